Context: an optimization exercise on an open-source flow, tuned for small area, a short achievable clock period and few clock cycles per item. The choices shown serve that exercise and are no tape-out recipe. Where RTL was checked, it was by simulation tests only, not by an equivalence proof against the original. Order is by start time. A run may have started before the one above it ended, and the first run may already hold edits. The series may have gaps, and a smaller design here may also do less where the tests do not look. For runs 2, 5, 6, 9 to 11, 16, 18 and 20, only the layout was checked, not whether the RTL still works. No activity file was given, so power comes from the tool's default toggle rates.

$ cat flow/design.v
module mult(
      input  reset,
      input  clk,
      input  [31:0] a_in,
      input  [31:0] b_in,
      input  start,
      output logic [63:0] product,
      output logic done);
      reg [7:0] count; 
      reg cycleAlternator;
      reg startRegister;
      reg carry; 
      always_ff @(posedge clk, posedge reset) begin
            if (reset) begin 
                  count <= '0;
                  product <= '0;
                  cycleAlternator <= 1'b1;
                  done <= 0;
                  startRegister <= 1'b0;
                  carry <= 1'b0;
            end
            else if (start || startRegister) begin
                  startRegister <= 1;
                  if (!count) begin 
                        product <= b_in; 
                        count <= count + 7'b1;
                        carry <= 1'b0;
                        done <= 0;
                  end
                  else begin
                        if (count == 7'b1000001) begin 
                              done <= 1;
                              count <= '0;
                              startRegister <= 1'b0;
                        end
                        else begin
                              if (cycleAlternator) begin
                                    if (product[0]) begin 
                                          {carry, product[63:32]} <= product [63:32] + a_in; 
                                          cycleAlternator <= !cycleAlternator;
                                    end
                                    else begin
                                          cycleAlternator <= !cycleAlternator; 
                                    end
                              end
                              else begin
                                    cycleAlternator <= !cycleAlternator;
                                    product <= {carry, product[63:1]};
                                    carry <= 1'b0;
                              end
                              count <= count + 7'b1; 
                        end
                  end
            end
            else
                  count <= 0; 
      end
endmodule
$ cat flow/run.sh
#!/bin/bash
# synth_recipe.tcl (not shown) runs the flow's synth.tcl, then flattens the netlist and writes it again
# the make line also repeats each setting of config.mk as NAME=value (left out here)
make -C /OpenROAD-flow-scripts/flow DESIGN_CONFIG=/design/flow/config.mk WORK_HOME=/design/flow/orfs CLKGATE_MAP_FILE= SYNTH_SCRIPT=/design/flow/synth_recipe.tcl finish
$ cat flow/config.mk
export PLATFORM = sky130hd
export DESIGN_NAME = mult
export DESIGN_NICKNAME = mult
export VERILOG_FILES = /design/flow/design.v
export SDC_FILE = /design/flow/constraint.sdc
export NUM_CORES = 4
export LEC_CHECK = 0
export CAP_MARGIN = 20
export CORE_MARGIN = 2
export CORE_UTILIZATION = 40
export PLACE_DENSITY = 0.6
export SLEW_MARGIN = 20
$ cat flow/constraint.sdc
create_clock -name core_clock -period 4.0 [get_ports {clk}]
set_input_delay 0.8000 -clock core_clock [delete_from_list [all_inputs] [get_ports {clk}]]
set_output_delay 0.8000 -clock core_clock [all_outputs]
set_load 0.01 [all_outputs]
==> flow_metrics.tcl, run 1 <==
set metrics [dict create \
    multiInputGateArea_um2 3120 \
    tightest_slew_ns 0.846 \
    syn-cell-area_um2 5190 \
    fin_total_pwr_w 0.00571 \
    synth_commonest_cells "75 x dfrtp_1, 65 x nand2_1, 64 x o21ai_0" \
    rr_endpoint "product[54]" \
    hold_viol 0 \
    num_antenna_cells 0 \
    path_cells "clkdlybuf4s50_1 -> ha_1 -> fa_1 -> a211oi_1 -> o21bai_2 -> a21oi_2 -> o21ba_2 -> a22oi_1 -> a221oi_1 -> xor2_1 -> o21ai_0" \
    yosysTopAreaCellShare 0.362 \
    critPathMaxFanout 4 \
    synth_top_area_cell "dfrtp_1" \
    grt_pass1_vias 4675 \
    ant_nets 0 \
    die_area_um2 13900 \
    track_usage 0.208 \
    wirelength_um 14200 \
    drive_above_1_share 0.0538 \
    cp.required_ns 4.19 \
    grt_overflow 0 \
    dr.pass1.iters 7 \
    ys_seq_area_frac 0.367 \
    post-route-min-period_ns 3.39 \
    setup_viol 0 \
    synth_edf_count 0 \
    crit_path_end "product[54]" \
    clk_pin_slew_worst_paths_ns 0.06 \
    io_pins 132 \
    htreeDepth 3 \
    grt_pass1_wl_um 23700 \
    clock_latency_ns 0.34 \
    crit_cells 11 \
    postCtsSetupBuffers 0 \
    cts-root-buf "clkbuf_16" \
    crit_path_end_kind "flop" \
    crit_type "in -> reg" \
    ys_seq_elements 76 \
    cts_tree "done" \
    power_density_nw_per_um2 820 \
    grt_setup_unrepaired "no" \
    r2r-start "product[32]" \
    postCtsHoldBufs 0 \
    cap_violations 0 \
    arrival_ns 3.57 \
    vias 4714 \
    synth_flop_cell "dfrtp_1" \
    post-route-period-util 0.847 \
    outcome "complete, no violations" \
    worst-path-buf-inv 1 \
    grt_max_degree 77 \
    port_buffers 131 \
    skew_ns 0.00713 \
    cpPeakStageDelay_ns 0.43 \
    synth-async-reset-ratio 1.00 \
    drc_errors 0 \
    cts_max_path_buffers 2 \
    hold_path_class "reg -> reg" \
    vdd_drop_max_mv 0.434 \
    core_um2 12700 \
    yosys-top-cells-area "dfrtp_1 36%, ha_1 8.4%, mux2i_1 8.1%" \
    critPathSlowestCell "fa_1" \
    cts.repair.resized 0 \
    start_kind "primary input" \
    relSlewSlack 0.436 \
    synthMostInstantiatedCell "dfrtp_1" \
    dieWidth_um 118 \
    slew_viol_final 0 \
    start_util 0.410 \
    clock-sinks 76 \
    wl_per_cell_um 16.5 \
    startpoint "a_in[0]" \
    power.leakage_nw 2.95 \
    rrSetupSlack_ns 1.07 \
    regArea_um2 1900 \
    die_height_um 118 \
    synth_area_per_cell_um2 9.16 \
    fmax_mhz 295 \
    grt_antenna_before_repair 0 \
    drt_iter0_drc 265 \
    nets 787 \
    num_rows 41 \
    syn2layout_area_growth_pct 34.1 \
    cts_made_buffers 9 \
    synth_nets 670 \
    via_per_inst 5.48 \
    fillerInstances 1194 \
    hpwl_um 10300 \
    syn-instance-count 567 \
    yosysUniqueCellTypes 61 \
    fin_tns_setup_ns 0 \
    rr_worst_depth 10 \
    yosys_warnings 1 \
    gp_congestion 0.841 \
    cp_top_family "compound AO/OA/AOI/OAI gates" \
]
## cell type report
type | count | area share
repair buffers | 138 | 0.198
clock inverters | 6 | 0.0129
multi-input cells | 451 | 0.448
clock buffers | 9 | 0.0324
flip-flops and latches | 76 | 0.273
well taps | 172 | 0.0309
inverters | 8 | 0.00431
## state kept, by name, indices dropped and copies added (netlist names)
name and flops:
carry 1, cycleAlternator 1, count 8, startRegister 1, product 64, done 1
## metrics by stage
step / area (um2) / hold slack [ns] / utilization / setup slack (ns) / std cells
2_1_floorplan: 5190 / 0.479 / - / 0.944 / 567
3_3_place_gp: 6650 / 0.487 / 0.524 / 0.315 / 845
3_5_place_dp: 6650 / 0.495 / 0.524 / 0.244 / 845
4_1_cts: 6960 / 0.510 / 0.549 / 0.605 / 860
5_1_grt: 6960 / 0.541 / 0.549 / 0.382 / 860
6_report: 6960 / 0.504 / 0.549 / 0.613 / 860
## how the worst min path moves through the flow
stage	from	end	slack, ns	cells after the start
6_report	product[12]	product[12]	0.50	2
5_1_grt	carry	carry	0.54	2
4_1_cts	product[12]	product[12]	0.51	2
3_5_place_dp	product[12]	product[12]	0.50	2
3_3_place_gp	product[12]	product[12]	0.49	2
2_1_floorplan	carry	carry	0.48	2
## worst reg2reg max path: stages, from the launching register on
cell	delay, ns
dfrtp_1	0.42
ha_1	0.23
fa_1	0.43
a211oi_1	0.37
o21bai_2	0.12
a21oi_2	0.23
o21ba_2	0.26
a22oi_1	0.14
a221oi_1	0.33
xor2_1	0.17
o21ai_0	0.08
## kinds of logic (layout without fill, tap and decap cells)
logic type               count (synthesis)  after routing  share of synthesized area
AO/OA/AOI/OAI                          195            195                      0.248
AND/OR/NAND/NOR                        148            148                      0.132
flip-flops                              76             76                      0.367
multiplexers                            43             43                     0.0832
buffers and inverters                   40            161                     0.0337
adder cells (fa/ha/maj)                 36             36                     0.0882
XOR/XNOR                                29             29                     0.0489
## where the power goes
part / internal [W] / switching [W] / leakage, nW
Clock: 0.000544 / 0.000330 / 0.151
Combinational: 0.00155 / 0.00178 / 1.83
Sequential: 0.00113 / 0.000383 / 0.968
## layout by cell type (no fill, tap or decap), drive strengths merged, types with 17 or more instances in the layout
master	Yosys	final
a21o	25	25
a21oi	35	35
clkdlybuf4s50	0	131
dfrtp	75	75
ha	35	35
mux2i	42	42
nand2	65	65
nor2	32	32
o21ai	72	72
xor2	17	17
## per-layer routing
layer,part of all wire,track usage
met2,0.48,0.340
met5,0,0
met4,0.012,0.0617
met1,0.47,0.277
met3,0.040,0.0441
Testbench counts, summed over its fixed seeds: cycles 79,200, items 1,200.
==> run 2: changes to the inputs <==
==> flow/design.v (replaced) <==
module mult(
      input  reset,
      input  clk,
      input  [31:0] a_in,
      input  [31:0] b_in,
      input  start,
      output logic [63:0] product,
      output logic done);
  logic busy;
  logic [2:0] cnt;
  logic [31:0] sw, cw;       
  logic [6:0] ls, lc;       
  logic [27:0] l;          
  logic cy;                  
  wire [6:0] bsel = busy ? l[6:0] : b_in[6:0];
  wire [31:0] ws = busy ? sw : 32'd0;
  wire [31:0] wc = busy ? cw : 32'd0;
  wire [31:0] pp0 = a_in & {32{bsel[0]}};
  wire [31:0] pp1 = a_in & {32{bsel[1]}};
  wire [31:0] pp2 = a_in & {32{bsel[2]}};
  wire [31:0] pp3 = a_in & {32{bsel[3]}};
  wire [31:0] pp4 = a_in & {32{bsel[4]}};
  wire [31:0] pp5 = a_in & {32{bsel[5]}};
  wire [31:0] pp6 = a_in & {32{bsel[6]}};
  wire s1 = wc[4] ^ ws[4];
  wire c2 = wc[4] & ws[4];
  wire s3 = wc[5] ^ ws[5] ^ pp0[5];
  wire c4 = (wc[5] & ws[5]) | (wc[5] & pp0[5]) | (ws[5] & pp0[5]);
  wire s5 = pp1[4] ^ pp2[3];
  wire c6 = pp1[4] & pp2[3];
  wire s7 = wc[6] ^ ws[6] ^ pp0[6];
  wire c8 = (wc[6] & ws[6]) | (wc[6] & pp0[6]) | (ws[6] & pp0[6]);
  wire s9 = pp1[5] ^ pp2[4] ^ pp3[3];
  wire c10 = (pp1[5] & pp2[4]) | (pp1[5] & pp3[3]) | (pp2[4] & pp3[3]);
  wire s11 = pp4[2] ^ pp5[1];
  wire c12 = pp4[2] & pp5[1];
  wire s13 = wc[7] ^ ws[7] ^ pp0[7];
  wire c14 = (wc[7] & ws[7]) | (wc[7] & pp0[7]) | (ws[7] & pp0[7]);
  wire s15 = pp1[6] ^ pp2[5] ^ pp3[4];
  wire c16 = (pp1[6] & pp2[5]) | (pp1[6] & pp3[4]) | (pp2[5] & pp3[4]);
  wire s17 = pp4[3] ^ pp5[2] ^ pp6[1];
  wire c18 = (pp4[3] & pp5[2]) | (pp4[3] & pp6[1]) | (pp5[2] & pp6[1]);
  wire s19 = wc[8] ^ ws[8] ^ pp0[8];
  wire c20 = (wc[8] & ws[8]) | (wc[8] & pp0[8]) | (ws[8] & pp0[8]);
  wire s21 = pp1[7] ^ pp2[6] ^ pp3[5];
  wire c22 = (pp1[7] & pp2[6]) | (pp1[7] & pp3[5]) | (pp2[6] & pp3[5]);
  wire s23 = pp4[4] ^ pp5[3] ^ pp6[2];
  wire c24 = (pp4[4] & pp5[3]) | (pp4[4] & pp6[2]) | (pp5[3] & pp6[2]);
  wire s25 = wc[9] ^ ws[9] ^ pp0[9];
  wire c26 = (wc[9] & ws[9]) | (wc[9] & pp0[9]) | (ws[9] & pp0[9]);
  wire s27 = pp1[8] ^ pp2[7] ^ pp3[6];
  wire c28 = (pp1[8] & pp2[7]) | (pp1[8] & pp3[6]) | (pp2[7] & pp3[6]);
  wire s29 = pp4[5] ^ pp5[4] ^ pp6[3];
  wire c30 = (pp4[5] & pp5[4]) | (pp4[5] & pp6[3]) | (pp5[4] & pp6[3]);
  wire s31 = wc[10] ^ ws[10] ^ pp0[10];
  wire c32 = (wc[10] & ws[10]) | (wc[10] & pp0[10]) | (ws[10] & pp0[10]);
  wire s33 = pp1[9] ^ pp2[8] ^ pp3[7];
  wire c34 = (pp1[9] & pp2[8]) | (pp1[9] & pp3[7]) | (pp2[8] & pp3[7]);
  wire s35 = pp4[6] ^ pp5[5] ^ pp6[4];
  wire c36 = (pp4[6] & pp5[5]) | (pp4[6] & pp6[4]) | (pp5[5] & pp6[4]);
  wire s37 = wc[11] ^ ws[11] ^ pp0[11];
  wire c38 = (wc[11] & ws[11]) | (wc[11] & pp0[11]) | (ws[11] & pp0[11]);
  wire s39 = pp1[10] ^ pp2[9] ^ pp3[8];
  wire c40 = (pp1[10] & pp2[9]) | (pp1[10] & pp3[8]) | (pp2[9] & pp3[8]);
  wire s41 = pp4[7] ^ pp5[6] ^ pp6[5];
  wire c42 = (pp4[7] & pp5[6]) | (pp4[7] & pp6[5]) | (pp5[6] & pp6[5]);
  wire s43 = wc[12] ^ ws[12] ^ pp0[12];
  wire c44 = (wc[12] & ws[12]) | (wc[12] & pp0[12]) | (ws[12] & pp0[12]);
  wire s45 = pp1[11] ^ pp2[10] ^ pp3[9];
  wire c46 = (pp1[11] & pp2[10]) | (pp1[11] & pp3[9]) | (pp2[10] & pp3[9]);
  wire s47 = pp4[8] ^ pp5[7] ^ pp6[6];
  wire c48 = (pp4[8] & pp5[7]) | (pp4[8] & pp6[6]) | (pp5[7] & pp6[6]);
  wire s49 = wc[13] ^ ws[13] ^ pp0[13];
  wire c50 = (wc[13] & ws[13]) | (wc[13] & pp0[13]) | (ws[13] & pp0[13]);
  wire s51 = pp1[12] ^ pp2[11] ^ pp3[10];
  wire c52 = (pp1[12] & pp2[11]) | (pp1[12] & pp3[10]) | (pp2[11] & pp3[10]);
  wire s53 = pp4[9] ^ pp5[8] ^ pp6[7];
  wire c54 = (pp4[9] & pp5[8]) | (pp4[9] & pp6[7]) | (pp5[8] & pp6[7]);
  wire s55 = wc[14] ^ ws[14] ^ pp0[14];
  wire c56 = (wc[14] & ws[14]) | (wc[14] & pp0[14]) | (ws[14] & pp0[14]);
  wire s57 = pp1[13] ^ pp2[12] ^ pp3[11];
  wire c58 = (pp1[13] & pp2[12]) | (pp1[13] & pp3[11]) | (pp2[12] & pp3[11]);
  wire s59 = pp4[10] ^ pp5[9] ^ pp6[8];
  wire c60 = (pp4[10] & pp5[9]) | (pp4[10] & pp6[8]) | (pp5[9] & pp6[8]);
  wire s61 = wc[15] ^ ws[15] ^ pp0[15];
  wire c62 = (wc[15] & ws[15]) | (wc[15] & pp0[15]) | (ws[15] & pp0[15]);
  wire s63 = pp1[14] ^ pp2[13] ^ pp3[12];
  wire c64 = (pp1[14] & pp2[13]) | (pp1[14] & pp3[12]) | (pp2[13] & pp3[12]);
  wire s65 = pp4[11] ^ pp5[10] ^ pp6[9];
  wire c66 = (pp4[11] & pp5[10]) | (pp4[11] & pp6[9]) | (pp5[10] & pp6[9]);
  wire s67 = wc[16] ^ ws[16] ^ pp0[16];
  wire c68 = (wc[16] & ws[16]) | (wc[16] & pp0[16]) | (ws[16] & pp0[16]);
  wire s69 = pp1[15] ^ pp2[14] ^ pp3[13];
  wire c70 = (pp1[15] & pp2[14]) | (pp1[15] & pp3[13]) | (pp2[14] & pp3[13]);
  wire s71 = pp4[12] ^ pp5[11] ^ pp6[10];
  wire c72 = (pp4[12] & pp5[11]) | (pp4[12] & pp6[10]) | (pp5[11] & pp6[10]);
  wire s73 = wc[17] ^ ws[17] ^ pp0[17];
  wire c74 = (wc[17] & ws[17]) | (wc[17] & pp0[17]) | (ws[17] & pp0[17]);
  wire s75 = pp1[16] ^ pp2[15] ^ pp3[14];
  wire c76 = (pp1[16] & pp2[15]) | (pp1[16] & pp3[14]) | (pp2[15] & pp3[14]);
  wire s77 = pp4[13] ^ pp5[12] ^ pp6[11];
  wire c78 = (pp4[13] & pp5[12]) | (pp4[13] & pp6[11]) | (pp5[12] & pp6[11]);
  wire s79 = wc[18] ^ ws[18] ^ pp0[18];
  wire c80 = (wc[18] & ws[18]) | (wc[18] & pp0[18]) | (ws[18] & pp0[18]);
  wire s81 = pp1[17] ^ pp2[16] ^ pp3[15];
  wire c82 = (pp1[17] & pp2[16]) | (pp1[17] & pp3[15]) | (pp2[16] & pp3[15]);
  wire s83 = pp4[14] ^ pp5[13] ^ pp6[12];
  wire c84 = (pp4[14] & pp5[13]) | (pp4[14] & pp6[12]) | (pp5[13] & pp6[12]);
  wire s85 = wc[19] ^ ws[19] ^ pp0[19];
  wire c86 = (wc[19] & ws[19]) | (wc[19] & pp0[19]) | (ws[19] & pp0[19]);
  wire s87 = pp1[18] ^ pp2[17] ^ pp3[16];
  wire c88 = (pp1[18] & pp2[17]) | (pp1[18] & pp3[16]) | (pp2[17] & pp3[16]);
  wire s89 = pp4[15] ^ pp5[14] ^ pp6[13];
  wire c90 = (pp4[15] & pp5[14]) | (pp4[15] & pp6[13]) | (pp5[14] & pp6[13]);
  wire s91 = wc[20] ^ ws[20] ^ pp0[20];
  wire c92 = (wc[20] & ws[20]) | (wc[20] & pp0[20]) | (ws[20] & pp0[20]);
  wire s93 = pp1[19] ^ pp2[18] ^ pp3[17];
  wire c94 = (pp1[19] & pp2[18]) | (pp1[19] & pp3[17]) | (pp2[18] & pp3[17]);
  wire s95 = pp4[16] ^ pp5[15] ^ pp6[14];
  wire c96 = (pp4[16] & pp5[15]) | (pp4[16] & pp6[14]) | (pp5[15] & pp6[14]);
  wire s97 = wc[21] ^ ws[21] ^ pp0[21];
  wire c98 = (wc[21] & ws[21]) | (wc[21] & pp0[21]) | (ws[21] & pp0[21]);
  wire s99 = pp1[20] ^ pp2[19] ^ pp3[18];
  wire c100 = (pp1[20] & pp2[19]) | (pp1[20] & pp3[18]) | (pp2[19] & pp3[18]);
  wire s101 = pp4[17] ^ pp5[16] ^ pp6[15];
  wire c102 = (pp4[17] & pp5[16]) | (pp4[17] & pp6[15]) | (pp5[16] & pp6[15]);
  wire s103 = wc[22] ^ ws[22] ^ pp0[22];
  wire c104 = (wc[22] & ws[22]) | (wc[22] & pp0[22]) | (ws[22] & pp0[22]);
  wire s105 = pp1[21] ^ pp2[20] ^ pp3[19];
  wire c106 = (pp1[21] & pp2[20]) | (pp1[21] & pp3[19]) | (pp2[20] & pp3[19]);
  wire s107 = pp4[18] ^ pp5[17] ^ pp6[16];
  wire c108 = (pp4[18] & pp5[17]) | (pp4[18] & pp6[16]) | (pp5[17] & pp6[16]);
  wire s109 = wc[23] ^ ws[23] ^ pp0[23];
  wire c110 = (wc[23] & ws[23]) | (wc[23] & pp0[23]) | (ws[23] & pp0[23]);
  wire s111 = pp1[22] ^ pp2[21] ^ pp3[20];
  wire c112 = (pp1[22] & pp2[21]) | (pp1[22] & pp3[20]) | (pp2[21] & pp3[20]);
  wire s113 = pp4[19] ^ pp5[18] ^ pp6[17];
  wire c114 = (pp4[19] & pp5[18]) | (pp4[19] & pp6[17]) | (pp5[18] & pp6[17]);
  wire s115 = wc[24] ^ ws[24] ^ pp0[24];
  wire c116 = (wc[24] & ws[24]) | (wc[24] & pp0[24]) | (ws[24] & pp0[24]);
  wire s117 = pp1[23] ^ pp2[22] ^ pp3[21];
  wire c118 = (pp1[23] & pp2[22]) | (pp1[23] & pp3[21]) | (pp2[22] & pp3[21]);
  wire s119 = pp4[20] ^ pp5[19] ^ pp6[18];
  wire c120 = (pp4[20] & pp5[19]) | (pp4[20] & pp6[18]) | (pp5[19] & pp6[18]);
  wire s121 = wc[25] ^ ws[25] ^ pp0[25];
  wire c122 = (wc[25] & ws[25]) | (wc[25] & pp0[25]) | (ws[25] & pp0[25]);
  wire s123 = pp1[24] ^ pp2[23] ^ pp3[22];
  wire c124 = (pp1[24] & pp2[23]) | (pp1[24] & pp3[22]) | (pp2[23] & pp3[22]);
  wire s125 = pp4[21] ^ pp5[20] ^ pp6[19];
  wire c126 = (pp4[21] & pp5[20]) | (pp4[21] & pp6[19]) | (pp5[20] & pp6[19]);
  wire s127 = wc[26] ^ ws[26] ^ pp0[26];
  wire c128 = (wc[26] & ws[26]) | (wc[26] & pp0[26]) | (ws[26] & pp0[26]);
  wire s129 = pp1[25] ^ pp2[24] ^ pp3[23];
  wire c130 = (pp1[25] & pp2[24]) | (pp1[25] & pp3[23]) | (pp2[24] & pp3[23]);
  wire s131 = pp4[22] ^ pp5[21] ^ pp6[20];
  wire c132 = (pp4[22] & pp5[21]) | (pp4[22] & pp6[20]) | (pp5[21] & pp6[20]);
  wire s133 = wc[27] ^ ws[27] ^ pp0[27];
  wire c134 = (wc[27] & ws[27]) | (wc[27] & pp0[27]) | (ws[27] & pp0[27]);
  wire s135 = pp1[26] ^ pp2[25] ^ pp3[24];
  wire c136 = (pp1[26] & pp2[25]) | (pp1[26] & pp3[24]) | (pp2[25] & pp3[24]);
  wire s137 = pp4[23] ^ pp5[22] ^ pp6[21];
  wire c138 = (pp4[23] & pp5[22]) | (pp4[23] & pp6[21]) | (pp5[22] & pp6[21]);
  wire s139 = wc[28] ^ ws[28] ^ pp0[28];
  wire c140 = (wc[28] & ws[28]) | (wc[28] & pp0[28]) | (ws[28] & pp0[28]);
  wire s141 = pp1[27] ^ pp2[26] ^ pp3[25];
  wire c142 = (pp1[27] & pp2[26]) | (pp1[27] & pp3[25]) | (pp2[26] & pp3[25]);
  wire s143 = pp4[24] ^ pp5[23] ^ pp6[22];
  wire c144 = (pp4[24] & pp5[23]) | (pp4[24] & pp6[22]) | (pp5[23] & pp6[22]);
  wire s145 = wc[29] ^ ws[29] ^ pp0[29];
  wire c146 = (wc[29] & ws[29]) | (wc[29] & pp0[29]) | (ws[29] & pp0[29]);
  wire s147 = pp1[28] ^ pp2[27] ^ pp3[26];
  wire c148 = (pp1[28] & pp2[27]) | (pp1[28] & pp3[26]) | (pp2[27] & pp3[26]);
  wire s149 = pp4[25] ^ pp5[24] ^ pp6[23];
  wire c150 = (pp4[25] & pp5[24]) | (pp4[25] & pp6[23]) | (pp5[24] & pp6[23]);
  wire s151 = wc[30] ^ ws[30] ^ pp0[30];
  wire c152 = (wc[30] & ws[30]) | (wc[30] & pp0[30]) | (ws[30] & pp0[30]);
  wire s153 = pp1[29] ^ pp2[28] ^ pp3[27];
  wire c154 = (pp1[29] & pp2[28]) | (pp1[29] & pp3[27]) | (pp2[28] & pp3[27]);
  wire s155 = pp4[26] ^ pp5[25] ^ pp6[24];
  wire c156 = (pp4[26] & pp5[25]) | (pp4[26] & pp6[24]) | (pp5[25] & pp6[24]);
  wire s157 = wc[31] ^ ws[31] ^ pp0[31];
  wire c158 = (wc[31] & ws[31]) | (wc[31] & pp0[31]) | (ws[31] & pp0[31]);
  wire s159 = pp1[30] ^ pp2[29] ^ pp3[28];
  wire c160 = (pp1[30] & pp2[29]) | (pp1[30] & pp3[28]) | (pp2[29] & pp3[28]);
  wire s161 = pp4[27] ^ pp5[26] ^ pp6[25];
  wire c162 = (pp4[27] & pp5[26]) | (pp4[27] & pp6[25]) | (pp5[26] & pp6[25]);
  wire s163 = pp1[31] ^ pp2[30] ^ pp3[29];
  wire c164 = (pp1[31] & pp2[30]) | (pp1[31] & pp3[29]) | (pp2[30] & pp3[29]);
  wire s165 = pp4[28] ^ pp5[27];
  wire c166 = pp4[28] & pp5[27];
  wire s167 = pp2[31] ^ pp3[30];
  wire c168 = pp2[31] & pp3[30];
  wire s169 = wc[2] ^ ws[2];
  wire c170 = wc[2] & ws[2];
  wire s171 = wc[3] ^ ws[3] ^ pp0[3];
  wire c172 = (wc[3] & ws[3]) | (wc[3] & pp0[3]) | (ws[3] & pp0[3]);
  wire s173 = pp1[2] ^ pp2[1];
  wire c174 = pp1[2] & pp2[1];
  wire s175 = s1 ^ pp0[4] ^ pp1[3];
  wire c176 = (s1 & pp0[4]) | (s1 & pp1[3]) | (pp0[4] & pp1[3]);
  wire s177 = pp2[2] ^ pp3[1] ^ pp4[0];
  wire c178 = (pp2[2] & pp3[1]) | (pp2[2] & pp4[0]) | (pp3[1] & pp4[0]);
  wire s179 = c2 ^ pp3[2] ^ pp4[1];
  wire c180 = (c2 & pp3[2]) | (c2 & pp4[1]) | (pp3[2] & pp4[1]);
  wire s181 = pp5[0] ^ s5 ^ s3;
  wire c182 = (pp5[0] & s5) | (pp5[0] & s3) | (s5 & s3);
  wire s183 = pp6[0] ^ c6 ^ s11;
  wire c184 = (pp6[0] & c6) | (pp6[0] & s11) | (c6 & s11);
  wire s185 = c4 ^ s7 ^ s9;
  wire c186 = (c4 & s7) | (c4 & s9) | (s7 & s9);
  wire s187 = c12 ^ c10 ^ c8;
  wire c188 = (c12 & c10) | (c12 & c8) | (c10 & c8);
  wire s189 = s13 ^ s15 ^ s17;
  wire c190 = (s13 & s15) | (s13 & s17) | (s15 & s17);
  wire s191 = c14 ^ c16 ^ c18;
  wire c192 = (c14 & c16) | (c14 & c18) | (c16 & c18);
  wire s193 = s19 ^ s21 ^ s23;
  wire c194 = (s19 & s21) | (s19 & s23) | (s21 & s23);
  wire s195 = c20 ^ c22 ^ c24;
  wire c196 = (c20 & c22) | (c20 & c24) | (c22 & c24);
  wire s197 = s25 ^ s27 ^ s29;
  wire c198 = (s25 & s27) | (s25 & s29) | (s27 & s29);
  wire s199 = c26 ^ c28 ^ c30;
  wire c200 = (c26 & c28) | (c26 & c30) | (c28 & c30);
  wire s201 = s31 ^ s33 ^ s35;
  wire c202 = (s31 & s33) | (s31 & s35) | (s33 & s35);
  wire s203 = c32 ^ c34 ^ c36;
  wire c204 = (c32 & c34) | (c32 & c36) | (c34 & c36);
  wire s205 = s37 ^ s39 ^ s41;
  wire c206 = (s37 & s39) | (s37 & s41) | (s39 & s41);
  wire s207 = c38 ^ c40 ^ c42;
  wire c208 = (c38 & c40) | (c38 & c42) | (c40 & c42);
  wire s209 = s43 ^ s45 ^ s47;
  wire c210 = (s43 & s45) | (s43 & s47) | (s45 & s47);
  wire s211 = c44 ^ c46 ^ c48;
  wire c212 = (c44 & c46) | (c44 & c48) | (c46 & c48);
  wire s213 = s49 ^ s51 ^ s53;
  wire c214 = (s49 & s51) | (s49 & s53) | (s51 & s53);
  wire s215 = c50 ^ c52 ^ c54;
  wire c216 = (c50 & c52) | (c50 & c54) | (c52 & c54);
  wire s217 = s55 ^ s57 ^ s59;
  wire c218 = (s55 & s57) | (s55 & s59) | (s57 & s59);
  wire s219 = c56 ^ c58 ^ c60;
  wire c220 = (c56 & c58) | (c56 & c60) | (c58 & c60);
  wire s221 = s61 ^ s63 ^ s65;
  wire c222 = (s61 & s63) | (s61 & s65) | (s63 & s65);
  wire s223 = c62 ^ c64 ^ c66;
  wire c224 = (c62 & c64) | (c62 & c66) | (c64 & c66);
  wire s225 = s67 ^ s69 ^ s71;
  wire c226 = (s67 & s69) | (s67 & s71) | (s69 & s71);
  wire s227 = c68 ^ c70 ^ c72;
  wire c228 = (c68 & c70) | (c68 & c72) | (c70 & c72);
  wire s229 = s73 ^ s75 ^ s77;
  wire c230 = (s73 & s75) | (s73 & s77) | (s75 & s77);
  wire s231 = c74 ^ c76 ^ c78;
  wire c232 = (c74 & c76) | (c74 & c78) | (c76 & c78);
  wire s233 = s79 ^ s81 ^ s83;
  wire c234 = (s79 & s81) | (s79 & s83) | (s81 & s83);
  wire s235 = c80 ^ c82 ^ c84;
  wire c236 = (c80 & c82) | (c80 & c84) | (c82 & c84);
  wire s237 = s85 ^ s87 ^ s89;
  wire c238 = (s85 & s87) | (s85 & s89) | (s87 & s89);
  wire s239 = c86 ^ c88 ^ c90;
  wire c240 = (c86 & c88) | (c86 & c90) | (c88 & c90);
  wire s241 = s91 ^ s93 ^ s95;
  wire c242 = (s91 & s93) | (s91 & s95) | (s93 & s95);
  wire s243 = c92 ^ c94 ^ c96;
  wire c244 = (c92 & c94) | (c92 & c96) | (c94 & c96);
  wire s245 = s101 ^ s97 ^ s99;
  wire c246 = (s101 & s97) | (s101 & s99) | (s97 & s99);
  wire s247 = c100 ^ c102 ^ c98;
  wire c248 = (c100 & c102) | (c100 & c98) | (c102 & c98);
  wire s249 = s103 ^ s105 ^ s107;
  wire c250 = (s103 & s105) | (s103 & s107) | (s105 & s107);
  wire s251 = c104 ^ c106 ^ c108;
  wire c252 = (c104 & c106) | (c104 & c108) | (c106 & c108);
  wire s253 = s109 ^ s111 ^ s113;
  wire c254 = (s109 & s111) | (s109 & s113) | (s111 & s113);
  wire s255 = c110 ^ c112 ^ c114;
  wire c256 = (c110 & c112) | (c110 & c114) | (c112 & c114);
  wire s257 = s115 ^ s117 ^ s119;
  wire c258 = (s115 & s117) | (s115 & s119) | (s117 & s119);
  wire s259 = c116 ^ c118 ^ c120;
  wire c260 = (c116 & c118) | (c116 & c120) | (c118 & c120);
  wire s261 = s121 ^ s123 ^ s125;
  wire c262 = (s121 & s123) | (s121 & s125) | (s123 & s125);
  wire s263 = c122 ^ c124 ^ c126;
  wire c264 = (c122 & c124) | (c122 & c126) | (c124 & c126);
  wire s265 = s127 ^ s129 ^ s131;
  wire c266 = (s127 & s129) | (s127 & s131) | (s129 & s131);
  wire s267 = c128 ^ c130 ^ c132;
  wire c268 = (c128 & c130) | (c128 & c132) | (c130 & c132);
  wire s269 = s133 ^ s135 ^ s137;
  wire c270 = (s133 & s135) | (s133 & s137) | (s135 & s137);
  wire s271 = c134 ^ c136 ^ c138;
  wire c272 = (c134 & c136) | (c134 & c138) | (c136 & c138);
  wire s273 = s139 ^ s141 ^ s143;
  wire c274 = (s139 & s141) | (s139 & s143) | (s141 & s143);
  wire s275 = c140 ^ c142 ^ c144;
  wire c276 = (c140 & c142) | (c140 & c144) | (c142 & c144);
  wire s277 = s145 ^ s147 ^ s149;
  wire c278 = (s145 & s147) | (s145 & s149) | (s147 & s149);
  wire s279 = c146 ^ c148 ^ c150;
  wire c280 = (c146 & c148) | (c146 & c150) | (c148 & c150);
  wire s281 = s151 ^ s153 ^ s155;
  wire c282 = (s151 & s153) | (s151 & s155) | (s153 & s155);
  wire s283 = c152 ^ c154 ^ c156;
  wire c284 = (c152 & c154) | (c152 & c156) | (c154 & c156);
  wire s285 = s157 ^ s159 ^ s161;
  wire c286 = (s157 & s159) | (s157 & s161) | (s159 & s161);
  wire s287 = pp6[26] ^ s165 ^ c158;
  wire c288 = (pp6[26] & s165) | (pp6[26] & c158) | (s165 & c158);
  wire s289 = c160 ^ c162 ^ s163;
  wire c290 = (c160 & c162) | (c160 & s163) | (c162 & s163);
  wire s291 = pp4[29] ^ pp5[28] ^ pp6[27];
  wire c292 = (pp4[29] & pp5[28]) | (pp4[29] & pp6[27]) | (pp5[28] & pp6[27]);
  wire s293 = c166 ^ s167 ^ c164;
  wire c294 = (c166 & s167) | (c166 & c164) | (s167 & c164);
  wire s295 = pp3[31] ^ pp4[30] ^ pp5[29];
  wire c296 = (pp3[31] & pp4[30]) | (pp3[31] & pp5[29]) | (pp4[30] & pp5[29]);
  wire s297 = pp6[28] ^ c168;
  wire c298 = pp6[28] & c168;
  wire s299 = pp4[31] ^ pp5[30];
  wire c300 = pp4[31] & pp5[30];
  wire s301 = wc[1] ^ ws[1];
  wire c302 = wc[1] & ws[1];
  wire s303 = s169 ^ pp0[2] ^ pp1[1];
  wire c304 = (s169 & pp0[2]) | (s169 & pp1[1]) | (pp0[2] & pp1[1]);
  wire s305 = c170 ^ pp3[0] ^ s173;
  wire c306 = (c170 & pp3[0]) | (c170 & s173) | (pp3[0] & s173);
  wire s307 = c174 ^ c172 ^ s175;
  wire c308 = (c174 & c172) | (c174 & s175) | (c172 & s175);
  wire s309 = c176 ^ c178 ^ s179;
  wire c310 = (c176 & c178) | (c176 & s179) | (c178 & s179);
  wire s311 = c180 ^ s183 ^ c182;
  wire c312 = (c180 & s183) | (c180 & c182) | (s183 & c182);
  wire s313 = c184 ^ c186 ^ s187;
  wire c314 = (c184 & c186) | (c184 & s187) | (c186 & s187);
  wire s315 = c188 ^ c190 ^ s191;
  wire c316 = (c188 & c190) | (c188 & s191) | (c190 & s191);
  wire s317 = c192 ^ c194 ^ s195;
  wire c318 = (c192 & c194) | (c192 & s195) | (c194 & s195);
  wire s319 = c196 ^ c198 ^ s199;
  wire c320 = (c196 & c198) | (c196 & s199) | (c198 & s199);
  wire s321 = c200 ^ c202 ^ s203;
  wire c322 = (c200 & c202) | (c200 & s203) | (c202 & s203);
  wire s323 = c204 ^ c206 ^ s207;
  wire c324 = (c204 & c206) | (c204 & s207) | (c206 & s207);
  wire s325 = c208 ^ c210 ^ s211;
  wire c326 = (c208 & c210) | (c208 & s211) | (c210 & s211);
  wire s327 = c212 ^ c214 ^ s215;
  wire c328 = (c212 & c214) | (c212 & s215) | (c214 & s215);
  wire s329 = c216 ^ c218 ^ s219;
  wire c330 = (c216 & c218) | (c216 & s219) | (c218 & s219);
  wire s331 = c220 ^ c222 ^ s223;
  wire c332 = (c220 & c222) | (c220 & s223) | (c222 & s223);
  wire s333 = c224 ^ c226 ^ s227;
  wire c334 = (c224 & c226) | (c224 & s227) | (c226 & s227);
  wire s335 = c228 ^ c230 ^ s231;
  wire c336 = (c228 & c230) | (c228 & s231) | (c230 & s231);
  wire s337 = c232 ^ c234 ^ s235;
  wire c338 = (c232 & c234) | (c232 & s235) | (c234 & s235);
  wire s339 = c236 ^ c238 ^ s239;
  wire c340 = (c236 & c238) | (c236 & s239) | (c238 & s239);
  wire s341 = c240 ^ c242 ^ s243;
  wire c342 = (c240 & c242) | (c240 & s243) | (c242 & s243);
  wire s343 = c244 ^ c246 ^ s247;
  wire c344 = (c244 & c246) | (c244 & s247) | (c246 & s247);
  wire s345 = c248 ^ c250 ^ s251;
  wire c346 = (c248 & c250) | (c248 & s251) | (c250 & s251);
  wire s347 = c252 ^ c254 ^ s255;
  wire c348 = (c252 & c254) | (c252 & s255) | (c254 & s255);
  wire s349 = c256 ^ c258 ^ s259;
  wire c350 = (c256 & c258) | (c256 & s259) | (c258 & s259);
  wire s351 = c260 ^ c262 ^ s263;
  wire c352 = (c260 & c262) | (c260 & s263) | (c262 & s263);
  wire s353 = c264 ^ c266 ^ s267;
  wire c354 = (c264 & c266) | (c264 & s267) | (c266 & s267);
  wire s355 = c268 ^ c270 ^ s271;
  wire c356 = (c268 & c270) | (c268 & s271) | (c270 & s271);
  wire s357 = c272 ^ c274 ^ s275;
  wire c358 = (c272 & c274) | (c272 & s275) | (c274 & s275);
  wire s359 = c276 ^ c278 ^ s279;
  wire c360 = (c276 & c278) | (c276 & s279) | (c278 & s279);
  wire s361 = c280 ^ c282 ^ s283;
  wire c362 = (c280 & c282) | (c280 & s283) | (c282 & s283);
  wire s363 = c284 ^ c286 ^ s287;
  wire c364 = (c284 & c286) | (c284 & s287) | (c286 & s287);
  wire s365 = s291 ^ c288 ^ c290;
  wire c366 = (s291 & c288) | (s291 & c290) | (c288 & c290);
  wire s367 = c292 ^ s295 ^ s297;
  wire c368 = (c292 & s295) | (c292 & s297) | (s295 & s297);
  wire s369 = pp6[29] ^ s299 ^ c296;
  wire c370 = (pp6[29] & s299) | (pp6[29] & c296) | (s299 & c296);
  wire s371 = pp5[31] ^ pp6[30];
  wire c372 = pp5[31] & pp6[30];
  wire s373 = wc[0] ^ ws[0];
  wire c374 = wc[0] & ws[0];
  wire s375 = s301 ^ pp0[1] ^ pp1[0];
  wire c376 = (s301 & pp0[1]) | (s301 & pp1[0]) | (pp0[1] & pp1[0]);
  wire s377 = c302 ^ pp2[0] ^ s303;
  wire c378 = (c302 & pp2[0]) | (c302 & s303) | (pp2[0] & s303);
  wire s379 = c304 ^ s171 ^ s305;
  wire c380 = (c304 & s171) | (c304 & s305) | (s171 & s305);
  wire s381 = s177 ^ c306 ^ s307;
  wire c382 = (s177 & c306) | (s177 & s307) | (c306 & s307);
  wire s383 = c308 ^ s181 ^ s309;
  wire c384 = (c308 & s181) | (c308 & s309) | (s181 & s309);
  wire s385 = c310 ^ s185 ^ s311;
  wire c386 = (c310 & s185) | (c310 & s311) | (s185 & s311);
  wire s387 = s189 ^ c312 ^ s313;
  wire c388 = (s189 & c312) | (s189 & s313) | (c312 & s313);
  wire s389 = s193 ^ c314 ^ s315;
  wire c390 = (s193 & c314) | (s193 & s315) | (c314 & s315);
  wire s391 = s197 ^ c316 ^ s317;
  wire c392 = (s197 & c316) | (s197 & s317) | (c316 & s317);
  wire s393 = s201 ^ c318 ^ s319;
  wire c394 = (s201 & c318) | (s201 & s319) | (c318 & s319);
  wire s395 = s205 ^ c320 ^ s321;
  wire c396 = (s205 & c320) | (s205 & s321) | (c320 & s321);
  wire s397 = s209 ^ c322 ^ s323;
  wire c398 = (s209 & c322) | (s209 & s323) | (c322 & s323);
  wire s399 = s213 ^ c324 ^ s325;
  wire c400 = (s213 & c324) | (s213 & s325) | (c324 & s325);
  wire s401 = s217 ^ c326 ^ s327;
  wire c402 = (s217 & c326) | (s217 & s327) | (c326 & s327);
  wire s403 = s221 ^ c328 ^ s329;
  wire c404 = (s221 & c328) | (s221 & s329) | (c328 & s329);
  wire s405 = s225 ^ c330 ^ s331;
  wire c406 = (s225 & c330) | (s225 & s331) | (c330 & s331);
  wire s407 = s229 ^ c332 ^ s333;
  wire c408 = (s229 & c332) | (s229 & s333) | (c332 & s333);
  wire s409 = s233 ^ c334 ^ s335;
  wire c410 = (s233 & c334) | (s233 & s335) | (c334 & s335);
  wire s411 = s237 ^ c336 ^ s337;
  wire c412 = (s237 & c336) | (s237 & s337) | (c336 & s337);
  wire s413 = s241 ^ c338 ^ s339;
  wire c414 = (s241 & c338) | (s241 & s339) | (c338 & s339);
  wire s415 = s245 ^ c340 ^ s341;
  wire c416 = (s245 & c340) | (s245 & s341) | (c340 & s341);
  wire s417 = s249 ^ c342 ^ s343;
  wire c418 = (s249 & c342) | (s249 & s343) | (c342 & s343);
  wire s419 = s253 ^ c344 ^ s345;
  wire c420 = (s253 & c344) | (s253 & s345) | (c344 & s345);
  wire s421 = s257 ^ c346 ^ s347;
  wire c422 = (s257 & c346) | (s257 & s347) | (c346 & s347);
  wire s423 = s261 ^ c348 ^ s349;
  wire c424 = (s261 & c348) | (s261 & s349) | (c348 & s349);
  wire s425 = s265 ^ c350 ^ s351;
  wire c426 = (s265 & c350) | (s265 & s351) | (c350 & s351);
  wire s427 = s269 ^ c352 ^ s353;
  wire c428 = (s269 & c352) | (s269 & s353) | (c352 & s353);
  wire s429 = s273 ^ c354 ^ s355;
  wire c430 = (s273 & c354) | (s273 & s355) | (c354 & s355);
  wire s431 = s277 ^ c356 ^ s357;
  wire c432 = (s277 & c356) | (s277 & s357) | (c356 & s357);
  wire s433 = s281 ^ c358 ^ s359;
  wire c434 = (s281 & c358) | (s281 & s359) | (c358 & s359);
  wire s435 = s285 ^ c360 ^ s361;
  wire c436 = (s285 & c360) | (s285 & s361) | (c360 & s361);
  wire s437 = s289 ^ c362 ^ s363;
  wire c438 = (s289 & c362) | (s289 & s363) | (c362 & s363);
  wire s439 = s293 ^ c364 ^ s365;
  wire c440 = (s293 & c364) | (s293 & s365) | (c364 & s365);
  wire s441 = c294 ^ s367 ^ c366;
  wire c442 = (c294 & s367) | (c294 & c366) | (s367 & c366);
  wire s443 = c298 ^ s369 ^ c368;
  wire c444 = (c298 & s369) | (c298 & c368) | (s369 & c368);
  wire s445 = c300 ^ s371 ^ c370;
  wire c446 = (c300 & s371) | (c300 & c370) | (s371 & c370);
  wire s447 = pp6[31] ^ c372;
  wire c448 = pp6[31] & c372;
  wire [38:0] r0 = {c448, s447, s445, s443, c440, c438, c436, c434, c432, c430, c428, c426, c424, c422, c420, c418, c416, c414, c412, c410, c408, c406, c404, c402, c400, c398, c396, c394, c392, c390, c388, c386, c384, c382, c380, c378, c376, c374, s373};
  wire [38:0] r1 = {1'b0, c446, c444, c442, s441, s439, s437, s435, s433, s431, s429, s427, s425, s423, s421, s419, s417, s415, s413, s411, s409, s407, s405, s403, s401, s399, s397, s395, s393, s391, s389, s387, s385, s383, s381, s379, s377, s375, pp0[0]};
  wire [7:0] lres = ls + lc + cy;
  always_ff @(posedge clk, posedge reset) begin
    if (reset) begin
      busy <= 1'b0;
      done <= 1'b0;
      cnt <= '0;
    end else if (start || busy) begin
      if (cnt == 3'd4) begin
        busy <= 1'b0;
        done <= 1'b1;
        cnt <= '0;
      end else begin
        busy <= 1'b1;
        done <= 1'b0;
        cnt <= cnt + 1'b1;
      end
    end
  end
  always_ff @(posedge clk) begin
    if (start || busy) begin
      sw <= r0[38:7];
      cw <= r1[38:7];
      ls <= r0[6:0];
      lc <= r1[6:0];
      cy <= busy & lres[7];
      l <= busy ? {lres[6:0], l[27:7]} : {3'd0, b_in[31:7]};
    end
  end
  assign product[27:0] = l;
  assign product[63:28] = {sw[28:0], ls} + {cw[28:0], lc} + cy;
endmodule
==> flow_metrics.tcl, run 2 <==
set metrics [dict create \
    ys_seq_elements 111 \
    slew_viol_final 0 \
    port_buffers 131 \
    clk_pin_slew_worst_paths_ns 0.10 \
    route.met3.wl_um 1310 \
    critPathMostFrequentCell "buf_4" \
    yosys-top-cells-area "fa_1 35%, edfxtp_1 26%, nand2_1 8.0%" \
    outcome "finished with violations" \
    synth_area_per_cell_um2 10.3 \
    die_area_um2 32000 \
    via_per_inst 5.00 \
    relSlewSlack 0.547 \
    synth_top_area_cell "fa_1" \
    crit_type "reg -> out" \
    synthMostInstantiatedCell "nand2_1" \
    highest_layer "met4" \
    wirelength_um 32000 \
    cpPeakStageDelay_ns 0.38 \
    grt_pass1_wl_um 51600 \
    drive_above_1_share 0.125 \
    grt_overflow 0 \
    met2WireLength_um 16000 \
    syn-instance-count 1183 \
    grt_antenna_before_repair 0 \
    largest_reg_flops 32 \
    gp_congestion 0.868 \
    setup_slack_ns -0.0798 \
    htreeDepth 3 \
    cap_violations 0 \
    hold_path_class "reg -> reg" \
    cts_tree "done" \
    holdWs_ns 0.500 \
    cts-root-buf "clkbuf_16" \
    post-route-period-util 1.02 \
    cts_made_buffers 9 \
    yosys_warnings 1 \
    placed_area_um2 14500 \
    synth_commonest_cells "262 x nand2_1, 212 x fa_1, 197 x inv_1" \
    arrival_ns 3.28 \
    nets 1682 \
    cts_max_path_buffers 2 \
    io_pins 132 \
    hold_viol 0 \
    ys_seq_area_frac 0.271 \
    track_usage 0.212 \
    dr.pass1.iters 5 \
    clock-sinks 111 \
    post-route-min-period_ns 4.08 \
    die_height_um 179 \
    grt_max_degree 54 \
    fin_area_um2 15000 \
    yosysUniqueCellTypes 49 \
    synth_edf_count 106 \
    wl_met1_um 14100 \
    grt_pass1_vias 9546 \
    hpwl_um 26400 \
    skew_ns 0.0193 \
    grt_setup_unrepaired "yes" \
    fmax_mhz 245 \
    vias 8767 \
    final_cell_mix "262 x nand2_1, 210 x fa_1, 195 x inv_1" \
    syn-cell-area_um2 12200 \
    ant_nets 0 \
    fin_util 0.496 \
    postCtsHoldBufs 0 \
    start_util 0.403 \
    core_um2 30300 \
    synth-async-reset-ratio 0.0450 \
    dieWidth_um 179 \
    tightest_slew_ns 0.680 \
    yosysTopAreaCellShare 0.347 \
    reg_top3 "sw x32, cw x31, l x28" \
    num_rows 64 \
    num_antenna_cells 0 \
    layout_commonest_cell "nand2_1" \
    drc_errors 0 \
    syn2layout_area_growth_pct 23.0 \
    critPathMaxFanout 4 \
    crit_path_end_kind "output pin" \
    synth_nets 1512 \
    fillerInstances 2787 \
    wl_per_cell_um 18.2 \
    setup_viol 4 \
    clock_latency_ns 0.38 \
    path_cells "fa_2 -> inv_2 -> fa_2 -> nand2b_4 -> a21o_1 -> a31o_4 -> o211a_4 -> o41ai_4 -> buf_4 -> buf_4 -> a31oi_2 -> xnor2_1 -> buf_4 -> buf_6" \
    critPathSlowestCell "edfxtp_1" \
    top_register "sw" \
    violations "negative setup slack" \
    start_kind "flop" \
    synth_flop_cell "edfxtp_1" \
    cp.required_ns 3.20 \
    drt_iter0_drc 509 \
]
[run 2: routing by layer]
metal  vias up  GRT usage
li1       4053          -
met1      4484      0.288
met2       195      0.364
met3        35     0.0201
met4         0     0.0545
met5         -          0
[run 2: cell type report]
cell class | instances | area [um2] | share of cell area
sequential | 111 | 3310 | 0.220
clock inverter | 7 | 101 | 0.00674
tap | 396 | 495 | 0.0329
clock buffer | 9 | 225 | 0.0150
timing repair buffer | 199 | 1950 | 0.130
inverter | 197 | 742 | 0.0493
multi-input combinational | 835 | 8220 | 0.546
[run 2: worst max-delay path: cells and delay by family (launching register included)]
| family | cells | cell delay, ns |
|---|---|---|
| compound gates | 5 | 1.03 |
| buf+inv | 5 | 0.59 |
| fa+ha+maj | 2 | 0.57 |
| flops | 1 | 0.38 |
| xor+xnor | 1 | 0.17 |
| simple gates | 1 | 0.15 |
[run 2: cells by family (layout without fill, tap and decap cells)]
| group | count (synthesis) | after routing | synth area share |
|---|---|---|---|
| simple gates | 380 | 380 | 0.137 |
| buf+inv | 237 | 412 | 0.0728 |
| mux | 32 | 32 | 0.0295 |
| compound gates | 129 | 129 | 0.0693 |
| fa+ha+maj | 262 | 262 | 0.398 |
| flops | 111 | 111 | 0.271 |
| xor+xnor | 32 | 32 | 0.0229 |
[run 2: worst paths after layout]
kind                       slack (ns)   start          end  depth (start not counted)
setup / recovery                -0.08   ls[0]  product[60]                         14
hold / removal                   0.50  cnt[2]       cnt[2]                          1
setup reg to reg                 0.40    busy       cw[16]                         10
hold reg to reg                  0.50  cnt[2]       cnt[2]                          1
max in group asynchronous        3.19   reset         busy                          2
min in group asynchronous        0.62   reset       cnt[0]                          2
[run 2: per-stage QoR]
stage / std cells / TNS (ns) / setup WS [ns]
5_1_grt: 1754 / -0.778 / -0.202
2_1_floorplan: 1183 / 0 / 0.161
4_1_cts: 1750 / -0.469 / -0.157
3_5_place_dp: 1729 / -5.10 / -0.176
3_3_place_gp: 1729 / -3.23 / -0.139
6_report: 1754 / -0.144 / -0.0798
[run 2: repair_timing]
| action | in CTS | in global routing |
|---|---|---|
| gates cloned | 0 | 0 |
| endpoints found under the setup margin | 23 | 18 |
| resized for setup | 64 | 45 |
| setup buffers | 5 | 4 |
| pin swaps | 9 | 15 |
Power of run 2 is left out: the tool's default activity adds up to more than one toggle a clock period on the data nets, which glitch-free logic cannot reach.
==> run 3: changes to the inputs <==
--- a/flow/design.v
+++ b/flow/design.v
@@ -11,10 +11,10 @@
   logic [31:0] sw, cw;       
   logic [6:0] ls, lc;       
   logic [27:0] l;          
-  logic cy;                  
   wire [6:0] bsel = busy ? l[6:0] : b_in[6:0];
   wire [31:0] ws = busy ? sw : 32'd0;
   wire [31:0] wc = busy ? cw : 32'd0;
+  wire cyi = busy & lres[7];   
   wire [31:0] pp0 = a_in & {32{bsel[0]}};
   wire [31:0] pp1 = a_in & {32{bsel[1]}};
   wire [31:0] pp2 = a_in & {32{bsel[2]}};
@@ -322,157 +322,159 @@
   wire c298 = pp6[28] & c168;
   wire s299 = pp4[31] ^ pp5[30];
   wire c300 = pp4[31] & pp5[30];
-  wire s301 = wc[1] ^ ws[1];
-  wire c302 = wc[1] & ws[1];
-  wire s303 = s169 ^ pp0[2] ^ pp1[1];
-  wire c304 = (s169 & pp0[2]) | (s169 & pp1[1]) | (pp0[2] & pp1[1]);
-  wire s305 = c170 ^ pp3[0] ^ s173;
-  wire c306 = (c170 & pp3[0]) | (c170 & s173) | (pp3[0] & s173);
-  wire s307 = c174 ^ c172 ^ s175;
-  wire c308 = (c174 & c172) | (c174 & s175) | (c172 & s175);
-  wire s309 = c176 ^ c178 ^ s179;
-  wire c310 = (c176 & c178) | (c176 & s179) | (c178 & s179);
-  wire s311 = c180 ^ s183 ^ c182;
-  wire c312 = (c180 & s183) | (c180 & c182) | (s183 & c182);
-  wire s313 = c184 ^ c186 ^ s187;
-  wire c314 = (c184 & c186) | (c184 & s187) | (c186 & s187);
-  wire s315 = c188 ^ c190 ^ s191;
-  wire c316 = (c188 & c190) | (c188 & s191) | (c190 & s191);
-  wire s317 = c192 ^ c194 ^ s195;
-  wire c318 = (c192 & c194) | (c192 & s195) | (c194 & s195);
-  wire s319 = c196 ^ c198 ^ s199;
-  wire c320 = (c196 & c198) | (c196 & s199) | (c198 & s199);
-  wire s321 = c200 ^ c202 ^ s203;
-  wire c322 = (c200 & c202) | (c200 & s203) | (c202 & s203);
-  wire s323 = c204 ^ c206 ^ s207;
-  wire c324 = (c204 & c206) | (c204 & s207) | (c206 & s207);
-  wire s325 = c208 ^ c210 ^ s211;
-  wire c326 = (c208 & c210) | (c208 & s211) | (c210 & s211);
-  wire s327 = c212 ^ c214 ^ s215;
-  wire c328 = (c212 & c214) | (c212 & s215) | (c214 & s215);
-  wire s329 = c216 ^ c218 ^ s219;
-  wire c330 = (c216 & c218) | (c216 & s219) | (c218 & s219);
-  wire s331 = c220 ^ c222 ^ s223;
-  wire c332 = (c220 & c222) | (c220 & s223) | (c222 & s223);
-  wire s333 = c224 ^ c226 ^ s227;
-  wire c334 = (c224 & c226) | (c224 & s227) | (c226 & s227);
-  wire s335 = c228 ^ c230 ^ s231;
-  wire c336 = (c228 & c230) | (c228 & s231) | (c230 & s231);
-  wire s337 = c232 ^ c234 ^ s235;
-  wire c338 = (c232 & c234) | (c232 & s235) | (c234 & s235);
-  wire s339 = c236 ^ c238 ^ s239;
-  wire c340 = (c236 & c238) | (c236 & s239) | (c238 & s239);
-  wire s341 = c240 ^ c242 ^ s243;
-  wire c342 = (c240 & c242) | (c240 & s243) | (c242 & s243);
-  wire s343 = c244 ^ c246 ^ s247;
-  wire c344 = (c244 & c246) | (c244 & s247) | (c246 & s247);
-  wire s345 = c248 ^ c250 ^ s251;
-  wire c346 = (c248 & c250) | (c248 & s251) | (c250 & s251);
-  wire s347 = c252 ^ c254 ^ s255;
-  wire c348 = (c252 & c254) | (c252 & s255) | (c254 & s255);
-  wire s349 = c256 ^ c258 ^ s259;
-  wire c350 = (c256 & c258) | (c256 & s259) | (c258 & s259);
-  wire s351 = c260 ^ c262 ^ s263;
-  wire c352 = (c260 & c262) | (c260 & s263) | (c262 & s263);
-  wire s353 = c264 ^ c266 ^ s267;
-  wire c354 = (c264 & c266) | (c264 & s267) | (c266 & s267);
-  wire s355 = c268 ^ c270 ^ s271;
-  wire c356 = (c268 & c270) | (c268 & s271) | (c270 & s271);
-  wire s357 = c272 ^ c274 ^ s275;
-  wire c358 = (c272 & c274) | (c272 & s275) | (c274 & s275);
-  wire s359 = c276 ^ c278 ^ s279;
-  wire c360 = (c276 & c278) | (c276 & s279) | (c278 & s279);
-  wire s361 = c280 ^ c282 ^ s283;
-  wire c362 = (c280 & c282) | (c280 & s283) | (c282 & s283);
-  wire s363 = c284 ^ c286 ^ s287;
-  wire c364 = (c284 & c286) | (c284 & s287) | (c286 & s287);
-  wire s365 = s291 ^ c288 ^ c290;
-  wire c366 = (s291 & c288) | (s291 & c290) | (c288 & c290);
-  wire s367 = c292 ^ s295 ^ s297;
-  wire c368 = (c292 & s295) | (c292 & s297) | (s295 & s297);
-  wire s369 = pp6[29] ^ s299 ^ c296;
-  wire c370 = (pp6[29] & s299) | (pp6[29] & c296) | (s299 & c296);
-  wire s371 = pp5[31] ^ pp6[30];
-  wire c372 = pp5[31] & pp6[30];
-  wire s373 = wc[0] ^ ws[0];
-  wire c374 = wc[0] & ws[0];
-  wire s375 = s301 ^ pp0[1] ^ pp1[0];
-  wire c376 = (s301 & pp0[1]) | (s301 & pp1[0]) | (pp0[1] & pp1[0]);
-  wire s377 = c302 ^ pp2[0] ^ s303;
-  wire c378 = (c302 & pp2[0]) | (c302 & s303) | (pp2[0] & s303);
-  wire s379 = c304 ^ s171 ^ s305;
-  wire c380 = (c304 & s171) | (c304 & s305) | (s171 & s305);
-  wire s381 = s177 ^ c306 ^ s307;
-  wire c382 = (s177 & c306) | (s177 & s307) | (c306 & s307);
-  wire s383 = c308 ^ s181 ^ s309;
-  wire c384 = (c308 & s181) | (c308 & s309) | (s181 & s309);
-  wire s385 = c310 ^ s185 ^ s311;
-  wire c386 = (c310 & s185) | (c310 & s311) | (s185 & s311);
-  wire s387 = s189 ^ c312 ^ s313;
-  wire c388 = (s189 & c312) | (s189 & s313) | (c312 & s313);
-  wire s389 = s193 ^ c314 ^ s315;
-  wire c390 = (s193 & c314) | (s193 & s315) | (c314 & s315);
-  wire s391 = s197 ^ c316 ^ s317;
-  wire c392 = (s197 & c316) | (s197 & s317) | (c316 & s317);
-  wire s393 = s201 ^ c318 ^ s319;
-  wire c394 = (s201 & c318) | (s201 & s319) | (c318 & s319);
-  wire s395 = s205 ^ c320 ^ s321;
-  wire c396 = (s205 & c320) | (s205 & s321) | (c320 & s321);
-  wire s397 = s209 ^ c322 ^ s323;
-  wire c398 = (s209 & c322) | (s209 & s323) | (c322 & s323);
-  wire s399 = s213 ^ c324 ^ s325;
-  wire c400 = (s213 & c324) | (s213 & s325) | (c324 & s325);
-  wire s401 = s217 ^ c326 ^ s327;
-  wire c402 = (s217 & c326) | (s217 & s327) | (c326 & s327);
-  wire s403 = s221 ^ c328 ^ s329;
-  wire c404 = (s221 & c328) | (s221 & s329) | (c328 & s329);
-  wire s405 = s225 ^ c330 ^ s331;
-  wire c406 = (s225 & c330) | (s225 & s331) | (c330 & s331);
-  wire s407 = s229 ^ c332 ^ s333;
-  wire c408 = (s229 & c332) | (s229 & s333) | (c332 & s333);
-  wire s409 = s233 ^ c334 ^ s335;
-  wire c410 = (s233 & c334) | (s233 & s335) | (c334 & s335);
-  wire s411 = s237 ^ c336 ^ s337;
-  wire c412 = (s237 & c336) | (s237 & s337) | (c336 & s337);
-  wire s413 = s241 ^ c338 ^ s339;
-  wire c414 = (s241 & c338) | (s241 & s339) | (c338 & s339);
-  wire s415 = s245 ^ c340 ^ s341;
-  wire c416 = (s245 & c340) | (s245 & s341) | (c340 & s341);
-  wire s417 = s249 ^ c342 ^ s343;
-  wire c418 = (s249 & c342) | (s249 & s343) | (c342 & s343);
-  wire s419 = s253 ^ c344 ^ s345;
-  wire c420 = (s253 & c344) | (s253 & s345) | (c344 & s345);
-  wire s421 = s257 ^ c346 ^ s347;
-  wire c422 = (s257 & c346) | (s257 & s347) | (c346 & s347);
-  wire s423 = s261 ^ c348 ^ s349;
-  wire c424 = (s261 & c348) | (s261 & s349) | (c348 & s349);
-  wire s425 = s265 ^ c350 ^ s351;
-  wire c426 = (s265 & c350) | (s265 & s351) | (c350 & s351);
-  wire s427 = s269 ^ c352 ^ s353;
-  wire c428 = (s269 & c352) | (s269 & s353) | (c352 & s353);
-  wire s429 = s273 ^ c354 ^ s355;
-  wire c430 = (s273 & c354) | (s273 & s355) | (c354 & s355);
-  wire s431 = s277 ^ c356 ^ s357;
-  wire c432 = (s277 & c356) | (s277 & s357) | (c356 & s357);
-  wire s433 = s281 ^ c358 ^ s359;
-  wire c434 = (s281 & c358) | (s281 & s359) | (c358 & s359);
-  wire s435 = s285 ^ c360 ^ s361;
-  wire c436 = (s285 & c360) | (s285 & s361) | (c360 & s361);
-  wire s437 = s289 ^ c362 ^ s363;
-  wire c438 = (s289 & c362) | (s289 & s363) | (c362 & s363);
-  wire s439 = s293 ^ c364 ^ s365;
-  wire c440 = (s293 & c364) | (s293 & s365) | (c364 & s365);
-  wire s441 = c294 ^ s367 ^ c366;
-  wire c442 = (c294 & s367) | (c294 & c366) | (s367 & c366);
-  wire s443 = c298 ^ s369 ^ c368;
-  wire c444 = (c298 & s369) | (c298 & c368) | (s369 & c368);
-  wire s445 = c300 ^ s371 ^ c370;
-  wire c446 = (c300 & s371) | (c300 & c370) | (s371 & c370);
-  wire s447 = pp6[31] ^ c372;
-  wire c448 = pp6[31] & c372;
-  wire [38:0] r0 = {c448, s447, s445, s443, c440, c438, c436, c434, c432, c430, c428, c426, c424, c422, c420, c418, c416, c414, c412, c410, c408, c406, c404, c402, c400, c398, c396, c394, c392, c390, c388, c386, c384, c382, c380, c378, c376, c374, s373};
-  wire [38:0] r1 = {1'b0, c446, c444, c442, s441, s439, s437, s435, s433, s431, s429, s427, s425, s423, s421, s419, s417, s415, s413, s411, s409, s407, s405, s403, s401, s399, s397, s395, s393, s391, s389, s387, s385, s383, s381, s379, s377, s375, pp0[0]};
-  wire [7:0] lres = ls + lc + cy;
+  wire s301 = wc[0] ^ ws[0];
+  wire c302 = wc[0] & ws[0];
+  wire s303 = wc[1] ^ ws[1] ^ pp0[1];
+  wire c304 = (wc[1] & ws[1]) | (wc[1] & pp0[1]) | (ws[1] & pp0[1]);
+  wire s305 = s169 ^ pp0[2] ^ pp1[1];
+  wire c306 = (s169 & pp0[2]) | (s169 & pp1[1]) | (pp0[2] & pp1[1]);
+  wire s307 = c170 ^ pp3[0] ^ s173;
+  wire c308 = (c170 & pp3[0]) | (c170 & s173) | (pp3[0] & s173);
+  wire s309 = c174 ^ c172 ^ s175;
+  wire c310 = (c174 & c172) | (c174 & s175) | (c172 & s175);
+  wire s311 = c176 ^ c178 ^ s179;
+  wire c312 = (c176 & c178) | (c176 & s179) | (c178 & s179);
+  wire s313 = c180 ^ s183 ^ c182;
+  wire c314 = (c180 & s183) | (c180 & c182) | (s183 & c182);
+  wire s315 = c184 ^ c186 ^ s187;
+  wire c316 = (c184 & c186) | (c184 & s187) | (c186 & s187);
+  wire s317 = c188 ^ c190 ^ s191;
+  wire c318 = (c188 & c190) | (c188 & s191) | (c190 & s191);
+  wire s319 = c192 ^ c194 ^ s195;
+  wire c320 = (c192 & c194) | (c192 & s195) | (c194 & s195);
+  wire s321 = c196 ^ c198 ^ s199;
+  wire c322 = (c196 & c198) | (c196 & s199) | (c198 & s199);
+  wire s323 = c200 ^ c202 ^ s203;
+  wire c324 = (c200 & c202) | (c200 & s203) | (c202 & s203);
+  wire s325 = c204 ^ c206 ^ s207;
+  wire c326 = (c204 & c206) | (c204 & s207) | (c206 & s207);
+  wire s327 = c208 ^ c210 ^ s211;
+  wire c328 = (c208 & c210) | (c208 & s211) | (c210 & s211);
+  wire s329 = c212 ^ c214 ^ s215;
+  wire c330 = (c212 & c214) | (c212 & s215) | (c214 & s215);
+  wire s331 = c216 ^ c218 ^ s219;
+  wire c332 = (c216 & c218) | (c216 & s219) | (c218 & s219);
+  wire s333 = c220 ^ c222 ^ s223;
+  wire c334 = (c220 & c222) | (c220 & s223) | (c222 & s223);
+  wire s335 = c224 ^ c226 ^ s227;
+  wire c336 = (c224 & c226) | (c224 & s227) | (c226 & s227);
+  wire s337 = c228 ^ c230 ^ s231;
+  wire c338 = (c228 & c230) | (c228 & s231) | (c230 & s231);
+  wire s339 = c232 ^ c234 ^ s235;
+  wire c340 = (c232 & c234) | (c232 & s235) | (c234 & s235);
+  wire s341 = c236 ^ c238 ^ s239;
+  wire c342 = (c236 & c238) | (c236 & s239) | (c238 & s239);
+  wire s343 = c240 ^ c242 ^ s243;
+  wire c344 = (c240 & c242) | (c240 & s243) | (c242 & s243);
+  wire s345 = c244 ^ c246 ^ s247;
+  wire c346 = (c244 & c246) | (c244 & s247) | (c246 & s247);
+  wire s347 = c248 ^ c250 ^ s251;
+  wire c348 = (c248 & c250) | (c248 & s251) | (c250 & s251);
+  wire s349 = c252 ^ c254 ^ s255;
+  wire c350 = (c252 & c254) | (c252 & s255) | (c254 & s255);
+  wire s351 = c256 ^ c258 ^ s259;
+  wire c352 = (c256 & c258) | (c256 & s259) | (c258 & s259);
+  wire s353 = c260 ^ c262 ^ s263;
+  wire c354 = (c260 & c262) | (c260 & s263) | (c262 & s263);
+  wire s355 = c264 ^ c266 ^ s267;
+  wire c356 = (c264 & c266) | (c264 & s267) | (c266 & s267);
+  wire s357 = c268 ^ c270 ^ s271;
+  wire c358 = (c268 & c270) | (c268 & s271) | (c270 & s271);
+  wire s359 = c272 ^ c274 ^ s275;
+  wire c360 = (c272 & c274) | (c272 & s275) | (c274 & s275);
+  wire s361 = c276 ^ c278 ^ s279;
+  wire c362 = (c276 & c278) | (c276 & s279) | (c278 & s279);
+  wire s363 = c280 ^ c282 ^ s283;
+  wire c364 = (c280 & c282) | (c280 & s283) | (c282 & s283);
+  wire s365 = c284 ^ c286 ^ s287;
+  wire c366 = (c284 & c286) | (c284 & s287) | (c286 & s287);
+  wire s367 = s291 ^ c288 ^ c290;
+  wire c368 = (s291 & c288) | (s291 & c290) | (c288 & c290);
+  wire s369 = c292 ^ s295 ^ s297;
+  wire c370 = (c292 & s295) | (c292 & s297) | (s295 & s297);
+  wire s371 = pp6[29] ^ s299 ^ c296;
+  wire c372 = (pp6[29] & s299) | (pp6[29] & c296) | (s299 & c296);
+  wire s373 = pp5[31] ^ pp6[30];
+  wire c374 = pp5[31] & pp6[30];
+  wire s375 = s301 ^ cyi;
+  wire c376 = s301 & cyi;
+  wire s377 = c302 ^ pp1[0] ^ s303;
+  wire c378 = (c302 & pp1[0]) | (c302 & s303) | (pp1[0] & s303);
+  wire s379 = pp2[0] ^ c304 ^ s305;
+  wire c380 = (pp2[0] & c304) | (pp2[0] & s305) | (c304 & s305);
+  wire s381 = c306 ^ s171 ^ s307;
+  wire c382 = (c306 & s171) | (c306 & s307) | (s171 & s307);
+  wire s383 = s177 ^ c308 ^ s309;
+  wire c384 = (s177 & c308) | (s177 & s309) | (c308 & s309);
+  wire s385 = c310 ^ s181 ^ s311;
+  wire c386 = (c310 & s181) | (c310 & s311) | (s181 & s311);
+  wire s387 = c312 ^ s185 ^ s313;
+  wire c388 = (c312 & s185) | (c312 & s313) | (s185 & s313);
+  wire s389 = s189 ^ c314 ^ s315;
+  wire c390 = (s189 & c314) | (s189 & s315) | (c314 & s315);
+  wire s391 = s193 ^ c316 ^ s317;
+  wire c392 = (s193 & c316) | (s193 & s317) | (c316 & s317);
+  wire s393 = s197 ^ c318 ^ s319;
+  wire c394 = (s197 & c318) | (s197 & s319) | (c318 & s319);
+  wire s395 = s201 ^ c320 ^ s321;
+  wire c396 = (s201 & c320) | (s201 & s321) | (c320 & s321);
+  wire s397 = s205 ^ c322 ^ s323;
+  wire c398 = (s205 & c322) | (s205 & s323) | (c322 & s323);
+  wire s399 = s209 ^ c324 ^ s325;
+  wire c400 = (s209 & c324) | (s209 & s325) | (c324 & s325);
+  wire s401 = s213 ^ c326 ^ s327;
+  wire c402 = (s213 & c326) | (s213 & s327) | (c326 & s327);
+  wire s403 = s217 ^ c328 ^ s329;
+  wire c404 = (s217 & c328) | (s217 & s329) | (c328 & s329);
+  wire s405 = s221 ^ c330 ^ s331;
+  wire c406 = (s221 & c330) | (s221 & s331) | (c330 & s331);
+  wire s407 = s225 ^ c332 ^ s333;
+  wire c408 = (s225 & c332) | (s225 & s333) | (c332 & s333);
+  wire s409 = s229 ^ c334 ^ s335;
+  wire c410 = (s229 & c334) | (s229 & s335) | (c334 & s335);
+  wire s411 = s233 ^ c336 ^ s337;
+  wire c412 = (s233 & c336) | (s233 & s337) | (c336 & s337);
+  wire s413 = s237 ^ c338 ^ s339;
+  wire c414 = (s237 & c338) | (s237 & s339) | (c338 & s339);
+  wire s415 = s241 ^ c340 ^ s341;
+  wire c416 = (s241 & c340) | (s241 & s341) | (c340 & s341);
+  wire s417 = s245 ^ c342 ^ s343;
+  wire c418 = (s245 & c342) | (s245 & s343) | (c342 & s343);
+  wire s419 = s249 ^ c344 ^ s345;
+  wire c420 = (s249 & c344) | (s249 & s345) | (c344 & s345);
+  wire s421 = s253 ^ c346 ^ s347;
+  wire c422 = (s253 & c346) | (s253 & s347) | (c346 & s347);
+  wire s423 = s257 ^ c348 ^ s349;
+  wire c424 = (s257 & c348) | (s257 & s349) | (c348 & s349);
+  wire s425 = s261 ^ c350 ^ s351;
+  wire c426 = (s261 & c350) | (s261 & s351) | (c350 & s351);
+  wire s427 = s265 ^ c352 ^ s353;
+  wire c428 = (s265 & c352) | (s265 & s353) | (c352 & s353);
+  wire s429 = s269 ^ c354 ^ s355;
+  wire c430 = (s269 & c354) | (s269 & s355) | (c354 & s355);
+  wire s431 = s273 ^ c356 ^ s357;
+  wire c432 = (s273 & c356) | (s273 & s357) | (c356 & s357);
+  wire s433 = s277 ^ c358 ^ s359;
+  wire c434 = (s277 & c358) | (s277 & s359) | (c358 & s359);
+  wire s435 = s281 ^ c360 ^ s361;
+  wire c436 = (s281 & c360) | (s281 & s361) | (c360 & s361);
+  wire s437 = s285 ^ c362 ^ s363;
+  wire c438 = (s285 & c362) | (s285 & s363) | (c362 & s363);
+  wire s439 = s289 ^ c364 ^ s365;
+  wire c440 = (s289 & c364) | (s289 & s365) | (c364 & s365);
+  wire s441 = s293 ^ c366 ^ s367;
+  wire c442 = (s293 & c366) | (s293 & s367) | (c366 & s367);
+  wire s443 = c294 ^ s369 ^ c368;
+  wire c444 = (c294 & s369) | (c294 & c368) | (s369 & c368);
+  wire s445 = c298 ^ s371 ^ c370;
+  wire c446 = (c298 & s371) | (c298 & c370) | (s371 & c370);
+  wire s447 = c300 ^ s373 ^ c372;
+  wire c448 = (c300 & s373) | (c300 & c372) | (s373 & c372);
+  wire s449 = pp6[31] ^ c374;
+  wire c450 = pp6[31] & c374;
+  wire [38:0] r0 = {c450, s449, s447, s445, c442, c440, c438, c436, c434, c432, c430, c428, c426, c424, c422, c420, c418, c416, c414, c412, c410, c408, c406, c404, c402, c400, c398, c396, c394, c392, c390, c388, c386, c384, c382, c380, c378, c376, pp0[0]};
+  wire [38:0] r1 = {1'b0, c448, c446, c444, s443, s441, s439, s437, s435, s433, s431, s429, s427, s425, s423, s421, s419, s417, s415, s413, s411, s409, s407, s405, s403, s401, s399, s397, s395, s393, s391, s389, s387, s385, s383, s381, s379, s377, s375};
+  wire [7:0] lres = ls + lc;
   always_ff @(posedge clk, posedge reset) begin
     if (reset) begin
       busy <= 1'b0;
@@ -496,10 +498,9 @@
       cw <= r1[38:7];
       ls <= r0[6:0];
       lc <= r1[6:0];
-      cy <= busy & lres[7];
       l <= busy ? {lres[6:0], l[27:7]} : {3'd0, b_in[31:7]};
     end
   end
   assign product[27:0] = l;
-  assign product[63:28] = {sw[28:0], ls} + {cw[28:0], lc} + cy;
+  assign product[63:28] = {sw[28:0], ls} + {cw[28:0], lc};
 endmodule
==> flow_metrics.tcl, run 3 <==
set metrics [dict create \
    synth_edf_count 105 \
    dieWidth_um 179 \
    final_cell_mix "265 x nand2_1, 211 x fa_1, 200 x inv_1" \
    vias 9043 \
    crit_path_end_kind "output pin" \
    synth_flop_cell "edfxtp_1" \
    setup_viol 0 \
    ys_seq_area_frac 0.266 \
    grt_max_degree 65 \
    via_per_inst 5.09 \
    cp.required_ns 3.20 \
    stdcell_count 1775 \
    dr.pass1.iters 5 \
    hold_path_class "reg -> reg" \
    tightest_slew_ns 0.826 \
    htreeDepth 3 \
    grt_antenna_before_repair 0 \
    arrival_ns 3.13 \
    num_antenna_cells 0 \
    start_util 0.405 \
    synth-async-reset-ratio 0.0455 \
    die_area_um2 32200 \
    clock-sinks 110 \
    hold_depth 1 \
    skew_ns 0.0140 \
    cts-root-buf "clkbuf_16" \
    hold_viol 0 \
    relSlewSlack 0.443 \
    fmax_mhz 254 \
    grt_setup_unrepaired "yes" \
    syn2layout_area_growth_pct 23.2 \
    clk_pin_slew_worst_paths_ns 0.09 \
    grt_pass1_vias 9618 \
    largest_reg_flops 32 \
    post-route-min-period_ns 3.93 \
    ant_nets 0 \
    wl_per_cell_um 18.4 \
    yosys_warnings 1 \
    track_usage 0.209 \
    placed_area_um2 14600 \
    outcome "complete, no violations" \
    port_buffers 131 \
    fin_area_um2 15200 \
    syn-cell-area_um2 12300 \
    yosys-top-cells-area "fa_1 34%, edfxtp_1 26%, nand2_1 8.1%" \
    crit_type "reg -> out" \
    synth_area_per_cell_um2 10.2 \
    cts_max_path_buffers 2 \
    layout_commonest_cell "nand2_1" \
    nets 1704 \
    reg_top3 "sw x32, cw x31, l x28" \
    synth_top_area_cell "fa_1" \
    hpwl_um 26300 \
    synthMostInstantiatedCell "nand2_1" \
    start_kind "flop" \
    synth_nets 1535 \
    yosysTopAreaCellShare 0.345 \
    core_um2 30400 \
    critPathMaxFanout 3 \
    gp_congestion 0.822 \
    postCtsHoldBufs 0 \
    synth_commonest_cells "265 x nand2_1, 212 x fa_1, 201 x inv_1" \
    regArea_um2 3280 \
    io_pins 132 \
    fillerInstances 2828 \
    cts_tree "done" \
    grt_overflow 0 \
    num_rows 64 \
    die_height_um 179 \
    grt_pass1_wl_um 52600 \
    rr_worst_depth 9 \
    drt_iter0_drc 537 \
    clock_latency_ns 0.37 \
    dp_cells 1749 \
    ys_seq_elements 110 \
    drive_above_1_share 0.125 \
    multiInputGateArea_um2 8360 \
    cap_violations 0 \
    yosysUniqueCellTypes 50 \
    cts_made_buffers 9 \
    slew_viol_final 0 \
    drc_errors 0 \
    syn-instance-count 1205 \
    wirelength_um 32700 \
    top_register "sw" \
    post-route-period-util 0.983 \
]
[run 3: cell count changes in the layout (fill, tap and decap cells not counted), sizes merged, moves of 5 or more]
| cell | change |
|---|---|
| nor2 | +6 |
| nor2b | -6 |
| a21o | -5 |
| o21a | -5 |
| o31ai | +5 |
[run 3: layer usage]
metal | up-vias | track usage | share of wire
li1 | 4146 | - | -
met1 | 4636 | 0.274 | 0.42
met2 | 234 | 0.361 | 0.51
met3 | 27 | 0.0391 | 0.052
met4 | 0 | 0.0442 | 0.014
met5 | - | 0 | 0
[run 3: per-stage QoR]
stage | util | hold WS [ns] | setup slack (ns) | setup TNS, ns
2_1_floorplan | - | 0.451 | 0.241 | 0
3_3_place_gp | 0.480 | 0.468 | -0.161 | -3.33
3_5_place_dp | 0.480 | 0.482 | -0.152 | -4.43
4_1_cts | 0.494 | 0.499 | -0.228 | -0.285
5_1_grt | 0.499 | 0.515 | -0.0880 | -0.120
6_report | 0.499 | 0.501 | 0.0678 | 0
[run 3: final timing paths]
path / start / end / slack [ns]
max: lc[6] / product[63] / 0.07
min: cnt[2] / cnt[2] / 0.50
max reg2reg: busy / cw[15] / 0.40
min reg2reg: cnt[2] / cnt[2] / 0.50
max in group asynchronous: reset / busy / 3.17
min in group asynchronous: reset / done / 0.63
[run 3: cell type report]
class                   count  share of cell area
clock inverters             7             0.00478
well taps                 396              0.0326
inverters                 201              0.0499
repair buffers            204               0.131
clock buffers               9              0.0148
flip-flops and latches    110               0.216
multi-input cells         848               0.551
[run 3: worst max-delay path, cell delays in order, from the launching register on]
cell	delay [ns]
edfxtp_1	0.43
ha_4	0.28
a211oi_4	0.27
o221ai_4	0.17
a211oi_4	0.37
o211ai_1	0.26
a21oi_2	0.29
buf_4	0.16
o21ai_4	0.06
a2111oi_4	0.28
buf_2	0.19
[run 3: cells by family after synthesis]
kind of cell,Yosys count,share of synthesized area
mux,36,0.0327
compound gates,125,0.0680
simple gates,394,0.140
flops,110,0.266
buf+inv,247,0.0753
fa+ha+maj,263,0.396
xor+xnor,30,0.0213
[run 3: timing repair]
item | CTS | global route
endpoints found under the setup margin | 25 | 18
cloned | 0 | 0
pin swaps | 5 | 21
gates resized for setup | 42 | 46
buffers inserted | 5 | 6
Testbench counts for the RTL of run 3, summed over its fixed seeds: cycles 6,000, items 1,200.
Power of run 3 is left out for the same reason.
==> run 4: changes to the inputs <==
==> flow/flow/run.sh (new file) <==
#!/bin/bash
export SYNTH_ARGS="-noabc"
bash standard.sh > standard.log 2>&1
==> flow/standard.sh (new file) <==
#!/bin/bash
# synth_recipe.tcl (not shown) runs the flow's synth.tcl, then flattens the netlist and writes it again
# the make line also repeats each setting of config.mk as NAME=value (left out here)
make -C /OpenROAD-flow-scripts/flow DESIGN_CONFIG=/design/flow/config.mk WORK_HOME=/design/flow/orfs CLKGATE_MAP_FILE= SYNTH_SCRIPT=/design/flow/synth_recipe.tcl "${@:-finish}"
removed: flow/run.sh
==> flow_metrics.tcl, run 4 <==
set metrics [dict create \
    start_kind "flop" \
    ys_seq_elements 110 \
    die_area_um2 31300 \
    core_um2 29600 \
    fmax_mhz 252 \
    nets 1462 \
    rr_worst_depth 7 \
    yosysUniqueCellTypes 54 \
    layout_commonest_cell "nor2b_1" \
    tightest_slew_ns 1.01 \
    post-route-period-util 0.990 \
    synth_flop_cell "edfxtp_1" \
    path_cells "ha_4 -> o21ai_0 -> o211ai_1 -> a31oi_2 -> nand3b_1 -> buf_4 -> a2111o_1 -> buf_4 -> a21bo_2 -> o311ai_1 -> buf_2" \
    yosysTopAreaCellShare 0.355 \
    fin_tns_setup_ns 0 \
    track_usage 0.210 \
    start_util 0.404 \
    min_to "cnt[2]" \
    highest_layer "met4" \
    dp_cells 1502 \
    stdcell_count 1528 \
    holdWs_ns 0.491 \
    ant_nets 0 \
    hold_path_class "reg -> reg" \
    cts-root-buf "clkbuf_16" \
    grt_max_degree 71 \
    r2r-start "busy" \
    critPathSlowestCell "edfxtp_1" \
    cap_violations 0 \
    die_height_um 177 \
    synth_commonest_cells "229 x nor2b_1, 212 x fa_1, 105 x edfxtp_1" \
    dr.pass1.iters 7 \
    grt_antenna_before_repair 2 \
    port_buffers 131 \
    outcome "complete, no violations" \
    yosys-top-cells-area "fa_1 36%, edfxtp_1 26%, nor2b_1 12%" \
    worstHoldStart "cnt[2]" \
    top_register "sw" \
    synth_top_area_cell "fa_1" \
    clk_pin_slew_worst_paths_ns 0.07 \
    grt_setup_unrepaired "yes" \
    met2WireLength_um 16300 \
    wl_met1_um 13300 \
    setup_viol 0 \
    clock-sinks 110 \
    largest_reg_flops 32 \
    arrival_ns 3.16 \
    via_per_inst 5.10 \
    relSlewSlack 0.327 \
    grt_overflow 0 \
    rrSetupSlack_ns 0.46 \
    grt_pass1_wl_um 49300 \
    post-route-min-period_ns 3.96 \
    htreeDepth 3 \
    synth_edf_count 105 \
    slew_viol_final 0 \
    critPathMostFrequentCell "buf_4" \
    synthMostInstantiatedCell "nor2b_1" \
    cpPeakStageDelay_ns 0.46 \
    syn-cell-area_um2 11900 \
    hold_viol 0 \
    io_pins 132 \
    cts_max_path_buffers 2 \
    ys_seq_area_frac 0.274 \
    cp_top_family "compound AO/OA/AOI/OAI gates" \
    reg_top3 "sw x32, cw x31, l x28" \
    synth-async-reset-ratio 0.0455 \
    synth_nets 1301 \
    dieWidth_um 177 \
    hold_depth 1 \
    syn2layout_area_growth_pct 23.5 \
    wirelength_um 31400 \
    gp_congestion 0.838 \
    skew_ns 0.00884 \
    cts_made_buffers 9 \
    clock_latency_ns 0.36 \
    yosys_warnings 1 \
    drive_above_1_share 0.148 \
    critPathMaxFanout 4 \
    worst-path-buf-inv 3 \
    wl_per_cell_um 20.6 \
    fin_util 0.499 \
    rr_endpoint "cw[25]" \
    vias 7796 \
    hpwl_um 24400 \
    synth_area_per_cell_um2 12.3 \
    crit_path_end_kind "output pin" \
    drt_iter0_drc 425 \
    route.met3.wl_um 1170 \
    drc_errors 0 \
    final_cell_mix "228 x nor2b_1, 211 x fa_1, 111 x clkdlybuf4s50_1" \
    cts_tree "done" \
    grt_pass1_vias 8667 \
    syn-instance-count 971 \
    num_rows 63 \
    cp.required_ns 3.20 \
    crit_type "reg -> out" \
]
[run 4: cells by family after synthesis]
group                      count (synthesis)  synth area share
and+or+nand+nor                          380             0.187
xor gates and xnor gates                  31            0.0227
muxes                                     33            0.0304
DFF                                      110             0.274
AOI/OAI and AO/OA                         98            0.0557
adders and majority gates                263             0.409
buffers and inverters                     56            0.0207
[run 4: worst max-delay path by stage]
stage	cells after the start	end	slack, ns	start
CTS	12	product[61]	-0.005	ls[1]
global placement	11	product[60]	-0.22	ls[0]
floorplan	8	cw[10]	0.44	busy
detailed placement	11	product[60]	-0.24	ls[0]
finish	11	product[61]	0.04	cw[10]
global route	13	product[60]	-0.12	ls[1]
[run 4: cell type report]
type,count,area (um2)
Antenna cell,1,2.50
Clock buffer,9,225
Clock inverter,7,95.1
Fill cell,2684,14800
Inverter,8,32.5
Multi-Input combinational cell,805,8750
Sequential cell,110,3280
Tap cell,390,488
Timing Repair Buffer,198,1880
[run 4: worst register-to-register path: stages, from the launching register on]
cell and delay [ns]:
dfrtp_4 0.65, mux2i_4 0.33, buf_12 0.22, nor2b_1 0.13, fa_1 0.51, fa_1 0.43
fa_1 0.53, fa_1 0.47
[run 4: per-stage QoR]
step	cell area, um2	setup slack [ns]
after global routing	14800	-0.117
after global placement	14200	-0.223
after CTS	14600	-0.00484
final	14800	0.0389
after floorplan	11900	0.441
after detailed placement	14200	-0.243
[run 4: what timing repair did]
action / in CTS / in global routing
resized for setup: 52 / 31
buffers inserted: 7 / 4
endpoints found under the setup margin: 21 / 17
hold buffers: 0 / 0
pin swaps: 16 / 14
[run 4: routing by layer]
| metal | vias up | global-route usage |
|---|---|---|
| met1 | 4021 | 0.273 |
| met5 | - | 0 |
| li1 | 3569 | - |
| met4 | 0 | 0.0561 |
| met2 | 171 | 0.368 |
| met3 | 35 | 0.0314 |
Power of run 4 is left out for the same reason.
--- run 5: outline of the changes from run 4 ---
flow/design.v: 506 -> 766 lines; modules unchanged: 0
  mult: edited, 506 -> 766 lines, shown in part
==> module mult, changes in run 5, first 45 of 1220 lines <==
@@ -7,14 +7,14 @@
       output logic [63:0] product,
       output logic done);
   logic busy;
-  logic [2:0] cnt;
+  logic [1:0] cnt;
   logic [31:0] sw, cw;       
-  logic [6:0] ls, lc;       
-  logic [27:0] l;          
-  wire [6:0] bsel = busy ? l[6:0] : b_in[6:0];
+  logic [10:0] ls, lc;       
+  logic [21:0] l;          
+  wire [10:0] bsel = busy ? l[10:0] : b_in[10:0];
   wire [31:0] ws = busy ? sw : 32'd0;
   wire [31:0] wc = busy ? cw : 32'd0;
-  wire cyi = busy & lres[7];   
+  wire cyi = busy & lres[11];   
   wire [31:0] pp0 = a_in & {32{bsel[0]}};
   wire [31:0] pp1 = a_in & {32{bsel[1]}};
   wire [31:0] pp2 = a_in & {32{bsel[2]}};
@@ -22,466 +22,726 @@
   wire [31:0] pp4 = a_in & {32{bsel[4]}};
   wire [31:0] pp5 = a_in & {32{bsel[5]}};
   wire [31:0] pp6 = a_in & {32{bsel[6]}};
-  wire s1 = wc[4] ^ ws[4];
-  wire c2 = wc[4] & ws[4];
-  wire s3 = wc[5] ^ ws[5] ^ pp0[5];
-  wire c4 = (wc[5] & ws[5]) | (wc[5] & pp0[5]) | (ws[5] & pp0[5]);
-  wire s5 = pp1[4] ^ pp2[3];
-  wire c6 = pp1[4] & pp2[3];
-  wire s7 = wc[6] ^ ws[6] ^ pp0[6];
-  wire c8 = (wc[6] & ws[6]) | (wc[6] & pp0[6]) | (ws[6] & pp0[6]);
-  wire s9 = pp1[5] ^ pp2[4] ^ pp3[3];
-  wire c10 = (pp1[5] & pp2[4]) | (pp1[5] & pp3[3]) | (pp2[4] & pp3[3]);
-  wire s11 = pp4[2] ^ pp5[1];
-  wire c12 = pp4[2] & pp5[1];
-  wire s13 = wc[7] ^ ws[7] ^ pp0[7];
-  wire c14 = (wc[7] & ws[7]) | (wc[7] & pp0[7]) | (ws[7] & pp0[7]);
-  wire s15 = pp1[6] ^ pp2[5] ^ pp3[4];
-  wire c16 = (pp1[6] & pp2[5]) | (pp1[6] & pp3[4]) | (pp2[5] & pp3[4]);
-  wire s17 = pp4[3] ^ pp5[2] ^ pp6[1];
-  wire c18 = (pp4[3] & pp5[2]) | (pp4[3] & pp6[1]) | (pp5[2] & pp6[1]);
-  wire s19 = wc[8] ^ ws[8] ^ pp0[8];
-  wire c20 = (wc[8] & ws[8]) | (wc[8] & pp0[8]) | (ws[8] & pp0[8]);
-  wire s21 = pp1[7] ^ pp2[6] ^ pp3[5];
==> flow/flow/run.sh (replaced) <==
#!/bin/bash
export SYNTH_ARGS="-noabc"
export BUFFER_PORTS_ARGS="-buffer_cell sky130_fd_sc_hd__buf_1"
bash standard.sh > standard.log 2>&1
==> flow_metrics.tcl, run 5 <==
set metrics [dict create \
    dp_cells 1985 \
    crit_type "reg -> out" \
    start_kind "flop" \
    multiInputGateArea_um2 12800 \
    syn2layout_area_growth_pct 22.1 \
    yosys_warnings 1 \
    path_cells "ha_4 -> nand3_2 -> o211ai_1 -> o41ai_2 -> buf_4 -> a2111o_1 -> o31a_1 -> buf_6 -> o21a_4 -> a21oi_2 -> xor2_1 -> buf_2" \
    slew_viol_final 0 \
    r2r-start "busy" \
    rr_worst_depth 10 \
    ant_nets 0 \
    setup_slack_ns -0.115 \
    stdcell_count 2040 \
    yosysUniqueCellTypes 52 \
    rr_endpoint "cw[7]" \
    rrSetupSlack_ns -0.02 \
    drive_above_1_share 0.250 \
    clock_latency_ns 0.37 \
    gp_congestion 0.863 \
    hold_path_class "in -> async" \
    grt_setup_unrepaired "yes" \
    post-route-period-util 1.03 \
    arrival_ns 3.31 \
    layout_commonest_cell "nor2b_1" \
    clk_pin_slew_worst_paths_ns 0.08 \
    top_register "sw" \
    reg_top3 "sw x32, cw x31, l x22" \
    crit_path_end_kind "output pin" \
    hpwl_um 36200 \
    vias 11000 \
    syn-instance-count 1340 \
    wl_per_cell_um 23.9 \
    largest_reg_flops 32 \
    grt_pass1_vias 12000 \
    wirelength_um 48700 \
    worst-path-buf-inv 3 \
    cts_tree "done" \
    drc_errors 0 \
    num_rows 72 \
    ys_seq_area_frac 0.209 \
    cp.required_ns 3.20 \
    cts_made_buffers 9 \
    synth_edf_count 107 \
    fmax_mhz 243 \
    relSlewSlack 0.590 \
    grt_overflow 0 \
    clock-sinks 111 \
    dr.pass1.iters 5 \
    critPathMaxFanout 3 \
    fillerInstances 3480 \
    setup_viol 9 \
    cap_violations 0 \
    core_um2 38900 \
    regArea_um2 3320 \
    synth_top_area_cell "fa_1" \
    critPathSlowestCell "edfxtp_1" \
    synth_commonest_cells "356 x nor2b_1, 332 x fa_1, 107 x edfxtp_1" \
    port_buffers 131 \
    postCtsHoldBufs 0 \
    start_util 0.407 \
    synth_area_per_cell_um2 11.8 \
    cpPeakStageDelay_ns 0.44 \
    num_antenna_cells 0 \
    yosys-top-cells-area "fa_1 42%, edfxtp_1 20%, nor2b_1 14%" \
    yosysTopAreaCellShare 0.419 \
    cts_max_path_buffers 2 \
    final_cell_mix "314 x nor2b_1, 236 x fa_1, 121 x buf_1" \
    synth-async-reset-ratio 0.0360 \
    syn-cell-area_um2 15900 \
    tightest_slew_ns 0.611 \
    violations "negative setup slack" \
    skew_ns 0.0110 \
    grt_max_degree 50 \
    synth_nets 1804 \
    synthMostInstantiatedCell "nor2b_1" \
    grt_pass1_wl_um 73100 \
    post-route-min-period_ns 4.11 \
    hold_viol 0 \
    drt_iter0_drc 861 \
    track_usage 0.236 \
    synth_flop_cell "edfxtp_1" \
    die_area_um2 41200 \
    io_pins 132 \
    htreeDepth 3 \
    cts-root-buf "clkbuf_16" \
    nets 1981 \
    via_per_inst 5.41 \
    fin_util 0.497 \
    ys_seq_elements 111 \
    dieWidth_um 203 \
    outcome "finished with violations" \
    cp_top_family "compound AO/OA/AOI/OAI gates" \
    die_height_um 203 \
    grt_antenna_before_repair 0 \
]
run 5: area by class of cell:
class,instances,share of cell area
Clock buffer,9,0.0116
Clock inverter,7,0.00472
Inverter,18,0.00362
Multi-Input combinational cell,1111,0.663
Sequential cell,111,0.171
Tap cell,518,0.0335
Timing Repair Buffer,266,0.112
run 5: worst max path at each step:
| stage | startpoint | end | slack, ns | cells after the start |
|---|---|---|---|---|
| after global routing | ls[0] | product[62] | -0.30 | 12 |
| after CTS | lc[5] | product[58] | -0.13 | 12 |
| after global placement | b_in[1] | cw[1] | -0.12 | 9 |
| after detailed placement | b_in[3] | cw[22] | -0.17 | 9 |
| final | lc[5] | product[58] | -0.11 | 12 |
| after floorplan | busy | cw[22] | 0.003 | 10 |
run 5: worst reg2reg max path, delay by kind of cell, from the launching register on:
family	cells	cell delay, ns
adder cells (fa/ha/maj)	5	2.38
buffers and inverters	3	0.48
flip-flops	1	0.54
multiplexers	1	0.33
AND/OR/NAND/NOR	1	0.05
run 5: what timing repair did:
action	in CTS	in global routing
endpoints found under the setup margin	18	66
gates resized for setup	50	181
gates cloned	2	6
buffers inserted	4	29
pin swaps	23	86
endpoints found under the hold margin	0	0
run 5: metrics by stage:
step / hold slack [ns] / worst slack [ns] / setup TNS [ns] / area [um2]
floorplan: 0.537 / 0.00291 / 0 / 15900
global placement: 0.497 / -0.117 / -1.35 / 17900
detailed placement: 0.505 / -0.167 / -2.57 / 17900
CTS: 0.275 / -0.126 / -0.999 / 18500
global route: 0.292 / -0.301 / -2.99 / 19400
finish: 0.277 / -0.115 / -0.376 / 19400
run 5: kinds of logic after synthesis:
family | count (synthesis) | share of synthesized area
buffers and inverters | 118 | 0.0305
xor gates and xnor gates | 38 | 0.0210
DFF | 111 | 0.209
adders and majority gates | 397 | 0.471
muxes | 34 | 0.0233
and+or+nand+nor | 509 | 0.191
AOI/OAI and AO/OA | 133 | 0.0545
run 5: per-layer routing:
layer	vias to the layer above	GRT usage	part of all wire
li1	4712	-	-
met1	5824	0.331	0.43
met2	429	0.386	0.47
met3	72	0.0319	0.065
met4	0	0.0678	0.027
met5	-	0	0
Power of run 5 is left out for the same reason.
==> run 6: changes to the inputs <==
--- a/flow/design.v
+++ b/flow/design.v
@@ -762,5 +762,219 @@
     end
   end
   assign product[21:0] = l;
-  assign product[63:22] = {sw[30:0], ls} + {cw[30:0], lc};
+  wire [41:0] ox = {sw[30:0], ls};
+  wire [41:0] oy = {cw[30:0], lc};
+  wire [41:0] og0 = ox & oy;
+  wire [41:0] op0 = ox ^ oy;
+  wire og1_1 = og0[1] | (op0[1] & og0[0]);
+  wire og1_3 = og0[3] | (op0[3] & og0[2]);
+  wire op1_3 = op0[3] & op0[2];
+  wire og1_5 = og0[5] | (op0[5] & og0[4]);
+  wire op1_5 = op0[5] & op0[4];
+  wire og1_7 = og0[7] | (op0[7] & og0[6]);
+  wire op1_7 = op0[7] & op0[6];
+  wire og1_9 = og0[9] | (op0[9] & og0[8]);
+  wire op1_9 = op0[9] & op0[8];
+  wire og1_11 = og0[11] | (op0[11] & og0[10]);
+  wire op1_11 = op0[11] & op0[10];
+  wire og1_13 = og0[13] | (op0[13] & og0[12]);
+  wire op1_13 = op0[13] & op0[12];
+  wire og1_15 = og0[15] | (op0[15] & og0[14]);
+  wire op1_15 = op0[15] & op0[14];
+  wire og1_17 = og0[17] | (op0[17] & og0[16]);
+  wire op1_17 = op0[17] & op0[16];
+  wire og1_19 = og0[19] | (op0[19] & og0[18]);
+  wire op1_19 = op0[19] & op0[18];
+  wire og1_21 = og0[21] | (op0[21] & og0[20]);
+  wire op1_21 = op0[21] & op0[20];
+  wire og1_23 = og0[23] | (op0[23] & og0[22]);
+  wire op1_23 = op0[23] & op0[22];
+  wire og1_25 = og0[25] | (op0[25] & og0[24]);
+  wire op1_25 = op0[25] & op0[24];
+  wire og1_27 = og0[27] | (op0[27] & og0[26]);
+  wire op1_27 = op0[27] & op0[26];
+  wire og1_29 = og0[29] | (op0[29] & og0[28]);
+  wire op1_29 = op0[29] & op0[28];
+  wire og1_31 = og0[31] | (op0[31] & og0[30]);
+  wire op1_31 = op0[31] & op0[30];
+  wire og1_33 = og0[33] | (op0[33] & og0[32]);
+  wire op1_33 = op0[33] & op0[32];
+  wire og1_35 = og0[35] | (op0[35] & og0[34]);
+  wire op1_35 = op0[35] & op0[34];
+  wire og1_37 = og0[37] | (op0[37] & og0[36]);
+  wire op1_37 = op0[37] & op0[36];
+  wire og1_39 = og0[39] | (op0[39] & og0[38]);
+  wire op1_39 = op0[39] & op0[38];
+  wire og1_41 = og0[41] | (op0[41] & og0[40]);
+  wire op1_41 = op0[41] & op0[40];
+  wire og2_2 = og0[2] | (op0[2] & og1_1);
+  wire og2_3 = og1_3 | (op1_3 & og1_1);
+  wire og2_6 = og0[6] | (op0[6] & og1_5);
+  wire op2_6 = op0[6] & op1_5;
+  wire og2_7 = og1_7 | (op1_7 & og1_5);
+  wire op2_7 = op1_7 & op1_5;
+  wire og2_10 = og0[10] | (op0[10] & og1_9);
+  wire op2_10 = op0[10] & op1_9;
+  wire og2_11 = og1_11 | (op1_11 & og1_9);
+  wire op2_11 = op1_11 & op1_9;
+  wire og2_14 = og0[14] | (op0[14] & og1_13);
+  wire op2_14 = op0[14] & op1_13;
+  wire og2_15 = og1_15 | (op1_15 & og1_13);
+  wire op2_15 = op1_15 & op1_13;
+  wire og2_18 = og0[18] | (op0[18] & og1_17);
+  wire op2_18 = op0[18] & op1_17;
+  wire og2_19 = og1_19 | (op1_19 & og1_17);
+  wire op2_19 = op1_19 & op1_17;
+  wire og2_22 = og0[22] | (op0[22] & og1_21);
+  wire op2_22 = op0[22] & op1_21;
+  wire og2_23 = og1_23 | (op1_23 & og1_21);
+  wire op2_23 = op1_23 & op1_21;
+  wire og2_26 = og0[26] | (op0[26] & og1_25);
+  wire op2_26 = op0[26] & op1_25;
+  wire og2_27 = og1_27 | (op1_27 & og1_25);
+  wire op2_27 = op1_27 & op1_25;
+  wire og2_30 = og0[30] | (op0[30] & og1_29);
+  wire op2_30 = op0[30] & op1_29;
+  wire og2_31 = og1_31 | (op1_31 & og1_29);
+  wire op2_31 = op1_31 & op1_29;
+  wire og2_34 = og0[34] | (op0[34] & og1_33);
+  wire op2_34 = op0[34] & op1_33;
+  wire og2_35 = og1_35 | (op1_35 & og1_33);
+  wire op2_35 = op1_35 & op1_33;
+  wire og2_38 = og0[38] | (op0[38] & og1_37);
+  wire op2_38 = op0[38] & op1_37;
+  wire og2_39 = og1_39 | (op1_39 & og1_37);
+  wire op2_39 = op1_39 & op1_37;
+  wire og3_4 = og0[4] | (op0[4] & og2_3);
+  wire og3_5 = og1_5 | (op1_5 & og2_3);
+  wire og3_6 = og2_6 | (op2_6 & og2_3);
+  wire og3_7 = og2_7 | (op2_7 & og2_3);
+  wire og3_12 = og0[12] | (op0[12] & og2_11);
+  wire op3_12 = op0[12] & op2_11;
+  wire og3_13 = og1_13 | (op1_13 & og2_11);
+  wire op3_13 = op1_13 & op2_11;
+  wire og3_14 = og2_14 | (op2_14 & og2_11);
+  wire op3_14 = op2_14 & op2_11;
+  wire og3_15 = og2_15 | (op2_15 & og2_11);
+  wire op3_15 = op2_15 & op2_11;
+  wire og3_20 = og0[20] | (op0[20] & og2_19);
+  wire op3_20 = op0[20] & op2_19;
+  wire og3_21 = og1_21 | (op1_21 & og2_19);
+  wire op3_21 = op1_21 & op2_19;
+  wire og3_22 = og2_22 | (op2_22 & og2_19);
+  wire op3_22 = op2_22 & op2_19;
+  wire og3_23 = og2_23 | (op2_23 & og2_19);
+  wire op3_23 = op2_23 & op2_19;
+  wire og3_28 = og0[28] | (op0[28] & og2_27);
+  wire op3_28 = op0[28] & op2_27;
+  wire og3_29 = og1_29 | (op1_29 & og2_27);
+  wire op3_29 = op1_29 & op2_27;
+  wire og3_30 = og2_30 | (op2_30 & og2_27);
+  wire op3_30 = op2_30 & op2_27;
+  wire og3_31 = og2_31 | (op2_31 & og2_27);
+  wire op3_31 = op2_31 & op2_27;
+  wire og3_36 = og0[36] | (op0[36] & og2_35);
+  wire op3_36 = op0[36] & op2_35;
+  wire og3_37 = og1_37 | (op1_37 & og2_35);
+  wire op3_37 = op1_37 & op2_35;
+  wire og3_38 = og2_38 | (op2_38 & og2_35);
+  wire op3_38 = op2_38 & op2_35;
+  wire og3_39 = og2_39 | (op2_39 & og2_35);
+  wire op3_39 = op2_39 & op2_35;
+  wire og4_8 = og0[8] | (op0[8] & og3_7);
+  wire og4_9 = og1_9 | (op1_9 & og3_7);
+  wire og4_10 = og2_10 | (op2_10 & og3_7);
+  wire og4_11 = og2_11 | (op2_11 & og3_7);
+  wire og4_12 = og3_12 | (op3_12 & og3_7);
+  wire og4_13 = og3_13 | (op3_13 & og3_7);
+  wire og4_14 = og3_14 | (op3_14 & og3_7);
+  wire og4_15 = og3_15 | (op3_15 & og3_7);
+  wire og4_24 = og0[24] | (op0[24] & og3_23);
+  wire op4_24 = op0[24] & op3_23;
+  wire og4_25 = og1_25 | (op1_25 & og3_23);
+  wire op4_25 = op1_25 & op3_23;
+  wire og4_26 = og2_26 | (op2_26 & og3_23);
+  wire op4_26 = op2_26 & op3_23;
+  wire og4_27 = og2_27 | (op2_27 & og3_23);
+  wire op4_27 = op2_27 & op3_23;
+  wire og4_28 = og3_28 | (op3_28 & og3_23);
+  wire op4_28 = op3_28 & op3_23;
+  wire og4_29 = og3_29 | (op3_29 & og3_23);
+  wire op4_29 = op3_29 & op3_23;
+  wire og4_30 = og3_30 | (op3_30 & og3_23);
+  wire op4_30 = op3_30 & op3_23;
+  wire og4_31 = og3_31 | (op3_31 & og3_23);
+  wire op4_31 = op3_31 & op3_23;
+  wire og4_40 = og0[40] | (op0[40] & og3_39);
+  wire op4_40 = op0[40] & op3_39;
+  wire og4_41 = og1_41 | (op1_41 & og3_39);
+  wire op4_41 = op1_41 & op3_39;
+  wire og5_16 = og0[16] | (op0[16] & og4_15);
+  wire og5_17 = og1_17 | (op1_17 & og4_15);
+  wire og5_18 = og2_18 | (op2_18 & og4_15);
+  wire og5_19 = og2_19 | (op2_19 & og4_15);
+  wire og5_20 = og3_20 | (op3_20 & og4_15);
+  wire og5_21 = og3_21 | (op3_21 & og4_15);
+  wire og5_22 = og3_22 | (op3_22 & og4_15);
+  wire og5_23 = og3_23 | (op3_23 & og4_15);
+  wire og5_24 = og4_24 | (op4_24 & og4_15);
+  wire og5_25 = og4_25 | (op4_25 & og4_15);
+  wire og5_26 = og4_26 | (op4_26 & og4_15);
+  wire og5_27 = og4_27 | (op4_27 & og4_15);
+  wire og5_28 = og4_28 | (op4_28 & og4_15);
+  wire og5_29 = og4_29 | (op4_29 & og4_15);
+  wire og5_30 = og4_30 | (op4_30 & og4_15);
+  wire og5_31 = og4_31 | (op4_31 & og4_15);
+  wire og6_32 = og0[32] | (op0[32] & og5_31);
+  wire og6_33 = og1_33 | (op1_33 & og5_31);
+  wire og6_34 = og2_34 | (op2_34 & og5_31);
+  wire og6_35 = og2_35 | (op2_35 & og5_31);
+  wire og6_36 = og3_36 | (op3_36 & og5_31);
+  wire og6_37 = og3_37 | (op3_37 & og5_31);
+  wire og6_38 = og3_38 | (op3_38 & og5_31);
+  wire og6_39 = og3_39 | (op3_39 & og5_31);
+  wire og6_40 = og4_40 | (op4_40 & og5_31);
+  wire og6_41 = og4_41 | (op4_41 & og5_31);
+  assign product[22] = op0[0];
+  assign product[23] = op0[1] ^ og0[0];
+  assign product[24] = op0[2] ^ og1_1;
+  assign product[25] = op0[3] ^ og2_2;
+  assign product[26] = op0[4] ^ og2_3;
+  assign product[27] = op0[5] ^ og3_4;
+  assign product[28] = op0[6] ^ og3_5;
+  assign product[29] = op0[7] ^ og3_6;
+  assign product[30] = op0[8] ^ og3_7;
+  assign product[31] = op0[9] ^ og4_8;
+  assign product[32] = op0[10] ^ og4_9;
+  assign product[33] = op0[11] ^ og4_10;
+  assign product[34] = op0[12] ^ og4_11;
+  assign product[35] = op0[13] ^ og4_12;
+  assign product[36] = op0[14] ^ og4_13;
+  assign product[37] = op0[15] ^ og4_14;
+  assign product[38] = op0[16] ^ og4_15;
+  assign product[39] = op0[17] ^ og5_16;
+  assign product[40] = op0[18] ^ og5_17;
+  assign product[41] = op0[19] ^ og5_18;
+  assign product[42] = op0[20] ^ og5_19;
+  assign product[43] = op0[21] ^ og5_20;
+  assign product[44] = op0[22] ^ og5_21;
+  assign product[45] = op0[23] ^ og5_22;
+  assign product[46] = op0[24] ^ og5_23;
+  assign product[47] = op0[25] ^ og5_24;
+  assign product[48] = op0[26] ^ og5_25;
+  assign product[49] = op0[27] ^ og5_26;
+  assign product[50] = op0[28] ^ og5_27;
+  assign product[51] = op0[29] ^ og5_28;
+  assign product[52] = op0[30] ^ og5_29;
+  assign product[53] = op0[31] ^ og5_30;
+  assign product[54] = op0[32] ^ og5_31;
+  assign product[55] = op0[33] ^ og6_32;
+  assign product[56] = op0[34] ^ og6_33;
+  assign product[57] = op0[35] ^ og6_34;
+  assign product[58] = op0[36] ^ og6_35;
+  assign product[59] = op0[37] ^ og6_36;
+  assign product[60] = op0[38] ^ og6_37;
+  assign product[61] = op0[39] ^ og6_38;
+  assign product[62] = op0[40] ^ og6_39;
+  assign product[63] = op0[41] ^ og6_40;
 endmodule
==> flow_metrics.tcl, run 6 <==
set metrics [dict create \
    outcome "finished with violations" \
    violations "negative setup slack" \
    wirelength_um 46100 \
    cpPeakStageDelay_ns 0.39 \
    critPathMaxFanout 2 \
    die_height_um 200 \
    synth_area_per_cell_um2 12.6 \
    hold_path_class "in -> async" \
    start_kind "flop" \
    reg_top3 "sw x32, cw x31, l x22" \
    rr_endpoint "cw[0]" \
    synth_flop_cell "edfxtp_1" \
    ys_seq_elements 111 \
    r2r-start "busy" \
    via_per_inst 5.20 \
    yosys-top-cells-area "fa_1 44%, edfxtp_1 21%, nor2b_1 14%" \
    io_pins 132 \
    path_cells "ha_2 -> fa_2 -> a211oi_4 -> nor4_4 -> o2111ai_2 -> a21oi_4 -> a32oi_2 -> buf_6 -> o311ai_4 -> or3_4 -> a31oi_4 -> xnor2_2 -> buf_2" \
    hpwl_um 32500 \
    num_antenna_cells 0 \
    gp_congestion 0.841 \
    syn2layout_area_growth_pct 26.6 \
    htreeDepth 3 \
    syn-cell-area_um2 15400 \
    relSlewSlack 0.402 \
    drt_iter0_drc 625 \
    nets 1888 \
    slew_viol_final 0 \
    synthMostInstantiatedCell "nor2b_1" \
    post-route-min-period_ns 4.26 \
    drc_errors 0 \
    synth_nets 1689 \
    synth_commonest_cells "353 x nor2b_1, 337 x fa_1, 107 x edfxtp_1" \
    grt_max_degree 67 \
    cp.required_ns 3.20 \
    setup_slack_ns -0.257 \
    cts_max_path_buffers 2 \
    cp_top_family "compound AO/OA/AOI/OAI gates" \
    clock_latency_ns 0.39 \
    fin_area_um2 19500 \
    largest_reg_flops 32 \
    clock-sinks 111 \
    cts-root-buf "clkbuf_16" \
    rrSetupSlack_ns -0.04 \
    grt_pass1_wl_um 65800 \
    core_um2 37800 \
    rr_worst_depth 11 \
    tightest_slew_ns 0.896 \
    cts_tree "done" \
    grt_antenna_before_repair 2 \
    layout_commonest_cell "nor2b_1" \
    clk_pin_slew_worst_paths_ns 0.09 \
    die_area_um2 40000 \
    fillerInstances 3249 \
    grt_setup_unrepaired "yes" \
    startpoint "lc[0]" \
    multiInputGateArea_um2 12700 \
    top_register "sw" \
    grt_overflow 0 \
    synth-async-reset-ratio 0.0360 \
    num_rows 71 \
    cap_violations 0 \
    regArea_um2 3320 \
    yosysTopAreaCellShare 0.439 \
    crit_type "reg -> out" \
    dieWidth_um 200 \
    yosysUniqueCellTypes 54 \
    start_util 0.407 \
    post-route-period-util 1.06 \
    synth_edf_count 107 \
    crit_path_end_kind "output pin" \
    setup_viol 19 \
    skew_ns 0.0109 \
    final_cell_mix "276 x nor2b_1, 241 x fa_1, 108 x buf_1" \
    wl_per_cell_um 23.8 \
    grt_pass1_vias 11100 \
    worst-path-buf-inv 2 \
    hold_viol 0 \
    yosys_warnings 1 \
    critPathSlowestCell "edfxtp_1" \
    arrival_ns 3.46 \
    crit_path_end "product[63]" \
    vias 10100 \
    syn-instance-count 1220 \
    dr.pass1.iters 5 \
    synth_top_area_cell "fa_1" \
    ys_seq_area_frac 0.215 \
    fmax_mhz 235 \
    port_buffers 131 \
    ant_nets 0 \
    placed_area_um2 17400 \
    drive_above_1_share 0.310 \
    track_usage 0.225 \
    crit_cells 13 \
    cts_made_buffers 9 \
    postCtsHoldBufs 0 \
]
run 6: what timing repair did:
action | 4_1_cts | 5_1_grt
endpoints found under the setup margin | 38 | 48
resized for setup | 48 | 244
cloned | 1 | 17
pin swaps | 14 | 102
setup buffers | 11 | 31
run 6: layout make-up:
type                    instances  share of cell area
clock buffers                   9              0.0116
clock inverters                 7             0.00495
inverters                      13             0.00264
multi-input cells            1012               0.651
flip-flops and latches        111               0.170
well taps                     511              0.0328
repair buffers                272               0.127
run 6: worst reg2reg max path, delay by kind of cell (launching register included):
kind	cells	cell delay, ns
adders and majority gates	5	2.31
and+or+nand+nor	1	0.14
buffers and inverters	4	0.61
muxes	1	0.18
DFF	1	0.53
run 6: how the worst min path moves through the flow:
stage,startpoint,end,cells after the start
5_1_grt,reset,busy,2
6_report,reset,busy,2
3_5_place_dp,done,done,1
3_3_place_gp,done,done,1
2_1_floorplan,cnt[1],cnt[1],2
4_1_cts,reset,busy,2
run 6: metrics by stage:
| stage | setup slack [ns] | setup TNS (ns) | hold WS, ns | utilization | cells |
|---|---|---|---|---|---|
| final | -0.257 | -2.17 | 0.253 | 0.516 | 1935 |
| after global routing | -0.418 | -6.61 | 0.251 | 0.516 | 1935 |
| after CTS | -0.359 | -2.86 | 0.241 | 0.476 | 1887 |
| after detailed placement | -0.162 | -2.89 | 0.501 | 0.460 | 1860 |
| after global placement | -0.164 | -2.10 | 0.496 | 0.460 | 1860 |
| after floorplan | -0.0136 | -0.291 | 0.537 | - | 1220 |
run 6: cell families after synthesis:
kind of cell,Yosys count,share of synthesized area
buffers and inverters,97,0.0259
multiplexers,34,0.0240
XOR/XNOR,35,0.0199
AND/OR/NAND/NOR,466,0.187
flip-flops,111,0.215
AO/OA/AOI/OAI,75,0.0368
adder cells (fa/ha/maj),402,0.491
run 6: metal layers:
metal | track usage | vias up | wire (um)
li1 | - | 4320 | -
met1 | 0.294 | 5340 | 18400
met2 | 0.395 | 303 | 24100
met3 | 0.0349 | 92 | 2320
met4 | 0.0502 | 2 | 1230
met5 | 0 | - | 8
Power of run 6 is left out for the same reason.
==> run 7: changes to the inputs <==
==> flow/design.v (replaced) <==
module mult(
      input  reset,
      input  clk,
      input  [31:0] a_in,
      input  [31:0] b_in,
      input  start,
      output logic [63:0] product,
      output logic done);
  logic busy;
  logic [2:0] cnt;
  logic [31:0] sw, cw;       
  logic [6:0] ls, lc;       
  logic [27:0] l;          
  wire [6:0] bsel = busy ? l[6:0] : b_in[6:0];
  wire [31:0] ws = busy ? sw : 32'd0;
  wire [31:0] wc = busy ? cw : 32'd0;
  wire cyi = busy & lres[7];   
  wire [31:0] pp0 = a_in & {32{bsel[0]}};
  wire [31:0] pp1 = a_in & {32{bsel[1]}};
  wire [31:0] pp2 = a_in & {32{bsel[2]}};
  wire [31:0] pp3 = a_in & {32{bsel[3]}};
  wire [31:0] pp4 = a_in & {32{bsel[4]}};
  wire [31:0] pp5 = a_in & {32{bsel[5]}};
  wire [31:0] pp6 = a_in & {32{bsel[6]}};
  wire s1 = wc[4] ^ ws[4];
  wire c2 = wc[4] & ws[4];
  wire s3 = wc[5] ^ ws[5] ^ pp0[5];
  wire c4 = (wc[5] & ws[5]) | (wc[5] & pp0[5]) | (ws[5] & pp0[5]);
  wire s5 = pp1[4] ^ pp2[3];
  wire c6 = pp1[4] & pp2[3];
  wire s7 = wc[6] ^ ws[6] ^ pp0[6];
  wire c8 = (wc[6] & ws[6]) | (wc[6] & pp0[6]) | (ws[6] & pp0[6]);
  wire s9 = pp1[5] ^ pp2[4] ^ pp3[3];
  wire c10 = (pp1[5] & pp2[4]) | (pp1[5] & pp3[3]) | (pp2[4] & pp3[3]);
  wire s11 = pp4[2] ^ pp5[1];
  wire c12 = pp4[2] & pp5[1];
  wire s13 = wc[7] ^ ws[7] ^ pp0[7];
  wire c14 = (wc[7] & ws[7]) | (wc[7] & pp0[7]) | (ws[7] & pp0[7]);
  wire s15 = pp1[6] ^ pp2[5] ^ pp3[4];
  wire c16 = (pp1[6] & pp2[5]) | (pp1[6] & pp3[4]) | (pp2[5] & pp3[4]);
  wire s17 = pp4[3] ^ pp5[2] ^ pp6[1];
  wire c18 = (pp4[3] & pp5[2]) | (pp4[3] & pp6[1]) | (pp5[2] & pp6[1]);
  wire s19 = wc[8] ^ ws[8] ^ pp0[8];
  wire c20 = (wc[8] & ws[8]) | (wc[8] & pp0[8]) | (ws[8] & pp0[8]);
  wire s21 = pp1[7] ^ pp2[6] ^ pp3[5];
  wire c22 = (pp1[7] & pp2[6]) | (pp1[7] & pp3[5]) | (pp2[6] & pp3[5]);
  wire s23 = pp4[4] ^ pp5[3] ^ pp6[2];
  wire c24 = (pp4[4] & pp5[3]) | (pp4[4] & pp6[2]) | (pp5[3] & pp6[2]);
  wire s25 = wc[9] ^ ws[9] ^ pp0[9];
  wire c26 = (wc[9] & ws[9]) | (wc[9] & pp0[9]) | (ws[9] & pp0[9]);
  wire s27 = pp1[8] ^ pp2[7] ^ pp3[6];
  wire c28 = (pp1[8] & pp2[7]) | (pp1[8] & pp3[6]) | (pp2[7] & pp3[6]);
  wire s29 = pp4[5] ^ pp5[4] ^ pp6[3];
  wire c30 = (pp4[5] & pp5[4]) | (pp4[5] & pp6[3]) | (pp5[4] & pp6[3]);
  wire s31 = wc[10] ^ ws[10] ^ pp0[10];
  wire c32 = (wc[10] & ws[10]) | (wc[10] & pp0[10]) | (ws[10] & pp0[10]);
  wire s33 = pp1[9] ^ pp2[8] ^ pp3[7];
  wire c34 = (pp1[9] & pp2[8]) | (pp1[9] & pp3[7]) | (pp2[8] & pp3[7]);
  wire s35 = pp4[6] ^ pp5[5] ^ pp6[4];
  wire c36 = (pp4[6] & pp5[5]) | (pp4[6] & pp6[4]) | (pp5[5] & pp6[4]);
  wire s37 = wc[11] ^ ws[11] ^ pp0[11];
  wire c38 = (wc[11] & ws[11]) | (wc[11] & pp0[11]) | (ws[11] & pp0[11]);
  wire s39 = pp1[10] ^ pp2[9] ^ pp3[8];
  wire c40 = (pp1[10] & pp2[9]) | (pp1[10] & pp3[8]) | (pp2[9] & pp3[8]);
  wire s41 = pp4[7] ^ pp5[6] ^ pp6[5];
  wire c42 = (pp4[7] & pp5[6]) | (pp4[7] & pp6[5]) | (pp5[6] & pp6[5]);
  wire s43 = wc[12] ^ ws[12] ^ pp0[12];
  wire c44 = (wc[12] & ws[12]) | (wc[12] & pp0[12]) | (ws[12] & pp0[12]);
  wire s45 = pp1[11] ^ pp2[10] ^ pp3[9];
  wire c46 = (pp1[11] & pp2[10]) | (pp1[11] & pp3[9]) | (pp2[10] & pp3[9]);
  wire s47 = pp4[8] ^ pp5[7] ^ pp6[6];
  wire c48 = (pp4[8] & pp5[7]) | (pp4[8] & pp6[6]) | (pp5[7] & pp6[6]);
  wire s49 = wc[13] ^ ws[13] ^ pp0[13];
  wire c50 = (wc[13] & ws[13]) | (wc[13] & pp0[13]) | (ws[13] & pp0[13]);
  wire s51 = pp1[12] ^ pp2[11] ^ pp3[10];
  wire c52 = (pp1[12] & pp2[11]) | (pp1[12] & pp3[10]) | (pp2[11] & pp3[10]);
  wire s53 = pp4[9] ^ pp5[8] ^ pp6[7];
  wire c54 = (pp4[9] & pp5[8]) | (pp4[9] & pp6[7]) | (pp5[8] & pp6[7]);
  wire s55 = wc[14] ^ ws[14] ^ pp0[14];
  wire c56 = (wc[14] & ws[14]) | (wc[14] & pp0[14]) | (ws[14] & pp0[14]);
  wire s57 = pp1[13] ^ pp2[12] ^ pp3[11];
  wire c58 = (pp1[13] & pp2[12]) | (pp1[13] & pp3[11]) | (pp2[12] & pp3[11]);
  wire s59 = pp4[10] ^ pp5[9] ^ pp6[8];
  wire c60 = (pp4[10] & pp5[9]) | (pp4[10] & pp6[8]) | (pp5[9] & pp6[8]);
  wire s61 = wc[15] ^ ws[15] ^ pp0[15];
  wire c62 = (wc[15] & ws[15]) | (wc[15] & pp0[15]) | (ws[15] & pp0[15]);
  wire s63 = pp1[14] ^ pp2[13] ^ pp3[12];
  wire c64 = (pp1[14] & pp2[13]) | (pp1[14] & pp3[12]) | (pp2[13] & pp3[12]);
  wire s65 = pp4[11] ^ pp5[10] ^ pp6[9];
  wire c66 = (pp4[11] & pp5[10]) | (pp4[11] & pp6[9]) | (pp5[10] & pp6[9]);
  wire s67 = wc[16] ^ ws[16] ^ pp0[16];
  wire c68 = (wc[16] & ws[16]) | (wc[16] & pp0[16]) | (ws[16] & pp0[16]);
  wire s69 = pp1[15] ^ pp2[14] ^ pp3[13];
  wire c70 = (pp1[15] & pp2[14]) | (pp1[15] & pp3[13]) | (pp2[14] & pp3[13]);
  wire s71 = pp4[12] ^ pp5[11] ^ pp6[10];
  wire c72 = (pp4[12] & pp5[11]) | (pp4[12] & pp6[10]) | (pp5[11] & pp6[10]);
  wire s73 = wc[17] ^ ws[17] ^ pp0[17];
  wire c74 = (wc[17] & ws[17]) | (wc[17] & pp0[17]) | (ws[17] & pp0[17]);
  wire s75 = pp1[16] ^ pp2[15] ^ pp3[14];
  wire c76 = (pp1[16] & pp2[15]) | (pp1[16] & pp3[14]) | (pp2[15] & pp3[14]);
  wire s77 = pp4[13] ^ pp5[12] ^ pp6[11];
  wire c78 = (pp4[13] & pp5[12]) | (pp4[13] & pp6[11]) | (pp5[12] & pp6[11]);
  wire s79 = wc[18] ^ ws[18] ^ pp0[18];
  wire c80 = (wc[18] & ws[18]) | (wc[18] & pp0[18]) | (ws[18] & pp0[18]);
  wire s81 = pp1[17] ^ pp2[16] ^ pp3[15];
  wire c82 = (pp1[17] & pp2[16]) | (pp1[17] & pp3[15]) | (pp2[16] & pp3[15]);
  wire s83 = pp4[14] ^ pp5[13] ^ pp6[12];
  wire c84 = (pp4[14] & pp5[13]) | (pp4[14] & pp6[12]) | (pp5[13] & pp6[12]);
  wire s85 = wc[19] ^ ws[19] ^ pp0[19];
  wire c86 = (wc[19] & ws[19]) | (wc[19] & pp0[19]) | (ws[19] & pp0[19]);
  wire s87 = pp1[18] ^ pp2[17] ^ pp3[16];
  wire c88 = (pp1[18] & pp2[17]) | (pp1[18] & pp3[16]) | (pp2[17] & pp3[16]);
  wire s89 = pp4[15] ^ pp5[14] ^ pp6[13];
  wire c90 = (pp4[15] & pp5[14]) | (pp4[15] & pp6[13]) | (pp5[14] & pp6[13]);
  wire s91 = wc[20] ^ ws[20] ^ pp0[20];
  wire c92 = (wc[20] & ws[20]) | (wc[20] & pp0[20]) | (ws[20] & pp0[20]);
  wire s93 = pp1[19] ^ pp2[18] ^ pp3[17];
  wire c94 = (pp1[19] & pp2[18]) | (pp1[19] & pp3[17]) | (pp2[18] & pp3[17]);
  wire s95 = pp4[16] ^ pp5[15] ^ pp6[14];
  wire c96 = (pp4[16] & pp5[15]) | (pp4[16] & pp6[14]) | (pp5[15] & pp6[14]);
  wire s97 = wc[21] ^ ws[21] ^ pp0[21];
  wire c98 = (wc[21] & ws[21]) | (wc[21] & pp0[21]) | (ws[21] & pp0[21]);
  wire s99 = pp1[20] ^ pp2[19] ^ pp3[18];
  wire c100 = (pp1[20] & pp2[19]) | (pp1[20] & pp3[18]) | (pp2[19] & pp3[18]);
  wire s101 = pp4[17] ^ pp5[16] ^ pp6[15];
  wire c102 = (pp4[17] & pp5[16]) | (pp4[17] & pp6[15]) | (pp5[16] & pp6[15]);
  wire s103 = wc[22] ^ ws[22] ^ pp0[22];
  wire c104 = (wc[22] & ws[22]) | (wc[22] & pp0[22]) | (ws[22] & pp0[22]);
  wire s105 = pp1[21] ^ pp2[20] ^ pp3[19];
  wire c106 = (pp1[21] & pp2[20]) | (pp1[21] & pp3[19]) | (pp2[20] & pp3[19]);
  wire s107 = pp4[18] ^ pp5[17] ^ pp6[16];
  wire c108 = (pp4[18] & pp5[17]) | (pp4[18] & pp6[16]) | (pp5[17] & pp6[16]);
  wire s109 = wc[23] ^ ws[23] ^ pp0[23];
  wire c110 = (wc[23] & ws[23]) | (wc[23] & pp0[23]) | (ws[23] & pp0[23]);
  wire s111 = pp1[22] ^ pp2[21] ^ pp3[20];
  wire c112 = (pp1[22] & pp2[21]) | (pp1[22] & pp3[20]) | (pp2[21] & pp3[20]);
  wire s113 = pp4[19] ^ pp5[18] ^ pp6[17];
  wire c114 = (pp4[19] & pp5[18]) | (pp4[19] & pp6[17]) | (pp5[18] & pp6[17]);
  wire s115 = wc[24] ^ ws[24] ^ pp0[24];
  wire c116 = (wc[24] & ws[24]) | (wc[24] & pp0[24]) | (ws[24] & pp0[24]);
  wire s117 = pp1[23] ^ pp2[22] ^ pp3[21];
  wire c118 = (pp1[23] & pp2[22]) | (pp1[23] & pp3[21]) | (pp2[22] & pp3[21]);
  wire s119 = pp4[20] ^ pp5[19] ^ pp6[18];
  wire c120 = (pp4[20] & pp5[19]) | (pp4[20] & pp6[18]) | (pp5[19] & pp6[18]);
  wire s121 = wc[25] ^ ws[25] ^ pp0[25];
  wire c122 = (wc[25] & ws[25]) | (wc[25] & pp0[25]) | (ws[25] & pp0[25]);
  wire s123 = pp1[24] ^ pp2[23] ^ pp3[22];
  wire c124 = (pp1[24] & pp2[23]) | (pp1[24] & pp3[22]) | (pp2[23] & pp3[22]);
  wire s125 = pp4[21] ^ pp5[20] ^ pp6[19];
  wire c126 = (pp4[21] & pp5[20]) | (pp4[21] & pp6[19]) | (pp5[20] & pp6[19]);
  wire s127 = wc[26] ^ ws[26] ^ pp0[26];
  wire c128 = (wc[26] & ws[26]) | (wc[26] & pp0[26]) | (ws[26] & pp0[26]);
  wire s129 = pp1[25] ^ pp2[24] ^ pp3[23];
  wire c130 = (pp1[25] & pp2[24]) | (pp1[25] & pp3[23]) | (pp2[24] & pp3[23]);
  wire s131 = pp4[22] ^ pp5[21] ^ pp6[20];
  wire c132 = (pp4[22] & pp5[21]) | (pp4[22] & pp6[20]) | (pp5[21] & pp6[20]);
  wire s133 = wc[27] ^ ws[27] ^ pp0[27];
  wire c134 = (wc[27] & ws[27]) | (wc[27] & pp0[27]) | (ws[27] & pp0[27]);
  wire s135 = pp1[26] ^ pp2[25] ^ pp3[24];
  wire c136 = (pp1[26] & pp2[25]) | (pp1[26] & pp3[24]) | (pp2[25] & pp3[24]);
  wire s137 = pp4[23] ^ pp5[22] ^ pp6[21];
  wire c138 = (pp4[23] & pp5[22]) | (pp4[23] & pp6[21]) | (pp5[22] & pp6[21]);
  wire s139 = wc[28] ^ ws[28] ^ pp0[28];
  wire c140 = (wc[28] & ws[28]) | (wc[28] & pp0[28]) | (ws[28] & pp0[28]);
  wire s141 = pp1[27] ^ pp2[26] ^ pp3[25];
  wire c142 = (pp1[27] & pp2[26]) | (pp1[27] & pp3[25]) | (pp2[26] & pp3[25]);
  wire s143 = pp4[24] ^ pp5[23] ^ pp6[22];
  wire c144 = (pp4[24] & pp5[23]) | (pp4[24] & pp6[22]) | (pp5[23] & pp6[22]);
  wire s145 = wc[29] ^ ws[29] ^ pp0[29];
  wire c146 = (wc[29] & ws[29]) | (wc[29] & pp0[29]) | (ws[29] & pp0[29]);
  wire s147 = pp1[28] ^ pp2[27] ^ pp3[26];
  wire c148 = (pp1[28] & pp2[27]) | (pp1[28] & pp3[26]) | (pp2[27] & pp3[26]);
  wire s149 = pp4[25] ^ pp5[24] ^ pp6[23];
  wire c150 = (pp4[25] & pp5[24]) | (pp4[25] & pp6[23]) | (pp5[24] & pp6[23]);
  wire s151 = wc[30] ^ ws[30] ^ pp0[30];
  wire c152 = (wc[30] & ws[30]) | (wc[30] & pp0[30]) | (ws[30] & pp0[30]);
  wire s153 = pp1[29] ^ pp2[28] ^ pp3[27];
  wire c154 = (pp1[29] & pp2[28]) | (pp1[29] & pp3[27]) | (pp2[28] & pp3[27]);
  wire s155 = pp4[26] ^ pp5[25] ^ pp6[24];
  wire c156 = (pp4[26] & pp5[25]) | (pp4[26] & pp6[24]) | (pp5[25] & pp6[24]);
  wire s157 = wc[31] ^ ws[31] ^ pp0[31];
  wire c158 = (wc[31] & ws[31]) | (wc[31] & pp0[31]) | (ws[31] & pp0[31]);
  wire s159 = pp1[30] ^ pp2[29] ^ pp3[28];
  wire c160 = (pp1[30] & pp2[29]) | (pp1[30] & pp3[28]) | (pp2[29] & pp3[28]);
  wire s161 = pp4[27] ^ pp5[26] ^ pp6[25];
  wire c162 = (pp4[27] & pp5[26]) | (pp4[27] & pp6[25]) | (pp5[26] & pp6[25]);
  wire s163 = pp1[31] ^ pp2[30] ^ pp3[29];
  wire c164 = (pp1[31] & pp2[30]) | (pp1[31] & pp3[29]) | (pp2[30] & pp3[29]);
  wire s165 = pp4[28] ^ pp5[27];
  wire c166 = pp4[28] & pp5[27];
  wire s167 = pp2[31] ^ pp3[30];
  wire c168 = pp2[31] & pp3[30];
  wire s169 = wc[2] ^ ws[2];
  wire c170 = wc[2] & ws[2];
  wire s171 = wc[3] ^ ws[3] ^ pp0[3];
  wire c172 = (wc[3] & ws[3]) | (wc[3] & pp0[3]) | (ws[3] & pp0[3]);
  wire s173 = pp1[2] ^ pp2[1];
  wire c174 = pp1[2] & pp2[1];
  wire s175 = s1 ^ pp0[4] ^ pp1[3];
  wire c176 = (s1 & pp0[4]) | (s1 & pp1[3]) | (pp0[4] & pp1[3]);
  wire s177 = pp2[2] ^ pp3[1] ^ pp4[0];
  wire c178 = (pp2[2] & pp3[1]) | (pp2[2] & pp4[0]) | (pp3[1] & pp4[0]);
  wire s179 = c2 ^ pp3[2] ^ pp4[1];
  wire c180 = (c2 & pp3[2]) | (c2 & pp4[1]) | (pp3[2] & pp4[1]);
  wire s181 = pp5[0] ^ s5 ^ s3;
  wire c182 = (pp5[0] & s5) | (pp5[0] & s3) | (s5 & s3);
  wire s183 = pp6[0] ^ c6 ^ s11;
  wire c184 = (pp6[0] & c6) | (pp6[0] & s11) | (c6 & s11);
  wire s185 = c4 ^ s7 ^ s9;
  wire c186 = (c4 & s7) | (c4 & s9) | (s7 & s9);
  wire s187 = c12 ^ c10 ^ c8;
  wire c188 = (c12 & c10) | (c12 & c8) | (c10 & c8);
  wire s189 = s13 ^ s15 ^ s17;
  wire c190 = (s13 & s15) | (s13 & s17) | (s15 & s17);
  wire s191 = c14 ^ c16 ^ c18;
  wire c192 = (c14 & c16) | (c14 & c18) | (c16 & c18);
  wire s193 = s19 ^ s21 ^ s23;
  wire c194 = (s19 & s21) | (s19 & s23) | (s21 & s23);
  wire s195 = c20 ^ c22 ^ c24;
  wire c196 = (c20 & c22) | (c20 & c24) | (c22 & c24);
  wire s197 = s25 ^ s27 ^ s29;
  wire c198 = (s25 & s27) | (s25 & s29) | (s27 & s29);
  wire s199 = c26 ^ c28 ^ c30;
  wire c200 = (c26 & c28) | (c26 & c30) | (c28 & c30);
  wire s201 = s31 ^ s33 ^ s35;
  wire c202 = (s31 & s33) | (s31 & s35) | (s33 & s35);
  wire s203 = c32 ^ c34 ^ c36;
  wire c204 = (c32 & c34) | (c32 & c36) | (c34 & c36);
  wire s205 = s37 ^ s39 ^ s41;
  wire c206 = (s37 & s39) | (s37 & s41) | (s39 & s41);
  wire s207 = c38 ^ c40 ^ c42;
  wire c208 = (c38 & c40) | (c38 & c42) | (c40 & c42);
  wire s209 = s43 ^ s45 ^ s47;
  wire c210 = (s43 & s45) | (s43 & s47) | (s45 & s47);
  wire s211 = c44 ^ c46 ^ c48;
  wire c212 = (c44 & c46) | (c44 & c48) | (c46 & c48);
  wire s213 = s49 ^ s51 ^ s53;
  wire c214 = (s49 & s51) | (s49 & s53) | (s51 & s53);
  wire s215 = c50 ^ c52 ^ c54;
  wire c216 = (c50 & c52) | (c50 & c54) | (c52 & c54);
  wire s217 = s55 ^ s57 ^ s59;
  wire c218 = (s55 & s57) | (s55 & s59) | (s57 & s59);
  wire s219 = c56 ^ c58 ^ c60;
  wire c220 = (c56 & c58) | (c56 & c60) | (c58 & c60);
  wire s221 = s61 ^ s63 ^ s65;
  wire c222 = (s61 & s63) | (s61 & s65) | (s63 & s65);
  wire s223 = c62 ^ c64 ^ c66;
  wire c224 = (c62 & c64) | (c62 & c66) | (c64 & c66);
  wire s225 = s67 ^ s69 ^ s71;
  wire c226 = (s67 & s69) | (s67 & s71) | (s69 & s71);
  wire s227 = c68 ^ c70 ^ c72;
  wire c228 = (c68 & c70) | (c68 & c72) | (c70 & c72);
  wire s229 = s73 ^ s75 ^ s77;
  wire c230 = (s73 & s75) | (s73 & s77) | (s75 & s77);
  wire s231 = c74 ^ c76 ^ c78;
  wire c232 = (c74 & c76) | (c74 & c78) | (c76 & c78);
  wire s233 = s79 ^ s81 ^ s83;
  wire c234 = (s79 & s81) | (s79 & s83) | (s81 & s83);
  wire s235 = c80 ^ c82 ^ c84;
  wire c236 = (c80 & c82) | (c80 & c84) | (c82 & c84);
  wire s237 = s85 ^ s87 ^ s89;
  wire c238 = (s85 & s87) | (s85 & s89) | (s87 & s89);
  wire s239 = c86 ^ c88 ^ c90;
  wire c240 = (c86 & c88) | (c86 & c90) | (c88 & c90);
  wire s241 = s91 ^ s93 ^ s95;
  wire c242 = (s91 & s93) | (s91 & s95) | (s93 & s95);
  wire s243 = c92 ^ c94 ^ c96;
  wire c244 = (c92 & c94) | (c92 & c96) | (c94 & c96);
  wire s245 = s101 ^ s97 ^ s99;
  wire c246 = (s101 & s97) | (s101 & s99) | (s97 & s99);
  wire s247 = c100 ^ c102 ^ c98;
  wire c248 = (c100 & c102) | (c100 & c98) | (c102 & c98);
  wire s249 = s103 ^ s105 ^ s107;
  wire c250 = (s103 & s105) | (s103 & s107) | (s105 & s107);
  wire s251 = c104 ^ c106 ^ c108;
  wire c252 = (c104 & c106) | (c104 & c108) | (c106 & c108);
  wire s253 = s109 ^ s111 ^ s113;
  wire c254 = (s109 & s111) | (s109 & s113) | (s111 & s113);
  wire s255 = c110 ^ c112 ^ c114;
  wire c256 = (c110 & c112) | (c110 & c114) | (c112 & c114);
  wire s257 = s115 ^ s117 ^ s119;
  wire c258 = (s115 & s117) | (s115 & s119) | (s117 & s119);
  wire s259 = c116 ^ c118 ^ c120;
  wire c260 = (c116 & c118) | (c116 & c120) | (c118 & c120);
  wire s261 = s121 ^ s123 ^ s125;
  wire c262 = (s121 & s123) | (s121 & s125) | (s123 & s125);
  wire s263 = c122 ^ c124 ^ c126;
  wire c264 = (c122 & c124) | (c122 & c126) | (c124 & c126);
  wire s265 = s127 ^ s129 ^ s131;
  wire c266 = (s127 & s129) | (s127 & s131) | (s129 & s131);
  wire s267 = c128 ^ c130 ^ c132;
  wire c268 = (c128 & c130) | (c128 & c132) | (c130 & c132);
  wire s269 = s133 ^ s135 ^ s137;
  wire c270 = (s133 & s135) | (s133 & s137) | (s135 & s137);
  wire s271 = c134 ^ c136 ^ c138;
  wire c272 = (c134 & c136) | (c134 & c138) | (c136 & c138);
  wire s273 = s139 ^ s141 ^ s143;
  wire c274 = (s139 & s141) | (s139 & s143) | (s141 & s143);
  wire s275 = c140 ^ c142 ^ c144;
  wire c276 = (c140 & c142) | (c140 & c144) | (c142 & c144);
  wire s277 = s145 ^ s147 ^ s149;
  wire c278 = (s145 & s147) | (s145 & s149) | (s147 & s149);
  wire s279 = c146 ^ c148 ^ c150;
  wire c280 = (c146 & c148) | (c146 & c150) | (c148 & c150);
  wire s281 = s151 ^ s153 ^ s155;
  wire c282 = (s151 & s153) | (s151 & s155) | (s153 & s155);
  wire s283 = c152 ^ c154 ^ c156;
  wire c284 = (c152 & c154) | (c152 & c156) | (c154 & c156);
  wire s285 = s157 ^ s159 ^ s161;
  wire c286 = (s157 & s159) | (s157 & s161) | (s159 & s161);
  wire s287 = pp6[26] ^ s165 ^ c158;
  wire c288 = (pp6[26] & s165) | (pp6[26] & c158) | (s165 & c158);
  wire s289 = c160 ^ c162 ^ s163;
  wire c290 = (c160 & c162) | (c160 & s163) | (c162 & s163);
  wire s291 = pp4[29] ^ pp5[28] ^ pp6[27];
  wire c292 = (pp4[29] & pp5[28]) | (pp4[29] & pp6[27]) | (pp5[28] & pp6[27]);
  wire s293 = c166 ^ s167 ^ c164;
  wire c294 = (c166 & s167) | (c166 & c164) | (s167 & c164);
  wire s295 = pp3[31] ^ pp4[30] ^ pp5[29];
  wire c296 = (pp3[31] & pp4[30]) | (pp3[31] & pp5[29]) | (pp4[30] & pp5[29]);
  wire s297 = pp6[28] ^ c168;
  wire c298 = pp6[28] & c168;
  wire s299 = pp4[31] ^ pp5[30];
  wire c300 = pp4[31] & pp5[30];
  wire s301 = wc[0] ^ ws[0];
  wire c302 = wc[0] & ws[0];
  wire s303 = wc[1] ^ ws[1] ^ pp0[1];
  wire c304 = (wc[1] & ws[1]) | (wc[1] & pp0[1]) | (ws[1] & pp0[1]);
  wire s305 = s169 ^ pp0[2] ^ pp1[1];
  wire c306 = (s169 & pp0[2]) | (s169 & pp1[1]) | (pp0[2] & pp1[1]);
  wire s307 = c170 ^ pp3[0] ^ s173;
  wire c308 = (c170 & pp3[0]) | (c170 & s173) | (pp3[0] & s173);
  wire s309 = c174 ^ c172 ^ s175;
  wire c310 = (c174 & c172) | (c174 & s175) | (c172 & s175);
  wire s311 = c176 ^ c178 ^ s179;
  wire c312 = (c176 & c178) | (c176 & s179) | (c178 & s179);
  wire s313 = c180 ^ s183 ^ c182;
  wire c314 = (c180 & s183) | (c180 & c182) | (s183 & c182);
  wire s315 = c184 ^ c186 ^ s187;
  wire c316 = (c184 & c186) | (c184 & s187) | (c186 & s187);
  wire s317 = c188 ^ c190 ^ s191;
  wire c318 = (c188 & c190) | (c188 & s191) | (c190 & s191);
  wire s319 = c192 ^ c194 ^ s195;
  wire c320 = (c192 & c194) | (c192 & s195) | (c194 & s195);
  wire s321 = c196 ^ c198 ^ s199;
  wire c322 = (c196 & c198) | (c196 & s199) | (c198 & s199);
  wire s323 = c200 ^ c202 ^ s203;
  wire c324 = (c200 & c202) | (c200 & s203) | (c202 & s203);
  wire s325 = c204 ^ c206 ^ s207;
  wire c326 = (c204 & c206) | (c204 & s207) | (c206 & s207);
  wire s327 = c208 ^ c210 ^ s211;
  wire c328 = (c208 & c210) | (c208 & s211) | (c210 & s211);
  wire s329 = c212 ^ c214 ^ s215;
  wire c330 = (c212 & c214) | (c212 & s215) | (c214 & s215);
  wire s331 = c216 ^ c218 ^ s219;
  wire c332 = (c216 & c218) | (c216 & s219) | (c218 & s219);
  wire s333 = c220 ^ c222 ^ s223;
  wire c334 = (c220 & c222) | (c220 & s223) | (c222 & s223);
  wire s335 = c224 ^ c226 ^ s227;
  wire c336 = (c224 & c226) | (c224 & s227) | (c226 & s227);
  wire s337 = c228 ^ c230 ^ s231;
  wire c338 = (c228 & c230) | (c228 & s231) | (c230 & s231);
  wire s339 = c232 ^ c234 ^ s235;
  wire c340 = (c232 & c234) | (c232 & s235) | (c234 & s235);
  wire s341 = c236 ^ c238 ^ s239;
  wire c342 = (c236 & c238) | (c236 & s239) | (c238 & s239);
  wire s343 = c240 ^ c242 ^ s243;
  wire c344 = (c240 & c242) | (c240 & s243) | (c242 & s243);
  wire s345 = c244 ^ c246 ^ s247;
  wire c346 = (c244 & c246) | (c244 & s247) | (c246 & s247);
  wire s347 = c248 ^ c250 ^ s251;
  wire c348 = (c248 & c250) | (c248 & s251) | (c250 & s251);
  wire s349 = c252 ^ c254 ^ s255;
  wire c350 = (c252 & c254) | (c252 & s255) | (c254 & s255);
  wire s351 = c256 ^ c258 ^ s259;
  wire c352 = (c256 & c258) | (c256 & s259) | (c258 & s259);
  wire s353 = c260 ^ c262 ^ s263;
  wire c354 = (c260 & c262) | (c260 & s263) | (c262 & s263);
  wire s355 = c264 ^ c266 ^ s267;
  wire c356 = (c264 & c266) | (c264 & s267) | (c266 & s267);
  wire s357 = c268 ^ c270 ^ s271;
  wire c358 = (c268 & c270) | (c268 & s271) | (c270 & s271);
  wire s359 = c272 ^ c274 ^ s275;
  wire c360 = (c272 & c274) | (c272 & s275) | (c274 & s275);
  wire s361 = c276 ^ c278 ^ s279;
  wire c362 = (c276 & c278) | (c276 & s279) | (c278 & s279);
  wire s363 = c280 ^ c282 ^ s283;
  wire c364 = (c280 & c282) | (c280 & s283) | (c282 & s283);
  wire s365 = c284 ^ c286 ^ s287;
  wire c366 = (c284 & c286) | (c284 & s287) | (c286 & s287);
  wire s367 = s291 ^ c288 ^ c290;
  wire c368 = (s291 & c288) | (s291 & c290) | (c288 & c290);
  wire s369 = c292 ^ s295 ^ s297;
  wire c370 = (c292 & s295) | (c292 & s297) | (s295 & s297);
  wire s371 = pp6[29] ^ s299 ^ c296;
  wire c372 = (pp6[29] & s299) | (pp6[29] & c296) | (s299 & c296);
  wire s373 = pp5[31] ^ pp6[30];
  wire c374 = pp5[31] & pp6[30];
  wire s375 = s301 ^ cyi;
  wire c376 = s301 & cyi;
  wire s377 = c302 ^ pp1[0] ^ s303;
  wire c378 = (c302 & pp1[0]) | (c302 & s303) | (pp1[0] & s303);
  wire s379 = pp2[0] ^ c304 ^ s305;
  wire c380 = (pp2[0] & c304) | (pp2[0] & s305) | (c304 & s305);
  wire s381 = c306 ^ s171 ^ s307;
  wire c382 = (c306 & s171) | (c306 & s307) | (s171 & s307);
  wire s383 = s177 ^ c308 ^ s309;
  wire c384 = (s177 & c308) | (s177 & s309) | (c308 & s309);
  wire s385 = c310 ^ s181 ^ s311;
  wire c386 = (c310 & s181) | (c310 & s311) | (s181 & s311);
  wire s387 = c312 ^ s185 ^ s313;
  wire c388 = (c312 & s185) | (c312 & s313) | (s185 & s313);
  wire s389 = s189 ^ c314 ^ s315;
  wire c390 = (s189 & c314) | (s189 & s315) | (c314 & s315);
  wire s391 = s193 ^ c316 ^ s317;
  wire c392 = (s193 & c316) | (s193 & s317) | (c316 & s317);
  wire s393 = s197 ^ c318 ^ s319;
  wire c394 = (s197 & c318) | (s197 & s319) | (c318 & s319);
  wire s395 = s201 ^ c320 ^ s321;
  wire c396 = (s201 & c320) | (s201 & s321) | (c320 & s321);
  wire s397 = s205 ^ c322 ^ s323;
  wire c398 = (s205 & c322) | (s205 & s323) | (c322 & s323);
  wire s399 = s209 ^ c324 ^ s325;
  wire c400 = (s209 & c324) | (s209 & s325) | (c324 & s325);
  wire s401 = s213 ^ c326 ^ s327;
  wire c402 = (s213 & c326) | (s213 & s327) | (c326 & s327);
  wire s403 = s217 ^ c328 ^ s329;
  wire c404 = (s217 & c328) | (s217 & s329) | (c328 & s329);
  wire s405 = s221 ^ c330 ^ s331;
  wire c406 = (s221 & c330) | (s221 & s331) | (c330 & s331);
  wire s407 = s225 ^ c332 ^ s333;
  wire c408 = (s225 & c332) | (s225 & s333) | (c332 & s333);
  wire s409 = s229 ^ c334 ^ s335;
  wire c410 = (s229 & c334) | (s229 & s335) | (c334 & s335);
  wire s411 = s233 ^ c336 ^ s337;
  wire c412 = (s233 & c336) | (s233 & s337) | (c336 & s337);
  wire s413 = s237 ^ c338 ^ s339;
  wire c414 = (s237 & c338) | (s237 & s339) | (c338 & s339);
  wire s415 = s241 ^ c340 ^ s341;
  wire c416 = (s241 & c340) | (s241 & s341) | (c340 & s341);
  wire s417 = s245 ^ c342 ^ s343;
  wire c418 = (s245 & c342) | (s245 & s343) | (c342 & s343);
  wire s419 = s249 ^ c344 ^ s345;
  wire c420 = (s249 & c344) | (s249 & s345) | (c344 & s345);
  wire s421 = s253 ^ c346 ^ s347;
  wire c422 = (s253 & c346) | (s253 & s347) | (c346 & s347);
  wire s423 = s257 ^ c348 ^ s349;
  wire c424 = (s257 & c348) | (s257 & s349) | (c348 & s349);
  wire s425 = s261 ^ c350 ^ s351;
  wire c426 = (s261 & c350) | (s261 & s351) | (c350 & s351);
  wire s427 = s265 ^ c352 ^ s353;
  wire c428 = (s265 & c352) | (s265 & s353) | (c352 & s353);
  wire s429 = s269 ^ c354 ^ s355;
  wire c430 = (s269 & c354) | (s269 & s355) | (c354 & s355);
  wire s431 = s273 ^ c356 ^ s357;
  wire c432 = (s273 & c356) | (s273 & s357) | (c356 & s357);
  wire s433 = s277 ^ c358 ^ s359;
  wire c434 = (s277 & c358) | (s277 & s359) | (c358 & s359);
  wire s435 = s281 ^ c360 ^ s361;
  wire c436 = (s281 & c360) | (s281 & s361) | (c360 & s361);
  wire s437 = s285 ^ c362 ^ s363;
  wire c438 = (s285 & c362) | (s285 & s363) | (c362 & s363);
  wire s439 = s289 ^ c364 ^ s365;
  wire c440 = (s289 & c364) | (s289 & s365) | (c364 & s365);
  wire s441 = s293 ^ c366 ^ s367;
  wire c442 = (s293 & c366) | (s293 & s367) | (c366 & s367);
  wire s443 = c294 ^ s369 ^ c368;
  wire c444 = (c294 & s369) | (c294 & c368) | (s369 & c368);
  wire s445 = c298 ^ s371 ^ c370;
  wire c446 = (c298 & s371) | (c298 & c370) | (s371 & c370);
  wire s447 = c300 ^ s373 ^ c372;
  wire c448 = (c300 & s373) | (c300 & c372) | (s373 & c372);
  wire s449 = pp6[31] ^ c374;
  wire c450 = pp6[31] & c374;
  wire [38:0] r0 = {c450, s449, s447, s445, c442, c440, c438, c436, c434, c432, c430, c428, c426, c424, c422, c420, c418, c416, c414, c412, c410, c408, c406, c404, c402, c400, c398, c396, c394, c392, c390, c388, c386, c384, c382, c380, c378, c376, pp0[0]};
  wire [38:0] r1 = {1'b0, c448, c446, c444, s443, s441, s439, s437, s435, s433, s431, s429, s427, s425, s423, s421, s419, s417, s415, s413, s411, s409, s407, s405, s403, s401, s399, s397, s395, s393, s391, s389, s387, s385, s383, s381, s379, s377, s375};
  wire [7:0] lres = ls + lc;
  always_ff @(posedge clk, posedge reset) begin
    if (reset) begin
      busy <= 1'b0;
      done <= 1'b0;
      cnt <= '0;
    end else if (start || busy) begin
      if (cnt == 3'd4) begin
        busy <= 1'b0;
        done <= 1'b1;
        cnt <= '0;
      end else begin
        busy <= 1'b1;
        done <= 1'b0;
        cnt <= cnt + 1'b1;
      end
    end
  end
  always_ff @(posedge clk) begin
    if (start || busy) begin
      sw <= r0[38:7];
      cw <= r1[38:7];
      ls <= r0[6:0];
      lc <= r1[6:0];
      l <= busy ? {lres[6:0], l[27:7]} : {3'd0, b_in[31:7]};
    end
  end
  assign product[27:0] = l;
  wire [35:0] ox = {sw[28:0], ls};
  wire [35:0] oy = {cw[28:0], lc};
  wire [35:0] og0 = ox & oy;
  wire [35:0] op0 = ox ^ oy;
  wire og1_1 = og0[1] | (op0[1] & og0[0]);
  wire og1_3 = og0[3] | (op0[3] & og0[2]);
  wire op1_3 = op0[3] & op0[2];
  wire og1_5 = og0[5] | (op0[5] & og0[4]);
  wire op1_5 = op0[5] & op0[4];
  wire og1_7 = og0[7] | (op0[7] & og0[6]);
  wire op1_7 = op0[7] & op0[6];
  wire og1_9 = og0[9] | (op0[9] & og0[8]);
  wire op1_9 = op0[9] & op0[8];
  wire og1_11 = og0[11] | (op0[11] & og0[10]);
  wire op1_11 = op0[11] & op0[10];
  wire og1_13 = og0[13] | (op0[13] & og0[12]);
  wire op1_13 = op0[13] & op0[12];
  wire og1_15 = og0[15] | (op0[15] & og0[14]);
  wire op1_15 = op0[15] & op0[14];
  wire og1_17 = og0[17] | (op0[17] & og0[16]);
  wire op1_17 = op0[17] & op0[16];
  wire og1_19 = og0[19] | (op0[19] & og0[18]);
  wire op1_19 = op0[19] & op0[18];
  wire og1_21 = og0[21] | (op0[21] & og0[20]);
  wire op1_21 = op0[21] & op0[20];
  wire og1_23 = og0[23] | (op0[23] & og0[22]);
  wire op1_23 = op0[23] & op0[22];
  wire og1_25 = og0[25] | (op0[25] & og0[24]);
  wire op1_25 = op0[25] & op0[24];
  wire og1_27 = og0[27] | (op0[27] & og0[26]);
  wire op1_27 = op0[27] & op0[26];
  wire og1_29 = og0[29] | (op0[29] & og0[28]);
  wire op1_29 = op0[29] & op0[28];
  wire og1_31 = og0[31] | (op0[31] & og0[30]);
  wire op1_31 = op0[31] & op0[30];
  wire og1_33 = og0[33] | (op0[33] & og0[32]);
  wire op1_33 = op0[33] & op0[32];
  wire og1_35 = og0[35] | (op0[35] & og0[34]);
  wire op1_35 = op0[35] & op0[34];
  wire og2_2 = og0[2] | (op0[2] & og1_1);
  wire og2_3 = og1_3 | (op1_3 & og1_1);
  wire og2_6 = og0[6] | (op0[6] & og1_5);
  wire op2_6 = op0[6] & op1_5;
  wire og2_7 = og1_7 | (op1_7 & og1_5);
  wire op2_7 = op1_7 & op1_5;
  wire og2_10 = og0[10] | (op0[10] & og1_9);
  wire op2_10 = op0[10] & op1_9;
  wire og2_11 = og1_11 | (op1_11 & og1_9);
  wire op2_11 = op1_11 & op1_9;
  wire og2_14 = og0[14] | (op0[14] & og1_13);
  wire op2_14 = op0[14] & op1_13;
  wire og2_15 = og1_15 | (op1_15 & og1_13);
  wire op2_15 = op1_15 & op1_13;
  wire og2_18 = og0[18] | (op0[18] & og1_17);
  wire op2_18 = op0[18] & op1_17;
  wire og2_19 = og1_19 | (op1_19 & og1_17);
  wire op2_19 = op1_19 & op1_17;
  wire og2_22 = og0[22] | (op0[22] & og1_21);
  wire op2_22 = op0[22] & op1_21;
  wire og2_23 = og1_23 | (op1_23 & og1_21);
  wire op2_23 = op1_23 & op1_21;
  wire og2_26 = og0[26] | (op0[26] & og1_25);
  wire op2_26 = op0[26] & op1_25;
  wire og2_27 = og1_27 | (op1_27 & og1_25);
  wire op2_27 = op1_27 & op1_25;
  wire og2_30 = og0[30] | (op0[30] & og1_29);
  wire op2_30 = op0[30] & op1_29;
  wire og2_31 = og1_31 | (op1_31 & og1_29);
  wire op2_31 = op1_31 & op1_29;
  wire og2_34 = og0[34] | (op0[34] & og1_33);
  wire op2_34 = op0[34] & op1_33;
  wire og2_35 = og1_35 | (op1_35 & og1_33);
  wire op2_35 = op1_35 & op1_33;
  wire og3_4 = og0[4] | (op0[4] & og2_3);
  wire og3_5 = og1_5 | (op1_5 & og2_3);
  wire og3_6 = og2_6 | (op2_6 & og2_3);
  wire og3_7 = og2_7 | (op2_7 & og2_3);
  wire og3_12 = og0[12] | (op0[12] & og2_11);
  wire op3_12 = op0[12] & op2_11;
  wire og3_13 = og1_13 | (op1_13 & og2_11);
  wire op3_13 = op1_13 & op2_11;
  wire og3_14 = og2_14 | (op2_14 & og2_11);
  wire op3_14 = op2_14 & op2_11;
  wire og3_15 = og2_15 | (op2_15 & og2_11);
  wire op3_15 = op2_15 & op2_11;
  wire og3_20 = og0[20] | (op0[20] & og2_19);
  wire op3_20 = op0[20] & op2_19;
  wire og3_21 = og1_21 | (op1_21 & og2_19);
  wire op3_21 = op1_21 & op2_19;
  wire og3_22 = og2_22 | (op2_22 & og2_19);
  wire op3_22 = op2_22 & op2_19;
  wire og3_23 = og2_23 | (op2_23 & og2_19);
  wire op3_23 = op2_23 & op2_19;
  wire og3_28 = og0[28] | (op0[28] & og2_27);
  wire op3_28 = op0[28] & op2_27;
  wire og3_29 = og1_29 | (op1_29 & og2_27);
  wire op3_29 = op1_29 & op2_27;
  wire og3_30 = og2_30 | (op2_30 & og2_27);
  wire op3_30 = op2_30 & op2_27;
  wire og3_31 = og2_31 | (op2_31 & og2_27);
  wire op3_31 = op2_31 & op2_27;
  wire og4_8 = og0[8] | (op0[8] & og3_7);
  wire og4_9 = og1_9 | (op1_9 & og3_7);
  wire og4_10 = og2_10 | (op2_10 & og3_7);
  wire og4_11 = og2_11 | (op2_11 & og3_7);
  wire og4_12 = og3_12 | (op3_12 & og3_7);
  wire og4_13 = og3_13 | (op3_13 & og3_7);
  wire og4_14 = og3_14 | (op3_14 & og3_7);
  wire og4_15 = og3_15 | (op3_15 & og3_7);
  wire og4_24 = og0[24] | (op0[24] & og3_23);
  wire op4_24 = op0[24] & op3_23;
  wire og4_25 = og1_25 | (op1_25 & og3_23);
  wire op4_25 = op1_25 & op3_23;
  wire og4_26 = og2_26 | (op2_26 & og3_23);
  wire op4_26 = op2_26 & op3_23;
  wire og4_27 = og2_27 | (op2_27 & og3_23);
  wire op4_27 = op2_27 & op3_23;
  wire og4_28 = og3_28 | (op3_28 & og3_23);
  wire op4_28 = op3_28 & op3_23;
  wire og4_29 = og3_29 | (op3_29 & og3_23);
  wire op4_29 = op3_29 & op3_23;
  wire og4_30 = og3_30 | (op3_30 & og3_23);
  wire op4_30 = op3_30 & op3_23;
  wire og4_31 = og3_31 | (op3_31 & og3_23);
  wire op4_31 = op3_31 & op3_23;
  wire og5_16 = og0[16] | (op0[16] & og4_15);
  wire og5_17 = og1_17 | (op1_17 & og4_15);
  wire og5_18 = og2_18 | (op2_18 & og4_15);
  wire og5_19 = og2_19 | (op2_19 & og4_15);
  wire og5_20 = og3_20 | (op3_20 & og4_15);
  wire og5_21 = og3_21 | (op3_21 & og4_15);
  wire og5_22 = og3_22 | (op3_22 & og4_15);
  wire og5_23 = og3_23 | (op3_23 & og4_15);
  wire og5_24 = og4_24 | (op4_24 & og4_15);
  wire og5_25 = og4_25 | (op4_25 & og4_15);
  wire og5_26 = og4_26 | (op4_26 & og4_15);
  wire og5_27 = og4_27 | (op4_27 & og4_15);
  wire og5_28 = og4_28 | (op4_28 & og4_15);
  wire og5_29 = og4_29 | (op4_29 & og4_15);
  wire og5_30 = og4_30 | (op4_30 & og4_15);
  wire og5_31 = og4_31 | (op4_31 & og4_15);
  wire og6_32 = og0[32] | (op0[32] & og5_31);
  wire og6_33 = og1_33 | (op1_33 & og5_31);
  wire og6_34 = og2_34 | (op2_34 & og5_31);
  wire og6_35 = og2_35 | (op2_35 & og5_31);
  assign product[28] = op0[0];
  assign product[29] = op0[1] ^ og0[0];
  assign product[30] = op0[2] ^ og1_1;
  assign product[31] = op0[3] ^ og2_2;
  assign product[32] = op0[4] ^ og2_3;
  assign product[33] = op0[5] ^ og3_4;
  assign product[34] = op0[6] ^ og3_5;
  assign product[35] = op0[7] ^ og3_6;
  assign product[36] = op0[8] ^ og3_7;
  assign product[37] = op0[9] ^ og4_8;
  assign product[38] = op0[10] ^ og4_9;
  assign product[39] = op0[11] ^ og4_10;
  assign product[40] = op0[12] ^ og4_11;
  assign product[41] = op0[13] ^ og4_12;
  assign product[42] = op0[14] ^ og4_13;
  assign product[43] = op0[15] ^ og4_14;
  assign product[44] = op0[16] ^ og4_15;
  assign product[45] = op0[17] ^ og5_16;
  assign product[46] = op0[18] ^ og5_17;
  assign product[47] = op0[19] ^ og5_18;
  assign product[48] = op0[20] ^ og5_19;
  assign product[49] = op0[21] ^ og5_20;
  assign product[50] = op0[22] ^ og5_21;
  assign product[51] = op0[23] ^ og5_22;
  assign product[52] = op0[24] ^ og5_23;
  assign product[53] = op0[25] ^ og5_24;
  assign product[54] = op0[26] ^ og5_25;
  assign product[55] = op0[27] ^ og5_26;
  assign product[56] = op0[28] ^ og5_27;
  assign product[57] = op0[29] ^ og5_28;
  assign product[58] = op0[30] ^ og5_29;
  assign product[59] = op0[31] ^ og5_30;
  assign product[60] = op0[32] ^ og5_31;
  assign product[61] = op0[33] ^ og6_32;
  assign product[62] = op0[34] ^ og6_33;
  assign product[63] = op0[35] ^ og6_34;
endmodule
==> flow_metrics.tcl, run 7 <==
set metrics [dict create \
    dr.pass1.iters 7 \
    synth_area_per_cell_um2 12.8 \
    cp_top_family "adder cells" \
    regArea_um2 3280 \
    layout_commonest_cell "nor2b_1" \
    grt_setup_unrepaired "yes" \
    crit_type "reg -> out" \
    tightest_slew_ns 0.525 \
    wirelength_um 28900 \
    synth_top_area_cell "fa_1" \
    met2WireLength_um 14800 \
    rr_worst_depth 7 \
    reg_top3 "sw x32, cw x31, l x28" \
    core_um2 28900 \
    wl_met1_um 12500 \
    setup_slack_ns 0.0807 \
    hold_path_class "in -> async" \
    gp_congestion 0.798 \
    syn-cell-area_um2 11800 \
    fmax_mhz 255 \
    drc_errors 0 \
    cap_violations 0 \
    io_pins 132 \
    fillerInstances 2691 \
    fin_area_um2 13300 \
    relSlewSlack 0.650 \
    yosys-top-cells-area "fa_1 37%, edfxtp_1 27%, nor2b_1 12%" \
    cp.required_ns 3.20 \
    yosysTopAreaCellShare 0.369 \
    highest_layer "met4" \
    hpwl_um 22000 \
    path_cells "ha_2 -> fa_2 -> a211oi_4 -> nor3_4 -> o21ai_2 -> a21oi_4 -> a211oi_4 -> o21bai_1 -> fa_2 -> buf_6" \
    yosys_warnings 1 \
    r2r-start "busy" \
    syn-instance-count 923 \
    rrSetupSlack_ns 0.39 \
    crit_path_end_kind "output pin" \
    ant_nets 0 \
    die_height_um 176 \
    setup_viol 0 \
    clock_latency_ns 0.37 \
    grt_overflow 0 \
    grt_pass1_vias 8127 \
    syn2layout_area_growth_pct 12.9 \
    clock-sinks 110 \
    via_per_inst 5.13 \
    stdcell_count 1435 \
    num_rows 62 \
    outcome "complete, no violations" \
    synth_flop_cell "edfxtp_1" \
    dp_cells 1417 \
    skew_ns 0.0147 \
    die_area_um2 30800 \
    fin_tns_setup_ns 0 \
    grt_pass1_wl_um 45900 \
    ys_seq_area_frac 0.279 \
    rr_endpoint "cw[12]" \
    multiInputGateArea_um2 8450 \
    synthMostInstantiatedCell "nor2b_1" \
    critPathSlowestCell "fa_2" \
    hold_viol 0 \
    post-route-period-util 0.980 \
    synth-async-reset-ratio 0.0455 \
    yosysUniqueCellTypes 47 \
    slew_viol_final 0 \
    htreeDepth 3 \
    clk_pin_slew_worst_paths_ns 0.09 \
    cts_made_buffers 9 \
    cts-root-buf "clkbuf_16" \
    placed_area_um2 12900 \
    track_usage 0.195 \
    drt_iter0_drc 423 \
    port_buffers 131 \
    synth_commonest_cells "227 x nor2b_1, 217 x fa_1, 105 x edfxtp_1" \
    post-route-min-period_ns 3.92 \
    synth_edf_count 105 \
    start_kind "flop" \
    cpPeakStageDelay_ns 0.54 \
    worst-path-buf-inv 1 \
    cts_tree "done" \
    num_antenna_cells 0 \
    grt_max_degree 90 \
    wl_per_cell_um 20.1 \
    top_register "sw" \
    postCtsHoldBufs 0 \
    start_util 0.408 \
    grt_antenna_before_repair 0 \
    dieWidth_um 176 \
    synth_nets 1258 \
    critPathMaxFanout 2 \
    arrival_ns 3.12 \
    final_cell_mix "227 x nor2b_1, 215 x fa_1, 127 x buf_1" \
    largest_reg_flops 32 \
    drive_above_1_share 0.0885 \
    preCtsSetupSlack_ns 0.198 \
    nets 1381 \
    cts_max_path_buffers 2 \
    ys_seq_elements 110 \
    vias 7364 \
    route.met3.wl_um 1120 \
]
[run 7: changes by cell type after synthesis, sizes merged, moves of 5 or more]
cell | before | now
xnor2 | 21 | 13
fa | 337 | 217
nor2b | 353 | 227
o21ai | 9 | 14
nand2 | 13 | 18
ha | 65 | 51
clkbuf | 75 | 30
nand2b | 1 | 6
[run 7: cell type report]
cell class | instances | area share
tap | 384 | 0.0362
timing repair buffer | 148 | 0.0550
clock buffer | 10 | 0.0172
inverter | 14 | 0.00414
sequential | 110 | 0.247
clock inverter | 6 | 0.00471
multi-input combinational | 763 | 0.636
[run 7: through the flow]
step	hold slack (ns)	util
2_1_floorplan	0.451	-
3_3_place_gp	0.468	0.447
3_5_place_dp	0.499	0.447
4_1_cts	0.278	0.458
5_1_grt	0.298	0.460
6_report	0.282	0.460
[run 7: repair_timing]
item                                    CTS  global route
endpoints found under the setup margin    6             7
buffers inserted                          1             1
pin swaps                                 7             9
gates resized for setup                   8            17
hold endpoints to repair                  0             0
[run 7: worst max-delay path by stage]
| stage | end | cells after the start | startpoint | slack, ns |
|---|---|---|---|---|
| 6_report | product[60] | 10 | lc[0] | 0.08 |
| 5_1_grt | product[43] | 9 | lc[0] | -0.0004 |
| 4_1_cts | product[61] | 11 | ls[0] | -0.006 |
| 3_5_place_dp | product[61] | 11 | ls[0] | 0.20 |
| 3_3_place_gp | product[61] | 11 | ls[0] | 0.24 |
| 2_1_floorplan | cw[10] | 7 | b_in[1] | 0.45 |
[run 7: per-layer routing]
metal,vias to the layer above,GRT usage
met5,-,0
li1,3311,-
met3,24,0.0225
met1,3874,0.265
met2,155,0.336
met4,0,0.0513
[run 7: cells by family after synthesis]
group / after synthesis / share of synthesized area
and+or+nand+nor: 360 / 0.184
adders and majority gates: 268 / 0.423
DFF: 110 / 0.279
AOI/OAI and AO/OA: 73 / 0.0444
buffers and inverters: 50 / 0.0173
muxes: 34 / 0.0317
xor gates and xnor gates: 28 / 0.0208
Testbench counts for the RTL of run 7, summed over its fixed seeds: cycles 6,000, items 1,200.
Power of run 7 is left out for the same reason.
==> run 8: changes to the inputs <==
==> flow/flow/run.sh (replaced) <==
#!/bin/bash
export SYNTH_ARGS="-noabc"
export ADDER_MAP_FILE=
export BUFFER_PORTS_ARGS="-buffer_cell sky130_fd_sc_hd__buf_1"
bash standard.sh > standard.log 2>&1
==> flow_metrics.tcl, run 8 <==
set metrics [dict create \
    outcome "finished with violations" \
    violations "negative setup slack" \
    path_cells "a21o_1 -> a2111oi_4 -> nor4_4 -> a221oi_2 -> a21oi_2 -> o211ai_1 -> nand4_1 -> maj3_2 -> maj3_2 -> xor2_1 -> buf_2" \
    via_per_inst 5.30 \
    r2r-start "busy" \
    critPathSlowestCell "edfxtp_1" \
    worst-path-buf-inv 1 \
    synth_nets 1581 \
    layout_commonest_cell "nand2_1" \
    dr.pass1.iters 5 \
    yosys-top-cells-area "edfxtp_1 24%, xnor2_1 18%, xor2_1 13%" \
    grt_overflow 0 \
    tightest_slew_ns 0.991 \
    hold_viol 0 \
    clock_latency_ns 0.37 \
    wirelength_um 35400 \
    synth_area_per_cell_um2 8.53 \
    start_util 0.408 \
    final_cell_mix "335 x nand2_1, 267 x xnor2_1, 185 x xor2_1" \
    ys_seq_elements 110 \
    critPathMaxFanout 3 \
    dieWidth_um 184 \
    setup_viol 6 \
    synth-async-reset-ratio 0.0455 \
    fmax_mhz 233 \
    relSlewSlack 0.339 \
    syn-instance-count 1514 \
    cp_top_family "compound AO/OA/AOI/OAI gates" \
    start_kind "flop" \
    yosysTopAreaCellShare 0.244 \
    preCtsSetupSlack_ns -0.0249 \
    cts_max_path_buffers 2 \
    core_um2 31600 \
    track_usage 0.210 \
    rr_endpoint "cw[20]" \
    io_pins 132 \
    htreeDepth 3 \
    ant_nets 0 \
    largest_reg_flops 32 \
    yosys_warnings 1 \
    cp.required_ns 3.20 \
    drc_errors 0 \
    synth_top_area_cell "edfxtp_1" \
    synth_flop_cell "edfxtp_1" \
    post-route-min-period_ns 4.30 \
    cts_made_buffers 9 \
    num_rows 65 \
    cpPeakStageDelay_ns 0.43 \
    grt_antenna_before_repair 1 \
    clk_pin_slew_worst_paths_ns 0.09 \
    hold_path_class "in -> async" \
    cap_violations 0 \
    post-route-period-util 1.07 \
    rrSetupSlack_ns 0.50 \
    ys_seq_area_frac 0.254 \
    fillerInstances 3067 \
    die_height_um 184 \
    grt_max_degree 63 \
    top_register "sw" \
    crit_path_end_kind "output pin" \
    setup_slack_ns -0.299 \
    reg_top3 "sw x32, cw x31, l x28" \
    gp_congestion 0.847 \
    port_buffers 131 \
    syn2layout_area_growth_pct 12.2 \
    clock-sinks 110 \
    synth_commonest_cells "336 x nand2_1, 267 x xnor2_1, 187 x xor2_1" \
    drive_above_1_share 0.108 \
    yosysUniqueCellTypes 58 \
    wl_per_cell_um 17.3 \
    cts-root-buf "clkbuf_16" \
    vias 10900 \
    synth_edf_count 105 \
    cts_tree "done" \
    die_area_um2 33700 \
    skew_ns 0.0186 \
    slew_viol_final 0 \
    arrival_ns 3.50 \
    grt_pass1_vias 10500 \
    synthMostInstantiatedCell "nand2_1" \
    grt_setup_unrepaired "yes" \
    rr_worst_depth 9 \
    syn-cell-area_um2 12900 \
    hpwl_um 26100 \
    grt_pass1_wl_um 55500 \
    crit_type "reg -> out" \
    drt_iter0_drc 704 \
    critPathMostFrequentCell "maj3_2" \
    nets 1708 \
]
## run 8: routing by layer
| layer | GRT usage | share of wire |
|---|---|---|
| met5 | 0 | 0 |
| met2 | 0.369 | 0.47 |
| met1 | 0.272 | 0.45 |
| met4 | 0.0554 | 0.019 |
| met3 | 0.0273 | 0.058 |
## run 8: worst max path at each step
stage	from	endpoint	slack [ns]	cells past startpoint
3_3_place_gp	ls[1]	product[63]	-0.001	11
6_report	sw[1]	product[63]	-0.30	11
2_1_floorplan	busy	done	0.23	8
3_5_place_dp	ls[1]	product[63]	-0.02	11
4_1_cts	sw[1]	product[63]	-0.22	11
5_1_grt	sw[1]	product[63]	-0.38	11
## run 8: metrics by stage
stage	cells	area (um2)	setup TNS, ns	hold WS [ns]	utilization
floorplan	1514	12900	0	0.472	-
finish	2050	14500	-0.984	0.315	0.458
CTS	2042	14400	-0.817	0.313	0.455
global placement	2009	13900	-0.00139	0.496	0.438
detailed placement	2009	13900	-0.0249	0.501	0.438
global route	2048	14500	-2.03	0.322	0.458
## run 8: worst reg2reg max path, stage by stage, from the launching register on
cell     delay, ns
dfrtp_4       0.52
mux2_2        0.90
nand2_1       0.25
maj3_1        0.44
xor2_1        0.17
xnor2_1       0.29
nor2_1        0.10
o21ai_2       0.21
xor2_1        0.22
xnor2_1       0.13
## run 8: kinds of logic (layout without fill, tap and decap cells)
group	after synthesis	count (layout)	share of synthesized area
xor+xnor	457	457	0.313
buf+inv	90	222	0.0309
other cells	0	2	0
mux	36	36	0.0316
fa+ha+maj	170	170	0.134
simple gates	497	497	0.159
compound gates	154	154	0.0768
flops	110	110	0.254
## run 8: what timing repair did
action	4_1_cts	5_1_grt
gates resized for setup	26	19
pin swaps	25	7
endpoints found under the setup margin	13	13
buffers inserted	17	6
hold buffers	0	0
## run 8: layout make-up
class / instances / area (um2) / area share
Clock buffer: 10 / 229 / 0.0158
Sequential cell: 110 / 3280 / 0.227
Antenna cell: 2 / 5.00 / 0.000346
Inverter: 16 / 63.8 / 0.00441
Tap cell: 402 / 503 / 0.0347
Timing Repair Buffer: 190 / 968 / 0.0669
Multi-Input combinational cell: 1314 / 9370 / 0.647
Clock inverter: 6 / 62.6 / 0.00432
Power of run 8 is left out for the same reason.
==> run 9: changes to the inputs <==
==> flow/design.v: back to that of run 6 <==
==> flow_metrics.tcl, run 9 <==
set metrics [dict create \
    largest_reg_flops 32 \
    cts-root-buf "clkbuf_16" \
    synth_area_per_cell_um2 8.45 \
    synth_commonest_cells "486 x nand2_1, 407 x xnor2_1, 242 x xor2_1" \
    relSlewSlack 0.315 \
    syn-cell-area_um2 17900 \
    post-route-period-util 1.08 \
    htreeDepth 3 \
    dr.pass1.iters 5 \
    multiInputGateArea_um2 14200 \
    gp_congestion 0.902 \
    fin_util 0.470 \
    path_cells "xor2_1 -> nand4_1 -> or4_4 -> o2bb2ai_4 -> a21oi_4 -> buf_6 -> o21ai_4 -> a21oi_2 -> buf_4 -> maj3_2 -> a221o_1 -> nor4b_4 -> buf_6" \
    cp_top_family "simple AND/OR/NAND/NOR gates" \
    crit_path_end_kind "output pin" \
    critPathSlowestCell "or4_4" \
    clock_latency_ns 0.40 \
    yosys-top-cells-area "xnor2_1 20%, edfxtp_1 18%, xor2_1 12%" \
    synth_top_area_cell "xnor2_1" \
    arrival_ns 3.51 \
    synth_flop_cell "edfxtp_1" \
    drt_iter0_drc 1080 \
    clock-sinks 111 \
    die_height_um 215 \
    rrSetupSlack_ns 0.27 \
    nets 2419 \
    clk_pin_slew_worst_paths_ns 0.08 \
    stdcell_count 2949 \
    ys_seq_area_frac 0.185 \
    setup_slack_ns -0.313 \
    rr_endpoint "cw[16]" \
    grt_pass1_wl_um 84300 \
    cts_tree "done" \
    num_antenna_cells 0 \
    syn-instance-count 2115 \
    grt_util_met3 0.0376 \
    layout_commonest_cell "nand2_1" \
    placed_area_um2 19900 \
    start_kind "flop" \
    reg_top3 "sw x32, cw x31, l x22" \
    top_register "sw" \
    wirelength_um 54300 \
    crit_type "reg -> out" \
    cpPeakStageDelay_ns 0.59 \
    yosys_warnings 1 \
    post-route-min-period_ns 4.31 \
    r2r-start "busy" \
    die_area_um2 46400 \
    slew_viol_final 0 \
    track_usage 0.232 \
    cap_violations 0 \
    drive_above_1_share 0.199 \
    io_pins 132 \
    hold_viol 0 \
    fillerInstances 4305 \
    grtUsageMet1 0.292 \
    critPathMostFrequentCell "buf_6" \
    worst-path-buf-inv 3 \
    skew_ns 0.0122 \
    hold_path_class "in -> async" \
    via_per_inst 5.30 \
    port_buffers 131 \
    grt_setup_unrepaired "yes" \
    core_um2 44100 \
    fmax_mhz 232 \
    hpwl_um 40600 \
    cts_made_buffers 9 \
    tightest_slew_ns 1.03 \
    start_util 0.405 \
    wl_per_cell_um 18.4 \
    ant_nets 0 \
    num_rows 77 \
    syn2layout_area_growth_pct 16.0 \
    postCtsHoldBufs 0 \
    synth-async-reset-ratio 0.0360 \
    grt_max_degree 71 \
    fin_area_um2 20700 \
    synth_nets 2182 \
    setup_viol 12 \
    grt_pass1_vias 15600 \
    grt_antenna_before_repair 0 \
    regArea_um2 3320 \
    outcome "finished with violations" \
    vias 15600 \
    final_cell_mix "486 x nand2_1, 400 x xnor2_1, 241 x xor2_1" \
    synth_edf_count 107 \
    dieWidth_um 215 \
    cts_max_path_buffers 2 \
    dp_cells 2906 \
    busiest_layer "met2" \
    critPathMaxFanout 2 \
    drc_errors 0 \
    violations "negative setup slack" \
    grt_overflow 0 \
    yosysTopAreaCellShare 0.199 \
    met2_usage 0.396 \
    synthMostInstantiatedCell "nand2_1" \
    rr_worst_depth 10 \
    yosysUniqueCellTypes 72 \
    cp.required_ns 3.20 \
    ys_seq_elements 111 \
]
[run 9: cell count changes in the layout (fill, tap and decap cells not counted), sizes merged, moves of 9 or more]
| cell | change |
|---|---|
| xnor2 | +164 |
| nand2 | +156 |
| buf | +131 |
| maj3 | +109 |
| xor2 | +61 |
| nor2 | +16 |
| xnor3 | +16 |
| inv | +14 |
| a21oi | +11 |
| o21ai | +9 |
[run 9: worst reg2reg max path, stage by stage (launching register included)]
cell      delay, ns
dfrtp_4        0.65
mux2_4         0.64
nand2_1        0.24
maj3_1         0.44
maj3_1         0.39
nor2_1         0.14
nand2b_1       0.13
xor2_1         0.22
xnor3_1        0.31
xor2_1         0.18
xnor2_1        0.15
[run 9: logic make-up after synthesis]
logic type	synth area share
AOI/OAI and AO/OA	0.0664
and+or+nand+nor	0.157
muxes	0.0216
buffers and inverters	0.0367
adders and majority gates	0.163
xor gates and xnor gates	0.370
DFF	0.185
[run 9: routing by layer]
layer	vias to the layer above	wire, um
met3	136	3700
met5	-	0
met2	574	25800
met1	7401	22800
met4	0	2090
li1	7507	-
[run 9: worst max-delay path by stage]
stage,startpoint,to,slack [ns],cells after the start
after floorplan,busy,cw[0],0.13,8
after CTS,cw[4],product[57],-0.31,13
after global routing,sw[4],product[57],-0.44,13
final,sw[4],product[57],-0.31,13
after global placement,lc[5],product[49],-0.03,11
after detailed placement,sw[0],product[39],-0.07,12
[run 9: final cells by class]
class                           count  share of cell area
Clock inverter                      7             0.00404
Sequential cell                   111               0.160
Clock buffer                        9              0.0109
Multi-Input combinational cell   1876               0.685
Inverter                           31             0.00579
Timing Repair Buffer              323              0.0988
Tap cell                          592              0.0357
[run 9: metrics by stage]
stage | hold WS [ns] | TNS (ns) | worst slack [ns]
finish | 0.250 | -1.75 | -0.313
global route | 0.273 | -4.18 | -0.445
CTS | 0.234 | -1.57 | -0.313
detailed placement | 0.500 | -0.135 | -0.0747
global placement | 0.468 | -0.0312 | -0.0257
floorplan | 0.481 | 0 | 0.126
[run 9: what timing repair did]
action | 4_1_cts | 5_1_grt
pin swaps | 35 | 34
buffers inserted | 18 | 12
endpoints found under the setup margin | 22 | 21
endpoints found under the hold margin | 0 | 0
gates resized for setup | 63 | 23
Power of run 9 is left out for the same reason.
==> run 10: changes to the inputs <==
==> flow/design.v (replaced) <==
module mult(
      input  reset,
      input  clk,
      input  [31:0] a_in,
      input  [31:0] b_in,
      input  start,
      output logic [63:0] product,
      output logic done);
  logic busy;                
  logic idle;                
  logic [2:0] cnt;
  logic [31:0] swn, cwn;     
  logic [6:0] lsn, lcn;     
  logic [27:0] l;          
  wire [6:0] bsel = idle ? b_in[6:0] : l[6:0];
  wire [31:0] wsn = swn | {32{~busy}};
  wire [31:0] wcn = cwn | {32{~busy}};
  wire [7:0] lres = ~lsn + ~lcn;
  wire cyin = ~(busy & lres[7]);   
  wire [31:0] pp0n = ~(a_in & {32{bsel[0]}});
  wire [31:0] pp1n = ~(a_in & {32{bsel[1]}});
  wire [31:0] pp2n = ~(a_in & {32{bsel[2]}});
  wire [31:0] pp3n = ~(a_in & {32{bsel[3]}});
  wire [31:0] pp4n = ~(a_in & {32{bsel[4]}});
  wire [31:0] pp5n = ~(a_in & {32{bsel[5]}});
  wire [31:0] pp6n = ~(a_in & {32{bsel[6]}});
  wire s1 = ~(wcn[4] ^ wsn[4]);
  wire c2 = wcn[4] | wsn[4];
  wire s3 = wcn[5] ^ wsn[5] ^ pp0n[5];
  wire c4 = (wcn[5] & wsn[5]) | (wcn[5] & pp0n[5]) | (wsn[5] & pp0n[5]);
  wire s5 = ~(pp1n[4] ^ pp2n[3]);
  wire c6 = pp1n[4] | pp2n[3];
  wire s7 = wcn[6] ^ wsn[6] ^ pp0n[6];
  wire c8 = (wcn[6] & wsn[6]) | (wcn[6] & pp0n[6]) | (wsn[6] & pp0n[6]);
  wire s9 = pp1n[5] ^ pp2n[4] ^ pp3n[3];
  wire c10 = (pp1n[5] & pp2n[4]) | (pp1n[5] & pp3n[3]) | (pp2n[4] & pp3n[3]);
  wire s11 = ~(pp4n[2] ^ pp5n[1]);
  wire c12 = pp4n[2] | pp5n[1];
  wire s13 = wcn[7] ^ wsn[7] ^ pp0n[7];
  wire c14 = (wcn[7] & wsn[7]) | (wcn[7] & pp0n[7]) | (wsn[7] & pp0n[7]);
  wire s15 = pp1n[6] ^ pp2n[5] ^ pp3n[4];
  wire c16 = (pp1n[6] & pp2n[5]) | (pp1n[6] & pp3n[4]) | (pp2n[5] & pp3n[4]);
  wire s17 = pp4n[3] ^ pp5n[2] ^ pp6n[1];
  wire c18 = (pp4n[3] & pp5n[2]) | (pp4n[3] & pp6n[1]) | (pp5n[2] & pp6n[1]);
  wire s19 = wcn[8] ^ wsn[8] ^ pp0n[8];
  wire c20 = (wcn[8] & wsn[8]) | (wcn[8] & pp0n[8]) | (wsn[8] & pp0n[8]);
  wire s21 = pp1n[7] ^ pp2n[6] ^ pp3n[5];
  wire c22 = (pp1n[7] & pp2n[6]) | (pp1n[7] & pp3n[5]) | (pp2n[6] & pp3n[5]);
  wire s23 = pp4n[4] ^ pp5n[3] ^ pp6n[2];
  wire c24 = (pp4n[4] & pp5n[3]) | (pp4n[4] & pp6n[2]) | (pp5n[3] & pp6n[2]);
  wire s25 = wcn[9] ^ wsn[9] ^ pp0n[9];
  wire c26 = (wcn[9] & wsn[9]) | (wcn[9] & pp0n[9]) | (wsn[9] & pp0n[9]);
  wire s27 = pp1n[8] ^ pp2n[7] ^ pp3n[6];
  wire c28 = (pp1n[8] & pp2n[7]) | (pp1n[8] & pp3n[6]) | (pp2n[7] & pp3n[6]);
  wire s29 = pp4n[5] ^ pp5n[4] ^ pp6n[3];
  wire c30 = (pp4n[5] & pp5n[4]) | (pp4n[5] & pp6n[3]) | (pp5n[4] & pp6n[3]);
  wire s31 = wcn[10] ^ wsn[10] ^ pp0n[10];
  wire c32 = (wcn[10] & wsn[10]) | (wcn[10] & pp0n[10]) | (wsn[10] & pp0n[10]);
  wire s33 = pp1n[9] ^ pp2n[8] ^ pp3n[7];
  wire c34 = (pp1n[9] & pp2n[8]) | (pp1n[9] & pp3n[7]) | (pp2n[8] & pp3n[7]);
  wire s35 = pp4n[6] ^ pp5n[5] ^ pp6n[4];
  wire c36 = (pp4n[6] & pp5n[5]) | (pp4n[6] & pp6n[4]) | (pp5n[5] & pp6n[4]);
  wire s37 = wcn[11] ^ wsn[11] ^ pp0n[11];
  wire c38 = (wcn[11] & wsn[11]) | (wcn[11] & pp0n[11]) | (wsn[11] & pp0n[11]);
  wire s39 = pp1n[10] ^ pp2n[9] ^ pp3n[8];
  wire c40 = (pp1n[10] & pp2n[9]) | (pp1n[10] & pp3n[8]) | (pp2n[9] & pp3n[8]);
  wire s41 = pp4n[7] ^ pp5n[6] ^ pp6n[5];
  wire c42 = (pp4n[7] & pp5n[6]) | (pp4n[7] & pp6n[5]) | (pp5n[6] & pp6n[5]);
  wire s43 = wcn[12] ^ wsn[12] ^ pp0n[12];
  wire c44 = (wcn[12] & wsn[12]) | (wcn[12] & pp0n[12]) | (wsn[12] & pp0n[12]);
  wire s45 = pp1n[11] ^ pp2n[10] ^ pp3n[9];
  wire c46 = (pp1n[11] & pp2n[10]) | (pp1n[11] & pp3n[9]) | (pp2n[10] & pp3n[9]);
  wire s47 = pp4n[8] ^ pp5n[7] ^ pp6n[6];
  wire c48 = (pp4n[8] & pp5n[7]) | (pp4n[8] & pp6n[6]) | (pp5n[7] & pp6n[6]);
  wire s49 = wcn[13] ^ wsn[13] ^ pp0n[13];
  wire c50 = (wcn[13] & wsn[13]) | (wcn[13] & pp0n[13]) | (wsn[13] & pp0n[13]);
  wire s51 = pp1n[12] ^ pp2n[11] ^ pp3n[10];
  wire c52 = (pp1n[12] & pp2n[11]) | (pp1n[12] & pp3n[10]) | (pp2n[11] & pp3n[10]);
  wire s53 = pp4n[9] ^ pp5n[8] ^ pp6n[7];
  wire c54 = (pp4n[9] & pp5n[8]) | (pp4n[9] & pp6n[7]) | (pp5n[8] & pp6n[7]);
  wire s55 = wcn[14] ^ wsn[14] ^ pp0n[14];
  wire c56 = (wcn[14] & wsn[14]) | (wcn[14] & pp0n[14]) | (wsn[14] & pp0n[14]);
  wire s57 = pp1n[13] ^ pp2n[12] ^ pp3n[11];
  wire c58 = (pp1n[13] & pp2n[12]) | (pp1n[13] & pp3n[11]) | (pp2n[12] & pp3n[11]);
  wire s59 = pp4n[10] ^ pp5n[9] ^ pp6n[8];
  wire c60 = (pp4n[10] & pp5n[9]) | (pp4n[10] & pp6n[8]) | (pp5n[9] & pp6n[8]);
  wire s61 = wcn[15] ^ wsn[15] ^ pp0n[15];
  wire c62 = (wcn[15] & wsn[15]) | (wcn[15] & pp0n[15]) | (wsn[15] & pp0n[15]);
  wire s63 = pp1n[14] ^ pp2n[13] ^ pp3n[12];
  wire c64 = (pp1n[14] & pp2n[13]) | (pp1n[14] & pp3n[12]) | (pp2n[13] & pp3n[12]);
  wire s65 = pp4n[11] ^ pp5n[10] ^ pp6n[9];
  wire c66 = (pp4n[11] & pp5n[10]) | (pp4n[11] & pp6n[9]) | (pp5n[10] & pp6n[9]);
  wire s67 = wcn[16] ^ wsn[16] ^ pp0n[16];
  wire c68 = (wcn[16] & wsn[16]) | (wcn[16] & pp0n[16]) | (wsn[16] & pp0n[16]);
  wire s69 = pp1n[15] ^ pp2n[14] ^ pp3n[13];
  wire c70 = (pp1n[15] & pp2n[14]) | (pp1n[15] & pp3n[13]) | (pp2n[14] & pp3n[13]);
  wire s71 = pp4n[12] ^ pp5n[11] ^ pp6n[10];
  wire c72 = (pp4n[12] & pp5n[11]) | (pp4n[12] & pp6n[10]) | (pp5n[11] & pp6n[10]);
  wire s73 = wcn[17] ^ wsn[17] ^ pp0n[17];
  wire c74 = (wcn[17] & wsn[17]) | (wcn[17] & pp0n[17]) | (wsn[17] & pp0n[17]);
  wire s75 = pp1n[16] ^ pp2n[15] ^ pp3n[14];
  wire c76 = (pp1n[16] & pp2n[15]) | (pp1n[16] & pp3n[14]) | (pp2n[15] & pp3n[14]);
  wire s77 = pp4n[13] ^ pp5n[12] ^ pp6n[11];
  wire c78 = (pp4n[13] & pp5n[12]) | (pp4n[13] & pp6n[11]) | (pp5n[12] & pp6n[11]);
  wire s79 = wcn[18] ^ wsn[18] ^ pp0n[18];
  wire c80 = (wcn[18] & wsn[18]) | (wcn[18] & pp0n[18]) | (wsn[18] & pp0n[18]);
  wire s81 = pp1n[17] ^ pp2n[16] ^ pp3n[15];
  wire c82 = (pp1n[17] & pp2n[16]) | (pp1n[17] & pp3n[15]) | (pp2n[16] & pp3n[15]);
  wire s83 = pp4n[14] ^ pp5n[13] ^ pp6n[12];
  wire c84 = (pp4n[14] & pp5n[13]) | (pp4n[14] & pp6n[12]) | (pp5n[13] & pp6n[12]);
  wire s85 = wcn[19] ^ wsn[19] ^ pp0n[19];
  wire c86 = (wcn[19] & wsn[19]) | (wcn[19] & pp0n[19]) | (wsn[19] & pp0n[19]);
  wire s87 = pp1n[18] ^ pp2n[17] ^ pp3n[16];
  wire c88 = (pp1n[18] & pp2n[17]) | (pp1n[18] & pp3n[16]) | (pp2n[17] & pp3n[16]);
  wire s89 = pp4n[15] ^ pp5n[14] ^ pp6n[13];
  wire c90 = (pp4n[15] & pp5n[14]) | (pp4n[15] & pp6n[13]) | (pp5n[14] & pp6n[13]);
  wire s91 = wcn[20] ^ wsn[20] ^ pp0n[20];
  wire c92 = (wcn[20] & wsn[20]) | (wcn[20] & pp0n[20]) | (wsn[20] & pp0n[20]);
  wire s93 = pp1n[19] ^ pp2n[18] ^ pp3n[17];
  wire c94 = (pp1n[19] & pp2n[18]) | (pp1n[19] & pp3n[17]) | (pp2n[18] & pp3n[17]);
  wire s95 = pp4n[16] ^ pp5n[15] ^ pp6n[14];
  wire c96 = (pp4n[16] & pp5n[15]) | (pp4n[16] & pp6n[14]) | (pp5n[15] & pp6n[14]);
  wire s97 = wcn[21] ^ wsn[21] ^ pp0n[21];
  wire c98 = (wcn[21] & wsn[21]) | (wcn[21] & pp0n[21]) | (wsn[21] & pp0n[21]);
  wire s99 = pp1n[20] ^ pp2n[19] ^ pp3n[18];
  wire c100 = (pp1n[20] & pp2n[19]) | (pp1n[20] & pp3n[18]) | (pp2n[19] & pp3n[18]);
  wire s101 = pp4n[17] ^ pp5n[16] ^ pp6n[15];
  wire c102 = (pp4n[17] & pp5n[16]) | (pp4n[17] & pp6n[15]) | (pp5n[16] & pp6n[15]);
  wire s103 = wcn[22] ^ wsn[22] ^ pp0n[22];
  wire c104 = (wcn[22] & wsn[22]) | (wcn[22] & pp0n[22]) | (wsn[22] & pp0n[22]);
  wire s105 = pp1n[21] ^ pp2n[20] ^ pp3n[19];
  wire c106 = (pp1n[21] & pp2n[20]) | (pp1n[21] & pp3n[19]) | (pp2n[20] & pp3n[19]);
  wire s107 = pp4n[18] ^ pp5n[17] ^ pp6n[16];
  wire c108 = (pp4n[18] & pp5n[17]) | (pp4n[18] & pp6n[16]) | (pp5n[17] & pp6n[16]);
  wire s109 = wcn[23] ^ wsn[23] ^ pp0n[23];
  wire c110 = (wcn[23] & wsn[23]) | (wcn[23] & pp0n[23]) | (wsn[23] & pp0n[23]);
  wire s111 = pp1n[22] ^ pp2n[21] ^ pp3n[20];
  wire c112 = (pp1n[22] & pp2n[21]) | (pp1n[22] & pp3n[20]) | (pp2n[21] & pp3n[20]);
  wire s113 = pp4n[19] ^ pp5n[18] ^ pp6n[17];
  wire c114 = (pp4n[19] & pp5n[18]) | (pp4n[19] & pp6n[17]) | (pp5n[18] & pp6n[17]);
  wire s115 = wcn[24] ^ wsn[24] ^ pp0n[24];
  wire c116 = (wcn[24] & wsn[24]) | (wcn[24] & pp0n[24]) | (wsn[24] & pp0n[24]);
  wire s117 = pp1n[23] ^ pp2n[22] ^ pp3n[21];
  wire c118 = (pp1n[23] & pp2n[22]) | (pp1n[23] & pp3n[21]) | (pp2n[22] & pp3n[21]);
  wire s119 = pp4n[20] ^ pp5n[19] ^ pp6n[18];
  wire c120 = (pp4n[20] & pp5n[19]) | (pp4n[20] & pp6n[18]) | (pp5n[19] & pp6n[18]);
  wire s121 = wcn[25] ^ wsn[25] ^ pp0n[25];
  wire c122 = (wcn[25] & wsn[25]) | (wcn[25] & pp0n[25]) | (wsn[25] & pp0n[25]);
  wire s123 = pp1n[24] ^ pp2n[23] ^ pp3n[22];
  wire c124 = (pp1n[24] & pp2n[23]) | (pp1n[24] & pp3n[22]) | (pp2n[23] & pp3n[22]);
  wire s125 = pp4n[21] ^ pp5n[20] ^ pp6n[19];
  wire c126 = (pp4n[21] & pp5n[20]) | (pp4n[21] & pp6n[19]) | (pp5n[20] & pp6n[19]);
  wire s127 = wcn[26] ^ wsn[26] ^ pp0n[26];
  wire c128 = (wcn[26] & wsn[26]) | (wcn[26] & pp0n[26]) | (wsn[26] & pp0n[26]);
  wire s129 = pp1n[25] ^ pp2n[24] ^ pp3n[23];
  wire c130 = (pp1n[25] & pp2n[24]) | (pp1n[25] & pp3n[23]) | (pp2n[24] & pp3n[23]);
  wire s131 = pp4n[22] ^ pp5n[21] ^ pp6n[20];
  wire c132 = (pp4n[22] & pp5n[21]) | (pp4n[22] & pp6n[20]) | (pp5n[21] & pp6n[20]);
  wire s133 = wcn[27] ^ wsn[27] ^ pp0n[27];
  wire c134 = (wcn[27] & wsn[27]) | (wcn[27] & pp0n[27]) | (wsn[27] & pp0n[27]);
  wire s135 = pp1n[26] ^ pp2n[25] ^ pp3n[24];
  wire c136 = (pp1n[26] & pp2n[25]) | (pp1n[26] & pp3n[24]) | (pp2n[25] & pp3n[24]);
  wire s137 = pp4n[23] ^ pp5n[22] ^ pp6n[21];
  wire c138 = (pp4n[23] & pp5n[22]) | (pp4n[23] & pp6n[21]) | (pp5n[22] & pp6n[21]);
  wire s139 = wcn[28] ^ wsn[28] ^ pp0n[28];
  wire c140 = (wcn[28] & wsn[28]) | (wcn[28] & pp0n[28]) | (wsn[28] & pp0n[28]);
  wire s141 = pp1n[27] ^ pp2n[26] ^ pp3n[25];
  wire c142 = (pp1n[27] & pp2n[26]) | (pp1n[27] & pp3n[25]) | (pp2n[26] & pp3n[25]);
  wire s143 = pp4n[24] ^ pp5n[23] ^ pp6n[22];
  wire c144 = (pp4n[24] & pp5n[23]) | (pp4n[24] & pp6n[22]) | (pp5n[23] & pp6n[22]);
  wire s145 = wcn[29] ^ wsn[29] ^ pp0n[29];
  wire c146 = (wcn[29] & wsn[29]) | (wcn[29] & pp0n[29]) | (wsn[29] & pp0n[29]);
  wire s147 = pp1n[28] ^ pp2n[27] ^ pp3n[26];
  wire c148 = (pp1n[28] & pp2n[27]) | (pp1n[28] & pp3n[26]) | (pp2n[27] & pp3n[26]);
  wire s149 = pp4n[25] ^ pp5n[24] ^ pp6n[23];
  wire c150 = (pp4n[25] & pp5n[24]) | (pp4n[25] & pp6n[23]) | (pp5n[24] & pp6n[23]);
  wire s151 = wcn[30] ^ wsn[30] ^ pp0n[30];
  wire c152 = (wcn[30] & wsn[30]) | (wcn[30] & pp0n[30]) | (wsn[30] & pp0n[30]);
  wire s153 = pp1n[29] ^ pp2n[28] ^ pp3n[27];
  wire c154 = (pp1n[29] & pp2n[28]) | (pp1n[29] & pp3n[27]) | (pp2n[28] & pp3n[27]);
  wire s155 = pp4n[26] ^ pp5n[25] ^ pp6n[24];
  wire c156 = (pp4n[26] & pp5n[25]) | (pp4n[26] & pp6n[24]) | (pp5n[25] & pp6n[24]);
  wire s157 = wcn[31] ^ wsn[31] ^ pp0n[31];
  wire c158 = (wcn[31] & wsn[31]) | (wcn[31] & pp0n[31]) | (wsn[31] & pp0n[31]);
  wire s159 = pp1n[30] ^ pp2n[29] ^ pp3n[28];
  wire c160 = (pp1n[30] & pp2n[29]) | (pp1n[30] & pp3n[28]) | (pp2n[29] & pp3n[28]);
  wire s161 = pp4n[27] ^ pp5n[26] ^ pp6n[25];
  wire c162 = (pp4n[27] & pp5n[26]) | (pp4n[27] & pp6n[25]) | (pp5n[26] & pp6n[25]);
  wire s163 = pp1n[31] ^ pp2n[30] ^ pp3n[29];
  wire c164 = (pp1n[31] & pp2n[30]) | (pp1n[31] & pp3n[29]) | (pp2n[30] & pp3n[29]);
  wire s165 = ~(pp4n[28] ^ pp5n[27]);
  wire c166 = pp4n[28] | pp5n[27];
  wire s167 = ~(pp2n[31] ^ pp3n[30]);
  wire c168 = pp2n[31] | pp3n[30];
  wire s169 = ~(wcn[2] ^ wsn[2]);
  wire c170 = wcn[2] | wsn[2];
  wire s171 = wcn[3] ^ wsn[3] ^ pp0n[3];
  wire c172 = (wcn[3] & wsn[3]) | (wcn[3] & pp0n[3]) | (wsn[3] & pp0n[3]);
  wire s173 = ~(pp1n[2] ^ pp2n[1]);
  wire c174 = pp1n[2] | pp2n[1];
  wire s175 = s1 ^ pp0n[4] ^ pp1n[3];
  wire c176 = (s1 & pp0n[4]) | (s1 & pp1n[3]) | (pp0n[4] & pp1n[3]);
  wire s177 = pp2n[2] ^ pp3n[1] ^ pp4n[0];
  wire c178 = (pp2n[2] & pp3n[1]) | (pp2n[2] & pp4n[0]) | (pp3n[1] & pp4n[0]);
  wire s179 = c2 ^ pp3n[2] ^ pp4n[1];
  wire c180 = (c2 & pp3n[2]) | (c2 & pp4n[1]) | (pp3n[2] & pp4n[1]);
  wire s181 = pp5n[0] ^ s5 ^ s3;
  wire c182 = (pp5n[0] & s5) | (pp5n[0] & s3) | (s5 & s3);
  wire s183 = pp6n[0] ^ c6 ^ s11;
  wire c184 = (pp6n[0] & c6) | (pp6n[0] & s11) | (c6 & s11);
  wire s185 = c4 ^ s7 ^ s9;
  wire c186 = (c4 & s7) | (c4 & s9) | (s7 & s9);
  wire s187 = c12 ^ c10 ^ c8;
  wire c188 = (c12 & c10) | (c12 & c8) | (c10 & c8);
  wire s189 = s13 ^ s15 ^ s17;
  wire c190 = (s13 & s15) | (s13 & s17) | (s15 & s17);
  wire s191 = c14 ^ c16 ^ c18;
  wire c192 = (c14 & c16) | (c14 & c18) | (c16 & c18);
  wire s193 = s19 ^ s21 ^ s23;
  wire c194 = (s19 & s21) | (s19 & s23) | (s21 & s23);
  wire s195 = c20 ^ c22 ^ c24;
  wire c196 = (c20 & c22) | (c20 & c24) | (c22 & c24);
  wire s197 = s25 ^ s27 ^ s29;
  wire c198 = (s25 & s27) | (s25 & s29) | (s27 & s29);
  wire s199 = c26 ^ c28 ^ c30;
  wire c200 = (c26 & c28) | (c26 & c30) | (c28 & c30);
  wire s201 = s31 ^ s33 ^ s35;
  wire c202 = (s31 & s33) | (s31 & s35) | (s33 & s35);
  wire s203 = c32 ^ c34 ^ c36;
  wire c204 = (c32 & c34) | (c32 & c36) | (c34 & c36);
  wire s205 = s37 ^ s39 ^ s41;
  wire c206 = (s37 & s39) | (s37 & s41) | (s39 & s41);
  wire s207 = c38 ^ c40 ^ c42;
  wire c208 = (c38 & c40) | (c38 & c42) | (c40 & c42);
  wire s209 = s43 ^ s45 ^ s47;
  wire c210 = (s43 & s45) | (s43 & s47) | (s45 & s47);
  wire s211 = c44 ^ c46 ^ c48;
  wire c212 = (c44 & c46) | (c44 & c48) | (c46 & c48);
  wire s213 = s49 ^ s51 ^ s53;
  wire c214 = (s49 & s51) | (s49 & s53) | (s51 & s53);
  wire s215 = c50 ^ c52 ^ c54;
  wire c216 = (c50 & c52) | (c50 & c54) | (c52 & c54);
  wire s217 = s55 ^ s57 ^ s59;
  wire c218 = (s55 & s57) | (s55 & s59) | (s57 & s59);
  wire s219 = c56 ^ c58 ^ c60;
  wire c220 = (c56 & c58) | (c56 & c60) | (c58 & c60);
  wire s221 = s61 ^ s63 ^ s65;
  wire c222 = (s61 & s63) | (s61 & s65) | (s63 & s65);
  wire s223 = c62 ^ c64 ^ c66;
  wire c224 = (c62 & c64) | (c62 & c66) | (c64 & c66);
  wire s225 = s67 ^ s69 ^ s71;
  wire c226 = (s67 & s69) | (s67 & s71) | (s69 & s71);
  wire s227 = c68 ^ c70 ^ c72;
  wire c228 = (c68 & c70) | (c68 & c72) | (c70 & c72);
  wire s229 = s73 ^ s75 ^ s77;
  wire c230 = (s73 & s75) | (s73 & s77) | (s75 & s77);
  wire s231 = c74 ^ c76 ^ c78;
  wire c232 = (c74 & c76) | (c74 & c78) | (c76 & c78);
  wire s233 = s79 ^ s81 ^ s83;
  wire c234 = (s79 & s81) | (s79 & s83) | (s81 & s83);
  wire s235 = c80 ^ c82 ^ c84;
  wire c236 = (c80 & c82) | (c80 & c84) | (c82 & c84);
  wire s237 = s85 ^ s87 ^ s89;
  wire c238 = (s85 & s87) | (s85 & s89) | (s87 & s89);
  wire s239 = c86 ^ c88 ^ c90;
  wire c240 = (c86 & c88) | (c86 & c90) | (c88 & c90);
  wire s241 = s91 ^ s93 ^ s95;
  wire c242 = (s91 & s93) | (s91 & s95) | (s93 & s95);
  wire s243 = c92 ^ c94 ^ c96;
  wire c244 = (c92 & c94) | (c92 & c96) | (c94 & c96);
  wire s245 = s101 ^ s97 ^ s99;
  wire c246 = (s101 & s97) | (s101 & s99) | (s97 & s99);
  wire s247 = c100 ^ c102 ^ c98;
  wire c248 = (c100 & c102) | (c100 & c98) | (c102 & c98);
  wire s249 = s103 ^ s105 ^ s107;
  wire c250 = (s103 & s105) | (s103 & s107) | (s105 & s107);
  wire s251 = c104 ^ c106 ^ c108;
  wire c252 = (c104 & c106) | (c104 & c108) | (c106 & c108);
  wire s253 = s109 ^ s111 ^ s113;
  wire c254 = (s109 & s111) | (s109 & s113) | (s111 & s113);
  wire s255 = c110 ^ c112 ^ c114;
  wire c256 = (c110 & c112) | (c110 & c114) | (c112 & c114);
  wire s257 = s115 ^ s117 ^ s119;
  wire c258 = (s115 & s117) | (s115 & s119) | (s117 & s119);
  wire s259 = c116 ^ c118 ^ c120;
  wire c260 = (c116 & c118) | (c116 & c120) | (c118 & c120);
  wire s261 = s121 ^ s123 ^ s125;
  wire c262 = (s121 & s123) | (s121 & s125) | (s123 & s125);
  wire s263 = c122 ^ c124 ^ c126;
  wire c264 = (c122 & c124) | (c122 & c126) | (c124 & c126);
  wire s265 = s127 ^ s129 ^ s131;
  wire c266 = (s127 & s129) | (s127 & s131) | (s129 & s131);
  wire s267 = c128 ^ c130 ^ c132;
  wire c268 = (c128 & c130) | (c128 & c132) | (c130 & c132);
  wire s269 = s133 ^ s135 ^ s137;
  wire c270 = (s133 & s135) | (s133 & s137) | (s135 & s137);
  wire s271 = c134 ^ c136 ^ c138;
  wire c272 = (c134 & c136) | (c134 & c138) | (c136 & c138);
  wire s273 = s139 ^ s141 ^ s143;
  wire c274 = (s139 & s141) | (s139 & s143) | (s141 & s143);
  wire s275 = c140 ^ c142 ^ c144;
  wire c276 = (c140 & c142) | (c140 & c144) | (c142 & c144);
  wire s277 = s145 ^ s147 ^ s149;
  wire c278 = (s145 & s147) | (s145 & s149) | (s147 & s149);
  wire s279 = c146 ^ c148 ^ c150;
  wire c280 = (c146 & c148) | (c146 & c150) | (c148 & c150);
  wire s281 = s151 ^ s153 ^ s155;
  wire c282 = (s151 & s153) | (s151 & s155) | (s153 & s155);
  wire s283 = c152 ^ c154 ^ c156;
  wire c284 = (c152 & c154) | (c152 & c156) | (c154 & c156);
  wire s285 = s157 ^ s159 ^ s161;
  wire c286 = (s157 & s159) | (s157 & s161) | (s159 & s161);
  wire s287 = pp6n[26] ^ s165 ^ c158;
  wire c288 = (pp6n[26] & s165) | (pp6n[26] & c158) | (s165 & c158);
  wire s289 = c160 ^ c162 ^ s163;
  wire c290 = (c160 & c162) | (c160 & s163) | (c162 & s163);
  wire s291 = pp4n[29] ^ pp5n[28] ^ pp6n[27];
  wire c292 = (pp4n[29] & pp5n[28]) | (pp4n[29] & pp6n[27]) | (pp5n[28] & pp6n[27]);
  wire s293 = c166 ^ s167 ^ c164;
  wire c294 = (c166 & s167) | (c166 & c164) | (s167 & c164);
  wire s295 = pp3n[31] ^ pp4n[30] ^ pp5n[29];
  wire c296 = (pp3n[31] & pp4n[30]) | (pp3n[31] & pp5n[29]) | (pp4n[30] & pp5n[29]);
  wire s297 = ~(pp6n[28] ^ c168);
  wire c298 = pp6n[28] | c168;
  wire s299 = ~(pp4n[31] ^ pp5n[30]);
  wire c300 = pp4n[31] | pp5n[30];
  wire s301 = ~(wcn[0] ^ wsn[0]);
  wire c302 = wcn[0] | wsn[0];
  wire s303 = wcn[1] ^ wsn[1] ^ pp0n[1];
  wire c304 = (wcn[1] & wsn[1]) | (wcn[1] & pp0n[1]) | (wsn[1] & pp0n[1]);
  wire s305 = s169 ^ pp0n[2] ^ pp1n[1];
  wire c306 = (s169 & pp0n[2]) | (s169 & pp1n[1]) | (pp0n[2] & pp1n[1]);
  wire s307 = c170 ^ pp3n[0] ^ s173;
  wire c308 = (c170 & pp3n[0]) | (c170 & s173) | (pp3n[0] & s173);
  wire s309 = c174 ^ c172 ^ s175;
  wire c310 = (c174 & c172) | (c174 & s175) | (c172 & s175);
  wire s311 = c176 ^ c178 ^ s179;
  wire c312 = (c176 & c178) | (c176 & s179) | (c178 & s179);
  wire s313 = c180 ^ s183 ^ c182;
  wire c314 = (c180 & s183) | (c180 & c182) | (s183 & c182);
  wire s315 = c184 ^ c186 ^ s187;
  wire c316 = (c184 & c186) | (c184 & s187) | (c186 & s187);
  wire s317 = c188 ^ c190 ^ s191;
  wire c318 = (c188 & c190) | (c188 & s191) | (c190 & s191);
  wire s319 = c192 ^ c194 ^ s195;
  wire c320 = (c192 & c194) | (c192 & s195) | (c194 & s195);
  wire s321 = c196 ^ c198 ^ s199;
  wire c322 = (c196 & c198) | (c196 & s199) | (c198 & s199);
  wire s323 = c200 ^ c202 ^ s203;
  wire c324 = (c200 & c202) | (c200 & s203) | (c202 & s203);
  wire s325 = c204 ^ c206 ^ s207;
  wire c326 = (c204 & c206) | (c204 & s207) | (c206 & s207);
  wire s327 = c208 ^ c210 ^ s211;
  wire c328 = (c208 & c210) | (c208 & s211) | (c210 & s211);
  wire s329 = c212 ^ c214 ^ s215;
  wire c330 = (c212 & c214) | (c212 & s215) | (c214 & s215);
  wire s331 = c216 ^ c218 ^ s219;
  wire c332 = (c216 & c218) | (c216 & s219) | (c218 & s219);
  wire s333 = c220 ^ c222 ^ s223;
  wire c334 = (c220 & c222) | (c220 & s223) | (c222 & s223);
  wire s335 = c224 ^ c226 ^ s227;
  wire c336 = (c224 & c226) | (c224 & s227) | (c226 & s227);
  wire s337 = c228 ^ c230 ^ s231;
  wire c338 = (c228 & c230) | (c228 & s231) | (c230 & s231);
  wire s339 = c232 ^ c234 ^ s235;
  wire c340 = (c232 & c234) | (c232 & s235) | (c234 & s235);
  wire s341 = c236 ^ c238 ^ s239;
  wire c342 = (c236 & c238) | (c236 & s239) | (c238 & s239);
  wire s343 = c240 ^ c242 ^ s243;
  wire c344 = (c240 & c242) | (c240 & s243) | (c242 & s243);
  wire s345 = c244 ^ c246 ^ s247;
  wire c346 = (c244 & c246) | (c244 & s247) | (c246 & s247);
  wire s347 = c248 ^ c250 ^ s251;
  wire c348 = (c248 & c250) | (c248 & s251) | (c250 & s251);
  wire s349 = c252 ^ c254 ^ s255;
  wire c350 = (c252 & c254) | (c252 & s255) | (c254 & s255);
  wire s351 = c256 ^ c258 ^ s259;
  wire c352 = (c256 & c258) | (c256 & s259) | (c258 & s259);
  wire s353 = c260 ^ c262 ^ s263;
  wire c354 = (c260 & c262) | (c260 & s263) | (c262 & s263);
  wire s355 = c264 ^ c266 ^ s267;
  wire c356 = (c264 & c266) | (c264 & s267) | (c266 & s267);
  wire s357 = c268 ^ c270 ^ s271;
  wire c358 = (c268 & c270) | (c268 & s271) | (c270 & s271);
  wire s359 = c272 ^ c274 ^ s275;
  wire c360 = (c272 & c274) | (c272 & s275) | (c274 & s275);
  wire s361 = c276 ^ c278 ^ s279;
  wire c362 = (c276 & c278) | (c276 & s279) | (c278 & s279);
  wire s363 = c280 ^ c282 ^ s283;
  wire c364 = (c280 & c282) | (c280 & s283) | (c282 & s283);
  wire s365 = c284 ^ c286 ^ s287;
  wire c366 = (c284 & c286) | (c284 & s287) | (c286 & s287);
  wire s367 = s291 ^ c288 ^ c290;
  wire c368 = (s291 & c288) | (s291 & c290) | (c288 & c290);
  wire s369 = c292 ^ s295 ^ s297;
  wire c370 = (c292 & s295) | (c292 & s297) | (s295 & s297);
  wire s371 = pp6n[29] ^ s299 ^ c296;
  wire c372 = (pp6n[29] & s299) | (pp6n[29] & c296) | (s299 & c296);
  wire s373 = ~(pp5n[31] ^ pp6n[30]);
  wire c374 = pp5n[31] | pp6n[30];
  wire s375 = ~(s301 ^ cyin);
  wire c376 = s301 | cyin;
  wire s377 = c302 ^ pp1n[0] ^ s303;
  wire c378 = (c302 & pp1n[0]) | (c302 & s303) | (pp1n[0] & s303);
  wire s379 = pp2n[0] ^ c304 ^ s305;
  wire c380 = (pp2n[0] & c304) | (pp2n[0] & s305) | (c304 & s305);
  wire s381 = c306 ^ s171 ^ s307;
  wire c382 = (c306 & s171) | (c306 & s307) | (s171 & s307);
  wire s383 = s177 ^ c308 ^ s309;
  wire c384 = (s177 & c308) | (s177 & s309) | (c308 & s309);
  wire s385 = c310 ^ s181 ^ s311;
  wire c386 = (c310 & s181) | (c310 & s311) | (s181 & s311);
  wire s387 = c312 ^ s185 ^ s313;
  wire c388 = (c312 & s185) | (c312 & s313) | (s185 & s313);
  wire s389 = s189 ^ c314 ^ s315;
  wire c390 = (s189 & c314) | (s189 & s315) | (c314 & s315);
  wire s391 = s193 ^ c316 ^ s317;
  wire c392 = (s193 & c316) | (s193 & s317) | (c316 & s317);
  wire s393 = s197 ^ c318 ^ s319;
  wire c394 = (s197 & c318) | (s197 & s319) | (c318 & s319);
  wire s395 = s201 ^ c320 ^ s321;
  wire c396 = (s201 & c320) | (s201 & s321) | (c320 & s321);
  wire s397 = s205 ^ c322 ^ s323;
  wire c398 = (s205 & c322) | (s205 & s323) | (c322 & s323);
  wire s399 = s209 ^ c324 ^ s325;
  wire c400 = (s209 & c324) | (s209 & s325) | (c324 & s325);
  wire s401 = s213 ^ c326 ^ s327;
  wire c402 = (s213 & c326) | (s213 & s327) | (c326 & s327);
  wire s403 = s217 ^ c328 ^ s329;
  wire c404 = (s217 & c328) | (s217 & s329) | (c328 & s329);
  wire s405 = s221 ^ c330 ^ s331;
  wire c406 = (s221 & c330) | (s221 & s331) | (c330 & s331);
  wire s407 = s225 ^ c332 ^ s333;
  wire c408 = (s225 & c332) | (s225 & s333) | (c332 & s333);
  wire s409 = s229 ^ c334 ^ s335;
  wire c410 = (s229 & c334) | (s229 & s335) | (c334 & s335);
  wire s411 = s233 ^ c336 ^ s337;
  wire c412 = (s233 & c336) | (s233 & s337) | (c336 & s337);
  wire s413 = s237 ^ c338 ^ s339;
  wire c414 = (s237 & c338) | (s237 & s339) | (c338 & s339);
  wire s415 = s241 ^ c340 ^ s341;
  wire c416 = (s241 & c340) | (s241 & s341) | (c340 & s341);
  wire s417 = s245 ^ c342 ^ s343;
  wire c418 = (s245 & c342) | (s245 & s343) | (c342 & s343);
  wire s419 = s249 ^ c344 ^ s345;
  wire c420 = (s249 & c344) | (s249 & s345) | (c344 & s345);
  wire s421 = s253 ^ c346 ^ s347;
  wire c422 = (s253 & c346) | (s253 & s347) | (c346 & s347);
  wire s423 = s257 ^ c348 ^ s349;
  wire c424 = (s257 & c348) | (s257 & s349) | (c348 & s349);
  wire s425 = s261 ^ c350 ^ s351;
  wire c426 = (s261 & c350) | (s261 & s351) | (c350 & s351);
  wire s427 = s265 ^ c352 ^ s353;
  wire c428 = (s265 & c352) | (s265 & s353) | (c352 & s353);
  wire s429 = s269 ^ c354 ^ s355;
  wire c430 = (s269 & c354) | (s269 & s355) | (c354 & s355);
  wire s431 = s273 ^ c356 ^ s357;
  wire c432 = (s273 & c356) | (s273 & s357) | (c356 & s357);
  wire s433 = s277 ^ c358 ^ s359;
  wire c434 = (s277 & c358) | (s277 & s359) | (c358 & s359);
  wire s435 = s281 ^ c360 ^ s361;
  wire c436 = (s281 & c360) | (s281 & s361) | (c360 & s361);
  wire s437 = s285 ^ c362 ^ s363;
  wire c438 = (s285 & c362) | (s285 & s363) | (c362 & s363);
  wire s439 = s289 ^ c364 ^ s365;
  wire c440 = (s289 & c364) | (s289 & s365) | (c364 & s365);
  wire s441 = s293 ^ c366 ^ s367;
  wire c442 = (s293 & c366) | (s293 & s367) | (c366 & s367);
  wire s443 = c294 ^ s369 ^ c368;
  wire c444 = (c294 & s369) | (c294 & c368) | (s369 & c368);
  wire s445 = c298 ^ s371 ^ c370;
  wire c446 = (c298 & s371) | (c298 & c370) | (s371 & c370);
  wire s447 = c300 ^ s373 ^ c372;
  wire c448 = (c300 & s373) | (c300 & c372) | (s373 & c372);
  wire s449 = ~(pp6n[31] ^ c374);
  wire c450 = pp6n[31] | c374;
  wire [38:0] r0n = {c450, s449, s447, s445, c442, c440, c438, c436, c434, c432, c430, c428, c426, c424, c422, c420, c418, c416, c414, c412, c410, c408, c406, c404, c402, c400, c398, c396, c394, c392, c390, c388, c386, c384, c382, c380, c378, c376, pp0n[0]};
  wire [38:0] r1n = {1'b1, c448, c446, c444, s443, s441, s439, s437, s435, s433, s431, s429, s427, s425, s423, s421, s419, s417, s415, s413, s411, s409, s407, s405, s403, s401, s399, s397, s395, s393, s391, s389, s387, s385, s383, s381, s379, s377, s375};
  always_ff @(posedge clk, posedge reset) begin
    if (reset) begin
      busy <= 1'b0;
      idle <= 1'b1;
      done <= 1'b0;
      cnt <= '0;
    end else if (start || busy) begin
      if (cnt == 3'd4) begin
        busy <= 1'b0;
        idle <= 1'b1;
        done <= 1'b1;
        cnt <= '0;
      end else begin
        busy <= 1'b1;
        idle <= 1'b0;
        done <= 1'b0;
        cnt <= cnt + 1'b1;
      end
    end
  end
  always_ff @(posedge clk) begin
    if (start || busy) begin
      swn <= r0n[38:7];
      cwn <= r1n[38:7];
      lsn <= r0n[6:0];
      lcn <= r1n[6:0];
      l <= busy ? {lres[6:0], l[27:7]} : {3'd0, b_in[31:7]};
    end
  end
  assign product[27:0] = l;
  wire [35:0] ox = ~{swn[28:0], lsn};
  wire [35:0] oy = ~{cwn[28:0], lcn};
  wire [35:0] og0 = ox & oy;
  wire [35:0] op0 = ox ^ oy;
  wire og1_1 = og0[1] | (op0[1] & og0[0]);
  wire og1_3 = og0[3] | (op0[3] & og0[2]);
  wire op1_3 = op0[3] & op0[2];
  wire og1_5 = og0[5] | (op0[5] & og0[4]);
  wire op1_5 = op0[5] & op0[4];
  wire og1_7 = og0[7] | (op0[7] & og0[6]);
  wire op1_7 = op0[7] & op0[6];
  wire og1_9 = og0[9] | (op0[9] & og0[8]);
  wire op1_9 = op0[9] & op0[8];
  wire og1_11 = og0[11] | (op0[11] & og0[10]);
  wire op1_11 = op0[11] & op0[10];
  wire og1_13 = og0[13] | (op0[13] & og0[12]);
  wire op1_13 = op0[13] & op0[12];
  wire og1_15 = og0[15] | (op0[15] & og0[14]);
  wire op1_15 = op0[15] & op0[14];
  wire og1_17 = og0[17] | (op0[17] & og0[16]);
  wire op1_17 = op0[17] & op0[16];
  wire og1_19 = og0[19] | (op0[19] & og0[18]);
  wire op1_19 = op0[19] & op0[18];
  wire og1_21 = og0[21] | (op0[21] & og0[20]);
  wire op1_21 = op0[21] & op0[20];
  wire og1_23 = og0[23] | (op0[23] & og0[22]);
  wire op1_23 = op0[23] & op0[22];
  wire og1_25 = og0[25] | (op0[25] & og0[24]);
  wire op1_25 = op0[25] & op0[24];
  wire og1_27 = og0[27] | (op0[27] & og0[26]);
  wire op1_27 = op0[27] & op0[26];
  wire og1_29 = og0[29] | (op0[29] & og0[28]);
  wire op1_29 = op0[29] & op0[28];
  wire og1_31 = og0[31] | (op0[31] & og0[30]);
  wire op1_31 = op0[31] & op0[30];
  wire og1_33 = og0[33] | (op0[33] & og0[32]);
  wire op1_33 = op0[33] & op0[32];
  wire og1_35 = og0[35] | (op0[35] & og0[34]);
  wire op1_35 = op0[35] & op0[34];
  wire og2_2 = og0[2] | (op0[2] & og1_1);
  wire og2_3 = og1_3 | (op1_3 & og1_1);
  wire og2_6 = og0[6] | (op0[6] & og1_5);
  wire op2_6 = op0[6] & op1_5;
  wire og2_7 = og1_7 | (op1_7 & og1_5);
  wire op2_7 = op1_7 & op1_5;
  wire og2_10 = og0[10] | (op0[10] & og1_9);
  wire op2_10 = op0[10] & op1_9;
  wire og2_11 = og1_11 | (op1_11 & og1_9);
  wire op2_11 = op1_11 & op1_9;
  wire og2_14 = og0[14] | (op0[14] & og1_13);
  wire op2_14 = op0[14] & op1_13;
  wire og2_15 = og1_15 | (op1_15 & og1_13);
  wire op2_15 = op1_15 & op1_13;
  wire og2_18 = og0[18] | (op0[18] & og1_17);
  wire op2_18 = op0[18] & op1_17;
  wire og2_19 = og1_19 | (op1_19 & og1_17);
  wire op2_19 = op1_19 & op1_17;
  wire og2_22 = og0[22] | (op0[22] & og1_21);
  wire op2_22 = op0[22] & op1_21;
  wire og2_23 = og1_23 | (op1_23 & og1_21);
  wire op2_23 = op1_23 & op1_21;
  wire og2_26 = og0[26] | (op0[26] & og1_25);
  wire op2_26 = op0[26] & op1_25;
  wire og2_27 = og1_27 | (op1_27 & og1_25);
  wire op2_27 = op1_27 & op1_25;
  wire og2_30 = og0[30] | (op0[30] & og1_29);
  wire op2_30 = op0[30] & op1_29;
  wire og2_31 = og1_31 | (op1_31 & og1_29);
  wire op2_31 = op1_31 & op1_29;
  wire og2_34 = og0[34] | (op0[34] & og1_33);
  wire op2_34 = op0[34] & op1_33;
  wire og2_35 = og1_35 | (op1_35 & og1_33);
  wire op2_35 = op1_35 & op1_33;
  wire og3_4 = og0[4] | (op0[4] & og2_3);
  wire og3_5 = og1_5 | (op1_5 & og2_3);
  wire og3_6 = og2_6 | (op2_6 & og2_3);
  wire og3_7 = og2_7 | (op2_7 & og2_3);
  wire og3_12 = og0[12] | (op0[12] & og2_11);
  wire op3_12 = op0[12] & op2_11;
  wire og3_13 = og1_13 | (op1_13 & og2_11);
  wire op3_13 = op1_13 & op2_11;
  wire og3_14 = og2_14 | (op2_14 & og2_11);
  wire op3_14 = op2_14 & op2_11;
  wire og3_15 = og2_15 | (op2_15 & og2_11);
  wire op3_15 = op2_15 & op2_11;
  wire og3_20 = og0[20] | (op0[20] & og2_19);
  wire op3_20 = op0[20] & op2_19;
  wire og3_21 = og1_21 | (op1_21 & og2_19);
  wire op3_21 = op1_21 & op2_19;
  wire og3_22 = og2_22 | (op2_22 & og2_19);
  wire op3_22 = op2_22 & op2_19;
  wire og3_23 = og2_23 | (op2_23 & og2_19);
  wire op3_23 = op2_23 & op2_19;
  wire og3_28 = og0[28] | (op0[28] & og2_27);
  wire op3_28 = op0[28] & op2_27;
  wire og3_29 = og1_29 | (op1_29 & og2_27);
  wire op3_29 = op1_29 & op2_27;
  wire og3_30 = og2_30 | (op2_30 & og2_27);
  wire op3_30 = op2_30 & op2_27;
  wire og3_31 = og2_31 | (op2_31 & og2_27);
  wire op3_31 = op2_31 & op2_27;
  wire og4_8 = og0[8] | (op0[8] & og3_7);
  wire og4_9 = og1_9 | (op1_9 & og3_7);
  wire og4_10 = og2_10 | (op2_10 & og3_7);
  wire og4_11 = og2_11 | (op2_11 & og3_7);
  wire og4_12 = og3_12 | (op3_12 & og3_7);
  wire og4_13 = og3_13 | (op3_13 & og3_7);
  wire og4_14 = og3_14 | (op3_14 & og3_7);
  wire og4_15 = og3_15 | (op3_15 & og3_7);
  wire og4_24 = og0[24] | (op0[24] & og3_23);
  wire op4_24 = op0[24] & op3_23;
  wire og4_25 = og1_25 | (op1_25 & og3_23);
  wire op4_25 = op1_25 & op3_23;
  wire og4_26 = og2_26 | (op2_26 & og3_23);
  wire op4_26 = op2_26 & op3_23;
  wire og4_27 = og2_27 | (op2_27 & og3_23);
  wire op4_27 = op2_27 & op3_23;
  wire og4_28 = og3_28 | (op3_28 & og3_23);
  wire op4_28 = op3_28 & op3_23;
  wire og4_29 = og3_29 | (op3_29 & og3_23);
  wire op4_29 = op3_29 & op3_23;
  wire og4_30 = og3_30 | (op3_30 & og3_23);
  wire op4_30 = op3_30 & op3_23;
  wire og4_31 = og3_31 | (op3_31 & og3_23);
  wire op4_31 = op3_31 & op3_23;
  wire og5_16 = og0[16] | (op0[16] & og4_15);
  wire og5_17 = og1_17 | (op1_17 & og4_15);
  wire og5_18 = og2_18 | (op2_18 & og4_15);
  wire og5_19 = og2_19 | (op2_19 & og4_15);
  wire og5_20 = og3_20 | (op3_20 & og4_15);
  wire og5_21 = og3_21 | (op3_21 & og4_15);
  wire og5_22 = og3_22 | (op3_22 & og4_15);
  wire og5_23 = og3_23 | (op3_23 & og4_15);
  wire og5_24 = og4_24 | (op4_24 & og4_15);
  wire og5_25 = og4_25 | (op4_25 & og4_15);
  wire og5_26 = og4_26 | (op4_26 & og4_15);
  wire og5_27 = og4_27 | (op4_27 & og4_15);
  wire og5_28 = og4_28 | (op4_28 & og4_15);
  wire og5_29 = og4_29 | (op4_29 & og4_15);
  wire og5_30 = og4_30 | (op4_30 & og4_15);
  wire og5_31 = og4_31 | (op4_31 & og4_15);
  wire og6_32 = og0[32] | (op0[32] & og5_31);
  wire og6_33 = og1_33 | (op1_33 & og5_31);
  wire og6_34 = og2_34 | (op2_34 & og5_31);
  wire og6_35 = og2_35 | (op2_35 & og5_31);
  assign product[28] = op0[0];
  assign product[29] = op0[1] ^ og0[0];
  assign product[30] = op0[2] ^ og1_1;
  assign product[31] = op0[3] ^ og2_2;
  assign product[32] = op0[4] ^ og2_3;
  assign product[33] = op0[5] ^ og3_4;
  assign product[34] = op0[6] ^ og3_5;
  assign product[35] = op0[7] ^ og3_6;
  assign product[36] = op0[8] ^ og3_7;
  assign product[37] = op0[9] ^ og4_8;
  assign product[38] = op0[10] ^ og4_9;
  assign product[39] = op0[11] ^ og4_10;
  assign product[40] = op0[12] ^ og4_11;
  assign product[41] = op0[13] ^ og4_12;
  assign product[42] = op0[14] ^ og4_13;
  assign product[43] = op0[15] ^ og4_14;
  assign product[44] = op0[16] ^ og4_15;
  assign product[45] = op0[17] ^ og5_16;
  assign product[46] = op0[18] ^ og5_17;
  assign product[47] = op0[19] ^ og5_18;
  assign product[48] = op0[20] ^ og5_19;
  assign product[49] = op0[21] ^ og5_20;
  assign product[50] = op0[22] ^ og5_21;
  assign product[51] = op0[23] ^ og5_22;
  assign product[52] = op0[24] ^ og5_23;
  assign product[53] = op0[25] ^ og5_24;
  assign product[54] = op0[26] ^ og5_25;
  assign product[55] = op0[27] ^ og5_26;
  assign product[56] = op0[28] ^ og5_27;
  assign product[57] = op0[29] ^ og5_28;
  assign product[58] = op0[30] ^ og5_29;
  assign product[59] = op0[31] ^ og5_30;
  assign product[60] = op0[32] ^ og5_31;
  assign product[61] = op0[33] ^ og6_32;
  assign product[62] = op0[34] ^ og6_33;
  assign product[63] = op0[35] ^ og6_34;
endmodule
==> flow/flow/run.sh (replaced) <==
#!/bin/bash
export SYNTH_ARGS="-noabc"
export BUFFER_PORTS_ARGS="-buffer_cell sky130_fd_sc_hd__buf_1"
bash standard.sh > standard.log 2>&1
==> flow_metrics.tcl, run 10 <==
set metrics [dict create \
    r2r-start "idle" \
    grt_max_degree 70 \
    fmax_mhz 245 \
    route.met3.wl_um 1060 \
    cts_max_path_buffers 2 \
    tightest_slew_ns 0.591 \
    cts_made_buffers 9 \
    ys_seq_area_frac 0.269 \
    final_cell_mix "222 x inv_1, 215 x fa_1, 205 x nor2b_1" \
    violations "negative setup slack" \
    grt_setup_unrepaired "yes" \
    drt_iter0_drc 394 \
    crit_path_end_kind "output pin" \
    setup_slack_ns -0.0835 \
    synth_commonest_cells "229 x inv_1, 217 x fa_1, 205 x nor2b_1" \
    cp.required_ns 3.20 \
    grt_antenna_before_repair 0 \
    clk_pin_slew_worst_paths_ns 0.09 \
    ant_nets 0 \
    syn-cell-area_um2 12300 \
    cts-root-buf "clkbuf_16" \
    synth-async-reset-ratio 0.0541 \
    grt_pass1_wl_um 47200 \
    drc_errors 0 \
    via_per_inst 4.81 \
    skew_ns 0.0137 \
    hold_viol 0 \
    grt_overflow 0 \
    die_area_um2 32200 \
    syn-instance-count 1128 \
    track_usage 0.194 \
    synth_flop_cell "edfxtp_1" \
    outcome "finished with violations" \
    clock_latency_ns 0.38 \
    dr.pass1.iters 5 \
    fillerInstances 2879 \
    synth_nets 1463 \
    hold_path_class "in -> async" \
    highest_layer "met4" \
    drive_above_1_share 0.107 \
    num_rows 64 \
    critPathMostFrequentCell "buf_4" \
    die_height_um 179 \
    setup_viol 5 \
    startpoint "swn[7]" \
    cap_violations 0 \
    critPathSlowestCell "a2111oi_4" \
    synth_edf_count 105 \
    gp_congestion 0.826 \
    htreeDepth 3 \
    wirelength_um 29200 \
    crit_type "reg -> out" \
    wl_met1_um 12800 \
    rrSetupSlack_ns 0.25 \
    path_cells "inv_2 -> ha_4 -> nand4_1 -> buf_4 -> a2111oi_4 -> o21ai_4 -> o41ai_4 -> buf_4 -> a311o_2 -> nor2_1 -> fa_2 -> xnor2_1 -> buf_4 -> buf_6" \
    met2WireLength_um 14800 \
    yosysTopAreaCellShare 0.353 \
    top_register "swn" \
    start_util 0.404 \
    slew_viol_final 0 \
    relSlewSlack 0.605 \
    cts_tree "done" \
    layout_commonest_cell "inv_1" \
    arrival_ns 3.28 \
    yosys-top-cells-area "fa_1 35%, edfxtp_1 26%, nor2b_1 10%" \
    holdWs_ns 0.303 \
    post-route-min-period_ns 4.08 \
    largest_reg_flops 32 \
    critPathMaxFanout 3 \
    reg_top3 "swn x32, cwn x31, l x28" \
    wl_per_cell_um 17.5 \
    cp_top_family "compound AO/OA/AOI/OAI gates" \
    worst-path-buf-inv 5 \
    rr_endpoint "cwn[19]" \
    syn2layout_area_growth_pct 15.0 \
    clock-sinks 111 \
    dieWidth_um 179 \
    post-route-period-util 1.02 \
    grt_pass1_vias 8657 \
    cpPeakStageDelay_ns 0.36 \
    io_pins 132 \
    port_buffers 131 \
    hpwl_um 22600 \
    synth_area_per_cell_um2 10.9 \
    yosys_warnings 1 \
    synthMostInstantiatedCell "inv_1" \
    core_um2 30400 \
    synth_top_area_cell "fa_1" \
    nets 1607 \
    vias 8040 \
    crit_path_end "product[61]" \
    yosysUniqueCellTypes 46 \
    num_antenna_cells 0 \
    crit_cells 14 \
    rr_worst_depth 9 \
    ys_seq_elements 111 \
    start_kind "flop" \
]
[run 10: timing repair]
| action | CTS | global route |
|---|---|---|
| setup buffers | 9 | 10 |
| pin swaps | 7 | 19 |
| setup endpoints to repair | 10 | 14 |
| hold buffers | 0 | 0 |
| gates resized for setup | 19 | 32 |
[run 10: logic make-up after synthesis]
group	Yosys count	share of synthesized area
xor+xnor	28	0.0199
flops	111	0.269
buf+inv	265	0.0821
simple gates	357	0.157
mux	33	0.0295
fa+ha+maj	268	0.405
compound gates	66	0.0374
[run 10: how the worst min path moves through the flow]
stage | to | slack [ns] | cells past startpoint
6_report | done | 0.30 | 2
3_3_place_gp | cnt[2] | 0.47 | 1
3_5_place_dp | cnt[2] | 0.50 | 1
5_1_grt | cnt[1] | 0.33 | 2
2_1_floorplan | cnt[2] | 0.45 | 1
4_1_cts | done | 0.29 | 2
[run 10: worst reg2reg max path, cell delays in order, from the launching register on]
cell	delay (ns)
dfstp_2	0.70
buf_4	0.19
mux2i_4	0.25
buf_12	0.23
nor2b_1	0.11
fa_1	0.56
inv_1	0.05
fa_1	0.38
fa_1	0.54
fa_1	0.46
[run 10: routing by layer]
metal  global-route usage  up-vias
li1                     -     3722
met1                0.259     4141
met2                0.332      146
met3               0.0253       31
met4               0.0538        0
met5                    0        -
[run 10: layout make-up]
cell class | count | area (um2) | area share
timing repair buffer | 169 | 920 | 0.0650
tap | 396 | 495 | 0.0350
inverter | 229 | 862 | 0.0609
clock buffer | 9 | 225 | 0.0159
multi-input combinational | 752 | 8260 | 0.584
clock inverter | 7 | 82.6 | 0.00584
sequential | 111 | 3310 | 0.234
[run 10: metrics by stage]
stage / std cells / setup TNS [ns] / util / area (um2) / setup WS, ns
after floorplan: 1128 / 0 / - / 12300 / 0.240
final: 1673 / -0.269 / 0.465 / 14100 / -0.0835
after global placement: 1640 / 0 / 0.444 / 13500 / 0.0484
after detailed placement: 1640 / 0 / 0.444 / 13500 / 0.0494
after CTS: 1665 / -0.433 / 0.459 / 14000 / -0.117
after global routing: 1673 / -2.41 / 0.465 / 14100 / -0.291
Power of run 10 is left out for the same reason.
==> run 11: changes to the inputs <==
--- a/flow/design.v
+++ b/flow/design.v
@@ -9,205 +9,205 @@
   logic busy;                
   logic idle;                
   logic [2:0] cnt;
-  logic [31:0] swn, cwn;     
-  logic [6:0] lsn, lcn;     
+  logic [31:0] sw, cw;     
+  logic [6:0] ls, lc;     
   logic [27:0] l;          
   wire [6:0] bsel = idle ? b_in[6:0] : l[6:0];
-  wire [31:0] wsn = swn | {32{~busy}};
-  wire [31:0] wcn = cwn | {32{~busy}};
-  wire [7:0] lres = ~lsn + ~lcn;
-  wire cyin = ~(busy & lres[7]);   
-  wire [31:0] pp0n = ~(a_in & {32{bsel[0]}});
-  wire [31:0] pp1n = ~(a_in & {32{bsel[1]}});
-  wire [31:0] pp2n = ~(a_in & {32{bsel[2]}});
-  wire [31:0] pp3n = ~(a_in & {32{bsel[3]}});
-  wire [31:0] pp4n = ~(a_in & {32{bsel[4]}});
-  wire [31:0] pp5n = ~(a_in & {32{bsel[5]}});
-  wire [31:0] pp6n = ~(a_in & {32{bsel[6]}});
-  wire s1 = ~(wcn[4] ^ wsn[4]);
-  wire c2 = wcn[4] | wsn[4];
-  wire s3 = wcn[5] ^ wsn[5] ^ pp0n[5];
-  wire c4 = (wcn[5] & wsn[5]) | (wcn[5] & pp0n[5]) | (wsn[5] & pp0n[5]);
-  wire s5 = ~(pp1n[4] ^ pp2n[3]);
-  wire c6 = pp1n[4] | pp2n[3];
-  wire s7 = wcn[6] ^ wsn[6] ^ pp0n[6];
-  wire c8 = (wcn[6] & wsn[6]) | (wcn[6] & pp0n[6]) | (wsn[6] & pp0n[6]);
-  wire s9 = pp1n[5] ^ pp2n[4] ^ pp3n[3];
-  wire c10 = (pp1n[5] & pp2n[4]) | (pp1n[5] & pp3n[3]) | (pp2n[4] & pp3n[3]);
-  wire s11 = ~(pp4n[2] ^ pp5n[1]);
-  wire c12 = pp4n[2] | pp5n[1];
-  wire s13 = wcn[7] ^ wsn[7] ^ pp0n[7];
-  wire c14 = (wcn[7] & wsn[7]) | (wcn[7] & pp0n[7]) | (wsn[7] & pp0n[7]);
-  wire s15 = pp1n[6] ^ pp2n[5] ^ pp3n[4];
-  wire c16 = (pp1n[6] & pp2n[5]) | (pp1n[6] & pp3n[4]) | (pp2n[5] & pp3n[4]);
-  wire s17 = pp4n[3] ^ pp5n[2] ^ pp6n[1];
-  wire c18 = (pp4n[3] & pp5n[2]) | (pp4n[3] & pp6n[1]) | (pp5n[2] & pp6n[1]);
-  wire s19 = wcn[8] ^ wsn[8] ^ pp0n[8];
-  wire c20 = (wcn[8] & wsn[8]) | (wcn[8] & pp0n[8]) | (wsn[8] & pp0n[8]);
-  wire s21 = pp1n[7] ^ pp2n[6] ^ pp3n[5];
-  wire c22 = (pp1n[7] & pp2n[6]) | (pp1n[7] & pp3n[5]) | (pp2n[6] & pp3n[5]);
-  wire s23 = pp4n[4] ^ pp5n[3] ^ pp6n[2];
-  wire c24 = (pp4n[4] & pp5n[3]) | (pp4n[4] & pp6n[2]) | (pp5n[3] & pp6n[2]);
-  wire s25 = wcn[9] ^ wsn[9] ^ pp0n[9];
-  wire c26 = (wcn[9] & wsn[9]) | (wcn[9] & pp0n[9]) | (wsn[9] & pp0n[9]);
-  wire s27 = pp1n[8] ^ pp2n[7] ^ pp3n[6];
-  wire c28 = (pp1n[8] & pp2n[7]) | (pp1n[8] & pp3n[6]) | (pp2n[7] & pp3n[6]);
-  wire s29 = pp4n[5] ^ pp5n[4] ^ pp6n[3];
-  wire c30 = (pp4n[5] & pp5n[4]) | (pp4n[5] & pp6n[3]) | (pp5n[4] & pp6n[3]);
-  wire s31 = wcn[10] ^ wsn[10] ^ pp0n[10];
-  wire c32 = (wcn[10] & wsn[10]) | (wcn[10] & pp0n[10]) | (wsn[10] & pp0n[10]);
-  wire s33 = pp1n[9] ^ pp2n[8] ^ pp3n[7];
-  wire c34 = (pp1n[9] & pp2n[8]) | (pp1n[9] & pp3n[7]) | (pp2n[8] & pp3n[7]);
-  wire s35 = pp4n[6] ^ pp5n[5] ^ pp6n[4];
-  wire c36 = (pp4n[6] & pp5n[5]) | (pp4n[6] & pp6n[4]) | (pp5n[5] & pp6n[4]);
-  wire s37 = wcn[11] ^ wsn[11] ^ pp0n[11];
-  wire c38 = (wcn[11] & wsn[11]) | (wcn[11] & pp0n[11]) | (wsn[11] & pp0n[11]);
-  wire s39 = pp1n[10] ^ pp2n[9] ^ pp3n[8];
-  wire c40 = (pp1n[10] & pp2n[9]) | (pp1n[10] & pp3n[8]) | (pp2n[9] & pp3n[8]);
-  wire s41 = pp4n[7] ^ pp5n[6] ^ pp6n[5];
-  wire c42 = (pp4n[7] & pp5n[6]) | (pp4n[7] & pp6n[5]) | (pp5n[6] & pp6n[5]);
-  wire s43 = wcn[12] ^ wsn[12] ^ pp0n[12];
-  wire c44 = (wcn[12] & wsn[12]) | (wcn[12] & pp0n[12]) | (wsn[12] & pp0n[12]);
-  wire s45 = pp1n[11] ^ pp2n[10] ^ pp3n[9];
-  wire c46 = (pp1n[11] & pp2n[10]) | (pp1n[11] & pp3n[9]) | (pp2n[10] & pp3n[9]);
-  wire s47 = pp4n[8] ^ pp5n[7] ^ pp6n[6];
-  wire c48 = (pp4n[8] & pp5n[7]) | (pp4n[8] & pp6n[6]) | (pp5n[7] & pp6n[6]);
-  wire s49 = wcn[13] ^ wsn[13] ^ pp0n[13];
-  wire c50 = (wcn[13] & wsn[13]) | (wcn[13] & pp0n[13]) | (wsn[13] & pp0n[13]);
-  wire s51 = pp1n[12] ^ pp2n[11] ^ pp3n[10];
-  wire c52 = (pp1n[12] & pp2n[11]) | (pp1n[12] & pp3n[10]) | (pp2n[11] & pp3n[10]);
-  wire s53 = pp4n[9] ^ pp5n[8] ^ pp6n[7];
-  wire c54 = (pp4n[9] & pp5n[8]) | (pp4n[9] & pp6n[7]) | (pp5n[8] & pp6n[7]);
-  wire s55 = wcn[14] ^ wsn[14] ^ pp0n[14];
-  wire c56 = (wcn[14] & wsn[14]) | (wcn[14] & pp0n[14]) | (wsn[14] & pp0n[14]);
-  wire s57 = pp1n[13] ^ pp2n[12] ^ pp3n[11];
-  wire c58 = (pp1n[13] & pp2n[12]) | (pp1n[13] & pp3n[11]) | (pp2n[12] & pp3n[11]);
-  wire s59 = pp4n[10] ^ pp5n[9] ^ pp6n[8];
-  wire c60 = (pp4n[10] & pp5n[9]) | (pp4n[10] & pp6n[8]) | (pp5n[9] & pp6n[8]);
-  wire s61 = wcn[15] ^ wsn[15] ^ pp0n[15];
-  wire c62 = (wcn[15] & wsn[15]) | (wcn[15] & pp0n[15]) | (wsn[15] & pp0n[15]);
-  wire s63 = pp1n[14] ^ pp2n[13] ^ pp3n[12];
-  wire c64 = (pp1n[14] & pp2n[13]) | (pp1n[14] & pp3n[12]) | (pp2n[13] & pp3n[12]);
-  wire s65 = pp4n[11] ^ pp5n[10] ^ pp6n[9];
-  wire c66 = (pp4n[11] & pp5n[10]) | (pp4n[11] & pp6n[9]) | (pp5n[10] & pp6n[9]);
-  wire s67 = wcn[16] ^ wsn[16] ^ pp0n[16];
-  wire c68 = (wcn[16] & wsn[16]) | (wcn[16] & pp0n[16]) | (wsn[16] & pp0n[16]);
-  wire s69 = pp1n[15] ^ pp2n[14] ^ pp3n[13];
-  wire c70 = (pp1n[15] & pp2n[14]) | (pp1n[15] & pp3n[13]) | (pp2n[14] & pp3n[13]);
-  wire s71 = pp4n[12] ^ pp5n[11] ^ pp6n[10];
-  wire c72 = (pp4n[12] & pp5n[11]) | (pp4n[12] & pp6n[10]) | (pp5n[11] & pp6n[10]);
-  wire s73 = wcn[17] ^ wsn[17] ^ pp0n[17];
-  wire c74 = (wcn[17] & wsn[17]) | (wcn[17] & pp0n[17]) | (wsn[17] & pp0n[17]);
-  wire s75 = pp1n[16] ^ pp2n[15] ^ pp3n[14];
-  wire c76 = (pp1n[16] & pp2n[15]) | (pp1n[16] & pp3n[14]) | (pp2n[15] & pp3n[14]);
-  wire s77 = pp4n[13] ^ pp5n[12] ^ pp6n[11];
-  wire c78 = (pp4n[13] & pp5n[12]) | (pp4n[13] & pp6n[11]) | (pp5n[12] & pp6n[11]);
-  wire s79 = wcn[18] ^ wsn[18] ^ pp0n[18];
-  wire c80 = (wcn[18] & wsn[18]) | (wcn[18] & pp0n[18]) | (wsn[18] & pp0n[18]);
-  wire s81 = pp1n[17] ^ pp2n[16] ^ pp3n[15];
-  wire c82 = (pp1n[17] & pp2n[16]) | (pp1n[17] & pp3n[15]) | (pp2n[16] & pp3n[15]);
-  wire s83 = pp4n[14] ^ pp5n[13] ^ pp6n[12];
-  wire c84 = (pp4n[14] & pp5n[13]) | (pp4n[14] & pp6n[12]) | (pp5n[13] & pp6n[12]);
-  wire s85 = wcn[19] ^ wsn[19] ^ pp0n[19];
-  wire c86 = (wcn[19] & wsn[19]) | (wcn[19] & pp0n[19]) | (wsn[19] & pp0n[19]);
-  wire s87 = pp1n[18] ^ pp2n[17] ^ pp3n[16];
-  wire c88 = (pp1n[18] & pp2n[17]) | (pp1n[18] & pp3n[16]) | (pp2n[17] & pp3n[16]);
-  wire s89 = pp4n[15] ^ pp5n[14] ^ pp6n[13];
-  wire c90 = (pp4n[15] & pp5n[14]) | (pp4n[15] & pp6n[13]) | (pp5n[14] & pp6n[13]);
-  wire s91 = wcn[20] ^ wsn[20] ^ pp0n[20];
-  wire c92 = (wcn[20] & wsn[20]) | (wcn[20] & pp0n[20]) | (wsn[20] & pp0n[20]);
-  wire s93 = pp1n[19] ^ pp2n[18] ^ pp3n[17];
-  wire c94 = (pp1n[19] & pp2n[18]) | (pp1n[19] & pp3n[17]) | (pp2n[18] & pp3n[17]);
-  wire s95 = pp4n[16] ^ pp5n[15] ^ pp6n[14];
-  wire c96 = (pp4n[16] & pp5n[15]) | (pp4n[16] & pp6n[14]) | (pp5n[15] & pp6n[14]);
-  wire s97 = wcn[21] ^ wsn[21] ^ pp0n[21];
-  wire c98 = (wcn[21] & wsn[21]) | (wcn[21] & pp0n[21]) | (wsn[21] & pp0n[21]);
-  wire s99 = pp1n[20] ^ pp2n[19] ^ pp3n[18];
-  wire c100 = (pp1n[20] & pp2n[19]) | (pp1n[20] & pp3n[18]) | (pp2n[19] & pp3n[18]);
-  wire s101 = pp4n[17] ^ pp5n[16] ^ pp6n[15];
-  wire c102 = (pp4n[17] & pp5n[16]) | (pp4n[17] & pp6n[15]) | (pp5n[16] & pp6n[15]);
-  wire s103 = wcn[22] ^ wsn[22] ^ pp0n[22];
-  wire c104 = (wcn[22] & wsn[22]) | (wcn[22] & pp0n[22]) | (wsn[22] & pp0n[22]);
-  wire s105 = pp1n[21] ^ pp2n[20] ^ pp3n[19];
-  wire c106 = (pp1n[21] & pp2n[20]) | (pp1n[21] & pp3n[19]) | (pp2n[20] & pp3n[19]);
-  wire s107 = pp4n[18] ^ pp5n[17] ^ pp6n[16];
-  wire c108 = (pp4n[18] & pp5n[17]) | (pp4n[18] & pp6n[16]) | (pp5n[17] & pp6n[16]);
-  wire s109 = wcn[23] ^ wsn[23] ^ pp0n[23];
-  wire c110 = (wcn[23] & wsn[23]) | (wcn[23] & pp0n[23]) | (wsn[23] & pp0n[23]);
-  wire s111 = pp1n[22] ^ pp2n[21] ^ pp3n[20];
-  wire c112 = (pp1n[22] & pp2n[21]) | (pp1n[22] & pp3n[20]) | (pp2n[21] & pp3n[20]);
-  wire s113 = pp4n[19] ^ pp5n[18] ^ pp6n[17];
-  wire c114 = (pp4n[19] & pp5n[18]) | (pp4n[19] & pp6n[17]) | (pp5n[18] & pp6n[17]);
-  wire s115 = wcn[24] ^ wsn[24] ^ pp0n[24];
-  wire c116 = (wcn[24] & wsn[24]) | (wcn[24] & pp0n[24]) | (wsn[24] & pp0n[24]);
-  wire s117 = pp1n[23] ^ pp2n[22] ^ pp3n[21];
-  wire c118 = (pp1n[23] & pp2n[22]) | (pp1n[23] & pp3n[21]) | (pp2n[22] & pp3n[21]);
-  wire s119 = pp4n[20] ^ pp5n[19] ^ pp6n[18];
-  wire c120 = (pp4n[20] & pp5n[19]) | (pp4n[20] & pp6n[18]) | (pp5n[19] & pp6n[18]);
-  wire s121 = wcn[25] ^ wsn[25] ^ pp0n[25];
-  wire c122 = (wcn[25] & wsn[25]) | (wcn[25] & pp0n[25]) | (wsn[25] & pp0n[25]);
-  wire s123 = pp1n[24] ^ pp2n[23] ^ pp3n[22];
-  wire c124 = (pp1n[24] & pp2n[23]) | (pp1n[24] & pp3n[22]) | (pp2n[23] & pp3n[22]);
-  wire s125 = pp4n[21] ^ pp5n[20] ^ pp6n[19];
-  wire c126 = (pp4n[21] & pp5n[20]) | (pp4n[21] & pp6n[19]) | (pp5n[20] & pp6n[19]);
-  wire s127 = wcn[26] ^ wsn[26] ^ pp0n[26];
-  wire c128 = (wcn[26] & wsn[26]) | (wcn[26] & pp0n[26]) | (wsn[26] & pp0n[26]);
-  wire s129 = pp1n[25] ^ pp2n[24] ^ pp3n[23];
-  wire c130 = (pp1n[25] & pp2n[24]) | (pp1n[25] & pp3n[23]) | (pp2n[24] & pp3n[23]);
-  wire s131 = pp4n[22] ^ pp5n[21] ^ pp6n[20];
-  wire c132 = (pp4n[22] & pp5n[21]) | (pp4n[22] & pp6n[20]) | (pp5n[21] & pp6n[20]);
-  wire s133 = wcn[27] ^ wsn[27] ^ pp0n[27];
-  wire c134 = (wcn[27] & wsn[27]) | (wcn[27] & pp0n[27]) | (wsn[27] & pp0n[27]);
-  wire s135 = pp1n[26] ^ pp2n[25] ^ pp3n[24];
-  wire c136 = (pp1n[26] & pp2n[25]) | (pp1n[26] & pp3n[24]) | (pp2n[25] & pp3n[24]);
-  wire s137 = pp4n[23] ^ pp5n[22] ^ pp6n[21];
-  wire c138 = (pp4n[23] & pp5n[22]) | (pp4n[23] & pp6n[21]) | (pp5n[22] & pp6n[21]);
-  wire s139 = wcn[28] ^ wsn[28] ^ pp0n[28];
-  wire c140 = (wcn[28] & wsn[28]) | (wcn[28] & pp0n[28]) | (wsn[28] & pp0n[28]);
-  wire s141 = pp1n[27] ^ pp2n[26] ^ pp3n[25];
-  wire c142 = (pp1n[27] & pp2n[26]) | (pp1n[27] & pp3n[25]) | (pp2n[26] & pp3n[25]);
-  wire s143 = pp4n[24] ^ pp5n[23] ^ pp6n[22];
-  wire c144 = (pp4n[24] & pp5n[23]) | (pp4n[24] & pp6n[22]) | (pp5n[23] & pp6n[22]);
-  wire s145 = wcn[29] ^ wsn[29] ^ pp0n[29];
-  wire c146 = (wcn[29] & wsn[29]) | (wcn[29] & pp0n[29]) | (wsn[29] & pp0n[29]);
-  wire s147 = pp1n[28] ^ pp2n[27] ^ pp3n[26];
-  wire c148 = (pp1n[28] & pp2n[27]) | (pp1n[28] & pp3n[26]) | (pp2n[27] & pp3n[26]);
-  wire s149 = pp4n[25] ^ pp5n[24] ^ pp6n[23];
-  wire c150 = (pp4n[25] & pp5n[24]) | (pp4n[25] & pp6n[23]) | (pp5n[24] & pp6n[23]);
-  wire s151 = wcn[30] ^ wsn[30] ^ pp0n[30];
-  wire c152 = (wcn[30] & wsn[30]) | (wcn[30] & pp0n[30]) | (wsn[30] & pp0n[30]);
-  wire s153 = pp1n[29] ^ pp2n[28] ^ pp3n[27];
-  wire c154 = (pp1n[29] & pp2n[28]) | (pp1n[29] & pp3n[27]) | (pp2n[28] & pp3n[27]);
-  wire s155 = pp4n[26] ^ pp5n[25] ^ pp6n[24];
-  wire c156 = (pp4n[26] & pp5n[25]) | (pp4n[26] & pp6n[24]) | (pp5n[25] & pp6n[24]);
-  wire s157 = wcn[31] ^ wsn[31] ^ pp0n[31];
-  wire c158 = (wcn[31] & wsn[31]) | (wcn[31] & pp0n[31]) | (wsn[31] & pp0n[31]);
-  wire s159 = pp1n[30] ^ pp2n[29] ^ pp3n[28];
-  wire c160 = (pp1n[30] & pp2n[29]) | (pp1n[30] & pp3n[28]) | (pp2n[29] & pp3n[28]);
-  wire s161 = pp4n[27] ^ pp5n[26] ^ pp6n[25];
-  wire c162 = (pp4n[27] & pp5n[26]) | (pp4n[27] & pp6n[25]) | (pp5n[26] & pp6n[25]);
-  wire s163 = pp1n[31] ^ pp2n[30] ^ pp3n[29];
-  wire c164 = (pp1n[31] & pp2n[30]) | (pp1n[31] & pp3n[29]) | (pp2n[30] & pp3n[29]);
-  wire s165 = ~(pp4n[28] ^ pp5n[27]);
-  wire c166 = pp4n[28] | pp5n[27];
-  wire s167 = ~(pp2n[31] ^ pp3n[30]);
-  wire c168 = pp2n[31] | pp3n[30];
-  wire s169 = ~(wcn[2] ^ wsn[2]);
-  wire c170 = wcn[2] | wsn[2];
-  wire s171 = wcn[3] ^ wsn[3] ^ pp0n[3];
-  wire c172 = (wcn[3] & wsn[3]) | (wcn[3] & pp0n[3]) | (wsn[3] & pp0n[3]);
-  wire s173 = ~(pp1n[2] ^ pp2n[1]);
-  wire c174 = pp1n[2] | pp2n[1];
-  wire s175 = s1 ^ pp0n[4] ^ pp1n[3];
-  wire c176 = (s1 & pp0n[4]) | (s1 & pp1n[3]) | (pp0n[4] & pp1n[3]);
-  wire s177 = pp2n[2] ^ pp3n[1] ^ pp4n[0];
-  wire c178 = (pp2n[2] & pp3n[1]) | (pp2n[2] & pp4n[0]) | (pp3n[1] & pp4n[0]);
-  wire s179 = c2 ^ pp3n[2] ^ pp4n[1];
-  wire c180 = (c2 & pp3n[2]) | (c2 & pp4n[1]) | (pp3n[2] & pp4n[1]);
-  wire s181 = pp5n[0] ^ s5 ^ s3;
-  wire c182 = (pp5n[0] & s5) | (pp5n[0] & s3) | (s5 & s3);
-  wire s183 = pp6n[0] ^ c6 ^ s11;
-  wire c184 = (pp6n[0] & c6) | (pp6n[0] & s11) | (c6 & s11);
+  wire [31:0] ws = sw & {32{busy}};
+  wire [31:0] wc = cw & {32{busy}};
+  wire [7:0] lres = ls + lc;
+  wire cyi = busy & lres[7];   
+  wire [31:0] pp0 = a_in & {32{bsel[0]}};
+  wire [31:0] pp1 = a_in & {32{bsel[1]}};
+  wire [31:0] pp2 = a_in & {32{bsel[2]}};
+  wire [31:0] pp3 = a_in & {32{bsel[3]}};
+  wire [31:0] pp4 = a_in & {32{bsel[4]}};
+  wire [31:0] pp5 = a_in & {32{bsel[5]}};
+  wire [31:0] pp6 = a_in & {32{bsel[6]}};
+  wire s1 = wc[4] ^ ws[4];
+  wire c2 = wc[4] & ws[4];
+  wire s3 = wc[5] ^ ws[5] ^ pp0[5];
+  wire c4 = (wc[5] & ws[5]) | (wc[5] & pp0[5]) | (ws[5] & pp0[5]);
+  wire s5 = pp1[4] ^ pp2[3];
+  wire c6 = pp1[4] & pp2[3];
+  wire s7 = wc[6] ^ ws[6] ^ pp0[6];
+  wire c8 = (wc[6] & ws[6]) | (wc[6] & pp0[6]) | (ws[6] & pp0[6]);
+  wire s9 = pp1[5] ^ pp2[4] ^ pp3[3];
+  wire c10 = (pp1[5] & pp2[4]) | (pp1[5] & pp3[3]) | (pp2[4] & pp3[3]);
+  wire s11 = pp4[2] ^ pp5[1];
+  wire c12 = pp4[2] & pp5[1];
+  wire s13 = wc[7] ^ ws[7] ^ pp0[7];
+  wire c14 = (wc[7] & ws[7]) | (wc[7] & pp0[7]) | (ws[7] & pp0[7]);
+  wire s15 = pp1[6] ^ pp2[5] ^ pp3[4];
+  wire c16 = (pp1[6] & pp2[5]) | (pp1[6] & pp3[4]) | (pp2[5] & pp3[4]);
+  wire s17 = pp4[3] ^ pp5[2] ^ pp6[1];
+  wire c18 = (pp4[3] & pp5[2]) | (pp4[3] & pp6[1]) | (pp5[2] & pp6[1]);
+  wire s19 = wc[8] ^ ws[8] ^ pp0[8];
+  wire c20 = (wc[8] & ws[8]) | (wc[8] & pp0[8]) | (ws[8] & pp0[8]);
+  wire s21 = pp1[7] ^ pp2[6] ^ pp3[5];
+  wire c22 = (pp1[7] & pp2[6]) | (pp1[7] & pp3[5]) | (pp2[6] & pp3[5]);
+  wire s23 = pp4[4] ^ pp5[3] ^ pp6[2];
+  wire c24 = (pp4[4] & pp5[3]) | (pp4[4] & pp6[2]) | (pp5[3] & pp6[2]);
+  wire s25 = wc[9] ^ ws[9] ^ pp0[9];
+  wire c26 = (wc[9] & ws[9]) | (wc[9] & pp0[9]) | (ws[9] & pp0[9]);
+  wire s27 = pp1[8] ^ pp2[7] ^ pp3[6];
+  wire c28 = (pp1[8] & pp2[7]) | (pp1[8] & pp3[6]) | (pp2[7] & pp3[6]);
+  wire s29 = pp4[5] ^ pp5[4] ^ pp6[3];
+  wire c30 = (pp4[5] & pp5[4]) | (pp4[5] & pp6[3]) | (pp5[4] & pp6[3]);
+  wire s31 = wc[10] ^ ws[10] ^ pp0[10];
+  wire c32 = (wc[10] & ws[10]) | (wc[10] & pp0[10]) | (ws[10] & pp0[10]);
+  wire s33 = pp1[9] ^ pp2[8] ^ pp3[7];
+  wire c34 = (pp1[9] & pp2[8]) | (pp1[9] & pp3[7]) | (pp2[8] & pp3[7]);
+  wire s35 = pp4[6] ^ pp5[5] ^ pp6[4];
+  wire c36 = (pp4[6] & pp5[5]) | (pp4[6] & pp6[4]) | (pp5[5] & pp6[4]);
+  wire s37 = wc[11] ^ ws[11] ^ pp0[11];
+  wire c38 = (wc[11] & ws[11]) | (wc[11] & pp0[11]) | (ws[11] & pp0[11]);
+  wire s39 = pp1[10] ^ pp2[9] ^ pp3[8];
+  wire c40 = (pp1[10] & pp2[9]) | (pp1[10] & pp3[8]) | (pp2[9] & pp3[8]);
+  wire s41 = pp4[7] ^ pp5[6] ^ pp6[5];
+  wire c42 = (pp4[7] & pp5[6]) | (pp4[7] & pp6[5]) | (pp5[6] & pp6[5]);
+  wire s43 = wc[12] ^ ws[12] ^ pp0[12];
+  wire c44 = (wc[12] & ws[12]) | (wc[12] & pp0[12]) | (ws[12] & pp0[12]);
+  wire s45 = pp1[11] ^ pp2[10] ^ pp3[9];
+  wire c46 = (pp1[11] & pp2[10]) | (pp1[11] & pp3[9]) | (pp2[10] & pp3[9]);
+  wire s47 = pp4[8] ^ pp5[7] ^ pp6[6];
+  wire c48 = (pp4[8] & pp5[7]) | (pp4[8] & pp6[6]) | (pp5[7] & pp6[6]);
+  wire s49 = wc[13] ^ ws[13] ^ pp0[13];
+  wire c50 = (wc[13] & ws[13]) | (wc[13] & pp0[13]) | (ws[13] & pp0[13]);
+  wire s51 = pp1[12] ^ pp2[11] ^ pp3[10];
+  wire c52 = (pp1[12] & pp2[11]) | (pp1[12] & pp3[10]) | (pp2[11] & pp3[10]);
+  wire s53 = pp4[9] ^ pp5[8] ^ pp6[7];
+  wire c54 = (pp4[9] & pp5[8]) | (pp4[9] & pp6[7]) | (pp5[8] & pp6[7]);
+  wire s55 = wc[14] ^ ws[14] ^ pp0[14];
+  wire c56 = (wc[14] & ws[14]) | (wc[14] & pp0[14]) | (ws[14] & pp0[14]);
+  wire s57 = pp1[13] ^ pp2[12] ^ pp3[11];
+  wire c58 = (pp1[13] & pp2[12]) | (pp1[13] & pp3[11]) | (pp2[12] & pp3[11]);
+  wire s59 = pp4[10] ^ pp5[9] ^ pp6[8];
+  wire c60 = (pp4[10] & pp5[9]) | (pp4[10] & pp6[8]) | (pp5[9] & pp6[8]);
+  wire s61 = wc[15] ^ ws[15] ^ pp0[15];
+  wire c62 = (wc[15] & ws[15]) | (wc[15] & pp0[15]) | (ws[15] & pp0[15]);
+  wire s63 = pp1[14] ^ pp2[13] ^ pp3[12];
+  wire c64 = (pp1[14] & pp2[13]) | (pp1[14] & pp3[12]) | (pp2[13] & pp3[12]);
+  wire s65 = pp4[11] ^ pp5[10] ^ pp6[9];
+  wire c66 = (pp4[11] & pp5[10]) | (pp4[11] & pp6[9]) | (pp5[10] & pp6[9]);
+  wire s67 = wc[16] ^ ws[16] ^ pp0[16];
+  wire c68 = (wc[16] & ws[16]) | (wc[16] & pp0[16]) | (ws[16] & pp0[16]);
+  wire s69 = pp1[15] ^ pp2[14] ^ pp3[13];
+  wire c70 = (pp1[15] & pp2[14]) | (pp1[15] & pp3[13]) | (pp2[14] & pp3[13]);
+  wire s71 = pp4[12] ^ pp5[11] ^ pp6[10];
+  wire c72 = (pp4[12] & pp5[11]) | (pp4[12] & pp6[10]) | (pp5[11] & pp6[10]);
+  wire s73 = wc[17] ^ ws[17] ^ pp0[17];
+  wire c74 = (wc[17] & ws[17]) | (wc[17] & pp0[17]) | (ws[17] & pp0[17]);
+  wire s75 = pp1[16] ^ pp2[15] ^ pp3[14];
+  wire c76 = (pp1[16] & pp2[15]) | (pp1[16] & pp3[14]) | (pp2[15] & pp3[14]);
+  wire s77 = pp4[13] ^ pp5[12] ^ pp6[11];
+  wire c78 = (pp4[13] & pp5[12]) | (pp4[13] & pp6[11]) | (pp5[12] & pp6[11]);
+  wire s79 = wc[18] ^ ws[18] ^ pp0[18];
+  wire c80 = (wc[18] & ws[18]) | (wc[18] & pp0[18]) | (ws[18] & pp0[18]);
+  wire s81 = pp1[17] ^ pp2[16] ^ pp3[15];
+  wire c82 = (pp1[17] & pp2[16]) | (pp1[17] & pp3[15]) | (pp2[16] & pp3[15]);
+  wire s83 = pp4[14] ^ pp5[13] ^ pp6[12];
+  wire c84 = (pp4[14] & pp5[13]) | (pp4[14] & pp6[12]) | (pp5[13] & pp6[12]);
+  wire s85 = wc[19] ^ ws[19] ^ pp0[19];
+  wire c86 = (wc[19] & ws[19]) | (wc[19] & pp0[19]) | (ws[19] & pp0[19]);
+  wire s87 = pp1[18] ^ pp2[17] ^ pp3[16];
+  wire c88 = (pp1[18] & pp2[17]) | (pp1[18] & pp3[16]) | (pp2[17] & pp3[16]);
+  wire s89 = pp4[15] ^ pp5[14] ^ pp6[13];
+  wire c90 = (pp4[15] & pp5[14]) | (pp4[15] & pp6[13]) | (pp5[14] & pp6[13]);
+  wire s91 = wc[20] ^ ws[20] ^ pp0[20];
+  wire c92 = (wc[20] & ws[20]) | (wc[20] & pp0[20]) | (ws[20] & pp0[20]);
+  wire s93 = pp1[19] ^ pp2[18] ^ pp3[17];
+  wire c94 = (pp1[19] & pp2[18]) | (pp1[19] & pp3[17]) | (pp2[18] & pp3[17]);
+  wire s95 = pp4[16] ^ pp5[15] ^ pp6[14];
+  wire c96 = (pp4[16] & pp5[15]) | (pp4[16] & pp6[14]) | (pp5[15] & pp6[14]);
+  wire s97 = wc[21] ^ ws[21] ^ pp0[21];
+  wire c98 = (wc[21] & ws[21]) | (wc[21] & pp0[21]) | (ws[21] & pp0[21]);
+  wire s99 = pp1[20] ^ pp2[19] ^ pp3[18];
+  wire c100 = (pp1[20] & pp2[19]) | (pp1[20] & pp3[18]) | (pp2[19] & pp3[18]);
+  wire s101 = pp4[17] ^ pp5[16] ^ pp6[15];
+  wire c102 = (pp4[17] & pp5[16]) | (pp4[17] & pp6[15]) | (pp5[16] & pp6[15]);
+  wire s103 = wc[22] ^ ws[22] ^ pp0[22];
+  wire c104 = (wc[22] & ws[22]) | (wc[22] & pp0[22]) | (ws[22] & pp0[22]);
+  wire s105 = pp1[21] ^ pp2[20] ^ pp3[19];
+  wire c106 = (pp1[21] & pp2[20]) | (pp1[21] & pp3[19]) | (pp2[20] & pp3[19]);
+  wire s107 = pp4[18] ^ pp5[17] ^ pp6[16];
+  wire c108 = (pp4[18] & pp5[17]) | (pp4[18] & pp6[16]) | (pp5[17] & pp6[16]);
+  wire s109 = wc[23] ^ ws[23] ^ pp0[23];
+  wire c110 = (wc[23] & ws[23]) | (wc[23] & pp0[23]) | (ws[23] & pp0[23]);
+  wire s111 = pp1[22] ^ pp2[21] ^ pp3[20];
+  wire c112 = (pp1[22] & pp2[21]) | (pp1[22] & pp3[20]) | (pp2[21] & pp3[20]);
+  wire s113 = pp4[19] ^ pp5[18] ^ pp6[17];
+  wire c114 = (pp4[19] & pp5[18]) | (pp4[19] & pp6[17]) | (pp5[18] & pp6[17]);
+  wire s115 = wc[24] ^ ws[24] ^ pp0[24];
+  wire c116 = (wc[24] & ws[24]) | (wc[24] & pp0[24]) | (ws[24] & pp0[24]);
+  wire s117 = pp1[23] ^ pp2[22] ^ pp3[21];
+  wire c118 = (pp1[23] & pp2[22]) | (pp1[23] & pp3[21]) | (pp2[22] & pp3[21]);
+  wire s119 = pp4[20] ^ pp5[19] ^ pp6[18];
+  wire c120 = (pp4[20] & pp5[19]) | (pp4[20] & pp6[18]) | (pp5[19] & pp6[18]);
+  wire s121 = wc[25] ^ ws[25] ^ pp0[25];
+  wire c122 = (wc[25] & ws[25]) | (wc[25] & pp0[25]) | (ws[25] & pp0[25]);
+  wire s123 = pp1[24] ^ pp2[23] ^ pp3[22];
+  wire c124 = (pp1[24] & pp2[23]) | (pp1[24] & pp3[22]) | (pp2[23] & pp3[22]);
+  wire s125 = pp4[21] ^ pp5[20] ^ pp6[19];
+  wire c126 = (pp4[21] & pp5[20]) | (pp4[21] & pp6[19]) | (pp5[20] & pp6[19]);
+  wire s127 = wc[26] ^ ws[26] ^ pp0[26];
+  wire c128 = (wc[26] & ws[26]) | (wc[26] & pp0[26]) | (ws[26] & pp0[26]);
+  wire s129 = pp1[25] ^ pp2[24] ^ pp3[23];
+  wire c130 = (pp1[25] & pp2[24]) | (pp1[25] & pp3[23]) | (pp2[24] & pp3[23]);
+  wire s131 = pp4[22] ^ pp5[21] ^ pp6[20];
+  wire c132 = (pp4[22] & pp5[21]) | (pp4[22] & pp6[20]) | (pp5[21] & pp6[20]);
+  wire s133 = wc[27] ^ ws[27] ^ pp0[27];
+  wire c134 = (wc[27] & ws[27]) | (wc[27] & pp0[27]) | (ws[27] & pp0[27]);
+  wire s135 = pp1[26] ^ pp2[25] ^ pp3[24];
+  wire c136 = (pp1[26] & pp2[25]) | (pp1[26] & pp3[24]) | (pp2[25] & pp3[24]);
+  wire s137 = pp4[23] ^ pp5[22] ^ pp6[21];
+  wire c138 = (pp4[23] & pp5[22]) | (pp4[23] & pp6[21]) | (pp5[22] & pp6[21]);
+  wire s139 = wc[28] ^ ws[28] ^ pp0[28];
+  wire c140 = (wc[28] & ws[28]) | (wc[28] & pp0[28]) | (ws[28] & pp0[28]);
+  wire s141 = pp1[27] ^ pp2[26] ^ pp3[25];
+  wire c142 = (pp1[27] & pp2[26]) | (pp1[27] & pp3[25]) | (pp2[26] & pp3[25]);
+  wire s143 = pp4[24] ^ pp5[23] ^ pp6[22];
+  wire c144 = (pp4[24] & pp5[23]) | (pp4[24] & pp6[22]) | (pp5[23] & pp6[22]);
+  wire s145 = wc[29] ^ ws[29] ^ pp0[29];
+  wire c146 = (wc[29] & ws[29]) | (wc[29] & pp0[29]) | (ws[29] & pp0[29]);
+  wire s147 = pp1[28] ^ pp2[27] ^ pp3[26];
+  wire c148 = (pp1[28] & pp2[27]) | (pp1[28] & pp3[26]) | (pp2[27] & pp3[26]);
+  wire s149 = pp4[25] ^ pp5[24] ^ pp6[23];
+  wire c150 = (pp4[25] & pp5[24]) | (pp4[25] & pp6[23]) | (pp5[24] & pp6[23]);
+  wire s151 = wc[30] ^ ws[30] ^ pp0[30];
+  wire c152 = (wc[30] & ws[30]) | (wc[30] & pp0[30]) | (ws[30] & pp0[30]);
+  wire s153 = pp1[29] ^ pp2[28] ^ pp3[27];
+  wire c154 = (pp1[29] & pp2[28]) | (pp1[29] & pp3[27]) | (pp2[28] & pp3[27]);
+  wire s155 = pp4[26] ^ pp5[25] ^ pp6[24];
+  wire c156 = (pp4[26] & pp5[25]) | (pp4[26] & pp6[24]) | (pp5[25] & pp6[24]);
+  wire s157 = wc[31] ^ ws[31] ^ pp0[31];
+  wire c158 = (wc[31] & ws[31]) | (wc[31] & pp0[31]) | (ws[31] & pp0[31]);
+  wire s159 = pp1[30] ^ pp2[29] ^ pp3[28];
+  wire c160 = (pp1[30] & pp2[29]) | (pp1[30] & pp3[28]) | (pp2[29] & pp3[28]);
+  wire s161 = pp4[27] ^ pp5[26] ^ pp6[25];
+  wire c162 = (pp4[27] & pp5[26]) | (pp4[27] & pp6[25]) | (pp5[26] & pp6[25]);
+  wire s163 = pp1[31] ^ pp2[30] ^ pp3[29];
+  wire c164 = (pp1[31] & pp2[30]) | (pp1[31] & pp3[29]) | (pp2[30] & pp3[29]);
+  wire s165 = pp4[28] ^ pp5[27];
+  wire c166 = pp4[28] & pp5[27];
+  wire s167 = pp2[31] ^ pp3[30];
+  wire c168 = pp2[31] & pp3[30];
+  wire s169 = wc[2] ^ ws[2];
+  wire c170 = wc[2] & ws[2];
+  wire s171 = wc[3] ^ ws[3] ^ pp0[3];
+  wire c172 = (wc[3] & ws[3]) | (wc[3] & pp0[3]) | (ws[3] & pp0[3]);
+  wire s173 = pp1[2] ^ pp2[1];
+  wire c174 = pp1[2] & pp2[1];
+  wire s175 = s1 ^ pp0[4] ^ pp1[3];
+  wire c176 = (s1 & pp0[4]) | (s1 & pp1[3]) | (pp0[4] & pp1[3]);
+  wire s177 = pp2[2] ^ pp3[1] ^ pp4[0];
+  wire c178 = (pp2[2] & pp3[1]) | (pp2[2] & pp4[0]) | (pp3[1] & pp4[0]);
+  wire s179 = c2 ^ pp3[2] ^ pp4[1];
+  wire c180 = (c2 & pp3[2]) | (c2 & pp4[1]) | (pp3[2] & pp4[1]);
+  wire s181 = pp5[0] ^ s5 ^ s3;
+  wire c182 = (pp5[0] & s5) | (pp5[0] & s3) | (s5 & s3);
+  wire s183 = pp6[0] ^ c6 ^ s11;
+  wire c184 = (pp6[0] & c6) | (pp6[0] & s11) | (c6 & s11);
   wire s185 = c4 ^ s7 ^ s9;
   wire c186 = (c4 & s7) | (c4 & s9) | (s7 & s9);
   wire s187 = c12 ^ c10 ^ c8;
@@ -310,28 +310,28 @@
   wire c284 = (c152 & c154) | (c152 & c156) | (c154 & c156);
   wire s285 = s157 ^ s159 ^ s161;
   wire c286 = (s157 & s159) | (s157 & s161) | (s159 & s161);
-  wire s287 = pp6n[26] ^ s165 ^ c158;
-  wire c288 = (pp6n[26] & s165) | (pp6n[26] & c158) | (s165 & c158);
+  wire s287 = pp6[26] ^ s165 ^ c158;
+  wire c288 = (pp6[26] & s165) | (pp6[26] & c158) | (s165 & c158);
   wire s289 = c160 ^ c162 ^ s163;
   wire c290 = (c160 & c162) | (c160 & s163) | (c162 & s163);
-  wire s291 = pp4n[29] ^ pp5n[28] ^ pp6n[27];
-  wire c292 = (pp4n[29] & pp5n[28]) | (pp4n[29] & pp6n[27]) | (pp5n[28] & pp6n[27]);
+  wire s291 = pp4[29] ^ pp5[28] ^ pp6[27];
+  wire c292 = (pp4[29] & pp5[28]) | (pp4[29] & pp6[27]) | (pp5[28] & pp6[27]);
   wire s293 = c166 ^ s167 ^ c164;
   wire c294 = (c166 & s167) | (c166 & c164) | (s167 & c164);
-  wire s295 = pp3n[31] ^ pp4n[30] ^ pp5n[29];
-  wire c296 = (pp3n[31] & pp4n[30]) | (pp3n[31] & pp5n[29]) | (pp4n[30] & pp5n[29]);
-  wire s297 = ~(pp6n[28] ^ c168);
-  wire c298 = pp6n[28] | c168;
-  wire s299 = ~(pp4n[31] ^ pp5n[30]);
-  wire c300 = pp4n[31] | pp5n[30];
-  wire s301 = ~(wcn[0] ^ wsn[0]);
-  wire c302 = wcn[0] | wsn[0];
-  wire s303 = wcn[1] ^ wsn[1] ^ pp0n[1];
-  wire c304 = (wcn[1] & wsn[1]) | (wcn[1] & pp0n[1]) | (wsn[1] & pp0n[1]);
-  wire s305 = s169 ^ pp0n[2] ^ pp1n[1];
-  wire c306 = (s169 & pp0n[2]) | (s169 & pp1n[1]) | (pp0n[2] & pp1n[1]);
-  wire s307 = c170 ^ pp3n[0] ^ s173;
-  wire c308 = (c170 & pp3n[0]) | (c170 & s173) | (pp3n[0] & s173);
+  wire s295 = pp3[31] ^ pp4[30] ^ pp5[29];
+  wire c296 = (pp3[31] & pp4[30]) | (pp3[31] & pp5[29]) | (pp4[30] & pp5[29]);
+  wire s297 = pp6[28] ^ c168;
+  wire c298 = pp6[28] & c168;
+  wire s299 = pp4[31] ^ pp5[30];
+  wire c300 = pp4[31] & pp5[30];
+  wire s301 = wc[0] ^ ws[0];
+  wire c302 = wc[0] & ws[0];
+  wire s303 = wc[1] ^ ws[1] ^ pp0[1];
+  wire c304 = (wc[1] & ws[1]) | (wc[1] & pp0[1]) | (ws[1] & pp0[1]);
+  wire s305 = s169 ^ pp0[2] ^ pp1[1];
+  wire c306 = (s169 & pp0[2]) | (s169 & pp1[1]) | (pp0[2] & pp1[1]);
+  wire s307 = c170 ^ pp3[0] ^ s173;
+  wire c308 = (c170 & pp3[0]) | (c170 & s173) | (pp3[0] & s173);
   wire s309 = c174 ^ c172 ^ s175;
   wire c310 = (c174 & c172) | (c174 & s175) | (c172 & s175);
   wire s311 = c176 ^ c178 ^ s179;
@@ -394,16 +394,16 @@
   wire c368 = (s291 & c288) | (s291 & c290) | (c288 & c290);
   wire s369 = c292 ^ s295 ^ s297;
   wire c370 = (c292 & s295) | (c292 & s297) | (s295 & s297);
-  wire s371 = pp6n[29] ^ s299 ^ c296;
-  wire c372 = (pp6n[29] & s299) | (pp6n[29] & c296) | (s299 & c296);
-  wire s373 = ~(pp5n[31] ^ pp6n[30]);
-  wire c374 = pp5n[31] | pp6n[30];
-  wire s375 = ~(s301 ^ cyin);
-  wire c376 = s301 | cyin;
-  wire s377 = c302 ^ pp1n[0] ^ s303;
-  wire c378 = (c302 & pp1n[0]) | (c302 & s303) | (pp1n[0] & s303);
-  wire s379 = pp2n[0] ^ c304 ^ s305;
-  wire c380 = (pp2n[0] & c304) | (pp2n[0] & s305) | (c304 & s305);
+  wire s371 = pp6[29] ^ s299 ^ c296;
+  wire c372 = (pp6[29] & s299) | (pp6[29] & c296) | (s299 & c296);
+  wire s373 = pp5[31] ^ pp6[30];
+  wire c374 = pp5[31] & pp6[30];
+  wire s375 = s301 ^ cyi;
+  wire c376 = s301 & cyi;
+  wire s377 = c302 ^ pp1[0] ^ s303;
+  wire c378 = (c302 & pp1[0]) | (c302 & s303) | (pp1[0] & s303);
+  wire s379 = pp2[0] ^ c304 ^ s305;
+  wire c380 = (pp2[0] & c304) | (pp2[0] & s305) | (c304 & s305);
   wire s381 = c306 ^ s171 ^ s307;
   wire c382 = (c306 & s171) | (c306 & s307) | (s171 & s307);
   wire s383 = s177 ^ c308 ^ s309;
@@ -472,10 +472,10 @@
   wire c446 = (c298 & s371) | (c298 & c370) | (s371 & c370);
   wire s447 = c300 ^ s373 ^ c372;
   wire c448 = (c300 & s373) | (c300 & c372) | (s373 & c372);
-  wire s449 = ~(pp6n[31] ^ c374);
-  wire c450 = pp6n[31] | c374;
-  wire [38:0] r0n = {c450, s449, s447, s445, c442, c440, c438, c436, c434, c432, c430, c428, c426, c424, c422, c420, c418, c416, c414, c412, c410, c408, c406, c404, c402, c400, c398, c396, c394, c392, c390, c388, c386, c384, c382, c380, c378, c376, pp0n[0]};
-  wire [38:0] r1n = {1'b1, c448, c446, c444, s443, s441, s439, s437, s435, s433, s431, s429, s427, s425, s423, s421, s419, s417, s415, s413, s411, s409, s407, s405, s403, s401, s399, s397, s395, s393, s391, s389, s387, s385, s383, s381, s379, s377, s375};
+  wire s449 = pp6[31] ^ c374;
+  wire c450 = pp6[31] & c374;
+  wire [38:0] r0 = {c450, s449, s447, s445, c442, c440, c438, c436, c434, c432, c430, c428, c426, c424, c422, c420, c418, c416, c414, c412, c410, c408, c406, c404, c402, c400, c398, c396, c394, c392, c390, c388, c386, c384, c382, c380, c378, c376, pp0[0]};
+  wire [38:0] r1 = {1'b0, c448, c446, c444, s443, s441, s439, s437, s435, s433, s431, s429, s427, s425, s423, s421, s419, s417, s415, s413, s411, s409, s407, s405, s403, s401, s399, s397, s395, s393, s391, s389, s387, s385, s383, s381, s379, s377, s375};
   always_ff @(posedge clk, posedge reset) begin
     if (reset) begin
       busy <= 1'b0;
@@ -498,16 +498,16 @@
   end
   always_ff @(posedge clk) begin
     if (start || busy) begin
-      swn <= r0n[38:7];
-      cwn <= r1n[38:7];
-      lsn <= r0n[6:0];
-      lcn <= r1n[6:0];
+      sw <= r0[38:7];
+      cw <= r1[38:7];
+      ls <= r0[6:0];
+      lc <= r1[6:0];
       l <= busy ? {lres[6:0], l[27:7]} : {3'd0, b_in[31:7]};
     end
   end
   assign product[27:0] = l;
-  wire [35:0] ox = ~{swn[28:0], lsn};
-  wire [35:0] oy = ~{cwn[28:0], lcn};
+  wire [35:0] ox = {sw[28:0], ls};
+  wire [35:0] oy = {cw[28:0], lc};
   wire [35:0] og0 = ox & oy;
   wire [35:0] op0 = ox ^ oy;
   wire og1_1 = og0[1] | (op0[1] & og0[0]);
==> flow_metrics.tcl, run 11 <==
set metrics [dict create \
    outcome "finished with violations" \
    violations "negative setup slack" \
    cp_top_family "adder cells" \
    port_buffers 131 \
    yosysTopAreaCellShare 0.368 \
    dr.pass1.iters 4 \
    cts-root-buf "clkbuf_16" \
    largest_reg_flops 32 \
    critPathMaxFanout 6 \
    syn-instance-count 924 \
    layout_commonest_cell "nor2b_1" \
    hpwl_um 21900 \
    rr_endpoint "cw[15]" \
    wirelength_um 28700 \
    cts_tree "done" \
    synth_flop_cell "edfxtp_1" \
    die_area_um2 30900 \
    syn2layout_area_growth_pct 14.2 \
    ys_seq_area_frac 0.280 \
    crit_path_end_kind "output pin" \
    grt_max_degree 59 \
    rr_worst_depth 7 \
    yosysUniqueCellTypes 54 \
    num_rows 62 \
    via_per_inst 5.15 \
    yosys-top-cells-area "fa_1 37%, edfxtp_1 27%, nor2b_1 12%" \
    fin_area_um2 13500 \
    dieWidth_um 176 \
    cts_max_path_buffers 2 \
    clk_pin_slew_worst_paths_ns 0.10 \
    setup_slack_ns -0.0407 \
    synth_edf_count 105 \
    setup_viol 1 \
    drt_iter0_drc 416 \
    placed_area_um2 12900 \
    post-route-period-util 1.01 \
    vias 7412 \
    synth_area_per_cell_um2 12.8 \
    worst-path-buf-inv 2 \
    cap_violations 0 \
    drive_above_1_share 0.110 \
    cp.required_ns 3.20 \
    crit_type "reg -> out" \
    synth_commonest_cells "226 x nor2b_1, 217 x fa_1, 105 x edfxtp_1" \
    relSlewSlack 0.452 \
    io_pins 132 \
    start_util 0.409 \
    grt_pass1_vias 8088 \
    rrSetupSlack_ns 0.30 \
    clock-sinks 111 \
    gp_congestion 0.813 \
    r2r-start "idle" \
    wl_per_cell_um 19.9 \
    grt_pass1_wl_um 45600 \
    core_um2 28900 \
    cpPeakStageDelay_ns 0.46 \
    fmax_mhz 247 \
    synthMostInstantiatedCell "nor2b_1" \
    synth-async-reset-ratio 0.0541 \
    cts_made_buffers 9 \
    grt_overflow 0 \
    ys_seq_elements 111 \
    arrival_ns 3.24 \
    hold_viol 0 \
    post-route-min-period_ns 4.04 \
    nets 1384 \
    preCtsSetupSlack_ns 0.244 \
    final_cell_mix "226 x nor2b_1, 214 x fa_1, 121 x buf_1" \
    hold_path_class "in -> async" \
    drc_errors 0 \
    tightest_slew_ns 0.821 \
    skew_ns 0.0201 \
    synth_nets 1259 \
    slew_viol_final 0 \
    yosys_warnings 1 \
    syn-cell-area_um2 11800 \
    reg_top3 "sw x32, cw x31, l x28" \
    ant_nets 0 \
    start_kind "flop" \
    path_cells "ha_4 -> nand4_1 -> buf_4 -> nor3_4 -> o21ai_4 -> a2111oi_4 -> nor3_4 -> o21bai_1 -> fa_2 -> buf_6" \
    die_height_um 176 \
    top_register "sw" \
    grt_setup_unrepaired "yes" \
    synth_top_area_cell "fa_1" \
    critPathSlowestCell "fa_2" \
    grt_antenna_before_repair 0 \
    num_antenna_cells 0 \
    htreeDepth 3 \
    clock_latency_ns 0.37 \
    critPathMostFrequentCell "nor3_4" \
    track_usage 0.193 \
]
## run 11: worst max path at each step
stage,startpoint,to,slack [ns],cells after the start
4_1_cts,lc[0],product[60],-0.08,10
3_3_place_gp,cw[7],product[60],0.24,9
3_5_place_dp,cw[6],product[60],0.24,9
2_1_floorplan,idle,cw[11],0.29,8
6_report,sw[7],product[60],-0.04,10
5_1_grt,sw[7],product[60],-0.18,10
## run 11: stage by stage
step | utilization | setup TNS, ns | instances | hold slack [ns]
5_1_grt | 0.468 | -0.726 | 1438 | 0.342
2_1_floorplan | - | 0 | 924 | 0.451
3_3_place_gp | 0.447 | 0 | 1414 | 0.471
4_1_cts | 0.464 | -0.160 | 1436 | 0.322
6_report | 0.468 | -0.0407 | 1438 | 0.322
3_5_place_dp | 0.447 | 0 | 1414 | 0.485
## run 11: cells by family after synthesis
kind of cell / after synthesis / share of synthesized area
XOR/XNOR: 28 / 0.0208
adder cells (fa/ha/maj): 268 / 0.422
flip-flops: 111 / 0.280
AO/OA/AOI/OAI: 73 / 0.0451
AND/OR/NAND/NOR: 359 / 0.184
multiplexers: 34 / 0.0316
buffers and inverters: 51 / 0.0175
## run 11: layout make-up
cell class / count / area (um2)
clock inverters: 7 / 91.3
well taps: 384 / 480
fillers: 2638 / 15400
inverters: 15 / 58.8
clock buffers: 9 / 225
flip-flops and latches: 111 / 3310
repair buffers: 150 / 753
multi-input cells: 762 / 8580
## run 11: repair_timing
| item | 4_1_cts | 5_1_grt |
|---|---|---|
| setup endpoints to repair | 9 | 14 |
| pin swaps | 15 | 10 |
| buffers inserted | 7 | 2 |
| cloned | 0 | 0 |
| hold buffers | 0 | 0 |
| gates resized for setup | 23 | 25 |
## run 11: routing by layer
metal	part of all wire	up-vias	global-route usage
li1	-	3321	-
met1	0.45	3869	0.268
met3	0.053	22	0.0346
met5	0	-	0
met4	0.010	0	0.0355
met2	0.49	200	0.323
Power of run 11 is left out for the same reason.
==> run 12: changes to the inputs <==
--- a/flow/design.v
+++ b/flow/design.v
@@ -7,12 +7,12 @@
       output logic [63:0] product,
       output logic done);
   logic busy;                
-  logic idle;                
+  logic selb;                
   logic [2:0] cnt;
   logic [31:0] sw, cw;     
   logic [6:0] ls, lc;     
   logic [27:0] l;          
-  wire [6:0] bsel = idle ? b_in[6:0] : l[6:0];
+  wire [6:0] bsel = selb ? l[6:0] : b_in[6:0];
   wire [31:0] ws = sw & {32{busy}};
   wire [31:0] wc = cw & {32{busy}};
   wire [7:0] lres = ls + lc;
@@ -479,23 +479,24 @@
   always_ff @(posedge clk, posedge reset) begin
     if (reset) begin
       busy <= 1'b0;
-      idle <= 1'b1;
       done <= 1'b0;
       cnt <= '0;
     end else if (start || busy) begin
       if (cnt == 3'd4) begin
         busy <= 1'b0;
-        idle <= 1'b1;
         done <= 1'b1;
         cnt <= '0;
       end else begin
         busy <= 1'b1;
-        idle <= 1'b0;
         done <= 1'b0;
         cnt <= cnt + 1'b1;
       end
     end
   end
+  always_ff @(posedge clk, posedge reset) begin
+    if (reset) selb <= 1'b0;
+    else selb <= (start || busy) && cnt != 3'd4;
+  end
   always_ff @(posedge clk) begin
     if (start || busy) begin
       sw <= r0[38:7];
==> flow_metrics.tcl, run 12 <==
set metrics [dict create \
    synth_flop_cell "edfxtp_1" \
    dr.pass1.iters 4 \
    top_register "sw" \
    hpwl_um 22400 \
    hold_path_class "in -> async" \
    vias 7441 \
    clock-sinks 111 \
    cp.required_ns 3.20 \
    die_area_um2 30900 \
    drt_iter0_drc 393 \
    num_antenna_cells 0 \
    start_kind "flop" \
    largest_reg_flops 32 \
    path_cells "ha_2 -> fa_2 -> a211oi_4 -> nor3_4 -> o21ai_2 -> buf_12 -> a21oi_2 -> nor3_2 -> buf_4 -> o21bai_4 -> fa_2 -> buf_6" \
    num_rows 62 \
    post-route-period-util 0.986 \
    nets 1388 \
    synth_area_per_cell_um2 12.8 \
    yosys-top-cells-area "fa_1 37%, edfxtp_1 27%, nor2b_1 12%" \
    cts_tree "done" \
    grt_pass1_wl_um 45400 \
    start_util 0.409 \
    preCtsSetupSlack_ns 0.271 \
    dieWidth_um 176 \
    setup_viol 0 \
    crit_path_end_kind "output pin" \
    yosysUniqueCellTypes 56 \
    drc_errors 0 \
    layout_commonest_cell "nor2b_1" \
    grt_max_degree 61 \
    htreeDepth 3 \
    dp_cells 1421 \
    crit_type "reg -> out" \
    syn-cell-area_um2 11800 \
    cpPeakStageDelay_ns 0.54 \
    relSlewSlack 0.370 \
    yosys_warnings 1 \
    ant_nets 0 \
    setup_slack_ns 0.0560 \
    syn2layout_area_growth_pct 13.7 \
    synthMostInstantiatedCell "nor2b_1" \
    fillerInstances 2663 \
    synth-async-reset-ratio 0.0541 \
    yosysTopAreaCellShare 0.368 \
    via_per_inst 5.16 \
    stdcell_count 1442 \
    synth_edf_count 105 \
    cts_made_buffers 9 \
    wirelength_um 28900 \
    critPathMaxFanout 3 \
    synth_top_area_cell "fa_1" \
    grt_pass1_vias 8129 \
    fmax_mhz 254 \
    post-route-min-period_ns 3.94 \
    critPathMostFrequentCell "fa_2" \
    grt_antenna_before_repair 0 \
    critPathSlowestCell "fa_2" \
    cts_max_path_buffers 2 \
    cts-root-buf "clkbuf_16" \
    final_cell_mix "227 x nor2b_1, 215 x fa_1, 125 x buf_1" \
    ys_seq_elements 111 \
    rrSetupSlack_ns 0.47 \
    reg_top3 "sw x32, cw x31, l x28" \
    outcome "complete, no violations" \
    tightest_slew_ns 0.945 \
    core_um2 28900 \
    track_usage 0.195 \
    drive_above_1_share 0.102 \
    skew_ns 0.0129 \
    die_height_um 176 \
    slew_viol_final 0 \
    clk_pin_slew_worst_paths_ns 0.08 \
    grt_setup_unrepaired "yes" \
    syn-instance-count 924 \
    wl_per_cell_um 20.0 \
    synth_commonest_cells "227 x nor2b_1, 217 x fa_1, 105 x edfxtp_1" \
    port_buffers 131 \
    gp_congestion 0.817 \
    ys_seq_area_frac 0.280 \
    synth_nets 1259 \
    hold_viol 0 \
    arrival_ns 3.14 \
    clock_latency_ns 0.37 \
    io_pins 132 \
    grt_overflow 0 \
    cap_violations 0 \
]
[run 12: changes by cell type after synthesis, sizes merged, moves of 3 or more]
cell | before | now
xor2 | 13 | 16
o21ai | 13 | 16
nor2 | 18 | 12
xnor2 | 15 | 12
a2111oi | 5 | 2
[run 12: metrics by stage]
| stage | setup TNS [ns] | util | instance area (um2) | hold WS [ns] |
|---|---|---|---|---|
| 4_1_cts | -0.195 | 0.464 | 13400 | 0.305 |
| 3_5_place_dp | 0 | 0.450 | 13000 | 0.478 |
| 5_1_grt | -0.210 | 0.465 | 13400 | 0.323 |
| 6_report | 0 | 0.465 | 13400 | 0.304 |
| 3_3_place_gp | 0 | 0.450 | 13000 | 0.480 |
| 2_1_floorplan | 0 | - | 11800 | 0.453 |
[run 12: cell families after synthesis]
group | share of synthesized area
AOI/OAI and AO/OA | 0.0463
xor gates and xnor gates | 0.0208
adders and majority gates | 0.422
buffers and inverters | 0.0168
DFF | 0.280
muxes | 0.0307
and+or+nand+nor | 0.184
[run 12: worst max-delay path, delay by kind of cell (launching register included)]
family | cells | cell delay [ns]
fa+ha+maj | 3 | 1.13
compound gates | 4 | 0.60
buf+inv | 3 | 0.42
flops | 1 | 0.38
simple gates | 2 | 0.26
[run 12: final cells by class]
class                      count  area (um2)  area share
inverter                      13        51.3     0.00382
multi-input combinational    764        8500       0.633
tap                          384         480      0.0358
clock buffer                  10         229      0.0171
clock inverter                 6        57.6     0.00429
timing repair buffer         154         807      0.0601
sequential                   111        3300       0.246
[run 12: metal layers]
layer  vias to the layer above  global-route usage  wire length [um]
li1                       3341                   -                 -
met5                         -                   0                 0
met4                         0              0.0523               555
met3                        30              0.0240               898
met2                       139               0.326             14400
met1                      3931               0.270             13000
[run 12: worst paths after layout]
| path | from | end | cells past startpoint |
|---|---|---|---|
| worst max-delay path | lc[0] | product[60] | 12 |
| worst min-delay path | reset | done | 2 |
| worst max register to register | selb | cw[25] | 8 |
| worst min register to register | cnt[2] | selb | 1 |
| max in group asynchronous | reset | busy | 2 |
| min in group core_clock | cnt[2] | selb | 1 |
[run 12: repair_timing]
action | 4_1_cts | 5_1_grt
hold buffers | 0 | 0
endpoints found under the setup margin | 5 | 18
buffers inserted | 4 | 1
pin swaps | 12 | 5
gates resized for setup | 20 | 9
cloned | 0 | 0
endpoints found under the hold margin | 0 | 0
Testbench counts for the RTL of run 12, summed over its fixed seeds: cycles 6,000, items 1,200.
Power of run 12 is left out for the same reason.
==> run 13: changes to the inputs <==
==> flow/flow/run.sh (replaced) <==
#!/bin/bash
# The standard layout (standard.sh) with these changes to its synthesis:
#  - Yosys's early "abc -fast" is skipped (SYNTH_ARGS=-noabc), so extract_fa
#    sees the carry-save tree as the RTL writes it;
#  - port buffers use the smallest buffer (the resizer upsizes where needed).
# Registers, their names and the flatten/rename steps are those of synth_recipe.tcl.
set -euo pipefail
HERE=$(pwd)
export SYNTH_ARGS="-noabc"
export BUFFER_PORTS_ARGS="-buffer_cell sky130_fd_sc_hd__buf_1"
sed 's|^\( *\)extract_fa {\*}\[dont_use_extract_fa_args\]$|\1extract_fa {*}[dont_use_extract_fa_args] * w:og* w:op* %u o:product %u %ci1 %d|' \
  "$FLOW_HOME/scripts/synth.tcl" > synth_x.tcl
grep -q 'o:product %u %ci1 %d' synth_x.tcl
sed "s|source \$::env(SCRIPTS_DIR)/synth.tcl|source $HERE/synth_x.tcl|" synth_recipe.tcl > synth_recipe_x.tcl
grep -q "source $HERE/synth_x.tcl" synth_recipe_x.tcl
sed "s|SYNTH_SCRIPT=[^ ]*|SYNTH_SCRIPT=$HERE/synth_recipe_x.tcl|" standard.sh > standard_x.sh
bash standard_x.sh synth > synth.log 2>&1
bash standard.sh > standard.log 2>&1
==> flow_metrics.tcl, run 13 <==
set metrics [dict create \
    cts-root-buf "clkbuf_16" \
    synth_commonest_cells "224 x nor2b_1, 211 x fa_1, 105 x edfxtp_1" \
    yosysUniqueCellTypes 47 \
    start_kind "flop" \
    tightest_slew_ns 0.833 \
    relSlewSlack 0.445 \
    synthMostInstantiatedCell "nor2b_1" \
    synth_top_area_cell "fa_1" \
    gp_congestion 0.785 \
    grt_max_degree 55 \
    track_usage 0.195 \
    hpwl_um 21000 \
    dr.pass1.iters 5 \
    top_register "sw" \
    crit_type "reg -> out" \
    port_buffers 131 \
    crit_path_end_kind "output pin" \
    htreeDepth 3 \
    outcome "finished with violations" \
    vias 7288 \
    io_pins 132 \
    r2r-start "selb" \
    rrSetupSlack_ns 0.53 \
    rr_worst_depth 8 \
    critPathMaxFanout 2 \
    hold_path_class "in -> async" \
    cts_made_buffers 9 \
    cts_max_path_buffers 2 \
    grt_util_met3 0.0343 \
    setup_slack_ns -0.0191 \
    skew_ns 0.0138 \
    syn2layout_area_growth_pct 15.6 \
    setup_viol 2 \
    fmax_mhz 249 \
    cp.required_ns 3.20 \
    final_cell_mix "224 x nor2b_1, 211 x fa_1, 121 x buf_1" \
    clk_pin_slew_worst_paths_ns 0.08 \
    grtUsageMet1 0.245 \
    yosys_warnings 1 \
    num_antenna_cells 0 \
    cts_tree "done" \
    die_height_um 174 \
    clock-sinks 111 \
    startpoint "sw[0]" \
    core_um2 28600 \
    grt_antenna_before_repair 1 \
    start_util 0.404 \
    syn-cell-area_um2 11600 \
    arrival_ns 3.22 \
    post-route-min-period_ns 4.02 \
    grt_pass1_vias 8253 \
    violations "negative setup slack" \
    yosysTopAreaCellShare 0.365 \
    cap_violations 0 \
    met2_usage 0.347 \
    slew_viol_final 0 \
    synth-async-reset-ratio 0.0541 \
    num_rows 62 \
    wl_per_cell_um 19.5 \
    drive_above_1_share 0.127 \
    synth_nets 1204 \
    via_per_inst 5.04 \
    ant_nets 0 \
    grt_pass1_wl_um 45300 \
    dieWidth_um 174 \
    ys_seq_elements 111 \
    busiest_layer "met2" \
    drt_iter0_drc 361 \
    layout_commonest_cell "nor2b_1" \
    reg_top3 "sw x32, cw x31, l x28" \
    hold_viol 0 \
    crit_path_end "product[63]" \
    synth_area_per_cell_um2 12.7 \
    yosys-top-cells-area "fa_1 37%, edfxtp_1 27%, nor2b_1 12%" \
    grt_overflow 0 \
    grt_setup_unrepaired "yes" \
    synth_flop_cell "edfxtp_1" \
    wirelength_um 28200 \
    syn-instance-count 910 \
    ys_seq_area_frac 0.285 \
    synth_edf_count 105 \
    rr_endpoint "cw[7]" \
    nets 1352 \
    drc_errors 0 \
    die_area_um2 30300 \
    holdWs_ns 0.312 \
    largest_reg_flops 32 \
    post-route-period-util 1.00 \
    clock_latency_ns 0.37 \
]
run 13: changes by cell type in the layout (fill, tap and decap cells not counted), moves of 7 or more:
cell,delta
a21oi_1,-11
buf_4,+21
maj3_2,+7
ha_1,-32
nor3_1,-7
xnor2_1,+37
o21ai_0,-7
maj3_1,+14
run 13: worst max-delay path: stages (launching register included):
cell	delay [ns]
edfxtp_1	0.45
xnor2_2	0.17
or4_4	0.56
a2111oi_4	0.32
o311ai_4	0.17
a21oi_4	0.22
o31ai_4	0.09
a222oi_1	0.34
a211oi_2	0.09
o21ai_1	0.16
xnor2_1	0.14
buf_2	0.15
run 13: area by class of cell:
class | count | area (um2)
clock inverter | 7 | 76.3
clock buffer | 9 | 225
inverter | 15 | 58.8
tap | 384 | 480
sequential | 111 | 3300
multi-input combinational | 748 | 8300
fill | 2660 | 15200
timing repair buffer | 173 | 932
run 13: through the flow:
step | std cells | utilization | cell area, um2 | setup slack (ns) | setup TNS (ns)
floorplan | 910 | - | 11600 | 0.449 | 0
global placement | 1417 | 0.447 | 12800 | 0.0287 | 0
detailed placement | 1417 | 0.447 | 12800 | 0.0105 | 0
CTS | 1444 | 0.465 | 13300 | -0.0451 | -0.128
global route | 1447 | 0.467 | 13400 | -0.198 | -1.14
finish | 1447 | 0.467 | 13400 | -0.0191 | -0.0248
run 13: cells by family (layout without fill, tap and decap cells):
group	count (synthesis)	count (layout)	synth area share
flip-flops	111	111	0.285
AND/OR/NAND/NOR	338	338	0.176
adder cells (fa/ha/maj)	248	248	0.401
buffers and inverters	51	204	0.0178
multiplexers	33	33	0.0314
XOR/XNOR	71	71	0.0537
AO/OA/AOI/OAI	58	58	0.0349
run 13: worst min path at each step:
stage                end  slack (ns)  cells after the start
global placement    selb        0.48                      1
global route        selb        0.32                      2
finish              selb        0.31                      2
detailed placement  selb        0.48                      1
CTS                 selb        0.30                      2
floorplan           selb        0.45                      1
run 13: metal layers:
| layer | part of all wire | wire length, um | up-vias |
|---|---|---|---|
| met2 | 0.52 | 14800 | 207 |
| li1 | - | - | 3282 |
| met5 | 0.00046 | 13 | - |
| met4 | 0.019 | 529 | 2 |
| met1 | 0.41 | 11400 | 3764 |
| met3 | 0.051 | 1450 | 33 |
run 13: timing repair:
action                     in CTS  in global routing
pin swaps                      20                 10
setup endpoints to repair      11                 12
setup buffers                  12                  3
hold buffers                    0                  0
gates resized for setup        33                 14
Power of run 13 is left out for the same reason.
==> run 14: changes to the inputs <==
--- a/flow/flow/run.sh
+++ b/flow/flow/run.sh
@@ -11,6 +11,8 @@
 sed 's|^\( *\)extract_fa {\*}\[dont_use_extract_fa_args\]$|\1extract_fa {*}[dont_use_extract_fa_args] * w:og* w:op* %u o:product %u %ci1 %d|' \
   "$FLOW_HOME/scripts/synth.tcl" > synth_x.tcl
 grep -q 'o:product %u %ci1 %d' synth_x.tcl
+sed -i 's|^\( *\)log_cmd abc {\*}\$abc_args$|\1log_cmd abc {*}$lib_args {*}$lib_dont_use_args -D 900 o:product %ci*:-sky130_fd_sc_hd__edfxtp_1\n\1log_cmd abc {*}$abc_args|' synth_x.tcl
+grep -q -- '-D 900 o:product' synth_x.tcl
 sed "s|source \$::env(SCRIPTS_DIR)/synth.tcl|source $HERE/synth_x.tcl|" synth_recipe.tcl > synth_recipe_x.tcl
 grep -q "source $HERE/synth_x.tcl" synth_recipe_x.tcl
 sed "s|SYNTH_SCRIPT=[^ ]*|SYNTH_SCRIPT=$HERE/synth_recipe_x.tcl|" standard.sh > standard_x.sh
==> flow_metrics.tcl, run 14 <==
set metrics [dict create \
    layout_commonest_cell "fa_1" \
    synth_commonest_cells "211 x fa_1, 161 x and2b_1, 105 x edfxtp_1" \
    reg_top3 "sw x32, cw x31, l x28" \
    critPathMaxFanout 2 \
    num_rows 62 \
    dieWidth_um 174 \
    synth_nets 1210 \
    final_cell_mix "211 x fa_1, 161 x and2b_1, 108 x buf_1" \
    synth_edf_count 105 \
    critPathMostFrequentCell "maj3_2" \
    nets 1407 \
    core_um2 28600 \
    relSlewSlack 0.431 \
    hold_viol 0 \
    route.met3.wl_um 774 \
    setup_slack_ns -2.10 \
    wl_met1_um 12600 \
    dr.pass1.iters 4 \
    wl_per_cell_um 18.4 \
    clock_latency_ns 0.37 \
    cts_tree "done" \
    cp.required_ns 3.20 \
    yosys_warnings 1 \
    grt_antenna_before_repair 0 \
    cts-root-buf "clkbuf_16" \
    yosysTopAreaCellShare 0.363 \
    fillerInstances 2607 \
    drive_above_1_share 0.178 \
    startpoint "ls[2]" \
    htreeDepth 3 \
    cts_made_buffers 9 \
    cap_violations 0 \
    vias 7347 \
    synth_flop_cell "edfxtp_1" \
    slew_viol_final 0 \
    drt_iter0_drc 348 \
    io_pins 132 \
    grt_pass1_wl_um 45100 \
    synth-async-reset-ratio 0.0541 \
    yosys-top-cells-area "fa_1 36%, edfxtp_1 27%, and2b_1 10%" \
    crit_path_end_kind "output pin" \
    grt_setup_unrepaired "yes" \
    post-route-period-util 1.52 \
    violations "negative setup slack" \
    path_cells "and2_4 -> maj3_2 -> a21oi_2 -> o21bai_1 -> a21o_1 -> maj3_2 -> a221oi_4 -> o311ai_4 -> a311oi_2 -> o311ai_2 -> a41oi_2 -> o41ai_4 -> a31o_1 -> a221oi_2 -> o211ai_1 -> nand3_2 -> a211oi_2 -> o221a_1 -> o221a_4 -> o21ai_2 -> a31oi_1 -> xnor2_1 -> buf_2" \
    gp_congestion 0.804 \
    ys_seq_area_frac 0.284 \
    setup_viol 22 \
    track_usage 0.194 \
    cts_max_path_buffers 2 \
    yosysUniqueCellTypes 46 \
    crit_type "reg -> out" \
    start_kind "flop" \
    grt_pass1_vias 8115 \
    start_util 0.406 \
    port_buffers 131 \
    syn-cell-area_um2 11600 \
    grt_max_degree 58 \
    die_height_um 174 \
    clk_pin_slew_worst_paths_ns 0.08 \
    highest_layer "met4" \
    rrSetupSlack_ns 0.46 \
    syn-instance-count 916 \
    top_register "sw" \
    largest_reg_flops 32 \
    cpPeakStageDelay_ns 0.40 \
    synthMostInstantiatedCell "fa_1" \
    tightest_slew_ns 0.853 \
    postCtsHoldBufs 0 \
    synth_area_per_cell_um2 12.7 \
    grt_overflow 0 \
    syn2layout_area_growth_pct 19.3 \
    synth_top_area_cell "fa_1" \
    hold_path_class "in -> async" \
    fin_util 0.485 \
    post-route-min-period_ns 6.10 \
    critPathSlowestCell "edfxtp_1" \
    drc_errors 0 \
    r2r-start "selb" \
    arrival_ns 5.30 \
    clock-sinks 111 \
    die_area_um2 30400 \
    met2WireLength_um 13800 \
    fmax_mhz 164 \
    hpwl_um 21600 \
    skew_ns 0.0138 \
    ys_seq_elements 111 \
    via_per_inst 4.88 \
    wirelength_um 27700 \
    outcome "finished with violations" \
    ant_nets 0 \
]
-- run 14: changes by cell type after synthesis, moves of 8 or more --
| cell | change |
|---|---|
| and2_0 | +12 |
| and2b_1 | +161 |
| inv_1 | -10 |
| maj3_1 | -17 |
| nand2_1 | +12 |
| nor2_1 | +14 |
| nor2b_1 | -160 |
| o21ai_0 | +11 |
| or2_0 | +8 |
| xnor2_1 | -14 |
-- run 14: through the flow --
step | hold WS [ns] | cells | setup TNS [ns] | instance area, um2 | worst slack (ns)
after global routing | 0.347 | 1502 | -30.74 | 13900 | -2.40
after CTS | 0.339 | 1499 | -26.65 | 13800 | -2.24
after detailed placement | 0.489 | 1478 | -19.02 | 13300 | -1.99
after floorplan | 0.478 | 916 | -12.91 | 11700 | -1.54
after global placement | 0.471 | 1478 | -17.85 | 13300 | -1.90
final | 0.332 | 1504 | -25.32 | 13900 | -2.10
-- run 14: cell type report --
class | count | area, um2 | share of cell area
diodes | 2 | 5.00 | 0.000361
clock buffers | 9 | 225 | 0.0162
clock inverters | 7 | 76.3 | 0.00550
inverters | 11 | 43.8 | 0.00316
multi-input cells | 758 | 8420 | 0.607
flip-flops and latches | 111 | 3300 | 0.238
well taps | 384 | 480 | 0.0346
repair buffers | 222 | 1320 | 0.0951
-- run 14: logic make-up after synthesis --
family,synth area share
AOI/OAI and AO/OA,0.0371
xor gates and xnor gates,0.0414
adders and majority gates,0.383
buffers and inverters,0.0171
DFF,0.284
muxes,0.0302
and+or+nand+nor,0.207
-- run 14: final timing paths --
path                                    end  depth (start not counted)
worst max-delay path            product[63]                         23
worst min-delay path                   selb                          2
worst max register to register       cw[22]                          8
worst min register to register         done                          2
max in group asynchronous              busy                          2
min in group core_clock                done                          2
-- run 14: layer usage --
layer / GRT usage / vias up
met5: 0 / -
met4: 0.0462 / 0
met3: 0.0236 / 24
met2: 0.325 / 95
met1: 0.269 / 3844
li1: - / 3384
-- run 14: worst max-delay path, delay by kind of cell (launching register included) --
family          cells  cell delay (ns)
flops               1             0.40
simple gates        2             0.30
fa+ha+maj           2             0.64
buf+inv             1             0.14
xor+xnor            1             0.13
compound gates     17             3.29
-- run 14: timing repair --
item | CTS | global route
setup buffers | 7 | 6
resized for setup | 42 | 16
endpoints found under the setup margin | 23 | 23
pin swaps | 29 | 19
Power of run 14 is left out for the same reason.
==> run 15: changes to the inputs <==
--- a/flow/flow/run.sh
+++ b/flow/flow/run.sh
@@ -11,8 +11,8 @@
 sed 's|^\( *\)extract_fa {\*}\[dont_use_extract_fa_args\]$|\1extract_fa {*}[dont_use_extract_fa_args] * w:og* w:op* %u o:product %u %ci1 %d|' \
   "$FLOW_HOME/scripts/synth.tcl" > synth_x.tcl
 grep -q 'o:product %u %ci1 %d' synth_x.tcl
-sed -i 's|^\( *\)log_cmd abc {\*}\$abc_args$|\1log_cmd abc {*}$lib_args {*}$lib_dont_use_args -D 900 o:product %ci*:-sky130_fd_sc_hd__edfxtp_1\n\1log_cmd abc {*}$abc_args|' synth_x.tcl
-grep -q -- '-D 900 o:product' synth_x.tcl
+sed -i 's|^\( *\)log_cmd abc {\*}\$abc_args$|\1log_cmd abc {*}$lib_args {*}$lib_dont_use_args -script {+strash;map,-D,1200;buffer;upsize,-D,1200;dnsize,-D,1200} o:product %ci*:-sky130_fd_sc_hd__edfxtp_1\n\1log_cmd abc {*}$abc_args|' synth_x.tcl
+grep -q -- '-script {+strash;map,-D,1200;buffer;upsize,-D,1200;dnsize,-D,1200} o:product' synth_x.tcl
 sed "s|source \$::env(SCRIPTS_DIR)/synth.tcl|source $HERE/synth_x.tcl|" synth_recipe.tcl > synth_recipe_x.tcl
 grep -q "source $HERE/synth_x.tcl" synth_recipe_x.tcl
 sed "s|SYNTH_SCRIPT=[^ ]*|SYNTH_SCRIPT=$HERE/synth_recipe_x.tcl|" standard.sh > standard_x.sh
==> flow_metrics.tcl, run 15 <==
set metrics [dict create \
    layout_commonest_cell "fa_1" \
    ant_nets 0 \
    htreeDepth 3 \
    io_pins 132 \
    crit_type "reg -> out" \
    hold_path_class "in -> async" \
    reg_top3 "sw x32, cw x31, l x28" \
    dr.pass1.iters 5 \
    postCtsHoldBufs 0 \
    clock_latency_ns 0.37 \
    synth_edf_count 105 \
    grt_overflow 0 \
    synth_commonest_cells "211 x fa_1, 161 x and2b_1, 105 x edfxtp_1" \
    drt_iter0_drc 413 \
    drc_errors 0 \
    synth-async-reset-ratio 0.0541 \
    die_height_um 179 \
    cts.repair.resized 0 \
    syn-instance-count 1022 \
    port_buffers 131 \
    synthMostInstantiatedCell "fa_1" \
    syn-cell-area_um2 12300 \
    yosysTopAreaCellShare 0.343 \
    cap_violations 0 \
    gp_congestion 0.788 \
    synth_flop_cell "edfxtp_1" \
    slew_viol_final 0 \
    postCtsSetupBuffers 0 \
    yosys-top-cells-area "fa_1 34%, edfxtp_1 26%, and2b_1 9.8%" \
    worst-path-buf-inv 1 \
    post-route-period-util 0.941 \
    crit_path_end_kind "output pin" \
    hpwl_um 22400 \
    grt_max_degree 63 \
    tightest_slew_ns 0.988 \
    num_antenna_cells 0 \
    clock-sinks 111 \
    cts_tree "done" \
    setup_viol 0 \
    largest_reg_flops 32 \
    grt_pass1_vias 8332 \
    path_cells "xor2_2 -> nand2_1 -> o21ai_1 -> nand2_1 -> nand2_2 -> a21boi_4 -> o21ai_4 -> nand2_2 -> nand2_2 -> nand2_1 -> nand3b_1 -> nand2_1 -> buf_1" \
    arrival_ns 2.96 \
    cp.required_ns 3.20 \
    wirelength_um 29100 \
    skew_ns 0.0131 \
    critPathSlowestCell "o21ai_4" \
    wl_per_cell_um 18.9 \
    critPathMaxFanout 15 \
    fin_area_um2 13700 \
    final_cell_mix "211 x fa_1, 161 x and2b_1, 131 x buf_1" \
    grt_setup_unrepaired "no" \
    synth_area_per_cell_um2 12.0 \
    cts_max_path_buffers 2 \
    hold_viol 0 \
    dieWidth_um 179 \
    die_area_um2 32200 \
    yosys_warnings 1 \
    top_register "sw" \
    fin_tns_setup_ns 0 \
    start_util 0.404 \
    vias 7732 \
    post-route-min-period_ns 3.76 \
    setup_slack_ns 0.238 \
    syn2layout_area_growth_pct 11.1 \
    nets 1433 \
    start_kind "flop" \
    preCtsSetupSlack_ns 0.216 \
    grt_antenna_before_repair 2 \
    dp_cells 1524 \
    critPathMostFrequentCell "nand2_1" \
    fmax_mhz 266 \
    cts-root-buf "clkbuf_16" \
    placed_area_um2 13400 \
    cpPeakStageDelay_ns 0.54 \
    grt_pass1_wl_um 46100 \
    relSlewSlack 0.342 \
    via_per_inst 5.02 \
    synth_top_area_cell "fa_1" \
    track_usage 0.189 \
    yosysUniqueCellTypes 58 \
    stdcell_count 1540 \
    drive_above_1_share 0.0848 \
    clk_pin_slew_worst_paths_ns 0.09 \
    ys_seq_elements 111 \
    core_um2 30400 \
    outcome "complete, no violations" \
    ys_seq_area_frac 0.269 \
    synth_nets 1316 \
    cp_top_family "simple AND/OR/NAND/NOR gates" \
    cts_made_buffers 9 \
    num_rows 64 \
]
## run 15: cell types whose count changed in the layout (fill, tap and decap cells not counted), sizes merged, moves of 9 or more
cell and delta:
xor2 +28, xnor2 -17, a31oi +9, clkinv -9
a21oi +17, nand2 +21, buf -78, o21ai +15
inv +44
## run 15: per-stage QoR
step | hold slack (ns) | utilization
final | 0.308 | 0.449
after global routing | 0.327 | 0.449
after detailed placement | 0.489 | 0.439
after CTS | 0.307 | 0.449
after global placement | 0.466 | 0.439
after floorplan | 0.478 | -
## run 15: routing by layer
layer / global-route usage / vias to the layer above / wire length [um]
met5: 0 / - / 27
met4: 0.0460 / 4 / 599
met3: 0.0300 / 35 / 1330
met2: 0.308 / 189 / 13700
met1: 0.267 / 3968 / 13500
li1: - / 3536 / -
## run 15: final cells by class
type                    count  area, um2
fillers                  2796      16800
well taps                 396        495
inverters                  46        175
clock buffers               9        225
flip-flops and latches    111       3300
clock inverters             7       93.8
multi-input cells         828       8680
repair buffers            143        694
## run 15: final timing paths
path / startpoint / end / slack [ns] / cells after the start
worst max register to register: selb / cw[23] / 0.33 / 7
worst max-delay path: ls[1] / product[62] / 0.24 / 13
worst min register to register: done / done / 0.50 / 2
min in group core_clock: done / done / 0.50 / 2
worst min-delay path: reset / selb / 0.31 / 2
max in group asynchronous: reset / busy / 3.49 / 2
## run 15: cell families after synthesis
kind of cell,after synthesis,synth area share
AO/OA/AOI/OAI,95,0.0503
XOR/XNOR,66,0.0543
adder cells (fa/ha/maj),231,0.363
buffers and inverters,83,0.0278
flip-flops,111,0.269
multiplexers,32,0.0286
AND/OR/NAND/NOR,404,0.207
Power of run 15 is left out for the same reason.
## Run 16: large edit since run 15, in outline
flow/design.v: 691 -> 985 lines; modules unchanged: 0
  mult: edited, 691 -> 985 lines, shown in part
==> module mult, changes in run 16, first 45 of 1372 lines <==
@@ -8,15 +8,15 @@
       output logic done);
   logic busy;                
   logic selb;                
-  logic [2:0] cnt;
+  logic [1:0] cnt;
   logic [31:0] sw, cw;     
-  logic [6:0] ls, lc;     
-  logic [27:0] l;          
-  wire [6:0] bsel = selb ? l[6:0] : b_in[6:0];
+  logic [10:0] ls, lc;     
+  logic [21:0] l;          
+  wire [10:0] bsel = selb ? l[10:0] : b_in[10:0];
   wire [31:0] ws = sw & {32{busy}};
   wire [31:0] wc = cw & {32{busy}};
-  wire [7:0] lres = ls + lc;
-  wire cyi = busy & lres[7];   
+  wire [11:0] lres = ls + lc;
+  wire cyi = busy & lres[11];   
   wire [31:0] pp0 = a_in & {32{bsel[0]}};
   wire [31:0] pp1 = a_in & {32{bsel[1]}};
   wire [31:0] pp2 = a_in & {32{bsel[2]}};
@@ -24,465 +24,725 @@
   wire [31:0] pp4 = a_in & {32{bsel[4]}};
   wire [31:0] pp5 = a_in & {32{bsel[5]}};
   wire [31:0] pp6 = a_in & {32{bsel[6]}};
-  wire s1 = wc[4] ^ ws[4];
-  wire c2 = wc[4] & ws[4];
-  wire s3 = wc[5] ^ ws[5] ^ pp0[5];
-  wire c4 = (wc[5] & ws[5]) | (wc[5] & pp0[5]) | (ws[5] & pp0[5]);
-  wire s5 = pp1[4] ^ pp2[3];
-  wire c6 = pp1[4] & pp2[3];
-  wire s7 = wc[6] ^ ws[6] ^ pp0[6];
-  wire c8 = (wc[6] & ws[6]) | (wc[6] & pp0[6]) | (ws[6] & pp0[6]);
-  wire s9 = pp1[5] ^ pp2[4] ^ pp3[3];
-  wire c10 = (pp1[5] & pp2[4]) | (pp1[5] & pp3[3]) | (pp2[4] & pp3[3]);
-  wire s11 = pp4[2] ^ pp5[1];
-  wire c12 = pp4[2] & pp5[1];
-  wire s13 = wc[7] ^ ws[7] ^ pp0[7];
-  wire c14 = (wc[7] & ws[7]) | (wc[7] & pp0[7]) | (ws[7] & pp0[7]);
-  wire s15 = pp1[6] ^ pp2[5] ^ pp3[4];
-  wire c16 = (pp1[6] & pp2[5]) | (pp1[6] & pp3[4]) | (pp2[5] & pp3[4]);
-  wire s17 = pp4[3] ^ pp5[2] ^ pp6[1];
-  wire c18 = (pp4[3] & pp5[2]) | (pp4[3] & pp6[1]) | (pp5[2] & pp6[1]);
-  wire s19 = wc[8] ^ ws[8] ^ pp0[8];
==> flow_metrics.tcl, run 16 <==
set metrics [dict create \
    outcome "finished with violations" \
    violations "negative setup slack" \
    ys_seq_area_frac 0.204 \
    wirelength_um 45400 \
    holdWs_ns 0.274 \
    syn-instance-count 1419 \
    critPathMostFrequentCell "fa_1" \
    largest_reg_flops 32 \
    synth_commonest_cells "331 x fa_1, 218 x and2b_1, 134 x nor2b_1" \
    grt_pass1_wl_um 69500 \
    path_cells "buf_12 -> mux2i_4 -> buf_12 -> clkbuf_16 -> and2b_1 -> fa_1 -> fa_1 -> fa_1 -> fa_1 -> fa_1" \
    dieWidth_um 206 \
    final_cell_mix "275 x fa_1, 218 x and2b_1, 133 x nor2b_1" \
    reg_top3 "sw x32, cw x31, l x22" \
    start_kind "flop" \
    syn2layout_area_growth_pct 15.2 \
    yosysUniqueCellTypes 63 \
    nets 1989 \
    cp.required_ns 4.12 \
    fmax_mhz 248 \
    grt_overflow 0 \
    fin_area_um2 18900 \
    cap_violations 0 \
    top_register "sw" \
    track_usage 0.222 \
    io_pins 132 \
    cts_tree "done" \
    critPathMaxFanout 13 \
    yosys-top-cells-area "fa_1 41%, edfxtp_1 20%, and2b_1 10%" \
    die_area_um2 42500 \
    cts_max_path_buffers 2 \
    start_util 0.403 \
    tightest_slew_ns 0.598 \
    ant_nets 0 \
    cts-root-buf "clkbuf_16" \
    port_buffers 131 \
    hpwl_um 35300 \
    yosys_warnings 1 \
    setup_slack_ns -0.0265 \
    yosysTopAreaCellShare 0.405 \
    grt_setup_unrepaired "yes" \
    ys_seq_elements 112 \
    skew_ns 0.0144 \
    drc_errors 0 \
    core_um2 40600 \
    clk_pin_slew_worst_paths_ns 0.09 \
    via_per_inst 5.11 \
    clock_latency_ns 0.39 \
    dr.pass1.iters 5 \
    hold_viol 0 \
    critPathSlowestCell "fa_1" \
    wl_per_cell_um 21.6 \
    syn-cell-area_um2 16400 \
    arrival_ns 4.15 \
    slew_viol_final 0 \
    grt_max_degree 56 \
    setup_viol 8 \
    synth_top_area_cell "fa_1" \
    num_rows 74 \
    grt_antenna_before_repair 1 \
    hold_path_class "in -> async" \
    post-route-period-util 1.01 \
    synth_area_per_cell_um2 11.5 \
    grt_pass1_vias 12000 \
    crit_path_end_kind "flop" \
    drive_above_1_share 0.149 \
    relSlewSlack 0.598 \
    synth-async-reset-ratio 0.0446 \
    vias 10800 \
    htreeDepth 3 \
    die_height_um 206 \
    placed_area_um2 18200 \
    layout_commonest_cell "fa_1" \
    post-route-min-period_ns 4.03 \
    drt_iter0_drc 521 \
    synthMostInstantiatedCell "fa_1" \
    cts_made_buffers 9 \
    clock-sinks 112 \
    synth_edf_count 107 \
    synth_nets 1841 \
    cpPeakStageDelay_ns 0.57 \
    gp_congestion 0.844 \
    synth_flop_cell "edfxtp_1" \
    crit_type "reg -> reg" \
]
==> run 16: cell type report <==
cell class	instances	area, um2
Fill cell	3761	21700
Inverter	66	250
Tap cell	532	666
Multi-Input combinational cell	1159	12700
Clock inverter	6	72.6
Clock buffer	10	229
Timing Repair Buffer	219	1610
Antenna cell	1	2.50
Sequential cell	112	3340
==> run 16: worst max-delay path: cells and delay by family, from the launching register on <==
family	cells	cell delay, ns
buf+inv	3	0.53
mux	1	0.27
simple gates	1	0.21
flops	1	0.41
fa+ha+maj	5	2.32
==> run 16: metrics by stage <==
stage               TNS (ns)  cells  utilization  setup WS (ns)
finish                -0.109   2105        0.465        -0.0265
global route           -2.01   2105        0.465         -0.138
CTS                   -0.567   2097        0.456        -0.0841
detailed placement     -9.17   2081        0.449         -0.276
global placement       -8.02   2081        0.449         -0.252
floorplan             -0.281   1419            -        -0.0136
==> run 16: path summary, 6_finish.rpt <==
check	from	end	slack, ns	cells after the start
worst max-delay path	selb	cw[5]	-0.03	10
worst min-delay path	reset	busy	0.27	2
worst max register to register	selb	cw[5]	-0.03	10
worst min register to register	done	done	0.52	1
max in group asynchronous	reset	busy	3.54	2
min in group core_clock	done	done	0.52	1
==> run 16: cells by family (layout without fill, tap and decap cells) <==
logic type / Yosys count / in the layout / synth area share
XOR/XNOR: 73 / 73 / 0.0469
AO/OA/AOI/OAI: 118 / 118 / 0.0451
AND/OR/NAND/NOR: 578 / 578 / 0.221
adder cells (fa/ha/maj): 358 / 358 / 0.425
other: 0 / 1 / 0
flip-flops: 112 / 112 / 0.204
buffers and inverters: 148 / 301 / 0.0363
multiplexers: 32 / 32 / 0.0212
==> run 16: metal layers <==
metal  wire [um]  part of all wire  vias to the layer above  GRT usage
li1            -                 -                     4783          -
met1       18800              0.41                     5628      0.280
met2       23400              0.52                      276      0.393
met3        1670             0.037                       69     0.0281
met4        1480             0.033                        0     0.0806
met5           0                 0                        -          0
==> run 16: timing repair <==
item                                   CTS  global route
pin swaps                                0             0
resized for setup                        2            63
hold buffers                             0             0
setup buffers                            0             3
cloned                                   0             4
endpoints found under the hold margin    0             0
setup endpoints to repair               22            52
Power of run 16 is left out for the same reason.
==> run 17: changes to the inputs <==
==> flow/design.v: back to that of run 12 <==
--- a/flow/flow/run.sh
+++ b/flow/flow/run.sh
@@ -11,8 +11,8 @@
 sed 's|^\( *\)extract_fa {\*}\[dont_use_extract_fa_args\]$|\1extract_fa {*}[dont_use_extract_fa_args] * w:og* w:op* %u o:product %u %ci1 %d|' \
   "$FLOW_HOME/scripts/synth.tcl" > synth_x.tcl
 grep -q 'o:product %u %ci1 %d' synth_x.tcl
-sed -i 's|^\( *\)log_cmd abc {\*}\$abc_args$|\1log_cmd abc {*}$lib_args {*}$lib_dont_use_args -script {+strash;map,-D,1200;buffer;upsize,-D,1200;dnsize,-D,1200} o:product %ci*:-sky130_fd_sc_hd__edfxtp_1\n\1log_cmd abc {*}$abc_args|' synth_x.tcl
-grep -q -- '-script {+strash;map,-D,1200;buffer;upsize,-D,1200;dnsize,-D,1200} o:product' synth_x.tcl
+sed -i 's|^\( *\)log_cmd abc {\*}\$abc_args$|\1log_cmd abc {*}$lib_args {*}$lib_dont_use_args -script {+strash;dch;map,-D,600;buffer;upsize,-D,600;dnsize,-D,600} o:product %ci*:-sky130_fd_sc_hd__edfxtp_1\n\1log_cmd abc {*}$abc_args|' synth_x.tcl
+grep -q -- '-script {+strash;dch;map,-D,600;buffer;upsize,-D,600;dnsize,-D,600} o:product' synth_x.tcl
 sed "s|source \$::env(SCRIPTS_DIR)/synth.tcl|source $HERE/synth_x.tcl|" synth_recipe.tcl > synth_recipe_x.tcl
 grep -q "source $HERE/synth_x.tcl" synth_recipe_x.tcl
 sed "s|SYNTH_SCRIPT=[^ ]*|SYNTH_SCRIPT=$HERE/synth_recipe_x.tcl|" standard.sh > standard_x.sh
==> flow_metrics.tcl, run 17 <==
set metrics [dict create \
    syn-cell-area_um2 12800 \
    dieWidth_um 183 \
    grt_pass1_wl_um 51500 \
    synth_fa_ha_area_frac 0.346 \
    yosysUniqueCellTypes 67 \
    ant_nets 0 \
    synth_xor_area_frac 0.0163 \
    via_per_inst 5.05 \
    arrival_ns 3.60 \
    clock_latency_ns 0.37 \
    skew_ns 0.0157 \
    ys_seq_elements 111 \
    tightest_slew_ns 0.872 \
    synth.area.mux_share 0.0275 \
    relSlewSlack 0.419 \
    synth_edf_count 105 \
    synth_compound_area_frac 0.0663 \
    fin_tns_setup_ns 0 \
    io_pins 132 \
    synthMostInstantiatedCell "fa_1" \
    yosys-top-cells-area "fa_1 33%, edfxtp_1 25%, and2b_1 9.4%" \
    die_area_um2 33500 \
    vias 8417 \
    post-route-min-period_ns 3.49 \
    largest_reg_flops 32 \
    setup_viol 0 \
    crit_type "reg -> reg" \
    wirelength_um 31300 \
    synth_top_area_cell "fa_1" \
    cts_tree "done" \
    reg_top3 "sw x32, cw x31, l x28" \
    port_buffers 131 \
    postCtsSetupBuffers 0 \
    dr.pass1.iters 5 \
    slew_viol_final 0 \
    grt_setup_unrepaired "no" \
    layout_commonest_cell "fa_1" \
    yosys_warnings 1 \
    synth_nets 1439 \
    start_kind "flop" \
    hold_viol 0 \
    synth-async-reset-ratio 0.0541 \
    drt_iter0_drc 454 \
    top_register "sw" \
    cts.repair.resized 0 \
    syn2layout_area_growth_pct 10.8 \
    grt_pass1_vias 9364 \
    crit_path_end_kind "flop" \
    num_antenna_cells 0 \
    cap_violations 0 \
    syn-instance-count 1145 \
    clk_pin_slew_worst_paths_ns 0.09 \
    drc_errors 0 \
    synth_flop_cell "edfxtp_1" \
    fmax_mhz 287 \
    start_util 0.406 \
    grt_overflow 0 \
    ys_seq_area_frac 0.258 \
    synth_simple_gate_area_frac 0.253 \
    hpwl_um 24400 \
    yosysTopAreaCellShare 0.330 \
    die_height_um 183 \
    synth_commonest_cells "211 x fa_1, 161 x and2b_1, 110 x nand2_1" \
    grt_max_degree 61 \
    critPathMaxFanout 32 \
    gp_congestion 0.845 \
    drive_above_1_share 0.111 \
    cts_max_path_buffers 2 \
    hold_path_class "in -> async" \
    grt_antenna_before_repair 0 \
    track_usage 0.200 \
    outcome "complete, no violations" \
    htreeDepth 3 \
    synth_area_per_cell_um2 11.2 \
    cp.required_ns 4.11 \
    wl_per_cell_um 18.8 \
    post-route-period-util 0.872 \
    num_rows 65 \
    cts-root-buf "clkbuf_16" \
    core_um2 31600 \
    final_cell_mix "211 x fa_1, 161 x and2b_1, 131 x buf_1" \
    postCtsHoldBufs 0 \
    nets 1555 \
    clock-sinks 111 \
    cts_made_buffers 9 \
    synth_top_family_by_area "adder cells" \
]
==> run 17: cell types whose count changed in the layout (fill, tap and decap cells not counted), moves of 19 or more <==
| cell | delta |
|---|---|
| buf_4 | -50 |
| and2b_1 | -57 |
| buf_12 | -23 |
| nor2b_1 | -70 |
| xnor2_1 | -24 |
| fa_1 | -64 |
| a21oi_1 | -19 |
| nand2_1 | +40 |
| fa_2 | -56 |
==> run 17: layer usage <==
| metal | vias up | share of wire | wire length (um) | GRT usage |
|---|---|---|---|---|
| met4 | 0 | 0.020 | 633 | 0.0547 |
| met1 | 4291 | 0.45 | 14000 | 0.269 |
| li1 | 3960 | - | - | - |
| met5 | - | 0 | 0 | 0 |
| met3 | 29 | 0.035 | 1100 | 0.0274 |
| met2 | 137 | 0.50 | 15500 | 0.343 |
==> run 17: area by class of cell <==
type,count,area [um2]
Clock buffer,9,225
Clock inverter,7,95.1
Fill cell,2998,17400
Inverter,66,263
Multi-Input combinational cell,931,9130
Sequential cell,111,3300
Tap cell,402,503
Timing Repair Buffer,142,674
==> run 17: kinds of logic (layout without fill, tap and decap cells) <==
logic type / count (synthesis) / in the layout
AOI/OAI and AO/OA: 115 / 115
muxes: 32 / 32
DFF: 111 / 111
and+or+nand+nor: 534 / 534
adders and majority gates: 227 / 227
buffers and inverters: 103 / 224
xor gates and xnor gates: 23 / 23
==> run 17: path summary, 6_finish.rpt <==
check,from,to,slack (ns),cells past startpoint
max,selb,cw[7],0.51,8
min,reset,cnt[1],0.31,2
max reg2reg,selb,cw[7],0.51,8
min reg2reg,done,done,0.49,2
max in group asynchronous,reset,busy,3.47,2
min in group core_clock,done,done,0.49,2
==> run 17: through the flow <==
stage / cells / hold WS [ns] / setup WS, ns / area (um2) / util
after floorplan: 1145 / 0.478 / 0.418 / 12800 / -
after global placement: 1652 / 0.464 / 0.248 / 13900 / 0.440
after detailed placement: 1652 / 0.477 / 0.260 / 13900 / 0.440
after CTS: 1668 / 0.299 / 0.482 / 14200 / 0.450
after global routing: 1668 / 0.314 / 0.350 / 14200 / 0.450
final: 1668 / 0.306 / 0.511 / 14200 / 0.450
==> run 17: worst max-delay path, stage by stage, from the launching register on <==
cell and delay (ns):
dfrtp_1 0.33, buf_4 0.22, mux2i_2 0.29, buf_12 0.23
and2b_1 0.23, fa_1 0.48, fa_1 0.43, fa_1 0.57
fa_1 0.42
Testbench counts for the RTL of run 17, summed over its fixed seeds: cycles 6,000, items 1,200.
Power of run 17 is left out for the same reason.
==> run 18: changes to the inputs <==
==> flow/design.v: back to that of run 16 <==
--- a/flow/flow/run.sh
+++ b/flow/flow/run.sh
@@ -11,8 +11,8 @@
 sed 's|^\( *\)extract_fa {\*}\[dont_use_extract_fa_args\]$|\1extract_fa {*}[dont_use_extract_fa_args] * w:og* w:op* %u o:product %u %ci1 %d|' \
   "$FLOW_HOME/scripts/synth.tcl" > synth_x.tcl
 grep -q 'o:product %u %ci1 %d' synth_x.tcl
-sed -i 's|^\( *\)log_cmd abc {\*}\$abc_args$|\1log_cmd abc {*}$lib_args {*}$lib_dont_use_args -script {+strash;dch;map,-D,600;buffer;upsize,-D,600;dnsize,-D,600} o:product %ci*:-sky130_fd_sc_hd__edfxtp_1\n\1log_cmd abc {*}$abc_args|' synth_x.tcl
-grep -q -- '-script {+strash;dch;map,-D,600;buffer;upsize,-D,600;dnsize,-D,600} o:product' synth_x.tcl
+sed -i 's|^\( *\)log_cmd abc {\*}\$abc_args$|\1log_cmd abc {*}$lib_args {*}$lib_dont_use_args -script {+strash;map,-D,1200;buffer;upsize,-D,1200;dnsize,-D,1200} o:product %ci*:-sky130_fd_sc_hd__edfxtp_1\n\1log_cmd abc {*}$abc_args|' synth_x.tcl
+grep -q -- '-script {+strash;map,-D,1200;buffer;upsize,-D,1200;dnsize,-D,1200} o:product' synth_x.tcl
 sed "s|source \$::env(SCRIPTS_DIR)/synth.tcl|source $HERE/synth_x.tcl|" synth_recipe.tcl > synth_recipe_x.tcl
 grep -q "source $HERE/synth_x.tcl" synth_recipe_x.tcl
 sed "s|SYNTH_SCRIPT=[^ ]*|SYNTH_SCRIPT=$HERE/synth_recipe_x.tcl|" standard.sh > standard_x.sh
--- a/flow/config.mk
+++ b/flow/config.mk
@@ -9,4 +9,5 @@
 export CORE_MARGIN = 2
 export CORE_UTILIZATION = 40
 export PLACE_DENSITY = 0.6
+export SETUP_SLACK_MARGIN = 0.15
 export SLEW_MARGIN = 20
==> flow_metrics.tcl, run 18 <==
set metrics [dict create \
    final_cell_mix "218 x and2b_1, 180 x fa_1, 151 x fa_2" \
    relSlewSlack 0.529 \
    synth_edf_count 107 \
    yosysTopAreaCellShare 0.405 \
    post-route-period-util 1.00 \
    num_rows 74 \
    synth_nets 1841 \
    grt_pass1_vias 12100 \
    skew_ns 0.0180 \
    cp.required_ns 4.12 \
    crit_path_end_kind "flop" \
    grt_overflow 0 \
    cts_tree "done" \
    cts_made_buffers 9 \
    rr_endpoint "cw[6]" \
    ys_seq_elements 112 \
    fin_area_um2 19600 \
    outcome "finished with violations" \
    synth-async-reset-ratio 0.0446 \
    grtUsageMet1 0.303 \
    start_util 0.403 \
    preCtsSetupSlack_ns -0.220 \
    post-route-min-period_ns 4.01 \
    synth_area_per_cell_um2 11.5 \
    cpPeakStageDelay_ns 0.55 \
    fmax_mhz 249 \
    tightest_slew_ns 0.700 \
    fillerInstances 3718 \
    reg_top3 "sw x32, cw x31, l x22" \
    met2_usage 0.386 \
    postCtsHoldBufs 0 \
    drc_errors 0 \
    synthMostInstantiatedCell "fa_1" \
    placed_area_um2 18500 \
    grt_antenna_before_repair 0 \
    via_per_inst 5.12 \
    arrival_ns 4.14 \
    hold_viol 0 \
    yosysUniqueCellTypes 63 \
    syn2layout_area_growth_pct 19.8 \
    syn-instance-count 1419 \
    wl_per_cell_um 22.6 \
    critPathMostFrequentCell "fa_2" \
    gp_congestion 0.872 \
    holdWs_ns 0.279 \
    r2r-start "selb" \
    rrSetupSlack_ns -0.01 \
    path_cells "buf_12 -> mux2i_4 -> buf_4 -> clkbuf_16 -> and2b_1 -> fa_1 -> fa_2 -> fa_2 -> fa_1 -> fa_2" \
    violations "negative setup slack" \
    setup_slack_ns -0.0148 \
    htreeDepth 3 \
    start_kind "flop" \
    yosys_warnings 1 \
    grt_max_degree 53 \
    slew_viol_final 0 \
    layout_commonest_cell "and2b_1" \
    crit_type "reg -> reg" \
    synth_top_area_cell "fa_1" \
    die_area_um2 42500 \
    largest_reg_flops 32 \
    grt_setup_unrepaired "yes" \
    worst-path-buf-inv 3 \
    cts-root-buf "clkbuf_16" \
    hold_path_class "in -> async" \
    die_height_um 206 \
    nets 2016 \
    vias 10900 \
    dieWidth_um 206 \
    drt_iter0_drc 717 \
    clock_latency_ns 0.39 \
    syn-cell-area_um2 16400 \
    synth_commonest_cells "331 x fa_1, 218 x and2b_1, 134 x nor2b_1" \
    grt_pass1_wl_um 71300 \
    rr_worst_depth 10 \
    yosys-top-cells-area "fa_1 41%, edfxtp_1 20%, and2b_1 10%" \
    busiest_layer "met2" \
    wirelength_um 48200 \
    drive_above_1_share 0.232 \
    clk_pin_slew_worst_paths_ns 0.10 \
    clock-sinks 112 \
    cts_max_path_buffers 2 \
    ys_seq_area_frac 0.204 \
    synth_flop_cell "edfxtp_1" \
    core_um2 40600 \
    grt_util_met3 0.0289 \
    ant_nets 0 \
    hpwl_um 36400 \
    track_usage 0.228 \
    cp_top_family "adder cells" \
    critPathSlowestCell "fa_1" \
    cap_violations 0 \
    top_register "sw" \
    port_buffers 131 \
    num_antenna_cells 0 \
    critPathMaxFanout 7 \
    dr.pass1.iters 5 \
    setup_viol 2 \
    io_pins 132 \
]
==> run 18: changes by cell type after synthesis, sizes merged, moves of 14 or more <==
| cell | change |
|---|---|
| or2 | -14 |
| a21oi | +15 |
| fa | +120 |
| nor2b | +71 |
| clkbuf | +43 |
| and2b | +57 |
| xor2 | +21 |
| xnor2 | +29 |
| nand2 | -62 |
==> run 18: kinds of logic after synthesis <==
logic type      share of synthesized area
buf+inv                            0.0363
compound gates                     0.0451
fa+ha+maj                           0.425
flops                               0.204
simple gates                        0.221
mux                                0.0212
xor+xnor                           0.0469
==> run 18: worst max-delay path by stage <==
stage	from	end	slack, ns	depth (start not counted)
floorplan	b_in[10]	cw[18]	0.11	8
global placement	b_in[2]	cw[17]	-0.17	9
detailed placement	b_in[2]	cw[2]	-0.22	9
CTS	selb	cw[10]	0.009	9
global route	selb	cw[3]	-0.08	10
finish	selb	cw[6]	-0.01	10
==> run 18: routing by layer <==
layer  routed length (um)  vias to the layer above  part of all wire
met5                    0                        -                 0
met1                20100                     5686              0.42
li1                     -                     4832                 -
met3                 2180                       81             0.045
met4                 1900                        0             0.039
met2                24000                      322              0.50
==> run 18: final cells by class <==
class	count	area, um2	share of cell area
Tap cell	532	666	0.0340
Sequential cell	112	3340	0.170
Clock buffer	9	225	0.0115
Clock inverter	7	83.8	0.00428
Inverter	66	250	0.0128
Timing Repair Buffer	246	1980	0.101
Multi-Input combinational cell	1159	13100	0.666
==> run 18: timing repair <==
| action | in CTS | in global routing |
|---|---|---|
| resized for setup | 57 | 66 |
| setup endpoints to repair | 63 | 72 |
| pin swaps | 9 | 61 |
| hold endpoints to repair | 0 | 0 |
| gates cloned | 0 | 10 |
| setup buffers | 3 | 17 |
==> run 18: worst reg2reg max path, delay by kind of cell, from the launching register on <==
family | cells | cell delay [ns]
adders and majority gates | 5 | 2.37
buffers and inverters | 3 | 0.50
DFF | 1 | 0.43
muxes | 1 | 0.26
and+or+nand+nor | 1 | 0.20
==> run 18: through the flow <==
step	setup TNS [ns]	utilization	instances
floorplan	0	-	1419
global placement	-5.32	0.455	2085
detailed placement	-7.16	0.455	2085
CTS	0	0.468	2104
global route	-0.950	0.483	2131
finish	-0.0226	0.483	2131
Power of run 18 is left out for the same reason.
==> run 19: changes to the inputs <==
--- a/flow/design.v
+++ b/flow/design.v
@@ -13,21 +13,23 @@
   logic [10:0] ls, lc;     
   logic [21:0] l;          
   wire [10:0] bsel = selb ? l[10:0] : b_in[10:0];
+  logic selc;                
+  wire [10:0] bselc = selc ? l[10:0] : b_in[10:0];
   wire [31:0] ws = sw & {32{busy}};
   wire [31:0] wc = cw & {32{busy}};
   wire [11:0] lres = ls + lc;
   wire cyi = busy & lres[11];   
-  wire [31:0] pp0 = a_in & {32{bsel[0]}};
-  wire [31:0] pp1 = a_in & {32{bsel[1]}};
-  wire [31:0] pp2 = a_in & {32{bsel[2]}};
-  wire [31:0] pp3 = a_in & {32{bsel[3]}};
-  wire [31:0] pp4 = a_in & {32{bsel[4]}};
-  wire [31:0] pp5 = a_in & {32{bsel[5]}};
-  wire [31:0] pp6 = a_in & {32{bsel[6]}};
-  wire [31:0] pp7 = a_in & {32{bsel[7]}};
-  wire [31:0] pp8 = a_in & {32{bsel[8]}};
-  wire [31:0] pp9 = a_in & {32{bsel[9]}};
-  wire [31:0] pp10 = a_in & {32{bsel[10]}};
+  wire [31:0] pp0 = a_in & {{16{bselc[0]}}, {16{bsel[0]}}};
+  wire [31:0] pp1 = a_in & {{16{bselc[1]}}, {16{bsel[1]}}};
+  wire [31:0] pp2 = a_in & {{16{bselc[2]}}, {16{bsel[2]}}};
+  wire [31:0] pp3 = a_in & {{16{bselc[3]}}, {16{bsel[3]}}};
+  wire [31:0] pp4 = a_in & {{16{bselc[4]}}, {16{bsel[4]}}};
+  wire [31:0] pp5 = a_in & {{16{bselc[5]}}, {16{bsel[5]}}};
+  wire [31:0] pp6 = a_in & {{16{bselc[6]}}, {16{bsel[6]}}};
+  wire [31:0] pp7 = a_in & {{16{bselc[7]}}, {16{bsel[7]}}};
+  wire [31:0] pp8 = a_in & {{16{bselc[8]}}, {16{bsel[8]}}};
+  wire [31:0] pp9 = a_in & {{16{bselc[9]}}, {16{bsel[9]}}};
+  wire [31:0] pp10 = a_in & {{16{bselc[10]}}, {16{bsel[10]}}};
   wire s1 = wc[7] ^ ws[7];
   wire c2 = wc[7] & ws[7];
   wire s3 = wc[8] ^ ws[8] ^ pp0[8];
@@ -757,6 +759,10 @@
     if (reset) selb <= 1'b0;
     else selb <= (start || busy) && cnt != 2'd2;
   end
+  always_ff @(posedge clk, posedge reset) begin
+    if (reset) selc <= 1'b0;
+    else selc <= busy ? cnt != 2'd2 : start;
+  end
   always_ff @(posedge clk) begin
     if (start || busy) begin
       sw <= r0[42:11];
--- a/flow/config.mk
+++ b/flow/config.mk
@@ -9,5 +9,5 @@
 export CORE_MARGIN = 2
 export CORE_UTILIZATION = 40
 export PLACE_DENSITY = 0.6
-export SETUP_SLACK_MARGIN = 0.15
+export SETUP_SLACK_MARGIN = 0.3
 export SLEW_MARGIN = 20
==> flow_metrics.tcl, run 19 <==
set metrics [dict create \
    postCtsHoldBufs 0 \
    dp_cells 2121 \
    grt_max_degree 60 \
    grt_overflow 0 \
    syn2layout_area_growth_pct 23.8 \
    synth_simple_gate_area_frac 0.224 \
    slew_viol_final 0 \
    core_um2 40900 \
    via_per_inst 5.12 \
    regArea_um2 3360 \
    drt_iter0_drc 670 \
    arrival_ns 4.10 \
    die_height_um 208 \
    setup_viol 0 \
    outcome "complete, no violations" \
    dieWidth_um 208 \
    stdcell_count 2204 \
    cts_max_path_buffers 2 \
    synth_nets 1859 \
    yosys-top-cells-area "fa_1 40%, edfxtp_1 19%, and2b_1 12%" \
    cts_made_buffers 17 \
    vias 11300 \
    ys_seq_area_frac 0.203 \
    grt_pass1_wl_um 73400 \
    fillerInstances 3679 \
    holdWs_ns 0.244 \
    die_area_um2 43100 \
    wl_per_cell_um 21.5 \
    rrSetupSlack_ns 0.07 \
    fin_area_um2 20500 \
    fmax_mhz 254 \
    final_cell_mix "260 x and2b_1, 183 x fa_1, 148 x fa_2" \
    start_kind "flop" \
    drive_above_1_share 0.262 \
    fin_util 0.502 \
    top_register "sw" \
    dr.pass1.iters 5 \
    yosysTopAreaCellShare 0.399 \
    rr_worst_depth 10 \
    largest_reg_flops 32 \
    yosys_warnings 1 \
    io_pins 132 \
    placed_area_um2 19100 \
    post-route-period-util 0.983 \
    cts_tree "done" \
    drc_errors 0 \
    ant_nets 0 \
    clock_latency_ns 0.44 \
    post-route-min-period_ns 3.93 \
    syn-cell-area_um2 16600 \
    layout_commonest_cell "and2b_1" \
    hpwl_um 37000 \
    multiInputGateArea_um2 13500 \
    rr_endpoint "cw[22]" \
    skew_ns 0.0107 \
    ys_seq_elements 113 \
    cts-root-buf "clkbuf_16" \
    synth_area_per_cell_um2 11.6 \
    crit_type "reg -> reg" \
    synth_compound_area_frac 0.0477 \
    hold_viol 0 \
    synth_edf_count 107 \
    grt_antenna_before_repair 1 \
    track_usage 0.225 \
    port_buffers 131 \
    num_rows 74 \
    htreeDepth 4 \
    critPathMaxFanout 16 \
    yosysUniqueCellTypes 67 \
    synth_top_family_by_area "adder cells" \
    wirelength_um 47500 \
    synth_xor_area_frac 0.0436 \
    synth_flop_cell "edfxtp_1" \
    r2r-start "selc" \
    grt_setup_unrepaired "yes" \
    crit_path_end_kind "flop" \
    tightest_slew_ns 0.658 \
    nets 2079 \
    reg_top3 "sw x32, cw x31, l x22" \
    synth_commonest_cells "331 x fa_1, 260 x and2b_1, 107 x edfxtp_1" \
    synthMostInstantiatedCell "fa_1" \
    syn-instance-count 1437 \
    synth_top_area_cell "fa_1" \
    relSlewSlack 0.562 \
    cp.required_ns 4.17 \
    synth_fa_ha_area_frac 0.419 \
    grt_pass1_vias 12700 \
    synth-async-reset-ratio 0.0531 \
    clock-sinks 113 \
    start_util 0.406 \
    clk_pin_slew_worst_paths_ns 0.06 \
    gp_congestion 0.858 \
    hold_path_class "in -> async" \
    cap_violations 0 \
    synth.area.mux_share 0.0280 \
]
run 19: cell types whose count changed after synthesis, sizes merged, moves of 3 or more:
cell / delta
nand3: +7
and2b: +42
clkbuf: -9
nor2b: -37
a21o: +3
mux2i: +13
run 19: per-stage QoR:
stage,setup TNS (ns),worst slack (ns)
floorplan,0,0.119
global placement,-10.31,-0.340
detailed placement,-11.81,-0.377
CTS,0,0.0817
global route,-0.0102,-0.00759
finish,0,0.0699
run 19: worst max path at each step:
stage          startpoint  endpoint  slack (ns)  cells past startpoint
5_1_grt              selb     cw[2]      -0.008                     10
2_1_floorplan     b_in[3]    cw[10]        0.12                      8
4_1_cts              selc    cw[18]        0.08                     10
3_5_place_dp      b_in[2]    cw[17]       -0.38                      8
3_3_place_gp      b_in[2]    cw[12]       -0.34                      8
6_report             selc    cw[22]        0.07                     10
run 19: logic make-up after synthesis:
| family | after synthesis |
|---|---|
| multiplexers | 44 |
| AND/OR/NAND/NOR | 586 |
| AO/OA/AOI/OAI | 124 |
| XOR/XNOR | 72 |
| adder cells (fa/ha/maj) | 358 |
| buffers and inverters | 140 |
| flip-flops | 113 |
run 19: per-layer routing:
metal,global-route usage,vias to the layer above,wire length [um]
met1,0.277,5906,19400
met4,0.0699,0,1210
met2,0.408,281,25300
met3,0.0301,69,1510
met5,0,-,0
li1,-,5033,-
run 19: layout make-up:
cell class | count | area share
tap | 532 | 0.0324
antenna | 2 | 0.000244
clock inverter | 15 | 0.00767
inverter | 67 | 0.0124
clock buffer | 17 | 0.0207
multi-input combinational | 1185 | 0.657
timing repair buffer | 273 | 0.106
sequential | 113 | 0.164
run 19: worst max-delay path: stages (launching register included):
cell and delay (ns):
dfrtp_1 0.37, buf_12 0.14, buf_12 0.11, mux2i_4 0.25, buf_12 0.18, and2b_1 0.21, fa_1 0.59, fa_2 0.47
fa_2 0.36, fa_2 0.55, fa_2 0.43
run 19: what timing repair did:
item                                    4_1_cts  5_1_grt
gates cloned                                  1        1
endpoints found under the setup margin       77       81
endpoints found under the hold margin         0        0
buffers inserted                             24       23
gates resized for setup                      29       96
pin swaps                                    18       30
Testbench counts for the RTL of run 19, summed over its fixed seeds: cycles 3,600, items 1,200.
Power of run 19 is left out for the same reason.
==> run 20: changes to the inputs <==
==> flow/design.v (replaced) <==
module mult(
      input  reset,
      input  clk,
      input  [31:0] a_in,
      input  [31:0] b_in,
      input  start,
      output logic [63:0] product,
      output logic done);
  logic busy;                
  logic selb;                
  logic [2:0] cnt;
  logic [31:0] sw, cw;     
  logic [6:0] ls, lc;     
  logic [27:0] l;          
  wire [6:0] bsel = selb ? l[6:0] : b_in[6:0];
  logic selc;                
  wire [6:0] bselc = selc ? l[6:0] : b_in[6:0];
  wire [31:0] ws = sw & {32{busy}};
  wire [31:0] wc = cw & {32{busy}};
  wire [7:0] lres = ls + lc;
  wire cyi = busy & lres[7];   
  wire [31:0] pp0 = a_in & {{16{bselc[0]}}, {16{bsel[0]}}};
  wire [31:0] pp1 = a_in & {{16{bselc[1]}}, {16{bsel[1]}}};
  wire [31:0] pp2 = a_in & {{16{bselc[2]}}, {16{bsel[2]}}};
  wire [31:0] pp3 = a_in & {{16{bselc[3]}}, {16{bsel[3]}}};
  wire [31:0] pp4 = a_in & {{16{bselc[4]}}, {16{bsel[4]}}};
  wire [31:0] pp5 = a_in & {{16{bselc[5]}}, {16{bsel[5]}}};
  wire [31:0] pp6 = a_in & {{16{bselc[6]}}, {16{bsel[6]}}};
  wire s1 = wc[4] ^ ws[4];
  wire c2 = wc[4] & ws[4];
  wire s3 = wc[5] ^ ws[5] ^ pp0[5];
  wire c4 = (wc[5] & ws[5]) | (wc[5] & pp0[5]) | (ws[5] & pp0[5]);
  wire s5 = pp1[4] ^ pp2[3];
  wire c6 = pp1[4] & pp2[3];
  wire s7 = wc[6] ^ ws[6] ^ pp0[6];
  wire c8 = (wc[6] & ws[6]) | (wc[6] & pp0[6]) | (ws[6] & pp0[6]);
  wire s9 = pp1[5] ^ pp2[4] ^ pp3[3];
  wire c10 = (pp1[5] & pp2[4]) | (pp1[5] & pp3[3]) | (pp2[4] & pp3[3]);
  wire s11 = pp4[2] ^ pp5[1];
  wire c12 = pp4[2] & pp5[1];
  wire s13 = wc[7] ^ ws[7] ^ pp0[7];
  wire c14 = (wc[7] & ws[7]) | (wc[7] & pp0[7]) | (ws[7] & pp0[7]);
  wire s15 = pp1[6] ^ pp2[5] ^ pp3[4];
  wire c16 = (pp1[6] & pp2[5]) | (pp1[6] & pp3[4]) | (pp2[5] & pp3[4]);
  wire s17 = pp4[3] ^ pp5[2] ^ pp6[1];
  wire c18 = (pp4[3] & pp5[2]) | (pp4[3] & pp6[1]) | (pp5[2] & pp6[1]);
  wire s19 = wc[8] ^ ws[8] ^ pp0[8];
  wire c20 = (wc[8] & ws[8]) | (wc[8] & pp0[8]) | (ws[8] & pp0[8]);
  wire s21 = pp1[7] ^ pp2[6] ^ pp3[5];
  wire c22 = (pp1[7] & pp2[6]) | (pp1[7] & pp3[5]) | (pp2[6] & pp3[5]);
  wire s23 = pp4[4] ^ pp5[3] ^ pp6[2];
  wire c24 = (pp4[4] & pp5[3]) | (pp4[4] & pp6[2]) | (pp5[3] & pp6[2]);
  wire s25 = wc[9] ^ ws[9] ^ pp0[9];
  wire c26 = (wc[9] & ws[9]) | (wc[9] & pp0[9]) | (ws[9] & pp0[9]);
  wire s27 = pp1[8] ^ pp2[7] ^ pp3[6];
  wire c28 = (pp1[8] & pp2[7]) | (pp1[8] & pp3[6]) | (pp2[7] & pp3[6]);
  wire s29 = pp4[5] ^ pp5[4] ^ pp6[3];
  wire c30 = (pp4[5] & pp5[4]) | (pp4[5] & pp6[3]) | (pp5[4] & pp6[3]);
  wire s31 = wc[10] ^ ws[10] ^ pp0[10];
  wire c32 = (wc[10] & ws[10]) | (wc[10] & pp0[10]) | (ws[10] & pp0[10]);
  wire s33 = pp1[9] ^ pp2[8] ^ pp3[7];
  wire c34 = (pp1[9] & pp2[8]) | (pp1[9] & pp3[7]) | (pp2[8] & pp3[7]);
  wire s35 = pp4[6] ^ pp5[5] ^ pp6[4];
  wire c36 = (pp4[6] & pp5[5]) | (pp4[6] & pp6[4]) | (pp5[5] & pp6[4]);
  wire s37 = wc[11] ^ ws[11] ^ pp0[11];
  wire c38 = (wc[11] & ws[11]) | (wc[11] & pp0[11]) | (ws[11] & pp0[11]);
  wire s39 = pp1[10] ^ pp2[9] ^ pp3[8];
  wire c40 = (pp1[10] & pp2[9]) | (pp1[10] & pp3[8]) | (pp2[9] & pp3[8]);
  wire s41 = pp4[7] ^ pp5[6] ^ pp6[5];
  wire c42 = (pp4[7] & pp5[6]) | (pp4[7] & pp6[5]) | (pp5[6] & pp6[5]);
  wire s43 = wc[12] ^ ws[12] ^ pp0[12];
  wire c44 = (wc[12] & ws[12]) | (wc[12] & pp0[12]) | (ws[12] & pp0[12]);
  wire s45 = pp1[11] ^ pp2[10] ^ pp3[9];
  wire c46 = (pp1[11] & pp2[10]) | (pp1[11] & pp3[9]) | (pp2[10] & pp3[9]);
  wire s47 = pp4[8] ^ pp5[7] ^ pp6[6];
  wire c48 = (pp4[8] & pp5[7]) | (pp4[8] & pp6[6]) | (pp5[7] & pp6[6]);
  wire s49 = wc[13] ^ ws[13] ^ pp0[13];
  wire c50 = (wc[13] & ws[13]) | (wc[13] & pp0[13]) | (ws[13] & pp0[13]);
  wire s51 = pp1[12] ^ pp2[11] ^ pp3[10];
  wire c52 = (pp1[12] & pp2[11]) | (pp1[12] & pp3[10]) | (pp2[11] & pp3[10]);
  wire s53 = pp4[9] ^ pp5[8] ^ pp6[7];
  wire c54 = (pp4[9] & pp5[8]) | (pp4[9] & pp6[7]) | (pp5[8] & pp6[7]);
  wire s55 = wc[14] ^ ws[14] ^ pp0[14];
  wire c56 = (wc[14] & ws[14]) | (wc[14] & pp0[14]) | (ws[14] & pp0[14]);
  wire s57 = pp1[13] ^ pp2[12] ^ pp3[11];
  wire c58 = (pp1[13] & pp2[12]) | (pp1[13] & pp3[11]) | (pp2[12] & pp3[11]);
  wire s59 = pp4[10] ^ pp5[9] ^ pp6[8];
  wire c60 = (pp4[10] & pp5[9]) | (pp4[10] & pp6[8]) | (pp5[9] & pp6[8]);
  wire s61 = wc[15] ^ ws[15] ^ pp0[15];
  wire c62 = (wc[15] & ws[15]) | (wc[15] & pp0[15]) | (ws[15] & pp0[15]);
  wire s63 = pp1[14] ^ pp2[13] ^ pp3[12];
  wire c64 = (pp1[14] & pp2[13]) | (pp1[14] & pp3[12]) | (pp2[13] & pp3[12]);
  wire s65 = pp4[11] ^ pp5[10] ^ pp6[9];
  wire c66 = (pp4[11] & pp5[10]) | (pp4[11] & pp6[9]) | (pp5[10] & pp6[9]);
  wire s67 = wc[16] ^ ws[16] ^ pp0[16];
  wire c68 = (wc[16] & ws[16]) | (wc[16] & pp0[16]) | (ws[16] & pp0[16]);
  wire s69 = pp1[15] ^ pp2[14] ^ pp3[13];
  wire c70 = (pp1[15] & pp2[14]) | (pp1[15] & pp3[13]) | (pp2[14] & pp3[13]);
  wire s71 = pp4[12] ^ pp5[11] ^ pp6[10];
  wire c72 = (pp4[12] & pp5[11]) | (pp4[12] & pp6[10]) | (pp5[11] & pp6[10]);
  wire s73 = wc[17] ^ ws[17] ^ pp0[17];
  wire c74 = (wc[17] & ws[17]) | (wc[17] & pp0[17]) | (ws[17] & pp0[17]);
  wire s75 = pp1[16] ^ pp2[15] ^ pp3[14];
  wire c76 = (pp1[16] & pp2[15]) | (pp1[16] & pp3[14]) | (pp2[15] & pp3[14]);
  wire s77 = pp4[13] ^ pp5[12] ^ pp6[11];
  wire c78 = (pp4[13] & pp5[12]) | (pp4[13] & pp6[11]) | (pp5[12] & pp6[11]);
  wire s79 = wc[18] ^ ws[18] ^ pp0[18];
  wire c80 = (wc[18] & ws[18]) | (wc[18] & pp0[18]) | (ws[18] & pp0[18]);
  wire s81 = pp1[17] ^ pp2[16] ^ pp3[15];
  wire c82 = (pp1[17] & pp2[16]) | (pp1[17] & pp3[15]) | (pp2[16] & pp3[15]);
  wire s83 = pp4[14] ^ pp5[13] ^ pp6[12];
  wire c84 = (pp4[14] & pp5[13]) | (pp4[14] & pp6[12]) | (pp5[13] & pp6[12]);
  wire s85 = wc[19] ^ ws[19] ^ pp0[19];
  wire c86 = (wc[19] & ws[19]) | (wc[19] & pp0[19]) | (ws[19] & pp0[19]);
  wire s87 = pp1[18] ^ pp2[17] ^ pp3[16];
  wire c88 = (pp1[18] & pp2[17]) | (pp1[18] & pp3[16]) | (pp2[17] & pp3[16]);
  wire s89 = pp4[15] ^ pp5[14] ^ pp6[13];
  wire c90 = (pp4[15] & pp5[14]) | (pp4[15] & pp6[13]) | (pp5[14] & pp6[13]);
  wire s91 = wc[20] ^ ws[20] ^ pp0[20];
  wire c92 = (wc[20] & ws[20]) | (wc[20] & pp0[20]) | (ws[20] & pp0[20]);
  wire s93 = pp1[19] ^ pp2[18] ^ pp3[17];
  wire c94 = (pp1[19] & pp2[18]) | (pp1[19] & pp3[17]) | (pp2[18] & pp3[17]);
  wire s95 = pp4[16] ^ pp5[15] ^ pp6[14];
  wire c96 = (pp4[16] & pp5[15]) | (pp4[16] & pp6[14]) | (pp5[15] & pp6[14]);
  wire s97 = wc[21] ^ ws[21] ^ pp0[21];
  wire c98 = (wc[21] & ws[21]) | (wc[21] & pp0[21]) | (ws[21] & pp0[21]);
  wire s99 = pp1[20] ^ pp2[19] ^ pp3[18];
  wire c100 = (pp1[20] & pp2[19]) | (pp1[20] & pp3[18]) | (pp2[19] & pp3[18]);
  wire s101 = pp4[17] ^ pp5[16] ^ pp6[15];
  wire c102 = (pp4[17] & pp5[16]) | (pp4[17] & pp6[15]) | (pp5[16] & pp6[15]);
  wire s103 = wc[22] ^ ws[22] ^ pp0[22];
  wire c104 = (wc[22] & ws[22]) | (wc[22] & pp0[22]) | (ws[22] & pp0[22]);
  wire s105 = pp1[21] ^ pp2[20] ^ pp3[19];
  wire c106 = (pp1[21] & pp2[20]) | (pp1[21] & pp3[19]) | (pp2[20] & pp3[19]);
  wire s107 = pp4[18] ^ pp5[17] ^ pp6[16];
  wire c108 = (pp4[18] & pp5[17]) | (pp4[18] & pp6[16]) | (pp5[17] & pp6[16]);
  wire s109 = wc[23] ^ ws[23] ^ pp0[23];
  wire c110 = (wc[23] & ws[23]) | (wc[23] & pp0[23]) | (ws[23] & pp0[23]);
  wire s111 = pp1[22] ^ pp2[21] ^ pp3[20];
  wire c112 = (pp1[22] & pp2[21]) | (pp1[22] & pp3[20]) | (pp2[21] & pp3[20]);
  wire s113 = pp4[19] ^ pp5[18] ^ pp6[17];
  wire c114 = (pp4[19] & pp5[18]) | (pp4[19] & pp6[17]) | (pp5[18] & pp6[17]);
  wire s115 = wc[24] ^ ws[24] ^ pp0[24];
  wire c116 = (wc[24] & ws[24]) | (wc[24] & pp0[24]) | (ws[24] & pp0[24]);
  wire s117 = pp1[23] ^ pp2[22] ^ pp3[21];
  wire c118 = (pp1[23] & pp2[22]) | (pp1[23] & pp3[21]) | (pp2[22] & pp3[21]);
  wire s119 = pp4[20] ^ pp5[19] ^ pp6[18];
  wire c120 = (pp4[20] & pp5[19]) | (pp4[20] & pp6[18]) | (pp5[19] & pp6[18]);
  wire s121 = wc[25] ^ ws[25] ^ pp0[25];
  wire c122 = (wc[25] & ws[25]) | (wc[25] & pp0[25]) | (ws[25] & pp0[25]);
  wire s123 = pp1[24] ^ pp2[23] ^ pp3[22];
  wire c124 = (pp1[24] & pp2[23]) | (pp1[24] & pp3[22]) | (pp2[23] & pp3[22]);
  wire s125 = pp4[21] ^ pp5[20] ^ pp6[19];
  wire c126 = (pp4[21] & pp5[20]) | (pp4[21] & pp6[19]) | (pp5[20] & pp6[19]);
  wire s127 = wc[26] ^ ws[26] ^ pp0[26];
  wire c128 = (wc[26] & ws[26]) | (wc[26] & pp0[26]) | (ws[26] & pp0[26]);
  wire s129 = pp1[25] ^ pp2[24] ^ pp3[23];
  wire c130 = (pp1[25] & pp2[24]) | (pp1[25] & pp3[23]) | (pp2[24] & pp3[23]);
  wire s131 = pp4[22] ^ pp5[21] ^ pp6[20];
  wire c132 = (pp4[22] & pp5[21]) | (pp4[22] & pp6[20]) | (pp5[21] & pp6[20]);
  wire s133 = wc[27] ^ ws[27] ^ pp0[27];
  wire c134 = (wc[27] & ws[27]) | (wc[27] & pp0[27]) | (ws[27] & pp0[27]);
  wire s135 = pp1[26] ^ pp2[25] ^ pp3[24];
  wire c136 = (pp1[26] & pp2[25]) | (pp1[26] & pp3[24]) | (pp2[25] & pp3[24]);
  wire s137 = pp4[23] ^ pp5[22] ^ pp6[21];
  wire c138 = (pp4[23] & pp5[22]) | (pp4[23] & pp6[21]) | (pp5[22] & pp6[21]);
  wire s139 = wc[28] ^ ws[28] ^ pp0[28];
  wire c140 = (wc[28] & ws[28]) | (wc[28] & pp0[28]) | (ws[28] & pp0[28]);
  wire s141 = pp1[27] ^ pp2[26] ^ pp3[25];
  wire c142 = (pp1[27] & pp2[26]) | (pp1[27] & pp3[25]) | (pp2[26] & pp3[25]);
  wire s143 = pp4[24] ^ pp5[23] ^ pp6[22];
  wire c144 = (pp4[24] & pp5[23]) | (pp4[24] & pp6[22]) | (pp5[23] & pp6[22]);
  wire s145 = wc[29] ^ ws[29] ^ pp0[29];
  wire c146 = (wc[29] & ws[29]) | (wc[29] & pp0[29]) | (ws[29] & pp0[29]);
  wire s147 = pp1[28] ^ pp2[27] ^ pp3[26];
  wire c148 = (pp1[28] & pp2[27]) | (pp1[28] & pp3[26]) | (pp2[27] & pp3[26]);
  wire s149 = pp4[25] ^ pp5[24] ^ pp6[23];
  wire c150 = (pp4[25] & pp5[24]) | (pp4[25] & pp6[23]) | (pp5[24] & pp6[23]);
  wire s151 = wc[30] ^ ws[30] ^ pp0[30];
  wire c152 = (wc[30] & ws[30]) | (wc[30] & pp0[30]) | (ws[30] & pp0[30]);
  wire s153 = pp1[29] ^ pp2[28] ^ pp3[27];
  wire c154 = (pp1[29] & pp2[28]) | (pp1[29] & pp3[27]) | (pp2[28] & pp3[27]);
  wire s155 = pp4[26] ^ pp5[25] ^ pp6[24];
  wire c156 = (pp4[26] & pp5[25]) | (pp4[26] & pp6[24]) | (pp5[25] & pp6[24]);
  wire s157 = wc[31] ^ ws[31] ^ pp0[31];
  wire c158 = (wc[31] & ws[31]) | (wc[31] & pp0[31]) | (ws[31] & pp0[31]);
  wire s159 = pp1[30] ^ pp2[29] ^ pp3[28];
  wire c160 = (pp1[30] & pp2[29]) | (pp1[30] & pp3[28]) | (pp2[29] & pp3[28]);
  wire s161 = pp4[27] ^ pp5[26] ^ pp6[25];
  wire c162 = (pp4[27] & pp5[26]) | (pp4[27] & pp6[25]) | (pp5[26] & pp6[25]);
  wire s163 = pp1[31] ^ pp2[30] ^ pp3[29];
  wire c164 = (pp1[31] & pp2[30]) | (pp1[31] & pp3[29]) | (pp2[30] & pp3[29]);
  wire s165 = pp4[28] ^ pp5[27];
  wire c166 = pp4[28] & pp5[27];
  wire s167 = pp2[31] ^ pp3[30];
  wire c168 = pp2[31] & pp3[30];
  wire s169 = wc[2] ^ ws[2];
  wire c170 = wc[2] & ws[2];
  wire s171 = wc[3] ^ ws[3] ^ pp0[3];
  wire c172 = (wc[3] & ws[3]) | (wc[3] & pp0[3]) | (ws[3] & pp0[3]);
  wire s173 = pp1[2] ^ pp2[1];
  wire c174 = pp1[2] & pp2[1];
  wire s175 = s1 ^ pp0[4] ^ pp1[3];
  wire c176 = (s1 & pp0[4]) | (s1 & pp1[3]) | (pp0[4] & pp1[3]);
  wire s177 = pp2[2] ^ pp3[1] ^ pp4[0];
  wire c178 = (pp2[2] & pp3[1]) | (pp2[2] & pp4[0]) | (pp3[1] & pp4[0]);
  wire s179 = c2 ^ pp3[2] ^ pp4[1];
  wire c180 = (c2 & pp3[2]) | (c2 & pp4[1]) | (pp3[2] & pp4[1]);
  wire s181 = pp5[0] ^ s5 ^ s3;
  wire c182 = (pp5[0] & s5) | (pp5[0] & s3) | (s5 & s3);
  wire s183 = pp6[0] ^ c6 ^ s11;
  wire c184 = (pp6[0] & c6) | (pp6[0] & s11) | (c6 & s11);
  wire s185 = c4 ^ s7 ^ s9;
  wire c186 = (c4 & s7) | (c4 & s9) | (s7 & s9);
  wire s187 = c12 ^ c10 ^ c8;
  wire c188 = (c12 & c10) | (c12 & c8) | (c10 & c8);
  wire s189 = s13 ^ s15 ^ s17;
  wire c190 = (s13 & s15) | (s13 & s17) | (s15 & s17);
  wire s191 = c14 ^ c16 ^ c18;
  wire c192 = (c14 & c16) | (c14 & c18) | (c16 & c18);
  wire s193 = s19 ^ s21 ^ s23;
  wire c194 = (s19 & s21) | (s19 & s23) | (s21 & s23);
  wire s195 = c20 ^ c22 ^ c24;
  wire c196 = (c20 & c22) | (c20 & c24) | (c22 & c24);
  wire s197 = s25 ^ s27 ^ s29;
  wire c198 = (s25 & s27) | (s25 & s29) | (s27 & s29);
  wire s199 = c26 ^ c28 ^ c30;
  wire c200 = (c26 & c28) | (c26 & c30) | (c28 & c30);
  wire s201 = s31 ^ s33 ^ s35;
  wire c202 = (s31 & s33) | (s31 & s35) | (s33 & s35);
  wire s203 = c32 ^ c34 ^ c36;
  wire c204 = (c32 & c34) | (c32 & c36) | (c34 & c36);
  wire s205 = s37 ^ s39 ^ s41;
  wire c206 = (s37 & s39) | (s37 & s41) | (s39 & s41);
  wire s207 = c38 ^ c40 ^ c42;
  wire c208 = (c38 & c40) | (c38 & c42) | (c40 & c42);
  wire s209 = s43 ^ s45 ^ s47;
  wire c210 = (s43 & s45) | (s43 & s47) | (s45 & s47);
  wire s211 = c44 ^ c46 ^ c48;
  wire c212 = (c44 & c46) | (c44 & c48) | (c46 & c48);
  wire s213 = s49 ^ s51 ^ s53;
  wire c214 = (s49 & s51) | (s49 & s53) | (s51 & s53);
  wire s215 = c50 ^ c52 ^ c54;
  wire c216 = (c50 & c52) | (c50 & c54) | (c52 & c54);
  wire s217 = s55 ^ s57 ^ s59;
  wire c218 = (s55 & s57) | (s55 & s59) | (s57 & s59);
  wire s219 = c56 ^ c58 ^ c60;
  wire c220 = (c56 & c58) | (c56 & c60) | (c58 & c60);
  wire s221 = s61 ^ s63 ^ s65;
  wire c222 = (s61 & s63) | (s61 & s65) | (s63 & s65);
  wire s223 = c62 ^ c64 ^ c66;
  wire c224 = (c62 & c64) | (c62 & c66) | (c64 & c66);
  wire s225 = s67 ^ s69 ^ s71;
  wire c226 = (s67 & s69) | (s67 & s71) | (s69 & s71);
  wire s227 = c68 ^ c70 ^ c72;
  wire c228 = (c68 & c70) | (c68 & c72) | (c70 & c72);
  wire s229 = s73 ^ s75 ^ s77;
  wire c230 = (s73 & s75) | (s73 & s77) | (s75 & s77);
  wire s231 = c74 ^ c76 ^ c78;
  wire c232 = (c74 & c76) | (c74 & c78) | (c76 & c78);
  wire s233 = s79 ^ s81 ^ s83;
  wire c234 = (s79 & s81) | (s79 & s83) | (s81 & s83);
  wire s235 = c80 ^ c82 ^ c84;
  wire c236 = (c80 & c82) | (c80 & c84) | (c82 & c84);
  wire s237 = s85 ^ s87 ^ s89;
  wire c238 = (s85 & s87) | (s85 & s89) | (s87 & s89);
  wire s239 = c86 ^ c88 ^ c90;
  wire c240 = (c86 & c88) | (c86 & c90) | (c88 & c90);
  wire s241 = s91 ^ s93 ^ s95;
  wire c242 = (s91 & s93) | (s91 & s95) | (s93 & s95);
  wire s243 = c92 ^ c94 ^ c96;
  wire c244 = (c92 & c94) | (c92 & c96) | (c94 & c96);
  wire s245 = s101 ^ s97 ^ s99;
  wire c246 = (s101 & s97) | (s101 & s99) | (s97 & s99);
  wire s247 = c100 ^ c102 ^ c98;
  wire c248 = (c100 & c102) | (c100 & c98) | (c102 & c98);
  wire s249 = s103 ^ s105 ^ s107;
  wire c250 = (s103 & s105) | (s103 & s107) | (s105 & s107);
  wire s251 = c104 ^ c106 ^ c108;
  wire c252 = (c104 & c106) | (c104 & c108) | (c106 & c108);
  wire s253 = s109 ^ s111 ^ s113;
  wire c254 = (s109 & s111) | (s109 & s113) | (s111 & s113);
  wire s255 = c110 ^ c112 ^ c114;
  wire c256 = (c110 & c112) | (c110 & c114) | (c112 & c114);
  wire s257 = s115 ^ s117 ^ s119;
  wire c258 = (s115 & s117) | (s115 & s119) | (s117 & s119);
  wire s259 = c116 ^ c118 ^ c120;
  wire c260 = (c116 & c118) | (c116 & c120) | (c118 & c120);
  wire s261 = s121 ^ s123 ^ s125;
  wire c262 = (s121 & s123) | (s121 & s125) | (s123 & s125);
  wire s263 = c122 ^ c124 ^ c126;
  wire c264 = (c122 & c124) | (c122 & c126) | (c124 & c126);
  wire s265 = s127 ^ s129 ^ s131;
  wire c266 = (s127 & s129) | (s127 & s131) | (s129 & s131);
  wire s267 = c128 ^ c130 ^ c132;
  wire c268 = (c128 & c130) | (c128 & c132) | (c130 & c132);
  wire s269 = s133 ^ s135 ^ s137;
  wire c270 = (s133 & s135) | (s133 & s137) | (s135 & s137);
  wire s271 = c134 ^ c136 ^ c138;
  wire c272 = (c134 & c136) | (c134 & c138) | (c136 & c138);
  wire s273 = s139 ^ s141 ^ s143;
  wire c274 = (s139 & s141) | (s139 & s143) | (s141 & s143);
  wire s275 = c140 ^ c142 ^ c144;
  wire c276 = (c140 & c142) | (c140 & c144) | (c142 & c144);
  wire s277 = s145 ^ s147 ^ s149;
  wire c278 = (s145 & s147) | (s145 & s149) | (s147 & s149);
  wire s279 = c146 ^ c148 ^ c150;
  wire c280 = (c146 & c148) | (c146 & c150) | (c148 & c150);
  wire s281 = s151 ^ s153 ^ s155;
  wire c282 = (s151 & s153) | (s151 & s155) | (s153 & s155);
  wire s283 = c152 ^ c154 ^ c156;
  wire c284 = (c152 & c154) | (c152 & c156) | (c154 & c156);
  wire s285 = s157 ^ s159 ^ s161;
  wire c286 = (s157 & s159) | (s157 & s161) | (s159 & s161);
  wire s287 = pp6[26] ^ s165 ^ c158;
  wire c288 = (pp6[26] & s165) | (pp6[26] & c158) | (s165 & c158);
  wire s289 = c160 ^ c162 ^ s163;
  wire c290 = (c160 & c162) | (c160 & s163) | (c162 & s163);
  wire s291 = pp4[29] ^ pp5[28] ^ pp6[27];
  wire c292 = (pp4[29] & pp5[28]) | (pp4[29] & pp6[27]) | (pp5[28] & pp6[27]);
  wire s293 = c166 ^ s167 ^ c164;
  wire c294 = (c166 & s167) | (c166 & c164) | (s167 & c164);
  wire s295 = pp3[31] ^ pp4[30] ^ pp5[29];
  wire c296 = (pp3[31] & pp4[30]) | (pp3[31] & pp5[29]) | (pp4[30] & pp5[29]);
  wire s297 = pp6[28] ^ c168;
  wire c298 = pp6[28] & c168;
  wire s299 = pp4[31] ^ pp5[30];
  wire c300 = pp4[31] & pp5[30];
  wire s301 = wc[0] ^ ws[0];
  wire c302 = wc[0] & ws[0];
  wire s303 = wc[1] ^ ws[1] ^ pp0[1];
  wire c304 = (wc[1] & ws[1]) | (wc[1] & pp0[1]) | (ws[1] & pp0[1]);
  wire s305 = s169 ^ pp0[2] ^ pp1[1];
  wire c306 = (s169 & pp0[2]) | (s169 & pp1[1]) | (pp0[2] & pp1[1]);
  wire s307 = c170 ^ pp3[0] ^ s173;
  wire c308 = (c170 & pp3[0]) | (c170 & s173) | (pp3[0] & s173);
  wire s309 = c174 ^ c172 ^ s175;
  wire c310 = (c174 & c172) | (c174 & s175) | (c172 & s175);
  wire s311 = c176 ^ c178 ^ s179;
  wire c312 = (c176 & c178) | (c176 & s179) | (c178 & s179);
  wire s313 = c180 ^ s183 ^ c182;
  wire c314 = (c180 & s183) | (c180 & c182) | (s183 & c182);
  wire s315 = c184 ^ c186 ^ s187;
  wire c316 = (c184 & c186) | (c184 & s187) | (c186 & s187);
  wire s317 = c188 ^ c190 ^ s191;
  wire c318 = (c188 & c190) | (c188 & s191) | (c190 & s191);
  wire s319 = c192 ^ c194 ^ s195;
  wire c320 = (c192 & c194) | (c192 & s195) | (c194 & s195);
  wire s321 = c196 ^ c198 ^ s199;
  wire c322 = (c196 & c198) | (c196 & s199) | (c198 & s199);
  wire s323 = c200 ^ c202 ^ s203;
  wire c324 = (c200 & c202) | (c200 & s203) | (c202 & s203);
  wire s325 = c204 ^ c206 ^ s207;
  wire c326 = (c204 & c206) | (c204 & s207) | (c206 & s207);
  wire s327 = c208 ^ c210 ^ s211;
  wire c328 = (c208 & c210) | (c208 & s211) | (c210 & s211);
  wire s329 = c212 ^ c214 ^ s215;
  wire c330 = (c212 & c214) | (c212 & s215) | (c214 & s215);
  wire s331 = c216 ^ c218 ^ s219;
  wire c332 = (c216 & c218) | (c216 & s219) | (c218 & s219);
  wire s333 = c220 ^ c222 ^ s223;
  wire c334 = (c220 & c222) | (c220 & s223) | (c222 & s223);
  wire s335 = c224 ^ c226 ^ s227;
  wire c336 = (c224 & c226) | (c224 & s227) | (c226 & s227);
  wire s337 = c228 ^ c230 ^ s231;
  wire c338 = (c228 & c230) | (c228 & s231) | (c230 & s231);
  wire s339 = c232 ^ c234 ^ s235;
  wire c340 = (c232 & c234) | (c232 & s235) | (c234 & s235);
  wire s341 = c236 ^ c238 ^ s239;
  wire c342 = (c236 & c238) | (c236 & s239) | (c238 & s239);
  wire s343 = c240 ^ c242 ^ s243;
  wire c344 = (c240 & c242) | (c240 & s243) | (c242 & s243);
  wire s345 = c244 ^ c246 ^ s247;
  wire c346 = (c244 & c246) | (c244 & s247) | (c246 & s247);
  wire s347 = c248 ^ c250 ^ s251;
  wire c348 = (c248 & c250) | (c248 & s251) | (c250 & s251);
  wire s349 = c252 ^ c254 ^ s255;
  wire c350 = (c252 & c254) | (c252 & s255) | (c254 & s255);
  wire s351 = c256 ^ c258 ^ s259;
  wire c352 = (c256 & c258) | (c256 & s259) | (c258 & s259);
  wire s353 = c260 ^ c262 ^ s263;
  wire c354 = (c260 & c262) | (c260 & s263) | (c262 & s263);
  wire s355 = c264 ^ c266 ^ s267;
  wire c356 = (c264 & c266) | (c264 & s267) | (c266 & s267);
  wire s357 = c268 ^ c270 ^ s271;
  wire c358 = (c268 & c270) | (c268 & s271) | (c270 & s271);
  wire s359 = c272 ^ c274 ^ s275;
  wire c360 = (c272 & c274) | (c272 & s275) | (c274 & s275);
  wire s361 = c276 ^ c278 ^ s279;
  wire c362 = (c276 & c278) | (c276 & s279) | (c278 & s279);
  wire s363 = c280 ^ c282 ^ s283;
  wire c364 = (c280 & c282) | (c280 & s283) | (c282 & s283);
  wire s365 = c284 ^ c286 ^ s287;
  wire c366 = (c284 & c286) | (c284 & s287) | (c286 & s287);
  wire s367 = s291 ^ c288 ^ c290;
  wire c368 = (s291 & c288) | (s291 & c290) | (c288 & c290);
  wire s369 = c292 ^ s295 ^ s297;
  wire c370 = (c292 & s295) | (c292 & s297) | (s295 & s297);
  wire s371 = pp6[29] ^ s299 ^ c296;
  wire c372 = (pp6[29] & s299) | (pp6[29] & c296) | (s299 & c296);
  wire s373 = pp5[31] ^ pp6[30];
  wire c374 = pp5[31] & pp6[30];
  wire s375 = s301 ^ cyi;
  wire c376 = s301 & cyi;
  wire s377 = c302 ^ pp1[0] ^ s303;
  wire c378 = (c302 & pp1[0]) | (c302 & s303) | (pp1[0] & s303);
  wire s379 = pp2[0] ^ c304 ^ s305;
  wire c380 = (pp2[0] & c304) | (pp2[0] & s305) | (c304 & s305);
  wire s381 = c306 ^ s171 ^ s307;
  wire c382 = (c306 & s171) | (c306 & s307) | (s171 & s307);
  wire s383 = s177 ^ c308 ^ s309;
  wire c384 = (s177 & c308) | (s177 & s309) | (c308 & s309);
  wire s385 = c310 ^ s181 ^ s311;
  wire c386 = (c310 & s181) | (c310 & s311) | (s181 & s311);
  wire s387 = c312 ^ s185 ^ s313;
  wire c388 = (c312 & s185) | (c312 & s313) | (s185 & s313);
  wire s389 = s189 ^ c314 ^ s315;
  wire c390 = (s189 & c314) | (s189 & s315) | (c314 & s315);
  wire s391 = s193 ^ c316 ^ s317;
  wire c392 = (s193 & c316) | (s193 & s317) | (c316 & s317);
  wire s393 = s197 ^ c318 ^ s319;
  wire c394 = (s197 & c318) | (s197 & s319) | (c318 & s319);
  wire s395 = s201 ^ c320 ^ s321;
  wire c396 = (s201 & c320) | (s201 & s321) | (c320 & s321);
  wire s397 = s205 ^ c322 ^ s323;
  wire c398 = (s205 & c322) | (s205 & s323) | (c322 & s323);
  wire s399 = s209 ^ c324 ^ s325;
  wire c400 = (s209 & c324) | (s209 & s325) | (c324 & s325);
  wire s401 = s213 ^ c326 ^ s327;
  wire c402 = (s213 & c326) | (s213 & s327) | (c326 & s327);
  wire s403 = s217 ^ c328 ^ s329;
  wire c404 = (s217 & c328) | (s217 & s329) | (c328 & s329);
  wire s405 = s221 ^ c330 ^ s331;
  wire c406 = (s221 & c330) | (s221 & s331) | (c330 & s331);
  wire s407 = s225 ^ c332 ^ s333;
  wire c408 = (s225 & c332) | (s225 & s333) | (c332 & s333);
  wire s409 = s229 ^ c334 ^ s335;
  wire c410 = (s229 & c334) | (s229 & s335) | (c334 & s335);
  wire s411 = s233 ^ c336 ^ s337;
  wire c412 = (s233 & c336) | (s233 & s337) | (c336 & s337);
  wire s413 = s237 ^ c338 ^ s339;
  wire c414 = (s237 & c338) | (s237 & s339) | (c338 & s339);
  wire s415 = s241 ^ c340 ^ s341;
  wire c416 = (s241 & c340) | (s241 & s341) | (c340 & s341);
  wire s417 = s245 ^ c342 ^ s343;
  wire c418 = (s245 & c342) | (s245 & s343) | (c342 & s343);
  wire s419 = s249 ^ c344 ^ s345;
  wire c420 = (s249 & c344) | (s249 & s345) | (c344 & s345);
  wire s421 = s253 ^ c346 ^ s347;
  wire c422 = (s253 & c346) | (s253 & s347) | (c346 & s347);
  wire s423 = s257 ^ c348 ^ s349;
  wire c424 = (s257 & c348) | (s257 & s349) | (c348 & s349);
  wire s425 = s261 ^ c350 ^ s351;
  wire c426 = (s261 & c350) | (s261 & s351) | (c350 & s351);
  wire s427 = s265 ^ c352 ^ s353;
  wire c428 = (s265 & c352) | (s265 & s353) | (c352 & s353);
  wire s429 = s269 ^ c354 ^ s355;
  wire c430 = (s269 & c354) | (s269 & s355) | (c354 & s355);
  wire s431 = s273 ^ c356 ^ s357;
  wire c432 = (s273 & c356) | (s273 & s357) | (c356 & s357);
  wire s433 = s277 ^ c358 ^ s359;
  wire c434 = (s277 & c358) | (s277 & s359) | (c358 & s359);
  wire s435 = s281 ^ c360 ^ s361;
  wire c436 = (s281 & c360) | (s281 & s361) | (c360 & s361);
  wire s437 = s285 ^ c362 ^ s363;
  wire c438 = (s285 & c362) | (s285 & s363) | (c362 & s363);
  wire s439 = s289 ^ c364 ^ s365;
  wire c440 = (s289 & c364) | (s289 & s365) | (c364 & s365);
  wire s441 = s293 ^ c366 ^ s367;
  wire c442 = (s293 & c366) | (s293 & s367) | (c366 & s367);
  wire s443 = c294 ^ s369 ^ c368;
  wire c444 = (c294 & s369) | (c294 & c368) | (s369 & c368);
  wire s445 = c298 ^ s371 ^ c370;
  wire c446 = (c298 & s371) | (c298 & c370) | (s371 & c370);
  wire s447 = c300 ^ s373 ^ c372;
  wire c448 = (c300 & s373) | (c300 & c372) | (s373 & c372);
  wire s449 = pp6[31] ^ c374;
  wire c450 = pp6[31] & c374;
  wire [38:0] r0 = {c450, s449, s447, s445, c442, c440, c438, c436, c434, c432, c430, c428, c426, c424, c422, c420, c418, c416, c414, c412, c410, c408, c406, c404, c402, c400, c398, c396, c394, c392, c390, c388, c386, c384, c382, c380, c378, c376, pp0[0]};
  wire [38:0] r1 = {1'b0, c448, c446, c444, s443, s441, s439, s437, s435, s433, s431, s429, s427, s425, s423, s421, s419, s417, s415, s413, s411, s409, s407, s405, s403, s401, s399, s397, s395, s393, s391, s389, s387, s385, s383, s381, s379, s377, s375};
  always_ff @(posedge clk, posedge reset) begin
    if (reset) begin
      busy <= 1'b0;
      done <= 1'b0;
      cnt <= '0;
    end else if (start || busy) begin
      if (cnt == 3'd4) begin
        busy <= 1'b0;
        done <= 1'b1;
        cnt <= '0;
      end else begin
        busy <= 1'b1;
        done <= 1'b0;
        cnt <= cnt + 1'b1;
      end
    end
  end
  always_ff @(posedge clk, posedge reset) begin
    if (reset) selb <= 1'b0;
    else selb <= (start || busy) && cnt != 3'd4;
  end
  always_ff @(posedge clk, posedge reset) begin
    if (reset) selc <= 1'b0;
    else selc <= busy ? cnt != 3'd4 : start;
  end
  always_ff @(posedge clk) begin
    if (start || busy) begin
      sw <= r0[38:7];
      cw <= r1[38:7];
      ls <= r0[6:0];
      lc <= r1[6:0];
      l <= busy ? {lres[6:0], l[27:7]} : {3'd0, b_in[31:7]};
    end
  end
  assign product[27:0] = l;
  wire [35:0] ox = {sw[28:0], ls};
  wire [35:0] oy = {cw[28:0], lc};
  wire [35:0] og0 = ox & oy;
  wire [35:0] op0 = ox ^ oy;
  wire og1_1 = og0[1] | (op0[1] & og0[0]);
  wire og1_3 = og0[3] | (op0[3] & og0[2]);
  wire op1_3 = op0[3] & op0[2];
  wire og1_5 = og0[5] | (op0[5] & og0[4]);
  wire op1_5 = op0[5] & op0[4];
  wire og1_7 = og0[7] | (op0[7] & og0[6]);
  wire op1_7 = op0[7] & op0[6];
  wire og1_9 = og0[9] | (op0[9] & og0[8]);
  wire op1_9 = op0[9] & op0[8];
  wire og1_11 = og0[11] | (op0[11] & og0[10]);
  wire op1_11 = op0[11] & op0[10];
  wire og1_13 = og0[13] | (op0[13] & og0[12]);
  wire op1_13 = op0[13] & op0[12];
  wire og1_15 = og0[15] | (op0[15] & og0[14]);
  wire op1_15 = op0[15] & op0[14];
  wire og1_17 = og0[17] | (op0[17] & og0[16]);
  wire op1_17 = op0[17] & op0[16];
  wire og1_19 = og0[19] | (op0[19] & og0[18]);
  wire op1_19 = op0[19] & op0[18];
  wire og1_21 = og0[21] | (op0[21] & og0[20]);
  wire op1_21 = op0[21] & op0[20];
  wire og1_23 = og0[23] | (op0[23] & og0[22]);
  wire op1_23 = op0[23] & op0[22];
  wire og1_25 = og0[25] | (op0[25] & og0[24]);
  wire op1_25 = op0[25] & op0[24];
  wire og1_27 = og0[27] | (op0[27] & og0[26]);
  wire op1_27 = op0[27] & op0[26];
  wire og1_29 = og0[29] | (op0[29] & og0[28]);
  wire op1_29 = op0[29] & op0[28];
  wire og1_31 = og0[31] | (op0[31] & og0[30]);
  wire op1_31 = op0[31] & op0[30];
  wire og1_33 = og0[33] | (op0[33] & og0[32]);
  wire op1_33 = op0[33] & op0[32];
  wire og1_35 = og0[35] | (op0[35] & og0[34]);
  wire op1_35 = op0[35] & op0[34];
  wire og2_2 = og0[2] | (op0[2] & og1_1);
  wire og2_3 = og1_3 | (op1_3 & og1_1);
  wire og2_6 = og0[6] | (op0[6] & og1_5);
  wire op2_6 = op0[6] & op1_5;
  wire og2_7 = og1_7 | (op1_7 & og1_5);
  wire op2_7 = op1_7 & op1_5;
  wire og2_10 = og0[10] | (op0[10] & og1_9);
  wire op2_10 = op0[10] & op1_9;
  wire og2_11 = og1_11 | (op1_11 & og1_9);
  wire op2_11 = op1_11 & op1_9;
  wire og2_14 = og0[14] | (op0[14] & og1_13);
  wire op2_14 = op0[14] & op1_13;
  wire og2_15 = og1_15 | (op1_15 & og1_13);
  wire op2_15 = op1_15 & op1_13;
  wire og2_18 = og0[18] | (op0[18] & og1_17);
  wire op2_18 = op0[18] & op1_17;
  wire og2_19 = og1_19 | (op1_19 & og1_17);
  wire op2_19 = op1_19 & op1_17;
  wire og2_22 = og0[22] | (op0[22] & og1_21);
  wire op2_22 = op0[22] & op1_21;
  wire og2_23 = og1_23 | (op1_23 & og1_21);
  wire op2_23 = op1_23 & op1_21;
  wire og2_26 = og0[26] | (op0[26] & og1_25);
  wire op2_26 = op0[26] & op1_25;
  wire og2_27 = og1_27 | (op1_27 & og1_25);
  wire op2_27 = op1_27 & op1_25;
  wire og2_30 = og0[30] | (op0[30] & og1_29);
  wire op2_30 = op0[30] & op1_29;
  wire og2_31 = og1_31 | (op1_31 & og1_29);
  wire op2_31 = op1_31 & op1_29;
  wire og2_34 = og0[34] | (op0[34] & og1_33);
  wire op2_34 = op0[34] & op1_33;
  wire og2_35 = og1_35 | (op1_35 & og1_33);
  wire op2_35 = op1_35 & op1_33;
  wire og3_4 = og0[4] | (op0[4] & og2_3);
  wire og3_5 = og1_5 | (op1_5 & og2_3);
  wire og3_6 = og2_6 | (op2_6 & og2_3);
  wire og3_7 = og2_7 | (op2_7 & og2_3);
  wire og3_12 = og0[12] | (op0[12] & og2_11);
  wire op3_12 = op0[12] & op2_11;
  wire og3_13 = og1_13 | (op1_13 & og2_11);
  wire op3_13 = op1_13 & op2_11;
  wire og3_14 = og2_14 | (op2_14 & og2_11);
  wire op3_14 = op2_14 & op2_11;
  wire og3_15 = og2_15 | (op2_15 & og2_11);
  wire op3_15 = op2_15 & op2_11;
  wire og3_20 = og0[20] | (op0[20] & og2_19);
  wire op3_20 = op0[20] & op2_19;
  wire og3_21 = og1_21 | (op1_21 & og2_19);
  wire op3_21 = op1_21 & op2_19;
  wire og3_22 = og2_22 | (op2_22 & og2_19);
  wire op3_22 = op2_22 & op2_19;
  wire og3_23 = og2_23 | (op2_23 & og2_19);
  wire op3_23 = op2_23 & op2_19;
  wire og3_28 = og0[28] | (op0[28] & og2_27);
  wire op3_28 = op0[28] & op2_27;
  wire og3_29 = og1_29 | (op1_29 & og2_27);
  wire op3_29 = op1_29 & op2_27;
  wire og3_30 = og2_30 | (op2_30 & og2_27);
  wire op3_30 = op2_30 & op2_27;
  wire og3_31 = og2_31 | (op2_31 & og2_27);
  wire op3_31 = op2_31 & op2_27;
  wire og4_8 = og0[8] | (op0[8] & og3_7);
  wire og4_9 = og1_9 | (op1_9 & og3_7);
  wire og4_10 = og2_10 | (op2_10 & og3_7);
  wire og4_11 = og2_11 | (op2_11 & og3_7);
  wire og4_12 = og3_12 | (op3_12 & og3_7);
  wire og4_13 = og3_13 | (op3_13 & og3_7);
  wire og4_14 = og3_14 | (op3_14 & og3_7);
  wire og4_15 = og3_15 | (op3_15 & og3_7);
  wire og4_24 = og0[24] | (op0[24] & og3_23);
  wire op4_24 = op0[24] & op3_23;
  wire og4_25 = og1_25 | (op1_25 & og3_23);
  wire op4_25 = op1_25 & op3_23;
  wire og4_26 = og2_26 | (op2_26 & og3_23);
  wire op4_26 = op2_26 & op3_23;
  wire og4_27 = og2_27 | (op2_27 & og3_23);
  wire op4_27 = op2_27 & op3_23;
  wire og4_28 = og3_28 | (op3_28 & og3_23);
  wire op4_28 = op3_28 & op3_23;
  wire og4_29 = og3_29 | (op3_29 & og3_23);
  wire op4_29 = op3_29 & op3_23;
  wire og4_30 = og3_30 | (op3_30 & og3_23);
  wire op4_30 = op3_30 & op3_23;
  wire og4_31 = og3_31 | (op3_31 & og3_23);
  wire op4_31 = op3_31 & op3_23;
  wire og5_16 = og0[16] | (op0[16] & og4_15);
  wire og5_17 = og1_17 | (op1_17 & og4_15);
  wire og5_18 = og2_18 | (op2_18 & og4_15);
  wire og5_19 = og2_19 | (op2_19 & og4_15);
  wire og5_20 = og3_20 | (op3_20 & og4_15);
  wire og5_21 = og3_21 | (op3_21 & og4_15);
  wire og5_22 = og3_22 | (op3_22 & og4_15);
  wire og5_23 = og3_23 | (op3_23 & og4_15);
  wire og5_24 = og4_24 | (op4_24 & og4_15);
  wire og5_25 = og4_25 | (op4_25 & og4_15);
  wire og5_26 = og4_26 | (op4_26 & og4_15);
  wire og5_27 = og4_27 | (op4_27 & og4_15);
  wire og5_28 = og4_28 | (op4_28 & og4_15);
  wire og5_29 = og4_29 | (op4_29 & og4_15);
  wire og5_30 = og4_30 | (op4_30 & og4_15);
  wire og5_31 = og4_31 | (op4_31 & og4_15);
  wire og6_32 = og0[32] | (op0[32] & og5_31);
  wire og6_33 = og1_33 | (op1_33 & og5_31);
  wire og6_34 = og2_34 | (op2_34 & og5_31);
  wire og6_35 = og2_35 | (op2_35 & og5_31);
  assign product[28] = op0[0];
  assign product[29] = op0[1] ^ og0[0];
  assign product[30] = op0[2] ^ og1_1;
  assign product[31] = op0[3] ^ og2_2;
  assign product[32] = op0[4] ^ og2_3;
  assign product[33] = op0[5] ^ og3_4;
  assign product[34] = op0[6] ^ og3_5;
  assign product[35] = op0[7] ^ og3_6;
  assign product[36] = op0[8] ^ og3_7;
  assign product[37] = op0[9] ^ og4_8;
  assign product[38] = op0[10] ^ og4_9;
  assign product[39] = op0[11] ^ og4_10;
  assign product[40] = op0[12] ^ og4_11;
  assign product[41] = op0[13] ^ og4_12;
  assign product[42] = op0[14] ^ og4_13;
  assign product[43] = op0[15] ^ og4_14;
  assign product[44] = op0[16] ^ og4_15;
  assign product[45] = op0[17] ^ og5_16;
  assign product[46] = op0[18] ^ og5_17;
  assign product[47] = op0[19] ^ og5_18;
  assign product[48] = op0[20] ^ og5_19;
  assign product[49] = op0[21] ^ og5_20;
  assign product[50] = op0[22] ^ og5_21;
  assign product[51] = op0[23] ^ og5_22;
  assign product[52] = op0[24] ^ og5_23;
  assign product[53] = op0[25] ^ og5_24;
  assign product[54] = op0[26] ^ og5_25;
  assign product[55] = op0[27] ^ og5_26;
  assign product[56] = op0[28] ^ og5_27;
  assign product[57] = op0[29] ^ og5_28;
  assign product[58] = op0[30] ^ og5_29;
  assign product[59] = op0[31] ^ og5_30;
  assign product[60] = op0[32] ^ og5_31;
  assign product[61] = op0[33] ^ og6_32;
  assign product[62] = op0[34] ^ og6_33;
  assign product[63] = op0[35] ^ og6_34;
endmodule
--- a/flow/flow/run.sh
+++ b/flow/flow/run.sh
@@ -11,8 +11,8 @@
 sed 's|^\( *\)extract_fa {\*}\[dont_use_extract_fa_args\]$|\1extract_fa {*}[dont_use_extract_fa_args] * w:og* w:op* %u o:product %u %ci1 %d|' \
   "$FLOW_HOME/scripts/synth.tcl" > synth_x.tcl
 grep -q 'o:product %u %ci1 %d' synth_x.tcl
-sed -i 's|^\( *\)log_cmd abc {\*}\$abc_args$|\1log_cmd abc {*}$lib_args {*}$lib_dont_use_args -script {+strash;map,-D,1200;buffer;upsize,-D,1200;dnsize,-D,1200} o:product %ci*:-sky130_fd_sc_hd__edfxtp_1\n\1log_cmd abc {*}$abc_args|' synth_x.tcl
-grep -q -- '-script {+strash;map,-D,1200;buffer;upsize,-D,1200;dnsize,-D,1200} o:product' synth_x.tcl
+sed -i 's|^\( *\)log_cmd abc {\*}\$abc_args$|\1log_cmd abc {*}$lib_args {*}$lib_dont_use_args -script {+strash;dch;map,-D,600;buffer;upsize,-D,600;dnsize,-D,600} o:product %ci*:-sky130_fd_sc_hd__edfxtp_1\n\1log_cmd abc {*}$abc_args|' synth_x.tcl
+grep -q -- '-script {+strash;dch;map,-D,600;buffer;upsize,-D,600;dnsize,-D,600} o:product' synth_x.tcl
 sed "s|source \$::env(SCRIPTS_DIR)/synth.tcl|source $HERE/synth_x.tcl|" synth_recipe.tcl > synth_recipe_x.tcl
 grep -q "source $HERE/synth_x.tcl" synth_recipe_x.tcl
 sed "s|SYNTH_SCRIPT=[^ ]*|SYNTH_SCRIPT=$HERE/synth_recipe_x.tcl|" standard.sh > standard_x.sh
--- a/flow/config.mk
+++ b/flow/config.mk
@@ -9,5 +9,4 @@
 export CORE_MARGIN = 2
 export CORE_UTILIZATION = 40
 export PLACE_DENSITY = 0.6
-export SETUP_SLACK_MARGIN = 0.3
 export SLEW_MARGIN = 20
==> flow_metrics.tcl, run 20 <==
set metrics [dict create \
    outcome "complete, no violations" \
    crit_cells 7 \
    clock-sinks 112 \
    yosysUniqueCellTypes 68 \
    ys_seq_area_frac 0.256 \
    hold_viol 0 \
    cp.required_ns 4.11 \
    gp_congestion 0.872 \
    grt_antenna_before_repair 2 \
    relSlewSlack 0.416 \
    htreeDepth 3 \
    path_cells "mux2i_1 -> buf_4 -> and2b_1 -> fa_1 -> fa_1 -> fa_1 -> fa_1" \
    cts.repair.resized 0 \
    critPathMostFrequentCell "fa_1" \
    clk_pin_slew_worst_paths_ns 0.08 \
    postCtsHoldBufs 0 \
    layout_commonest_cell "fa_1" \
    grt_setup_unrepaired "no" \
    slew_viol_final 0 \
    cts_max_path_buffers 2 \
    arrival_ns 3.63 \
    fin_tns_setup_ns 0 \
    via_per_inst 5.04 \
    wl_per_cell_um 18.5 \
    die_height_um 184 \
    preCtsSetupSlack_ns 0.297 \
    synthMostInstantiatedCell "fa_1" \
    crit_path_end "cw[20]" \
    crit_type "reg -> reg" \
    ys_seq_elements 112 \
    startpoint "selc" \
    post-route-min-period_ns 3.53 \
    worst-path-buf-inv 1 \
    critPathMaxFanout 16 \
    hpwl_um 25400 \
    critPathSlowestCell "dfrtp_1" \
    vias 8532 \
    synth_commonest_cells "211 x fa_1, 196 x and2b_1, 116 x nand2_1" \
    io_pins 132 \
    wirelength_um 31300 \
    grt_overflow 0 \
    syn2layout_area_growth_pct 10.3 \
    dieWidth_um 184 \
    start_kind "flop" \
    yosysTopAreaCellShare 0.325 \
    synth_area_per_cell_um2 11.3 \
    start_util 0.409 \
    crit_path_end_kind "flop" \
    placed_area_um2 14000 \
    setup_viol 0 \
    rr_endpoint "cw[20]" \
    yosys_warnings 1 \
    top_register "sw" \
    final_cell_mix "211 x fa_1, 196 x and2b_1, 131 x buf_1" \
    die_area_um2 33900 \
    syn-instance-count 1153 \
    cts-root-buf "clkbuf_16" \
    setup_slack_ns 0.472 \
    rrSetupSlack_ns 0.47 \
    clock_latency_ns 0.37 \
    skew_ns 0.0181 \
    grt_pass1_vias 9419 \
    tightest_slew_ns 0.877 \
    reg_top3 "sw x32, cw x31, l x28" \
    nets 1579 \
    grt_pass1_wl_um 50600 \
    fin_area_um2 14300 \
    cpPeakStageDelay_ns 0.63 \
    ant_nets 0 \
    port_buffers 131 \
    r2r-start "selc" \
    synth_nets 1447 \
    postCtsSetupBuffers 0 \
    synth-async-reset-ratio 0.0625 \
    cts_tree "done" \
    dr.pass1.iters 5 \
    holdWs_ns 0.328 \
    drt_iter0_drc 500 \
    num_rows 65 \
    syn-cell-area_um2 13000 \
    grt_max_degree 59 \
    fmax_mhz 283 \
    synth_flop_cell "edfxtp_1" \
    drive_above_1_share 0.112 \
    hold_path_class "in -> async" \
    yosys-top-cells-area "fa_1 33%, edfxtp_1 24%, and2b_1 11%" \
    synth_top_area_cell "fa_1" \
    rr_worst_depth 7 \
    post-route-period-util 0.882 \
    cap_violations 0 \
    largest_reg_flops 32 \
    core_um2 31700 \
    synth_edf_count 105 \
    fillerInstances 2985 \
    cp_top_family "adder cells" \
    cts_made_buffers 9 \
    track_usage 0.195 \
    drc_errors 0 \
]
[run 20: how the worst min path moves through the flow]
stage | from | to | slack [ns]
finish | reset | cnt[0] | 0.33
global placement | done | done | 0.47
detailed placement | done | done | 0.48
global route | reset | done | 0.34
CTS | reset | done | 0.32
floorplan | cnt[2] | busy | 0.50
[run 20: area by class of cell]
cell class	instances	area [um2]	area share
multi-input combinational	943	9240	0.646
antenna	2	5.00	0.000350
tap	402	503	0.0351
clock buffer	10	229	0.0160
clock inverter	6	67.6	0.00472
sequential	112	3330	0.233
inverter	66	258	0.0180
timing repair buffer	153	682	0.0476
[run 20: metal layers]
layer | vias up | GRT usage | share of wire
li1 | 4043 | - | -
met1 | 4307 | 0.259 | 0.45
met2 | 158 | 0.344 | 0.51
met3 | 24 | 0.0245 | 0.032
met4 | 0 | 0.0390 | 0.015
met5 | - | 0 | 0
[run 20: logic make-up (layout without fill, tap and decap cells)]
| family | count (synthesis) | after routing | synth area share |
|---|---|---|---|
| multiplexers | 40 | 40 | 0.0333 |
| other | 0 | 2 | 0 |
| flip-flops | 112 | 112 | 0.256 |
| AND/OR/NAND/NOR | 537 | 537 | 0.255 |
| buffers and inverters | 98 | 235 | 0.0316 |
| XOR/XNOR | 22 | 22 | 0.0148 |
| AO/OA/AOI/OAI | 117 | 117 | 0.0674 |
| adder cells (fa/ha/maj) | 227 | 227 | 0.341 |
[run 20: per-stage QoR]
stage / std cells / util
after floorplan: 1153 / -
after global placement: 1676 / 0.442
after detailed placement: 1676 / 0.442
after CTS: 1692 / 0.451
after global routing: 1694 / 0.451
final: 1694 / 0.451
Power of run 20 is left out for the same reason.
==> run 21: changes to the inputs <==
==> flow/design.v: back to that of run 19 <==
--- a/flow/flow/run.sh
+++ b/flow/flow/run.sh
@@ -11,8 +11,8 @@
 sed 's|^\( *\)extract_fa {\*}\[dont_use_extract_fa_args\]$|\1extract_fa {*}[dont_use_extract_fa_args] * w:og* w:op* %u o:product %u %ci1 %d|' \
   "$FLOW_HOME/scripts/synth.tcl" > synth_x.tcl
 grep -q 'o:product %u %ci1 %d' synth_x.tcl
-sed -i 's|^\( *\)log_cmd abc {\*}\$abc_args$|\1log_cmd abc {*}$lib_args {*}$lib_dont_use_args -script {+strash;dch;map,-D,600;buffer;upsize,-D,600;dnsize,-D,600} o:product %ci*:-sky130_fd_sc_hd__edfxtp_1\n\1log_cmd abc {*}$abc_args|' synth_x.tcl
-grep -q -- '-script {+strash;dch;map,-D,600;buffer;upsize,-D,600;dnsize,-D,600} o:product' synth_x.tcl
+sed -i 's|^\( *\)log_cmd abc {\*}\$abc_args$|\1log_cmd abc {*}$lib_args {*}$lib_dont_use_args -script {+strash;map,-D,1200;buffer;upsize,-D,1200;dnsize,-D,1200} o:product %ci*:-sky130_fd_sc_hd__edfxtp_1\n\1log_cmd abc {*}$abc_args|' synth_x.tcl
+grep -q -- '-script {+strash;map,-D,1200;buffer;upsize,-D,1200;dnsize,-D,1200} o:product' synth_x.tcl
 sed "s|source \$::env(SCRIPTS_DIR)/synth.tcl|source $HERE/synth_x.tcl|" synth_recipe.tcl > synth_recipe_x.tcl
 grep -q "source $HERE/synth_x.tcl" synth_recipe_x.tcl
 sed "s|SYNTH_SCRIPT=[^ ]*|SYNTH_SCRIPT=$HERE/synth_recipe_x.tcl|" standard.sh > standard_x.sh
==> flow_metrics.tcl, run 21 <==
set metrics [dict create \
    outcome "complete, no violations" \
    track_usage 0.225 \
    grtUsageMet1 0.286 \
    post-route-period-util 0.988 \
    cap_violations 0 \
    yosys_warnings 1 \
    clk_pin_slew_worst_paths_ns 0.06 \
    via_per_inst 5.15 \
    hold_path_class "in -> async" \
    synthMostInstantiatedCell "fa_1" \
    syn-cell-area_um2 16600 \
    synth_area_per_cell_um2 11.6 \
    htreeDepth 4 \
    syn-instance-count 1437 \
    ys_seq_area_frac 0.203 \
    largest_reg_flops 32 \
    slew_viol_final 0 \
    layout_commonest_cell "fa_1" \
    vias 11200 \
    postCtsHoldBufs 0 \
    tightest_slew_ns 0.842 \
    die_height_um 208 \
    dp_cells 2127 \
    cts_made_buffers 17 \
    relSlewSlack 0.439 \
    r2r-start "selc" \
    crit_type "reg -> reg" \
    yosys-top-cells-area "fa_1 40%, edfxtp_1 19%, and2b_1 12%" \
    hpwl_um 37500 \
    skew_ns 0.0167 \
    final_cell_mix "324 x fa_1, 260 x and2b_1, 131 x buf_1" \
    drive_above_1_share 0.137 \
    grt_pass1_vias 12400 \
    yosysTopAreaCellShare 0.399 \
    grt_overflow 0 \
    grt_max_degree 61 \
    yosysUniqueCellTypes 67 \
    dieWidth_um 208 \
    synth_commonest_cells "331 x fa_1, 260 x and2b_1, 107 x edfxtp_1" \
    synth_edf_count 107 \
    synth-async-reset-ratio 0.0531 \
    core_um2 40900 \
    synth_flop_cell "edfxtp_1" \
    drt_iter0_drc 646 \
    io_pins 132 \
    grt_antenna_before_repair 2 \
    synth_top_area_cell "fa_1" \
    port_buffers 131 \
    cts-root-buf "clkbuf_16" \
    clock_latency_ns 0.44 \
    hold_viol 0 \
    post-route-min-period_ns 3.95 \
    critPathMaxFanout 11 \
    cts_tree "done" \
    crit_path_end_kind "flop" \
    reg_top3 "sw x32, cw x31, l x22" \
    setup_viol 0 \
    ys_seq_elements 113 \
    multiInputGateArea_um2 12800 \
    grt_setup_unrepaired "yes" \
    met2_usage 0.393 \
    syn2layout_area_growth_pct 17.3 \
    busiest_layer "met2" \
    die_area_um2 43100 \
    ant_nets 0 \
    fillerInstances 3774 \
    top_register "sw" \
    cp.required_ns 4.17 \
    drc_errors 0 \
    wl_per_cell_um 21.6 \
    stdcell_count 2172 \
    wirelength_um 46900 \
    regArea_um2 3370 \
    start_kind "flop" \
    synth_nets 1859 \
    cts_max_path_buffers 2 \
    clock-sinks 113 \
    num_rows 74 \
    gp_congestion 0.886 \
    arrival_ns 4.12 \
    startpoint "selc" \
    fmax_mhz 253 \
    nets 2046 \
    grt_pass1_wl_um 73000 \
    dr.pass1.iters 5 \
    grt_util_met3 0.0298 \
    start_util 0.406 \
]
[run 21: path summary, 6_finish.rpt]
kind	endpoint	slack, ns	depth (start not counted)
max in group asynchronous	busy	3.52	2
min in group core_clock	done	0.51	1
hold reg to reg	done	0.51	1
setup reg to reg	cw[20]	0.05	9
setup / recovery	cw[20]	0.05	9
hold / removal	done	0.27	2
[run 21: cells by family (layout without fill, tap and decap cells)]
logic type / after synthesis / after routing / synth area share
flip-flops: 113 / 113 / 0.203
AND/OR/NAND/NOR: 586 / 586 / 0.224
XOR/XNOR: 72 / 72 / 0.0436
buffers and inverters: 140 / 340 / 0.0345
multiplexers: 44 / 44 / 0.0280
adder cells (fa/ha/maj): 358 / 358 / 0.419
other: 0 / 3 / 0
AO/OA/AOI/OAI: 124 / 124 / 0.0477
[run 21: cell type report]
cell class                      instances  area share
Sequential cell                       113       0.173
Clock buffer                           17      0.0219
Multi-Input combinational cell       1184       0.659
Timing Repair Buffer                  241      0.0927
Clock inverter                         15     0.00559
Antenna cell                            3    0.000386
Tap cell                              532      0.0342
Inverter                               67      0.0130
[run 21: stage by stage]
step	util	hold WS [ns]	area (um2)	TNS, ns	setup WS [ns]
2_1_floorplan	-	0.537	16700	0	0.00334
3_5_place_dp	0.457	0.499	18700	-8.82	-0.260
3_3_place_gp	0.457	0.495	18700	-7.43	-0.239
5_1_grt	0.476	0.277	19500	-0.0476	-0.0155
6_report	0.476	0.266	19500	0	0.0468
4_1_cts	0.470	0.266	19200	0	0.00762
[run 21: routing by layer]
metal,routed length [um],part of all wire
met2,24400,0.52
met5,0,0
met4,1450,0.031
met1,19400,0.41
met3,1750,0.037
[run 21: worst max-delay path: stages (launching register included)]
cell	delay, ns
dfrtp_2	0.41
buf_12	0.16
mux2i_2	0.29
buf_12	0.18
and2b_1	0.20
fa_1	0.57
fa_1	0.45
fa_1	0.41
fa_1	0.57
fa_1	0.45
[run 21: repair_timing]
item / in CTS / in global routing
buffers inserted: 0 / 8
setup endpoints to repair: 0 / 26
gates resized for setup: 0 / 27
Testbench counts for the RTL of run 21, summed over its fixed seeds: cycles 3,600, items 1,200.
Power of run 21 is left out for the same reason.
==> run 22: changes to the inputs <==
--- a/flow/config.mk
+++ b/flow/config.mk
@@ -8,5 +8,6 @@
 export CAP_MARGIN = 20
 export CORE_MARGIN = 2
 export CORE_UTILIZATION = 40
+export CTS_BUF_LIST = sky130_fd_sc_hd__clkbuf_8
 export PLACE_DENSITY = 0.6
 export SLEW_MARGIN = 20
==> flow_metrics.tcl, run 22 <==
set metrics [dict create \
    outcome "complete, no violations" \
    crit_path_end "cw[13]" \
    yosys-top-cells-area "fa_1 40%, edfxtp_1 19%, and2b_1 12%" \
    critPathMaxFanout 16 \
    reg_top3 "sw x32, cw x31, l x22" \
    hpwl_um 37500 \
    clk_pin_slew_worst_paths_ns 0.08 \
    top_register "sw" \
    htreeDepth 4 \
    layout_commonest_cell "fa_1" \
    holdWs_ns 0.225 \
    num_rows 74 \
    io_pins 132 \
    multiInputGateArea_um2 12800 \
    synth_top_area_cell "fa_1" \
    die_height_um 208 \
    cts_max_path_buffers 2 \
    setup_viol 0 \
    grt_overflow 0 \
    drc_errors 0 \
    die_area_um2 43100 \
    path_cells "buf_12 -> mux2i_4 -> buf_12 -> and2b_1 -> fa_1 -> fa_1 -> fa_1 -> fa_1 -> fa_1" \
    skew_ns 0.0240 \
    core_um2 40900 \
    post-route-min-period_ns 3.95 \
    dr.pass1.iters 5 \
    via_per_inst 5.17 \
    syn-instance-count 1437 \
    regArea_um2 3370 \
    cts_made_buffers 17 \
    r2r-start "selc" \
    fillerInstances 3805 \
    ant_nets 0 \
    wirelength_um 46700 \
    yosysTopAreaCellShare 0.399 \
    vias 11200 \
    rr_worst_depth 9 \
    rr_endpoint "cw[13]" \
    drive_above_1_share 0.135 \
    cp.required_ns 4.21 \
    drt_iter0_drc 594 \
    synth_area_per_cell_um2 11.6 \
    start_util 0.406 \
    rrSetupSlack_ns 0.05 \
    tightest_slew_ns 0.859 \
    wl_per_cell_um 21.5 \
    track_usage 0.224 \
    fin_util 0.470 \
    yosysUniqueCellTypes 67 \
    synthMostInstantiatedCell "fa_1" \
    arrival_ns 4.16 \
    cpPeakStageDelay_ns 0.60 \
    cts-root-buf "clkbuf_8" \
    grt_pass1_vias 12400 \
    dieWidth_um 208 \
    gp_congestion 0.886 \
    largest_reg_flops 32 \
    hold_viol 0 \
    ys_seq_elements 113 \
    postCtsHoldBufs 0 \
    grt_antenna_before_repair 2 \
    cap_violations 0 \
    grt_setup_unrepaired "yes" \
    grt_max_degree 61 \
    clock-sinks 113 \
    hold_path_class "in -> async" \
    grt_pass1_wl_um 72800 \
    synth_edf_count 107 \
    final_cell_mix "326 x fa_1, 260 x and2b_1, 131 x buf_1" \
    fmax_mhz 253 \
    ys_seq_area_frac 0.203 \
    syn2layout_area_growth_pct 15.8 \
    crit_path_end_kind "flop" \
    post-route-period-util 0.986 \
    synth_flop_cell "edfxtp_1" \
    syn-cell-area_um2 16600 \
    synth_nets 1859 \
    synth-async-reset-ratio 0.0531 \
    cts_tree "done" \
    slew_viol_final 0 \
    crit_type "reg -> reg" \
    relSlewSlack 0.427 \
    nets 2042 \
    clock_latency_ns 0.48 \
    critPathSlowestCell "fa_1" \
    start_kind "flop" \
    port_buffers 131 \
    critPathMostFrequentCell "fa_1" \
    startpoint "selc" \
    yosys_warnings 1 \
    synth_commonest_cells "331 x fa_1, 260 x and2b_1, 107 x edfxtp_1" \
]
run 22: stage by stage:
step           instance area, um2  setup TNS [ns]  worst slack (ns)  instances
6_report                    19200               0            0.0545       2167
5_1_grt                     19200         -0.0731           -0.0210       2167
4_1_cts                     19000               0           0.00647       2159
3_5_place_dp                18700           -8.82            -0.260       2127
3_3_place_gp                18700           -7.43            -0.239       2127
2_1_floorplan               16700               0           0.00334       1437
run 22: critical path, delay by kind of cell, from the launching register on:
kind	cells	cell delay, ns
adders and majority gates	5	2.49
muxes	1	0.26
and+or+nand+nor	1	0.21
DFF	1	0.38
buffers and inverters	2	0.34
run 22: per-layer routing:
metal  share of wire  track usage  wire [um]  vias to the layer above
li1                -            -          -                     4957
met1            0.41        0.285      19200                     5899
met5               0            0          0                        -
met2            0.52        0.392      24200                      274
met3           0.039       0.0289       1830                       70
met4           0.032       0.0802       1480                        0
run 22: cell families (layout without fill, tap and decap cells):
logic type | count (synthesis) | in the layout | share of synthesized area
compound gates | 124 | 124 | 0.0477
xor+xnor | 72 | 72 | 0.0436
fa+ha+maj | 358 | 358 | 0.419
buf+inv | 140 | 336 | 0.0345
flops | 113 | 113 | 0.203
mux | 44 | 44 | 0.0280
other cells | 0 | 2 | 0
simple gates | 586 | 586 | 0.224
run 22: worst min path at each step:
stage	start	end	slack [ns]	depth (start not counted)
floorplan	cnt[1]	cnt[1]	0.54	2
global placement	done	done	0.49	1
detailed placement	done	done	0.50	1
CTS	reset	done	0.21	2
global route	reset	done	0.22	2
finish	reset	done	0.23	2
run 22: final cells by class:
| class | count | area share |
|---|---|---|
| sequential | 113 | 0.175 |
| inverter | 67 | 0.0132 |
| timing repair buffer | 237 | 0.0921 |
| multi-input combinational | 1184 | 0.667 |
| clock inverter | 15 | 0.00566 |
| clock buffer | 17 | 0.0122 |
| antenna | 2 | 0.000260 |
| tap | 532 | 0.0346 |
run 22: what timing repair did:
action	in CTS	in global routing
resized for setup	2	17
pin swaps	0	2
gates cloned	0	1
endpoints found under the setup margin	10	28
buffers inserted	0	5
Power of run 22 is left out for the same reason.
==> run 23: changes to the inputs <==
--- a/flow/config.mk
+++ b/flow/config.mk
@@ -7,7 +7,7 @@
 export LEC_CHECK = 0
 export CAP_MARGIN = 20
 export CORE_MARGIN = 2
-export CORE_UTILIZATION = 40
+export CORE_UTILIZATION = 55
 export CTS_BUF_LIST = sky130_fd_sc_hd__clkbuf_8
-export PLACE_DENSITY = 0.6
+export PLACE_DENSITY = 0.7
 export SLEW_MARGIN = 20
==> flow_metrics.tcl, run 23 <==
set metrics [dict create \
    grt_max_degree 60 \
    slew_viol_final 0 \
    wirelength_um 44100 \
    critPathMaxFanout 9 \
    start_kind "flop" \
    yosys_warnings 1 \
    ys_seq_area_frac 0.203 \
    grt_setup_unrepaired "yes" \
    clock-sinks 113 \
    reg_top3 "sw x32, cw x31, l x22" \
    hpwl_um 35000 \
    post-route-min-period_ns 3.95 \
    fin_area_um2 18900 \
    cp.required_ns 4.20 \
    yosysTopAreaCellShare 0.399 \
    port_buffers 131 \
    synth_commonest_cells "331 x fa_1, 260 x and2b_1, 107 x edfxtp_1" \
    synth-async-reset-ratio 0.0531 \
    die_height_um 178 \
    ys_seq_elements 113 \
    arrival_ns 4.16 \
    largest_reg_flops 32 \
    gp_congestion 0.915 \
    synth_flop_cell "edfxtp_1" \
    synthMostInstantiatedCell "fa_1" \
    cts_made_buffers 17 \
    tightest_slew_ns 0.717 \
    syn-cell-area_um2 16600 \
    cp_top_family "adder cells" \
    cpPeakStageDelay_ns 0.59 \
    relSlewSlack 0.522 \
    num_rows 63 \
    syn-instance-count 1437 \
    layout_commonest_cell "fa_1" \
    yosys-top-cells-area "fa_1 40%, edfxtp_1 19%, and2b_1 12%" \
    hold_path_class "in -> async" \
    critPathMostFrequentCell "fa_1" \
    placed_area_um2 18300 \
    io_pins 132 \
    track_usage 0.297 \
    outcome "complete, no violations" \
    fmax_mhz 253 \
    yosysUniqueCellTypes 67 \
    final_cell_mix "330 x fa_1, 260 x and2b_1, 131 x buf_1" \
    core_um2 29700 \
    dieWidth_um 178 \
    crit_type "reg -> reg" \
    grt_overflow 0 \
    crit_path_end_kind "flop" \
    start_util 0.559 \
    top_register "sw" \
    grt_pass1_vias 12200 \
    path_cells "buf_4 -> mux2i_2 -> buf_4 -> buf_4 -> nor2b_1 -> fa_1 -> fa_1 -> fa_1 -> fa_1 -> fa_1" \
    cts-root-buf "clkbuf_8" \
    vias 11300 \
    setup_viol 0 \
    synth_nets 1859 \
    syn2layout_area_growth_pct 13.6 \
    wl_per_cell_um 21.9 \
    via_per_inst 5.58 \
    htreeDepth 4 \
    die_area_um2 31600 \
    drt_iter0_drc 730 \
    cts_max_path_buffers 2 \
    clock_latency_ns 0.47 \
    clk_pin_slew_worst_paths_ns 0.09 \
    post-route-period-util 0.988 \
    synth_area_per_cell_um2 11.6 \
    worst-path-buf-inv 3 \
    fillerInstances 2339 \
    nets 2034 \
    synth_edf_count 107 \
    cap_violations 0 \
    hold_viol 0 \
    grt_antenna_before_repair 2 \
    grt_pass1_wl_um 69100 \
    cts_tree "done" \
    dr.pass1.iters 5 \
    skew_ns 0.0180 \
    critPathSlowestCell "fa_1" \
    drc_errors 0 \
    synth_top_area_cell "fa_1" \
    ant_nets 0 \
    drive_above_1_share 0.126 \
]
## run 23: cell types whose count changed in the layout (fill, tap and decap cells not counted), moves of 2 or more
cell      change
buf_12       -11
buf_6         +2
clkinv_2      -4
fa_1          +4
fa_2          -4
inv_8         +2
mux2i_1       +2
mux2i_2       +2
mux2i_4       -4
xor2_2        -2
xor2_4        +2
## run 23: area by class of cell
| type | count | area, um2 | share of cell area |
|---|---|---|---|
| antenna | 2 | 5.00 | 0.000265 |
| clock buffer | 17 | 234 | 0.0124 |
| clock inverter | 15 | 151 | 0.00803 |
| inverter | 67 | 254 | 0.0135 |
| multi-input combinational | 1185 | 12800 | 0.679 |
| sequential | 113 | 3360 | 0.178 |
| tap | 390 | 488 | 0.0259 |
| timing repair buffer | 228 | 1560 | 0.0825 |
## run 23: stage by stage
stage | TNS [ns] | instances | utilization | hold WS (ns) | setup WS, ns
global placement | -6.99 | 1977 | 0.617 | 0.490 | -0.208
CTS | 0 | 2009 | 0.630 | 0.210 | 0.0736
global route | -0.0614 | 2016 | 0.635 | 0.232 | -0.0238
finish | 0 | 2017 | 0.635 | 0.229 | 0.0491
floorplan | 0 | 1437 | - | 0.537 | 0.00334
detailed placement | -8.77 | 1977 | 0.617 | 0.506 | -0.257
## run 23: logic make-up after synthesis
logic type / Yosys count / synth area share
AND/OR/NAND/NOR: 586 / 0.224
adder cells (fa/ha/maj): 358 / 0.419
buffers and inverters: 140 / 0.0345
AO/OA/AOI/OAI: 124 / 0.0477
flip-flops: 113 / 0.203
XOR/XNOR: 72 / 0.0436
multiplexers: 44 / 0.0280
## run 23: final timing paths
kind                       start    end  slack, ns  depth (start not counted)
max                         selb  cw[1]       0.05                         10
min                        reset   done       0.23                          2
max reg2reg                 selb  cw[1]       0.05                         10
min reg2reg                 done   done       0.53                          1
max in group asynchronous  reset   busy       3.54                          2
min in group core_clock     done   done       0.53                          1
## run 23: repair_timing
| item | in CTS | in global routing |
|---|---|---|
| pin swaps | 0 | 6 |
| resized for setup | 1 | 11 |
| buffers inserted | 0 | 5 |
| gates cloned | 0 | 1 |
| hold buffers | 0 | 0 |
| endpoints found under the setup margin | 12 | 22 |
## run 23: per-layer routing
metal | vias up | share of wire | global-route usage | wire (um)
met3 | 77 | 0.065 | 0.0585 | 2840
met2 | 403 | 0.48 | 0.476 | 21000
li1 | 4949 | - | - | -
met5 | - | 0 | 0 | 0
met4 | 0 | 0.031 | 0.0994 | 1370
met1 | 5826 | 0.43 | 0.408 | 18800
Power of run 23 is left out for the same reason.
==> run 24: changes to the inputs <==
--- a/flow/design.v
+++ b/flow/design.v
@@ -15,21 +15,25 @@
   wire [10:0] bsel = selb ? l[10:0] : b_in[10:0];
   logic selc;                
   wire [10:0] bselc = selc ? l[10:0] : b_in[10:0];
+  logic seld;                
+  wire [10:0] bseld = seld ? l[10:0] : b_in[10:0];
+  logic sele;                
+  wire [10:0] bsele = sele ? l[10:0] : b_in[10:0];
   wire [31:0] ws = sw & {32{busy}};
   wire [31:0] wc = cw & {32{busy}};
   wire [11:0] lres = ls + lc;
   wire cyi = busy & lres[11];   
-  wire [31:0] pp0 = a_in & {{16{bselc[0]}}, {16{bsel[0]}}};
-  wire [31:0] pp1 = a_in & {{16{bselc[1]}}, {16{bsel[1]}}};
-  wire [31:0] pp2 = a_in & {{16{bselc[2]}}, {16{bsel[2]}}};
-  wire [31:0] pp3 = a_in & {{16{bselc[3]}}, {16{bsel[3]}}};
-  wire [31:0] pp4 = a_in & {{16{bselc[4]}}, {16{bsel[4]}}};
-  wire [31:0] pp5 = a_in & {{16{bselc[5]}}, {16{bsel[5]}}};
-  wire [31:0] pp6 = a_in & {{16{bselc[6]}}, {16{bsel[6]}}};
-  wire [31:0] pp7 = a_in & {{16{bselc[7]}}, {16{bsel[7]}}};
-  wire [31:0] pp8 = a_in & {{16{bselc[8]}}, {16{bsel[8]}}};
-  wire [31:0] pp9 = a_in & {{16{bselc[9]}}, {16{bsel[9]}}};
-  wire [31:0] pp10 = a_in & {{16{bselc[10]}}, {16{bsel[10]}}};
+  wire [31:0] pp0 = a_in & {{8{bsele[0]}}, {8{bseld[0]}}, {8{bselc[0]}}, {8{bsel[0]}}};
+  wire [31:0] pp1 = a_in & {{8{bsele[1]}}, {8{bseld[1]}}, {8{bselc[1]}}, {8{bsel[1]}}};
+  wire [31:0] pp2 = a_in & {{8{bsele[2]}}, {8{bseld[2]}}, {8{bselc[2]}}, {8{bsel[2]}}};
+  wire [31:0] pp3 = a_in & {{8{bsele[3]}}, {8{bseld[3]}}, {8{bselc[3]}}, {8{bsel[3]}}};
+  wire [31:0] pp4 = a_in & {{8{bsele[4]}}, {8{bseld[4]}}, {8{bselc[4]}}, {8{bsel[4]}}};
+  wire [31:0] pp5 = a_in & {{8{bsele[5]}}, {8{bseld[5]}}, {8{bselc[5]}}, {8{bsel[5]}}};
+  wire [31:0] pp6 = a_in & {{8{bsele[6]}}, {8{bseld[6]}}, {8{bselc[6]}}, {8{bsel[6]}}};
+  wire [31:0] pp7 = a_in & {{8{bsele[7]}}, {8{bseld[7]}}, {8{bselc[7]}}, {8{bsel[7]}}};
+  wire [31:0] pp8 = a_in & {{8{bsele[8]}}, {8{bseld[8]}}, {8{bselc[8]}}, {8{bsel[8]}}};
+  wire [31:0] pp9 = a_in & {{8{bsele[9]}}, {8{bseld[9]}}, {8{bselc[9]}}, {8{bsel[9]}}};
+  wire [31:0] pp10 = a_in & {{8{bsele[10]}}, {8{bseld[10]}}, {8{bselc[10]}}, {8{bsel[10]}}};
   wire s1 = wc[7] ^ ws[7];
   wire c2 = wc[7] & ws[7];
   wire s3 = wc[8] ^ ws[8] ^ pp0[8];
@@ -763,6 +767,14 @@
     if (reset) selc <= 1'b0;
     else selc <= busy ? cnt != 2'd2 : start;
   end
+  always_ff @(posedge clk, posedge reset) begin
+    if (reset) seld <= 1'b0;
+    else seld <= (start || busy) && !cnt[1];
+  end
+  always_ff @(posedge clk, posedge reset) begin
+    if (reset) sele <= 1'b0;
+    else sele <= busy ? !cnt[1] : start;
+  end
   always_ff @(posedge clk) begin
     if (start || busy) begin
       sw <= r0[42:11];
==> flow_metrics.tcl, run 24 <==
set metrics [dict create \
    final_cell_mix "331 x fa_1, 273 x nor2b_1, 131 x buf_1" \
    synthMostInstantiatedCell "fa_1" \
    tightest_slew_ns 0.590 \
    synth_flop_cell "edfxtp_1" \
    dieWidth_um 178 \
    synth-async-reset-ratio 0.0696 \
    cp.required_ns 4.21 \
    ant_nets 0 \
    critPathSlowestCell "fa_1" \
    fin_util 0.637 \
    skew_ns 0.0201 \
    ys_seq_area_frac 0.206 \
    ys_seq_elements 115 \
    fin_tns_setup_ns 0 \
    synth_top_area_cell "fa_1" \
    grt_util_met3 0.0823 \
    hold_path_class "in -> async" \
    num_rows 63 \
    nets 2074 \
    post-route-min-period_ns 3.91 \
    cts_tree "done" \
    grt_pass1_vias 12300 \
    busiest_layer "met2" \
    drc_errors 0 \
    setup_viol 0 \
    syn2layout_area_growth_pct 14.0 \
    yosysUniqueCellTypes 65 \
    path_cells "buf_12 -> mux2i_1 -> buf_4 -> and2b_1 -> fa_1 -> fa_1 -> fa_1 -> fa_1 -> fa_1" \
    track_usage 0.298 \
    clock_latency_ns 0.47 \
    dr.pass1.iters 5 \
    via_per_inst 5.58 \
    cts_max_path_buffers 2 \
    cap_violations 0 \
    synth_area_per_cell_um2 11.6 \
    gp_congestion 0.917 \
    postCtsHoldBufs 0 \
    wirelength_um 44500 \
    grt_antenna_before_repair 1 \
    syn-instance-count 1428 \
    preCtsSetupSlack_ns -0.313 \
    fmax_mhz 256 \
    grt_max_degree 50 \
    relSlewSlack 0.606 \
    fillerInstances 2381 \
    setup_slack_ns 0.0920 \
    cts-root-buf "clkbuf_8" \
    top_register "sw" \
    synth_commonest_cells "331 x fa_1, 273 x nor2b_1, 107 x edfxtp_1" \
    htreeDepth 4 \
    hold_viol 0 \
    grt_setup_unrepaired "no" \
    yosys-top-cells-area "fa_1 40%, edfxtp_1 19%, nor2b_1 10%" \
    die_area_um2 31600 \
    syn-cell-area_um2 16600 \
    outcome "complete, no violations" \
    drive_above_1_share 0.138 \
    wl_per_cell_um 21.6 \
    start_util 0.559 \
    start_kind "flop" \
    grt_overflow 0 \
    crit_path_end_kind "flop" \
    arrival_ns 4.11 \
    die_height_um 178 \
    grtUsageMet1 0.401 \
    port_buffers 131 \
    vias 11500 \
    met2_usage 0.476 \
    slew_viol_final 0 \
    layout_commonest_cell "fa_1" \
    critPathMostFrequentCell "fa_1" \
    clock-sinks 115 \
    cts_made_buffers 17 \
    crit_type "reg -> reg" \
    yosysTopAreaCellShare 0.399 \
    post-route-period-util 0.977 \
    critPathMaxFanout 9 \
    clk_pin_slew_worst_paths_ns 0.09 \
    reg_top3 "sw x32, cw x31, l x22" \
    drt_iter0_drc 761 \
    cpPeakStageDelay_ns 0.58 \
    grt_pass1_wl_um 69300 \
    largest_reg_flops 32 \
    io_pins 132 \
    synth_edf_count 107 \
    yosys_warnings 1 \
    hpwl_um 36700 \
    synth_nets 1850 \
    core_um2 29700 \
]
run 24: cell types whose count changed after synthesis, moves of 10 or more:
cell      before  now
inv_1         65   43
o21ai_0       31   18
o21ai_1        4   14
mux2i_1       24   45
and2b_1      260   80
nor2b_1       97  273
clkbuf_1      62   38
run 24: final cells by class:
| type | instances | area, um2 | share of cell area |
|---|---|---|---|
| inverters | 55 | 209 | 0.0110 |
| diodes | 1 | 2.50 | 0.000132 |
| clock buffers | 17 | 234 | 0.0124 |
| flip-flops and latches | 115 | 3420 | 0.181 |
| multi-input cells | 1206 | 12700 | 0.673 |
| repair buffers | 257 | 1680 | 0.0885 |
| well taps | 390 | 488 | 0.0258 |
| clock inverters | 15 | 158 | 0.00833 |
run 24: worst paths after layout:
kind | slack [ns] | end | from | cells after the start
min | 0.23 | cnt[0] | reset | 2
max in group asynchronous | 3.51 | seld | reset | 2
min in group core_clock | 0.50 | seld | cnt[1] | 1
min reg2reg | 0.50 | seld | cnt[1] | 1
max | 0.09 | cw[9] | seld | 9
max reg2reg | 0.09 | cw[9] | seld | 9
run 24: cells by family after synthesis:
logic type      Yosys count  share of synthesized area
xor+xnor                 75                     0.0491
simple gates            587                      0.210
fa+ha+maj               358                      0.419
flops                   115                      0.206
buf+inv                 107                     0.0283
mux                      64                     0.0400
compound gates          122                     0.0476
run 24: stage by stage:
| step | hold slack (ns) | cells | area, um2 |
|---|---|---|---|
| final | 0.229 | 2056 | 18900 |
| after global routing | 0.218 | 2056 | 18900 |
| after CTS | 0.213 | 2050 | 18800 |
| after detailed placement | 0.488 | 2018 | 18500 |
| after global placement | 0.477 | 2018 | 18500 |
| after floorplan | 0.447 | 1428 | 16600 |
run 24: what timing repair did:
item | in CTS | in global routing
setup endpoints to repair | 0 | 21
resized for setup | 0 | 4
setup buffers | 0 | 5
endpoints found under the hold margin | 0 | 0
run 24: per-layer routing:
metal / vias to the layer above / share of wire / wire length (um)
li1: 5065 / - / -
met1: 5911 / 0.42 / 18500
met2: 437 / 0.47 / 21000
met3: 62 / 0.085 / 3760
met4: 0 / 0.028 / 1230
met5: - / 0 / 0
run 24: critical path: cells and delay by family, from the launching register on:
kind                     cells  cell delay (ns)
adder cells (fa/ha/maj)      5             2.44
buffers and inverters        2             0.37
flip-flops                   1             0.44
multiplexers                 1             0.21
AND/OR/NAND/NOR              1             0.21
Testbench counts for the RTL of run 24, summed over its fixed seeds: cycles 3,600, items 1,200.
Power of run 24 is left out for the same reason.
==> run 25: changes to the inputs <==
--- a/flow/config.mk
+++ b/flow/config.mk
@@ -10,4 +10,5 @@
 export CORE_UTILIZATION = 55
 export CTS_BUF_LIST = sky130_fd_sc_hd__clkbuf_8
 export PLACE_DENSITY = 0.7
+export SETUP_SLACK_MARGIN = 0.2
 export SLEW_MARGIN = 20
==> flow_metrics.tcl, run 25 <==
set metrics [dict create \
    post-route-period-util 0.978 \
    dieWidth_um 178 \
    cts-root-buf "clkbuf_8" \
    synth_top_area_cell "fa_1" \
    yosys-top-cells-area "fa_1 40%, edfxtp_1 19%, nor2b_1 10%" \
    top_register "sw" \
    crit_path_end_kind "flop" \
    post-route-min-period_ns 3.91 \
    grt_pass1_wl_um 71700 \
    busiest_layer "met2" \
    hold_path_class "in -> async" \
    synth-async-reset-ratio 0.0696 \
    clk_pin_slew_worst_paths_ns 0.10 \
    port_buffers 131 \
    yosysTopAreaCellShare 0.399 \
    grt_pass1_vias 12800 \
    drt_iter0_drc 942 \
    cp.required_ns 4.20 \
    dr.pass1.iters 5 \
    syn-instance-count 1428 \
    core_um2 29700 \
    io_pins 132 \
    ant_nets 0 \
    final_cell_mix "237 x nor2b_1, 215 x fa_1, 128 x buf_1" \
    gp_congestion 0.933 \
    yosys_warnings 1 \
    via_per_inst 5.62 \
    fin_util 0.682 \
    relSlewSlack 0.618 \
    grt_util_met3 0.0823 \
    ys_seq_area_frac 0.206 \
    cts_tree "done" \
    synth_area_per_cell_um2 11.6 \
    reg_top3 "sw x32, cw x31, l x22" \
    track_usage 0.310 \
    drive_above_1_share 0.267 \
    synth_commonest_cells "331 x fa_1, 273 x nor2b_1, 107 x edfxtp_1" \
    largest_reg_flops 32 \
    slew_viol_final 0 \
    die_height_um 178 \
    hold_viol 0 \
    die_area_um2 31600 \
    hpwl_um 36700 \
    syn2layout_area_growth_pct 22.1 \
    grt_max_degree 58 \
    clock_latency_ns 0.48 \
    fmax_mhz 256 \
    cap_violations 0 \
    setup_viol 0 \
    synth_nets 1850 \
    clock-sinks 115 \
    syn-cell-area_um2 16600 \
    cts_max_path_buffers 2 \
    grt_antenna_before_repair 1 \
    nets 2101 \
    grt_overflow 0 \
    arrival_ns 4.11 \
    wirelength_um 47000 \
    drc_errors 0 \
    grtUsageMet1 0.402 \
    synth_flop_cell "edfxtp_1" \
    outcome "complete, no violations" \
    met2_usage 0.509 \
    yosysUniqueCellTypes 65 \
    num_rows 63 \
    synth_edf_count 107 \
    postCtsHoldBufs 0 \
    grt_setup_unrepaired "yes" \
    start_util 0.559 \
    start_kind "flop" \
    skew_ns 0.0233 \
    htreeDepth 4 \
    critPathMaxFanout 5 \
    cts_made_buffers 17 \
    tightest_slew_ns 0.573 \
    ys_seq_elements 115 \
    vias 11700 \
    crit_type "reg -> reg" \
    synthMostInstantiatedCell "fa_1" \
    wl_per_cell_um 22.6 \
    layout_commonest_cell "nor2b_1" \
]
run 25: path summary, 6_finish.rpt:
check | startpoint | end | slack, ns | cells after the start
max | selc | cw[10] | 0.09 | 9
min in group core_clock | cnt[1] | seld | 0.52 | 1
max in group asynchronous | reset | seld | 3.49 | 2
min | reset | cnt[1] | 0.23 | 2
max reg2reg | selc | cw[10] | 0.09 | 9
min reg2reg | cnt[1] | seld | 0.52 | 1
run 25: cell families after synthesis:
logic type,share of synthesized area
multiplexers,0.0400
AO/OA/AOI/OAI,0.0476
flip-flops,0.206
AND/OR/NAND/NOR,0.210
buffers and inverters,0.0283
adder cells (fa/ha/maj),0.419
XOR/XNOR,0.0491
run 25: final cells by class:
cell class,count,area [um2]
clock buffer,17,234
sequential,115,3420
timing repair buffer,284,2160
clock inverter,15,154
tap,390,488
inverter,55,209
multi-input combinational,1206,13600
fill,2141,9450
antenna,1,2.50
run 25: repair_timing:
item	4_1_cts	5_1_grt
setup buffers	25	18
pin swaps	63	72
resized for setup	92	113
hold endpoints to repair	0	0
cloned	2	1
setup endpoints to repair	50	70
run 25: through the flow:
step / instances / TNS, ns / hold WS [ns] / instance area, um2 / worst slack, ns
6_report: 2083 / 0 / 0.229 / 20300 / 0.0883
3_5_place_dp: 2004 / -12.59 / 0.490 / 18800 / -0.384
3_3_place_gp: 2004 / -10.26 / 0.483 / 18800 / -0.293
2_1_floorplan: 1428 / 0 / 0.447 / 17000 / 0.205
4_1_cts: 2063 / 0 / 0.220 / 19800 / 0.142
5_1_grt: 2083 / 0 / 0.260 / 20300 / 0.0528
run 25: critical path, cell delays in order, from the launching register on:
cell and delay (ns):
dfrtp_2 0.45, clkbuf_16 0.20, mux2i_4 0.31, buf_6 0.16, nor2b_2 0.05, fa_1 0.63
fa_2 0.49, fa_2 0.37, fa_1 0.54, fa_2 0.44
run 25: routing by layer:
metal  part of all wire  vias up
met5                  0        -
met4              0.029        0
met3              0.080       94
met2               0.49      503
met1               0.40     5995
li1                   -     5120
Power of run 25 is left out for the same reason.
==> run 26: changes to the inputs <==
--- a/flow/config.mk
+++ b/flow/config.mk
@@ -9,6 +9,8 @@
 export CORE_MARGIN = 2
 export CORE_UTILIZATION = 55
 export CTS_BUF_LIST = sky130_fd_sc_hd__clkbuf_8
+export CTS_CLUSTER_DIAMETER = 120
+export CTS_CLUSTER_SIZE = 40
 export PLACE_DENSITY = 0.7
-export SETUP_SLACK_MARGIN = 0.2
+export SETUP_SLACK_MARGIN = 0.1
 export SLEW_MARGIN = 20
==> flow_metrics.tcl, run 26 <==
set metrics [dict create \
    outcome "complete, no violations" \
    ys_seq_elements 115 \
    final_cell_mix "321 x fa_1, 273 x nor2b_1, 131 x buf_1" \
    rr_endpoint "cw[12]" \
    regArea_um2 3410 \
    cts_max_path_buffers 2 \
    post-route-period-util 0.963 \
    nets 2060 \
    num_rows 63 \
    htreeDepth 4 \
    cts_made_buffers 17 \
    die_area_um2 31600 \
    placed_area_um2 18400 \
    ant_nets 0 \
    largest_reg_flops 32 \
    grt_max_degree 76 \
    port_buffers 131 \
    path_cells "buf_12 -> mux2i_4 -> buf_6 -> and2b_1 -> fa_1 -> fa_1 -> fa_1 -> fa_1 -> fa_1" \
    reg_top3 "sw x32, cw x31, l x22" \
    synth_flop_cell "edfxtp_1" \
    syn2layout_area_growth_pct 14.5 \
    io_pins 132 \
    yosys_warnings 1 \
    grt_overflow 0 \
    dr.pass1.iters 6 \
    start_kind "flop" \
    synth_edf_count 107 \
    crit_type "reg -> reg" \
    multiInputGateArea_um2 12900 \
    slew_viol_final 0 \
    arrival_ns 4.05 \
    stdcell_count 2044 \
    hold_path_class "in -> async" \
    cts_tree "done" \
    drive_above_1_share 0.148 \
    clk_pin_slew_worst_paths_ns 0.08 \
    clock_latency_ns 0.47 \
    dp_cells 2000 \
    layout_commonest_cell "fa_1" \
    wl_per_cell_um 21.6 \
    track_usage 0.298 \
    synth_area_per_cell_um2 11.6 \
    critPathMostFrequentCell "fa_1" \
    yosysTopAreaCellShare 0.399 \
    yosysUniqueCellTypes 65 \
    drt_iter0_drc 758 \
    synthMostInstantiatedCell "fa_1" \
    top_register "sw" \
    synth_top_area_cell "fa_1" \
    die_height_um 178 \
    setup_viol 0 \
    rrSetupSlack_ns 0.15 \
    grt_pass1_wl_um 69100 \
    postCtsHoldBufs 0 \
    fillerInstances 2344 \
    clock-sinks 115 \
    wirelength_um 44100 \
    vias 11400 \
    cap_violations 0 \
    post-route-min-period_ns 3.85 \
    skew_ns 0.0252 \
    crit_path_end_kind "flop" \
    cp.required_ns 4.20 \
    syn-cell-area_um2 16600 \
    via_per_inst 5.57 \
    ys_seq_area_frac 0.206 \
    fin_area_um2 19000 \
    synth-async-reset-ratio 0.0696 \
    core_um2 29700 \
    grt_antenna_before_repair 3 \
    dieWidth_um 178 \
    drc_errors 0 \
    critPathMaxFanout 11 \
    critPathSlowestCell "fa_1" \
    synth_nets 1850 \
    hpwl_um 36200 \
    tightest_slew_ns 1.00 \
    syn-instance-count 1428 \
    yosys-top-cells-area "fa_1 40%, edfxtp_1 19%, nor2b_1 10%" \
    start_util 0.559 \
    relSlewSlack 0.330 \
    r2r-start "seld" \
    cts-root-buf "clkbuf_8" \
    grt_setup_unrepaired "yes" \
    fmax_mhz 260 \
    rr_worst_depth 9 \
    grt_pass1_vias 12400 \
    cpPeakStageDelay_ns 0.56 \
    synth_commonest_cells "331 x fa_1, 273 x nor2b_1, 107 x edfxtp_1" \
    hold_viol 0 \
    gp_congestion 0.901 \
]
==> run 26: cell types whose count changed in the layout (fill, tap and decap cells not counted), sizes merged <==
| cell | delta |
|---|---|
| inv | -2 |
| diode | +2 |
| clkinvlp | -1 |
| buf | -37 |
| clkbuf | -4 |
| clkinv | +3 |
==> run 26: through the flow <==
| stage | utilization | setup WS (ns) | hold slack [ns] | setup TNS, ns |
|---|---|---|---|---|
| finish | 0.640 | 0.148 | 0.245 | 0 |
| global route | 0.640 | 0.0794 | 0.234 | 0 |
| CTS | 0.631 | 0.108 | 0.221 | 0 |
| detailed placement | 0.619 | -0.275 | 0.486 | -9.33 |
| global placement | 0.619 | -0.210 | 0.484 | -6.45 |
| floorplan | - | 0.104 | 0.447 | 0 |
==> run 26: worst max path at each step <==
stage,startpoint,endpoint,cells past startpoint
2_1_floorplan,b_in[10],cw[1],7
3_3_place_gp,b_in[3],cw[6],9
3_5_place_dp,b_in[3],cw[12],9
4_1_cts,ls[7],product[61],12
5_1_grt,seld,cw[13],9
6_report,seld,cw[12],9
==> run 26: area by class of cell <==
class,count,area share
timing repair buffer,243,0.0847
sequential,115,0.180
clock inverter,15,0.00638
tap,390,0.0257
inverter,55,0.0110
antenna,3,0.000395
multi-input combinational,1206,0.680
clock buffer,17,0.0123
==> run 26: worst max-delay path: cells and delay by family (launching register included) <==
family / cells / cell delay, ns
simple gates: 1 / 0.21
flops: 1 / 0.37
fa+ha+maj: 5 / 2.42
buf+inv: 2 / 0.34
mux: 1 / 0.26
==> run 26: cells by family after synthesis <==
kind of cell,share of synthesized area
muxes,0.0400
buffers and inverters,0.0283
adders and majority gates,0.419
DFF,0.206
and+or+nand+nor,0.210
AOI/OAI and AO/OA,0.0476
xor gates and xnor gates,0.0491
==> run 26: layer usage <==
metal,global-route usage,vias up,part of all wire
met1,0.399,5907,0.42
met2,0.476,379,0.48
li1,-,5035,-
met4,0.109,0,0.031
met3,0.0713,70,0.071
met5,0,-,0
==> run 26: timing repair <==
item / CTS / global route
gates resized for setup: 0 / 31
endpoints found under the setup margin: 0 / 43
setup buffers: 0 / 9
Power of run 26 is left out for the same reason.
==> run 27: changes to the inputs <==
--- a/flow/config.mk
+++ b/flow/config.mk
@@ -9,8 +9,6 @@
 export CORE_MARGIN = 2
 export CORE_UTILIZATION = 55
 export CTS_BUF_LIST = sky130_fd_sc_hd__clkbuf_8
-export CTS_CLUSTER_DIAMETER = 120
-export CTS_CLUSTER_SIZE = 40
 export PLACE_DENSITY = 0.7
 export SETUP_SLACK_MARGIN = 0.1
 export SLEW_MARGIN = 20
==> flow_metrics.tcl, run 27 <==
set metrics [dict create \
    outcome "complete, no violations" \
    post-route-min-period_ns 3.85 \
    synth_nets 1850 \
    start_util 0.559 \
    start_kind "flop" \
    hold_viol 0 \
    vias 11400 \
    wirelength_um 44100 \
    gp_congestion 0.901 \
    met2_usage 0.476 \
    placed_area_um2 18400 \
    top_register "sw" \
    rr_worst_depth 9 \
    busiest_layer "met2" \
    reg_top3 "sw x32, cw x31, l x22" \
    startpoint "seld" \
    grt_overflow 0 \
    final_cell_mix "321 x fa_1, 273 x nor2b_1, 131 x buf_1" \
    dieWidth_um 178 \
    critPathSlowestCell "fa_1" \
    num_rows 63 \
    yosysTopAreaCellShare 0.399 \
    nets 2060 \
    clock_latency_ns 0.47 \
    critPathMaxFanout 11 \
    drt_iter0_drc 758 \
    track_usage 0.298 \
    synth_flop_cell "edfxtp_1" \
    grt_max_degree 76 \
    synth_top_area_cell "fa_1" \
    yosys-top-cells-area "fa_1 40%, edfxtp_1 19%, nor2b_1 10%" \
    cts-root-buf "clkbuf_8" \
    arrival_ns 4.05 \
    drive_above_1_share 0.148 \
    postCtsHoldBufs 0 \
    via_per_inst 5.57 \
    wl_per_cell_um 21.6 \
    synthMostInstantiatedCell "fa_1" \
    synth_commonest_cells "331 x fa_1, 273 x nor2b_1, 107 x edfxtp_1" \
    grt_util_met3 0.0713 \
    clk_pin_slew_worst_paths_ns 0.08 \
    crit_path_end_kind "flop" \
    die_height_um 178 \
    crit_path_end "cw[12]" \
    grt_pass1_wl_um 69100 \
    hold_path_class "in -> async" \
    ys_seq_elements 115 \
    cpPeakStageDelay_ns 0.56 \
    cp.required_ns 4.20 \
    yosys_warnings 1 \
    r2r-start "seld" \
    core_um2 29700 \
    slew_viol_final 0 \
    dr.pass1.iters 6 \
    syn-cell-area_um2 16600 \
    clock-sinks 115 \
    rrSetupSlack_ns 0.15 \
    syn2layout_area_growth_pct 14.5 \
    die_area_um2 31600 \
    hpwl_um 36200 \
    grt_pass1_vias 12400 \
    critPathMostFrequentCell "fa_1" \
    cts_made_buffers 17 \
    tightest_slew_ns 1.00 \
    synth_edf_count 107 \
    yosysUniqueCellTypes 65 \
    largest_reg_flops 32 \
    fin_util 0.640 \
    grtUsageMet1 0.399 \
    layout_commonest_cell "fa_1" \
    grt_setup_unrepaired "yes" \
    grt_antenna_before_repair 3 \
    post-route-period-util 0.963 \
    htreeDepth 4 \
    ant_nets 0 \
    fmax_mhz 260 \
    ys_seq_area_frac 0.206 \
    relSlewSlack 0.330 \
    rr_endpoint "cw[12]" \
    port_buffers 131 \
    setup_viol 0 \
    io_pins 132 \
    fin_area_um2 19000 \
    synth_area_per_cell_um2 11.6 \
    cap_violations 0 \
    cts_tree "done" \
    crit_type "reg -> reg" \
    synth-async-reset-ratio 0.0696 \
    syn-instance-count 1428 \
    cts_max_path_buffers 2 \
    drc_errors 0 \
    skew_ns 0.0252 \
    path_cells "buf_12 -> mux2i_4 -> buf_6 -> and2b_1 -> fa_1 -> fa_1 -> fa_1 -> fa_1 -> fa_1" \
]
[run 27: cell counts in the layout (fill, tap and decap cells not counted)]
Identical to the previous run, type by type.
[run 27: what timing repair did]
action	4_1_cts	5_1_grt
resized for setup	0	31
hold endpoints to repair	0	0
buffers inserted	0	9
setup endpoints to repair	0	43
[run 27: critical path: cells and delay by family, from the launching register on]
family                     cells  cell delay [ns]
buffers and inverters          2             0.34
muxes                          1             0.26
adders and majority gates      5             2.42
DFF                            1             0.37
and+or+nand+nor                1             0.21
[run 27: layout make-up]
cell class | instances | area (um2)
Timing Repair Buffer | 243 | 1610
Tap cell | 390 | 488
Multi-Input combinational cell | 1206 | 12900
Clock buffer | 17 | 234
Fill cell | 2344 | 10700
Sequential cell | 115 | 3410
Antenna cell | 3 | 7.51
Inverter | 55 | 209
Clock inverter | 15 | 121
[run 27: kinds of logic after synthesis]
family,Yosys count,synth area share
AND/OR/NAND/NOR,587,0.210
XOR/XNOR,75,0.0491
buffers and inverters,107,0.0283
adder cells (fa/ha/maj),358,0.419
multiplexers,64,0.0400
AO/OA/AOI/OAI,122,0.0476
flip-flops,115,0.206
[run 27: per-stage QoR]
stage | hold WS, ns | setup slack, ns | instances | TNS, ns
after floorplan | 0.447 | 0.104 | 1428 | 0
after global placement | 0.484 | -0.210 | 2000 | -6.45
after detailed placement | 0.486 | -0.275 | 2000 | -9.33
after CTS | 0.221 | 0.108 | 2032 | 0
after global routing | 0.234 | 0.0794 | 2044 | 0
final | 0.245 | 0.148 | 2044 | 0
[run 27: metal layers]
layer | vias to the layer above | routed length [um]
met5 | - | 0
met4 | 0 | 1380
met3 | 70 | 3140
met2 | 379 | 21200
met1 | 5907 | 18300
li1 | 5035 | -
[run 27: how the worst min path moves through the flow]
stage,from,endpoint,slack [ns],cells after the start
after floorplan,cnt[1],seld,0.45,1
after global placement,cnt[1],seld,0.48,1
after detailed placement,cnt[1],seld,0.49,1
after CTS,reset,done,0.22,2
after global routing,reset,done,0.23,2
final,reset,cnt[0],0.24,2
Power of run 27 is left out for the same reason.
==> run 28: changes to the inputs <==
--- a/flow/config.mk
+++ b/flow/config.mk
@@ -7,8 +7,8 @@
 export LEC_CHECK = 0
 export CAP_MARGIN = 20
 export CORE_MARGIN = 2
-export CORE_UTILIZATION = 55
+export CORE_UTILIZATION = 50
 export CTS_BUF_LIST = sky130_fd_sc_hd__clkbuf_8
-export PLACE_DENSITY = 0.7
+export PLACE_DENSITY = 0.65
 export SETUP_SLACK_MARGIN = 0.1
 export SLEW_MARGIN = 20
==> flow_metrics.tcl, run 28 <==
set metrics [dict create \
    start_util 0.509 \
    dr.pass1.iters 5 \
    worst-path-buf-inv 1 \
    vias 11300 \
    rr_endpoint "cw[4]" \
    grt_setup_unrepaired "yes" \
    yosysTopAreaCellShare 0.399 \
    syn-cell-area_um2 16600 \
    synth_area_per_cell_um2 11.6 \
    grt_overflow 0 \
    ys_seq_area_frac 0.206 \
    yosysUniqueCellTypes 65 \
    wirelength_um 45100 \
    placed_area_um2 18500 \
    rrSetupSlack_ns 0.19 \
    tightest_slew_ns 0.549 \
    post-route-period-util 0.953 \
    yosys-top-cells-area "fa_1 40%, edfxtp_1 19%, nor2b_1 10%" \
    path_cells "mux2i_2 -> buf_4 -> and2b_1 -> fa_1 -> fa_1 -> fa_1 -> fa_1 -> fa_1" \
    fillerInstances 2743 \
    syn2layout_area_growth_pct 15.1 \
    hold_viol 0 \
    cpPeakStageDelay_ns 0.57 \
    io_pins 132 \
    critPathMostFrequentCell "fa_1" \
    synthMostInstantiatedCell "fa_1" \
    slew_viol_final 0 \
    synth_edf_count 107 \
    arrival_ns 4.04 \
    syn-instance-count 1428 \
    nets 2064 \
    htreeDepth 4 \
    drt_iter0_drc 697 \
    clock_latency_ns 0.49 \
    cp.required_ns 4.23 \
    synth_top_area_cell "fa_1" \
    die_height_um 186 \
    fin_area_um2 19100 \
    via_per_inst 5.41 \
    grt_pass1_wl_um 70300 \
    setup_viol 0 \
    largest_reg_flops 32 \
    wl_per_cell_um 21.5 \
    num_rows 66 \
    post-route-min-period_ns 3.81 \
    layout_commonest_cell "fa_1" \
    dieWidth_um 186 \
    hpwl_um 37000 \
    cts_max_path_buffers 2 \
    holdWs_ns 0.221 \
    synth_commonest_cells "331 x fa_1, 273 x nor2b_1, 107 x edfxtp_1" \
    yosys_warnings 1 \
    crit_type "reg -> reg" \
    skew_ns 0.0182 \
    synth-async-reset-ratio 0.0696 \
    grt_max_degree 51 \
    track_usage 0.279 \
    hold_path_class "in -> async" \
    start_kind "flop" \
    grt_pass1_vias 12300 \
    rr_worst_depth 8 \
    die_area_um2 34700 \
    fin_tns_setup_ns 0 \
    cts_made_buffers 17 \
    fmax_mhz 262 \
    port_buffers 131 \
    gp_congestion 0.885 \
    core_um2 32600 \
    ant_nets 0 \
    cts_tree "done" \
    outcome "complete, no violations" \
    top_register "sw" \
    critPathSlowestCell "fa_1" \
    cts-root-buf "clkbuf_8" \
    synth_flop_cell "edfxtp_1" \
    drive_above_1_share 0.140 \
    grt_antenna_before_repair 3 \
    synth_nets 1850 \
    clk_pin_slew_worst_paths_ns 0.08 \
    drc_errors 0 \
    cp_top_family "adder cells" \
    ys_seq_elements 115 \
    clock-sinks 115 \
    relSlewSlack 0.634 \
    crit_path_end_kind "flop" \
    critPathMaxFanout 8 \
    reg_top3 "sw x32, cw x31, l x22" \
    cap_violations 0 \
    postCtsHoldBufs 0 \
    final_cell_mix "330 x fa_1, 273 x nor2b_1, 131 x buf_1" \
    r2r-start "l[6]" \
]
[run 28: cell counts after synthesis]
No cell type changed its count.
[run 28: how the worst max path moves through the flow]
stage | from | endpoint | cells past startpoint
2_1_floorplan | b_in[10] | cw[1] | 7
3_3_place_gp | b_in[10] | cw[8] | 9
3_5_place_dp | b_in[10] | cw[8] | 9
4_1_cts | ls[8] | product[57] | 12
5_1_grt | seld | cw[10] | 9
6_report | l[6] | cw[4] | 8
[run 28: cell type report]
type,instances,area [um2],area share
well taps,442,553,0.0289
inverters,55,209,0.0109
clock inverters,13,145,0.00759
diodes,2,5.00,0.000262
repair buffers,247,1680,0.0878
flip-flops and latches,115,3410,0.179
clock buffers,17,234,0.0122
multi-input cells,1206,12900,0.674
[run 28: timing repair]
action / in CTS / in global routing
pin swaps: 0 / 2
resized for setup: 3 / 15
endpoints found under the setup margin: 9 / 29
gates cloned: 0 / 0
setup buffers: 0 / 8
[run 28: logic make-up (layout without fill, tap and decap cells)]
kind of cell | Yosys count | in the layout | synth area share
compound gates | 122 | 122 | 0.0476
xor+xnor | 75 | 75 | 0.0491
fa+ha+maj | 358 | 358 | 0.419
buf+inv | 107 | 332 | 0.0283
flops | 115 | 115 | 0.206
mux | 64 | 64 | 0.0400
other cells | 0 | 2 | 0
simple gates | 587 | 587 | 0.210
[run 28: metal layers]
layer / vias up / global-route usage / share of wire
li1: 5036 / - / -
met1: 5867 / 0.361 / 0.41
met2: 354 / 0.467 / 0.50
met3: 76 / 0.0555 / 0.053
met4: 2 / 0.105 / 0.035
met5: - / 0 / 0.00018
[run 28: per-stage QoR]
stage | setup slack [ns] | utilization | std cells
floorplan | 0.104 | - | 1428
global placement | -0.234 | 0.568 | 2057
detailed placement | -0.258 | 0.568 | 2057
CTS | 0.117 | 0.581 | 2087
global route | 0.0662 | 0.586 | 2097
finish | 0.189 | 0.586 | 2097
Power of run 28 is left out for the same reason.

==> afterwards: timing with drivers on the ports <==
The results above use ideal ports. As a check the final layouts listed here were re-extracted and re-timed, cells and wires unchanged.
Step 1 (the two cells are an assumption about what drives the block):
set clk [get_ports {clk}]
set_driving_cell -lib_cell sky130_fd_sc_hd__clkbuf_16 $clk
set_driving_cell -lib_cell sky130_fd_sc_hd__buf_2 [delete_from_list [all_inputs] $clk]
Step 2 times the ports against the registers' clock, not the clock port: input delays grow and output delays shrink by t, the midpoint of the rising clock arrivals with the driver on.
Slacks: ideal ports / drivers / drivers and shift; pairs: ideal ports / drivers.
run | t, ns | setup WS [ns] | latest minus earliest clock arrival (ns)
run 1 | 0.373 | 0.613 / 0.623 / 0.250 | 0.008 / 0.008
run 2 | 0.413 | -0.080 / -0.124 / -0.197 | 0.022 / 0.022
run 3 | 0.414 | 0.068 / 0.017 / -0.161 | 0.018 / 0.018
run 4 | 0.405 | 0.039 / -0.008 / -0.005 | 0.009 / 0.009
run 5 | 0.420 | -0.115 / -0.168 / -0.226 | 0.011 / 0.011
run 6 | 0.436 | -0.257 / -0.306 / -0.194 | 0.011 / 0.011
run 7 | 0.410 | 0.081 / 0.031 / 0.343 | 0.015 / 0.015
run 8 | 0.413 | -0.299 / -0.351 / 0.062 | 0.020 / 0.021
run 9 | 0.444 | -0.313 / -0.362 / 0.081 | 0.013 / 0.013
run 10 | 0.419 | -0.084 / -0.134 / 0.253 | 0.015 / 0.015
run 11 | 0.411 | -0.041 / -0.091 / 0.299 | 0.024 / 0.024
run 12 | 0.412 | 0.056 / 0.006 / 0.374 | 0.013 / 0.013
run 13 | 0.409 | -0.019 / -0.071 / 0.324 | 0.014 / 0.015
run 14 | 0.409 | -2.095 / -2.139 / -1.730 | 0.014 / 0.014
run 15 | 0.408 | 0.238 / 0.191 / 0.201 | 0.013 / 0.013
run 16 | 0.431 | -0.027 / -0.027 / -0.267 | 0.015 / 0.015
run 17 | 0.413 | 0.511 / 0.511 / 0.251 | 0.016 / 0.016
run 18 | 0.433 | -0.015 / -0.015 / -0.256 | 0.019 / 0.018
run 19 | 0.480 | 0.070 / 0.070 / -0.233 | 0.010 / 0.010
run 20 | 0.401 | 0.472 / 0.452 / 0.278 | 0.019 / 0.019
run 21 | 0.490 | 0.047 / 0.047 / -0.317 | 0.017 / 0.017
run 22 | 0.520 | 0.054 / 0.054 / -0.304 | 0.024 / 0.024
run 23 | 0.500 | 0.049 / 0.049 / -0.272 | 0.018 / 0.018
run 24 | 0.513 | 0.092 / 0.092 / -0.306 | 0.020 / 0.020
run 25 | 0.516 | 0.088 / 0.088 / -0.366 | 0.025 / 0.024
run 26 | 0.510 | 0.148 / 0.148 / -0.301 | 0.027 / 0.027
run 27 | 0.510 | 0.148 / 0.148 / -0.301 | 0.027 / 0.027
run 28 | 0.528 | 0.189 / 0.189 / -0.307 | 0.019 / 0.019
With both steps, setup timing fails in 11 of these runs, where it was met with ideal ports. The setup slack of run 28, which loses most, moves by 0.000 ns with the drivers and by -0.496 ns with both steps.
